What follows belongs to an exercise in optimizing a design on an open flow for small area, a short achievable clock period and few clock cycles; a production flow would make more cautious choices.
Where RTL was checked, it was by simulation tests only, not by an equivalence proof against the original.
The runs stand in the order in which they began. Some may have run side by side, so a run need not build on the results above it, and the first need not be the original design.
Some runs may be left out. An edit can pass the tests and still lose a function that they never use.
No functional check of the RTL was part of runs 3, 9, 11 to 18, 20, 23 to 27 and 33.
Power is estimated from default activity; no workload was simulated.

$ cat flow/design.v
module fp_mult(A,B,clk,reset,C,done,flow);
    input [31:0] A,B;
    input clk;
    input reset;
    output [31:0] C;
    output done;
    output [1:0] flow;
    parameter step1 = 3'b000;
    parameter step2 = 3'b001;
    parameter step3 = 3'b010;
    parameter step4 = 3'b011;
    parameter step5 = 3'b100;
    parameter step6 = 3'b101;
    parameter step7 = 3'b110;
    parameter step8 = 3'b111;
    parameter normal = 2'b00;
    parameter overflow = 2'b01;
    parameter underflow = 2'b10;
    reg [2:0] state;
    reg [1:0] r_flow;
    reg r_done;
    reg c1_out;
    reg [8:0] c2_out;
    reg [47:0] c3_out_b;
    reg [24:0] c3_out_s;
    reg [23:0] a_mult, b_mult;
    reg start;
    wire [47:0] c_mult;
    wire done_mult;
    wire a1_in = A[31];
    wire b1_in = B[31];
    wire [7:0] a2_in = A[30:23];
    wire [7:0] b2_in = B[30:23];
    wire [22:0] a3_in = A[22:0];
    wire [22:0] b3_in = B[22:0];
    assign flow = r_flow;
    assign done = r_done;
    assign C = {c1_out, c2_out[7:0], c3_out_s[22:0]};
    bit24_mult mult(a_mult, b_mult, clk, reset, start, c_mult, done_mult);
    always @(posedge clk)
    begin
        if (reset)
        begin
            r_flow <= 2'b00;
            r_done <= 1'b0;
            c1_out <= 1'b0;
            c2_out <= 9'b0;
            c3_out_s <= 25'b0;
            c3_out_b <= 48'b0;
            a_mult <= 24'b0;
            b_mult <= 24'b0;
            start <= 1'b0;
			state <= step1;
        end 
        else
        begin
            case (state)
                step1:
                begin
                    if (a2_in + b2_in < 127)
                    begin
                    r_flow <= 2'b10;
                    state <= step8;
                    end
                    else
                    begin
                    state <= step2;
                    end
                end
                step2:
                begin
                    c1_out <= a1_in ^ b1_in;
                    c2_out <= a2_in + b2_in - 127;
                    a_mult <= {1'b1, a3_in};
                    b_mult <= {1'b1, b3_in};
                    start <= 1'b1;
                    state <= step3;
                end
                step3:
                begin
                    if (done_mult)
                    begin
                        c3_out_b <= c_mult;
                        state <= step4;
                    end
                    start <= 1'b0;
                end
                step4:
                begin
                    if (c3_out_b[47])
                    begin
                        c3_out_b <= c3_out_b >> 1;
                        c2_out <= c2_out + 1;
                    end
                    state <= step5;
                end
                step5:
                begin
                    if (c2_out >= 255)
                    begin
		                r_flow <= 2'b01;
                        state <= step8;
                    end
                    else
                    begin
                        if (c3_out_b[22])
                        begin
                            c3_out_s <= c3_out_b[47:23] + 1;
                            state <= step6;
                        end
                        else 
                        begin
                            c3_out_s <= c3_out_b[47:23];
                            state <= step7;
                        end
                    end
                end
                step6: 
                begin
                    c3_out_b <= {c3_out_s, 23'b0};
                    state <= step4;
                end
                step7: r_done <= 1'b1;
                step8:
                begin
                    c1_out <= 1'b0;
                    c2_out <= 9'b0;
                    c3_out_s <= 25'b0;
                    state <= step7;
                end
            endcase
        end
    end
endmodule
module bit24_mult(A,B,clk,reset,start,C,done);
    input [23:0] A,B;
    input clk;
    input start, reset;
    output [47:0] C;
    output done;
    parameter step1 = 2'b00;
    parameter step2 = 2'b01;
    parameter step3 = 2'b10;
    reg [1:0] state;
    reg [5:0] counter;
    reg r_done;
    reg [47:0] r_c;
    reg [23:0] P, PA;
    reg[23:0] a_add, b_add;
    reg cin;
    wire [23:0] c_add;
    wire cout_add;
    assign C = r_c;
    assign done = r_done;
    bit24_select_adder adder(a_add, b_add, cin, c_add, cout_add);
    always@(posedge clk)
    begin
        if (reset)
        begin
            counter <= 0;
            r_done <= 1'b0;
            P <= 24'b0;
            PA <= 24'b0;
            a_add <= 24'b0;
            b_add <= 24'b0;
            cin <= 1'b0;
            state <= step1;
        end
        else
        begin
            case (state)
                step1:
                begin
                    if (start)
                    begin
                    counter <= 0;
                    P <= 24'b0;
                    PA <= A;
                    state <= step2;
                    end
                end
                step2:
                begin
                    if (counter == 24)
                    begin
                        r_c <= {P, PA};
                        r_done <= 1'b1;
                        state <= step1;
                    end
                    else
                    begin
                        counter <= counter + 1;
                        a_add <= {24{PA[0]}} & B;
                        b_add <= P[23:0];
                        state <= step3;
                    end
                end
                step3:
                begin
                    P <= {cout_add, c_add[23:1]};
                    PA <= {c_add[0], PA[23:1]};
                    state <= step2;
                end
            endcase
        end
    end
endmodule
module bit24_select_adder(A,B,CIN,C,COUT);
    input [23:0] A,B;
    input CIN;
    output [23:0] C;
    output COUT;
    wire [5:0] TC;
    bit4_select_adder adder1(A[3:0],B[3:0],C[3:0],CIN,TC[0]);
    bit4_select_adder adder2(A[7:4],B[7:4],C[7:4],TC[0],TC[1]);
    bit4_select_adder adder3(A[11:8],B[11:8],C[11:8],TC[1],TC[2]);
    bit4_select_adder adder4(A[15:12],B[15:12],C[15:12],TC[2],TC[3]);
    bit4_select_adder adder5(A[19:16],B[19:16],C[19:16],TC[3],TC[4]);
    bit4_select_adder adder6(A[23:20],B[23:20],C[23:20],TC[4],TC[5]);
    assign COUT = TC[5];
endmodule
module bit4_select_adder(A,B,C,CIN,COUT);
    input [3:0] A,B;
    input CIN;
    output [3:0] C;
    output COUT;
    wire COUTG,COUTV;
    wire [3:0] CG,CV;
    parameter GROUND = 1'b0;
    parameter VDD = 1'b1;
    bit4_adder adder1(A,B,CG,GROUND,COUTG);
    bit4_adder adder2(A,B,CV,VDD,COUTV);
    adder_mux mux1(CG[0],CV[0],CIN,C[0]);
    adder_mux mux2(CG[1],CV[1],CIN,C[1]);
    adder_mux mux3(CG[2],CV[2],CIN,C[2]);
    adder_mux mux4(CG[3],CV[3],CIN,C[3]);
    adder_mux mux5(COUTG,COUTV,CIN,COUT);
endmodule
module adder_mux(CG,CV,CIN,C);
    input CG,CV,CIN;
    output C;
    assign C = (CIN) ? CV : CG;
endmodule 
module bit4_adder(A,B,C,CIN,COUT);
    input [3:0] A,B;
    input CIN;
    output [3:0] C;
    output COUT;
    wire [2:0] TC;
    full_adder adder1(A[0],B[0],C[0],CIN,TC[0]);
    full_adder adder2(A[1],B[1],C[1],TC[0],TC[1]);
    full_adder adder3(A[2],B[2],C[2],TC[1],TC[2]);
    full_adder adder4(A[3],B[3],C[3],TC[2],COUT);
endmodule
module full_adder(A,B,C,CIN,COUT);
    input A,B,CIN;
    output C,COUT;
    assign C = A ^ B ^ CIN;
    assign COUT = (A & B) | (A & CIN) | (B & CIN);
endmodule
$ cat flow/run.sh
#!/bin/bash
# synth_recipe.tcl (not shown) runs the flow's synth.tcl, then flattens the netlist and writes it again
# the make line also repeats each setting of config.mk as NAME=value (left out here)
make -C /OpenROAD-flow-scripts/flow DESIGN_CONFIG=/design/flow/config.mk WORK_HOME=/design/flow/orfs CLKGATE_MAP_FILE= SYNTH_SCRIPT=/design/flow/synth_recipe.tcl finish
$ cat flow/config.mk
export PLATFORM = sky130hd
export DESIGN_NAME = fp_mult
export DESIGN_NICKNAME = fp_mult
export VERILOG_FILES = /design/flow/design.v
export SDC_FILE = /design/flow/constraint.sdc
export NUM_CORES = 4
export LEC_CHECK = 0
export CAP_MARGIN = 20
export CORE_MARGIN = 2
export CORE_UTILIZATION = 40
export SLEW_MARGIN = 20
$ cat flow/constraint.sdc
create_clock -name core_clock -period 5.0 [get_ports {clk}]
set_input_delay 1.0000 -clock core_clock [delete_from_list [all_inputs] [get_ports {clk}]]
set_output_delay 1.0000 -clock core_clock [all_outputs]
set_load 0.01 [all_outputs]
==> results of run 1 <==
[routing by layer]
metal  wire length (µm)  share of wire (%)
met1              13400                 51
met2              11300                 43
met3               1060                4.0
met4                373                1.4
met5                  0                  0
[placed cells by master (no fill, tap or decap), types with 6 or more instances in the layout]
cell and count:
sky130_fd_sc_hd__or3_1 9, sky130_fd_sc_hd__nor2b_1 6, sky130_fd_sc_hd__xor2_1 20, sky130_fd_sc_hd__xnor2_1 30
sky130_fd_sc_hd__ha_1 41, sky130_fd_sc_hd__nor3b_1 7, sky130_fd_sc_hd__a22oi_1 42, sky130_fd_sc_hd__nor2_1 138
sky130_fd_sc_hd__nand4_1 7, sky130_fd_sc_hd__or2_2 7, sky130_fd_sc_hd__buf_4 14, sky130_fd_sc_hd__mux2i_1 7
sky130_fd_sc_hd__clkdlybuf4s50_1 99, sky130_fd_sc_hd__nor3_1 12, sky130_fd_sc_hd__edfxtp_1 26, sky130_fd_sc_hd__inv_1 48
sky130_fd_sc_hd__o21ai_0 27, sky130_fd_sc_hd__nand2_1 271, sky130_fd_sc_hd__a21oi_1 136, sky130_fd_sc_hd__and3_1 11
sky130_fd_sc_hd__nand3_1 45, sky130_fd_sc_hd__a311oi_1 45, sky130_fd_sc_hd__clkbuf_16 27, sky130_fd_sc_hd__a211oi_1 21
sky130_fd_sc_hd__nand2b_1 8, sky130_fd_sc_hd__dfxtp_1 220
[kinds of logic (layout without fill, tap and decap cells)]
group / Yosys count / count (layout) / synth area share, %
buf+inv: 167 / 213 / 6.50
compound gates: 315 / 315 / 18.2
flops: 246 / 246 / 45.1
fa+ha+maj: 45 / 45 / 5.16
simple gates: 543 / 543 / 20.3
xor+xnor: 50 / 50 / 3.81
mux: 10 / 10 / 0.925
[power by group through the flow]
stage	clock network [mW]	registers, mW	logic [mW]
4_1_cts	2.09	2.38	0.971
6_report	2.05	2.38	0.961
3_5_place_dp	0	2.42	0.967
2_1_floorplan	0	2.33	0.745
3_3_place_gp	0	2.42	0.953
5_1_grt	2.17	2.41	1.09
[flip-flops by register name, indices dropped and copies added, names as in the netlist, 3 cells and up]
name / cells
a_mult: 23
mult.counter: 6
c3_out_b: 26
b_mult: 24
mult.P: 24
mult.b_add: 24
mult.a_add: 24
c2_out: 9
c3_out_s: 25
mult.r_c: 26
mult.PA: 24
state: 3
[cell type report]
type                            instances  area share, %
Multi-Input combinational cell        963           41.5
Sequential cell                       246           38.4
Timing Repair Buffer                  115           8.35
Clock buffer                           34           5.49
Tap cell                              384           3.56
Clock inverter                         15           1.36
Inverter                               49           1.36
[worst max path at each step]
| stage | startpoint | to | slack, ps |
|---|---|---|---|
| 2_1_floorplan | mult.b_add[0]$_SDFFE_PP0P_ | mult.P[21]$_SDFFE_PP0P_ | 870 |
| 3_3_place_gp | A[23] | state[1]$_SDFFE_PP0P_ | 540 |
| 3_5_place_dp | A[23] | state[1]$_SDFFE_PP0P_ | 460 |
| 4_1_cts | mult.a_add[0]$_SDFFE_PP0P_ | mult.P[21]$_SDFFE_PP0P_ | 610 |
| 5_1_grt | mult.b_add[0]$_SDFFE_PP0P_ | mult.P[21]$_SDFFE_PP0P_ | 390 |
| 6_report | mult.a_add[0]$_SDFFE_PP0P_ | mult.P[21]$_SDFFE_PP0P_ | 600 |
[critical path: stages (launching register included)]
cell                       delay (ps)
sky130_fd_sc_hd__dfxtp_1          330
sky130_fd_sc_hd__ha_1             140
sky130_fd_sc_hd__inv_1             50
sky130_fd_sc_hd__fa_1             380
sky130_fd_sc_hd__fa_1             390
sky130_fd_sc_hd__fa_1             420
sky130_fd_sc_hd__nor2b_1          240
sky130_fd_sc_hd__o311ai_4         150
sky130_fd_sc_hd__a2111o_1         500
sky130_fd_sc_hd__a311o_2          440
sky130_fd_sc_hd__o211ai_4         140
sky130_fd_sc_hd__mux2i_2          360
sky130_fd_sc_hd__mux2i_1          190
sky130_fd_sc_hd__or4b_1           520
sky130_fd_sc_hd__nand3_1           90
[per-stage QoR]
step	worst slack [ps]	instance area [µm²]	cells	hold slack, ps	utilization (%)
finish	604	13500	1806	448	47.4
global route	394	13500	1806	477	47.4
CTS	605	13500	1806	451	47.4
detailed placement	456	12600	1757	443	44.2
global placement	540	12600	1756	441	44.1
floorplan	868	11500	1376	422	-
==> results.ini, run 1 <==
[status]
status=timing/DRC/antenna clean

[worst_setup_path]
crit-reg2reg-capture=mult.P[21]$_SDFFE_PP0P_
reg_to_reg_start=mult.a_add[0]$_SDFFE_PP0P_
cp_max_fo=4
timing.critical_path.to_type=flip-flop
worst-r2r-cell-count=14
crit_path_start_kind=flip-flop
r2r_slack_ps=600
crit_required_ps=5470
cp_data_arrival_time_ps=4860
crit_type=flip-flop to flip-flop

[clocking]
cts_tree=done
cts_post_setup_buffers_inserted=0
clock-root-buffer=sky130_fd_sc_hd__clkbuf_16
numCtsBuffers=27
post_cts_resize_count=0
path_clk_slew_ps=60
cts_sinks=246
ctsHoldBuffers=0
worst_skew_pair.late_latency_ps=530
ctsLongestPathBuffers=3
cts_max_level=1

[global_route]
grt_pass1_wl_um=43500
met2_usage_pct=26.5
overflow=0
grt_start_max_net_pins=81
globalRouteMet1Util_pct=25.4
gr-usage-all-layers_pct=17.1
grt.busiest_layer=met2
grt_pass1_vias=8616
grt_use_met3_pct=2.48
grt_antenna_before_repair=0

[synthesis]
synth_sequential_area_ratio_pct=45.1
syn_area_per_cell_um2=8.36
yosys_most_used_dff=sky130_fd_sc_hd__dfxtp_1
synthArstFlopShare_pct=0
synth_enable_flop_cells=26
yosysWarnings=2
yosys_register_bits=246
post_synth_num_cell_types=62
most_frequently_used_cell_type_in_the_post_synthesis_netlist=sky130_fd_sc_hd__nand2_1
most_area_consuming_cells_after_synthesis=sky130_fd_sc_hd__dfxtp_1 (38%), sky130_fd_sc_hd__nand2_1 (8.8%), sky130_fd_sc_hd__edfxtp_1 (6.8%)
synth_largest_area_cell=sky130_fd_sc_hd__dfxtp_1
synth.cells.most_frequent=sky130_fd_sc_hd__nand2_1 (271), sky130_fd_sc_hd__dfxtp_1 (220), sky130_fd_sc_hd__nor2_1 (141), sky130_fd_sc_hd__a21oi_1 (136), sky130_fd_sc_hd__clkbuf_1 (80)
netlist_area_mm2=0.0115
postSynthNetCount=1487
synthesis.instances=1376
share_of_the_synthesized_area_in_the_top_cell_type_pct=38.3

[power_and_ir_drop]
powerDensity_mw_per_mm2=400
total_switching_power_mw=1.56
p_int_mw=3.83
p_total_mw=5.40
pwr-share-comb_pct=17.8
leakagePower_nw=4.76
pwr-share-seq_pct=44.1
sw_frac_of_total_pct=29.0
ir_worst_vdd_mv=0.250
portion_of_total_power_attributed_to_the_clock_network_pct=38.1

[sta]
timing.final.setup_violations=0
timing.clock.skew_ps=11.4
timing_hold_violations_final=0
worst_pin_slew_ps=1020
layout_min_cycle_time_ps=4400
max_freq_ghz=0.227
rsz_0062_raised_after_global_routing=false
timing.slew.headroom_pct=31.5
totalNegativeSetupSlack_ps=0
final_min_period_over_clock_period_pct=87.9
drv_slew=0

[floorplan]
effective_utilization_at_floorplan_pct=40.4
design.portCount=101
dieWidth_um=174
fp.dieArea_mm2=0.0301
rows=62
die_y_um=174
area_of_the_placeable_core_mm2=0.0285

[place]
post-dp-hpwl_um=17500
place.gp.congestion=0.813
placement.io_buffers=100

[min_path]
hold-path-cell-count=2
min_to=mult.a_add[1]$_SDFFE_PP0P_
hold_path_class=flip-flop to flip-flop
min_from=mult.a_add[1]$_SDFFE_PP0P_

[detailed_routing]
drt_first_pass_iters=5
drt_iter0_drc=543
postRouteAntennaNets=0
routed-via-count=9304
routed_wire_length_per_instance_um=14.5
route.final.wire_length_um=26200
vias_per_cell=5.15
route.detailed.drc=0

[finish]
register_area_mm2=0.00518
area.growth.synth_to_final_pct=17.4
antennaDiodeCount=0
multi_input_comb_area_mm2=0.00560
final_layout_size_suffix_gt1_share_pct=6.19
final_net_count=1513
final.fill_count=2794

[flow_run]
drv.max_cap_violation_count=0

Testbench counts, summed over its fixed seeds: cycles 140,472.
==> run 2: changes to the inputs <==
==> flow/design.v (replaced) <==
module fp_mult(A, B, clk, reset, C, done, flow);
    input [31:0] A, B;
    input clk;
    input reset;
    output [31:0] C;
    output done;
    output [1:0] flow;
    wire be0_one = B[0] ^ 1'b0;
    wire be0_two = (B[1] & ~B[0] & ~1'b0) | (~B[1] & B[0] & 1'b0);
    wire be0_neg = B[1];
    wire pp1 = ((be0_one & A[0])) ^ be0_neg;
    wire pp2 = ((be0_one & A[1]) | (be0_two & A[0])) ^ be0_neg;
    wire pp3 = ((be0_one & A[2]) | (be0_two & A[1])) ^ be0_neg;
    wire pp4 = ((be0_one & A[3]) | (be0_two & A[2])) ^ be0_neg;
    wire pp5 = ((be0_one & A[4]) | (be0_two & A[3])) ^ be0_neg;
    wire pp6 = ((be0_one & A[5]) | (be0_two & A[4])) ^ be0_neg;
    wire pp7 = ((be0_one & A[6]) | (be0_two & A[5])) ^ be0_neg;
    wire pp8 = ((be0_one & A[7]) | (be0_two & A[6])) ^ be0_neg;
    wire pp9 = ((be0_one & A[8]) | (be0_two & A[7])) ^ be0_neg;
    wire pp10 = ((be0_one & A[9]) | (be0_two & A[8])) ^ be0_neg;
    wire pp11 = ((be0_one & A[10]) | (be0_two & A[9])) ^ be0_neg;
    wire pp12 = ((be0_one & A[11]) | (be0_two & A[10])) ^ be0_neg;
    wire pp13 = ((be0_one & A[12]) | (be0_two & A[11])) ^ be0_neg;
    wire pp14 = ((be0_one & A[13]) | (be0_two & A[12])) ^ be0_neg;
    wire pp15 = ((be0_one & A[14]) | (be0_two & A[13])) ^ be0_neg;
    wire pp16 = ((be0_one & A[15]) | (be0_two & A[14])) ^ be0_neg;
    wire pp17 = ((be0_one & A[16]) | (be0_two & A[15])) ^ be0_neg;
    wire pp18 = ((be0_one & A[17]) | (be0_two & A[16])) ^ be0_neg;
    wire pp19 = ((be0_one & A[18]) | (be0_two & A[17])) ^ be0_neg;
    wire pp20 = ((be0_one & A[19]) | (be0_two & A[18])) ^ be0_neg;
    wire pp21 = ((be0_one & A[20]) | (be0_two & A[19])) ^ be0_neg;
    wire pp22 = ((be0_one & A[21]) | (be0_two & A[20])) ^ be0_neg;
    wire pp23 = ((be0_one & A[22]) | (be0_two & A[21])) ^ be0_neg;
    wire pp24 = (be0_one | (be0_two & A[22])) ^ be0_neg;
    wire pp25 = (be0_two) ^ be0_neg;
    wire pp26 = ~be0_neg;
    wire pp27 = be0_neg;
    wire be1_one = B[2] ^ B[1];
    wire be1_two = (B[3] & ~B[2] & ~B[1]) | (~B[3] & B[2] & B[1]);
    wire be1_neg = B[3];
    wire pp28 = ((be1_one & A[0])) ^ be1_neg;
    wire pp29 = ((be1_one & A[1]) | (be1_two & A[0])) ^ be1_neg;
    wire pp30 = ((be1_one & A[2]) | (be1_two & A[1])) ^ be1_neg;
    wire pp31 = ((be1_one & A[3]) | (be1_two & A[2])) ^ be1_neg;
    wire pp32 = ((be1_one & A[4]) | (be1_two & A[3])) ^ be1_neg;
    wire pp33 = ((be1_one & A[5]) | (be1_two & A[4])) ^ be1_neg;
    wire pp34 = ((be1_one & A[6]) | (be1_two & A[5])) ^ be1_neg;
    wire pp35 = ((be1_one & A[7]) | (be1_two & A[6])) ^ be1_neg;
    wire pp36 = ((be1_one & A[8]) | (be1_two & A[7])) ^ be1_neg;
    wire pp37 = ((be1_one & A[9]) | (be1_two & A[8])) ^ be1_neg;
    wire pp38 = ((be1_one & A[10]) | (be1_two & A[9])) ^ be1_neg;
    wire pp39 = ((be1_one & A[11]) | (be1_two & A[10])) ^ be1_neg;
    wire pp40 = ((be1_one & A[12]) | (be1_two & A[11])) ^ be1_neg;
    wire pp41 = ((be1_one & A[13]) | (be1_two & A[12])) ^ be1_neg;
    wire pp42 = ((be1_one & A[14]) | (be1_two & A[13])) ^ be1_neg;
    wire pp43 = ((be1_one & A[15]) | (be1_two & A[14])) ^ be1_neg;
    wire pp44 = ((be1_one & A[16]) | (be1_two & A[15])) ^ be1_neg;
    wire pp45 = ((be1_one & A[17]) | (be1_two & A[16])) ^ be1_neg;
    wire pp46 = ((be1_one & A[18]) | (be1_two & A[17])) ^ be1_neg;
    wire pp47 = ((be1_one & A[19]) | (be1_two & A[18])) ^ be1_neg;
    wire pp48 = ((be1_one & A[20]) | (be1_two & A[19])) ^ be1_neg;
    wire pp49 = ((be1_one & A[21]) | (be1_two & A[20])) ^ be1_neg;
    wire pp50 = ((be1_one & A[22]) | (be1_two & A[21])) ^ be1_neg;
    wire pp51 = (be1_one | (be1_two & A[22])) ^ be1_neg;
    wire pp52 = (be1_two) ^ be1_neg;
    wire pp53 = ~be1_neg;
    wire pp54 = be1_neg;
    wire be2_one = B[4] ^ B[3];
    wire be2_two = (B[5] & ~B[4] & ~B[3]) | (~B[5] & B[4] & B[3]);
    wire be2_neg = B[5];
    wire pp55 = ((be2_one & A[0])) ^ be2_neg;
    wire pp56 = ((be2_one & A[1]) | (be2_two & A[0])) ^ be2_neg;
    wire pp57 = ((be2_one & A[2]) | (be2_two & A[1])) ^ be2_neg;
    wire pp58 = ((be2_one & A[3]) | (be2_two & A[2])) ^ be2_neg;
    wire pp59 = ((be2_one & A[4]) | (be2_two & A[3])) ^ be2_neg;
    wire pp60 = ((be2_one & A[5]) | (be2_two & A[4])) ^ be2_neg;
    wire pp61 = ((be2_one & A[6]) | (be2_two & A[5])) ^ be2_neg;
    wire pp62 = ((be2_one & A[7]) | (be2_two & A[6])) ^ be2_neg;
    wire pp63 = ((be2_one & A[8]) | (be2_two & A[7])) ^ be2_neg;
    wire pp64 = ((be2_one & A[9]) | (be2_two & A[8])) ^ be2_neg;
    wire pp65 = ((be2_one & A[10]) | (be2_two & A[9])) ^ be2_neg;
    wire pp66 = ((be2_one & A[11]) | (be2_two & A[10])) ^ be2_neg;
    wire pp67 = ((be2_one & A[12]) | (be2_two & A[11])) ^ be2_neg;
    wire pp68 = ((be2_one & A[13]) | (be2_two & A[12])) ^ be2_neg;
    wire pp69 = ((be2_one & A[14]) | (be2_two & A[13])) ^ be2_neg;
    wire pp70 = ((be2_one & A[15]) | (be2_two & A[14])) ^ be2_neg;
    wire pp71 = ((be2_one & A[16]) | (be2_two & A[15])) ^ be2_neg;
    wire pp72 = ((be2_one & A[17]) | (be2_two & A[16])) ^ be2_neg;
    wire pp73 = ((be2_one & A[18]) | (be2_two & A[17])) ^ be2_neg;
    wire pp74 = ((be2_one & A[19]) | (be2_two & A[18])) ^ be2_neg;
    wire pp75 = ((be2_one & A[20]) | (be2_two & A[19])) ^ be2_neg;
    wire pp76 = ((be2_one & A[21]) | (be2_two & A[20])) ^ be2_neg;
    wire pp77 = ((be2_one & A[22]) | (be2_two & A[21])) ^ be2_neg;
    wire pp78 = (be2_one | (be2_two & A[22])) ^ be2_neg;
    wire pp79 = (be2_two) ^ be2_neg;
    wire pp80 = ~be2_neg;
    wire pp81 = be2_neg;
    wire be3_one = B[6] ^ B[5];
    wire be3_two = (B[7] & ~B[6] & ~B[5]) | (~B[7] & B[6] & B[5]);
    wire be3_neg = B[7];
    wire pp82 = ((be3_one & A[0])) ^ be3_neg;
    wire pp83 = ((be3_one & A[1]) | (be3_two & A[0])) ^ be3_neg;
    wire pp84 = ((be3_one & A[2]) | (be3_two & A[1])) ^ be3_neg;
    wire pp85 = ((be3_one & A[3]) | (be3_two & A[2])) ^ be3_neg;
    wire pp86 = ((be3_one & A[4]) | (be3_two & A[3])) ^ be3_neg;
    wire pp87 = ((be3_one & A[5]) | (be3_two & A[4])) ^ be3_neg;
    wire pp88 = ((be3_one & A[6]) | (be3_two & A[5])) ^ be3_neg;
    wire pp89 = ((be3_one & A[7]) | (be3_two & A[6])) ^ be3_neg;
    wire pp90 = ((be3_one & A[8]) | (be3_two & A[7])) ^ be3_neg;
    wire pp91 = ((be3_one & A[9]) | (be3_two & A[8])) ^ be3_neg;
    wire pp92 = ((be3_one & A[10]) | (be3_two & A[9])) ^ be3_neg;
    wire pp93 = ((be3_one & A[11]) | (be3_two & A[10])) ^ be3_neg;
    wire pp94 = ((be3_one & A[12]) | (be3_two & A[11])) ^ be3_neg;
    wire pp95 = ((be3_one & A[13]) | (be3_two & A[12])) ^ be3_neg;
    wire pp96 = ((be3_one & A[14]) | (be3_two & A[13])) ^ be3_neg;
    wire pp97 = ((be3_one & A[15]) | (be3_two & A[14])) ^ be3_neg;
    wire pp98 = ((be3_one & A[16]) | (be3_two & A[15])) ^ be3_neg;
    wire pp99 = ((be3_one & A[17]) | (be3_two & A[16])) ^ be3_neg;
    wire pp100 = ((be3_one & A[18]) | (be3_two & A[17])) ^ be3_neg;
    wire pp101 = ((be3_one & A[19]) | (be3_two & A[18])) ^ be3_neg;
    wire pp102 = ((be3_one & A[20]) | (be3_two & A[19])) ^ be3_neg;
    wire pp103 = ((be3_one & A[21]) | (be3_two & A[20])) ^ be3_neg;
    wire pp104 = ((be3_one & A[22]) | (be3_two & A[21])) ^ be3_neg;
    wire pp105 = (be3_one | (be3_two & A[22])) ^ be3_neg;
    wire pp106 = (be3_two) ^ be3_neg;
    wire pp107 = ~be3_neg;
    wire pp108 = be3_neg;
    wire be4_one = B[8] ^ B[7];
    wire be4_two = (B[9] & ~B[8] & ~B[7]) | (~B[9] & B[8] & B[7]);
    wire be4_neg = B[9];
    wire pp109 = ((be4_one & A[0])) ^ be4_neg;
    wire pp110 = ((be4_one & A[1]) | (be4_two & A[0])) ^ be4_neg;
    wire pp111 = ((be4_one & A[2]) | (be4_two & A[1])) ^ be4_neg;
    wire pp112 = ((be4_one & A[3]) | (be4_two & A[2])) ^ be4_neg;
    wire pp113 = ((be4_one & A[4]) | (be4_two & A[3])) ^ be4_neg;
    wire pp114 = ((be4_one & A[5]) | (be4_two & A[4])) ^ be4_neg;
    wire pp115 = ((be4_one & A[6]) | (be4_two & A[5])) ^ be4_neg;
    wire pp116 = ((be4_one & A[7]) | (be4_two & A[6])) ^ be4_neg;
    wire pp117 = ((be4_one & A[8]) | (be4_two & A[7])) ^ be4_neg;
    wire pp118 = ((be4_one & A[9]) | (be4_two & A[8])) ^ be4_neg;
    wire pp119 = ((be4_one & A[10]) | (be4_two & A[9])) ^ be4_neg;
    wire pp120 = ((be4_one & A[11]) | (be4_two & A[10])) ^ be4_neg;
    wire pp121 = ((be4_one & A[12]) | (be4_two & A[11])) ^ be4_neg;
    wire pp122 = ((be4_one & A[13]) | (be4_two & A[12])) ^ be4_neg;
    wire pp123 = ((be4_one & A[14]) | (be4_two & A[13])) ^ be4_neg;
    wire pp124 = ((be4_one & A[15]) | (be4_two & A[14])) ^ be4_neg;
    wire pp125 = ((be4_one & A[16]) | (be4_two & A[15])) ^ be4_neg;
    wire pp126 = ((be4_one & A[17]) | (be4_two & A[16])) ^ be4_neg;
    wire pp127 = ((be4_one & A[18]) | (be4_two & A[17])) ^ be4_neg;
    wire pp128 = ((be4_one & A[19]) | (be4_two & A[18])) ^ be4_neg;
    wire pp129 = ((be4_one & A[20]) | (be4_two & A[19])) ^ be4_neg;
    wire pp130 = ((be4_one & A[21]) | (be4_two & A[20])) ^ be4_neg;
    wire pp131 = ((be4_one & A[22]) | (be4_two & A[21])) ^ be4_neg;
    wire pp132 = (be4_one | (be4_two & A[22])) ^ be4_neg;
    wire pp133 = (be4_two) ^ be4_neg;
    wire pp134 = ~be4_neg;
    wire pp135 = be4_neg;
    wire be5_one = B[10] ^ B[9];
    wire be5_two = (B[11] & ~B[10] & ~B[9]) | (~B[11] & B[10] & B[9]);
    wire be5_neg = B[11];
    wire pp136 = ((be5_one & A[0])) ^ be5_neg;
    wire pp137 = ((be5_one & A[1]) | (be5_two & A[0])) ^ be5_neg;
    wire pp138 = ((be5_one & A[2]) | (be5_two & A[1])) ^ be5_neg;
    wire pp139 = ((be5_one & A[3]) | (be5_two & A[2])) ^ be5_neg;
    wire pp140 = ((be5_one & A[4]) | (be5_two & A[3])) ^ be5_neg;
    wire pp141 = ((be5_one & A[5]) | (be5_two & A[4])) ^ be5_neg;
    wire pp142 = ((be5_one & A[6]) | (be5_two & A[5])) ^ be5_neg;
    wire pp143 = ((be5_one & A[7]) | (be5_two & A[6])) ^ be5_neg;
    wire pp144 = ((be5_one & A[8]) | (be5_two & A[7])) ^ be5_neg;
    wire pp145 = ((be5_one & A[9]) | (be5_two & A[8])) ^ be5_neg;
    wire pp146 = ((be5_one & A[10]) | (be5_two & A[9])) ^ be5_neg;
    wire pp147 = ((be5_one & A[11]) | (be5_two & A[10])) ^ be5_neg;
    wire pp148 = ((be5_one & A[12]) | (be5_two & A[11])) ^ be5_neg;
    wire pp149 = ((be5_one & A[13]) | (be5_two & A[12])) ^ be5_neg;
    wire pp150 = ((be5_one & A[14]) | (be5_two & A[13])) ^ be5_neg;
    wire pp151 = ((be5_one & A[15]) | (be5_two & A[14])) ^ be5_neg;
    wire pp152 = ((be5_one & A[16]) | (be5_two & A[15])) ^ be5_neg;
    wire pp153 = ((be5_one & A[17]) | (be5_two & A[16])) ^ be5_neg;
    wire pp154 = ((be5_one & A[18]) | (be5_two & A[17])) ^ be5_neg;
    wire pp155 = ((be5_one & A[19]) | (be5_two & A[18])) ^ be5_neg;
    wire pp156 = ((be5_one & A[20]) | (be5_two & A[19])) ^ be5_neg;
    wire pp157 = ((be5_one & A[21]) | (be5_two & A[20])) ^ be5_neg;
    wire pp158 = ((be5_one & A[22]) | (be5_two & A[21])) ^ be5_neg;
    wire pp159 = (be5_one | (be5_two & A[22])) ^ be5_neg;
    wire pp160 = (be5_two) ^ be5_neg;
    wire pp161 = ~be5_neg;
    wire pp162 = be5_neg;
    wire be6_one = B[12] ^ B[11];
    wire be6_two = (B[13] & ~B[12] & ~B[11]) | (~B[13] & B[12] & B[11]);
    wire be6_neg = B[13];
    wire pp163 = ((be6_one & A[0])) ^ be6_neg;
    wire pp164 = ((be6_one & A[1]) | (be6_two & A[0])) ^ be6_neg;
    wire pp165 = ((be6_one & A[2]) | (be6_two & A[1])) ^ be6_neg;
    wire pp166 = ((be6_one & A[3]) | (be6_two & A[2])) ^ be6_neg;
    wire pp167 = ((be6_one & A[4]) | (be6_two & A[3])) ^ be6_neg;
    wire pp168 = ((be6_one & A[5]) | (be6_two & A[4])) ^ be6_neg;
    wire pp169 = ((be6_one & A[6]) | (be6_two & A[5])) ^ be6_neg;
    wire pp170 = ((be6_one & A[7]) | (be6_two & A[6])) ^ be6_neg;
    wire pp171 = ((be6_one & A[8]) | (be6_two & A[7])) ^ be6_neg;
    wire pp172 = ((be6_one & A[9]) | (be6_two & A[8])) ^ be6_neg;
    wire pp173 = ((be6_one & A[10]) | (be6_two & A[9])) ^ be6_neg;
    wire pp174 = ((be6_one & A[11]) | (be6_two & A[10])) ^ be6_neg;
    wire pp175 = ((be6_one & A[12]) | (be6_two & A[11])) ^ be6_neg;
    wire pp176 = ((be6_one & A[13]) | (be6_two & A[12])) ^ be6_neg;
    wire pp177 = ((be6_one & A[14]) | (be6_two & A[13])) ^ be6_neg;
    wire pp178 = ((be6_one & A[15]) | (be6_two & A[14])) ^ be6_neg;
    wire pp179 = ((be6_one & A[16]) | (be6_two & A[15])) ^ be6_neg;
    wire pp180 = ((be6_one & A[17]) | (be6_two & A[16])) ^ be6_neg;
    wire pp181 = ((be6_one & A[18]) | (be6_two & A[17])) ^ be6_neg;
    wire pp182 = ((be6_one & A[19]) | (be6_two & A[18])) ^ be6_neg;
    wire pp183 = ((be6_one & A[20]) | (be6_two & A[19])) ^ be6_neg;
    wire pp184 = ((be6_one & A[21]) | (be6_two & A[20])) ^ be6_neg;
    wire pp185 = ((be6_one & A[22]) | (be6_two & A[21])) ^ be6_neg;
    wire pp186 = (be6_one | (be6_two & A[22])) ^ be6_neg;
    wire pp187 = (be6_two) ^ be6_neg;
    wire pp188 = ~be6_neg;
    wire pp189 = be6_neg;
    wire be7_one = B[14] ^ B[13];
    wire be7_two = (B[15] & ~B[14] & ~B[13]) | (~B[15] & B[14] & B[13]);
    wire be7_neg = B[15];
    wire pp190 = ((be7_one & A[0])) ^ be7_neg;
    wire pp191 = ((be7_one & A[1]) | (be7_two & A[0])) ^ be7_neg;
    wire pp192 = ((be7_one & A[2]) | (be7_two & A[1])) ^ be7_neg;
    wire pp193 = ((be7_one & A[3]) | (be7_two & A[2])) ^ be7_neg;
    wire pp194 = ((be7_one & A[4]) | (be7_two & A[3])) ^ be7_neg;
    wire pp195 = ((be7_one & A[5]) | (be7_two & A[4])) ^ be7_neg;
    wire pp196 = ((be7_one & A[6]) | (be7_two & A[5])) ^ be7_neg;
    wire pp197 = ((be7_one & A[7]) | (be7_two & A[6])) ^ be7_neg;
    wire pp198 = ((be7_one & A[8]) | (be7_two & A[7])) ^ be7_neg;
    wire pp199 = ((be7_one & A[9]) | (be7_two & A[8])) ^ be7_neg;
    wire pp200 = ((be7_one & A[10]) | (be7_two & A[9])) ^ be7_neg;
    wire pp201 = ((be7_one & A[11]) | (be7_two & A[10])) ^ be7_neg;
    wire pp202 = ((be7_one & A[12]) | (be7_two & A[11])) ^ be7_neg;
    wire pp203 = ((be7_one & A[13]) | (be7_two & A[12])) ^ be7_neg;
    wire pp204 = ((be7_one & A[14]) | (be7_two & A[13])) ^ be7_neg;
    wire pp205 = ((be7_one & A[15]) | (be7_two & A[14])) ^ be7_neg;
    wire pp206 = ((be7_one & A[16]) | (be7_two & A[15])) ^ be7_neg;
    wire pp207 = ((be7_one & A[17]) | (be7_two & A[16])) ^ be7_neg;
    wire pp208 = ((be7_one & A[18]) | (be7_two & A[17])) ^ be7_neg;
    wire pp209 = ((be7_one & A[19]) | (be7_two & A[18])) ^ be7_neg;
    wire pp210 = ((be7_one & A[20]) | (be7_two & A[19])) ^ be7_neg;
    wire pp211 = ((be7_one & A[21]) | (be7_two & A[20])) ^ be7_neg;
    wire pp212 = ((be7_one & A[22]) | (be7_two & A[21])) ^ be7_neg;
    wire pp213 = (be7_one | (be7_two & A[22])) ^ be7_neg;
    wire pp214 = (be7_two) ^ be7_neg;
    wire pp215 = ~be7_neg;
    wire pp216 = be7_neg;
    wire be8_one = B[16] ^ B[15];
    wire be8_two = (B[17] & ~B[16] & ~B[15]) | (~B[17] & B[16] & B[15]);
    wire be8_neg = B[17];
    wire pp217 = ((be8_one & A[0])) ^ be8_neg;
    wire pp218 = ((be8_one & A[1]) | (be8_two & A[0])) ^ be8_neg;
    wire pp219 = ((be8_one & A[2]) | (be8_two & A[1])) ^ be8_neg;
    wire pp220 = ((be8_one & A[3]) | (be8_two & A[2])) ^ be8_neg;
    wire pp221 = ((be8_one & A[4]) | (be8_two & A[3])) ^ be8_neg;
    wire pp222 = ((be8_one & A[5]) | (be8_two & A[4])) ^ be8_neg;
    wire pp223 = ((be8_one & A[6]) | (be8_two & A[5])) ^ be8_neg;
    wire pp224 = ((be8_one & A[7]) | (be8_two & A[6])) ^ be8_neg;
    wire pp225 = ((be8_one & A[8]) | (be8_two & A[7])) ^ be8_neg;
    wire pp226 = ((be8_one & A[9]) | (be8_two & A[8])) ^ be8_neg;
    wire pp227 = ((be8_one & A[10]) | (be8_two & A[9])) ^ be8_neg;
    wire pp228 = ((be8_one & A[11]) | (be8_two & A[10])) ^ be8_neg;
    wire pp229 = ((be8_one & A[12]) | (be8_two & A[11])) ^ be8_neg;
    wire pp230 = ((be8_one & A[13]) | (be8_two & A[12])) ^ be8_neg;
    wire pp231 = ((be8_one & A[14]) | (be8_two & A[13])) ^ be8_neg;
    wire pp232 = ((be8_one & A[15]) | (be8_two & A[14])) ^ be8_neg;
    wire pp233 = ((be8_one & A[16]) | (be8_two & A[15])) ^ be8_neg;
    wire pp234 = ((be8_one & A[17]) | (be8_two & A[16])) ^ be8_neg;
    wire pp235 = ((be8_one & A[18]) | (be8_two & A[17])) ^ be8_neg;
    wire pp236 = ((be8_one & A[19]) | (be8_two & A[18])) ^ be8_neg;
    wire pp237 = ((be8_one & A[20]) | (be8_two & A[19])) ^ be8_neg;
    wire pp238 = ((be8_one & A[21]) | (be8_two & A[20])) ^ be8_neg;
    wire pp239 = ((be8_one & A[22]) | (be8_two & A[21])) ^ be8_neg;
    wire pp240 = (be8_one | (be8_two & A[22])) ^ be8_neg;
    wire pp241 = (be8_two) ^ be8_neg;
    wire pp242 = ~be8_neg;
    wire pp243 = be8_neg;
    wire be9_one = B[18] ^ B[17];
    wire be9_two = (B[19] & ~B[18] & ~B[17]) | (~B[19] & B[18] & B[17]);
    wire be9_neg = B[19];
    wire pp244 = ((be9_one & A[0])) ^ be9_neg;
    wire pp245 = ((be9_one & A[1]) | (be9_two & A[0])) ^ be9_neg;
    wire pp246 = ((be9_one & A[2]) | (be9_two & A[1])) ^ be9_neg;
    wire pp247 = ((be9_one & A[3]) | (be9_two & A[2])) ^ be9_neg;
    wire pp248 = ((be9_one & A[4]) | (be9_two & A[3])) ^ be9_neg;
    wire pp249 = ((be9_one & A[5]) | (be9_two & A[4])) ^ be9_neg;
    wire pp250 = ((be9_one & A[6]) | (be9_two & A[5])) ^ be9_neg;
    wire pp251 = ((be9_one & A[7]) | (be9_two & A[6])) ^ be9_neg;
    wire pp252 = ((be9_one & A[8]) | (be9_two & A[7])) ^ be9_neg;
    wire pp253 = ((be9_one & A[9]) | (be9_two & A[8])) ^ be9_neg;
    wire pp254 = ((be9_one & A[10]) | (be9_two & A[9])) ^ be9_neg;
    wire pp255 = ((be9_one & A[11]) | (be9_two & A[10])) ^ be9_neg;
    wire pp256 = ((be9_one & A[12]) | (be9_two & A[11])) ^ be9_neg;
    wire pp257 = ((be9_one & A[13]) | (be9_two & A[12])) ^ be9_neg;
    wire pp258 = ((be9_one & A[14]) | (be9_two & A[13])) ^ be9_neg;
    wire pp259 = ((be9_one & A[15]) | (be9_two & A[14])) ^ be9_neg;
    wire pp260 = ((be9_one & A[16]) | (be9_two & A[15])) ^ be9_neg;
    wire pp261 = ((be9_one & A[17]) | (be9_two & A[16])) ^ be9_neg;
    wire pp262 = ((be9_one & A[18]) | (be9_two & A[17])) ^ be9_neg;
    wire pp263 = ((be9_one & A[19]) | (be9_two & A[18])) ^ be9_neg;
    wire pp264 = ((be9_one & A[20]) | (be9_two & A[19])) ^ be9_neg;
    wire pp265 = ((be9_one & A[21]) | (be9_two & A[20])) ^ be9_neg;
    wire pp266 = ((be9_one & A[22]) | (be9_two & A[21])) ^ be9_neg;
    wire pp267 = (be9_one | (be9_two & A[22])) ^ be9_neg;
    wire pp268 = (be9_two) ^ be9_neg;
    wire pp269 = ~be9_neg;
    wire pp270 = be9_neg;
    wire be10_one = B[20] ^ B[19];
    wire be10_two = (B[21] & ~B[20] & ~B[19]) | (~B[21] & B[20] & B[19]);
    wire be10_neg = B[21];
    wire pp271 = ((be10_one & A[0])) ^ be10_neg;
    wire pp272 = ((be10_one & A[1]) | (be10_two & A[0])) ^ be10_neg;
    wire pp273 = ((be10_one & A[2]) | (be10_two & A[1])) ^ be10_neg;
    wire pp274 = ((be10_one & A[3]) | (be10_two & A[2])) ^ be10_neg;
    wire pp275 = ((be10_one & A[4]) | (be10_two & A[3])) ^ be10_neg;
    wire pp276 = ((be10_one & A[5]) | (be10_two & A[4])) ^ be10_neg;
    wire pp277 = ((be10_one & A[6]) | (be10_two & A[5])) ^ be10_neg;
    wire pp278 = ((be10_one & A[7]) | (be10_two & A[6])) ^ be10_neg;
    wire pp279 = ((be10_one & A[8]) | (be10_two & A[7])) ^ be10_neg;
    wire pp280 = ((be10_one & A[9]) | (be10_two & A[8])) ^ be10_neg;
    wire pp281 = ((be10_one & A[10]) | (be10_two & A[9])) ^ be10_neg;
    wire pp282 = ((be10_one & A[11]) | (be10_two & A[10])) ^ be10_neg;
    wire pp283 = ((be10_one & A[12]) | (be10_two & A[11])) ^ be10_neg;
    wire pp284 = ((be10_one & A[13]) | (be10_two & A[12])) ^ be10_neg;
    wire pp285 = ((be10_one & A[14]) | (be10_two & A[13])) ^ be10_neg;
    wire pp286 = ((be10_one & A[15]) | (be10_two & A[14])) ^ be10_neg;
    wire pp287 = ((be10_one & A[16]) | (be10_two & A[15])) ^ be10_neg;
    wire pp288 = ((be10_one & A[17]) | (be10_two & A[16])) ^ be10_neg;
    wire pp289 = ((be10_one & A[18]) | (be10_two & A[17])) ^ be10_neg;
    wire pp290 = ((be10_one & A[19]) | (be10_two & A[18])) ^ be10_neg;
    wire pp291 = ((be10_one & A[20]) | (be10_two & A[19])) ^ be10_neg;
    wire pp292 = ((be10_one & A[21]) | (be10_two & A[20])) ^ be10_neg;
    wire pp293 = ((be10_one & A[22]) | (be10_two & A[21])) ^ be10_neg;
    wire pp294 = (be10_one | (be10_two & A[22])) ^ be10_neg;
    wire pp295 = (be10_two) ^ be10_neg;
    wire pp296 = ~be10_neg;
    wire pp297 = be10_neg;
    wire be11_one = B[22] ^ B[21];
    wire be11_two = (1'b1 & ~B[22] & ~B[21]) | (~1'b1 & B[22] & B[21]);
    wire be11_neg = 1'b1;
    wire pp298 = ((be11_one & A[0])) ^ be11_neg;
    wire pp299 = ((be11_one & A[1]) | (be11_two & A[0])) ^ be11_neg;
    wire pp300 = ((be11_one & A[2]) | (be11_two & A[1])) ^ be11_neg;
    wire pp301 = ((be11_one & A[3]) | (be11_two & A[2])) ^ be11_neg;
    wire pp302 = ((be11_one & A[4]) | (be11_two & A[3])) ^ be11_neg;
    wire pp303 = ((be11_one & A[5]) | (be11_two & A[4])) ^ be11_neg;
    wire pp304 = ((be11_one & A[6]) | (be11_two & A[5])) ^ be11_neg;
    wire pp305 = ((be11_one & A[7]) | (be11_two & A[6])) ^ be11_neg;
    wire pp306 = ((be11_one & A[8]) | (be11_two & A[7])) ^ be11_neg;
    wire pp307 = ((be11_one & A[9]) | (be11_two & A[8])) ^ be11_neg;
    wire pp308 = ((be11_one & A[10]) | (be11_two & A[9])) ^ be11_neg;
    wire pp309 = ((be11_one & A[11]) | (be11_two & A[10])) ^ be11_neg;
    wire pp310 = ((be11_one & A[12]) | (be11_two & A[11])) ^ be11_neg;
    wire pp311 = ((be11_one & A[13]) | (be11_two & A[12])) ^ be11_neg;
    wire pp312 = ((be11_one & A[14]) | (be11_two & A[13])) ^ be11_neg;
    wire pp313 = ((be11_one & A[15]) | (be11_two & A[14])) ^ be11_neg;
    wire pp314 = ((be11_one & A[16]) | (be11_two & A[15])) ^ be11_neg;
    wire pp315 = ((be11_one & A[17]) | (be11_two & A[16])) ^ be11_neg;
    wire pp316 = ((be11_one & A[18]) | (be11_two & A[17])) ^ be11_neg;
    wire pp317 = ((be11_one & A[19]) | (be11_two & A[18])) ^ be11_neg;
    wire pp318 = ((be11_one & A[20]) | (be11_two & A[19])) ^ be11_neg;
    wire pp319 = ((be11_one & A[21]) | (be11_two & A[20])) ^ be11_neg;
    wire pp320 = ((be11_one & A[22]) | (be11_two & A[21])) ^ be11_neg;
    wire pp321 = (be11_one | (be11_two & A[22])) ^ be11_neg;
    wire pp322 = (be11_two) ^ be11_neg;
    wire pp323 = A[0];
    wire pp324 = A[1];
    wire pp325 = A[2];
    wire pp326 = A[3];
    wire pp327 = A[4];
    wire pp328 = A[5];
    wire pp329 = A[6];
    wire pp330 = A[7];
    wire pp331 = A[8];
    wire pp332 = A[9];
    wire pp333 = A[10];
    wire pp334 = A[11];
    wire pp335 = A[12];
    wire pp336 = A[13];
    wire pp337 = A[14];
    wire pp338 = A[15];
    wire pp339 = A[16];
    wire pp340 = A[17];
    wire pp341 = A[18];
    wire pp342 = A[19];
    wire pp343 = A[20];
    wire pp344 = A[21];
    wire pp345 = A[22];
    wire k346 = 1'b1;
    wire k347 = 1'b1;
    wire k348 = 1'b1;
    wire k349 = 1'b1;
    wire k350 = 1'b1;
    wire k351 = 1'b1;
    wire k352 = 1'b1;
    wire k353 = 1'b1;
    wire k354 = 1'b1;
    wire k355 = 1'b1;
    wire k356 = 1'b1;
    wire k357 = 1'b1;
    wire k358 = 1'b1;
    wire k359 = 1'b1;
    wire s360 = pp54 ^ pp3;
    wire c361 = pp54 & pp3;
    wire s362 = pp4 ^ pp29;
    wire c363 = pp4 & pp29;
    wire s364 = pp81 ^ pp5 ^ pp30;
    wire c365 = (pp81 & pp5) | (pp81 & pp30) | (pp5 & pp30);
    wire s366 = pp55 ^ c363;
    wire c367 = pp55 & c363;
    wire s368 = pp6 ^ pp31 ^ pp56;
    wire c369 = (pp6 & pp31) | (pp6 & pp56) | (pp31 & pp56);
    wire s370 = c365 ^ s368;
    wire c371 = c365 & s368;
    wire s372 = pp108 ^ pp7 ^ pp32;
    wire c373 = (pp108 & pp7) | (pp108 & pp32) | (pp7 & pp32);
    wire s374 = pp57 ^ pp82 ^ c369;
    wire c375 = (pp57 & pp82) | (pp57 & c369) | (pp82 & c369);
    wire s376 = s372 ^ c371;
    wire c377 = s372 & c371;
    wire s378 = pp8 ^ pp33 ^ pp58;
    wire c379 = (pp8 & pp33) | (pp8 & pp58) | (pp33 & pp58);
    wire s380 = pp83 ^ c373 ^ s378;
    wire c381 = (pp83 & c373) | (pp83 & s378) | (c373 & s378);
    wire s382 = c375 ^ s380;
    wire c383 = c375 & s380;
    wire s384 = pp135 ^ pp9 ^ pp34;
    wire c385 = (pp135 & pp9) | (pp135 & pp34) | (pp9 & pp34);
    wire s386 = pp59 ^ pp84 ^ pp109;
    wire c387 = (pp59 & pp84) | (pp59 & pp109) | (pp84 & pp109);
    wire s388 = c379 ^ s384 ^ s386;
    wire c389 = (c379 & s384) | (c379 & s386) | (s384 & s386);
    wire s390 = c381 ^ s388;
    wire c391 = c381 & s388;
    wire s392 = pp10 ^ pp35 ^ pp60;
    wire c393 = (pp10 & pp35) | (pp10 & pp60) | (pp35 & pp60);
    wire s394 = pp85 ^ pp110 ^ c385;
    wire c395 = (pp85 & pp110) | (pp85 & c385) | (pp110 & c385);
    wire s396 = c387 ^ s392 ^ s394;
    wire c397 = (c387 & s392) | (c387 & s394) | (s392 & s394);
    wire s398 = c389 ^ c391;
    wire c399 = c389 & c391;
    wire s400 = pp162 ^ pp11 ^ pp36;
    wire c401 = (pp162 & pp11) | (pp162 & pp36) | (pp11 & pp36);
    wire s402 = pp61 ^ pp86 ^ pp111;
    wire c403 = (pp61 & pp86) | (pp61 & pp111) | (pp86 & pp111);
    wire s404 = pp136 ^ c393 ^ s400;
    wire c405 = (pp136 & c393) | (pp136 & s400) | (c393 & s400);
    wire s406 = s402 ^ c395 ^ s404;
    wire c407 = (s402 & c395) | (s402 & s404) | (c395 & s404);
    wire s408 = c397 ^ s406;
    wire c409 = c397 & s406;
    wire s410 = pp12 ^ pp37 ^ pp62;
    wire c411 = (pp12 & pp37) | (pp12 & pp62) | (pp37 & pp62);
    wire s412 = pp87 ^ pp112 ^ pp137;
    wire c413 = (pp87 & pp112) | (pp87 & pp137) | (pp112 & pp137);
    wire s414 = c401 ^ c403 ^ s410;
    wire c415 = (c401 & c403) | (c401 & s410) | (c403 & s410);
    wire s416 = s412 ^ c405 ^ s414;
    wire c417 = (s412 & c405) | (s412 & s414) | (c405 & s414);
    wire s418 = c407 ^ s416;
    wire c419 = c407 & s416;
    wire s420 = pp189 ^ pp13 ^ pp38;
    wire c421 = (pp189 & pp13) | (pp189 & pp38) | (pp13 & pp38);
    wire s422 = pp63 ^ pp88 ^ pp113;
    wire c423 = (pp63 & pp88) | (pp63 & pp113) | (pp88 & pp113);
    wire s424 = pp138 ^ pp163 ^ c411;
    wire c425 = (pp138 & pp163) | (pp138 & c411) | (pp163 & c411);
    wire s426 = c413 ^ s420 ^ s422;
    wire c427 = (c413 & s420) | (c413 & s422) | (s420 & s422);
    wire s428 = s424 ^ c415 ^ s426;
    wire c429 = (s424 & c415) | (s424 & s426) | (c415 & s426);
    wire s430 = c417 ^ s428;
    wire c431 = c417 & s428;
    wire s432 = pp14 ^ pp39 ^ pp64;
    wire c433 = (pp14 & pp39) | (pp14 & pp64) | (pp39 & pp64);
    wire s434 = pp89 ^ pp114 ^ pp139;
    wire c435 = (pp89 & pp114) | (pp89 & pp139) | (pp114 & pp139);
    wire s436 = pp164 ^ c421 ^ c423;
    wire c437 = (pp164 & c421) | (pp164 & c423) | (c421 & c423);
    wire s438 = s432 ^ s434 ^ c425;
    wire c439 = (s432 & s434) | (s432 & c425) | (s434 & c425);
    wire s440 = s436 ^ c427 ^ s438;
    wire c441 = (s436 & c427) | (s436 & s438) | (c427 & s438);
    wire s442 = c429 ^ c431;
    wire c443 = c429 & c431;
    wire s444 = pp216 ^ pp15 ^ pp40;
    wire c445 = (pp216 & pp15) | (pp216 & pp40) | (pp15 & pp40);
    wire s446 = pp65 ^ pp90 ^ pp115;
    wire c447 = (pp65 & pp90) | (pp65 & pp115) | (pp90 & pp115);
    wire s448 = pp140 ^ pp165 ^ pp190;
    wire c449 = (pp140 & pp165) | (pp140 & pp190) | (pp165 & pp190);
    wire s450 = c433 ^ c435 ^ s444;
    wire c451 = (c433 & c435) | (c433 & s444) | (c435 & s444);
    wire s452 = s446 ^ s448 ^ c437;
    wire c453 = (s446 & s448) | (s446 & c437) | (s448 & c437);
    wire s454 = s450 ^ c439 ^ s452;
    wire c455 = (s450 & c439) | (s450 & s452) | (c439 & s452);
    wire s456 = c441 ^ s454;
    wire c457 = c441 & s454;
    wire s458 = pp16 ^ pp41 ^ pp66;
    wire c459 = (pp16 & pp41) | (pp16 & pp66) | (pp41 & pp66);
    wire s460 = pp91 ^ pp116 ^ pp141;
    wire c461 = (pp91 & pp116) | (pp91 & pp141) | (pp116 & pp141);
    wire s462 = pp166 ^ pp191 ^ c445;
    wire c463 = (pp166 & pp191) | (pp166 & c445) | (pp191 & c445);
    wire s464 = c447 ^ c449 ^ s458;
    wire c465 = (c447 & c449) | (c447 & s458) | (c449 & s458);
    wire s466 = s460 ^ s462 ^ c451;
    wire c467 = (s460 & s462) | (s460 & c451) | (s462 & c451);
    wire s468 = s464 ^ c453 ^ s466;
    wire c469 = (s464 & c453) | (s464 & s466) | (c453 & s466);
    wire s470 = c455 ^ s468;
    wire c471 = c455 & s468;
    wire s472 = pp243 ^ pp17 ^ pp42;
    wire c473 = (pp243 & pp17) | (pp243 & pp42) | (pp17 & pp42);
    wire s474 = pp67 ^ pp92 ^ pp117;
    wire c475 = (pp67 & pp92) | (pp67 & pp117) | (pp92 & pp117);
    wire s476 = pp142 ^ pp167 ^ pp192;
    wire c477 = (pp142 & pp167) | (pp142 & pp192) | (pp167 & pp192);
    wire s478 = pp217 ^ c459 ^ c461;
    wire c479 = (pp217 & c459) | (pp217 & c461) | (c459 & c461);
    wire s480 = s472 ^ s474 ^ s476;
    wire c481 = (s472 & s474) | (s472 & s476) | (s474 & s476);
    wire s482 = c463 ^ s478 ^ c465;
    wire c483 = (c463 & s478) | (c463 & c465) | (s478 & c465);
    wire s484 = s480 ^ c467 ^ s482;
    wire c485 = (s480 & c467) | (s480 & s482) | (c467 & s482);
    wire s486 = c469 ^ s484;
    wire c487 = c469 & s484;
    wire s488 = pp18 ^ pp43 ^ pp68;
    wire c489 = (pp18 & pp43) | (pp18 & pp68) | (pp43 & pp68);
    wire s490 = pp93 ^ pp118 ^ pp143;
    wire c491 = (pp93 & pp118) | (pp93 & pp143) | (pp118 & pp143);
    wire s492 = pp168 ^ pp193 ^ pp218;
    wire c493 = (pp168 & pp193) | (pp168 & pp218) | (pp193 & pp218);
    wire s494 = c473 ^ c475 ^ c477;
    wire c495 = (c473 & c475) | (c473 & c477) | (c475 & c477);
    wire s496 = s488 ^ s490 ^ s492;
    wire c497 = (s488 & s490) | (s488 & s492) | (s490 & s492);
    wire s498 = c479 ^ s494 ^ c481;
    wire c499 = (c479 & s494) | (c479 & c481) | (s494 & c481);
    wire s500 = s496 ^ c483 ^ s498;
    wire c501 = (s496 & c483) | (s496 & s498) | (c483 & s498);
    wire s502 = c485 ^ s500;
    wire c503 = c485 & s500;
    wire s504 = pp270 ^ pp19 ^ pp44;
    wire c505 = (pp270 & pp19) | (pp270 & pp44) | (pp19 & pp44);
    wire s506 = pp69 ^ pp94 ^ pp119;
    wire c507 = (pp69 & pp94) | (pp69 & pp119) | (pp94 & pp119);
    wire s508 = pp144 ^ pp169 ^ pp194;
    wire c509 = (pp144 & pp169) | (pp144 & pp194) | (pp169 & pp194);
    wire s510 = pp219 ^ pp244 ^ c489;
    wire c511 = (pp219 & pp244) | (pp219 & c489) | (pp244 & c489);
    wire s512 = c491 ^ c493 ^ s504;
    wire c513 = (c491 & c493) | (c491 & s504) | (c493 & s504);
    wire s514 = s506 ^ s508 ^ c495;
    wire c515 = (s506 & s508) | (s506 & c495) | (s508 & c495);
    wire s516 = s510 ^ c497 ^ s512;
    wire c517 = (s510 & c497) | (s510 & s512) | (c497 & s512);
    wire s518 = s514 ^ c499 ^ s516;
    wire c519 = (s514 & c499) | (s514 & s516) | (c499 & s516);
    wire s520 = c501 ^ s518;
    wire c521 = c501 & s518;
    wire s522 = pp20 ^ pp45 ^ pp70;
    wire c523 = (pp20 & pp45) | (pp20 & pp70) | (pp45 & pp70);
    wire s524 = pp95 ^ pp120 ^ pp145;
    wire c525 = (pp95 & pp120) | (pp95 & pp145) | (pp120 & pp145);
    wire s526 = pp170 ^ pp195 ^ pp220;
    wire c527 = (pp170 & pp195) | (pp170 & pp220) | (pp195 & pp220);
    wire s528 = pp245 ^ c505 ^ c507;
    wire c529 = (pp245 & c505) | (pp245 & c507) | (c505 & c507);
    wire s530 = c509 ^ s522 ^ s524;
    wire c531 = (c509 & s522) | (c509 & s524) | (s522 & s524);
    wire s532 = s526 ^ c511 ^ s528;
    wire c533 = (s526 & c511) | (s526 & s528) | (c511 & s528);
    wire s534 = c513 ^ s530 ^ c515;
    wire c535 = (c513 & s530) | (c513 & c515) | (s530 & c515);
    wire s536 = c517 ^ s532 ^ s534;
    wire c537 = (c517 & s532) | (c517 & s534) | (s532 & s534);
    wire s538 = c519 ^ c521;
    wire c539 = c519 & c521;
    wire s540 = pp297 ^ pp21 ^ pp46;
    wire c541 = (pp297 & pp21) | (pp297 & pp46) | (pp21 & pp46);
    wire s542 = pp71 ^ pp96 ^ pp121;
    wire c543 = (pp71 & pp96) | (pp71 & pp121) | (pp96 & pp121);
    wire s544 = pp146 ^ pp171 ^ pp196;
    wire c545 = (pp146 & pp171) | (pp146 & pp196) | (pp171 & pp196);
    wire s546 = pp221 ^ pp246 ^ pp271;
    wire c547 = (pp221 & pp246) | (pp221 & pp271) | (pp246 & pp271);
    wire s548 = c523 ^ c525 ^ c527;
    wire c549 = (c523 & c525) | (c523 & c527) | (c525 & c527);
    wire s550 = s540 ^ s542 ^ s544;
    wire c551 = (s540 & s542) | (s540 & s544) | (s542 & s544);
    wire s552 = s546 ^ c529 ^ s548;
    wire c553 = (s546 & c529) | (s546 & s548) | (c529 & s548);
    wire s554 = c531 ^ s550 ^ c533;
    wire c555 = (c531 & s550) | (c531 & c533) | (s550 & c533);
    wire s556 = s552 ^ c535 ^ s554;
    wire c557 = (s552 & c535) | (s552 & s554) | (c535 & s554);
    wire s558 = c537 ^ s556;
    wire c559 = c537 & s556;
    wire s560 = pp22 ^ pp47 ^ pp72;
    wire c561 = (pp22 & pp47) | (pp22 & pp72) | (pp47 & pp72);
    wire s562 = pp97 ^ pp122 ^ pp147;
    wire c563 = (pp97 & pp122) | (pp97 & pp147) | (pp122 & pp147);
    wire s564 = pp172 ^ pp197 ^ pp222;
    wire c565 = (pp172 & pp197) | (pp172 & pp222) | (pp197 & pp222);
    wire s566 = pp247 ^ pp272 ^ c541;
    wire c567 = (pp247 & pp272) | (pp247 & c541) | (pp272 & c541);
    wire s568 = c543 ^ c545 ^ c547;
    wire c569 = (c543 & c545) | (c543 & c547) | (c545 & c547);
    wire s570 = s560 ^ s562 ^ s564;
    wire c571 = (s560 & s562) | (s560 & s564) | (s562 & s564);
    wire s572 = c549 ^ s566 ^ s568;
    wire c573 = (c549 & s566) | (c549 & s568) | (s566 & s568);
    wire s574 = c551 ^ s570 ^ c553;
    wire c575 = (c551 & s570) | (c551 & c553) | (s570 & c553);
    wire s576 = s572 ^ c555 ^ s574;
    wire c577 = (s572 & c555) | (s572 & s574) | (c555 & s574);
    wire s578 = c557 ^ s576;
    wire c579 = c557 & s576;
    wire s580 = k346 ^ pp23 ^ pp48;
    wire c581 = (k346 & pp23) | (k346 & pp48) | (pp23 & pp48);
    wire s582 = pp73 ^ pp98 ^ pp123;
    wire c583 = (pp73 & pp98) | (pp73 & pp123) | (pp98 & pp123);
    wire s584 = pp148 ^ pp173 ^ pp198;
    wire c585 = (pp148 & pp173) | (pp148 & pp198) | (pp173 & pp198);
    wire s586 = pp223 ^ pp248 ^ pp273;
    wire c587 = (pp223 & pp248) | (pp223 & pp273) | (pp248 & pp273);
    wire s588 = pp298 ^ c561 ^ c563;
    wire c589 = (pp298 & c561) | (pp298 & c563) | (c561 & c563);
    wire s590 = c565 ^ s580 ^ s582;
    wire c591 = (c565 & s580) | (c565 & s582) | (s580 & s582);
    wire s592 = s584 ^ s586 ^ c567;
    wire c593 = (s584 & s586) | (s584 & c567) | (s586 & c567);
    wire s594 = c569 ^ s588 ^ c571;
    wire c595 = (c569 & s588) | (c569 & c571) | (s588 & c571);
    wire s596 = s590 ^ s592 ^ c573;
    wire c597 = (s590 & s592) | (s590 & c573) | (s592 & c573);
    wire s598 = s594 ^ c575 ^ s596;
    wire c599 = (s594 & c575) | (s594 & s596) | (c575 & s596);
    wire s600 = c577 ^ s598;
    wire c601 = c577 & s598;
    wire s602 = pp24 ^ pp49 ^ pp74;
    wire c603 = (pp24 & pp49) | (pp24 & pp74) | (pp49 & pp74);
    wire s604 = pp99 ^ pp124 ^ pp149;
    wire c605 = (pp99 & pp124) | (pp99 & pp149) | (pp124 & pp149);
    wire s606 = pp174 ^ pp199 ^ pp224;
    wire c607 = (pp174 & pp199) | (pp174 & pp224) | (pp199 & pp224);
    wire s608 = pp249 ^ pp274 ^ pp299;
    wire c609 = (pp249 & pp274) | (pp249 & pp299) | (pp274 & pp299);
    wire s610 = c581 ^ c583 ^ c585;
    wire c611 = (c581 & c583) | (c581 & c585) | (c583 & c585);
    wire s612 = c587 ^ s602 ^ s604;
    wire c613 = (c587 & s602) | (c587 & s604) | (s602 & s604);
    wire s614 = s606 ^ s608 ^ c589;
    wire c615 = (s606 & s608) | (s606 & c589) | (s608 & c589);
    wire s616 = s610 ^ c591 ^ s612;
    wire c617 = (s610 & c591) | (s610 & s612) | (c591 & s612);
    wire s618 = c593 ^ s614 ^ c595;
    wire c619 = (c593 & s614) | (c593 & c595) | (s614 & c595);
    wire s620 = s616 ^ c597 ^ s618;
    wire c621 = (s616 & c597) | (s616 & s618) | (c597 & s618);
    wire s622 = c599 ^ s620;
    wire c623 = c599 & s620;
    wire s624 = pp323 ^ pp25 ^ pp50;
    wire c625 = (pp323 & pp25) | (pp323 & pp50) | (pp25 & pp50);
    wire s626 = pp75 ^ pp100 ^ pp125;
    wire c627 = (pp75 & pp100) | (pp75 & pp125) | (pp100 & pp125);
    wire s628 = pp150 ^ pp175 ^ pp200;
    wire c629 = (pp150 & pp175) | (pp150 & pp200) | (pp175 & pp200);
    wire s630 = pp225 ^ pp250 ^ pp275;
    wire c631 = (pp225 & pp250) | (pp225 & pp275) | (pp250 & pp275);
    wire s632 = pp300 ^ c603 ^ c605;
    wire c633 = (pp300 & c603) | (pp300 & c605) | (c603 & c605);
    wire s634 = c607 ^ c609 ^ s624;
    wire c635 = (c607 & c609) | (c607 & s624) | (c609 & s624);
    wire s636 = s626 ^ s628 ^ s630;
    wire c637 = (s626 & s628) | (s626 & s630) | (s628 & s630);
    wire s638 = c611 ^ s632 ^ c613;
    wire c639 = (c611 & s632) | (c611 & c613) | (s632 & c613);
    wire s640 = s634 ^ s636 ^ c615;
    wire c641 = (s634 & s636) | (s634 & c615) | (s636 & c615);
    wire s642 = c617 ^ s638 ^ s640;
    wire c643 = (c617 & s638) | (c617 & s640) | (s638 & s640);
    wire s644 = c619 ^ s642 ^ c621;
    wire c645 = (c619 & s642) | (c619 & c621) | (s642 & c621);
    wire s646 = k347 ^ pp26 ^ pp324;
    wire c647 = (k347 & pp26) | (k347 & pp324) | (pp26 & pp324);
    wire s648 = pp51 ^ pp76 ^ pp101;
    wire c649 = (pp51 & pp76) | (pp51 & pp101) | (pp76 & pp101);
    wire s650 = pp126 ^ pp151 ^ pp176;
    wire c651 = (pp126 & pp151) | (pp126 & pp176) | (pp151 & pp176);
    wire s652 = pp201 ^ pp226 ^ pp251;
    wire c653 = (pp201 & pp226) | (pp201 & pp251) | (pp226 & pp251);
    wire s654 = pp276 ^ pp301 ^ s646;
    wire c655 = (pp276 & pp301) | (pp276 & s646) | (pp301 & s646);
    wire s656 = c625 ^ c627 ^ c629;
    wire c657 = (c625 & c627) | (c625 & c629) | (c627 & c629);
    wire s658 = c631 ^ s648 ^ s650;
    wire c659 = (c631 & s648) | (c631 & s650) | (s648 & s650);
    wire s660 = s652 ^ s654 ^ c633;
    wire c661 = (s652 & s654) | (s652 & c633) | (s654 & c633);
    wire s662 = s656 ^ c635 ^ c637;
    wire c663 = (s656 & c635) | (s656 & c637) | (c635 & c637);
    wire s664 = s658 ^ s660 ^ c639;
    wire c665 = (s658 & s660) | (s658 & c639) | (s660 & c639);
    wire s666 = s662 ^ c641 ^ s664;
    wire c667 = (s662 & c641) | (s662 & s664) | (c641 & s664);
    wire s668 = c643 ^ s666;
    wire c669 = c643 & s666;
    wire s670 = k348 ^ pp325 ^ pp52;
    wire c671 = (k348 & pp325) | (k348 & pp52) | (pp325 & pp52);
    wire s672 = pp77 ^ pp102 ^ pp127;
    wire c673 = (pp77 & pp102) | (pp77 & pp127) | (pp102 & pp127);
    wire s674 = pp152 ^ pp177 ^ pp202;
    wire c675 = (pp152 & pp177) | (pp152 & pp202) | (pp177 & pp202);
    wire s676 = pp227 ^ pp252 ^ pp277;
    wire c677 = (pp227 & pp252) | (pp227 & pp277) | (pp252 & pp277);
    wire s678 = pp302 ^ c647 ^ c649;
    wire c679 = (pp302 & c647) | (pp302 & c649) | (c647 & c649);
    wire s680 = c651 ^ c653 ^ s670;
    wire c681 = (c651 & c653) | (c651 & s670) | (c653 & s670);
    wire s682 = s672 ^ s674 ^ s676;
    wire c683 = (s672 & s674) | (s672 & s676) | (s674 & s676);
    wire s684 = c655 ^ c657 ^ s678;
    wire c685 = (c655 & c657) | (c655 & s678) | (c657 & s678);
    wire s686 = c659 ^ s680 ^ s682;
    wire c687 = (c659 & s680) | (c659 & s682) | (s680 & s682);
    wire s688 = c661 ^ c663 ^ s684;
    wire c689 = (c661 & c663) | (c661 & s684) | (c663 & s684);
    wire s690 = s686 ^ c665 ^ s688;
    wire c691 = (s686 & c665) | (s686 & s688) | (c665 & s688);
    wire s692 = c667 ^ s690;
    wire c693 = c667 & s690;
    wire s694 = pp53 ^ pp326 ^ pp78;
    wire c695 = (pp53 & pp326) | (pp53 & pp78) | (pp326 & pp78);
    wire s696 = pp103 ^ pp128 ^ pp153;
    wire c697 = (pp103 & pp128) | (pp103 & pp153) | (pp128 & pp153);
    wire s698 = pp178 ^ pp203 ^ pp228;
    wire c699 = (pp178 & pp203) | (pp178 & pp228) | (pp203 & pp228);
    wire s700 = pp253 ^ pp278 ^ pp303;
    wire c701 = (pp253 & pp278) | (pp253 & pp303) | (pp278 & pp303);
    wire s702 = c671 ^ c673 ^ c675;
    wire c703 = (c671 & c673) | (c671 & c675) | (c673 & c675);
    wire s704 = c677 ^ s694 ^ s696;
    wire c705 = (c677 & s694) | (c677 & s696) | (s694 & s696);
    wire s706 = s698 ^ s700 ^ c679;
    wire c707 = (s698 & s700) | (s698 & c679) | (s700 & c679);
    wire s708 = s702 ^ c681 ^ c683;
    wire c709 = (s702 & c681) | (s702 & c683) | (c681 & c683);
    wire s710 = s704 ^ s706 ^ c685;
    wire c711 = (s704 & s706) | (s704 & c685) | (s706 & c685);
    wire s712 = c687 ^ s708 ^ c689;
    wire c713 = (c687 & s708) | (c687 & c689) | (s708 & c689);
    wire s714 = s710 ^ c691 ^ s712;
    wire c715 = (s710 & c691) | (s710 & s712) | (c691 & s712);
    wire s716 = k349 ^ pp327 ^ pp79;
    wire c717 = (k349 & pp327) | (k349 & pp79) | (pp327 & pp79);
    wire s718 = pp104 ^ pp129 ^ pp154;
    wire c719 = (pp104 & pp129) | (pp104 & pp154) | (pp129 & pp154);
    wire s720 = pp179 ^ pp204 ^ pp229;
    wire c721 = (pp179 & pp204) | (pp179 & pp229) | (pp204 & pp229);
    wire s722 = pp254 ^ pp279 ^ pp304;
    wire c723 = (pp254 & pp279) | (pp254 & pp304) | (pp279 & pp304);
    wire s724 = c695 ^ c697 ^ c699;
    wire c725 = (c695 & c697) | (c695 & c699) | (c697 & c699);
    wire s726 = c701 ^ s716 ^ s718;
    wire c727 = (c701 & s716) | (c701 & s718) | (s716 & s718);
    wire s728 = s720 ^ s722 ^ c703;
    wire c729 = (s720 & s722) | (s720 & c703) | (s722 & c703);
    wire s730 = s724 ^ c705 ^ s726;
    wire c731 = (s724 & c705) | (s724 & s726) | (c705 & s726);
    wire s732 = c707 ^ s728 ^ c709;
    wire c733 = (c707 & s728) | (c707 & c709) | (s728 & c709);
    wire s734 = s730 ^ c711 ^ s732;
    wire c735 = (s730 & c711) | (s730 & s732) | (c711 & s732);
    wire s736 = c713 ^ s734;
    wire c737 = c713 & s734;
    wire s738 = pp80 ^ pp328 ^ pp105;
    wire c739 = (pp80 & pp328) | (pp80 & pp105) | (pp328 & pp105);
    wire s740 = pp130 ^ pp155 ^ pp180;
    wire c741 = (pp130 & pp155) | (pp130 & pp180) | (pp155 & pp180);
    wire s742 = pp205 ^ pp230 ^ pp255;
    wire c743 = (pp205 & pp230) | (pp205 & pp255) | (pp230 & pp255);
    wire s744 = pp280 ^ pp305 ^ c717;
    wire c745 = (pp280 & pp305) | (pp280 & c717) | (pp305 & c717);
    wire s746 = c719 ^ c721 ^ c723;
    wire c747 = (c719 & c721) | (c719 & c723) | (c721 & c723);
    wire s748 = s738 ^ s740 ^ s742;
    wire c749 = (s738 & s740) | (s738 & s742) | (s740 & s742);
    wire s750 = c725 ^ s744 ^ s746;
    wire c751 = (c725 & s744) | (c725 & s746) | (s744 & s746);
    wire s752 = c727 ^ s748 ^ c729;
    wire c753 = (c727 & s748) | (c727 & c729) | (s748 & c729);
    wire s754 = c731 ^ s750 ^ s752;
    wire c755 = (c731 & s750) | (c731 & s752) | (s750 & s752);
    wire s756 = c733 ^ s754 ^ c735;
    wire c757 = (c733 & s754) | (c733 & c735) | (s754 & c735);
    wire s758 = k350 ^ pp329 ^ pp106;
    wire c759 = (k350 & pp329) | (k350 & pp106) | (pp329 & pp106);
    wire s760 = pp131 ^ pp156 ^ pp181;
    wire c761 = (pp131 & pp156) | (pp131 & pp181) | (pp156 & pp181);
    wire s762 = pp206 ^ pp231 ^ pp256;
    wire c763 = (pp206 & pp231) | (pp206 & pp256) | (pp231 & pp256);
    wire s764 = pp281 ^ pp306 ^ c739;
    wire c765 = (pp281 & pp306) | (pp281 & c739) | (pp306 & c739);
    wire s766 = c741 ^ c743 ^ s758;
    wire c767 = (c741 & c743) | (c741 & s758) | (c743 & s758);
    wire s768 = s760 ^ s762 ^ c745;
    wire c769 = (s760 & s762) | (s760 & c745) | (s762 & c745);
    wire s770 = c747 ^ s764 ^ c749;
    wire c771 = (c747 & s764) | (c747 & c749) | (s764 & c749);
    wire s772 = s766 ^ s768 ^ c751;
    wire c773 = (s766 & s768) | (s766 & c751) | (s768 & c751);
    wire s774 = s770 ^ c753 ^ s772;
    wire c775 = (s770 & c753) | (s770 & s772) | (c753 & s772);
    wire s776 = c755 ^ s774;
    wire c777 = c755 & s774;
    wire s778 = pp107 ^ pp330 ^ pp132;
    wire c779 = (pp107 & pp330) | (pp107 & pp132) | (pp330 & pp132);
    wire s780 = pp157 ^ pp182 ^ pp207;
    wire c781 = (pp157 & pp182) | (pp157 & pp207) | (pp182 & pp207);
    wire s782 = pp232 ^ pp257 ^ pp282;
    wire c783 = (pp232 & pp257) | (pp232 & pp282) | (pp257 & pp282);
    wire s784 = pp307 ^ c759 ^ c761;
    wire c785 = (pp307 & c759) | (pp307 & c761) | (c759 & c761);
    wire s786 = c763 ^ s778 ^ s780;
    wire c787 = (c763 & s778) | (c763 & s780) | (s778 & s780);
    wire s788 = s782 ^ c765 ^ s784;
    wire c789 = (s782 & c765) | (s782 & s784) | (c765 & s784);
    wire s790 = c767 ^ s786 ^ c769;
    wire c791 = (c767 & s786) | (c767 & c769) | (s786 & c769);
    wire s792 = c771 ^ s788 ^ s790;
    wire c793 = (c771 & s788) | (c771 & s790) | (s788 & s790);
    wire s794 = c773 ^ s792 ^ c775;
    wire c795 = (c773 & s792) | (c773 & c775) | (s792 & c775);
    wire s796 = k351 ^ pp331 ^ pp133;
    wire c797 = (k351 & pp331) | (k351 & pp133) | (pp331 & pp133);
    wire s798 = pp158 ^ pp183 ^ pp208;
    wire c799 = (pp158 & pp183) | (pp158 & pp208) | (pp183 & pp208);
    wire s800 = pp233 ^ pp258 ^ pp283;
    wire c801 = (pp233 & pp258) | (pp233 & pp283) | (pp258 & pp283);
    wire s802 = pp308 ^ c779 ^ c781;
    wire c803 = (pp308 & c779) | (pp308 & c781) | (c779 & c781);
    wire s804 = c783 ^ s796 ^ s798;
    wire c805 = (c783 & s796) | (c783 & s798) | (s796 & s798);
    wire s806 = s800 ^ c785 ^ s802;
    wire c807 = (s800 & c785) | (s800 & s802) | (c785 & s802);
    wire s808 = c787 ^ s804 ^ c789;
    wire c809 = (c787 & s804) | (c787 & c789) | (s804 & c789);
    wire s810 = s806 ^ c791 ^ s808;
    wire c811 = (s806 & c791) | (s806 & s808) | (c791 & s808);
    wire s812 = c793 ^ s810;
    wire c813 = c793 & s810;
    wire s814 = pp134 ^ pp332 ^ pp159;
    wire c815 = (pp134 & pp332) | (pp134 & pp159) | (pp332 & pp159);
    wire s816 = pp184 ^ pp209 ^ pp234;
    wire c817 = (pp184 & pp209) | (pp184 & pp234) | (pp209 & pp234);
    wire s818 = pp259 ^ pp284 ^ pp309;
    wire c819 = (pp259 & pp284) | (pp259 & pp309) | (pp284 & pp309);
    wire s820 = c797 ^ c799 ^ c801;
    wire c821 = (c797 & c799) | (c797 & c801) | (c799 & c801);
    wire s822 = s814 ^ s816 ^ s818;
    wire c823 = (s814 & s816) | (s814 & s818) | (s816 & s818);
    wire s824 = c803 ^ s820 ^ c805;
    wire c825 = (c803 & s820) | (c803 & c805) | (s820 & c805);
    wire s826 = s822 ^ c807 ^ s824;
    wire c827 = (s822 & c807) | (s822 & s824) | (c807 & s824);
    wire s828 = c809 ^ s826 ^ c811;
    wire c829 = (c809 & s826) | (c809 & c811) | (s826 & c811);
    wire s830 = k352 ^ pp333 ^ pp160;
    wire c831 = (k352 & pp333) | (k352 & pp160) | (pp333 & pp160);
    wire s832 = pp185 ^ pp210 ^ pp235;
    wire c833 = (pp185 & pp210) | (pp185 & pp235) | (pp210 & pp235);
    wire s834 = pp260 ^ pp285 ^ pp310;
    wire c835 = (pp260 & pp285) | (pp260 & pp310) | (pp285 & pp310);
    wire s836 = c815 ^ c817 ^ c819;
    wire c837 = (c815 & c817) | (c815 & c819) | (c817 & c819);
    wire s838 = s830 ^ s832 ^ s834;
    wire c839 = (s830 & s832) | (s830 & s834) | (s832 & s834);
    wire s840 = c821 ^ s836 ^ c823;
    wire c841 = (c821 & s836) | (c821 & c823) | (s836 & c823);
    wire s842 = s838 ^ c825 ^ s840;
    wire c843 = (s838 & c825) | (s838 & s840) | (c825 & s840);
    wire s844 = c827 ^ s842;
    wire c845 = c827 & s842;
    wire s846 = pp161 ^ pp334 ^ pp186;
    wire c847 = (pp161 & pp334) | (pp161 & pp186) | (pp334 & pp186);
    wire s848 = pp211 ^ pp236 ^ pp261;
    wire c849 = (pp211 & pp236) | (pp211 & pp261) | (pp236 & pp261);
    wire s850 = pp286 ^ pp311 ^ c831;
    wire c851 = (pp286 & pp311) | (pp286 & c831) | (pp311 & c831);
    wire s852 = c833 ^ c835 ^ s846;
    wire c853 = (c833 & c835) | (c833 & s846) | (c835 & s846);
    wire s854 = s848 ^ c837 ^ s850;
    wire c855 = (s848 & c837) | (s848 & s850) | (c837 & s850);
    wire s856 = c839 ^ s852 ^ c841;
    wire c857 = (c839 & s852) | (c839 & c841) | (s852 & c841);
    wire s858 = s854 ^ c843 ^ s856;
    wire c859 = (s854 & c843) | (s854 & s856) | (c843 & s856);
    wire s860 = k353 ^ pp335 ^ pp187;
    wire c861 = (k353 & pp335) | (k353 & pp187) | (pp335 & pp187);
    wire s862 = pp212 ^ pp237 ^ pp262;
    wire c863 = (pp212 & pp237) | (pp212 & pp262) | (pp237 & pp262);
    wire s864 = pp287 ^ pp312 ^ c847;
    wire c865 = (pp287 & pp312) | (pp287 & c847) | (pp312 & c847);
    wire s866 = c849 ^ s860 ^ s862;
    wire c867 = (c849 & s860) | (c849 & s862) | (s860 & s862);
    wire s868 = c851 ^ s864 ^ c853;
    wire c869 = (c851 & s864) | (c851 & c853) | (s864 & c853);
    wire s870 = s866 ^ c855 ^ s868;
    wire c871 = (s866 & c855) | (s866 & s868) | (c855 & s868);
    wire s872 = c857 ^ s870;
    wire c873 = c857 & s870;
    wire s874 = pp188 ^ pp336 ^ pp213;
    wire c875 = (pp188 & pp336) | (pp188 & pp213) | (pp336 & pp213);
    wire s876 = pp238 ^ pp263 ^ pp288;
    wire c877 = (pp238 & pp263) | (pp238 & pp288) | (pp263 & pp288);
    wire s878 = pp313 ^ c861 ^ c863;
    wire c879 = (pp313 & c861) | (pp313 & c863) | (c861 & c863);
    wire s880 = s874 ^ s876 ^ c865;
    wire c881 = (s874 & s876) | (s874 & c865) | (s876 & c865);
    wire s882 = s878 ^ c867 ^ s880;
    wire c883 = (s878 & c867) | (s878 & s880) | (c867 & s880);
    wire s884 = c869 ^ s882 ^ c871;
    wire c885 = (c869 & s882) | (c869 & c871) | (s882 & c871);
    wire s886 = k354 ^ pp337 ^ pp214;
    wire c887 = (k354 & pp337) | (k354 & pp214) | (pp337 & pp214);
    wire s888 = pp239 ^ pp264 ^ pp289;
    wire c889 = (pp239 & pp264) | (pp239 & pp289) | (pp264 & pp289);
    wire s890 = pp314 ^ c875 ^ c877;
    wire c891 = (pp314 & c875) | (pp314 & c877) | (c875 & c877);
    wire s892 = s886 ^ s888 ^ c879;
    wire c893 = (s886 & s888) | (s886 & c879) | (s888 & c879);
    wire s894 = s890 ^ c881 ^ s892;
    wire c895 = (s890 & c881) | (s890 & s892) | (c881 & s892);
    wire s896 = c883 ^ s894;
    wire c897 = c883 & s894;
    wire s898 = pp215 ^ pp338 ^ pp240;
    wire c899 = (pp215 & pp338) | (pp215 & pp240) | (pp338 & pp240);
    wire s900 = pp265 ^ pp290 ^ pp315;
    wire c901 = (pp265 & pp290) | (pp265 & pp315) | (pp290 & pp315);
    wire s902 = c887 ^ c889 ^ s898;
    wire c903 = (c887 & c889) | (c887 & s898) | (c889 & s898);
    wire s904 = s900 ^ c891 ^ s902;
    wire c905 = (s900 & c891) | (s900 & s902) | (c891 & s902);
    wire s906 = c893 ^ s904 ^ c895;
    wire c907 = (c893 & s904) | (c893 & c895) | (s904 & c895);
    wire s908 = k355 ^ pp339 ^ pp241;
    wire c909 = (k355 & pp339) | (k355 & pp241) | (pp339 & pp241);
    wire s910 = pp266 ^ pp291 ^ pp316;
    wire c911 = (pp266 & pp291) | (pp266 & pp316) | (pp291 & pp316);
    wire s912 = c899 ^ c901 ^ s908;
    wire c913 = (c899 & c901) | (c899 & s908) | (c901 & s908);
    wire s914 = s910 ^ c903 ^ s912;
    wire c915 = (s910 & c903) | (s910 & s912) | (c903 & s912);
    wire s916 = c905 ^ s914;
    wire c917 = c905 & s914;
    wire s918 = pp242 ^ pp340 ^ pp267;
    wire c919 = (pp242 & pp340) | (pp242 & pp267) | (pp340 & pp267);
    wire s920 = pp292 ^ pp317 ^ c909;
    wire c921 = (pp292 & pp317) | (pp292 & c909) | (pp317 & c909);
    wire s922 = c911 ^ s918 ^ s920;
    wire c923 = (c911 & s918) | (c911 & s920) | (s918 & s920);
    wire s924 = c913 ^ c915 ^ s922;
    wire c925 = (c913 & c915) | (c913 & s922) | (c915 & s922);
    wire s926 = k356 ^ pp341 ^ pp268;
    wire c927 = (k356 & pp341) | (k356 & pp268) | (pp341 & pp268);
    wire s928 = pp293 ^ pp318 ^ c919;
    wire c929 = (pp293 & pp318) | (pp293 & c919) | (pp318 & c919);
    wire s930 = s926 ^ c921 ^ s928;
    wire c931 = (s926 & c921) | (s926 & s928) | (c921 & s928);
    wire s932 = c923 ^ s930;
    wire c933 = c923 & s930;
    wire s934 = pp269 ^ pp342 ^ pp294;
    wire c935 = (pp269 & pp342) | (pp269 & pp294) | (pp342 & pp294);
    wire s936 = pp319 ^ c927 ^ s934;
    wire c937 = (pp319 & c927) | (pp319 & s934) | (c927 & s934);
    wire s938 = c929 ^ s936 ^ c931;
    wire c939 = (c929 & s936) | (c929 & c931) | (s936 & c931);
    wire s940 = k357 ^ pp343 ^ pp295;
    wire c941 = (k357 & pp343) | (k357 & pp295) | (pp343 & pp295);
    wire s942 = pp320 ^ c935 ^ s940;
    wire c943 = (pp320 & c935) | (pp320 & s940) | (c935 & s940);
    wire s944 = c937 ^ s942;
    wire c945 = c937 & s942;
    wire s946 = pp296 ^ pp344 ^ pp321;
    wire c947 = (pp296 & pp344) | (pp296 & pp321) | (pp344 & pp321);
    wire s948 = c941 ^ s946 ^ c943;
    wire c949 = (c941 & s946) | (c941 & c943) | (s946 & c943);
    wire s950 = k358 ^ pp345 ^ pp322;
    wire c951 = (k358 & pp345) | (k358 & pp322) | (pp345 & pp322);
    wire s952 = c947 ^ s950;
    wire c953 = c947 & s950;
    wire s954 = k359 ^ c951;
    wire c955 = k359 & c951;
    wire [21:0] low_s = {c559, c539, s536, c503, c487, c471, c457, c443, s440, c419, c409, c399, s396, c383, c377, s374, c367, s364, c361, pp28, pp2, pp1};
    wire [21:0] low_c = {s578, s558, s538, s520, s502, s486, s470, s456, s442, s430, s418, s408, s398, s390, s382, s376, s370, s366, s362, s360, 1'b0, pp27};
    wire [22:0] low_sum = {1'b0, low_s} + {1'b0, low_c};
    wire [25:0] hi_s = {c953, c949, c945, c939, c933, c925, c917, c907, c897, c885, c873, c859, c845, c829, c813, c795, c777, c757, c737, c715, c693, c669, c645, c623, c601, c579};
    wire [25:0] hi_c = {s954, s952, s948, s944, s938, s932, s924, s916, s906, s896, s884, s872, s858, s844, s828, s812, s794, s776, s756, s736, s714, s692, s668, s644, s622, s600};
    reg [25:0] r_s, r_c;
    reg r_cin;
    reg [8:0] r_esum;
    reg r_sign;
    reg r_done;
    always @(posedge clk) begin
        if (reset) begin
            r_s <= hi_s;
            r_c <= hi_c;
            r_cin <= low_sum[22];
            r_esum <= {1'b0, A[30:23]} + {1'b0, B[30:23]};
            r_sign <= A[31] ^ B[31];
            r_done <= 1'b1;
        end
    end
    wire [25:0] q = r_s + r_c + r_cin;        
    wire [24:0] t = q[25] ? q[25:1] : q[24:0];   
    wire [23:0] s = {1'b0, t[23:1]} + t[0];   
    wire [9:0] e = {1'b0, r_esum} - 10'd127 + q[25] + s[23];
    wire uf = r_esum < 9'd127;
    wire ov = !uf && e >= 10'd255;
    assign done = r_done;
    assign flow = uf ? 2'b10 : ov ? 2'b01 : 2'b00;
    assign C = (uf || ov) ? 32'd0 : {r_sign, e[7:0], s[22:0]};
endmodule
==> run 2 against run 1 <==
Against the previous run: now fails the layout checks on negative setup slack; total power rose to 3.3 times the previous value; utilization up 8.6 points; die area up 92%; fmax down 41%; setup slack worse by 3000 ps; critical path type is now flip-flop to primary output; largest power group is now combinational logic.
==> results.ini, run 2 <==
[global_route]
grt_start_max_net_pins=79
overflow=0
gr-usage-all-layers_pct=32.8
grt_antenna_before_repair=2
grt_pass1_vias=24292
grt_pass1_wl_um=146000

[synthesis]
post_synth_fa_ha_maj_area_fraction_pct=29.9
yosys_register_bits=63
synth_enable_flop_cells=63
syn_area_per_cell_um2=7.39
synthArstFlopShare_pct=0
most_area_consuming_cells_after_synthesis=sky130_fd_sc_hd__fa_1 (23%), sky130_fd_sc_hd__a21oi_1 (8.5%), sky130_fd_sc_hd__edfxtp_1 (8.4%)
post_synth_mux_area_share_pct=0.413
fraction_of_the_mapped_netlist_area_in_compound_gates_pct=33.8
dominant_combinational_cell_family_by_area_after_synthesis=compound AO/OA/AOI/OAI gates
post_synth_num_cell_types=78
synthesis.instances=3035
yosys_most_used_dff=sky130_fd_sc_hd__edfxtp_1
yosysWarnings=1
share_of_the_synthesized_area_in_the_top_cell_type_pct=22.7
synth.cells.most_frequent=sky130_fd_sc_hd__a21oi_1 (380), sky130_fd_sc_hd__inv_1 (302), sky130_fd_sc_hd__clkbuf_1 (284), sky130_fd_sc_hd__fa_1 (254), sky130_fd_sc_hd__nor2_1 (240)
postSynthNetCount=3464
most_frequently_used_cell_type_in_the_post_synthesis_netlist=sky130_fd_sc_hd__a21oi_1
yosys.area_share.xor_xnor_pct=3.56
netlist_area_mm2=0.0224
synth_largest_area_cell=sky130_fd_sc_hd__fa_1
synth_sequential_area_ratio_pct=8.44
yosys.area_share.simple_pct=12.8

[worst_setup_path]
critical-path-slowest-cell=sky130_fd_sc_hd__or4b_4
crit_required_ps=4000
timing.critical_path.to_type=primary output
critPathBufInv=7
path_depth=33
cp_max_fo=5
crit_path_start_kind=flip-flop
crit_type=flip-flop to primary output
worst_path_largest_cell_delay_ps=500
cp_data_arrival_time_ps=6440
cpLargestDelayFamily=simple AND/OR/NAND/NOR gates

[flow_run]
drv.max_cap_violation_count=0

[status]
status=failed layout checks
check.faults=negative setup slack

[power_and_ir_drop]
pwr-share-comb_pct=89.2
p_int_mw=9.20
ir_worst_vdd_mv=0.466
sw_frac_of_total_pct=48.5
powerDensity_mw_per_mm2=578
leakagePower_nw=13.2
pwr-share-seq_pct=7.4
total_switching_power_mw=8.66
portion_of_total_power_attributed_to_the_clock_network_pct=3.5

[sta]
timing_hold_violations_final=0
max_freq_ghz=0.134
finalWorstSetupSlack_ps=-2440
final_min_period_over_clock_period_pct=149
drv_slew=0
timing.slew.headroom_pct=55.6
layout_min_cycle_time_ps=7440
rsz_0062_raised_after_global_routing=true
finalHoldWorstSlack_ps=1130
worst_pin_slew_ps=658
timing.final.setup_violations=34

[clocking]
path_clk_slew_ps=60
ctsLongestPathBuffers=2
cts_sinks=63
clock-root-buffer=sky130_fd_sc_hd__clkbuf_16
cts_tree=done
cts_max_level=3
numCtsBuffers=9

[finish]
layout.cells.most_common=sky130_fd_sc_hd__buf_4
final_net_count=3970
layout.cells.most_common_list=sky130_fd_sc_hd__buf_4 (658), sky130_fd_sc_hd__a21oi_1 (366), sky130_fd_sc_hd__inv_1 (276)
final_layout_size_suffix_gt1_share_pct=32.4
register_area_mm2=0.00189
area.growth.synth_to_final_pct=38.0
final_core_util_pct=56.0
multi_input_comb_area_mm2=0.0195
final.fill_count=5194
layout_top_registers=r_c x26, r_s x26, r_esum x9

[detailed_routing]
route.detailed.drc=0
drt_iter0_drc=2908
route.final.wire_length_um=97900
routed_wire_length_per_instance_um=22.8
routed-via-count=25906
drt_first_pass_iters=6
postRouteAntennaNets=0
vias_per_cell=6.03

[min_path]
hold-path-cell-count=1
hold_path_class=input port to flip-flop

[place]
post-dp-hpwl_um=77100
place.gp.congestion=0.970
placement.io_buffers=99

[floorplan]
rows=86
dieWidth_um=241
design.portCount=101
die_y_um=241
area_of_the_placeable_core_mm2=0.0552
effective_utilization_at_floorplan_pct=40.6
fp.dieArea_mm2=0.0580

-- run 2: changes by cell type after synthesis, moves of 58 or more --
cell / change
sky130_fd_sc_hd__inv_1: +254
sky130_fd_sc_hd__fa_1: +250
sky130_fd_sc_hd__a21oi_1: +244
sky130_fd_sc_hd__dfxtp_1: -220
sky130_fd_sc_hd__clkbuf_1: +204
sky130_fd_sc_hd__o21ai_0: +183
sky130_fd_sc_hd__o22ai_1: +131
sky130_fd_sc_hd__nor2_1: +99
sky130_fd_sc_hd__a211oi_1: +77
sky130_fd_sc_hd__a22oi_1: +69
sky130_fd_sc_hd__ha_1: +68
sky130_fd_sc_hd__nand2_1: -58
-- run 2: cell families after synthesis --
family	after synthesis
buffers and inverters	657
AOI/OAI and AO/OA	1186
muxes	9
other	1
adders and majority gates	388
and+or+nand+nor	640
DFF	63
xor gates and xnor gates	91
-- run 2: through the flow --
step           setup slack (ps)  cells  total power, mW  area, µm²  setup TNS (ps)
2_1_floorplan             -2100   3035             9.55      23000          -66810
3_3_place_gp              -2470   4205             15.5      28500          -98440
3_5_place_dp              -2590   4205             15.8      28500         -102100
4_1_cts                   -2450   4263             17.2      29900          -75660
5_1_grt                   -2710   4295             19.7      30900          -81630
6_report                  -2440   4295             17.9      30900          -73590
-- run 2: power groups by stage --
stage	Clock [mW]	Sequential, mW	Combinational (mW)
after CTS	0.628	1.29	15.3
after floorplan	0	1.27	8.28
after global placement	0	1.28	14.3
after global routing	0.656	1.33	17.7
after detailed placement	0	1.29	14.5
final	0.619	1.32	15.9
-- run 2: path summary, 6_finish.rpt --
path / from / slack (ps) / endpoint
max: r_s[22]$_DFFE_PP_ / -2440 / C[14]
min: reset / 1130 / r_sign$_DFFE_PP_
-- run 2: timing repair --
item / in CTS / in global routing
gates resized for setup: 437 / 188
cloned: 4 / 5
pin swaps: 88 / 89
hold buffers: 0 / 0
buffers inserted: 43 / 32
endpoints found under the setup margin: 61 / 52
-- run 2: area by class of cell --
type | count | share of cell area, %
sequential | 63 | 6.12
tap | 748 | 3.03
timing repair buffer | 838 | 22.8
timing repair inverter | 1 | 0.0202
inverter | 311 | 3.87
clock inverter | 7 | 0.239
clock buffer | 9 | 0.728
multi-input combinational | 2317 | 63.2
antenna | 1 | 0.00809
-- run 2: routing by layer --
metal	global-route usage (%)	part of all wire, %	vias up
met5	0	0	-
met2	49.3	43	1373
met1	48.3	44	12556
li1	-	-	11787
met4	9.03	3.3	0
met3	5.60	9.7	190
Testbench counts for the RTL of run 2, summed over its fixed seeds: cycles 2,400.
--- run 3: outline of the changes from run 2 ---
flow/design.v: 1028 -> 1258 lines; modules unchanged: 0
  fp_mult: edited, 1028 -> 1246 lines, shown in part
  fa_cell: new, 6 lines
  ha_cell: new, 6 lines
==> module fp_mult as of run 3, first 31 of 1246 lines <==
module fp_mult(A, B, clk, reset, C, done, flow);
    input [31:0] A, B;
    input clk;
    input reset;
    output [31:0] C;
    output done;
    output [1:0] flow;
    wire be0_one = B[0] ^ 1'b0;
    wire be0_two = (B[1] & ~B[0] & ~1'b0) | (~B[1] & B[0] & 1'b0);
    wire be0_neg = B[1];
    wire pp1 = ((be0_one & A[0])) ^ be0_neg;
    wire pp2 = ((be0_one & A[1]) | (be0_two & A[0])) ^ be0_neg;
    wire pp3 = ((be0_one & A[2]) | (be0_two & A[1])) ^ be0_neg;
    wire pp4 = ((be0_one & A[3]) | (be0_two & A[2])) ^ be0_neg;
    wire pp5 = ((be0_one & A[4]) | (be0_two & A[3])) ^ be0_neg;
    wire pp6 = ((be0_one & A[5]) | (be0_two & A[4])) ^ be0_neg;
    wire pp7 = ((be0_one & A[6]) | (be0_two & A[5])) ^ be0_neg;
    wire pp8 = ((be0_one & A[7]) | (be0_two & A[6])) ^ be0_neg;
    wire pp9 = ((be0_one & A[8]) | (be0_two & A[7])) ^ be0_neg;
    wire pp10 = ((be0_one & A[9]) | (be0_two & A[8])) ^ be0_neg;
    wire pp11 = ((be0_one & A[10]) | (be0_two & A[9])) ^ be0_neg;
    wire pp12 = ((be0_one & A[11]) | (be0_two & A[10])) ^ be0_neg;
    wire pp13 = ((be0_one & A[12]) | (be0_two & A[11])) ^ be0_neg;
    wire pp14 = ((be0_one & A[13]) | (be0_two & A[12])) ^ be0_neg;
    wire pp15 = ((be0_one & A[14]) | (be0_two & A[13])) ^ be0_neg;
    wire pp16 = ((be0_one & A[15]) | (be0_two & A[14])) ^ be0_neg;
    wire pp17 = ((be0_one & A[16]) | (be0_two & A[15])) ^ be0_neg;
    wire pp18 = ((be0_one & A[17]) | (be0_two & A[16])) ^ be0_neg;
    wire pp19 = ((be0_one & A[18]) | (be0_two & A[17])) ^ be0_neg;
    wire pp20 = ((be0_one & A[19]) | (be0_two & A[18])) ^ be0_neg;
    wire pp21 = ((be0_one & A[20]) | (be0_two & A[19])) ^ be0_neg;
==> module fa_cell as of run 3 <==
module fa_cell(a, b, c, s, co);
    input a, b, c;
    output s, co;
    assign s = a ^ b ^ c;
    assign co = (a & b) | (a & c) | (b & c);
endmodule
==> module ha_cell as of run 3 <==
module ha_cell(a, b, s, co);
    input a, b;
    output s, co;
    assign s = a ^ b;
    assign co = a & b;
endmodule
--- a/flow/config.mk
+++ b/flow/config.mk
@@ -5,7 +5,9 @@
 export SDC_FILE = /design/flow/constraint.sdc
 export NUM_CORES = 4
 export LEC_CHECK = 0
+export ABC_AREA = 1
 export CAP_MARGIN = 20
 export CORE_MARGIN = 2
 export CORE_UTILIZATION = 40
 export SLEW_MARGIN = 20
+export SYNTH_HIERARCHICAL = 1
==> run 3 against run 2 <==
Against the previous run: the layout still fails its checks (negative setup slack); clock-buffer cell count increased by 2; first-iteration DRC count down 62%; clock power increased by 5.2%; synthesized cell count decreased by 38%; routed wire length is 42% lower; area after synthesis decreased by 22%; critical path depth decreased by 6.
==> results.ini, run 3 <==
[detailed_routing]
postRouteAntennaNets=0
drt_iter0_drc=1113
drt_first_pass_iters=8
route.final.wire_length_um=57200
routed-via-count=14629
vias_per_cell=5.44
routed_wire_length_per_instance_um=21.3
route.detailed.drc=0

[synthesis]
yosysWarnings=7
synth_enable_flop_cells=90
syn_area_per_cell_um2=9.27
most_frequently_used_cell_type_in_the_post_synthesis_netlist=sky130_fd_sc_hd__xor2_1
most_area_consuming_cells_after_synthesis=sky130_fd_sc_hd__fa_1 (29%), sky130_fd_sc_hd__edfxtp_1 (16%), sky130_fd_sc_hd__xor2_1 (14%)
synth.cells.most_frequent=sky130_fd_sc_hd__xor2_1 (288), sky130_fd_sc_hd__o22ai_1 (263), sky130_fd_sc_hd__fa_1 (256), sky130_fd_sc_hd__nand2_1 (212), sky130_fd_sc_hd__inv_1 (185)
synth_largest_area_cell=sky130_fd_sc_hd__fa_1
synthesis.instances=1880
postSynthNetCount=2326
netlist_area_mm2=0.0174
synth_sequential_area_ratio_pct=15.5
share_of_the_synthesized_area_in_the_top_cell_type_pct=29.4
post_synth_num_cell_types=47
yosys_most_used_dff=sky130_fd_sc_hd__edfxtp_1
synthArstFlopShare_pct=0
yosys_register_bits=90

[worst_setup_path]
crit_path_start_kind=flip-flop
crit_required_ps=4000
cp_data_arrival_time_ps=4080
critical-path-slowest-cell=sky130_fd_sc_hd__edfxtp_1
worst_path_largest_cell_delay_ps=420
timing.critical_path.to_type=primary output
crit_type=flip-flop to primary output
critPathMostFrequentCell=sky130_fd_sc_hd__nand2_2
cp_max_fo=6

[finish]
largest_reg_flops=80
postLayoutCellArea_mm2=0.0212
antennaDiodeCount=0
final_net_count=2545
layout.cells.most_common=sky130_fd_sc_hd__xor2_1
area.growth.synth_to_final_pct=21.9
layout_top_registers=r_m x80, r_esum x9, r_sign x1
final_layout_size_suffix_gt1_share_pct=18.7
top_register=r_m
layout.cells.most_common_list=sky130_fd_sc_hd__xor2_1 (288), sky130_fd_sc_hd__o22ai_1 (263), sky130_fd_sc_hd__fa_1 (254)

[sta]
timing_hold_violations_final=0
max_freq_ghz=0.197
timing.slew.headroom_pct=40.1
worst_pin_slew_ps=898
finalWorstSetupSlack_ps=-84.2
totalNegativeSetupSlack_ps=-1650
drv_slew=0
rsz_0062_raised_after_global_routing=true
final_min_period_over_clock_period_pct=102
timing.final.setup_violations=30
layout_min_cycle_time_ps=5080

[place]
post-dp-hpwl_um=46100
place_area_mm2=0.0205
detailedPlace.worstSlack_ps=-268
placement.io_buffers=99
place.gp.congestion=0.974

[power_and_ir_drop]
pwr-share-seq_pct=11.7
leakagePower_nw=9.39
powerDensity_mw_per_mm2=747
pwr-share-comb_pct=84.2
portion_of_total_power_attributed_to_the_clock_network_pct=4.1
total_switching_power_mw=7.85
ir_worst_vdd_mv=0.453
p_int_mw=8.01
sw_frac_of_total_pct=49.5

[min_path]
min_to=r_esum[1]$_DFFE_PP_
min_from=reset
hold-path-cell-count=1
hold_path_class=input port to flip-flop

[global_route]
gr-usage-all-layers_pct=25.6
grt_pass1_wl_um=86400
grt_antenna_before_repair=1
overflow=0
grt_pass1_vias=14654
grt_start_max_net_pins=64

[clocking]
ctsHoldBuffers=0
numCtsBuffers=9
cts_max_level=3
ctsLongestPathBuffers=2
cts_tree=done
path_clk_slew_ps=70
cts_sinks=90
clock-root-buffer=sky130_fd_sc_hd__clkbuf_16

[flow_run]
drv.max_cap_violation_count=0

[status]
check.faults=negative setup slack
status=failed layout checks

[floorplan]
design.portCount=101
rows=76
dieWidth_um=213
fp.dieArea_mm2=0.0453
effective_utilization_at_floorplan_pct=40.5
area_of_the_placeable_core_mm2=0.0431
die_y_um=213

[run 3: cell types whose count changed after synthesis, moves of 117 or more]
cell,change
sky130_fd_sc_hd__nor2_1,-155
sky130_fd_sc_hd__a21oi_1,-353
sky130_fd_sc_hd__o22ai_1,+129
sky130_fd_sc_hd__clkbuf_1,-195
sky130_fd_sc_hd__xor2_1,+243
sky130_fd_sc_hd__o21ai_0,-169
sky130_fd_sc_hd__inv_1,-117
[run 3: layer usage]
layer / track usage, % / vias to the layer above / routed length [µm]
li1: - / 6723 / -
met1: 34.4 / 7154 / 24300
met2: 41.3 / 654 / 26300
met3: 4.46 / 98 / 4470
met4: 9.96 / 0 / 2180
met5: 0 / - / 0
[run 3: worst max-delay path by stage]
stage,from,end,slack [ps],cells past startpoint
final,r_m[3]$_DFFE_PP_,C[4],-80,27
after CTS,r_m[3]$_DFFE_PP_,C[16],-260,27
after floorplan,B[7],r_m[80]$_DFFE_PP_,40,14
after global placement,B[13],r_m[22]$_DFFE_PP_,-240,12
after detailed placement,B[3],r_m[80]$_DFFE_PP_,-270,12
after global routing,r_m[1]$_DFFE_PP_,C[11],-320,27
[run 3: power groups by stage]
| stage | registers, mW | logic, mW | clock network [mW] |
|---|---|---|---|
| after global placement | 1.86 | 12.1 | 0 |
| after detailed placement | 1.87 | 12.4 | 0 |
| final | 1.86 | 13.4 | 0.651 |
| after global routing | 1.90 | 15.0 | 0.695 |
| after floorplan | 1.80 | 8.18 | 0 |
| after CTS | 1.86 | 12.4 | 0.671 |
[run 3: area by class of cell]
type	count	area [µm²]
fill	4053	21800
multi-input combinational	1455	13600
timing repair buffer	348	3200
sequential	90	2700
inverter	195	732
tap	585	732
clock buffer	11	233
clock inverter	5	31.3
[run 3: modules after synthesis (local to each module, per instance)]
| module | flip-flops and latches | cell area (µm²) | cells |
|---|---|---|---|
| fa_cell | 0 | 20.0 | 1 |
| fp_mult | 90 | 11800 | 1581 |
| ha_cell | 0 | 12.5 | 1 |
[run 3: cells by family (layout without fill, tap and decap cells)]
logic type,after synthesis,count (layout),share of synthesized area (%)
and+or+nand+nor,409,409,10.6
adders and majority gates,380,380,38.3
AOI/OAI and AO/OA,368,368,12.9
buffers and inverters,335,559,7.74
xor gates and xnor gates,297,297,14.9
DFF,90,90,15.5
other,1,1,0.0215
[run 3: per-stage QoR]
step / hold WS (ps) / std cells / power [mW] / util, %
floorplan: 1110 / 1880 / 9.98 / -
global placement: 1680 / 2658 / 13.9 / 47.6
detailed placement: 1680 / 2658 / 14.3 / 47.6
CTS: 1290 / 2684 / 14.9 / 48.3
global route: 1320 / 2689 / 17.6 / 49.3
finish: 1280 / 2689 / 15.9 / 49.3
[run 3: worst max-delay path, delay by kind of cell, from the launching register on]
kind	cells	cell delay, ps
and+or+nand+nor	18	1650
AOI/OAI and AO/OA	1	130
DFF	1	420
buffers and inverters	4	450
adders and majority gates	4	1040
[run 3: what timing repair did]
action,4_1_cts,5_1_grt
pin swaps,5,20
resized for setup,134,104
endpoints found under the setup margin,33,39
setup buffers,10,8
--- run 4: outline of the changes from run 3 ---
flow/design.v: 1258 -> 1251 lines; modules unchanged: 2
  fp_mult: edited, 1246 -> 1239 lines, shown in part
==> module fp_mult, changes in run 4, first 32 of 946 lines <==
@@ -565,556 +565,544 @@
     wire s522, c523;
     fa_cell u_s522 (.a(s518), .b(c503), .c(s520), .s(s522), .co(c523));
     wire s524, c525;
-    fa_cell u_s524 (.a(pp297), .b(pp21), .c(pp46), .s(s524), .co(c525));
+    ha_cell u_s524 (.a(c505), .b(c507), .s(s524), .co(c525));
     wire s526, c527;
-    fa_cell u_s526 (.a(pp71), .b(pp96), .c(pp121), .s(s526), .co(c527));
+    fa_cell u_s526 (.a(pp297), .b(pp21), .c(pp46), .s(s526), .co(c527));
     wire s528, c529;
-    fa_cell u_s528 (.a(pp146), .b(pp171), .c(pp196), .s(s528), .co(c529));
+    fa_cell u_s528 (.a(pp71), .b(pp96), .c(pp121), .s(s528), .co(c529));
     wire s530, c531;
-    fa_cell u_s530 (.a(pp221), .b(pp246), .c(pp271), .s(s530), .co(c531));
+    fa_cell u_s530 (.a(pp146), .b(pp171), .c(pp196), .s(s530), .co(c531));
     wire s532, c533;
-    fa_cell u_s532 (.a(c509), .b(c511), .c(c513), .s(s532), .co(c533));
+    fa_cell u_s532 (.a(pp221), .b(pp246), .c(pp271), .s(s532), .co(c533));
     wire s534, c535;
-    fa_cell u_s534 (.a(s524), .b(s526), .c(s528), .s(s534), .co(c535));
+    fa_cell u_s534 (.a(c509), .b(c511), .c(c513), .s(s534), .co(c535));
     wire s536, c537;
-    fa_cell u_s536 (.a(s530), .b(c515), .c(c517), .s(s536), .co(c537));
+    fa_cell u_s536 (.a(s526), .b(s528), .c(s530), .s(s536), .co(c537));
     wire s538, c539;
-    fa_cell u_s538 (.a(s532), .b(s534), .c(c519), .s(s538), .co(c539));
+    fa_cell u_s538 (.a(s532), .b(c515), .c(c517), .s(s538), .co(c539));
     wire s540, c541;
-    fa_cell u_s540 (.a(s536), .b(c521), .c(s538), .s(s540), .co(c541));
+    fa_cell u_s540 (.a(s534), .b(s536), .c(c519), .s(s540), .co(c541));
     wire s542, c543;
-    fa_cell u_s542 (.a(pp22), .b(pp47), .c(pp72), .s(s542), .co(c543));
==> run 4 against run 3 <==
Against the previous run: now clean on timing, DRC and antenna; synthesized cell count rose by 14%; clock-buffer cell count fell by 1; via count rose by 13%; clock power barely moved; global-route usage rose by 1.1 points; hold slack got worse by 50 ps; total power rose by 11%; design area rose by 6.5%; first-iteration DRC count rose by 19%.
==> results.ini, run 4 <==
[synthesis]
share_of_the_synthesized_area_in_the_top_cell_type_pct=27.6
most_frequently_used_cell_type_in_the_post_synthesis_netlist=sky130_fd_sc_hd__nand2_1
synthesis.instances=2140
yosys_register_bits=91
yosys.area_share.simple_pct=13.9
post_synth_fa_ha_maj_area_fraction_pct=35.5
synth_enable_flop_cells=91
synth_largest_area_cell=sky130_fd_sc_hd__fa_1
syn_area_per_cell_um2=8.69
synthArstFlopShare_pct=0
fraction_of_the_mapped_netlist_area_in_compound_gates_pct=13.7
most_area_consuming_cells_after_synthesis=sky130_fd_sc_hd__fa_1 (28%), sky130_fd_sc_hd__edfxtp_1 (15%), sky130_fd_sc_hd__xor2_1 (14%)
dominant_combinational_cell_family_by_area_after_synthesis=adder cells
post_synth_num_cell_types=50
postSynthNetCount=2580
synth_sequential_area_ratio_pct=14.7
yosys_most_used_dff=sky130_fd_sc_hd__edfxtp_1
netlist_area_mm2=0.0186
yosys.area_share.xor_xnor_pct=14.1
synth.cells.most_frequent=sky130_fd_sc_hd__nand2_1 (337), sky130_fd_sc_hd__xor2_1 (295), sky130_fd_sc_hd__o22ai_1 (263), sky130_fd_sc_hd__fa_1 (256), sky130_fd_sc_hd__inv_1 (202)
post_synth_mux_area_share_pct=0.215
yosysWarnings=7

[finish]
antennaDiodeCount=0
postLayoutCellArea_mm2=0.0226
layout_top_registers=r_m x81, r_esum x9, r_sign x1
layout.cells.most_common_list=sky130_fd_sc_hd__nand2_1 (323), sky130_fd_sc_hd__xor2_1 (289), sky130_fd_sc_hd__buf_4 (258)
stdcell_count=2995
final_net_count=2823
final_layout_size_suffix_gt1_share_pct=20.6
area.growth.synth_to_final_pct=21.7
layout.cells.most_common=sky130_fd_sc_hd__nand2_1
largest_reg_flops=81
top_register=r_m

[place]
place_area_mm2=0.0218
place.detailed.instances=2949
place.gp.congestion=0.981
placement.io_buffers=99
post-dp-hpwl_um=51200

[detailed_routing]
route.detailed.drc=0
vias_per_cell=5.52
postRouteAntennaNets=0
drt_iter0_drc=1324
route.final.wire_length_um=63100
routed_wire_length_per_instance_um=21.1
drt_first_pass_iters=7
routed-via-count=16547

[global_route]
gr-usage-all-layers_pct=26.7
grt_antenna_before_repair=2
grt_pass1_wl_um=97600
overflow=0
grt_pass1_vias=16596
grt_start_max_net_pins=55

[clocking]
ctsHoldBuffers=0
ctsLongestPathBuffers=2
cts_sinks=91
cts_max_level=3
cts_tree=done
clock-root-buffer=sky130_fd_sc_hd__clkbuf_16
path_clk_slew_ps=70
numCtsBuffers=9

[worst_setup_path]
crit_required_ps=5130
cp_max_fo=9
crit_path_start_kind=input port
cp_data_arrival_time_ps=5010
crit_type=input port to flip-flop
timing.critical_path.to_type=flip-flop

[floorplan]
dieWidth_um=220
die_y_um=220
fp.dieArea_mm2=0.0482
area_of_the_placeable_core_mm2=0.0463
design.portCount=101
rows=79
effective_utilization_at_floorplan_pct=40.2

[sta]
max_freq_ghz=0.205
drv_slew=0
worst_pin_slew_ps=792
layout_min_cycle_time_ps=4880
rsz_0062_raised_after_global_routing=true
timing_hold_violations_final=0
timing.final.setup_violations=0
timing.slew.headroom_pct=47.2
final_min_period_over_clock_period_pct=97.6

[min_path]
hold_path_class=input port to flip-flop

[flow_run]
drv.max_cap_violation_count=0

[power_and_ir_drop]
pwr-share-comb_pct=85.3
powerDensity_mw_per_mm2=776
ir_worst_vdd_mv=0.844
portion_of_total_power_attributed_to_the_clock_network_pct=3.7
sw_frac_of_total_pct=52.3
total_switching_power_mw=9.19
pwr-share-seq_pct=11.0
leakagePower_nw=10.3
p_int_mw=8.37

[status]
status=timing/DRC/antenna clean

run 4: metal layers:
layer	vias up	part of all wire, %	global-route usage [%]
met1	8081	43	36.0
li1	7617	-	-
met5	-	0.021	0
met3	141	7.2	4.07
met2	706	45	42.1
met4	2	4.9	12.6
run 4: worst max-delay path: stages:
cell and delay (ps):
sky130_fd_sc_hd__clkdlybuf4s50_1 560, sky130_fd_sc_hd__inv_1 190, sky130_fd_sc_hd__buf_4 230, sky130_fd_sc_hd__o22ai_1 200
sky130_fd_sc_hd__xor2_1 210, sky130_fd_sc_hd__fa_1 470, sky130_fd_sc_hd__fa_2 640, sky130_fd_sc_hd__fa_1 460
sky130_fd_sc_hd__fa_1 470, sky130_fd_sc_hd__ha_1 300, sky130_fd_sc_hd__ha_1 270
run 4: area by class of cell:
class	instances	area, µm²
well taps	607	759
fillers	4476	23600
repair buffers	383	3240
inverters	221	841
clock buffers	10	229
clock inverters	6	41.3
multi-input cells	1677	14800
flip-flops and latches	91	2730
run 4: what timing repair did:
action	CTS	global route
pin swaps	20	55
setup buffers	19	11
resized for setup	91	150
setup endpoints to repair	51	64
run 4: cells by family (layout without fill, tap and decap cells):
| family | after synthesis | count (layout) |
|---|---|---|
| AOI/OAI and AO/OA | 422 | 422 |
| other | 1 | 1 |
| adders and majority gates | 374 | 374 |
| xor gates and xnor gates | 299 | 299 |
| DFF | 91 | 91 |
| and+or+nand+nor | 577 | 577 |
| buffers and inverters | 372 | 620 |
| muxes | 4 | 4 |
run 4: metrics by stage:
stage	util, %	power [mW]	setup WS (ps)	setup TNS [ps]	hold slack (ps)
floorplan	-	11.8	3.94	0	1110
global placement	47.1	16.1	-590	-15640	1630
detailed placement	47.1	16.5	-563	-16070	1640
CTS	48.3	17.4	-28.4	-153	1240
global route	48.9	19.6	-81.7	-304	1240
finish	48.9	17.6	119	0	1230
run 4: path summary, 6_finish.rpt:
| check | depth (start not counted) | from | endpoint |
|---|---|---|---|
| hold / removal | 1 | reset | r_m[75]$_DFFE_PP_ |
| setup / recovery | 11 | A[17] | r_m[81]$_DFFE_PP_ |
run 4: power groups by stage:
stage	Clock [mW]	Sequential, mW	Combinational, mW
after detailed placement	0	1.95	14.5
after global routing	0.699	1.97	17.0
after CTS	0.678	1.93	14.8
final	0.650	1.92	15.0
after floorplan	0	1.89	9.89
after global placement	0	1.94	14.2
run 4: modules after synthesis, one instance, submodules excluded:
module | flip-flops and latches | cell area [µm²] | cells inside
fp_mult | 91 | 13100 | 1847
ha_cell | 0 | 12.5 | 1
fa_cell | 0 | 20.0 | 1
Testbench counts for the RTL of run 4, summed over its fixed seeds: cycles 2,400.
==> run 5: changes to the inputs <==
--- a/flow/config.mk
+++ b/flow/config.mk
@@ -9,5 +9,6 @@
 export CAP_MARGIN = 20
 export CORE_MARGIN = 2
 export CORE_UTILIZATION = 40
+export SETUP_SLACK_MARGIN = 0.3
 export SLEW_MARGIN = 20
 export SYNTH_HIERARCHICAL = 1
==> run 5 against run 4 <==
Against the previous run: routed wire length shrank 3.4%; design area grew 2.5%; flip-flop and latch count is the same; non-clock buffer count shrank 8; global-route usage shrank 0.87 points; critical path depth grew 13; die area is the same; clock-buffer cell count is the same; synthesized cell count is the same; sequential share of layout area shrank 0.29 points; critical endpoint is now C[29]; largest cell class unchanged; highest routed layer is now met4.
==> results.ini, run 5 <==
[synthesis]
post_synth_num_cell_types=50
most_area_consuming_cells_after_synthesis=sky130_fd_sc_hd__fa_1 (28%), sky130_fd_sc_hd__edfxtp_1 (15%), sky130_fd_sc_hd__xor2_1 (14%)
yosysWarnings=7
most_frequently_used_cell_type_in_the_post_synthesis_netlist=sky130_fd_sc_hd__nand2_1
synth_largest_area_cell=sky130_fd_sc_hd__fa_1
yosys_register_bits=91
synthArstFlopShare_pct=0
synthesis.instances=2140
synth.cells.most_frequent=sky130_fd_sc_hd__nand2_1 (337), sky130_fd_sc_hd__xor2_1 (295), sky130_fd_sc_hd__o22ai_1 (263), sky130_fd_sc_hd__fa_1 (256), sky130_fd_sc_hd__inv_1 (202)
yosys_most_used_dff=sky130_fd_sc_hd__edfxtp_1
postSynthNetCount=2580
syn_area_per_cell_um2=8.69
share_of_the_synthesized_area_in_the_top_cell_type_pct=27.6
netlist_area_mm2=0.0186
synth_sequential_area_ratio_pct=14.7
synth_enable_flop_cells=91

[detailed_routing]
route.final.wire_length_um=60900
vias_per_cell=5.51
drt_first_pass_iters=5
routed-via-count=16444
drt_iter0_drc=1220
routed_wire_length_per_instance_um=20.4
route.detailed.drc=0
postRouteAntennaNets=0

[sta]
rsz_0062_raised_after_global_routing=true
worst_pin_slew_ps=868
finalWorstSetupSlack_ps=174
layout_min_cycle_time_ps=4830
totalNegativeSetupSlack_ps=0
drv_slew=0
timing.final.setup_violations=0
finalHoldWorstSlack_ps=1250
final_min_period_over_clock_period_pct=96.5
max_freq_ghz=0.207
timing_hold_violations_final=0
timing.slew.headroom_pct=42.2

[min_path]
hold_path_class=input port to flip-flop

[finish]
largest_reg_flops=81
final_layout_size_suffix_gt1_share_pct=25.9
top_register=r_m
antennaDiodeCount=0
postLayoutCellArea_mm2=0.0232
area.growth.synth_to_final_pct=24.6
final_core_util_pct=50.1
layout.cells.most_common=sky130_fd_sc_hd__nand2_1
final.fill_count=4385
layout.cells.most_common_list=sky130_fd_sc_hd__nand2_1 (300), sky130_fd_sc_hd__xor2_1 (276), sky130_fd_sc_hd__buf_4 (244)
register_area_mm2=0.00273
multi_input_comb_area_mm2=0.0154
layout_top_registers=r_m x81, r_esum x9, r_sign x1
final_net_count=2815
stdcell_count=2987

[global_route]
grt_antenna_before_repair=1
grt_pass1_wl_um=95200
overflow=0
grt_start_max_net_pins=65
grt_pass1_vias=16578
gr-usage-all-layers_pct=25.8

[clocking]
cts_tree=done
ctsHoldBuffers=0
clock-root-buffer=sky130_fd_sc_hd__clkbuf_16
cts_sinks=91
ctsLongestPathBuffers=2
cts_max_level=3
path_clk_slew_ps=70
numCtsBuffers=9

[power_and_ir_drop]
ir_worst_vdd_mv=0.735
powerDensity_mw_per_mm2=770
leakagePower_nw=10.3
p_total_mw=17.8

[floorplan]
area_of_the_placeable_core_mm2=0.0463
die_y_um=220
design.portCount=101
effective_utilization_at_floorplan_pct=40.2
rows=79
fp.dieArea_mm2=0.0482
dieWidth_um=220

[worst_setup_path]
cp_max_fo=8
crit_type=flip-flop to primary output
cp_data_arrival_time_ps=3830
crit_path_start_kind=flip-flop
crit_required_ps=4000
timing.critical_path.to_type=primary output

[place]
post-dp-hpwl_um=48800
place.gp.congestion=0.967
place.detailed.instances=2922
place_area_mm2=0.0216
detailedPlace.worstSlack_ps=-460
placement.io_buffers=99

[status]
status=timing/DRC/antenna clean

[flow_run]
drv.max_cap_violation_count=0

==> run 5: kinds of logic (layout without fill, tap and decap cells) <==
| logic type | after synthesis | count (layout) | synth area share, % |
|---|---|---|---|
| buffers and inverters | 372 | 612 | 7.82 |
| other | 1 | 1 | 0.0202 |
| adder cells (fa/ha/maj) | 374 | 374 | 35.5 |
| AO/OA/AOI/OAI | 422 | 422 | 13.7 |
| flip-flops | 91 | 91 | 14.7 |
| XOR/XNOR | 299 | 299 | 14.1 |
| AND/OR/NAND/NOR | 577 | 577 | 13.9 |
| multiplexers | 4 | 4 | 0.215 |
==> run 5: layer usage <==
layer	vias to the layer above	GRT usage (%)	routed length, µm
met4	0	9.02	2050
met1	8076	35.2	26700
li1	7583	-	-
met2	655	42.6	28800
met5	-	0	0
met3	130	2.87	3400
==> run 5: area by class of cell <==
class                           count  area share [%]
Clock buffer                       10           0.988
Multi-Input combinational cell   1677            66.2
Timing Repair Buffer              375            13.7
Inverter                          221            3.75
Clock inverter                      6           0.275
Tap cell                          607            3.28
Sequential cell                    91            11.8
==> run 5: worst max-delay path, stage by stage, from the launching register on <==
cell	delay [ps]
sky130_fd_sc_hd__edfxtp_1	460
sky130_fd_sc_hd__fa_2	640
sky130_fd_sc_hd__ha_2	180
sky130_fd_sc_hd__inv_2	40
sky130_fd_sc_hd__fa_2	350
sky130_fd_sc_hd__inv_2	70
sky130_fd_sc_hd__nand3_2	60
sky130_fd_sc_hd__nand2_2	80
sky130_fd_sc_hd__nand2_2	70
sky130_fd_sc_hd__nand2_4	90
sky130_fd_sc_hd__nand2_4	70
sky130_fd_sc_hd__nand2_8	90
sky130_fd_sc_hd__nand2_8	80
sky130_fd_sc_hd__nand2_8	80
sky130_fd_sc_hd__nand2_4	50
sky130_fd_sc_hd__nand2_4	100
sky130_fd_sc_hd__buf_6	110
sky130_fd_sc_hd__nand2_4	60
sky130_fd_sc_hd__nand4_4	110
sky130_fd_sc_hd__nand2_2	70
sky130_fd_sc_hd__nor2_4	120
sky130_fd_sc_hd__buf_6	160
sky130_fd_sc_hd__nand3_1	100
sky130_fd_sc_hd__nand2_2	100
sky130_fd_sc_hd__buf_6	100
==> run 5: per-module statistics from Yosys (local to each module, per instance) <==
| module | area (µm²) | copies in the design | flops+latches | cells |
|---|---|---|---|---|
| fp_mult | 13100 | 1 | 91 | 1847 |
| fa_cell | 20.0 | 250 | 0 | 1 |
| ha_cell | 12.5 | 43 | 0 | 1 |
==> run 5: worst paths after layout <==
kind                  cells after the start           endpoint  slack (ps)        startpoint
worst min-delay path                      1  r_m[60]$_DFFE_PP_        1250             reset
worst max-delay path                     24              C[29]         170  r_m[4]$_DFFE_PP_
==> run 5: repair_timing <==
item | in CTS | in global routing
gates resized for setup | 277 | 135
pin swaps | 47 | 72
setup buffers | 31 | 15
setup endpoints to repair | 71 | 54
cloned | 1 | 2
==> run 5: report_power, final <==
group | leakage (nW) | switching (mW) | internal [mW]
combinational | 9.32 | 8.84 | 6.38
clock | 0.141 | 0.312 | 0.388
sequential | 0.888 | 0.155 | 1.77
total | 10.3 | 9.30 | 8.53
==> run 6: changes to the inputs <==
--- a/flow/config.mk
+++ b/flow/config.mk
@@ -8,7 +8,6 @@
 export ABC_AREA = 1
 export CAP_MARGIN = 20
 export CORE_MARGIN = 2
-export CORE_UTILIZATION = 40
-export SETUP_SLACK_MARGIN = 0.3
+export CORE_UTILIZATION = 60
 export SLEW_MARGIN = 20
 export SYNTH_HIERARCHICAL = 1
==> run 6 against run 5 <==
Against the previous run: now fails the layout checks on negative setup slack; flip-flop and latch count unchanged; hold slack got worse by 18 ps; utilization increased by 23 points; total power increased by 1.3%; critical path depth decreased by 9; cell count decreased by 7.1%; largest power group unchanged.
==> results.ini, run 6 <==
[place]
place_area_mm2=0.0212
place.detailed.instances=2709
place.gp.congestion=1.00
placement.io_buffers=99
post-dp-hpwl_um=46900
detailedPlace.worstSlack_ps=-500

[synthesis]
yosys_most_used_dff=sky130_fd_sc_hd__edfxtp_1
synthesis.instances=2140
syn_area_per_cell_um2=8.69
postSynthNetCount=2580
yosys_register_bits=91
yosysWarnings=7
most_area_consuming_cells_after_synthesis=sky130_fd_sc_hd__fa_1 (28%), sky130_fd_sc_hd__edfxtp_1 (15%), sky130_fd_sc_hd__xor2_1 (14%)
post_synth_num_cell_types=50
synthArstFlopShare_pct=0
share_of_the_synthesized_area_in_the_top_cell_type_pct=27.6
synth_enable_flop_cells=91
synth_sequential_area_ratio_pct=14.7
synth.cells.most_frequent=sky130_fd_sc_hd__nand2_1 (337), sky130_fd_sc_hd__xor2_1 (295), sky130_fd_sc_hd__o22ai_1 (263), sky130_fd_sc_hd__fa_1 (256), sky130_fd_sc_hd__inv_1 (202)
synth_largest_area_cell=sky130_fd_sc_hd__fa_1
netlist_area_mm2=0.0186
most_frequently_used_cell_type_in_the_post_synthesis_netlist=sky130_fd_sc_hd__nand2_1

[finish]
antennaDiodeCount=0
top_register=r_m
layout_top_registers=r_m x81, r_esum x9, r_sign x1
stdcell_count=2774
final_core_util_pct=73.0
final_net_count=2813
postLayoutCellArea_mm2=0.0223
final_layout_size_suffix_gt1_share_pct=19.8
layout.cells.most_common_list=sky130_fd_sc_hd__nand2_1 (328), sky130_fd_sc_hd__xor2_1 (289), sky130_fd_sc_hd__o22ai_1 (245), sky130_fd_sc_hd__buf_4 (245), sky130_fd_sc_hd__fa_1 (239)
final.fill_count=2328
largest_reg_flops=81
layout.cells.most_common=sky130_fd_sc_hd__nand2_1
area.growth.synth_to_final_pct=20.1

[sta]
rsz_0062_raised_after_global_routing=true
timing.slew.headroom_pct=42.9
max_freq_ghz=0.199
drv_slew=0
finalWorstSetupSlack_ps=-19.4
layout_min_cycle_time_ps=5020
final_min_period_over_clock_period_pct=100
timing.final.setup_violations=7
worst_pin_slew_ps=856
timing_hold_violations_final=0

[detailed_routing]
route.detailed.drc=0
drt_first_pass_iters=6
route.final.wire_length_um=59900
vias_per_cell=6.07
routed_wire_length_per_instance_um=21.6
drt_iter0_drc=1816
postRouteAntennaNets=0
routed-via-count=16847

[global_route]
overflow=0
gr-usage-all-layers_pct=35.7
grt_start_max_net_pins=68
grt_pass1_wl_um=90500
grt_pass1_vias=16496
grt_antenna_before_repair=0

[clocking]
cts_tree=done
ctsHoldBuffers=0
cts_max_level=3
path_clk_slew_ps=70
numCtsBuffers=9
cts_sinks=91
clock-root-buffer=sky130_fd_sc_hd__clkbuf_16
ctsLongestPathBuffers=2

[flow_run]
drv.max_cap_violation_count=0

[floorplan]
effective_utilization_at_floorplan_pct=60.8
fp.dieArea_mm2=0.0324
dieWidth_um=180
design.portCount=101
die_y_um=180
rows=64
area_of_the_placeable_core_mm2=0.0306

[worst_setup_path]
crit_path_start_kind=input port
crit_type=input port to flip-flop
cp_data_arrival_time_ps=5130
crit_required_ps=5110
timing.critical_path.to_type=flip-flop
cp_max_fo=5

[power_and_ir_drop]
pwr-share-comb_pct=85.3
powerDensity_mw_per_mm2=809
portion_of_total_power_attributed_to_the_clock_network_pct=4.0
total_switching_power_mw=9.43
pwr-share-seq_pct=10.7
leakagePower_nw=10.2
sw_frac_of_total_pct=52.2
p_int_mw=8.64
p_total_mw=18.1
ir_worst_vdd_mv=0.549

[min_path]
hold_path_class=input port to flip-flop

[status]
status=failed layout checks
check.faults=negative setup slack

run 6: kinds of logic after synthesis:
family,Yosys count,share of synthesized area (%)
compound gates,422,13.7
xor+xnor,299,14.1
fa+ha+maj,374,35.5
buf+inv,372,7.82
flops,91,14.7
mux,4,0.215
other cells,1,0.0202
simple gates,577,13.9
run 6: per-stage QoR:
| step | setup TNS, ps | hold slack [ps] |
|---|---|---|
| floorplan | 0 | 1110 |
| global placement | -9560 | 1630 |
| detailed placement | -12900 | 1640 |
| CTS | -1140 | 1260 |
| global route | -3700 | 1290 |
| finish | -92.1 | 1230 |
run 6: metal layers:
metal | vias up | part of all wire, % | global-route usage (%)
met5 | - | 0 | 0
met4 | 0 | 4.9 | 16.3
met3 | 189 | 8.8 | 5.58
met2 | 965 | 47 | 57.5
met1 | 8109 | 40 | 48.0
li1 | 7584 | - | -
run 6: worst max-delay path, cell delays in order:
cell                              delay (ps)
sky130_fd_sc_hd__clkdlybuf4s50_1         470
sky130_fd_sc_hd__buf_6                   130
sky130_fd_sc_hd__inv_2                    70
sky130_fd_sc_hd__o21ai_1                 120
sky130_fd_sc_hd__nand2_1                 130
sky130_fd_sc_hd__buf_4                   170
sky130_fd_sc_hd__o22ai_2                 160
sky130_fd_sc_hd__xor2_2                  130
sky130_fd_sc_hd__fa_2                    400
sky130_fd_sc_hd__fa_2                    390
sky130_fd_sc_hd__fa_1                    410
sky130_fd_sc_hd__fa_2                    550
sky130_fd_sc_hd__fa_1                    430
sky130_fd_sc_hd__ha_1                    290
sky130_fd_sc_hd__ha_1                    290
run 6: repair_timing:
| item | CTS | global route |
|---|---|---|
| gates cloned | 0 | 6 |
| buffers inserted | 12 | 31 |
| endpoints found under the setup margin | 38 | 53 |
| gates resized for setup | 70 | 164 |
| pin swaps | 11 | 48 |
run 6: final timing paths:
path  start  slack [ps]  depth (start not counted)           endpoint
max   B[15]         -20                         15  r_m[79]$_DFFE_PP_
min   reset        1230                          1  r_m[27]$_DFFE_PP_
run 6: power groups by stage:
stage / logic, mW / registers (mW) / clock network (mW)
after floorplan: 9.89 / 1.89 / 0
after global placement: 13.7 / 1.93 / 0
after detailed placement: 14.3 / 1.95 / 0
after CTS: 14.4 / 1.94 / 0.728
after global routing: 17.0 / 1.97 / 0.757
final: 15.4 / 1.94 / 0.718
run 6: final cells by class:
type	instances	area, µm²	area share [%]
inverters	221	840	3.76
clock buffers	9	225	1.01
well taps	396	495	2.22
repair buffers	371	3140	14.0
clock inverters	7	82.6	0.370
flip-flops and latches	91	2730	12.2
multi-input cells	1679	14800	66.4
run 6: per-module statistics from Yosys (local to each module, per instance):
module / flip-flops and latches / times used / cells inside / area, µm²
fp_mult: 91 / 1 / 1847 / 13100
fa_cell: 0 / 250 / 1 / 20.0
ha_cell: 0 / 43 / 1 / 12.5
==> run 7: changes to the inputs <==
--- a/flow/config.mk
+++ b/flow/config.mk
@@ -8,6 +8,7 @@
 export ABC_AREA = 1
 export CAP_MARGIN = 20
 export CORE_MARGIN = 2
-export CORE_UTILIZATION = 60
+export CORE_UTILIZATION = 40
+export GPL_TIMING_DRIVEN = 0
 export SLEW_MARGIN = 20
 export SYNTH_HIERARCHICAL = 1
==> run 7 against run 6 <==
Against the previous run: the layout still fails its checks (negative setup slack); setup slack lost 23 ps; synthesized cell count is the same; first-iteration DRC count fell by 6.1%; via count increased by 0.46%; critical path type unchanged; largest cell class unchanged.
==> results.ini, run 7 <==
[status]
status=failed layout checks
check.faults=negative setup slack

[global_route]
grt_start_max_net_pins=62
grt_antenna_before_repair=1
gr-usage-all-layers_pct=29.3
overflow=0
grt_pass1_vias=17086
grt_pass1_wl_um=105000

[detailed_routing]
vias_per_cell=5.68
route.final.wire_length_um=70500
route.detailed.drc=0
postRouteAntennaNets=0
drt_first_pass_iters=6
routed_wire_length_per_instance_um=23.7
routed-via-count=16924
drt_iter0_drc=1706

[sta]
max_freq_ghz=0.198
totalNegativeSetupSlack_ps=-49.2
finalHoldWorstSlack_ps=1030
timing.slew.headroom_pct=35.0
worst_pin_slew_ps=975
layout_min_cycle_time_ps=5040
rsz_0062_raised_after_global_routing=true
timing_hold_violations_final=0
finalWorstSetupSlack_ps=-42.5
final_min_period_over_clock_period_pct=101
drv_slew=0
timing.final.setup_violations=2

[clocking]
cts_max_level=3
cts_sinks=91
ctsHoldBuffers=0
clock-root-buffer=sky130_fd_sc_hd__clkbuf_16
cts_tree=done
path_clk_slew_ps=80
numCtsBuffers=9
ctsLongestPathBuffers=2

[finish]
top_register=r_m
layout_top_registers=r_m x81, r_esum x9, r_sign x1
final_layout_size_suffix_gt1_share_pct=21.3
final_net_count=2808
antennaDiodeCount=0
layout.cells.most_common=sky130_fd_sc_hd__nand2_1
area.growth.synth_to_final_pct=22.0
largest_reg_flops=81
stdcell_count=2980
final_core_util_pct=49.0
postLayoutCellArea_mm2=0.0227
layout.cells.most_common_list=sky130_fd_sc_hd__nand2_1 (320), sky130_fd_sc_hd__xor2_1 (282), sky130_fd_sc_hd__o22ai_1 (231)

[place]
place.gp.congestion=1.06
place_area_mm2=0.0204
placement.io_buffers=99
post-dp-hpwl_um=56000
place.detailed.instances=2847

[worst_setup_path]
crit_path_start_kind=input port
crit_type=input port to flip-flop
crit_required_ps=5110
worstSetupStartpoint=B[21]
critical_path.endpoint=r_m[11]$_DFFE_PP_
timing.critical_path.to_type=flip-flop
cp_max_fo=10
cp_data_arrival_time_ps=5150

[synthesis]
syn_area_per_cell_um2=8.69
synth.cells.most_frequent=sky130_fd_sc_hd__nand2_1 (337), sky130_fd_sc_hd__xor2_1 (295), sky130_fd_sc_hd__o22ai_1 (263), sky130_fd_sc_hd__fa_1 (256), sky130_fd_sc_hd__inv_1 (202)
post_synth_num_cell_types=50
synthArstFlopShare_pct=0
most_area_consuming_cells_after_synthesis=sky130_fd_sc_hd__fa_1 (28%), sky130_fd_sc_hd__edfxtp_1 (15%), sky130_fd_sc_hd__xor2_1 (14%)
synth_sequential_area_ratio_pct=14.7
yosysWarnings=7
yosys_most_used_dff=sky130_fd_sc_hd__edfxtp_1
synth_largest_area_cell=sky130_fd_sc_hd__fa_1
postSynthNetCount=2580
share_of_the_synthesized_area_in_the_top_cell_type_pct=27.6
yosys_register_bits=91
netlist_area_mm2=0.0186
synthesis.instances=2140
synth_enable_flop_cells=91
most_frequently_used_cell_type_in_the_post_synthesis_netlist=sky130_fd_sc_hd__nand2_1

[floorplan]
effective_utilization_at_floorplan_pct=40.2
dieWidth_um=220
die_y_um=220
area_of_the_placeable_core_mm2=0.0463
design.portCount=101
rows=79
fp.dieArea_mm2=0.0482

[min_path]
min_from=reset
hold_path_class=input port to flip-flop
hold-path-cell-count=1

[flow_run]
drv.max_cap_violation_count=0

[power_and_ir_drop]
leakagePower_nw=10.1
powerDensity_mw_per_mm2=806
ir_worst_vdd_mv=0.621

## run 7: cell count changes in the layout (fill, tap and decap cells not counted), moves of 12 or more
cell / delta
sky130_fd_sc_hd__buf_4: -108
sky130_fd_sc_hd__clkbuf_2: +33
sky130_fd_sc_hd__clkbuf_1: +28
sky130_fd_sc_hd__inv_1: -19
sky130_fd_sc_hd__clkbuf_4: +18
sky130_fd_sc_hd__clkbuf_8: +16
sky130_fd_sc_hd__clkdlybuf4s50_1: -16
sky130_fd_sc_hd__o22ai_1: -14
sky130_fd_sc_hd__o22ai_2: +12
## run 7: area by class of cell
| cell class | count | area (µm²) |
|---|---|---|
| Timing Repair Buffer | 224 | 1850 |
| Clock inverter | 6 | 71.3 |
| Multi-Input combinational cell | 1677 | 15100 |
| Inverter | 221 | 877 |
| Clock buffer | 10 | 229 |
| Tap cell | 607 | 759 |
| Fill cell | 4381 | 23600 |
| Sequential cell | 91 | 2730 |
| Buffer | 144 | 1100 |
## run 7: Yosys stat by module, one instance, submodules excluded
module	cells	cell area (µm²)
ha_cell	1	12.5
fa_cell	1	20.0
fp_mult	1847	13100
## run 7: cell families after synthesis
group	share of synthesized area [%]
other	0.0202
XOR/XNOR	14.1
AO/OA/AOI/OAI	13.7
buffers and inverters	7.82
adder cells (fa/ha/maj)	35.5
AND/OR/NAND/NOR	13.9
multiplexers	0.215
flip-flops	14.7
## run 7: where the power goes
part	internal (mW)	switching [mW]	leakage, nW
Combinational	6.43	9.24	9.10
Sequential	1.77	0.142	0.888
Clock	0.392	0.324	0.140
## run 7: worst min-delay path by stage
stage                               end  slack [ps]
floorplan           r_esum[0]$_DFFE_PP_        1110
global placement    r_esum[0]$_DFFE_PP_        1680
detailed placement     r_m[6]$_DFFE_PP_        1420
CTS                    r_m[2]$_DFFE_PP_         990
global route           r_m[2]$_DFFE_PP_        1020
finish                 r_m[2]$_DFFE_PP_        1030
## run 7: through the flow
stage               power (mW)  worst slack [ps]
floorplan                 11.8              3.94
global placement          16.6             -1590
detailed placement        16.7             -1540
CTS                       18.0              -119
global route              20.4              -116
finish                    18.3             -42.5
## run 7: metal layers
layer  wire length, µm  track usage, %  vias up
met3              4770            3.99      224
met5                 0               0        -
li1                  -               -     7595
met1             29100            38.0     8278
met2             32400            48.0      827
met4              4290            15.1        0
## run 7: critical path, stage by stage
cell and delay, ps:
sky130_fd_sc_hd__clkdlybuf4s50_1 530, sky130_fd_sc_hd__clkbuf_8 190, sky130_fd_sc_hd__clkinvlp_4 150, sky130_fd_sc_hd__o21ai_0 180, sky130_fd_sc_hd__nand2_1 120, sky130_fd_sc_hd__buf_4 220
sky130_fd_sc_hd__o22ai_1 180, sky130_fd_sc_hd__xor2_1 240, sky130_fd_sc_hd__fa_1 530, sky130_fd_sc_hd__fa_1 430, sky130_fd_sc_hd__fa_2 380, sky130_fd_sc_hd__fa_1 530
sky130_fd_sc_hd__fa_1 460
## run 7: repair_timing
item	in CTS	in global routing
pin swaps	44	55
setup endpoints to repair	85	62
cloned	3	1
gates resized for setup	354	192
buffers inserted	86	34
==> run 8: changes to the inputs <==
==> flow/flow/run.sh (new file) <==
#!/bin/bash
set -o pipefail
export BUFFER_PORTS_ARGS="-buffer_cell sky130_fd_sc_hd__buf_4"
bash standard.sh > standard.log 2>&1
==> flow/standard.sh (new file) <==
#!/bin/bash
# synth_recipe.tcl (not shown) runs the flow's synth.tcl, then flattens the netlist and writes it again
# the make line also repeats each setting of config.mk as NAME=value (left out here)
make -C /OpenROAD-flow-scripts/flow DESIGN_CONFIG=/design/flow/config.mk WORK_HOME=/design/flow/orfs CLKGATE_MAP_FILE= SYNTH_SCRIPT=/design/flow/synth_recipe.tcl "${@:-finish}"
--- a/flow/config.mk
+++ b/flow/config.mk
@@ -9,6 +9,5 @@
 export CAP_MARGIN = 20
 export CORE_MARGIN = 2
 export CORE_UTILIZATION = 40
-export GPL_TIMING_DRIVEN = 0
 export SLEW_MARGIN = 20
 export SYNTH_HIERARCHICAL = 1
removed: flow/run.sh
==> run 8 against run 7 <==
Against the previous run: now clean on timing, DRC and antenna; hold slack lost 120 ps; critical path depth grew 10; first-iteration DRC count is 13% lower; critical path type is now flip-flop to primary output.
==> results.ini, run 8 <==
[status]
status=timing/DRC/antenna clean

[sta]
layout_min_cycle_time_ps=4900
timing.final.setup_violations=0
worst_pin_slew_ps=1140
timing.slew.headroom_pct=23.7
max_freq_ghz=0.204
finalWorstSetupSlack_ps=97.4
totalNegativeSetupSlack_ps=0
final_min_period_over_clock_period_pct=98.1
timing_hold_violations_final=0
finalHoldWorstSlack_ps=909
rsz_0062_raised_after_global_routing=true
drv_slew=0

[finish]
largest_reg_flops=81
final_net_count=2715
layout_top_registers=r_m x81, r_esum x9, r_sign x1
layout.cells.most_common=sky130_fd_sc_hd__nand2_1
stdcell_count=2887
area.growth.synth_to_final_pct=16.1
layout.cells.most_common_list=sky130_fd_sc_hd__nand2_1 (324), sky130_fd_sc_hd__xor2_1 (294), sky130_fd_sc_hd__o22ai_1 (263)
top_register=r_m
final_core_util_pct=46.7
final_layout_size_suffix_gt1_share_pct=17.5
postLayoutCellArea_mm2=0.0216
antennaDiodeCount=0

[power_and_ir_drop]
p_total_mw=18.0
total_switching_power_mw=9.43
pwr-share-seq_pct=10.8
leakagePower_nw=9.75
pwr-share-comb_pct=85.4
p_int_mw=8.54
sw_frac_of_total_pct=52.5
ir_worst_vdd_mv=0.848
powerDensity_mw_per_mm2=832
portion_of_total_power_attributed_to_the_clock_network_pct=3.9

[min_path]
hold_path_class=input port to flip-flop
min_to=r_esum[0]$_DFFE_PP_
hold-path-cell-count=2
min_from=B[23]

[flow_run]
drv.max_cap_violation_count=0

[clocking]
cts_tree=done
numCtsBuffers=9
cts_max_level=3
cts_sinks=91
ctsLongestPathBuffers=2
path_clk_slew_ps=70
clock-root-buffer=sky130_fd_sc_hd__clkbuf_16
ctsHoldBuffers=0

[place]
place.detailed.instances=2849
place.gp.congestion=0.985
post-dp-hpwl_um=50800
place_area_mm2=0.0208
placement.io_buffers=99
detailedPlace.worstSlack_ps=-180

[synthesis]
synthArstFlopShare_pct=0
syn_area_per_cell_um2=8.69
synth_sequential_area_ratio_pct=14.7
netlist_area_mm2=0.0186
post_synth_num_cell_types=50
share_of_the_synthesized_area_in_the_top_cell_type_pct=27.6
postSynthNetCount=2580
most_frequently_used_cell_type_in_the_post_synthesis_netlist=sky130_fd_sc_hd__nand2_1
yosys_register_bits=91
synth_largest_area_cell=sky130_fd_sc_hd__fa_1
synthesis.instances=2140
most_area_consuming_cells_after_synthesis=sky130_fd_sc_hd__fa_1 (28%), sky130_fd_sc_hd__edfxtp_1 (15%), sky130_fd_sc_hd__xor2_1 (14%)
synth_enable_flop_cells=91
yosys_most_used_dff=sky130_fd_sc_hd__edfxtp_1
synth.cells.most_frequent=sky130_fd_sc_hd__nand2_1 (337), sky130_fd_sc_hd__xor2_1 (295), sky130_fd_sc_hd__o22ai_1 (263), sky130_fd_sc_hd__fa_1 (256), sky130_fd_sc_hd__inv_1 (202)
yosysWarnings=7

[global_route]
overflow=0
grt_antenna_before_repair=0
grt_pass1_vias=16120
grt_pass1_wl_um=95900
gr-usage-all-layers_pct=26.1
grt_start_max_net_pins=60

[detailed_routing]
drt_first_pass_iters=5
drt_iter0_drc=1476
route.detailed.drc=0
route.final.wire_length_um=62600
vias_per_cell=5.58
routed-via-count=16122
postRouteAntennaNets=0
routed_wire_length_per_instance_um=21.7

[floorplan]
dieWidth_um=220
rows=79
effective_utilization_at_floorplan_pct=40.2
fp.dieArea_mm2=0.0482
area_of_the_placeable_core_mm2=0.0463
design.portCount=101
die_y_um=220

[worst_setup_path]
cp_data_arrival_time_ps=3900
crit_type=flip-flop to primary output
crit_path_start_kind=flip-flop
cp_max_fo=8
crit_required_ps=4000
timing.critical_path.to_type=primary output

==> run 8: cell types whose count changed in the layout (fill, tap and decap cells not counted), sizes merged, moves of 2 or more <==
| cell | change |
|---|---|
| buf | +70 |
| clkbuf | -101 |
| clkdlybuf4s15 | -3 |
| clkdlybuf4s50 | -38 |
| clkinv | +2 |
| clkinvlp | -12 |
| dlygate4sd2 | -12 |
| dlymetal6s2s | -9 |
| inv | +10 |
==> run 8: cells by family (layout without fill, tap and decap cells) <==
group           Yosys count  count (layout)  share of synthesized area [%]
compound gates          422             422                           13.7
xor+xnor                299             299                           14.1
fa+ha+maj               374             374                           35.5
buf+inv                 372             511                           7.82
flops                    91              91                           14.7
mux                       4               4                          0.215
other cells               1               1                         0.0202
simple gates            577             578                           13.9
==> run 8: final cells by class <==
cell class              instances  area, µm²
repair buffers                274       2330
well taps                     607        759
clock inverters                 6       63.8
multi-input cells            1678      14600
clock buffers                  10        229
flip-flops and latches         91       2730
inverters                     221        840
fillers                      4485      24700
==> run 8: worst max-delay path, cell delays in order, from the launching register on <==
cell and delay (ps):
sky130_fd_sc_hd__edfxtp_1 510, sky130_fd_sc_hd__fa_1 560, sky130_fd_sc_hd__ha_2 180, sky130_fd_sc_hd__inv_2 40, sky130_fd_sc_hd__fa_2 380, sky130_fd_sc_hd__inv_2 60
sky130_fd_sc_hd__nand3_2 60, sky130_fd_sc_hd__nand2_2 110, sky130_fd_sc_hd__nand2_2 70, sky130_fd_sc_hd__nand2_4 130, sky130_fd_sc_hd__nand2_4 80, sky130_fd_sc_hd__nand2_8 100
sky130_fd_sc_hd__nand2_8 70, sky130_fd_sc_hd__nand2_4 90, sky130_fd_sc_hd__nand2_4 70, sky130_fd_sc_hd__nand2_8 100, sky130_fd_sc_hd__nand2_8 70, sky130_fd_sc_hd__nand3_4 90
sky130_fd_sc_hd__nand2_4 60, sky130_fd_sc_hd__inv_2 70, sky130_fd_sc_hd__nand4_4 140, sky130_fd_sc_hd__clkbuf_16 240, sky130_fd_sc_hd__a21oi_2 120, sky130_fd_sc_hd__buf_4 130
==> run 8: worst max path at each step <==
stage | from | endpoint | slack, ps | cells past startpoint
global route | r_m[4]$_DFFE_PP_ | C[2] | -70 | 23
CTS | r_m[4]$_DFFE_PP_ | C[17] | 10 | 22
finish | r_m[4]$_DFFE_PP_ | C[31] | 100 | 23
floorplan | B[5] | r_m[81]$_DFFE_PP_ | 4 | 14
detailed placement | B[13] | r_m[81]$_DFFE_PP_ | -180 | 13
global placement | B[1] | r_m[81]$_DFFE_PP_ | -200 | 14
==> run 8: modules after synthesis (local to each module, per instance) <==
module,cells,cell area [µm²],copies in the design,flip-flops and latches
fp_mult,1847,13100,1,91
ha_cell,1,12.5,43,0
fa_cell,1,20.0,250,0
==> run 8: power groups by stage <==
stage | Clock [mW] | Sequential, mW | Combinational [mW]
2_1_floorplan | 0 | 1.89 | 9.89
3_3_place_gp | 0 | 1.94 | 13.8
3_5_place_dp | 0 | 1.95 | 14.1
4_1_cts | 0.715 | 1.94 | 14.4
5_1_grt | 0.747 | 1.97 | 17.3
6_report | 0.697 | 1.93 | 15.3
==> run 8: layer usage <==
layer	vias to the layer above	GRT usage [%]	wire length [µm]	share of wire, %
met5	-	0	0	0
met4	0	7.56	1970	3.2
met3	103	3.73	4100	6.5
met2	657	42.1	28600	46
met1	7978	36.7	27800	45
li1	7384	-	-	-
==> run 8: timing repair <==
| item | in CTS | in global routing |
|---|---|---|
| cloned | 0 | 5 |
| pin swaps | 4 | 17 |
| resized for setup | 12 | 57 |
| buffers inserted | 6 | 12 |
| setup endpoints to repair | 33 | 33 |
==> run 9: too many edits to list; what changed since run 8 <==
flow/design.v: 1251 -> 1281 lines; modules unchanged: 2
  fp_mult: edited, 1239 -> 1269 lines, shown in part
==> module fp_mult, changes in run 9, first 35 of 752 lines <==
@@ -666,439 +666,469 @@
     fa_cell u_s622 (.a(s614), .b(s616), .c(s618), .s(s622), .co(c623));
     wire s624, c625;
     fa_cell u_s624 (.a(c601), .b(s620), .c(s622), .s(s624), .co(c625));
-    wire s626 = ~(pp324 ^ pp26);
-    wire c627 = pp324 | pp26;
-    wire s628, c629;
-    fa_cell u_s628 (.a(pp51), .b(pp76), .c(pp101), .s(s628), .co(c629));
+    wire s626, c627;
+    ha_cell u_s626 (.a(c603), .b(s624), .s(s626), .co(c627));
+    wire s628 = ~(pp324 ^ pp26);
+    wire c629 = pp324 | pp26;
     wire s630, c631;
-    fa_cell u_s630 (.a(pp126), .b(pp151), .c(pp176), .s(s630), .co(c631));
+    fa_cell u_s630 (.a(pp51), .b(pp76), .c(pp101), .s(s630), .co(c631));
     wire s632, c633;
-    fa_cell u_s632 (.a(pp201), .b(pp226), .c(pp251), .s(s632), .co(c633));
+    fa_cell u_s632 (.a(pp126), .b(pp151), .c(pp176), .s(s632), .co(c633));
     wire s634, c635;
-    fa_cell u_s634 (.a(pp276), .b(pp301), .c(s626), .s(s634), .co(c635));
+    fa_cell u_s634 (.a(pp201), .b(pp226), .c(pp251), .s(s634), .co(c635));
     wire s636, c637;
-    fa_cell u_s636 (.a(c607), .b(c609), .c(c611), .s(s636), .co(c637));
+    fa_cell u_s636 (.a(pp276), .b(pp301), .c(s628), .s(s636), .co(c637));
     wire s638, c639;
-    fa_cell u_s638 (.a(c613), .b(s628), .c(s630), .s(s638), .co(c639));
+    fa_cell u_s638 (.a(c607), .b(c609), .c(c611), .s(s638), .co(c639));
     wire s640, c641;
-    fa_cell u_s640 (.a(s632), .b(s634), .c(c615), .s(s640), .co(c641));
+    fa_cell u_s640 (.a(c613), .b(s630), .c(s632), .s(s640), .co(c641));
     wire s642, c643;
-    fa_cell u_s642 (.a(c617), .b(c619), .c(s636), .s(s642), .co(c643));
+    fa_cell u_s642 (.a(s634), .b(s636), .c(c615), .s(s642), .co(c643));
     wire s644, c645;
-    fa_cell u_s644 (.a(s638), .b(c621), .c(s640), .s(s644), .co(c645));
==> run 9 against run 8 <==
Against the previous run: fmax is 0.81% higher; global-route usage rose by 0.33 points; utilization barely moved; hold slack better by 12 ps; critical path depth stayed put; first-iteration DRC count is 2.2% lower; still clean on timing, DRC and antenna.
==> results.ini, run 9 <==
[synthesis]
synth_sequential_area_ratio_pct=13.9
syn_area_per_cell_um2=8.62
yosys_most_used_dff=sky130_fd_sc_hd__edfxtp_1
synthArstFlopShare_pct=0
most_frequently_used_cell_type_in_the_post_synthesis_netlist=sky130_fd_sc_hd__nand2_1
synthesis.instances=2106
yosysWarnings=7
netlist_area_mm2=0.0182
yosys_register_bits=84
post_synth_num_cell_types=44
synth_enable_flop_cells=84
postSynthNetCount=2553
share_of_the_synthesized_area_in_the_top_cell_type_pct=28.2
synth_largest_area_cell=sky130_fd_sc_hd__fa_1
most_area_consuming_cells_after_synthesis=sky130_fd_sc_hd__fa_1 (28%), sky130_fd_sc_hd__xor2_1 (15%), sky130_fd_sc_hd__edfxtp_1 (14%)
synth.cells.most_frequent=sky130_fd_sc_hd__nand2_1 (337), sky130_fd_sc_hd__xor2_1 (302), sky130_fd_sc_hd__o22ai_1 (268), sky130_fd_sc_hd__fa_1 (256), sky130_fd_sc_hd__inv_1 (197)

[worst_setup_path]
timing.critical_path.to_type=primary output
critPathMostFrequentCell=sky130_fd_sc_hd__nand2_4
cp_data_arrival_time_ps=3860
crit_path_start_kind=flip-flop
path_depth=23
crit_required_ps=4000
cpLargestDelayFamily=simple AND/OR/NAND/NOR gates
cp_max_fo=6
worst_path_largest_cell_delay_ps=490
crit_type=flip-flop to primary output
critPathBufInv=4
timing.critical_path.cells=fa_1 -> ha_2 -> fa_2 -> nand3_1 -> nand2_2 -> nand4_1 -> nand2_2 -> nand2_2 -> nand2_4 -> nand2_4 -> nand2_1 -> nand2_2 -> nand2_4 -> inv_6 -> nand2_4 -> nand2_8 -> nor2_8 -> nand2_4 -> nand4_4 -> buf_6 -> o21ai_2 -> buf_4 -> buf_4
critical-path-slowest-cell=sky130_fd_sc_hd__fa_1

[finish]
layout.cells.most_common=sky130_fd_sc_hd__nand2_1
area.growth.synth_to_final_pct=15.9
stdcell_count=2829
final_layout_size_suffix_gt1_share_pct=16.8
postLayoutCellArea_mm2=0.0210
layout_top_registers=r_m x74, r_esum x9, r_sign x1
antennaDiodeCount=0
final_net_count=2672
top_register=r_m
largest_reg_flops=74
layout.cells.most_common_list=sky130_fd_sc_hd__nand2_1 (319), sky130_fd_sc_hd__xor2_1 (300), sky130_fd_sc_hd__o22ai_1 (268)

[detailed_routing]
vias_per_cell=5.56
route.final.wire_length_um=61900
route.detailed.drc=0
routed_wire_length_per_instance_um=21.9
routed-via-count=15738
drt_iter0_drc=1444
drt_first_pass_iters=5
postRouteAntennaNets=0

[clocking]
clock-root-buffer=sky130_fd_sc_hd__clkbuf_16
cts_sinks=84
ctsHoldBuffers=0
cts_max_level=3
cts_tree=done
ctsLongestPathBuffers=2
numCtsBuffers=9
path_clk_slew_ps=70

[global_route]
overflow=0
grt_start_max_net_pins=50
grt_pass1_wl_um=95300
gr-usage-all-layers_pct=26.5
grt_pass1_vias=15679
grt_antenna_before_repair=0

[power_and_ir_drop]
pwr-share-seq_pct=10.3
pwr-share-comb_pct=85.4
total_switching_power_mw=9.09
p_int_mw=8.26
sw_frac_of_total_pct=52.4
powerDensity_mw_per_mm2=825
p_total_mw=17.3
portion_of_total_power_attributed_to_the_clock_network_pct=4.3
ir_worst_vdd_mv=0.568
leakagePower_nw=9.47

[sta]
layout_min_cycle_time_ps=4860
worst_pin_slew_ps=751
timing_hold_violations_final=0
finalWorstSetupSlack_ps=137
rsz_0062_raised_after_global_routing=true
timing.slew.headroom_pct=49.9
drv_slew=0
final_min_period_over_clock_period_pct=97.3
max_freq_ghz=0.206
timing.final.setup_violations=0

[floorplan]
dieWidth_um=217
design.portCount=101
fp.dieArea_mm2=0.0471
effective_utilization_at_floorplan_pct=40.3
rows=78
area_of_the_placeable_core_mm2=0.0451
die_y_um=217

[status]
status=timing/DRC/antenna clean

[min_path]
hold-path-cell-count=2
min_from=B[23]
hold_path_class=input port to flip-flop
min_to=r_esum[0]$_DFFE_PP_

[place]
post-dp-hpwl_um=49900
place.detailed.instances=2798
detailedPlace.worstSlack_ps=-40.9
placement.io_buffers=99
place_area_mm2=0.0202
place.gp.congestion=0.954

[flow_run]
drv.max_cap_violation_count=0

## run 9: cell types whose count changed after synthesis, sizes merged, moves of 5 or more
cell    before  now
nand3b       7    0
o21ai      104  109
xor2       295  302
o22ai      263  268
nand4       13    6
nand2      359  354
nand3       76   37
a21oi       34   54
o21bai       3    8
ha         118  125
edfxtp      91   84
inv        219  214
## run 9: power groups by stage
stage | clock network (mW) | logic, mW | registers [mW]
5_1_grt | 0.776 | 16.7 | 1.83
2_1_floorplan | 0 | 9.37 | 1.74
3_3_place_gp | 0 | 13.5 | 1.80
3_5_place_dp | 0 | 13.8 | 1.81
6_report | 0.737 | 14.8 | 1.79
4_1_cts | 0.758 | 14.2 | 1.80
## run 9: how the worst max path moves through the flow
| stage | startpoint | endpoint | slack (ps) |
|---|---|---|---|
| floorplan | B[9] | r_m[1]$_DFFE_PP_ | 7 |
| global placement | B[13] | r_m[1]$_DFFE_PP_ | -5 |
| detailed placement | B[13] | r_m[1]$_DFFE_PP_ | -40 |
| CTS | r_m[2]$_DFFE_PP_ | C[15] | 4 |
| global route | r_m[3]$_DFFE_PP_ | C[30] | -40 |
| finish | r_m[4]$_DFFE_PP_ | C[16] | 140 |
## run 9: logic make-up (layout without fill, tap and decap cells)
family	after synthesis	in the layout	share of synthesized area, %
AOI/OAI and AO/OA	454	454	14.7
xor gates and xnor gates	303	303	14.6
and+or+nand+nor	514	514	11.9
other	1	1	0.0207
adders and majority gates	381	381	36.9
muxes	1	1	0.0551
buffers and inverters	368	491	7.91
DFF	84	84	13.9
## run 9: timing repair
item,in CTS,in global routing
hold endpoints to repair,0,0
setup endpoints to repair,32,32
gates resized for setup,23,65
buffers inserted,5,10
pin swaps,5,30
gates cloned,0,1
## run 9: per-layer routing
| layer | share of wire (%) | track usage [%] | wire, µm |
|---|---|---|---|
| met1 | 44 | 37.6 | 27500 |
| met2 | 45 | 41.0 | 27600 |
| met3 | 7.7 | 4.64 | 4790 |
| met4 | 3.3 | 8.52 | 2030 |
| met5 | 0 | 0 | 0 |
## run 9: metrics by stage
stage	util [%]	hold WS, ps	setup TNS (ps)
finish	46.6	920	0
global route	46.6	919	-287
CTS	45.9	904	0
detailed placement	44.9	1310	-42.9
global placement	44.9	1310	-4.62
floorplan	-	1110	0
## run 9: final cells by class
type                       instances  area [µm²]
sequential                        84        2520
tap                              600         751
clock buffer                       9         225
multi-input combinational       1654       14500
fill                            4367       24100
clock inverter                     6        88.8
timing repair buffer             261        2140
inverter                         215         830
## run 9: Yosys stat by module (local to each module, per instance)
module,area [µm²],flops+latches,cells
fp_mult,12500,84,1806
fa_cell,20.0,0,1
ha_cell,12.5,0,1
## Run 10: large edit since run 9, in outline
flow/design.v: 1281 -> 1269 lines; modules unchanged: 2
  fp_mult: edited, 1269 -> 1257 lines, shown in part
==> module fp_mult, changes in run 10, first 35 of 769 lines <==
@@ -666,469 +666,457 @@
     fa_cell u_s622 (.a(s614), .b(s616), .c(s618), .s(s622), .co(c623));
     wire s624, c625;
     fa_cell u_s624 (.a(c601), .b(s620), .c(s622), .s(s624), .co(c625));
-    wire s626, c627;
-    ha_cell u_s626 (.a(c603), .b(s624), .s(s626), .co(c627));
-    wire s628 = ~(pp324 ^ pp26);
-    wire c629 = pp324 | pp26;
+    wire s626 = ~(pp324 ^ pp26);
+    wire c627 = pp324 | pp26;
+    wire s628, c629;
+    fa_cell u_s628 (.a(pp51), .b(pp76), .c(pp101), .s(s628), .co(c629));
     wire s630, c631;
-    fa_cell u_s630 (.a(pp51), .b(pp76), .c(pp101), .s(s630), .co(c631));
+    fa_cell u_s630 (.a(pp126), .b(pp151), .c(pp176), .s(s630), .co(c631));
     wire s632, c633;
-    fa_cell u_s632 (.a(pp126), .b(pp151), .c(pp176), .s(s632), .co(c633));
+    fa_cell u_s632 (.a(pp201), .b(pp226), .c(pp251), .s(s632), .co(c633));
     wire s634, c635;
-    fa_cell u_s634 (.a(pp201), .b(pp226), .c(pp251), .s(s634), .co(c635));
+    fa_cell u_s634 (.a(pp276), .b(pp301), .c(s626), .s(s634), .co(c635));
     wire s636, c637;
-    fa_cell u_s636 (.a(pp276), .b(pp301), .c(s628), .s(s636), .co(c637));
+    fa_cell u_s636 (.a(c607), .b(c609), .c(c611), .s(s636), .co(c637));
     wire s638, c639;
-    fa_cell u_s638 (.a(c607), .b(c609), .c(c611), .s(s638), .co(c639));
+    fa_cell u_s638 (.a(c613), .b(s628), .c(s630), .s(s638), .co(c639));
     wire s640, c641;
-    fa_cell u_s640 (.a(c613), .b(s630), .c(s632), .s(s640), .co(c641));
+    fa_cell u_s640 (.a(s632), .b(s634), .c(c615), .s(s640), .co(c641));
     wire s642, c643;
-    fa_cell u_s642 (.a(s634), .b(s636), .c(c615), .s(s642), .co(c643));
+    fa_cell u_s642 (.a(c617), .b(c619), .c(s636), .s(s642), .co(c643));
     wire s644, c645;
-    fa_cell u_s644 (.a(c617), .b(c619), .c(s638), .s(s644), .co(c645));
==> run 10 against run 9 <==
Against the previous run: critical path depth unchanged; die area up 1.9%; fmax about the same; cell count down 0.42%; synthesized cell count up 0.47%; sequential share of layout area up 1.0 points; critical endpoint is now C[23]; largest power group unchanged; highest routed layer unchanged.
==> results.ini, run 10 <==
[status]
status=timing/DRC/antenna clean

[finish]
area.growth.synth_to_final_pct=13.6
final.fill_count=4445
layout_top_registers=r_m x81, r_esum x9, r_sign x1
final_layout_size_suffix_gt1_share_pct=16.6
top_register=r_m
layout.cells.most_common_list=sky130_fd_sc_hd__nand2_1 (302), sky130_fd_sc_hd__xor2_1 (295), sky130_fd_sc_hd__o22ai_1 (263)
register_area_mm2=0.00273
largest_reg_flops=81
final_core_util_pct=46.2
antennaDiodeCount=0
final_net_count=2652
layout.cells.most_common=sky130_fd_sc_hd__nand2_1
multi_input_comb_area_mm2=0.0145

[global_route]
grt_pass1_vias=15847
grt_start_max_net_pins=59
overflow=0
gr-usage-all-layers_pct=25.5
grt_pass1_wl_um=93800
grt_antenna_before_repair=0

[sta]
timing.final.setup_violations=0
layout_min_cycle_time_ps=4860
final_min_period_over_clock_period_pct=97.3
max_freq_ghz=0.206
drv_slew=0
timing.slew.headroom_pct=41.1
rsz_0062_raised_after_global_routing=true
timing_hold_violations_final=0
finalWorstSetupSlack_ps=136
worst_pin_slew_ps=883

[detailed_routing]
routed-via-count=15606
drt_iter0_drc=1574
routed_wire_length_per_instance_um=21.2
postRouteAntennaNets=0
vias_per_cell=5.54
drt_first_pass_iters=6
route.detailed.drc=0
route.final.wire_length_um=59700

[clocking]
cts_tree=done
ctsLongestPathBuffers=2
cts_sinks=91
numCtsBuffers=9
ctsHoldBuffers=0
cts_max_level=3
clock-root-buffer=sky130_fd_sc_hd__clkbuf_16
path_clk_slew_ps=80

[synthesis]
postSynthNetCount=2556
post_synth_num_cell_types=43
most_frequently_used_cell_type_in_the_post_synthesis_netlist=sky130_fd_sc_hd__nand2_1
share_of_the_synthesized_area_in_the_top_cell_type_pct=27.7
synth_sequential_area_ratio_pct=14.8
synthesis.instances=2116
netlist_area_mm2=0.0185
yosys_most_used_dff=sky130_fd_sc_hd__edfxtp_1
synthArstFlopShare_pct=0
most_area_consuming_cells_after_synthesis=sky130_fd_sc_hd__fa_1 (28%), sky130_fd_sc_hd__edfxtp_1 (15%), sky130_fd_sc_hd__xor2_1 (14%)
syn_area_per_cell_um2=8.74
synth.cells.most_frequent=sky130_fd_sc_hd__nand2_1 (311), sky130_fd_sc_hd__xor2_1 (295), sky130_fd_sc_hd__o22ai_1 (263), sky130_fd_sc_hd__fa_1 (256), sky130_fd_sc_hd__inv_1 (200)
yosysWarnings=7
synth_largest_area_cell=sky130_fd_sc_hd__fa_1
yosys_register_bits=91
synth_enable_flop_cells=91

[worst_setup_path]
crit_type=flip-flop to primary output
crit_path_start_kind=flip-flop
cp_max_fo=7
cp_data_arrival_time_ps=3860
timing.critical_path.to_type=primary output
crit_required_ps=4000

[floorplan]
dieWidth_um=219
effective_utilization_at_floorplan_pct=40.7
rows=78
fp.dieArea_mm2=0.0480
die_y_um=219
area_of_the_placeable_core_mm2=0.0455
design.portCount=101

[power_and_ir_drop]
leakagePower_nw=9.40
ir_worst_vdd_mv=0.531
p_total_mw=17.3
powerDensity_mw_per_mm2=821

[min_path]
hold_path_class=input port to flip-flop

[place]
post-dp-hpwl_um=48400
placement.io_buffers=99
place.gp.congestion=0.956
detailedPlace.worstSlack_ps=20.0

[flow_run]
drv.max_cap_violation_count=0

==> run 10: metal layers <==
layer	GRT usage [%]	vias to the layer above	share of wire, %	routed length, µm
met5	0	-	0	0
met2	41.0	620	46	27500
li1	-	7272	-	-
met1	35.9	7632	45	26700
met3	3.30	82	6.6	3950
met4	7.82	0	2.8	1660
==> run 10: worst paths after layout <==
check / end / depth (start not counted) / start / slack (ps)
worst max-delay path: C[23] / 23 / r_m[4]$_DFFE_PP_ / 140
worst min-delay path: r_esum[0]$_DFFE_PP_ / 2 / B[23] / 920
==> run 10: cells by family after synthesis <==
logic type,after synthesis,synth area share [%]
simple gates,549,13.2
compound gates,422,13.8
fa+ha+maj,374,35.7
buf+inv,373,7.99
xor+xnor,302,14.3
flops,91,14.8
mux,4,0.216
other cells,1,0.0203
==> run 10: critical path: stages (launching register included) <==
cell	delay [ps]
sky130_fd_sc_hd__edfxtp_1	400
sky130_fd_sc_hd__fa_1	570
sky130_fd_sc_hd__ha_2	170
sky130_fd_sc_hd__inv_1	50
sky130_fd_sc_hd__fa_2	370
sky130_fd_sc_hd__inv_2	70
sky130_fd_sc_hd__nand3_2	60
sky130_fd_sc_hd__nand2_2	100
sky130_fd_sc_hd__nand2_2	70
sky130_fd_sc_hd__nand2_4	90
sky130_fd_sc_hd__nand2_4	50
sky130_fd_sc_hd__nand2_4	100
sky130_fd_sc_hd__nand2_4	80
sky130_fd_sc_hd__nand2_4	70
sky130_fd_sc_hd__nand2_4	70
sky130_fd_sc_hd__nand2_8	110
sky130_fd_sc_hd__nand2_8	70
sky130_fd_sc_hd__nand3_4	90
sky130_fd_sc_hd__nand2_4	60
sky130_fd_sc_hd__inv_2	80
sky130_fd_sc_hd__nand4_4	160
sky130_fd_sc_hd__buf_12	240
sky130_fd_sc_hd__o21ai_4	220
sky130_fd_sc_hd__buf_6	130
==> run 10: layout make-up <==
cell class | instances | share of cell area (%)
clock inverter | 7 | 0.423
multi-input combinational | 1652 | 69.0
clock buffer | 9 | 1.07
tap | 600 | 3.57
sequential | 91 | 13.0
inverter | 219 | 3.92
timing repair buffer | 239 | 9.04
==> run 10: what timing repair did <==
action,4_1_cts,5_1_grt
setup buffers,5,7
endpoints found under the setup margin,31,33
pin swaps,3,13
gates cloned,1,0
resized for setup,11,48
==> run 10: where the power goes <==
group          switching [mW]  total (mW)  internal, mW
Combinational            8.63        14.7          6.04
Sequential              0.151        1.86          1.71
Clock                   0.363       0.723         0.360
Total                    9.15        17.3          8.11
==> run 10: stage by stage <==
| step | hold slack [ps] | TNS, ps | instance area (µm²) | instances |
|---|---|---|---|---|
| 3_3_place_gp | 1320 | 0 | 20300 | 2788 |
| 3_5_place_dp | 1310 | 0 | 20300 | 2788 |
| 5_1_grt | 923 | -79.0 | 21000 | 2817 |
| 4_1_cts | 909 | 0 | 20800 | 2810 |
| 2_1_floorplan | 1110 | 0 | 18500 | 2116 |
| 6_report | 921 | 0 | 21000 | 2817 |
==> run 10: modules after synthesis (local to each module, per instance) <==
module / area, µm² / flip-flops and latches / times used / cells
fp_mult: 13000 / 91 / 1 / 1823
ha_cell: 12.5 / 0 / 43 / 1
fa_cell: 20.0 / 0 / 250 / 1
Testbench counts for the RTL of run 10, summed over its fixed seeds: cycles 2,400.
==> run 11: too many edits to list; what changed since run 10 <==
flow/design.v: 1269 -> 1287 lines; modules unchanged: 2
  fp_mult: edited, 1257 -> 1275 lines, shown in part
==> module fp_mult, changes in run 11, first 33 of 807 lines <==
@@ -647,476 +647,494 @@
     wire s604, c605;
     fa_cell u_s604 (.a(c581), .b(s600), .c(s602), .s(s604), .co(c605));
     wire s606, c607;
-    fa_cell u_s606 (.a(pp323), .b(pp25), .c(pp50), .s(s606), .co(c607));
+    ha_cell u_s606 (.a(c583), .b(s604), .s(s606), .co(c607));
     wire s608, c609;
-    fa_cell u_s608 (.a(pp75), .b(pp100), .c(pp125), .s(s608), .co(c609));
+    fa_cell u_s608 (.a(pp323), .b(pp25), .c(pp50), .s(s608), .co(c609));
     wire s610, c611;
-    fa_cell u_s610 (.a(pp150), .b(pp175), .c(pp200), .s(s610), .co(c611));
+    fa_cell u_s610 (.a(pp75), .b(pp100), .c(pp125), .s(s610), .co(c611));
     wire s612, c613;
-    fa_cell u_s612 (.a(pp225), .b(pp250), .c(pp275), .s(s612), .co(c613));
+    fa_cell u_s612 (.a(pp150), .b(pp175), .c(pp200), .s(s612), .co(c613));
     wire s614, c615;
-    fa_cell u_s614 (.a(pp300), .b(c587), .c(c589), .s(s614), .co(c615));
+    fa_cell u_s614 (.a(pp225), .b(pp250), .c(pp275), .s(s614), .co(c615));
     wire s616, c617;
-    fa_cell u_s616 (.a(c591), .b(c593), .c(s606), .s(s616), .co(c617));
+    fa_cell u_s616 (.a(pp300), .b(c587), .c(c589), .s(s616), .co(c617));
     wire s618, c619;
-    fa_cell u_s618 (.a(s608), .b(s610), .c(s612), .s(s618), .co(c619));
+    fa_cell u_s618 (.a(c591), .b(c593), .c(s608), .s(s618), .co(c619));
     wire s620, c621;
-    fa_cell u_s620 (.a(c595), .b(c597), .c(c599), .s(s620), .co(c621));
+    fa_cell u_s620 (.a(s610), .b(s612), .c(s614), .s(s620), .co(c621));
     wire s622, c623;
-    fa_cell u_s622 (.a(s614), .b(s616), .c(s618), .s(s622), .co(c623));
+    fa_cell u_s622 (.a(c595), .b(c597), .c(c599), .s(s622), .co(c623));
     wire s624, c625;
-    fa_cell u_s624 (.a(c601), .b(s620), .c(s622), .s(s624), .co(c625));
-    wire s626 = ~(pp324 ^ pp26);
==> run 11 against run 10 <==
Against the previous run: still clean on timing, DRC and antenna; die area barely moved; total power barely moved; combinational power barely moved; via count rose by 2.2%; cell count rose by 1.7%; sequential share of layout area fell by 0.77 points; design area rose by 1.6%; fmax rose by 0.73%; synthesized cell count rose by 0.24%; first-iteration DRC count fell by 13%; clock-buffer cell count rose by 1; utilization rose by 0.73 points; critical path type unchanged.
==> results.ini, run 11 <==
[synthesis]
fraction_of_the_mapped_netlist_area_in_compound_gates_pct=13.8
share_of_the_synthesized_area_in_the_top_cell_type_pct=27.7
yosys.area_share.simple_pct=13.2
most_area_consuming_cells_after_synthesis=sky130_fd_sc_hd__fa_1 (28%), sky130_fd_sc_hd__edfxtp_1 (14%), sky130_fd_sc_hd__xor2_1 (14%)
yosysWarnings=7
synth_enable_flop_cells=87
yosys_most_used_dff=sky130_fd_sc_hd__edfxtp_1
yosys_register_bits=87
synth_largest_area_cell=sky130_fd_sc_hd__fa_1
yosys.area_share.xor_xnor_pct=14.3
synth_sequential_area_ratio_pct=14.1
post_synth_mux_area_share_pct=0.217
most_frequently_used_cell_type_in_the_post_synthesis_netlist=sky130_fd_sc_hd__nand2_1
syn_area_per_cell_um2=8.72
synthesis.instances=2121
synth.cells.most_frequent=sky130_fd_sc_hd__nand2_1 (311), sky130_fd_sc_hd__xor2_1 (295), sky130_fd_sc_hd__o22ai_1 (263), sky130_fd_sc_hd__fa_1 (256), sky130_fd_sc_hd__inv_1 (200)
postSynthNetCount=2570
post_synth_fa_ha_maj_area_fraction_pct=36.3
dominant_combinational_cell_family_by_area_after_synthesis=adder cells
post_synth_num_cell_types=43
netlist_area_mm2=0.0185
synthArstFlopShare_pct=0

[sta]
timing_hold_violations_final=0
drv_slew=0
timing.final.setup_violations=0
worst_pin_slew_ps=701
max_freq_ghz=0.207
final_min_period_over_clock_period_pct=96.6
totalNegativeSetupSlack_ps=0
timing.slew.headroom_pct=53.3
layout_min_cycle_time_ps=4830

[floorplan]
dieWidth_um=219
area_of_the_placeable_core_mm2=0.0455
effective_utilization_at_floorplan_pct=40.7
design.portCount=101
die_y_um=219
rows=78
fp.dieArea_mm2=0.0480

[status]
status=timing/DRC/antenna clean

[min_path]
hold-path-cell-count=2
min_from=A[31]
min_to=r_sign$_DFFE_PP_
hold_path_class=input port to flip-flop

[clocking]
cts_tree=done
ctsHoldBuffers=0
cts_sinks=87
path_clk_slew_ps=80
ctsLongestPathBuffers=2
cts_max_level=3
numCtsBuffers=9
clock-root-buffer=sky130_fd_sc_hd__clkbuf_16

[finish]
layout.cells.most_common_list=sky130_fd_sc_hd__nand2_1 (309), sky130_fd_sc_hd__xor2_1 (295), sky130_fd_sc_hd__buf_4 (266)
layout_top_registers=r_m x77, r_esum x9, r_sign x1
final.fill_count=4445
final_net_count=2710
area.growth.synth_to_final_pct=15.5
antennaDiodeCount=0
layout.cells.most_common=sky130_fd_sc_hd__nand2_1
final_layout_size_suffix_gt1_share_pct=17.5
postLayoutCellArea_mm2=0.0214
top_register=r_m
largest_reg_flops=77

[worst_setup_path]
timing.critical_path.to_type=primary output
crit_required_ps=4000
cp_max_fo=8
crit_type=flip-flop to primary output
cp_data_arrival_time_ps=3830
crit_path_start_kind=flip-flop

[detailed_routing]
routed_wire_length_per_instance_um=20.6
drt_first_pass_iters=7
vias_per_cell=5.56
drt_iter0_drc=1362
route.final.wire_length_um=59100
route.detailed.drc=0
postRouteAntennaNets=0
routed-via-count=15947

[global_route]
grt_start_max_net_pins=50
grt_antenna_before_repair=0
overflow=0
gr-usage-all-layers_pct=25.0
grt_pass1_vias=15909
grt_pass1_wl_um=92000

[power_and_ir_drop]
pwr-share-comb_pct=84.7
pwr-share-seq_pct=11.0
p_int_mw=8.16
ir_worst_vdd_mv=0.761
powerDensity_mw_per_mm2=808
leakagePower_nw=9.63
total_switching_power_mw=9.10
portion_of_total_power_attributed_to_the_clock_network_pct=4.3
sw_frac_of_total_pct=52.7

[place]
place.gp.congestion=0.962
place_area_mm2=0.0208
post-dp-hpwl_um=48200
placement.io_buffers=99

[flow_run]
drv.max_cap_violation_count=0

-- run 11: changes by cell type after synthesis, sizes merged --
cell	delta
edfxtp	-4
ha	+9
-- run 11: cell families (layout without fill, tap and decap cells) --
| logic type | Yosys count | count (layout) |
|---|---|---|
| xor gates and xnor gates | 302 | 302 |
| buffers and inverters | 373 | 517 |
| muxes | 4 | 4 |
| and+or+nand+nor | 549 | 550 |
| DFF | 87 | 87 |
| other | 1 | 1 |
| adders and majority gates | 383 | 383 |
| AOI/OAI and AO/OA | 422 | 422 |
-- run 11: worst max-delay path by stage --
stage / start / to / slack, ps / cells after the start
finish: r_m[16]$_DFFE_PP_ / C[29] / 170 / 19
CTS: r_m[3]$_DFFE_PP_ / C[16] / 5 / 17
global route: r_m[9]$_DFFE_PP_ / C[17] / -30 / 16
floorplan: B[5] / r_m[11]$_DFFE_PP_ / 20 / 13
global placement: B[13] / r_m[13]$_DFFE_PP_ / -110 / 14
detailed placement: B[9] / r_m[1]$_DFFE_PP_ / -200 / 13
-- run 11: per-module statistics from Yosys (local to each module, per instance) --
| module | times used | flip-flops and latches | area [µm²] |
|---|---|---|---|
| fa_cell | 250 | 0 | 20.0 |
| fp_mult | 1 | 87 | 12800 |
| ha_cell | 52 | 0 | 12.5 |
-- run 11: what timing repair did --
| action | CTS | global route |
|---|---|---|
| cloned | 0 | 1 |
| pin swaps | 0 | 10 |
| resized for setup | 1 | 27 |
| buffers inserted | 0 | 7 |
| hold endpoints to repair | 0 | 0 |
| endpoints found under the setup margin | 1 | 34 |
-- run 11: power by group through the flow --
stage	Sequential, mW	Combinational (mW)	Clock [mW]
after floorplan	1.85	9.75	0
after global placement	1.91	13.6	0
after detailed placement	1.91	14.0	0
after CTS	1.90	14.1	0.767
after global routing	1.93	16.4	0.783
final	1.90	14.6	0.743
-- run 11: area by class of cell --
type	count	area, µm²	share of cell area [%]
Clock buffer	10	229	1.07
Clock inverter	6	85.1	0.398
Inverter	219	826	3.87
Multi-Input combinational cell	1662	14600	68.2
Sequential cell	87	2610	12.2
Tap cell	600	751	3.52
Timing Repair Buffer	282	2290	10.7
-- run 11: per-stage QoR --
stage          hold WS (ps)  total power, mW  cells  worst slack (ps)  utilization, %
5_1_grt                 923             19.2   2866             -31.3            47.0
6_report                923             17.3   2866               172            47.0
3_3_place_gp           1300             15.5   2842              -112            45.8
4_1_cts                 901             16.8   2858              4.95            46.5
2_1_floorplan          1110             11.6   2121              16.2               -
3_5_place_dp           1310             15.9   2842              -196            45.8
-- run 11: critical path, cell delays in order, from the launching register on --
cell	delay, ps
sky130_fd_sc_hd__edfxtp_1	450
sky130_fd_sc_hd__ha_1	380
sky130_fd_sc_hd__ha_1	400
sky130_fd_sc_hd__nand2_2	130
sky130_fd_sc_hd__inv_2	30
sky130_fd_sc_hd__a21oi_1	220
sky130_fd_sc_hd__nand2_4	130
sky130_fd_sc_hd__nand2_2	100
sky130_fd_sc_hd__nand2_4	100
sky130_fd_sc_hd__nand2_4	100
sky130_fd_sc_hd__nand3_1	100
sky130_fd_sc_hd__nand2_1	160
sky130_fd_sc_hd__nand2_2	150
sky130_fd_sc_hd__nand4_1	170
sky130_fd_sc_hd__nand2_1	110
sky130_fd_sc_hd__nor2_4	140
sky130_fd_sc_hd__buf_4	200
sky130_fd_sc_hd__nand3_1	90
sky130_fd_sc_hd__nand2_1	140
sky130_fd_sc_hd__buf_4	150
-- run 11: layer usage --
layer	up-vias	share of wire, %	global-route usage (%)
met5	-	0	0
met4	0	3.3	8.65
met3	89	6.3	2.81
met2	691	46	40.0
met1	7798	45	35.1
li1	7369	-	-
## Run 12: large edit since run 11, in outline
flow/design.v: 1287 -> 1279 lines; modules unchanged: 2
  fp_mult: edited, 1275 -> 1267 lines, shown in part
==> module fp_mult, changes in run 12, first 33 of 619 lines <==
@@ -761,254 +761,254 @@
     wire s718, c719;
     fa_cell u_s718 (.a(s714), .b(c695), .c(s716), .s(s718), .co(c719));
     wire s720, c721;
-    ha_cell u_s720 (.a(c697), .b(s718), .s(s720), .co(c721));
+    fa_cell u_s720 (.a(pp328), .b(pp80), .c(pp105), .s(s720), .co(c721));
     wire s722, c723;
-    fa_cell u_s722 (.a(pp328), .b(pp80), .c(pp105), .s(s722), .co(c723));
+    fa_cell u_s722 (.a(pp130), .b(pp155), .c(pp180), .s(s722), .co(c723));
     wire s724, c725;
-    fa_cell u_s724 (.a(pp130), .b(pp155), .c(pp180), .s(s724), .co(c725));
+    fa_cell u_s724 (.a(pp205), .b(pp230), .c(pp255), .s(s724), .co(c725));
     wire s726, c727;
-    fa_cell u_s726 (.a(pp205), .b(pp230), .c(pp255), .s(s726), .co(c727));
+    fa_cell u_s726 (.a(pp280), .b(pp305), .c(c701), .s(s726), .co(c727));
     wire s728, c729;
-    fa_cell u_s728 (.a(pp280), .b(pp305), .c(c701), .s(s728), .co(c729));
+    fa_cell u_s728 (.a(c703), .b(c705), .c(c707), .s(s728), .co(c729));
     wire s730, c731;
-    fa_cell u_s730 (.a(c703), .b(c705), .c(c707), .s(s730), .co(c731));
+    fa_cell u_s730 (.a(s720), .b(s722), .c(s724), .s(s730), .co(c731));
     wire s732, c733;
-    fa_cell u_s732 (.a(s722), .b(s724), .c(s726), .s(s732), .co(c733));
+    fa_cell u_s732 (.a(c709), .b(c711), .c(s726), .s(s732), .co(c733));
     wire s734, c735;
-    fa_cell u_s734 (.a(c709), .b(c711), .c(s728), .s(s734), .co(c735));
+    fa_cell u_s734 (.a(s728), .b(s730), .c(c713), .s(s734), .co(c735));
     wire s736, c737;
-    fa_cell u_s736 (.a(s730), .b(s732), .c(c713), .s(s736), .co(c737));
-    wire s738, c739;
-    fa_cell u_s738 (.a(c715), .b(s734), .c(s736), .s(s738), .co(c739));
+    fa_cell u_s736 (.a(c715), .b(s732), .c(s734), .s(s736), .co(c737));
+    wire s738 = ~(pp329 ^ pp106);
==> run 12 against run 11 <==
Against the previous run: first-iteration DRC count is 1.6% higher; utilization shrank 0.73 points; total power down 0.90%; area after synthesis about the same; hold slack worse by 16 ps; design area fell by 1.6%; still clean.
==> results.ini, run 12 <==
[status]
status=timing/DRC/antenna clean

[finish]
final_layout_size_suffix_gt1_share_pct=16.6
area.growth.synth_to_final_pct=13.6
final_net_count=2681
top_register=r_m
layout.cells.most_common=sky130_fd_sc_hd__nand2_1
final_core_util_pct=46.2
layout.cells.most_common_list=sky130_fd_sc_hd__nand2_1 (309), sky130_fd_sc_hd__xor2_1 (295), sky130_fd_sc_hd__o22ai_1 (263)
layout_top_registers=r_m x79, r_esum x9, r_sign x1
antennaDiodeCount=0
largest_reg_flops=79

[floorplan]
dieWidth_um=219
die_y_um=219
area_of_the_placeable_core_mm2=0.0455
rows=78
effective_utilization_at_floorplan_pct=40.7
fp.dieArea_mm2=0.0480
design.portCount=101

[clocking]
cts_max_level=3
ctsLongestPathBuffers=2
cts_sinks=89
cts_tree=done
clock-root-buffer=sky130_fd_sc_hd__clkbuf_16
path_clk_slew_ps=80
numCtsBuffers=9

[detailed_routing]
met3WireLength_um=4190
route.detailed.drc=0
routed_wire_length_per_instance_um=20.8
dr.max_layer_used=met5
drt_iter0_drc=1384
met2_wirelength_um=27300
route.final.wire_length_um=59100
drt_first_pass_iters=6
wl_met1_um=25700
vias_per_cell=5.56
postRouteAntennaNets=0
routed-via-count=15786

[sta]
finalHoldWorstSlack_ps=907
final_min_period_over_clock_period_pct=96.0
max_freq_ghz=0.208
worst_pin_slew_ps=911
timing.slew.headroom_pct=39.3
layout_min_cycle_time_ps=4800
timing_hold_violations_final=0
drv_slew=0
timing.final.setup_violations=0

[worst_setup_path]
worst_path_largest_cell_delay_ps=550
timing.critical_path.to_type=primary output
crit_required_ps=4000
crit_type=flip-flop to primary output
critPathMostFrequentCell=sky130_fd_sc_hd__nand2_1
cp_max_fo=12
crit_path_start_kind=flip-flop
critPathBufInv=4
cpLargestDelayFamily=simple AND/OR/NAND/NOR gates
critical-path-slowest-cell=sky130_fd_sc_hd__fa_1
cp_data_arrival_time_ps=3800
timing.critical_path.cells=fa_1 -> ha_1 -> nand2_2 -> inv_1 -> nand2_1 -> nand2_1 -> a21oi_2 -> nand2_4 -> nand2_4 -> nand2_1 -> nand2_4 -> nand2_8 -> inv_2 -> nand3_1 -> nand2_1 -> nand2_2 -> nor2_8 -> buf_4 -> nand3_1 -> o21ai_2 -> buf_4

[synthesis]
most_area_consuming_cells_after_synthesis=sky130_fd_sc_hd__fa_1 (28%), sky130_fd_sc_hd__edfxtp_1 (14%), sky130_fd_sc_hd__xor2_1 (14%)
syn_area_per_cell_um2=8.73
share_of_the_synthesized_area_in_the_top_cell_type_pct=27.7
post_synth_num_cell_types=43
synth_largest_area_cell=sky130_fd_sc_hd__fa_1
synthArstFlopShare_pct=0
synthesis.instances=2119
yosys_register_bits=89
synth_sequential_area_ratio_pct=14.4
synth.cells.most_frequent=sky130_fd_sc_hd__nand2_1 (311), sky130_fd_sc_hd__xor2_1 (295), sky130_fd_sc_hd__o22ai_1 (263), sky130_fd_sc_hd__fa_1 (256), sky130_fd_sc_hd__inv_1 (200)
yosysWarnings=7
netlist_area_mm2=0.0185
yosys_most_used_dff=sky130_fd_sc_hd__edfxtp_1
most_frequently_used_cell_type_in_the_post_synthesis_netlist=sky130_fd_sc_hd__nand2_1
postSynthNetCount=2564
synth_enable_flop_cells=89

[power_and_ir_drop]
powerDensity_mw_per_mm2=813
ir_worst_vdd_mv=0.599
leakagePower_nw=9.46

[global_route]
gr-usage-all-layers_pct=24.9
overflow=0
grt_pass1_vias=15672
grt_pass1_wl_um=91400
grt_antenna_before_repair=1
grt_start_max_net_pins=63

[min_path]
min_to=r_esum[0]$_DFFE_PP_
hold-path-cell-count=2
hold_path_class=input port to flip-flop
min_from=B[23]

[place]
placement.io_buffers=99
post-dp-hpwl_um=48000
place.gp.congestion=0.931

[flow_run]
drv.max_cap_violation_count=0

==> run 12: cell types whose count changed in the layout (fill, tap and decap cells not counted), sizes merged <==
cell and delta:
clkinvlp -2, ha -4, edfxtp +2, nand2 +1, buf -23, bufinv -1
clkbuf -2, inv +4
==> run 12: Yosys stat by module (local to each module, per instance) <==
module   flops+latches  cell area [µm²]  times used  cells inside
fa_cell              0             20.0         250             1
ha_cell              0             12.5          48             1
fp_mult             89            12900           1          1821
==> run 12: cell families after synthesis <==
| logic type | count (synthesis) | synth area share, % |
|---|---|---|
| other | 1 | 0.0203 |
| muxes | 4 | 0.216 |
| adders and majority gates | 379 | 36.0 |
| DFF | 89 | 14.4 |
| buffers and inverters | 373 | 7.99 |
| AOI/OAI and AO/OA | 422 | 13.8 |
| xor gates and xnor gates | 302 | 14.3 |
| and+or+nand+nor | 549 | 13.2 |
==> run 12: area by class of cell <==
type                            count  area, µm²
Inverter                          219        823
Multi-Input combinational cell   1659      14500
Timing Repair Buffer              258       1970
Clock inverter                      7       92.6
Tap cell                          600        751
Sequential cell                    89       2670
Clock buffer                        9        225
Fill cell                        4464      24500
==> run 12: layer usage <==
layer / track usage (%) / vias to the layer above
met3: 3.53 / 95
met5: 0 / -
met4: 8.33 / 2
met1: 34.1 / 7729
li1: - / 7314
met2: 40.3 / 646
==> run 12: timing repair <==
| action | 4_1_cts | 5_1_grt |
|---|---|---|
| gates resized for setup | 1 | 20 |
| hold buffers | 0 | 0 |
| setup endpoints to repair | 3 | 32 |
| pin swaps | 1 | 6 |
| setup buffers | 0 | 8 |
| gates cloned | 0 | 2 |
==> run 12: worst max-delay path by stage <==
stage	from	cells past startpoint	to	slack (ps)
final	r_m[35]$_DFFE_PP_	21	C[4]	200
after CTS	r_m[25]$_DFFE_PP_	21	C[5]	60
after floorplan	B[5]	13	r_m[11]$_DFFE_PP_	20
after global placement	B[9]	13	r_m[1]$_DFFE_PP_	-20
after detailed placement	B[9]	13	r_m[1]$_DFFE_PP_	-100
after global routing	r_m[27]$_DFFE_PP_	21	C[20]	-7
==> run 12: power breakdown <==
part           internal (mW)  switching (mW)  leakage, nW
Clock                  0.402           0.344        0.156
Combinational           5.90            8.56         8.44
Sequential              1.74           0.149        0.868
Total                   8.04            9.06         9.46
==> run 12: per-stage QoR <==
| step | power (mW) | area, µm² | std cells | setup WS, ps | setup TNS (ps) |
|---|---|---|---|---|---|
| after global placement | 15.6 | 20500 | 2815 | -22.1 | -22.1 |
| final | 17.1 | 21000 | 2841 | 198 | 0 |
| after floorplan | 11.6 | 18500 | 2119 | 16.2 | 0 |
| after detailed placement | 15.9 | 20500 | 2815 | -100 | -191 |
| after CTS | 16.7 | 20800 | 2831 | 56.5 | 0 |
| after global routing | 19.1 | 21000 | 2841 | -6.60 | -8.38 |
==> run 13: too many edits to list; what changed since run 12 <==
flow/design.v: 1279 -> 1317 lines; modules unchanged: 2
  fp_mult: edited, 1267 -> 1300 lines, shown in part
  xor_cell: new, 5 lines
==> module fp_mult, changes in run 13, first 33 of 847 lines <==
@@ -647,360 +647,360 @@
     wire s604, c605;
     fa_cell u_s604 (.a(c581), .b(s600), .c(s602), .s(s604), .co(c605));
     wire s606, c607;
-    ha_cell u_s606 (.a(c583), .b(s604), .s(s606), .co(c607));
+    fa_cell u_s606 (.a(pp323), .b(pp25), .c(pp50), .s(s606), .co(c607));
     wire s608, c609;
-    fa_cell u_s608 (.a(pp323), .b(pp25), .c(pp50), .s(s608), .co(c609));
+    fa_cell u_s608 (.a(pp75), .b(pp100), .c(pp125), .s(s608), .co(c609));
     wire s610, c611;
-    fa_cell u_s610 (.a(pp75), .b(pp100), .c(pp125), .s(s610), .co(c611));
+    fa_cell u_s610 (.a(pp150), .b(pp175), .c(pp200), .s(s610), .co(c611));
     wire s612, c613;
-    fa_cell u_s612 (.a(pp150), .b(pp175), .c(pp200), .s(s612), .co(c613));
+    fa_cell u_s612 (.a(pp225), .b(pp250), .c(pp275), .s(s612), .co(c613));
     wire s614, c615;
-    fa_cell u_s614 (.a(pp225), .b(pp250), .c(pp275), .s(s614), .co(c615));
+    fa_cell u_s614 (.a(pp300), .b(c587), .c(c589), .s(s614), .co(c615));
     wire s616, c617;
-    fa_cell u_s616 (.a(pp300), .b(c587), .c(c589), .s(s616), .co(c617));
+    fa_cell u_s616 (.a(c591), .b(c593), .c(s606), .s(s616), .co(c617));
     wire s618, c619;
-    fa_cell u_s618 (.a(c591), .b(c593), .c(s608), .s(s618), .co(c619));
+    fa_cell u_s618 (.a(s608), .b(s610), .c(s612), .s(s618), .co(c619));
     wire s620, c621;
-    fa_cell u_s620 (.a(s610), .b(s612), .c(s614), .s(s620), .co(c621));
+    fa_cell u_s620 (.a(c595), .b(c597), .c(c599), .s(s620), .co(c621));
     wire s622, c623;
-    fa_cell u_s622 (.a(c595), .b(c597), .c(c599), .s(s622), .co(c623));
+    fa_cell u_s622 (.a(s614), .b(s616), .c(s618), .s(s622), .co(c623));
     wire s624, c625;
-    fa_cell u_s624 (.a(s616), .b(s618), .c(s620), .s(s624), .co(c625));
-    wire s626, c627;
==> module xor_cell as of run 13 <==
module xor_cell(a, b, y);
    input a, b;
    output y;
    assign y = a ^ b;
endmodule
==> run 13 against run 12 <==
Against the previous run: combinational power is 14% lower; hold slack worse by 10 ps; die area is 1.8% higher; via count grew 6.0%; clock-buffer cell count unchanged; clock power is essentially flat; first-iteration DRC count increased by 5.3%; fmax down 0.14%; total power down 11%; setup slack worse by 6.7 ps; area after synthesis is 1.8% higher; routed wire length is 4.9% higher.
==> results.ini, run 13 <==
[place]
post-dp-hpwl_um=49100
place.gp.congestion=0.970
detailedPlace.worstSlack_ps=70.4
placement.io_buffers=99
place.detailed.instances=3022

[global_route]
grt_antenna_before_repair=1
grt_start_max_net_pins=61
gr-usage-all-layers_pct=25.6
grt_pass1_vias=16874
overflow=0
grt_pass1_wl_um=97100

[finish]
final_layout_size_suffix_gt1_share_pct=14.5
top_register=r_m
largest_reg_flops=81
area.growth.synth_to_final_pct=14.5
layout.cells.most_common=sky130_fd_sc_hd__nand2_1
stdcell_count=3053
final_net_count=2838
layout.cells.most_common_list=sky130_fd_sc_hd__nand2_1 (467), sky130_fd_sc_hd__xor2_1 (290), sky130_fd_sc_hd__inv_1 (286)
layout_top_registers=r_m x81, r_esum x9, r_sign x1
antennaDiodeCount=0

[sta]
layout_min_cycle_time_ps=4810
timing.final.setup_violations=0
drv_slew=0
timing.slew.headroom_pct=40.3
final_min_period_over_clock_period_pct=96.2
timing_hold_violations_final=0
rsz_0062_raised_after_global_routing=true
max_freq_ghz=0.208
worst_pin_slew_ps=895
finalWorstSetupSlack_ps=191

[worst_setup_path]
worst_path_largest_cell_delay_ps=590
cpLargestDelayFamily=simple AND/OR/NAND/NOR gates
critical-path-slowest-cell=sky130_fd_sc_hd__fa_1
crit_path_start_kind=flip-flop
cp_data_arrival_time_ps=3810
critPathBufInv=6
critPathMostFrequentCell=sky130_fd_sc_hd__nand2_2
crit_required_ps=4000
crit_type=flip-flop to primary output
cp_max_fo=7
timing.critical_path.to_type=primary output

[synthesis]
synthesis.instances=2341
synth_enable_flop_cells=91
synth_largest_area_cell=sky130_fd_sc_hd__fa_1
yosysWarnings=7
yosys_register_bits=91
most_frequently_used_cell_type_in_the_post_synthesis_netlist=sky130_fd_sc_hd__nand2_1
yosys_most_used_dff=sky130_fd_sc_hd__edfxtp_1
synthArstFlopShare_pct=0
syn_area_per_cell_um2=8.05
postSynthNetCount=2737
synth.cells.most_frequent=sky130_fd_sc_hd__nand2_1 (486), sky130_fd_sc_hd__xor2_1 (291), sky130_fd_sc_hd__inv_1 (287), sky130_fd_sc_hd__o22ai_1 (263), sky130_fd_sc_hd__fa_1 (251)
share_of_the_synthesized_area_in_the_top_cell_type_pct=26.7
most_area_consuming_cells_after_synthesis=sky130_fd_sc_hd__fa_1 (27%), sky130_fd_sc_hd__edfxtp_1 (15%), sky130_fd_sc_hd__xor2_1 (14%)
synth_sequential_area_ratio_pct=14.5
netlist_area_mm2=0.0188
post_synth_num_cell_types=50

[floorplan]
effective_utilization_at_floorplan_pct=40.5
dieWidth_um=221
design.portCount=101
fp.dieArea_mm2=0.0488
rows=79
die_y_um=221
area_of_the_placeable_core_mm2=0.0466

[detailed_routing]
drt_iter0_drc=1457
route.final.wire_length_um=62000
vias_per_cell=5.48
drt_first_pass_iters=5
routed_wire_length_per_instance_um=20.3
routed-via-count=16740
postRouteAntennaNets=0
route.detailed.drc=0

[power_and_ir_drop]
leakagePower_nw=10.1
ir_worst_vdd_mv=0.724
total_switching_power_mw=7.97
portion_of_total_power_attributed_to_the_clock_network_pct=4.9
sw_frac_of_total_pct=52.3
pwr-share-comb_pct=82.3
pwr-share-seq_pct=12.8
powerDensity_mw_per_mm2=707
p_int_mw=7.27

[clocking]
path_clk_slew_ps=70
cts_sinks=91
clock-root-buffer=sky130_fd_sc_hd__clkbuf_16
cts_max_level=3
cts_tree=done
ctsLongestPathBuffers=2
numCtsBuffers=9

[flow_run]
drv.max_cap_violation_count=0

[status]
status=timing/DRC/antenna clean

[min_path]
hold_path_class=input port to flip-flop

run 13: cell count changes after synthesis, moves of 10 or more:
cell,previous run,this run
sky130_fd_sc_hd__o21ai_1,14,1
sky130_fd_sc_hd__o21ai_0,75,91
sky130_fd_sc_hd__nand2_1,311,486
sky130_fd_sc_hd__ha_1,123,79
sky130_fd_sc_hd__o21ai_2,11,1
sky130_fd_sc_hd__inv_1,200,287
sky130_fd_sc_hd__nand3_1,75,90
run 13: per-module statistics from Yosys (local to each module, per instance):
module    cell area, µm²  times used  cells inside  flops+latches
fp_mult            12700           1          1851             91
fa_cell             20.0         250             1              0
xor_cell            18.8          43             5              0
ha_cell             12.5          25             1              0
run 13: power groups by stage:
stage | logic, mW | clock network, mW | registers (mW)
final | 12.5 | 0.748 | 1.95
after global routing | 14.3 | 0.790 | 2.01
after CTS | 12.1 | 0.764 | 1.96
after detailed placement | 11.8 | 0 | 1.97
after global placement | 11.6 | 0 | 1.96
after floorplan | 8.21 | 0 | 1.89
run 13: cell families after synthesis:
group                    synth area share (%)
flip-flops                               14.5
XOR/XNOR                                 13.8
adder cells (fa/ha/maj)                  31.9
buffers and inverters                    9.44
AND/OR/NAND/NOR                          16.7
other                                  0.0199
AO/OA/AOI/OAI                            13.6
run 13: path summary, 6_finish.rpt:
check                                 end  slack, ps  depth (start not counted)             start
worst max-delay path                C[16]        190                         26  r_m[5]$_DFFE_PP_
worst min-delay path  r_esum[0]$_DFFE_PP_        900                          2             B[23]
run 13: area by class of cell:
cell class | count | area (µm²)
clock buffers | 9 | 225
flip-flops and latches | 91 | 2730
fillers | 4573 | 25000
well taps | 607 | 759
inverters | 306 | 1160
clock inverters | 6 | 81.3
repair buffers | 244 | 2080
multi-input cells | 1790 | 14500
run 13: stage by stage:
step                      setup TNS [ps]  hold slack, ps  utilization (%)  instance area, µm²  power (mW)
after floorplan                        0            1110                -               18800        10.1
after global placement                 0            1290             44.7               20800        13.5
after detailed placement               0            1300             44.7               20800        13.7
after CTS                              0             880             45.6               21200        14.8
after global routing                -425             894             46.3               21600        17.1
final                                  0             896             46.3               21600        15.2
run 13: timing repair:
item / 4_1_cts / 5_1_grt
hold buffers: 0 / 0
gates resized for setup: 11 / 63
endpoints found under the setup margin: 32 / 32
pin swaps: 5 / 25
gates cloned: 1 / 2
setup buffers: 5 / 9
run 13: layer usage:
layer	wire length (µm)	global-route usage [%]	vias up
met3	4860	4.90	89
met5	0	0	-
met2	27700	39.9	642
met1	27800	36.0	8162
met4	1710	8.05	0
li1	-	-	7847
--- run 14: outline of the changes from run 13 ---
flow/design.v: 1317 -> 1592 lines; modules unchanged: 3
  fp_mult: edited, 1300 -> 1575 lines, shown in part
==> module fp_mult, changes in run 14, first 30 of 906 lines <==
@@ -8,333 +8,608 @@
     wire be0_one = B[0] ^ 1'b0;
     wire be0_two = (B[1] & ~B[0] & ~1'b0) | (~B[1] & B[0] & 1'b0);
     wire be0_neg = B[1];
-    wire pp1 = ((be0_one & A[0])) ^ be0_neg;
-    wire pp2 = ((be0_one & A[1]) | (be0_two & A[0])) ^ be0_neg;
-    wire pp3 = ((be0_one & A[2]) | (be0_two & A[1])) ^ be0_neg;
-    wire pp4 = ((be0_one & A[3]) | (be0_two & A[2])) ^ be0_neg;
-    wire pp5 = ((be0_one & A[4]) | (be0_two & A[3])) ^ be0_neg;
-    wire pp6 = ((be0_one & A[5]) | (be0_two & A[4])) ^ be0_neg;
-    wire pp7 = ((be0_one & A[6]) | (be0_two & A[5])) ^ be0_neg;
-    wire pp8 = ((be0_one & A[7]) | (be0_two & A[6])) ^ be0_neg;
-    wire pp9 = ((be0_one & A[8]) | (be0_two & A[7])) ^ be0_neg;
-    wire pp10 = ((be0_one & A[9]) | (be0_two & A[8])) ^ be0_neg;
-    wire pp11 = ((be0_one & A[10]) | (be0_two & A[9])) ^ be0_neg;
-    wire pp12 = ((be0_one & A[11]) | (be0_two & A[10])) ^ be0_neg;
-    wire pp13 = ((be0_one & A[12]) | (be0_two & A[11])) ^ be0_neg;
-    wire pp14 = ((be0_one & A[13]) | (be0_two & A[12])) ^ be0_neg;
-    wire pp15 = ((be0_one & A[14]) | (be0_two & A[13])) ^ be0_neg;
-    wire pp16 = ((be0_one & A[15]) | (be0_two & A[14])) ^ be0_neg;
-    wire pp17 = ((be0_one & A[16]) | (be0_two & A[15])) ^ be0_neg;
-    wire pp18 = ((be0_one & A[17]) | (be0_two & A[16])) ^ be0_neg;
-    wire pp19 = ((be0_one & A[18]) | (be0_two & A[17])) ^ be0_neg;
-    wire pp20 = ((be0_one & A[19]) | (be0_two & A[18])) ^ be0_neg;
-    wire pp21 = ((be0_one & A[20]) | (be0_two & A[19])) ^ be0_neg;
-    wire pp22 = ((be0_one & A[21]) | (be0_two & A[20])) ^ be0_neg;
-    wire pp23 = ((be0_one & A[22]) | (be0_two & A[21])) ^ be0_neg;
-    wire pp24 = (be0_one | (be0_two & A[22])) ^ be0_neg;
-    wire pp25 = (be0_two) ^ be0_neg;
-    wire pp26 = ~be0_neg;
==> run 14 against run 13 <==
Against the previous run: largest cell class unchanged; highest routed layer unchanged; combinational power down 4%; largest power group unchanged; critical path depth fell by 1; sequential share of layout area grew 0.17 points; critical endpoint is now C[18]; synthesized cell count is 0.56% higher.
==> results.ini, run 14 <==
[floorplan]
design.portCount=101
dieWidth_um=222
die_y_um=222
area_of_the_placeable_core_mm2=0.0468
fp.dieArea_mm2=0.0493
rows=79
effective_utilization_at_floorplan_pct=40.6

[detailed_routing]
route.detailed.drc=0
route.final.wire_length_um=58900
postRouteAntennaNets=0
drt_first_pass_iters=5
vias_per_cell=5.47
routed_wire_length_per_instance_um=19.4
routed-via-count=16599
drt_iter0_drc=1540

[clocking]
clock-root-buffer=sky130_fd_sc_hd__clkbuf_16
path_clk_slew_ps=70
numCtsBuffers=9
ctsLongestPathBuffers=2
cts_sinks=91
cts_tree=done
ctsHoldBuffers=0
cts_max_level=3

[sta]
layout_min_cycle_time_ps=4770
timing.slew.headroom_pct=33.2
timing.final.setup_violations=0
totalNegativeSetupSlack_ps=0
finalHoldWorstSlack_ps=908
drv_slew=0
final_min_period_over_clock_period_pct=95.5
max_freq_ghz=0.209
timing_hold_violations_final=0
worst_pin_slew_ps=1000

[synthesis]
netlist_area_mm2=0.0190
synth_largest_area_cell=sky130_fd_sc_hd__fa_1
synth_enable_flop_cells=91
yosys_most_used_dff=sky130_fd_sc_hd__edfxtp_1
synth.cells.most_frequent=sky130_fd_sc_hd__nand2_1 (481), sky130_fd_sc_hd__inv_1 (326), sky130_fd_sc_hd__o22ai_1 (273), sky130_fd_sc_hd__xnor2_1 (253), sky130_fd_sc_hd__fa_1 (251)
post_synth_num_cell_types=49
synthesis.instances=2354
syn_area_per_cell_um2=8.07
yosysWarnings=7
share_of_the_synthesized_area_in_the_top_cell_type_pct=26.4
most_area_consuming_cells_after_synthesis=sky130_fd_sc_hd__fa_1 (26%), sky130_fd_sc_hd__edfxtp_1 (14%), sky130_fd_sc_hd__xnor2_1 (12%)
most_frequently_used_cell_type_in_the_post_synthesis_netlist=sky130_fd_sc_hd__nand2_1
synthArstFlopShare_pct=0
postSynthNetCount=2760
yosys_register_bits=91
synth_sequential_area_ratio_pct=14.4

[worst_setup_path]
cp_max_fo=8
timing.critical_path.to_type=primary output
worst_path_largest_cell_delay_ps=590
critPathBufInv=5
crit_path_start_kind=flip-flop
cp_data_arrival_time_ps=3770
critical-path-slowest-cell=sky130_fd_sc_hd__fa_1
critPathMostFrequentCell=sky130_fd_sc_hd__nand2_2
crit_type=flip-flop to primary output
crit_required_ps=4000
cpLargestDelayFamily=simple AND/OR/NAND/NOR gates

[flow_run]
drv.max_cap_violation_count=0

[power_and_ir_drop]
powerDensity_mw_per_mm2=684
leakagePower_nw=9.61
ir_worst_vdd_mv=0.309

[global_route]
gr-usage-all-layers_pct=24.4
grt_antenna_before_repair=2
grt_pass1_wl_um=92900
grt_pass1_vias=16559
grt_start_max_net_pins=67
overflow=0

[finish]
layout_top_registers=r_m x81, r_esum x9, r_sign x1
layout.cells.most_common_list=sky130_fd_sc_hd__nand2_1 (467), sky130_fd_sc_hd__inv_1 (325), sky130_fd_sc_hd__o22ai_1 (273)
final.fill_count=4526
final_layout_size_suffix_gt1_share_pct=13.1
largest_reg_flops=81
area.growth.synth_to_final_pct=12.1
layout.cells.most_common=sky130_fd_sc_hd__nand2_1
final_net_count=2827
top_register=r_m

[place]
place.gp.congestion=0.940
placement.io_buffers=99
post-dp-hpwl_um=48000

[min_path]
hold_path_class=input port to flip-flop

[status]
status=timing/DRC/antenna clean

-- run 14: cell families (layout without fill, tap and decap cells) --
| group | after synthesis | count (layout) | synth area share, % |
|---|---|---|---|
| flip-flops | 91 | 91 | 14.4 |
| other | 1 | 3 | 0.0197 |
| XOR/XNOR | 283 | 283 | 13.0 |
| AND/OR/NAND/NOR | 714 | 715 | 16.4 |
| AO/OA/AOI/OAI | 433 | 433 | 13.7 |
| adder cells (fa/ha/maj) | 340 | 340 | 32.3 |
| buffers and inverters | 492 | 563 | 10.1 |
-- run 14: final cells by class --
cell class / instances / area (µm²) / area share [%]
Clock buffer: 9 / 225 / 1.06
Clock inverter: 7 / 67.6 / 0.317
Tap cell: 607 / 759 / 3.57
Antenna cell: 2 / 5.00 / 0.0235
Inverter: 339 / 1280 / 6.01
Sequential cell: 91 / 2730 / 12.8
Timing Repair Buffer: 208 / 1740 / 8.17
Multi-Input combinational cell: 1772 / 14500 / 68.0
-- run 14: per-module statistics from Yosys (local to each module, per instance) --
module / times used / flops+latches / cell area, µm²
ha_cell: 25 / 0 / 12.5
xor_cell: 43 / 0 / 18.8
fa_cell: 250 / 0 / 20.0
fp_mult: 1 / 91 / 12900
-- run 14: what timing repair did --
action                     in CTS  in global routing
pin swaps                       2                 17
setup endpoints to repair      31                 32
resized for setup               9                 43
cloned                          1                  4
setup buffers                   2                 16
-- run 14: path summary, 6_finish.rpt --
| check | startpoint | to | slack, ps | cells past startpoint |
|---|---|---|---|---|
| worst max-delay path | r_m[7]$_DFFE_PP_ | C[18] | 230 | 25 |
| worst min-delay path | B[23] | r_esum[0]$_DFFE_PP_ | 910 | 2 |
-- run 14: metrics by stage --
stage	worst slack [ps]	instance area, µm²	cells	total power, mW	util [%]
2_1_floorplan	71.2	19000	2354	9.89	-
3_3_place_gp	214	20600	2994	13.1	44.0
3_5_place_dp	143	20600	2994	13.3	44.0
4_1_cts	-9.04	20900	3013	14.2	44.8
5_1_grt	-23.8	21300	3033	16.3	45.5
6_report	226	21300	3035	14.6	45.5
-- run 14: power breakdown --
| part | internal (mW) | total, mW | switching, mW |
|---|---|---|---|
| clock | 0.385 | 0.699 | 0.314 |
| sequential | 1.64 | 1.86 | 0.223 |
| combinational | 4.89 | 12.0 | 7.12 |
-- run 14: metal layers --
metal / global-route usage (%) / vias up / wire [µm]
li1: - / 7836 / -
met1: 33.3 / 8009 / 26000
met2: 37.1 / 669 / 25600
met3: 6.23 / 85 / 5320
met4: 9.18 / 0 / 2040
met5: 0 / - / 0
==> run 15: changes to the inputs <==
--- a/flow/design.v
+++ b/flow/design.v
@@ -1299,76 +1299,58 @@
             r_done <= 1'b1;
         end
     end
-    wire s972;
-    xor_cell u_s972 (.a(r_m[0]), .b(r_m[1]), .y(s972));
-    wire c973 = r_m[0] & r_m[1];
+    wire s972, c973;
+    ha_cell u_s972 (.a(r_m[0]), .b(r_m[1]), .s(s972), .co(c973));
     wire s974, c975;
     fa_cell u_s974 (.a(r_m[2]), .b(r_m[3]), .c(r_m[4]), .s(s974), .co(c975));
     wire s976, c977;
     fa_cell u_s976 (.a(r_m[5]), .b(r_m[6]), .c(r_m[7]), .s(s976), .co(c977));
-    wire s978;
-    xor_cell u_s978 (.a(r_m[8]), .b(r_m[9]), .y(s978));
-    wire c979 = r_m[8] & r_m[9];
-    wire s980;
-    xor_cell u_s980 (.a(r_m[10]), .b(r_m[11]), .y(s980));
-    wire c981 = r_m[10] & r_m[11];
+    wire s978, c979;
+    ha_cell u_s978 (.a(r_m[8]), .b(r_m[9]), .s(s978), .co(c979));
+    wire s980, c981;
+    ha_cell u_s980 (.a(r_m[10]), .b(r_m[11]), .s(s980), .co(c981));
     wire s982, c983;
     fa_cell u_s982 (.a(r_m[12]), .b(r_m[13]), .c(r_m[14]), .s(s982), .co(c983));
-    wire s984;
-    xor_cell u_s984 (.a(r_m[15]), .b(r_m[16]), .y(s984));
-    wire c985 = r_m[15] & r_m[16];
+    wire s984, c985;
+    ha_cell u_s984 (.a(r_m[15]), .b(r_m[16]), .s(s984), .co(c985));
     wire s986, c987;
     fa_cell u_s986 (.a(r_m[17]), .b(r_m[18]), .c(r_m[19]), .s(s986), .co(c987));
-    wire s988;
-    xor_cell u_s988 (.a(r_m[20]), .b(r_m[21]), .y(s988));
-    wire c989 = r_m[20] & r_m[21];
+    wire s988, c989;
+    ha_cell u_s988 (.a(r_m[20]), .b(r_m[21]), .s(s988), .co(c989));
     wire s990, c991;
     fa_cell u_s990 (.a(r_m[22]), .b(r_m[23]), .c(r_m[24]), .s(s990), .co(c991));
-    wire s992;
-    xor_cell u_s992 (.a(r_m[25]), .b(r_m[26]), .y(s992));
-    wire c993 = r_m[25] & r_m[26];
+    wire s992, c993;
+    ha_cell u_s992 (.a(r_m[25]), .b(r_m[26]), .s(s992), .co(c993));
     wire s994, c995;
     fa_cell u_s994 (.a(r_m[27]), .b(r_m[28]), .c(r_m[29]), .s(s994), .co(c995));
-    wire s996;
-    xor_cell u_s996 (.a(r_m[30]), .b(r_m[31]), .y(s996));
-    wire c997 = r_m[30] & r_m[31];
+    wire s996, c997;
+    ha_cell u_s996 (.a(r_m[30]), .b(r_m[31]), .s(s996), .co(c997));
     wire s998, c999;
     fa_cell u_s998 (.a(r_m[32]), .b(r_m[33]), .c(r_m[34]), .s(s998), .co(c999));
-    wire s1000;
-    xor_cell u_s1000 (.a(r_m[35]), .b(r_m[36]), .y(s1000));
-    wire c1001 = r_m[35] & r_m[36];
+    wire s1000, c1001;
+    ha_cell u_s1000 (.a(r_m[35]), .b(r_m[36]), .s(s1000), .co(c1001));
     wire s1002, c1003;
     fa_cell u_s1002 (.a(r_m[37]), .b(r_m[38]), .c(r_m[39]), .s(s1002), .co(c1003));
-    wire s1004;
-    xor_cell u_s1004 (.a(r_m[40]), .b(r_m[41]), .y(s1004));
-    wire c1005 = r_m[40] & r_m[41];
-    wire s1006;
-    xor_cell u_s1006 (.a(r_m[42]), .b(r_m[43]), .y(s1006));
-    wire c1007 = r_m[42] & r_m[43];
-    wire s1008;
-    xor_cell u_s1008 (.a(r_m[44]), .b(r_m[45]), .y(s1008));
-    wire c1009 = r_m[44] & r_m[45];
-    wire s1010;
-    xor_cell u_s1010 (.a(r_m[46]), .b(r_m[47]), .y(s1010));
-    wire c1011 = r_m[46] & r_m[47];
-    wire s1012;
-    xor_cell u_s1012 (.a(r_m[48]), .b(r_m[49]), .y(s1012));
-    wire c1013 = r_m[48] & r_m[49];
-    wire s1014;
-    xor_cell u_s1014 (.a(r_m[50]), .b(r_m[51]), .y(s1014));
-    wire c1015 = r_m[50] & r_m[51];
-    wire s1016;
-    xor_cell u_s1016 (.a(r_m[52]), .b(r_m[53]), .y(s1016));
-    wire c1017 = r_m[52] & r_m[53];
-    wire s1018;
-    xor_cell u_s1018 (.a(r_m[54]), .b(r_m[55]), .y(s1018));
-    wire c1019 = r_m[54] & r_m[55];
-    wire s1020;
-    xor_cell u_s1020 (.a(r_m[56]), .b(r_m[57]), .y(s1020));
-    wire c1021 = r_m[56] & r_m[57];
-    wire s1022;
-    xor_cell u_s1022 (.a(r_m[58]), .b(r_m[59]), .y(s1022));
-    wire c1023 = r_m[58] & r_m[59];
+    wire s1004, c1005;
+    ha_cell u_s1004 (.a(r_m[40]), .b(r_m[41]), .s(s1004), .co(c1005));
+    wire s1006, c1007;
+    ha_cell u_s1006 (.a(r_m[42]), .b(r_m[43]), .s(s1006), .co(c1007));
+    wire s1008, c1009;
+    ha_cell u_s1008 (.a(r_m[44]), .b(r_m[45]), .s(s1008), .co(c1009));
+    wire s1010, c1011;
+    ha_cell u_s1010 (.a(r_m[46]), .b(r_m[47]), .s(s1010), .co(c1011));
+    wire s1012, c1013;
+    ha_cell u_s1012 (.a(r_m[48]), .b(r_m[49]), .s(s1012), .co(c1013));
+    wire s1014, c1015;
+    ha_cell u_s1014 (.a(r_m[50]), .b(r_m[51]), .s(s1014), .co(c1015));
+    wire s1016, c1017;
+    ha_cell u_s1016 (.a(r_m[52]), .b(r_m[53]), .s(s1016), .co(c1017));
+    wire s1018, c1019;
+    ha_cell u_s1018 (.a(r_m[54]), .b(r_m[55]), .s(s1018), .co(c1019));
+    wire s1020, c1021;
+    ha_cell u_s1020 (.a(r_m[56]), .b(r_m[57]), .s(s1020), .co(c1021));
+    wire s1022, c1023;
+    ha_cell u_s1022 (.a(r_m[58]), .b(r_m[59]), .s(s1022), .co(c1023));
     wire g1024 = r_m[64] & r_m[65];
     wire p1025 = r_m[64] ^ r_m[65];
     wire g1026 = r_m[66] & r_m[67];
@@ -1413,32 +1395,7 @@
     wire [24:0] xa = r_a[25:1];
     wire [24:0] xb = r_b;
     wire [24:0] gg = xa & xb;
-    wire [24:0] pp;
-    xor_cell u_pp0 (.a(xa[0]), .b(xb[0]), .y(pp[0]));
-    xor_cell u_pp1 (.a(xa[1]), .b(xb[1]), .y(pp[1]));
-    xor_cell u_pp2 (.a(xa[2]), .b(xb[2]), .y(pp[2]));
-    xor_cell u_pp3 (.a(xa[3]), .b(xb[3]), .y(pp[3]));
-    xor_cell u_pp4 (.a(xa[4]), .b(xb[4]), .y(pp[4]));
-    xor_cell u_pp5 (.a(xa[5]), .b(xb[5]), .y(pp[5]));
-    xor_cell u_pp6 (.a(xa[6]), .b(xb[6]), .y(pp[6]));
-    xor_cell u_pp7 (.a(xa[7]), .b(xb[7]), .y(pp[7]));
-    xor_cell u_pp8 (.a(xa[8]), .b(xb[8]), .y(pp[8]));
-    xor_cell u_pp9 (.a(xa[9]), .b(xb[9]), .y(pp[9]));
-    xor_cell u_pp10 (.a(xa[10]), .b(xb[10]), .y(pp[10]));
-    xor_cell u_pp11 (.a(xa[11]), .b(xb[11]), .y(pp[11]));
-    xor_cell u_pp12 (.a(xa[12]), .b(xb[12]), .y(pp[12]));
-    xor_cell u_pp13 (.a(xa[13]), .b(xb[13]), .y(pp[13]));
-    xor_cell u_pp14 (.a(xa[14]), .b(xb[14]), .y(pp[14]));
-    xor_cell u_pp15 (.a(xa[15]), .b(xb[15]), .y(pp[15]));
-    xor_cell u_pp16 (.a(xa[16]), .b(xb[16]), .y(pp[16]));
-    xor_cell u_pp17 (.a(xa[17]), .b(xb[17]), .y(pp[17]));
-    xor_cell u_pp18 (.a(xa[18]), .b(xb[18]), .y(pp[18]));
-    xor_cell u_pp19 (.a(xa[19]), .b(xb[19]), .y(pp[19]));
-    xor_cell u_pp20 (.a(xa[20]), .b(xb[20]), .y(pp[20]));
-    xor_cell u_pp21 (.a(xa[21]), .b(xb[21]), .y(pp[21]));
-    xor_cell u_pp22 (.a(xa[22]), .b(xb[22]), .y(pp[22]));
-    xor_cell u_pp23 (.a(xa[23]), .b(xb[23]), .y(pp[23]));
-    xor_cell u_pp24 (.a(xa[24]), .b(xb[24]), .y(pp[24]));
+    wire [24:0] pp = xa ^ xb;
     wire G0_1 = gg[1] | (pp[1] & gg[0]);
     wire P0_1 = pp[1] & pp[0];
     wire G0_3 = gg[3] | (pp[3] & gg[2]);
@@ -1585,8 +1542,3 @@
     assign s = a ^ b;
     assign co = a & b;
 endmodule
-module xor_cell(a, b, y);
-    input a, b;
-    output y;
-    assign y = a ^ b;
-endmodule
==> run 15 against run 14 <==
Against the previous run: sequential power is 4% lower; die area is 2.8% lower; highest routed layer is now met5; hold slack better by 8.3 ps; routed wire length is 1.6% higher; critical path depth fell by 3; non-clock buffer count decreased by 12; sequential share of layout area is 0.38 points higher; setup slack got worse by 150 ps; clock power is 2% lower; via count decreased by 5.4%; critical endpoint is now C[6]; first-iteration DRC count fell by 1.9%.
==> results.ini, run 15 <==
[floorplan]
effective_utilization_at_floorplan_pct=40.6
dieWidth_um=219
design.portCount=101
area_of_the_placeable_core_mm2=0.0455
fp.dieArea_mm2=0.0479
rows=78
die_y_um=219

[detailed_routing]
route.final.wire_length_um=59900
vias_per_cell=5.64
routed_wire_length_per_instance_um=21.5
drt_first_pass_iters=5
route.detailed.drc=0
postRouteAntennaNets=0
routed-via-count=15703
drt_iter0_drc=1511

[sta]
timing.slew.headroom_pct=34.2
rsz_0062_raised_after_global_routing=true
timing.final.setup_violations=0
worst_pin_slew_ps=987
totalNegativeSetupSlack_ps=0
layout_min_cycle_time_ps=4920
timing_hold_violations_final=0
final_min_period_over_clock_period_pct=98.4
max_freq_ghz=0.203
drv_slew=0

[status]
status=timing/DRC/antenna clean

[worst_setup_path]
crit_type=flip-flop to primary output
crit_path_start_kind=flip-flop
cp_max_fo=6
crit_required_ps=4000
cp_data_arrival_time_ps=3920
timing.critical_path.to_type=primary output

[global_route]
grt_antenna_before_repair=1
gr-usage-all-layers_pct=25.5
grt_pass1_wl_um=92100
overflow=0
grt_start_max_net_pins=68
grt_pass1_vias=15813

[synthesis]
yosys_register_bits=91
most_area_consuming_cells_after_synthesis=sky130_fd_sc_hd__fa_1 (28%), sky130_fd_sc_hd__edfxtp_1 (15%), sky130_fd_sc_hd__xnor2_1 (12%)
netlist_area_mm2=0.0185
synth_enable_flop_cells=91
yosysWarnings=7
most_frequently_used_cell_type_in_the_post_synthesis_netlist=sky130_fd_sc_hd__nand2_1
synthArstFlopShare_pct=0
post_synth_num_cell_types=46
synth_largest_area_cell=sky130_fd_sc_hd__fa_1
share_of_the_synthesized_area_in_the_top_cell_type_pct=27.8
yosys_most_used_dff=sky130_fd_sc_hd__edfxtp_1
postSynthNetCount=2570
synth_sequential_area_ratio_pct=14.8
synthesis.instances=2120
syn_area_per_cell_um2=8.71
synth.cells.most_frequent=sky130_fd_sc_hd__nand2_1 (284), sky130_fd_sc_hd__o22ai_1 (274), sky130_fd_sc_hd__xnor2_1 (258), sky130_fd_sc_hd__fa_1 (256), sky130_fd_sc_hd__inv_1 (246)

[place]
place.gp.congestion=0.985
place_area_mm2=0.0200
post-dp-hpwl_um=49200
placement.io_buffers=99

[clocking]
cts_max_level=3
numCtsBuffers=9
clock-root-buffer=sky130_fd_sc_hd__clkbuf_16
cts_tree=done
cts_sinks=91
ctsLongestPathBuffers=2
path_clk_slew_ps=60
ctsHoldBuffers=0

[min_path]
hold_path_class=input port to flip-flop
min_from=B[23]
hold-path-cell-count=2
min_to=r_esum[0]$_DFFE_PP_

[finish]
layout.cells.most_common_list=sky130_fd_sc_hd__nand2_1 (279), sky130_fd_sc_hd__o22ai_1 (274), sky130_fd_sc_hd__xnor2_1 (257)
antennaDiodeCount=0
area.growth.synth_to_final_pct=12.0
layout.cells.most_common=sky130_fd_sc_hd__nand2_1
layout_top_registers=r_m x81, r_esum x9, r_sign x1
multi_input_comb_area_mm2=0.0144
register_area_mm2=0.00273
final.fill_count=4496
largest_reg_flops=81
final_net_count=2628
final_layout_size_suffix_gt1_share_pct=13.1
postLayoutCellArea_mm2=0.0207
top_register=r_m

[power_and_ir_drop]
ir_worst_vdd_mv=0.666
leakagePower_nw=8.82
powerDensity_mw_per_mm2=809
p_total_mw=16.7

[flow_run]
drv.max_cap_violation_count=0

[run 15: per-layer routing]
| layer | track usage, % | routed length, µm |
|---|---|---|
| met3 | 4.92 | 4400 |
| met5 | 0 | 10 |
| met4 | 11.4 | 2670 |
| met1 | 34.1 | 25600 |
| met2 | 40.2 | 27200 |
[run 15: cells by family after synthesis]
logic type | after synthesis | synth area share (%)
muxes | 8 | 0.434
xor gates and xnor gates | 286 | 13.6
buffers and inverters | 401 | 8.39
AOI/OAI and AO/OA | 440 | 14.1
DFF | 91 | 14.8
adders and majority gates | 384 | 36.4
and+or+nand+nor | 509 | 12.2
other | 1 | 0.0203
[run 15: cell type report]
cell class / instances / area share (%)
flip-flops and latches: 91 / 13.2
clock inverters: 3 / 0.188
inverters: 252 / 4.61
well taps: 600 / 3.63
clock buffers: 13 / 1.16
repair buffers: 196 / 7.35
multi-input cells: 1628 / 69.8
[run 15: where the power goes]
part | total [mW] | leakage, nW | internal [mW] | switching (mW)
sequential | 1.78 | 0.887 | 1.63 | 0.148
clock | 0.682 | 0.135 | 0.386 | 0.296
combinational | 14.3 | 7.80 | 5.85 | 8.40
total | 16.7 | 8.82 | 7.88 | 8.84
[run 15: worst max path at each step]
stage	cells after the start	to	from	slack (ps)
4_1_cts	23	C[1]	r_m[2]$_DFFE_PP_	20
3_5_place_dp	10	r_m[1]$_DFFE_PP_	B[5]	70
6_report	22	C[6]	r_m[3]$_DFFE_PP_	80
2_1_floorplan	14	r_m[1]$_DFFE_PP_	B[7]	70
5_1_grt	23	C[1]	r_m[3]$_DFFE_PP_	-70
3_3_place_gp	10	r_m[1]$_DFFE_PP_	B[5]	120
[run 15: timing repair]
| action | in CTS | in global routing |
|---|---|---|
| pin swaps | 3 | 13 |
| setup buffers | 2 | 13 |
| cloned | 1 | 3 |
| resized for setup | 14 | 55 |
| endpoints found under the setup margin | 32 | 33 |
[run 15: modules after synthesis (local to each module, per instance)]
module,area (µm²),cells
fp_mult,12900,1827
fa_cell,20.0,1
ha_cell,12.5,1
[run 15: stage by stage]
step / worst slack [ps] / utilization (%) / instances / hold slack (ps)
2_1_floorplan: 71.2 / - / 2120 / 1110
3_3_place_gp: 120 / 43.9 / 2749 / 1320
3_5_place_dp: 68.8 / 43.9 / 2749 / 1290
4_1_cts: 24.1 / 44.7 / 2768 / 889
5_1_grt: -66.1 / 45.5 / 2783 / 915
6_report: 80.3 / 45.5 / 2783 / 917
[run 15: critical path, cell delays in order, from the launching register on]
cell and delay, ps:
sky130_fd_sc_hd__edfxtp_1 410, sky130_fd_sc_hd__fa_1 580, sky130_fd_sc_hd__ha_2 180, sky130_fd_sc_hd__inv_2 40, sky130_fd_sc_hd__fa_2 370, sky130_fd_sc_hd__inv_1 70
sky130_fd_sc_hd__nand2_1 60, sky130_fd_sc_hd__nand2_2 90, sky130_fd_sc_hd__nand3_2 90, sky130_fd_sc_hd__nand2_4 130, sky130_fd_sc_hd__nand2_4 80, sky130_fd_sc_hd__nand2_8 100
sky130_fd_sc_hd__buf_4 110, sky130_fd_sc_hd__nand2_1 50, sky130_fd_sc_hd__o211ai_1 100, sky130_fd_sc_hd__nor2_2 130, sky130_fd_sc_hd__nand4_1 140, sky130_fd_sc_hd__nand2_1 100
sky130_fd_sc_hd__nor2_4 240, sky130_fd_sc_hd__buf_4 210, sky130_fd_sc_hd__nand3_1 70, sky130_fd_sc_hd__o21ai_1 80, sky130_fd_sc_hd__buf_4 130
## Run 16: large edit since run 15, in outline
flow/design.v: 1544 -> 1576 lines; modules unchanged: 2
  fp_mult: edited, 1532 -> 1564 lines, shown in part
==> module fp_mult, changes in run 16, first 33 of 830 lines <==
@@ -922,476 +922,508 @@
     wire s604, c605;
     fa_cell u_s604 (.a(c581), .b(s600), .c(s602), .s(s604), .co(c605));
     wire s606, c607;
-    fa_cell u_s606 (.a(pp323), .b(pp25), .c(pp50), .s(s606), .co(c607));
+    ha_cell u_s606 (.a(c583), .b(s604), .s(s606), .co(c607));
     wire s608, c609;
-    fa_cell u_s608 (.a(pp75), .b(pp100), .c(pp125), .s(s608), .co(c609));
+    fa_cell u_s608 (.a(pp323), .b(pp25), .c(pp50), .s(s608), .co(c609));
     wire s610, c611;
-    fa_cell u_s610 (.a(pp150), .b(pp175), .c(pp200), .s(s610), .co(c611));
+    fa_cell u_s610 (.a(pp75), .b(pp100), .c(pp125), .s(s610), .co(c611));
     wire s612, c613;
-    fa_cell u_s612 (.a(pp225), .b(pp250), .c(pp275), .s(s612), .co(c613));
+    fa_cell u_s612 (.a(pp150), .b(pp175), .c(pp200), .s(s612), .co(c613));
     wire s614, c615;
-    fa_cell u_s614 (.a(pp300), .b(c587), .c(c589), .s(s614), .co(c615));
+    fa_cell u_s614 (.a(pp225), .b(pp250), .c(pp275), .s(s614), .co(c615));
     wire s616, c617;
-    fa_cell u_s616 (.a(c591), .b(c593), .c(s606), .s(s616), .co(c617));
+    fa_cell u_s616 (.a(pp300), .b(c587), .c(c589), .s(s616), .co(c617));
     wire s618, c619;
-    fa_cell u_s618 (.a(s608), .b(s610), .c(s612), .s(s618), .co(c619));
+    fa_cell u_s618 (.a(c591), .b(c593), .c(s608), .s(s618), .co(c619));
     wire s620, c621;
-    fa_cell u_s620 (.a(c595), .b(c597), .c(c599), .s(s620), .co(c621));
+    fa_cell u_s620 (.a(s610), .b(s612), .c(s614), .s(s620), .co(c621));
     wire s622, c623;
-    fa_cell u_s622 (.a(s614), .b(s616), .c(s618), .s(s622), .co(c623));
+    fa_cell u_s622 (.a(c595), .b(c597), .c(c599), .s(s622), .co(c623));
     wire s624, c625;
-    fa_cell u_s624 (.a(c601), .b(s620), .c(s622), .s(s624), .co(c625));
-    wire s626 = ~(pp324 ^ pp26);
==> run 16 against run 15 <==
Against the previous run: still clean on timing, DRC and antenna; utilization rose by 0.76 points; fmax rose by 2.1%; combinational power fell by 4%; via count rose by 0.31%; hold slack got worse by 1.8 ps; first-iteration DRC count fell by 12%; highest routed layer is now met4.
==> results.ini, run 16 <==
[status]
status=timing/DRC/antenna clean

[finish]
layout_top_registers=r_m x73, r_esum x9, r_sign x1
final_layout_size_suffix_gt1_share_pct=13.2
final_net_count=2680
layout.cells.most_common_list=sky130_fd_sc_hd__nand2_1 (282), sky130_fd_sc_hd__o22ai_1 (274), sky130_fd_sc_hd__xnor2_1 (258)
layout.cells.most_common=sky130_fd_sc_hd__nand2_1
area.growth.synth_to_final_pct=13.9
final.fill_count=4445
largest_reg_flops=73
top_register=r_m

[worst_setup_path]
cpLargestDelayFamily=simple AND/OR/NAND/NOR gates
crit_required_ps=4000
cp_max_fo=7
cp_data_arrival_time_ps=3820
timing.critical_path.to_type=primary output
crit_type=flip-flop to primary output
crit_path_start_kind=flip-flop
critical-path-slowest-cell=sky130_fd_sc_hd__edfxtp_1
timing.critical_path.cells=ha_4 -> ha_1 -> inv_1 -> fa_2 -> inv_1 -> nand2_1 -> nand2_1 -> nand3_2 -> nand2_4 -> nand2_2 -> nand2_4 -> nand2_4 -> nand3_4 -> nand3_2 -> nand4_1 -> nand2_1 -> nor2_4 -> buf_12 -> buf_12 -> nand3_1 -> o21ai_1 -> buf_4
critPathBufInv=5
worst_path_largest_cell_delay_ps=500

[sta]
timing.slew.headroom_pct=39.1
drv_slew=0
final_min_period_over_clock_period_pct=96.4
max_freq_ghz=0.207
timing.final.setup_violations=0
totalNegativeSetupSlack_ps=0
layout_min_cycle_time_ps=4820
worst_pin_slew_ps=913
timing_hold_violations_final=0

[floorplan]
dieWidth_um=219
rows=78
die_y_um=219
area_of_the_placeable_core_mm2=0.0454
fp.dieArea_mm2=0.0478
design.portCount=101
effective_utilization_at_floorplan_pct=40.6

[detailed_routing]
vias_per_cell=5.59
routed_wire_length_per_instance_um=21.4
route.final.wire_length_um=60400
drt_iter0_drc=1325
route.detailed.drc=0
postRouteAntennaNets=0
drt_first_pass_iters=5
routed-via-count=15752

[synthesis]
share_of_the_synthesized_area_in_the_top_cell_type_pct=27.8
yosys_most_used_dff=sky130_fd_sc_hd__edfxtp_1
postSynthNetCount=2594
yosysWarnings=7
synth.cells.most_frequent=sky130_fd_sc_hd__nand2_1 (284), sky130_fd_sc_hd__o22ai_1 (274), sky130_fd_sc_hd__xnor2_1 (258), sky130_fd_sc_hd__fa_1 (256), sky130_fd_sc_hd__inv_1 (246)
most_area_consuming_cells_after_synthesis=sky130_fd_sc_hd__fa_1 (28%), sky130_fd_sc_hd__edfxtp_1 (14%), sky130_fd_sc_hd__xnor2_1 (12%)
most_frequently_used_cell_type_in_the_post_synthesis_netlist=sky130_fd_sc_hd__nand2_1
synth_largest_area_cell=sky130_fd_sc_hd__fa_1
synth_enable_flop_cells=83
yosys_register_bits=83
synthArstFlopShare_pct=0
netlist_area_mm2=0.0184
synth_sequential_area_ratio_pct=13.5
syn_area_per_cell_um2=8.66
post_synth_num_cell_types=46
synthesis.instances=2128

[clocking]
path_clk_slew_ps=70
cts_sinks=83
clock-root-buffer=sky130_fd_sc_hd__clkbuf_16
numCtsBuffers=9
ctsLongestPathBuffers=2
cts_tree=done
cts_max_level=3

[power_and_ir_drop]
ir_worst_vdd_mv=0.725
leakagePower_nw=9.09
p_total_mw=16.3
powerDensity_mw_per_mm2=776

[global_route]
grt_pass1_wl_um=92200
grt_antenna_before_repair=1
gr-usage-all-layers_pct=25.8
grt_pass1_vias=15400
overflow=0
grt_start_max_net_pins=62

[flow_run]
drv.max_cap_violation_count=0

[place]
place.gp.congestion=0.956
placement.io_buffers=99
post-dp-hpwl_um=49500

[min_path]
min_to=r_sign$_DFFE_PP_
hold_path_class=input port to flip-flop
hold-path-cell-count=2
min_from=A[31]

-- run 16: report_power, final --
group	internal, mW	switching (mW)
registers	1.64	0.135
clock network	0.485	0.314
logic	5.66	8.03
-- run 16: layer usage --
metal / GRT usage, % / share of wire [%]
met1: 37.0 / 45
met2: 37.8 / 43
met3: 5.34 / 7.9
met4: 9.93 / 3.5
met5: 0 / 0
-- run 16: worst max path at each step --
stage               slack [ps]  depth (start not counted)              from                 to
floorplan                   20                         14             B[21]  r_m[19]$_DFFE_PP_
global placement            20                         14             B[11]  r_m[15]$_DFFE_PP_
detailed placement          -4                         11             B[13]   r_m[1]$_DFFE_PP_
CTS                          3                         22  r_m[3]$_DFFE_PP_              C[18]
global route               -70                         18  r_m[3]$_DFFE_PP_              C[27]
finish                     180                         22  r_m[3]$_DFFE_PP_               C[1]
-- run 16: cell type report --
cell class	instances	area, µm²	share of cell area (%)
Multi-Input combinational cell	1644	14500	69.1
Clock buffer	10	229	1.09
Antenna cell	1	2.50	0.0119
Clock inverter	6	104	0.495
Timing Repair Buffer	224	1950	9.28
Tap cell	600	751	3.58
Inverter	252	953	4.55
Sequential cell	83	2490	11.9
-- run 16: logic make-up after synthesis --
family                     share of synthesized area (%)
other                                             0.0204
buffers and inverters                               8.41
and+or+nand+nor                                     12.3
AOI/OAI and AO/OA                                   14.1
DFF                                                 13.5
muxes                                              0.435
adders and majority gates                           37.6
xor gates and xnor gates                            13.6
-- run 16: metrics by stage --
step | worst slack [ps] | cell area, µm² | instances | hold slack (ps) | utilization [%]
after floorplan | 19.7 | 18400 | 2128 | 1110 | -
after global placement | 20.5 | 20400 | 2794 | 1310 | 45.0
after detailed placement | -3.54 | 20400 | 2794 | 1310 | 45.0
after CTS | 2.68 | 20800 | 2810 | 896 | 45.8
after global routing | -69.2 | 21000 | 2820 | 905 | 46.2
final | 179 | 21000 | 2820 | 915 | 46.2
-- run 16: modules after synthesis (local to each module, per instance) --
module,copies in the design,flops+latches,cell area (µm²)
fp_mult,1,83,12700
fa_cell,250,0,20.0
ha_cell,59,0,12.5
-- run 16: repair_timing --
action,4_1_cts,5_1_grt
cloned,0,3
hold buffers,0,0
pin swaps,0,3
endpoints found under the setup margin,29,33
gates resized for setup,7,19
setup buffers,0,6
==> run 17: changes to the inputs <==
--- a/flow/design.v
+++ b/flow/design.v
@@ -1319,111 +1319,97 @@
     wire P1001 = 1'b0;
     wire G1002 = g962 | (p963 & g960);
     wire P1003 = p963 & p961;
-    reg [73:0] r_m;           
+    wire G1004 = G1002 | (P1003 & G1000);
+    wire P1005 = 1'b0;
+    wire G1006 = g964 | (p965 & G1004);
+    wire P1007 = 1'b0;
+    wire G1008 = g966 | (p967 & G1006);
+    wire P1009 = 1'b0;
+    wire G1010 = g970 | (p971 & g968);
+    wire P1011 = p971 & p969;
+    wire G1012 = g974 | (p975 & g972);
+    wire P1013 = p975 & p973;
+    wire G1014 = G1010 | (P1011 & G1008);
+    wire P1015 = 1'b0;
+    wire G1016 = g976 | (p977 & G1012);
+    wire P1017 = p977 & P1013;
+    wire G1018 = G1016 | (P1017 & G1014);
+    wire P1019 = 1'b0;
+    reg [57:0] r_m;           
     reg [8:0] r_esum;
     reg r_sign;
     reg r_done;
     always @(posedge clk) begin
         if (reset) begin
-            r_m <= {s564, c545, s544, c525, s524, s522, s506, c489, s488, c473, s472, c457, s456, c443, s442, c429, s428, s426, P1003, G1002, P1001, G1000, s938, c937, c933, s936, s932, c929, c923, s928, s922, c917, c909, s916, s908, c901, c891, s900, s890, c881, c869, s880, s868, c857, c843, s856, s842, c829, c813, s828, s812, c797, c779, s796, s778, c761, c741, s760, s740, c721, c699, s720, s698, c677, s676, c653, c629, s652, s628, c607, c585, s606, s584, c565};
+            r_m <= {s564, c545, s544, c525, P1019, G1018, s938, c937, c933, s936, s932, c929, c923, s928, s922, c917, c909, s916, s908, c901, c891, s900, s890, c881, c869, s880, s868, c857, c843, s856, s842, c829, c813, s828, s812, c797, c779, s796, s778, c761, c741, s760, s740, c721, c699, s720, s698, c677, s676, c653, c629, s652, s628, c607, c585, s606, s584, c565};
             r_esum <= {1'b0, A[30:23]} + {1'b0, B[30:23]};
             r_sign <= A[31] ^ B[31];
             r_done <= 1'b1;
         end
     end
-    wire s1004, c1005;
-    ha_cell u_s1004 (.a(r_m[0]), .b(r_m[1]), .s(s1004), .co(c1005));
-    wire s1006, c1007;
-    ha_cell u_s1006 (.a(r_m[2]), .b(r_m[3]), .s(s1006), .co(c1007));
-    wire s1008, c1009;
-    ha_cell u_s1008 (.a(r_m[4]), .b(r_m[5]), .s(s1008), .co(c1009));
-    wire s1010, c1011;
-    ha_cell u_s1010 (.a(r_m[6]), .b(r_m[7]), .s(s1010), .co(c1011));
-    wire s1012, c1013;
-    ha_cell u_s1012 (.a(r_m[8]), .b(r_m[9]), .s(s1012), .co(c1013));
-    wire s1014, c1015;
-    ha_cell u_s1014 (.a(r_m[10]), .b(r_m[11]), .s(s1014), .co(c1015));
-    wire s1016, c1017;
-    ha_cell u_s1016 (.a(r_m[12]), .b(r_m[13]), .s(s1016), .co(c1017));
-    wire s1018, c1019;
-    ha_cell u_s1018 (.a(r_m[14]), .b(r_m[15]), .s(s1018), .co(c1019));
     wire s1020, c1021;
-    ha_cell u_s1020 (.a(r_m[16]), .b(r_m[17]), .s(s1020), .co(c1021));
+    ha_cell u_s1020 (.a(r_m[0]), .b(r_m[1]), .s(s1020), .co(c1021));
     wire s1022, c1023;
-    ha_cell u_s1022 (.a(r_m[18]), .b(r_m[19]), .s(s1022), .co(c1023));
+    ha_cell u_s1022 (.a(r_m[2]), .b(r_m[3]), .s(s1022), .co(c1023));
     wire s1024, c1025;
-    ha_cell u_s1024 (.a(r_m[20]), .b(r_m[21]), .s(s1024), .co(c1025));
+    ha_cell u_s1024 (.a(r_m[4]), .b(r_m[5]), .s(s1024), .co(c1025));
     wire s1026, c1027;
-    ha_cell u_s1026 (.a(r_m[22]), .b(r_m[23]), .s(s1026), .co(c1027));
+    ha_cell u_s1026 (.a(r_m[6]), .b(r_m[7]), .s(s1026), .co(c1027));
     wire s1028, c1029;
-    ha_cell u_s1028 (.a(r_m[24]), .b(r_m[25]), .s(s1028), .co(c1029));
+    ha_cell u_s1028 (.a(r_m[8]), .b(r_m[9]), .s(s1028), .co(c1029));
     wire s1030, c1031;
-    ha_cell u_s1030 (.a(r_m[26]), .b(r_m[27]), .s(s1030), .co(c1031));
+    ha_cell u_s1030 (.a(r_m[10]), .b(r_m[11]), .s(s1030), .co(c1031));
     wire s1032, c1033;
-    ha_cell u_s1032 (.a(r_m[28]), .b(r_m[29]), .s(s1032), .co(c1033));
+    ha_cell u_s1032 (.a(r_m[12]), .b(r_m[13]), .s(s1032), .co(c1033));
     wire s1034, c1035;
-    ha_cell u_s1034 (.a(r_m[30]), .b(r_m[31]), .s(s1034), .co(c1035));
+    ha_cell u_s1034 (.a(r_m[14]), .b(r_m[15]), .s(s1034), .co(c1035));
     wire s1036, c1037;
-    ha_cell u_s1036 (.a(r_m[32]), .b(r_m[33]), .s(s1036), .co(c1037));
+    ha_cell u_s1036 (.a(r_m[16]), .b(r_m[17]), .s(s1036), .co(c1037));
     wire s1038, c1039;
-    ha_cell u_s1038 (.a(r_m[34]), .b(r_m[35]), .s(s1038), .co(c1039));
+    ha_cell u_s1038 (.a(r_m[18]), .b(r_m[19]), .s(s1038), .co(c1039));
     wire s1040, c1041;
-    ha_cell u_s1040 (.a(r_m[36]), .b(r_m[37]), .s(s1040), .co(c1041));
+    ha_cell u_s1040 (.a(r_m[20]), .b(r_m[21]), .s(s1040), .co(c1041));
     wire s1042, c1043;
-    ha_cell u_s1042 (.a(r_m[38]), .b(r_m[39]), .s(s1042), .co(c1043));
+    ha_cell u_s1042 (.a(r_m[22]), .b(r_m[23]), .s(s1042), .co(c1043));
     wire s1044, c1045;
-    ha_cell u_s1044 (.a(r_m[40]), .b(r_m[41]), .s(s1044), .co(c1045));
+    ha_cell u_s1044 (.a(r_m[24]), .b(r_m[25]), .s(s1044), .co(c1045));
     wire s1046, c1047;
-    ha_cell u_s1046 (.a(r_m[42]), .b(r_m[43]), .s(s1046), .co(c1047));
+    ha_cell u_s1046 (.a(r_m[26]), .b(r_m[27]), .s(s1046), .co(c1047));
     wire s1048, c1049;
-    ha_cell u_s1048 (.a(r_m[44]), .b(r_m[45]), .s(s1048), .co(c1049));
+    ha_cell u_s1048 (.a(r_m[28]), .b(r_m[29]), .s(s1048), .co(c1049));
     wire s1050, c1051;
-    ha_cell u_s1050 (.a(r_m[46]), .b(r_m[47]), .s(s1050), .co(c1051));
+    ha_cell u_s1050 (.a(r_m[30]), .b(r_m[31]), .s(s1050), .co(c1051));
     wire s1052, c1053;
-    ha_cell u_s1052 (.a(r_m[48]), .b(r_m[49]), .s(s1052), .co(c1053));
+    ha_cell u_s1052 (.a(r_m[32]), .b(r_m[33]), .s(s1052), .co(c1053));
     wire s1054, c1055;
-    ha_cell u_s1054 (.a(r_m[50]), .b(r_m[51]), .s(s1054), .co(c1055));
-    wire g1056 = r_m[56] & r_m[57];
-    wire p1057 = r_m[56] ^ r_m[57];
-    wire g1058 = r_m[58] & r_m[59];
-    wire p1059 = r_m[58] ^ r_m[59];
-    wire g1060 = r_m[60] & r_m[61];
-    wire p1061 = r_m[60] ^ r_m[61];
-    wire g1062 = r_m[62] & r_m[63];
-    wire p1063 = r_m[62] ^ r_m[63];
-    wire g1064 = r_m[64] & r_m[65];
-    wire p1065 = r_m[64] ^ r_m[65];
-    wire g1066 = r_m[66] & r_m[67];
-    wire p1067 = r_m[66] ^ r_m[67];
-    wire g1068 = r_m[68] & r_m[69];
-    wire p1069 = r_m[68] ^ r_m[69];
-    wire g1070 = r_m[70] & r_m[71];
-    wire p1071 = r_m[70] ^ r_m[71];
-    wire g1072 = r_m[72] & r_m[73];
-    wire p1073 = r_m[72] ^ r_m[73];
-    wire G1074 = r_m[54] | (r_m[55] & r_m[52]);
-    wire P1075 = 1'b0;
-    wire G1076 = g1056 | (p1057 & G1074);
+    ha_cell u_s1054 (.a(r_m[34]), .b(r_m[35]), .s(s1054), .co(c1055));
+    wire s1056, c1057;
+    ha_cell u_s1056 (.a(r_m[36]), .b(r_m[37]), .s(s1056), .co(c1057));
+    wire s1058, c1059;
+    ha_cell u_s1058 (.a(r_m[38]), .b(r_m[39]), .s(s1058), .co(c1059));
+    wire s1060, c1061;
+    ha_cell u_s1060 (.a(r_m[40]), .b(r_m[41]), .s(s1060), .co(c1061));
+    wire s1062, c1063;
+    ha_cell u_s1062 (.a(r_m[42]), .b(r_m[43]), .s(s1062), .co(c1063));
+    wire s1064, c1065;
+    ha_cell u_s1064 (.a(r_m[44]), .b(r_m[45]), .s(s1064), .co(c1065));
+    wire s1066, c1067;
+    ha_cell u_s1066 (.a(r_m[46]), .b(r_m[47]), .s(s1066), .co(c1067));
+    wire s1068, c1069;
+    ha_cell u_s1068 (.a(r_m[48]), .b(r_m[49]), .s(s1068), .co(c1069));
+    wire s1070, c1071;
+    ha_cell u_s1070 (.a(r_m[50]), .b(r_m[51]), .s(s1070), .co(c1071));
+    wire g1072 = r_m[54] & r_m[55];
+    wire p1073 = r_m[54] ^ r_m[55];
+    wire g1074 = r_m[56] & r_m[57];
+    wire p1075 = r_m[56] ^ r_m[57];
+    wire G1076 = g1072 | (p1073 & r_m[52]);
     wire P1077 = 1'b0;
-    wire G1078 = g1060 | (p1061 & g1058);
-    wire P1079 = p1061 & p1059;
-    wire G1080 = g1064 | (p1065 & g1062);
-    wire P1081 = p1065 & p1063;
-    wire G1082 = g1068 | (p1069 & g1066);
-    wire P1083 = p1069 & p1067;
-    wire G1084 = g1072 | (p1073 & g1070);
-    wire P1085 = p1073 & p1071;
-    wire G1086 = G1078 | (P1079 & G1076);
-    wire P1087 = 1'b0;
-    wire G1088 = G1082 | (P1083 & G1080);
-    wire P1089 = P1083 & P1081;
-    wire G1090 = G1088 | (P1089 & G1086);
-    wire P1091 = 1'b0;
-    wire G1092 = G1084 | (P1085 & G1090);
-    wire P1093 = 1'b0;
-    wire cin = G1092;
-    wire [25:0] r_a = {c1053, c1051, c1049, c1047, c1045, c1043, c1041, c1039, c1037, c1035, c1033, c1031, c1029, c1027, c1025, c1023, c1021, c1019, c1017, c1015, c1013, c1011, c1009, c1007, c1005, s1004};
-    wire [24:0] r_b = {s1054, s1052, s1050, s1048, s1046, s1044, s1042, s1040, s1038, s1036, s1034, s1032, s1030, s1028, s1026, s1024, s1022, s1020, s1018, s1016, s1014, s1012, s1010, s1008, s1006};
+    wire G1078 = g1074 | (p1075 & G1076);
+    wire P1079 = 1'b0;
+    wire cin = G1078;
+    wire [25:0] r_a = {c1069, c1067, c1065, c1063, c1061, c1059, c1057, c1055, c1053, c1051, c1049, c1047, c1045, c1043, c1041, c1039, c1037, c1035, c1033, c1031, c1029, c1027, c1025, c1023, c1021, s1020};
+    wire [24:0] r_b = {s1070, s1068, s1066, s1064, s1062, s1060, s1058, s1056, s1054, s1052, s1050, s1048, s1046, s1044, s1042, s1040, s1038, s1036, s1034, s1032, s1030, s1028, s1026, s1024, s1022};
     wire [24:0] xa = r_a[25:1];
     wire [24:0] xb = r_b;
     wire [24:0] gg = xa & xb;
==> run 17 against run 16 <==
Against the previous run: synthesized cell count is 1.7% lower; utilization up 2.6 points; largest power group unchanged; global-route usage rose by 0.80 points.
==> results.ini, run 17 <==
[detailed_routing]
drt_first_pass_iters=6
routed-via-count=15900
drt_iter0_drc=1296
vias_per_cell=5.52
routed_wire_length_per_instance_um=21.4
postRouteAntennaNets=0
route.detailed.drc=0
route.final.wire_length_um=61800

[sta]
timing.final.setup_violations=0
max_freq_ghz=0.204
drv_slew=0
final_min_period_over_clock_period_pct=98.2
layout_min_cycle_time_ps=4910
timing.slew.headroom_pct=40.0
worst_pin_slew_ps=900
rsz_0062_raised_after_global_routing=true
finalWorstSetupSlack_ps=89.9
timing_hold_violations_final=0

[synthesis]
synthArstFlopShare_pct=0
most_frequently_used_cell_type_in_the_post_synthesis_netlist=sky130_fd_sc_hd__nand2_1
netlist_area_mm2=0.0178
yosys.area_share.simple_pct=12.0
post_synth_fa_ha_maj_area_fraction_pct=39.0
yosys.area_share.xor_xnor_pct=14.1
yosysWarnings=7
synth.cells.most_frequent=sky130_fd_sc_hd__nand2_1 (298), sky130_fd_sc_hd__o22ai_1 (278), sky130_fd_sc_hd__fa_1 (256), sky130_fd_sc_hd__xnor2_1 (255), sky130_fd_sc_hd__inv_1 (244)
most_area_consuming_cells_after_synthesis=sky130_fd_sc_hd__fa_1 (29%), sky130_fd_sc_hd__xnor2_1 (13%), sky130_fd_sc_hd__edfxtp_1 (11%)
postSynthNetCount=2557
syn_area_per_cell_um2=8.49
fraction_of_the_mapped_netlist_area_in_compound_gates_pct=14.7
post_synth_num_cell_types=47
synthesis.instances=2091
yosys_most_used_dff=sky130_fd_sc_hd__edfxtp_1
synth_sequential_area_ratio_pct=11.3
post_synth_mux_area_share_pct=0.113
yosys_register_bits=67
share_of_the_synthesized_area_in_the_top_cell_type_pct=28.9
synth_enable_flop_cells=67
dominant_combinational_cell_family_by_area_after_synthesis=adder cells
synth_largest_area_cell=sky130_fd_sc_hd__fa_1

[worst_setup_path]
cp_data_arrival_time_ps=3910
crit_type=flip-flop to primary output
critical-path-slowest-cell=sky130_fd_sc_hd__edfxtp_1
timing.critical_path.to_type=primary output
critPathMostFrequentCell=sky130_fd_sc_hd__nand2_4
worst_path_largest_cell_delay_ps=370
crit_required_ps=4000
cp_max_fo=8
crit_path_start_kind=flip-flop

[global_route]
gr-usage-all-layers_pct=26.6
grt_pass1_wl_um=93500
grt_antenna_before_repair=1
grt_start_max_net_pins=68
grt_pass1_vias=16013
overflow=0

[place]
detailedPlace.worstSlack_ps=-210
post-dp-hpwl_um=51700
place.gp.congestion=0.986
placement.io_buffers=99
place_area_mm2=0.0204

[clocking]
clock-root-buffer=sky130_fd_sc_hd__clkbuf_16
cts_sinks=67
cts_max_level=3
ctsLongestPathBuffers=2
path_clk_slew_ps=50
numCtsBuffers=9
ctsHoldBuffers=0
cts_tree=done

[finish]
postLayoutCellArea_mm2=0.0215
register_area_mm2=0.00201
layout_top_registers=r_m x57, r_esum x9, r_sign x1
largest_reg_flops=57
final_layout_size_suffix_gt1_share_pct=21.3
multi_input_comb_area_mm2=0.0148
final_net_count=2750
top_register=r_m
final_core_util_pct=48.9
area.growth.synth_to_final_pct=21.2
layout.cells.most_common=sky130_fd_sc_hd__buf_4
layout.cells.most_common_list=sky130_fd_sc_hd__buf_4 (297), sky130_fd_sc_hd__o22ai_1 (268), sky130_fd_sc_hd__nand2_1 (260)
final.fill_count=4257

[min_path]
min_from=A[31]
hold-path-cell-count=2
hold_path_class=input port to flip-flop
min_to=r_sign$_DFFE_PP_

[floorplan]
design.portCount=101
effective_utilization_at_floorplan_pct=40.3
rows=77
die_y_um=215
fp.dieArea_mm2=0.0461
dieWidth_um=215
area_of_the_placeable_core_mm2=0.0440

[power_and_ir_drop]
sw_frac_of_total_pct=52.3
p_int_mw=8.50
ir_worst_vdd_mv=0.682
powerDensity_mw_per_mm2=829
portion_of_total_power_attributed_to_the_clock_network_pct=3.8
leakagePower_nw=9.47
pwr-share-seq_pct=8.2
total_switching_power_mw=9.34
pwr-share-comb_pct=88.0

[status]
status=timing/DRC/antenna clean

[flow_run]
drv.max_cap_violation_count=0

## run 17: cell count changes after synthesis, moves of 5 or more
cell	previous run	this run
sky130_fd_sc_hd__nand4_1	18	6
sky130_fd_sc_hd__nor2_1	64	88
sky130_fd_sc_hd__a211oi_1	0	9
sky130_fd_sc_hd__nand2_1	284	298
sky130_fd_sc_hd__o21ai_0	82	70
sky130_fd_sc_hd__a21oi_1	42	49
sky130_fd_sc_hd__buf_4	8	3
sky130_fd_sc_hd__o21ai_1	19	3
sky130_fd_sc_hd__nand3_1	91	68
sky130_fd_sc_hd__mux2i_1	8	2
sky130_fd_sc_hd__edfxtp_1	83	67
sky130_fd_sc_hd__a31oi_1	2	7
## run 17: area by class of cell
| type | instances | area share [%] |
|---|---|---|
| clock buffer | 11 | 1.08 |
| tap | 592 | 3.44 |
| inverter | 250 | 4.37 |
| sequential | 67 | 9.35 |
| clock inverter | 5 | 0.361 |
| multi-input combinational | 1623 | 68.7 |
| timing repair buffer | 333 | 12.7 |
| antenna | 1 | 0.0116 |
## run 17: power groups by stage
stage	Combinational, mW	Sequential (mW)	Clock [mW]
2_1_floorplan	9.31	1.40	0
3_3_place_gp	13.8	1.44	0
3_5_place_dp	14.0	1.45	0
4_1_cts	14.3	1.44	0.696
5_1_grt	17.5	1.48	0.714
6_report	15.7	1.46	0.679
## run 17: worst max-delay path by stage
stage | startpoint | endpoint | cells after the start
global route | r_m[2]$_DFFE_PP_ | C[12] | 28
finish | r_m[2]$_DFFE_PP_ | C[12] | 27
CTS | r_m[3]$_DFFE_PP_ | C[9] | 26
global placement | B[9] | r_m[52]$_DFFE_PP_ | 15
detailed placement | B[9] | r_m[52]$_DFFE_PP_ | 15
floorplan | B[9] | r_m[52]$_DFFE_PP_ | 19
## run 17: layer usage
metal	track usage [%]	up-vias	share of wire (%)
met5	0	-	0
met4	11.8	0	4.6
met3	4.70	120	6.8
met2	42.8	582	46
met1	34.9	7830	42
li1	-	7368	-
## run 17: through the flow
step	TNS [ps]	instances	hold slack [ps]	power (mW)
3_3_place_gp	-731	2840	1290	15.2
2_1_floorplan	-44.6	2091	1110	10.7
5_1_grt	-2490	2881	966	19.7
3_5_place_dp	-1240	2840	1310	15.4
4_1_cts	0	2863	933	16.5
6_report	0	2882	953	17.8
## run 17: cell families (layout without fill, tap and decap cells)
| group | count (synthesis) | after routing |
|---|---|---|
| flops | 67 | 67 |
| fa+ha+maj | 400 | 400 |
| mux | 2 | 2 |
| other cells | 1 | 2 |
| compound gates | 434 | 434 |
| buf+inv | 401 | 599 |
| xor+xnor | 286 | 286 |
| simple gates | 500 | 500 |
## run 17: worst max-delay path: cells and delay by family (launching register included)
kind	cells	cell delay, ps
AOI/OAI and AO/OA	2	150
DFF	1	370
buffers and inverters	4	510
adders and majority gates	3	890
and+or+nand+nor	18	1630
## run 17: modules after synthesis, one instance, submodules excluded
module,flops+latches,cells inside
fa_cell,0,1
fp_mult,67,1782
ha_cell,0,1
## run 17: what timing repair did
item / in CTS / in global routing
gates resized for setup: 27 / 129
pin swaps: 7 / 43
setup endpoints to repair: 33 / 34
cloned: 1 / 2
setup buffers: 6 / 17
--- run 18: outline of the changes from run 17 ---
flow/design.v: 1562 -> 1554 lines; modules unchanged: 2
  fp_mult: edited, 1550 -> 1535 lines, shown in part
  hold_mux: new, 7 lines
==> module fp_mult, changes in run 18, first 33 of 827 lines <==
@@ -922,494 +922,479 @@
     wire s604, c605;
     fa_cell u_s604 (.a(c581), .b(s600), .c(s602), .s(s604), .co(c605));
     wire s606, c607;
-    ha_cell u_s606 (.a(c583), .b(s604), .s(s606), .co(c607));
+    fa_cell u_s606 (.a(pp323), .b(pp25), .c(pp50), .s(s606), .co(c607));
     wire s608, c609;
-    fa_cell u_s608 (.a(pp323), .b(pp25), .c(pp50), .s(s608), .co(c609));
+    fa_cell u_s608 (.a(pp75), .b(pp100), .c(pp125), .s(s608), .co(c609));
     wire s610, c611;
-    fa_cell u_s610 (.a(pp75), .b(pp100), .c(pp125), .s(s610), .co(c611));
+    fa_cell u_s610 (.a(pp150), .b(pp175), .c(pp200), .s(s610), .co(c611));
     wire s612, c613;
-    fa_cell u_s612 (.a(pp150), .b(pp175), .c(pp200), .s(s612), .co(c613));
+    fa_cell u_s612 (.a(pp225), .b(pp250), .c(pp275), .s(s612), .co(c613));
     wire s614, c615;
-    fa_cell u_s614 (.a(pp225), .b(pp250), .c(pp275), .s(s614), .co(c615));
+    fa_cell u_s614 (.a(pp300), .b(c587), .c(c589), .s(s614), .co(c615));
     wire s616, c617;
-    fa_cell u_s616 (.a(pp300), .b(c587), .c(c589), .s(s616), .co(c617));
+    fa_cell u_s616 (.a(c591), .b(c593), .c(s606), .s(s616), .co(c617));
     wire s618, c619;
-    fa_cell u_s618 (.a(c591), .b(c593), .c(s608), .s(s618), .co(c619));
+    fa_cell u_s618 (.a(s608), .b(s610), .c(s612), .s(s618), .co(c619));
     wire s620, c621;
-    fa_cell u_s620 (.a(s610), .b(s612), .c(s614), .s(s620), .co(c621));
+    fa_cell u_s620 (.a(c595), .b(c597), .c(c599), .s(s620), .co(c621));
     wire s622, c623;
-    fa_cell u_s622 (.a(c595), .b(c597), .c(c599), .s(s622), .co(c623));
+    fa_cell u_s622 (.a(s614), .b(s616), .c(s618), .s(s622), .co(c623));
     wire s624, c625;
-    fa_cell u_s624 (.a(s616), .b(s618), .c(s620), .s(s624), .co(c625));
-    wire s626, c627;
==> module hold_mux as of run 18 <==
module hold_mux(load, q, d, y);
    parameter W = 1;
    input load;
    input [W-1:0] q, d;
    output [W-1:0] y;
    assign y = load ? d : q;
endmodule
==> run 18 against run 17 <==
Against the previous run: via count is 3.7% higher; routed wire length decreased by 2.7%; clock power increased by 14%; combinational power is 24% lower; largest cell class unchanged; clock-buffer cell count is the same.
==> results.ini, run 18 <==
[global_route]
grt.busiest_layer=met2
gr-usage-all-layers_pct=25.2
met2_usage_pct=39.0
grt_pass1_wl_um=92600
overflow=0
grt_antenna_before_repair=1
grt_pass1_vias=16113
globalRouteMet1Util_pct=33.2
grt_start_max_net_pins=61
grt_use_met3_pct=6.25

[finish]
largest_reg_flops=81
antennaDiodeCount=0
layout.cells.most_common_list=sky130_fd_sc_hd__nand2_1 (544), sky130_fd_sc_hd__o22ai_1 (274), sky130_fd_sc_hd__fa_1 (254)
layout.cells.most_common=sky130_fd_sc_hd__nand2_1
layout_top_registers=r_m x81, r_esum x9, r_sign x1
top_register=r_m
area.growth.synth_to_final_pct=10.3
final_net_count=2857
final.fill_count=4635
postLayoutCellArea_mm2=0.0206
final_layout_size_suffix_gt1_share_pct=11.3

[detailed_routing]
vias_per_cell=5.46
routed_wire_length_per_instance_um=19.9
postRouteAntennaNets=0
routed-via-count=16484
route.final.wire_length_um=60100
drt_first_pass_iters=5
drt_iter0_drc=1267
route.detailed.drc=0

[worst_setup_path]
reg_to_reg_start=r_m[21]$_DFF_P_
cp_data_arrival_time_ps=3810
cp_max_fo=16
worstSetupStartpoint=r_m[3]$_DFF_P_
crit_path_start_kind=flip-flop
crit_required_ps=4000
timing.critical_path.to_type=primary output
crit_type=flip-flop to primary output

[sta]
timing.final.setup_violations=0
timing.slew.headroom_pct=53.3
finalWorstSetupSlack_ps=194
timing_hold_violations_final=0
final_min_period_over_clock_period_pct=96.1
worst_pin_slew_ps=692
max_freq_ghz=0.208
finalHoldWorstSlack_ps=452
timing.clock.skew_ps=0
totalNegativeSetupSlack_ps=0
rsz_0062_raised_after_global_routing=true
drv_slew=0
layout_min_cycle_time_ps=4810

[min_path]
hold_path_class=flip-flop to flip-flop
min_from=r_m[56]$_DFF_P_

[power_and_ir_drop]
p_total_mw=14.1
powerDensity_mw_per_mm2=686
leakagePower_nw=9.42
ir_worst_vdd_mv=0.626

[floorplan]
fp.dieArea_mm2=0.0484
dieWidth_um=220
area_of_the_placeable_core_mm2=0.0463
rows=79
effective_utilization_at_floorplan_pct=40.3
die_y_um=220
design.portCount=101

[clocking]
ctsHoldBuffers=0
clock-root-buffer=sky130_fd_sc_hd__clkbuf_16
numCtsBuffers=9
path_clk_slew_ps=60
cts_tree=done
worst_skew_pair.late_latency_ps=360
cts_max_level=3
ctsLongestPathBuffers=2
cts_sinks=91

[status]
status=timing/DRC/antenna clean

[synthesis]
syn_area_per_cell_um2=7.88
postSynthNetCount=2817
synthesis.instances=2367
netlist_area_mm2=0.0187
yosysWarnings=7

[place]
place_area_mm2=0.0201
post-dp-hpwl_um=50300
detailedPlace.worstSlack_ps=157
place.gp.congestion=1.03
placement.io_buffers=99

[flow_run]
drv.max_cap_violation_count=0

-- run 18: worst paths after layout --
path,end,slack (ps),cells after the start
worst max-delay path,C[0],190,23
worst min-delay path,r_m[56]$_DFF_P_,450,2
worst max register to register,r_m[21]$_DFF_P_,4340,2
worst min register to register,r_m[56]$_DFF_P_,450,2
-- run 18: power by group --
group | internal [mW] | switching (mW) | total (mW) | leakage [nW]
Clock | 0.467 | 0.309 | 0.776 | 0.163
Combinational | 4.94 | 7.08 | 12.0 | 8.48
Sequential | 1.10 | 0.220 | 1.32 | 0.777
-- run 18: final cells by class --
cell class	count	area, µm²	share of cell area (%)
clock buffers	11	253	1.23
clock inverters	5	82.6	0.401
inverters	248	931	4.52
multi-input cells	1864	15100	73.4
flip-flops and latches	91	1920	9.35
well taps	607	759	3.69
repair buffers	193	1520	7.41
-- run 18: metal layers --
metal | share of wire, % | vias to the layer above
met5 | 0.022 | -
met2 | 44 | 656
li1 | - | 7842
met4 | 4.8 | 2
met3 | 8.1 | 128
met1 | 43 | 7856
-- run 18: per-stage QoR --
step | instances | util [%]
finish | 3019 | 44.5
global placement | 2991 | 43.4
floorplan | 2367 | -
detailed placement | 2991 | 43.4
CTS | 3011 | 44.2
global route | 3019 | 44.5
-- run 18: timing repair --
action	CTS	global route
pin swaps	2	9
endpoints found under the setup margin	28	32
gates resized for setup	5	17
setup buffers	4	8
-- run 18: critical path: stages (launching register included) --
cell                      delay, ps
sky130_fd_sc_hd__dfxtp_2        330
sky130_fd_sc_hd__fa_1           560
sky130_fd_sc_hd__ha_1           150
sky130_fd_sc_hd__inv_1           50
sky130_fd_sc_hd__fa_2           360
sky130_fd_sc_hd__inv_1           70
sky130_fd_sc_hd__nand2_1         60
sky130_fd_sc_hd__nand2_2         70
sky130_fd_sc_hd__nand3_2         80
sky130_fd_sc_hd__nand2_4        100
sky130_fd_sc_hd__nand2_4         60
sky130_fd_sc_hd__nand2_8         80
sky130_fd_sc_hd__nand2_4         70
sky130_fd_sc_hd__nand2_1         70
sky130_fd_sc_hd__nand2_2         90
sky130_fd_sc_hd__nand2_8        140
sky130_fd_sc_hd__nand2_1         80
sky130_fd_sc_hd__nand3_1        130
sky130_fd_sc_hd__nand2_2        100
sky130_fd_sc_hd__inv_2           90
sky130_fd_sc_hd__nand4_4         90
sky130_fd_sc_hd__buf_12         180
sky130_fd_sc_hd__o21ai_0        230
sky130_fd_sc_hd__buf_4          180
==> run 19: too many edits to list; what changed since run 18 <==
flow/design.v: 1554 -> 1586 lines; modules unchanged: 3
  fp_mult: edited, 1535 -> 1567 lines, shown in part
==> module fp_mult, changes in run 19, first 33 of 832 lines <==
@@ -922,377 +922,409 @@
     wire s604, c605;
     fa_cell u_s604 (.a(c581), .b(s600), .c(s602), .s(s604), .co(c605));
     wire s606, c607;
-    fa_cell u_s606 (.a(pp323), .b(pp25), .c(pp50), .s(s606), .co(c607));
+    ha_cell u_s606 (.a(c583), .b(s604), .s(s606), .co(c607));
     wire s608, c609;
-    fa_cell u_s608 (.a(pp75), .b(pp100), .c(pp125), .s(s608), .co(c609));
+    fa_cell u_s608 (.a(pp323), .b(pp25), .c(pp50), .s(s608), .co(c609));
     wire s610, c611;
-    fa_cell u_s610 (.a(pp150), .b(pp175), .c(pp200), .s(s610), .co(c611));
+    fa_cell u_s610 (.a(pp75), .b(pp100), .c(pp125), .s(s610), .co(c611));
     wire s612, c613;
-    fa_cell u_s612 (.a(pp225), .b(pp250), .c(pp275), .s(s612), .co(c613));
+    fa_cell u_s612 (.a(pp150), .b(pp175), .c(pp200), .s(s612), .co(c613));
     wire s614, c615;
-    fa_cell u_s614 (.a(pp300), .b(c587), .c(c589), .s(s614), .co(c615));
+    fa_cell u_s614 (.a(pp225), .b(pp250), .c(pp275), .s(s614), .co(c615));
     wire s616, c617;
-    fa_cell u_s616 (.a(c591), .b(c593), .c(s606), .s(s616), .co(c617));
+    fa_cell u_s616 (.a(pp300), .b(c587), .c(c589), .s(s616), .co(c617));
     wire s618, c619;
-    fa_cell u_s618 (.a(s608), .b(s610), .c(s612), .s(s618), .co(c619));
+    fa_cell u_s618 (.a(c591), .b(c593), .c(s608), .s(s618), .co(c619));
     wire s620, c621;
-    fa_cell u_s620 (.a(c595), .b(c597), .c(c599), .s(s620), .co(c621));
+    fa_cell u_s620 (.a(s610), .b(s612), .c(s614), .s(s620), .co(c621));
     wire s622, c623;
-    fa_cell u_s622 (.a(s614), .b(s616), .c(s618), .s(s622), .co(c623));
+    fa_cell u_s622 (.a(c595), .b(c597), .c(c599), .s(s622), .co(c623));
     wire s624, c625;
-    fa_cell u_s624 (.a(c601), .b(s620), .c(s622), .s(s624), .co(c625));
-    wire s626 = ~(pp324 ^ pp26);
==> run 19 against run 18 <==
Against the previous run: still clean; fmax increased by 2.3%; hold slack got worse by 3.6 ps; setup slack improved by 110 ps; flip-flop and latch count decreased by 8; routed wire length about the same.
==> results.ini, run 19 <==
[floorplan]
die_y_um=219
design.portCount=101
dieWidth_um=219
fp.dieArea_mm2=0.0481
effective_utilization_at_floorplan_pct=40.7
rows=78
area_of_the_placeable_core_mm2=0.0456

[detailed_routing]
route.final.wire_length_um=60100
drt_first_pass_iters=7
routed-via-count=16623
drt_iter0_drc=1084
route.detailed.drc=0
postRouteAntennaNets=0
routed_wire_length_per_instance_um=20.0
vias_per_cell=5.52

[sta]
timing.slew.headroom_pct=43.5
worst_pin_slew_ps=848
drv_slew=0
final_min_period_over_clock_period_pct=93.9
timing_hold_violations_final=0
timing.clock.skew_ps=0
timing.final.setup_violations=0
max_freq_ghz=0.213
rsz_0062_raised_after_global_routing=false
layout_min_cycle_time_ps=4700

[global_route]
gr-usage-all-layers_pct=25.3
grt_pass1_wl_um=92700
grt_pass1_vias=16470
overflow=0
grt_antenna_before_repair=0
grt_start_max_net_pins=84

[finish]
top_register=r_m
stdcell_count=3011
layout_top_registers=r_m x73, r_esum x9, r_sign x1
layout.cells.most_common=sky130_fd_sc_hd__nand2_1
register_area_mm2=0.00176
layout.cells.most_common_list=sky130_fd_sc_hd__nand2_1 (521), sky130_fd_sc_hd__o22ai_1 (274), sky130_fd_sc_hd__fa_1 (254)
final_net_count=2872
antennaDiodeCount=0
final.fill_count=4545
largest_reg_flops=73
multi_input_comb_area_mm2=0.0152
final_layout_size_suffix_gt1_share_pct=11.7
area.growth.synth_to_final_pct=11.2

[clocking]
cts_max_level=3
path_clk_slew_ps=60
clock-root-buffer=sky130_fd_sc_hd__clkbuf_16
worst_skew_pair.late_latency_ps=350
cts_sinks=83
cts_tree=done
numCtsBuffers=9
ctsHoldBuffers=0
ctsLongestPathBuffers=2

[status]
status=timing/DRC/antenna clean

[worst_setup_path]
crit-reg2reg-capture=r_m[31]$_DFF_P_
critical-path-slowest-cell=sky130_fd_sc_hd__fa_2
cp_max_fo=15
timing.critical_path.cells=ha_4 -> ha_1 -> inv_1 -> fa_2 -> inv_1 -> nand2_1 -> nand2_1 -> nand3_2 -> nand2_4 -> nand2_4 -> nand2_8 -> nand2_4 -> nand2_1 -> nand2_2 -> nand2_4 -> nand3_1 -> nand2_1 -> nand2_2 -> nor2_4 -> buf_4 -> nand3_1 -> o21ai_0 -> buf_4
worstSetupStartpoint=r_m[3]$_DFF_P_
crit_required_ps=4000
r2r_slack_ps=4420
worst-r2r-cell-count=2
timing.critical_path.to_type=primary output
crit_path_start_kind=flip-flop
cp_data_arrival_time_ps=3700
crit_type=flip-flop to primary output
worst_path_largest_cell_delay_ps=360
reg_to_reg_start=r_m[31]$_DFF_P_
critical_path.endpoint=C[5]

[min_path]
hold_path_class=flip-flop to flip-flop

[place]
place.detailed.instances=2993
place.gp.congestion=0.984
placement.io_buffers=99
post-dp-hpwl_um=51200

[synthesis]
synthesis.instances=2350
yosysWarnings=7
postSynthNetCount=2816
syn_area_per_cell_um2=7.90
netlist_area_mm2=0.0186

[power_and_ir_drop]
ir_worst_vdd_mv=0.534
p_total_mw=13.4
leakagePower_nw=9.48
powerDensity_mw_per_mm2=649

[flow_run]
drv.max_cap_violation_count=0

==> run 19: worst min path at each step <==
stage | startpoint | cells past startpoint | slack [ps] | end
3_3_place_gp | r_m[54]$_DFF_P_ | 2 | 430 | r_m[54]$_DFF_P_
3_5_place_dp | r_m[52]$_DFF_P_ | 2 | 440 | r_m[52]$_DFF_P_
5_1_grt | r_m[42]$_DFF_P_ | 2 | 470 | r_m[42]$_DFF_P_
6_report | r_m[52]$_DFF_P_ | 2 | 450 | r_m[52]$_DFF_P_
4_1_cts | r_m[52]$_DFF_P_ | 2 | 450 | r_m[52]$_DFF_P_
2_1_floorplan | r_m[55]$_DFF_P_ | 2 | 420 | r_m[55]$_DFF_P_
==> run 19: timing repair <==
item / in CTS / in global routing
gates resized for setup: 1 / 11
endpoints found under the setup margin: 1 / 31
pin swaps: 1 / 3
buffers inserted: 0 / 2
==> run 19: cell type report <==
| cell class | instances | share of cell area [%] |
|---|---|---|
| Multi-Input combinational cell | 1856 | 73.6 |
| Inverter | 248 | 4.52 |
| Sequential cell | 83 | 8.54 |
| Clock inverter | 7 | 0.412 |
| Tap cell | 600 | 3.64 |
| Clock buffer | 9 | 1.09 |
| Timing Repair Buffer | 208 | 8.19 |
==> run 19: where the power goes <==
group	switching (mW)	total [mW]	internal, mW	leakage [nW]
Combinational	6.74	11.5	4.78	8.63
Sequential	0.169	1.18	1.02	0.709
Clock	0.301	0.696	0.395	0.146
==> run 19: critical path: cells and delay by family, from the launching register on <==
family | cells | cell delay (ps)
fa+ha+maj | 3 | 760
buf+inv | 4 | 550
flops | 1 | 350
compound gates | 1 | 180
simple gates | 15 | 1460
==> run 19: metrics by stage <==
step | hold WS (ps) | worst slack [ps] | setup TNS, ps | utilization [%] | area, µm²
2_1_floorplan | 419 | 2.38 | 0 | - | 18600
6_report | 449 | 304 | 0 | 45.3 | 20600
5_1_grt | 473 | 16.4 | 0 | 45.3 | 20600
3_5_place_dp | 439 | -6.61 | -6.61 | 44.5 | 20300
4_1_cts | 454 | 6.64 | 0 | 45.2 | 20600
3_3_place_gp | 430 | 40.3 | 0 | 44.5 | 20300
==> run 19: routing by layer <==
layer / global-route usage [%] / vias to the layer above / part of all wire (%)
li1: - / 7841 / -
met1: 32.0 / 8127 / 42
met2: 42.6 / 526 / 48
met3: 3.80 / 129 / 5.5
met4: 11.5 / 0 / 4.8
met5: 0 / - / 0
Testbench counts for the RTL of run 19, summed over its fixed seeds: cycles 2,400.
## Run 20: large edit since run 19, in outline
flow/design.v: 1586 -> 1536 lines; modules unchanged: 3
  fp_mult: edited, 1567 -> 1517 lines, shown in part
==> module fp_mult, changes in run 20, first 35 of 818 lines <==
@@ -901,405 +901,405 @@
     fa_cell u_s582 (.a(s578), .b(c559), .c(s580), .s(s582), .co(c583));
     wire s584, c585;
     fa_cell u_s584 (.a(c561), .b(s582), .c(c563), .s(s584), .co(c585));
-    wire s586 = ~(pp24 ^ pp49);
-    wire c587 = pp24 | pp49;
-    wire s588, c589;
-    fa_cell u_s588 (.a(pp74), .b(pp99), .c(pp124), .s(s588), .co(c589));
+    wire s586, c587;
+    ha_cell u_s586 (.a(c565), .b(s584), .s(s586), .co(c587));
+    wire s588 = ~(pp24 ^ pp49);
+    wire c589 = pp24 | pp49;
     wire s590, c591;
-    fa_cell u_s590 (.a(pp149), .b(pp174), .c(pp199), .s(s590), .co(c591));
+    fa_cell u_s590 (.a(pp74), .b(pp99), .c(pp124), .s(s590), .co(c591));
     wire s592, c593;
-    fa_cell u_s592 (.a(pp224), .b(pp249), .c(pp274), .s(s592), .co(c593));
+    fa_cell u_s592 (.a(pp149), .b(pp174), .c(pp199), .s(s592), .co(c593));
     wire s594, c595;
-    fa_cell u_s594 (.a(pp299), .b(c567), .c(c569), .s(s594), .co(c595));
+    fa_cell u_s594 (.a(pp224), .b(pp249), .c(pp274), .s(s594), .co(c595));
     wire s596, c597;
-    fa_cell u_s596 (.a(c571), .b(c573), .c(s586), .s(s596), .co(c597));
+    fa_cell u_s596 (.a(pp299), .b(c567), .c(c569), .s(s596), .co(c597));
     wire s598, c599;
-    fa_cell u_s598 (.a(s588), .b(s590), .c(s592), .s(s598), .co(c599));
+    fa_cell u_s598 (.a(c571), .b(c573), .c(s588), .s(s598), .co(c599));
     wire s600, c601;
-    fa_cell u_s600 (.a(c575), .b(c577), .c(s594), .s(s600), .co(c601));
+    fa_cell u_s600 (.a(s590), .b(s592), .c(s594), .s(s600), .co(c601));
     wire s602, c603;
-    fa_cell u_s602 (.a(s596), .b(s598), .c(c579), .s(s602), .co(c603));
+    fa_cell u_s602 (.a(c575), .b(c577), .c(s596), .s(s602), .co(c603));
     wire s604, c605;
-    fa_cell u_s604 (.a(c581), .b(s600), .c(s602), .s(s604), .co(c605));
==> run 20 against run 19 <==
Against the previous run: total power fell by 5.1%; hold slack gained 2.0 ps; clock power increased by 18%; setup slack got worse by 190 ps; still clean; combinational power shrank 7%; area after synthesis down 1.7%; clock-buffer cell count grew 2; non-clock buffer count increased by 74; utilization is 0.98 points higher; first-iteration DRC count increased by 48%.
==> results.ini, run 20 <==
[global_route]
overflow=0
grt_use_met3_pct=4.94
grt.busiest_layer=met2
grt_antenna_before_repair=0
grt_pass1_wl_um=94000
globalRouteMet1Util_pct=34.9
grt_pass1_vias=16368
grt_start_max_net_pins=83
gr-usage-all-layers_pct=25.8
met2_usage_pct=40.3

[worst_setup_path]
reg_to_reg_start=r_m[0]$_DFF_P_
crit_type=input port to flip-flop
crit_path_start_kind=input port
worstSetupStartpoint=B[13]
cp_data_arrival_time_ps=5200
timing.critical_path.to_type=flip-flop
cp_max_fo=25
crit_required_ps=5310

[clocking]
clock-root-buffer=sky130_fd_sc_hd__clkbuf_16
cts_sinks=82
numCtsBuffers=9
ctsHoldBuffers=0
worst_skew_pair.late_latency_ps=360
cts_tree=done
ctsLongestPathBuffers=2
cts_max_level=3
path_clk_slew_ps=70

[detailed_routing]
postRouteAntennaNets=0
route.detailed.drc=0
vias_per_cell=5.37
drt_first_pass_iters=6
drt_iter0_drc=1606
routed_wire_length_per_instance_um=19.7
routed-via-count=16397
route.final.wire_length_um=60200

[min_path]
min_from=r_m[65]$_DFF_P_
hold_path_class=flip-flop to flip-flop

[sta]
finalWorstSetupSlack_ps=110
rsz_0062_raised_after_global_routing=false
drv_slew=0
timing.slew.headroom_pct=38.1
worst_pin_slew_ps=928
finalHoldWorstSlack_ps=451
final_min_period_over_clock_period_pct=97.8
timing.clock.skew_ps=0
totalNegativeSetupSlack_ps=0
timing_hold_violations_final=0
timing.final.setup_violations=0
layout_min_cycle_time_ps=4890
max_freq_ghz=0.204

[place]
detailedPlace.worstSlack_ps=-221
post-dp-hpwl_um=51100
place.gp.congestion=0.963
placement.io_buffers=99
place.detailed.instances=3037
place_area_mm2=0.0205

[finish]
antennaDiodeCount=0
register_area_mm2=0.00174
largest_reg_flops=72
layout_top_registers=r_m x72, r_esum x9, r_sign x1
layout.cells.most_common=sky130_fd_sc_hd__nand2_1
final_layout_size_suffix_gt1_share_pct=14.5
layout.cells.most_common_list=sky130_fd_sc_hd__nand2_1 (517), sky130_fd_sc_hd__buf_4 (273), sky130_fd_sc_hd__o22ai_1 (270)
multi_input_comb_area_mm2=0.0149
area.growth.synth_to_final_pct=14.6
final.fill_count=4507
top_register=r_m
final_core_util_pct=46.3
stdcell_count=3056
final_net_count=2892
postLayoutCellArea_mm2=0.0209

[synthesis]
synthesis.instances=2320
postSynthNetCount=2761
yosysWarnings=7
syn_area_per_cell_um2=7.87
netlist_area_mm2=0.0183

[floorplan]
design.portCount=101
dieWidth_um=218
area_of_the_placeable_core_mm2=0.0452
fp.dieArea_mm2=0.0473
rows=78
effective_utilization_at_floorplan_pct=40.4
die_y_um=218

[power_and_ir_drop]
ir_worst_vdd_mv=0.402
leakagePower_nw=9.62
p_total_mw=12.7
powerDensity_mw_per_mm2=609

[status]
status=timing/DRC/antenna clean

[flow_run]
drv.max_cap_violation_count=0

[run 20: cell types whose count changed in the layout (fill, tap and decap cells not counted), moves of 3 or more]
cell                      change
sky130_fd_sc_hd__o22ai_2      +4
sky130_fd_sc_hd__o22ai_1      -4
sky130_fd_sc_hd__buf_4       +76
sky130_fd_sc_hd__nand2_1      -4
sky130_fd_sc_hd__o21ai_0      +3
sky130_fd_sc_hd__ha_1        -25
sky130_fd_sc_hd__fa_1         +3
[run 20: worst paths after layout]
path / endpoint / slack, ps / cells after the start
worst max-delay path: r_m[2]$_DFF_P_ / 110 / 14
worst min-delay path: r_m[65]$_DFF_P_ / 450 / 2
worst max register to register: r_m[0]$_DFF_P_ / 4320 / 2
worst min register to register: r_m[65]$_DFF_P_ / 450 / 2
[run 20: timing repair]
item | in CTS | in global routing
endpoints found under the setup margin | 0 | 26
gates resized for setup | 0 | 5
setup buffers | 0 | 3
[run 20: final cells by class]
cell class | count | area share (%)
multi-input cells | 1828 | 71.2
repair buffers | 282 | 10.7
flip-flops and latches | 82 | 8.33
inverters | 248 | 4.48
well taps | 600 | 3.59
clock buffers | 11 | 1.21
clock inverters | 5 | 0.515
[run 20: power breakdown]
group	switching [mW]	internal, mW	leakage (nW)	total [mW]
Combinational	6.18	4.53	8.75	10.7
Sequential	0.197	1.01	0.700	1.20
Clock	0.299	0.522	0.175	0.821
[run 20: routing by layer]
| metal | share of wire, % | wire length (µm) | vias to the layer above |
|---|---|---|---|
| met5 | 0 | 0 | - |
| met4 | 4.2 | 2510 | 0 |
| met3 | 7.5 | 4520 | 108 |
| met2 | 44 | 26600 | 643 |
| met1 | 44 | 26600 | 7791 |
| li1 | - | - | 7855 |
[run 20: critical path, cell delays in order]
cell,delay (ps)
sky130_fd_sc_hd__buf_4,140
sky130_fd_sc_hd__buf_4,160
sky130_fd_sc_hd__buf_12,170
sky130_fd_sc_hd__xnor2_1,240
sky130_fd_sc_hd__o22ai_1,170
sky130_fd_sc_hd__fa_1,470
sky130_fd_sc_hd__fa_1,480
sky130_fd_sc_hd__fa_1,430
sky130_fd_sc_hd__fa_1,470
sky130_fd_sc_hd__fa_1,400
sky130_fd_sc_hd__fa_1,430
sky130_fd_sc_hd__fa_1,500
sky130_fd_sc_hd__nand2_1,50
sky130_fd_sc_hd__nand2_1,100
==> run 21: changes to the inputs <==
==> flow/design.v: back to that of run 19 <==
--- a/flow/config.mk
+++ b/flow/config.mk
@@ -9,5 +9,7 @@
 export CAP_MARGIN = 20
 export CORE_MARGIN = 2
 export CORE_UTILIZATION = 40
+export CTS_BUF_LIST = sky130_fd_sc_hd__clkbuf_8
+export CTS_CLUSTER_SIZE = 40
 export SLEW_MARGIN = 20
 export SYNTH_HIERARCHICAL = 1
==> run 21 against run 20 <==
Against the previous run: critical endpoint is now C[17]; register-to-register slack better by 90 ps; still clean on timing, DRC and antenna; total power up 4.0%; routed wire length decreased by 0.16%; flip-flop and latch count rose by 1; largest power group unchanged; fmax rose by 2.6%; hold slack better by 1.5 ps; cell count down 1.4%.
==> results.ini, run 21 <==
[floorplan]
design.portCount=101
dieWidth_um=219
fp.dieArea_mm2=0.0481
die_y_um=219
area_of_the_placeable_core_mm2=0.0456
effective_utilization_at_floorplan_pct=40.7
rows=78

[detailed_routing]
route.detailed.drc=0
postRouteAntennaNets=0
drt_iter0_drc=1155
route.final.wire_length_um=60100
vias_per_cell=5.52
drt_first_pass_iters=5
routed_wire_length_per_instance_um=20.0
routed-via-count=16615

[finish]
layout.cells.most_common=sky130_fd_sc_hd__nand2_1
largest_reg_flops=73
antennaDiodeCount=0
final_layout_size_suffix_gt1_share_pct=11.7
top_register=r_m
area.growth.synth_to_final_pct=10.7
final_net_count=2873
layout.cells.most_common_list=sky130_fd_sc_hd__nand2_1 (521), sky130_fd_sc_hd__o22ai_1 (274), sky130_fd_sc_hd__fa_1 (254)
postLayoutCellArea_mm2=0.0206
final_core_util_pct=45.1
layout_top_registers=r_m x73, r_esum x9, r_sign x1

[clocking]
worst_skew_pair.late_latency_ps=390
cts_max_level=3
cts_tree=done
numCtsBuffers=9
ctsHoldBuffers=0
clock-root-buffer=sky130_fd_sc_hd__clkbuf_8
cts_sinks=83
ctsLongestPathBuffers=2
path_clk_slew_ps=90

[global_route]
grt_antenna_before_repair=0
grt_pass1_wl_um=92600
grt_pass1_vias=16480
overflow=0
grt_start_max_net_pins=84
gr-usage-all-layers_pct=25.3

[place]
placement.io_buffers=99
detailedPlace.worstSlack_ps=-6.61
place_area_mm2=0.0203
post-dp-hpwl_um=51200
place.gp.congestion=0.984

[flow_run]
drv.max_cap_violation_count=0

[synthesis]
postSynthNetCount=2816
synthesis.instances=2350
syn_area_per_cell_um2=7.90
yosysWarnings=7
netlist_area_mm2=0.0186

[sta]
drv_slew=0
timing.final.setup_violations=0
finalWorstSetupSlack_ps=232
timing_hold_violations_final=0
finalHoldWorstSlack_ps=452
worst_pin_slew_ps=857
timing.slew.headroom_pct=42.8
final_min_period_over_clock_period_pct=95.4
timing.clock.skew_ps=0
layout_min_cycle_time_ps=4770
rsz_0062_raised_after_global_routing=true
max_freq_ghz=0.210

[power_and_ir_drop]
powerDensity_mw_per_mm2=644
leakagePower_nw=9.44
ir_worst_vdd_mv=0.527

[worst_setup_path]
timing.critical_path.to_type=primary output
worst-r2r-cell-count=2
cp_max_fo=10
cp_data_arrival_time_ps=3770
r2r_slack_ps=4410
crit-reg2reg-capture=r_m[31]$_DFF_P_
crit_path_start_kind=flip-flop
reg_to_reg_start=r_m[31]$_DFF_P_
crit_type=flip-flop to primary output
crit_required_ps=4000

[status]
status=timing/DRC/antenna clean

[min_path]
hold_path_class=flip-flop to flip-flop
min_from=r_m[52]$_DFF_P_
min_to=r_m[52]$_DFF_P_
hold-path-cell-count=2

-- run 21: metal layers --
metal | GRT usage (%) | vias up | part of all wire (%)
met5 | 0 | - | 0
met4 | 12.0 | 0 | 5.0
met3 | 3.53 | 142 | 5.1
met2 | 42.5 | 519 | 48
met1 | 31.9 | 8119 | 42
li1 | - | 7835 | -
-- run 21: how the worst max path moves through the flow --
stage                      endpoint      startpoint  depth (start not counted)  slack, ps
finish                        C[17]  r_m[3]$_DFF_P_                         25        230
global route                  C[17]  r_m[3]$_DFF_P_                         25       -120
floorplan           r_m[11]$_DFF_P_           B[17]                         16          2
global placement    r_m[15]$_DFF_P_            B[9]                         13         40
CTS                           C[17]  r_m[3]$_DFF_P_                         25        0.5
detailed placement  r_m[15]$_DFF_P_            B[9]                         13         -7
-- run 21: layout make-up --
type	instances	area, µm²
fill	4563	25000
multi-input combinational	1856	15200
sequential	83	1760
timing repair buffer	209	1700
inverter	248	933
tap	600	751
clock buffer	9	124
clock inverter	7	85.1
-- run 21: where the power goes --
| part | total (mW) | switching, mW | internal (mW) |
|---|---|---|---|
| combinational | 11.5 | 6.75 | 4.79 |
| sequential | 1.18 | 0.170 | 1.01 |
| clock | 0.517 | 0.279 | 0.239 |
-- run 21: metrics by stage --
stage	total power, mW	setup TNS [ps]	cells
floorplan	9.16	0	2350
global placement	12.5	0	2993
detailed placement	12.7	-6.61	2993
CTS	13.3	0	3009
global route	14.9	-119	3012
finish	13.2	0	3012
-- run 21: repair_timing --
action	4_1_cts	5_1_grt
setup endpoints to repair	1	33
pin swaps	2	4
setup buffers	0	3
gates resized for setup	2	9
-- run 21: worst max-delay path: stages (launching register included) --
cell and delay [ps]:
sky130_fd_sc_hd__dfxtp_2 360, sky130_fd_sc_hd__ha_4 270, sky130_fd_sc_hd__ha_1 130, sky130_fd_sc_hd__inv_1 50, sky130_fd_sc_hd__fa_2 360, sky130_fd_sc_hd__inv_1 80
sky130_fd_sc_hd__nand2_1 50, sky130_fd_sc_hd__nand2_1 80, sky130_fd_sc_hd__nand3_1 110, sky130_fd_sc_hd__nand2_2 130, sky130_fd_sc_hd__nand2_4 70, sky130_fd_sc_hd__nand2_8 100
sky130_fd_sc_hd__inv_1 60, sky130_fd_sc_hd__fa_2 340, sky130_fd_sc_hd__nand2_1 70, sky130_fd_sc_hd__inv_1 40, sky130_fd_sc_hd__nor2_2 110, sky130_fd_sc_hd__inv_1 70
sky130_fd_sc_hd__o21ai_0 70, sky130_fd_sc_hd__nand2_1 110, sky130_fd_sc_hd__nand2_1 60, sky130_fd_sc_hd__o21ai_0 110, sky130_fd_sc_hd__o21ai_1 210, sky130_fd_sc_hd__nand3_1 90
sky130_fd_sc_hd__o21ai_1 80, sky130_fd_sc_hd__buf_4 130
Testbench counts for the RTL of run 21, summed over its fixed seeds: cycles 2,400.
==> run 22: changes to the inputs <==
==> flow/flow/run.sh (replaced) <==
#!/bin/bash
set -o pipefail
export BUFFER_PORTS_ARGS="-buffer_cell sky130_fd_sc_hd__buf_2"
bash standard.sh > standard.log 2>&1
--- a/flow/config.mk
+++ b/flow/config.mk
@@ -9,7 +9,5 @@
 export CAP_MARGIN = 20
 export CORE_MARGIN = 2
 export CORE_UTILIZATION = 40
-export CTS_BUF_LIST = sky130_fd_sc_hd__clkbuf_8
-export CTS_CLUSTER_SIZE = 40
 export SLEW_MARGIN = 20
 export SYNTH_HIERARCHICAL = 1
==> run 22 against run 21 <==
Against the previous run: die area stayed put; clock-buffer cell count grew 2; total power increased by 0.71%; global-route usage up 0.70 points; critical path depth decreased by 9; routed wire length increased by 3.1%; sequential share of layout area down 0.075 points; register-to-register slack barely moved; design area increased by 0.88%; setup slack improved by 7.3 ps; sequential power is essentially flat; critical path type unchanged; highest routed layer unchanged.
==> results.ini, run 22 <==
[status]
status=timing/DRC/antenna clean

[worst_setup_path]
crit-reg2reg-capture=r_m[2]$_DFF_P_
critPathBufInv=4
timing.critical_path.cells=ha_4 -> inv_1 -> ha_1 -> nand3_1 -> nor2_2 -> nand2_2 -> nor2_4 -> nand2_1 -> nand4_1 -> nand3_1 -> buf_4 -> nand4_1 -> nand4_4 -> buf_4 -> o21ai_1 -> buf_2
cpLargestDelayFamily=simple AND/OR/NAND/NOR gates
path_depth=16
critical-path-slowest-cell=sky130_fd_sc_hd__ha_1
worst_path_largest_cell_delay_ps=350
crit_required_ps=4000
reg_to_reg_start=r_m[2]$_DFF_P_
worst-r2r-cell-count=2
worstSetupStartpoint=r_m[3]$_DFF_P_
timing.critical_path.to_type=primary output
critical_path.endpoint=C[10]
r2r_slack_ps=4410
crit_type=flip-flop to primary output
crit_path_start_kind=flip-flop
cp_data_arrival_time_ps=3760
cp_max_fo=10

[floorplan]
die_y_um=219
effective_utilization_at_floorplan_pct=40.7
design.portCount=101
fp.dieArea_mm2=0.0481
rows=78
area_of_the_placeable_core_mm2=0.0456
dieWidth_um=219

[detailed_routing]
route.detailed.drc=0
postRouteAntennaNets=0
vias_per_cell=5.49
drt_first_pass_iters=5
route.final.wire_length_um=62000
routed-via-count=16791
routed_wire_length_per_instance_um=20.3
drt_iter0_drc=1214

[place]
place.detailed.instances=3038
post-dp-hpwl_um=52400
place_area_mm2=0.0203
placement.io_buffers=99
place.gp.congestion=1.00

[clocking]
numCtsBuffers=9
cts_max_level=3
worst_skew_pair.late_latency_ps=370
clock-root-buffer=sky130_fd_sc_hd__clkbuf_16
ctsHoldBuffers=0
cts_tree=done
ctsLongestPathBuffers=2
cts_sinks=83
path_clk_slew_ps=60

[finish]
layout.cells.most_common_list=sky130_fd_sc_hd__nand2_1 (520), sky130_fd_sc_hd__o22ai_1 (274), sky130_fd_sc_hd__fa_1 (254)
layout.cells.most_common=sky130_fd_sc_hd__nand2_1
multi_input_comb_area_mm2=0.0152
final_layout_size_suffix_gt1_share_pct=13.5
final_net_count=2918
final.fill_count=4585
area.growth.synth_to_final_pct=11.7
antennaDiodeCount=0
largest_reg_flops=73
stdcell_count=3057
layout_top_registers=r_m x73, r_esum x9, r_sign x1
top_register=r_m
postLayoutCellArea_mm2=0.0207
register_area_mm2=0.00176

[flow_run]
drv.max_cap_violation_count=0

[synthesis]
postSynthNetCount=2816
syn_area_per_cell_um2=7.90
netlist_area_mm2=0.0186
synthesis.instances=2350
yosysWarnings=7

[global_route]
grt_start_max_net_pins=85
grt_pass1_wl_um=94800
grt_antenna_before_repair=0
grt_pass1_vias=16626
gr-usage-all-layers_pct=26.0
overflow=0

[power_and_ir_drop]
p_total_mw=13.3
ir_worst_vdd_mv=0.717
powerDensity_mw_per_mm2=643
leakagePower_nw=9.63

[sta]
timing.final.setup_violations=0
timing.slew.headroom_pct=41.5
totalNegativeSetupSlack_ps=0
layout_min_cycle_time_ps=4760
drv_slew=0
worst_pin_slew_ps=878
timing_hold_violations_final=0
final_min_period_over_clock_period_pct=95.2
max_freq_ghz=0.210
timing.clock.skew_ps=0

[min_path]
hold-path-cell-count=2
hold_path_class=flip-flop to flip-flop

run 22: how the worst min path moves through the flow:
stage	start	to	slack, ps
detailed placement	r_m[54]$_DFF_P_	r_m[54]$_DFF_P_	430
global placement	r_m[54]$_DFF_P_	r_m[54]$_DFF_P_	430
global route	r_m[8]$_DFF_P_	r_m[8]$_DFF_P_	470
finish	r_m[51]$_DFF_P_	r_m[51]$_DFF_P_	450
CTS	r_m[54]$_DFF_P_	r_m[54]$_DFF_P_	450
floorplan	r_m[55]$_DFF_P_	r_m[55]$_DFF_P_	420
run 22: layer usage:
metal / vias up / GRT usage, % / routed length, µm
li1: 7925 / - / -
met4: 0 / 13.6 / 3400
met3: 140 / 3.12 / 3160
met2: 556 / 43.1 / 29300
met1: 8170 / 33.2 / 26100
met5: - / 0 / 0
run 22: metrics by stage:
stage                     hold WS (ps)  setup slack, ps  util, %
after floorplan                    419             2.38        -
after global placement             431            -49.9     44.6
after detailed placement           433            -31.2     44.6
after CTS                          449             2.27     45.3
after global routing               466            -50.6     45.5
final                              449              239     45.5
run 22: where the power goes:
part           switching (mW)  internal (mW)  leakage, nW
Combinational            6.80           4.68         8.78
Clock                   0.301          0.370        0.145
Sequential              0.167           1.02        0.709
Total                    7.27           6.06         9.63
run 22: area by class of cell:
cell class	count	area share, %
Multi-Input combinational cell	1856	73.3
Tap cell	600	3.62
Inverter	248	4.49
Sequential cell	83	8.50
Clock buffer	11	1.22
Timing Repair Buffer	254	8.62
Clock inverter	5	0.205
run 22: worst register-to-register path, cell delays in order, from the launching register on:
cell                      delay (ps)
sky130_fd_sc_hd__dfxtp_1         380
sky130_fd_sc_hd__nand2_1          70
sky130_fd_sc_hd__nand2_1          90
run 22: what timing repair did:
action / 4_1_cts / 5_1_grt
resized for setup: 1 / 13
setup buffers: 0 / 3
endpoints found under the setup margin: 1 / 26
pin swaps: 0 / 5
==> run 23: changes to the inputs <==
--- a/flow/design.v
+++ b/flow/design.v
@@ -1255,48 +1255,48 @@
     ha_cell u_s936 (.a(c931), .b(s934), .s(s936), .co(c937));
     wire s938 = ~c935;
     wire c939 = c935;
-    wire g940 = pp27 & pp1;
-    wire p941 = pp27 ^ pp1;
-    wire g942 = pp28 & s346;
-    wire p943 = pp28 ^ s346;
-    wire g944 = c347 & s348;
-    wire p945 = c347 ^ s348;
-    wire g946 = s352 & s350;
-    wire p947 = s352 ^ s350;
-    wire g948 = s354 & s356;
-    wire p949 = s354 ^ s356;
-    wire g950 = s362 & s360;
-    wire p951 = s362 ^ s360;
-    wire g952 = s366 & s368;
-    wire p953 = s366 ^ s368;
-    wire g954 = c369 & s376;
-    wire p955 = c369 ^ s376;
-    wire g956 = s382 & s384;
-    wire p957 = s382 ^ s384;
-    wire g958 = s392 & s394;
-    wire p959 = s392 ^ s394;
-    wire g960 = c395 & s404;
-    wire p961 = c395 ^ s404;
-    wire g962 = c405 & s416;
-    wire p963 = c405 ^ s416;
-    wire g964 = s426 & s428;
-    wire p965 = s426 ^ s428;
-    wire g966 = c429 & s442;
-    wire p967 = c429 ^ s442;
-    wire g968 = c443 & s456;
-    wire p969 = c443 ^ s456;
-    wire g970 = c457 & s472;
-    wire p971 = c457 ^ s472;
-    wire g972 = c473 & s488;
-    wire p973 = c473 ^ s488;
-    wire g974 = c489 & s506;
-    wire p975 = c489 ^ s506;
-    wire g976 = s522 & s524;
-    wire p977 = s522 ^ s524;
-    wire g978 = c525 & s544;
-    wire p979 = c525 ^ s544;
-    wire g980 = c545 & s564;
-    wire p981 = c545 ^ s564;
+    wire g940, p941;
+    ha_cell u_g940 (.a(pp27), .b(pp1), .s(p941), .co(g940));
+    wire g942, p943;
+    ha_cell u_g942 (.a(pp28), .b(s346), .s(p943), .co(g942));
+    wire g944, p945;
+    ha_cell u_g944 (.a(c347), .b(s348), .s(p945), .co(g944));
+    wire g946, p947;
+    ha_cell u_g946 (.a(s352), .b(s350), .s(p947), .co(g946));
+    wire g948, p949;
+    ha_cell u_g948 (.a(s354), .b(s356), .s(p949), .co(g948));
+    wire g950, p951;
+    ha_cell u_g950 (.a(s362), .b(s360), .s(p951), .co(g950));
+    wire g952, p953;
+    ha_cell u_g952 (.a(s366), .b(s368), .s(p953), .co(g952));
+    wire g954, p955;
+    ha_cell u_g954 (.a(c369), .b(s376), .s(p955), .co(g954));
+    wire g956, p957;
+    ha_cell u_g956 (.a(s382), .b(s384), .s(p957), .co(g956));
+    wire g958, p959;
+    ha_cell u_g958 (.a(s392), .b(s394), .s(p959), .co(g958));
+    wire g960, p961;
+    ha_cell u_g960 (.a(c395), .b(s404), .s(p961), .co(g960));
+    wire g962, p963;
+    ha_cell u_g962 (.a(c405), .b(s416), .s(p963), .co(g962));
+    wire g964, p965;
+    ha_cell u_g964 (.a(s426), .b(s428), .s(p965), .co(g964));
+    wire g966, p967;
+    ha_cell u_g966 (.a(c429), .b(s442), .s(p967), .co(g966));
+    wire g968, p969;
+    ha_cell u_g968 (.a(c443), .b(s456), .s(p969), .co(g968));
+    wire g970, p971;
+    ha_cell u_g970 (.a(c457), .b(s472), .s(p971), .co(g970));
+    wire g972, p973;
+    ha_cell u_g972 (.a(c473), .b(s488), .s(p973), .co(g972));
+    wire g974, p975;
+    ha_cell u_g974 (.a(c489), .b(s506), .s(p975), .co(g974));
+    wire g976, p977;
+    ha_cell u_g976 (.a(s522), .b(s524), .s(p977), .co(g976));
+    wire g978, p979;
+    ha_cell u_g978 (.a(c525), .b(s544), .s(p979), .co(g978));
+    wire g980, p981;
+    ha_cell u_g980 (.a(c545), .b(s564), .s(p981), .co(g980));
     wire G982 = 1'b0 | (pp2 & g940);
     wire P983 = 1'b0;
     wire G984 = g942 | (p943 & G982);
@@ -1386,24 +1386,24 @@
     ha_cell u_s1052 (.a(r_m[48]), .b(r_m[49]), .s(s1052), .co(c1053));
     wire s1054, c1055;
     ha_cell u_s1054 (.a(r_m[50]), .b(r_m[51]), .s(s1054), .co(c1055));
-    wire g1056 = r_m[56] & r_m[57];
-    wire p1057 = r_m[56] ^ r_m[57];
-    wire g1058 = r_m[58] & r_m[59];
-    wire p1059 = r_m[58] ^ r_m[59];
-    wire g1060 = r_m[60] & r_m[61];
-    wire p1061 = r_m[60] ^ r_m[61];
-    wire g1062 = r_m[62] & r_m[63];
-    wire p1063 = r_m[62] ^ r_m[63];
-    wire g1064 = r_m[64] & r_m[65];
-    wire p1065 = r_m[64] ^ r_m[65];
-    wire g1066 = r_m[66] & r_m[67];
-    wire p1067 = r_m[66] ^ r_m[67];
-    wire g1068 = r_m[68] & r_m[69];
-    wire p1069 = r_m[68] ^ r_m[69];
-    wire g1070 = r_m[70] & r_m[71];
-    wire p1071 = r_m[70] ^ r_m[71];
-    wire g1072 = r_m[72] & r_m[73];
-    wire p1073 = r_m[72] ^ r_m[73];
+    wire g1056, p1057;
+    ha_cell u_g1056 (.a(r_m[56]), .b(r_m[57]), .s(p1057), .co(g1056));
+    wire g1058, p1059;
+    ha_cell u_g1058 (.a(r_m[58]), .b(r_m[59]), .s(p1059), .co(g1058));
+    wire g1060, p1061;
+    ha_cell u_g1060 (.a(r_m[60]), .b(r_m[61]), .s(p1061), .co(g1060));
+    wire g1062, p1063;
+    ha_cell u_g1062 (.a(r_m[62]), .b(r_m[63]), .s(p1063), .co(g1062));
+    wire g1064, p1065;
+    ha_cell u_g1064 (.a(r_m[64]), .b(r_m[65]), .s(p1065), .co(g1064));
+    wire g1066, p1067;
+    ha_cell u_g1066 (.a(r_m[66]), .b(r_m[67]), .s(p1067), .co(g1066));
+    wire g1068, p1069;
+    ha_cell u_g1068 (.a(r_m[68]), .b(r_m[69]), .s(p1069), .co(g1068));
+    wire g1070, p1071;
+    ha_cell u_g1070 (.a(r_m[70]), .b(r_m[71]), .s(p1071), .co(g1070));
+    wire g1072, p1073;
+    ha_cell u_g1072 (.a(r_m[72]), .b(r_m[73]), .s(p1073), .co(g1072));
     wire G1074 = r_m[54] | (r_m[55] & r_m[52]);
     wire P1075 = 1'b0;
     wire G1076 = g1056 | (p1057 & G1074);
@@ -1429,8 +1429,32 @@
     wire [24:0] r_b = {s1054, s1052, s1050, s1048, s1046, s1044, s1042, s1040, s1038, s1036, s1034, s1032, s1030, s1028, s1026, s1024, s1022, s1020, s1018, s1016, s1014, s1012, s1010, s1008, s1006};
     wire [24:0] xa = r_a[25:1];
     wire [24:0] xb = r_b;
-    wire [24:0] gg = xa & xb;
-    wire [24:0] pp = xa ^ xb;
+    wire [24:0] gg, pp;
+    ha_cell u_gp0 (.a(xa[0]), .b(xb[0]), .s(pp[0]), .co(gg[0]));
+    ha_cell u_gp1 (.a(xa[1]), .b(xb[1]), .s(pp[1]), .co(gg[1]));
+    ha_cell u_gp2 (.a(xa[2]), .b(xb[2]), .s(pp[2]), .co(gg[2]));
+    ha_cell u_gp3 (.a(xa[3]), .b(xb[3]), .s(pp[3]), .co(gg[3]));
+    ha_cell u_gp4 (.a(xa[4]), .b(xb[4]), .s(pp[4]), .co(gg[4]));
+    ha_cell u_gp5 (.a(xa[5]), .b(xb[5]), .s(pp[5]), .co(gg[5]));
+    ha_cell u_gp6 (.a(xa[6]), .b(xb[6]), .s(pp[6]), .co(gg[6]));
+    ha_cell u_gp7 (.a(xa[7]), .b(xb[7]), .s(pp[7]), .co(gg[7]));
+    ha_cell u_gp8 (.a(xa[8]), .b(xb[8]), .s(pp[8]), .co(gg[8]));
+    ha_cell u_gp9 (.a(xa[9]), .b(xb[9]), .s(pp[9]), .co(gg[9]));
+    ha_cell u_gp10 (.a(xa[10]), .b(xb[10]), .s(pp[10]), .co(gg[10]));
+    ha_cell u_gp11 (.a(xa[11]), .b(xb[11]), .s(pp[11]), .co(gg[11]));
+    ha_cell u_gp12 (.a(xa[12]), .b(xb[12]), .s(pp[12]), .co(gg[12]));
+    ha_cell u_gp13 (.a(xa[13]), .b(xb[13]), .s(pp[13]), .co(gg[13]));
+    ha_cell u_gp14 (.a(xa[14]), .b(xb[14]), .s(pp[14]), .co(gg[14]));
+    ha_cell u_gp15 (.a(xa[15]), .b(xb[15]), .s(pp[15]), .co(gg[15]));
+    ha_cell u_gp16 (.a(xa[16]), .b(xb[16]), .s(pp[16]), .co(gg[16]));
+    ha_cell u_gp17 (.a(xa[17]), .b(xb[17]), .s(pp[17]), .co(gg[17]));
+    ha_cell u_gp18 (.a(xa[18]), .b(xb[18]), .s(pp[18]), .co(gg[18]));
+    ha_cell u_gp19 (.a(xa[19]), .b(xb[19]), .s(pp[19]), .co(gg[19]));
+    ha_cell u_gp20 (.a(xa[20]), .b(xb[20]), .s(pp[20]), .co(gg[20]));
+    ha_cell u_gp21 (.a(xa[21]), .b(xb[21]), .s(pp[21]), .co(gg[21]));
+    ha_cell u_gp22 (.a(xa[22]), .b(xb[22]), .s(pp[22]), .co(gg[22]));
+    ha_cell u_gp23 (.a(xa[23]), .b(xb[23]), .s(pp[23]), .co(gg[23]));
+    ha_cell u_gp24 (.a(xa[24]), .b(xb[24]), .s(pp[24]), .co(gg[24]));
     wire G0_1 = gg[1] | (pp[1] & gg[0]);
     wire P0_1 = pp[1] & pp[0];
     wire G0_3 = gg[3] | (pp[3] & gg[2]);
==> flow/flow/run.sh (replaced) <==
#!/bin/bash
set -o pipefail
export BUFFER_PORTS_ARGS="-buffer_cell sky130_fd_sc_hd__buf_4"
bash standard.sh > standard.log 2>&1
==> run 23 against run 22 <==
Against the previous run: largest cell class unchanged; fmax about the same; clock power is 18% higher; combinational power about the same.
==> results.ini, run 23 <==
[status]
status=timing/DRC/antenna clean

[worst_setup_path]
worstSetupStartpoint=r_m[25]$_DFF_P_
cp_data_arrival_time_ps=3760
critical_path.endpoint=C[20]
worst-r2r-cell-count=2
crit_required_ps=4000
crit_type=flip-flop to primary output
r2r_slack_ps=4280
reg_to_reg_start=r_m[25]$_DFF_P_
crit_path_start_kind=flip-flop
critPathMostFrequentCell=sky130_fd_sc_hd__nand2_1
crit-reg2reg-capture=r_m[25]$_DFF_P_
timing.critical_path.cells=ha_1 -> ha_1 -> nand2_1 -> inv_2 -> nand2_1 -> nand2_1 -> a21oi_2 -> nand2_4 -> nand2_4 -> nand3_2 -> nand2_8 -> nand3_1 -> nand2_1 -> nand2_4 -> nor2_8 -> buf_12 -> nand3_1 -> o21ai_1 -> buf_4
cp_max_fo=15
worst_path_largest_cell_delay_ps=490
timing.critical_path.to_type=primary output
critical-path-slowest-cell=sky130_fd_sc_hd__dfxtp_1

[clocking]
cts_sinks=83
path_clk_slew_ps=80
ctsLongestPathBuffers=2
worst_skew_pair.late_latency_ps=370
clock-root-buffer=sky130_fd_sc_hd__clkbuf_16
numCtsBuffers=9
ctsHoldBuffers=0
cts_tree=done
cts_max_level=3

[floorplan]
design.portCount=101
fp.dieArea_mm2=0.0482
area_of_the_placeable_core_mm2=0.0456
die_y_um=220
rows=78
effective_utilization_at_floorplan_pct=40.8
dieWidth_um=220

[sta]
totalNegativeSetupSlack_ps=0
drv_slew=0
timing.clock.skew_ps=0
timing.slew.headroom_pct=47.4
layout_min_cycle_time_ps=4760
timing_hold_violations_final=0
timing.final.setup_violations=0
final_min_period_over_clock_period_pct=95.3
max_freq_ghz=0.210
worst_pin_slew_ps=788

[finish]
layout.cells.most_common=sky130_fd_sc_hd__nand2_1
layout_top_registers=r_m x73, r_esum x9, r_sign x1
final_net_count=2879
final_core_util_pct=45.3
antennaDiodeCount=0
final_layout_size_suffix_gt1_share_pct=12.1
layout.cells.most_common_list=sky130_fd_sc_hd__nand2_1 (514), sky130_fd_sc_hd__o22ai_1 (271), sky130_fd_sc_hd__xnor2_1 (256)
largest_reg_flops=73
top_register=r_m
area.growth.synth_to_final_pct=11.2

[global_route]
grt_start_max_net_pins=74
grt_antenna_before_repair=0
grt_pass1_vias=16217
grt_pass1_wl_um=91900
overflow=0
gr-usage-all-layers_pct=24.7

[synthesis]
syn_area_per_cell_um2=7.88
yosysWarnings=7
netlist_area_mm2=0.0186
postSynthNetCount=2824
synthesis.instances=2358

[detailed_routing]
postRouteAntennaNets=0
routed-via-count=16501
route.final.wire_length_um=59100
route.detailed.drc=0
drt_first_pass_iters=5
vias_per_cell=5.47
routed_wire_length_per_instance_um=19.6
drt_iter0_drc=1658

[place]
place.gp.congestion=0.932
post-dp-hpwl_um=48300
placement.io_buffers=99

[power_and_ir_drop]
total_switching_power_mw=7.06
powerDensity_mw_per_mm2=648
leakagePower_nw=9.49
sw_frac_of_total_pct=52.7
pwr-share-comb_pct=85.0
pwr-share-seq_pct=9.1
portion_of_total_power_attributed_to_the_clock_network_pct=5.9
p_int_mw=6.33
ir_worst_vdd_mv=0.402

[flow_run]
drv.max_cap_violation_count=0

[min_path]
hold_path_class=flip-flop to flip-flop

-- run 23: worst max-delay path, delay by kind of cell, from the launching register on --
kind | cells | cell delay (ps)
AND/OR/NAND/NOR | 12 | 1570
adder cells (fa/ha/maj) | 2 | 660
flip-flops | 1 | 490
buffers and inverters | 3 | 370
AO/OA/AOI/OAI | 2 | 280
-- run 23: area by class of cell --
cell class,count,area (µm²)
clock inverter,6,91.3
tap,600,751
clock buffer,10,250
fill,4549,24900
sequential,83,1760
multi-input combinational,1873,15200
inverter,237,893
timing repair buffer,209,1670
-- run 23: power by group through the flow --
| stage | sequential (mW) | combinational (mW) | clock [mW] |
|---|---|---|---|
| 6_report | 1.22 | 11.4 | 0.791 |
| 5_1_grt | 1.25 | 13.0 | 0.833 |
| 4_1_cts | 1.21 | 11.3 | 0.810 |
| 3_5_place_dp | 1.22 | 11.2 | 0 |
| 3_3_place_gp | 1.22 | 11.0 | 0 |
| 2_1_floorplan | 1.14 | 8.12 | 0 |
-- run 23: per-layer routing --
layer  part of all wire [%]  track usage (%)
met3                    7.3             3.86
met4                    2.4             6.76
met5                      0                0
met2                     44             38.9
met1                     46             35.2
-- run 23: timing repair --
| action | 4_1_cts | 5_1_grt |
|---|---|---|
| endpoints found under the hold margin | 0 | 0 |
| endpoints found under the setup margin | 1 | 33 |
| cloned | 0 | 1 |
| gates resized for setup | 0 | 10 |
| pin swaps | 1 | 1 |
| buffers inserted | 1 | 4 |
-- run 23: worst min path at each step --
stage	start	end	slack (ps)	cells past startpoint
2_1_floorplan	r_m[55]$_DFF_P_	r_m[55]$_DFF_P_	420	2
3_3_place_gp	r_m[55]$_DFF_P_	r_m[55]$_DFF_P_	430	2
3_5_place_dp	r_m[55]$_DFF_P_	r_m[55]$_DFF_P_	440	2
4_1_cts	r_m[55]$_DFF_P_	r_m[55]$_DFF_P_	450	2
5_1_grt	r_m[72]$_DFF_P_	r_m[72]$_DFF_P_	470	2
6_report	r_m[65]$_DFF_P_	r_m[65]$_DFF_P_	450	2
-- run 23: stage by stage --
step	worst slack (ps)	hold WS, ps	total power [mW]	instance area [µm²]	std cells
6_report	235	449	13.4	20700	3018
3_3_place_gp	34.3	428	12.2	20200	2996
5_1_grt	-0.206	465	15.0	20700	3018
2_1_floorplan	2.34	419	9.26	18600	2358
3_5_place_dp	13.6	436	12.4	20200	2996
4_1_cts	42.6	452	13.3	20600	3013
==> run 24: changes to the inputs <==
--- a/flow/design.v
+++ b/flow/design.v
@@ -60,7 +60,8 @@
     wire be0_sgn = B[1] & ~(B[0] & 1'b0);
     wire pp26 = ~be0_sgn;
     wire pp27 = be0_sgn;
-    wire be1_one = B[2] ^ B[1];
+    wire be1_one;
+    xor_cell u_be1_one (.a(B[2]), .b(B[1]), .y(be1_one));
     wire be1_two = (B[3] & ~B[2] & ~B[1]) | (~B[3] & B[2] & B[1]);
     wire be1_neg = B[3];
     wire be1_x0 = (A[0] ^ B[3]);
@@ -115,7 +116,8 @@
     wire be1_sgn = B[3] & ~(B[2] & B[1]);
     wire pp53 = ~be1_sgn;
     wire pp54 = be1_sgn;
-    wire be2_one = B[4] ^ B[3];
+    wire be2_one;
+    xor_cell u_be2_one (.a(B[4]), .b(B[3]), .y(be2_one));
     wire be2_two = (B[5] & ~B[4] & ~B[3]) | (~B[5] & B[4] & B[3]);
     wire be2_neg = B[5];
     wire be2_x0 = (A[0] ^ B[5]);
@@ -170,7 +172,8 @@
     wire be2_sgn = B[5] & ~(B[4] & B[3]);
     wire pp80 = ~be2_sgn;
     wire pp81 = be2_sgn;
-    wire be3_one = B[6] ^ B[5];
+    wire be3_one;
+    xor_cell u_be3_one (.a(B[6]), .b(B[5]), .y(be3_one));
     wire be3_two = (B[7] & ~B[6] & ~B[5]) | (~B[7] & B[6] & B[5]);
     wire be3_neg = B[7];
     wire be3_x0 = (A[0] ^ B[7]);
@@ -225,7 +228,8 @@
     wire be3_sgn = B[7] & ~(B[6] & B[5]);
     wire pp107 = ~be3_sgn;
     wire pp108 = be3_sgn;
-    wire be4_one = B[8] ^ B[7];
+    wire be4_one;
+    xor_cell u_be4_one (.a(B[8]), .b(B[7]), .y(be4_one));
     wire be4_two = (B[9] & ~B[8] & ~B[7]) | (~B[9] & B[8] & B[7]);
     wire be4_neg = B[9];
     wire be4_x0 = (A[0] ^ B[9]);
@@ -280,7 +284,8 @@
     wire be4_sgn = B[9] & ~(B[8] & B[7]);
     wire pp134 = ~be4_sgn;
     wire pp135 = be4_sgn;
-    wire be5_one = B[10] ^ B[9];
+    wire be5_one;
+    xor_cell u_be5_one (.a(B[10]), .b(B[9]), .y(be5_one));
     wire be5_two = (B[11] & ~B[10] & ~B[9]) | (~B[11] & B[10] & B[9]);
     wire be5_neg = B[11];
     wire be5_x0 = (A[0] ^ B[11]);
@@ -335,7 +340,8 @@
     wire be5_sgn = B[11] & ~(B[10] & B[9]);
     wire pp161 = ~be5_sgn;
     wire pp162 = be5_sgn;
-    wire be6_one = B[12] ^ B[11];
+    wire be6_one;
+    xor_cell u_be6_one (.a(B[12]), .b(B[11]), .y(be6_one));
     wire be6_two = (B[13] & ~B[12] & ~B[11]) | (~B[13] & B[12] & B[11]);
     wire be6_neg = B[13];
     wire be6_x0 = (A[0] ^ B[13]);
@@ -390,7 +396,8 @@
     wire be6_sgn = B[13] & ~(B[12] & B[11]);
     wire pp188 = ~be6_sgn;
     wire pp189 = be6_sgn;
-    wire be7_one = B[14] ^ B[13];
+    wire be7_one;
+    xor_cell u_be7_one (.a(B[14]), .b(B[13]), .y(be7_one));
     wire be7_two = (B[15] & ~B[14] & ~B[13]) | (~B[15] & B[14] & B[13]);
     wire be7_neg = B[15];
     wire be7_x0 = (A[0] ^ B[15]);
@@ -445,7 +452,8 @@
     wire be7_sgn = B[15] & ~(B[14] & B[13]);
     wire pp215 = ~be7_sgn;
     wire pp216 = be7_sgn;
-    wire be8_one = B[16] ^ B[15];
+    wire be8_one;
+    xor_cell u_be8_one (.a(B[16]), .b(B[15]), .y(be8_one));
     wire be8_two = (B[17] & ~B[16] & ~B[15]) | (~B[17] & B[16] & B[15]);
     wire be8_neg = B[17];
     wire be8_x0 = (A[0] ^ B[17]);
@@ -500,7 +508,8 @@
     wire be8_sgn = B[17] & ~(B[16] & B[15]);
     wire pp242 = ~be8_sgn;
     wire pp243 = be8_sgn;
-    wire be9_one = B[18] ^ B[17];
+    wire be9_one;
+    xor_cell u_be9_one (.a(B[18]), .b(B[17]), .y(be9_one));
     wire be9_two = (B[19] & ~B[18] & ~B[17]) | (~B[19] & B[18] & B[17]);
     wire be9_neg = B[19];
     wire be9_x0 = (A[0] ^ B[19]);
@@ -555,7 +564,8 @@
     wire be9_sgn = B[19] & ~(B[18] & B[17]);
     wire pp269 = ~be9_sgn;
     wire pp270 = be9_sgn;
-    wire be10_one = B[20] ^ B[19];
+    wire be10_one;
+    xor_cell u_be10_one (.a(B[20]), .b(B[19]), .y(be10_one));
     wire be10_two = (B[21] & ~B[20] & ~B[19]) | (~B[21] & B[20] & B[19]);
     wire be10_neg = B[21];
     wire be10_x0 = (A[0] ^ B[21]);
@@ -610,7 +620,8 @@
     wire be10_sgn = B[21] & ~(B[20] & B[19]);
     wire pp296 = ~be10_sgn;
     wire pp297 = be10_sgn;
-    wire be11_one = B[22] ^ B[21];
+    wire be11_one;
+    xor_cell u_be11_one (.a(B[22]), .b(B[21]), .y(be11_one));
     wire be11_two = (1'b1 & ~B[22] & ~B[21]) | (~1'b1 & B[22] & B[21]);
     wire be11_neg = 1'b1;
     wire pp298 = ((be11_one & A[0])) ^ be11_neg;
@@ -1608,3 +1619,8 @@
     output [W-1:0] y;
     assign y = load ? d : q;
 endmodule
+module xor_cell(a, b, y);
+    input a, b;
+    output y;
+    assign y = a ^ b;
+endmodule
==> run 24 against run 23 <==
Against the previous run: still clean; area after synthesis up 0.28%; design area shrank 0.24%; synthesized cell count increased by 0.64%; flip-flop and latch count unchanged; register-to-register slack gained 30 ps; clock power decreased by 9.7%; critical path type unchanged; critical endpoint is now C[0]; largest power group unchanged.
==> results.ini, run 24 <==
[power_and_ir_drop]
ir_worst_vdd_mv=0.357
leakagePower_nw=9.52
powerDensity_mw_per_mm2=602
p_total_mw=12.4

[synthesis]
synthesis.instances=2373
netlist_area_mm2=0.0186
postSynthNetCount=2828
syn_area_per_cell_um2=7.85
yosysWarnings=7

[place]
post-dp-hpwl_um=48500
place.gp.congestion=0.918
detailedPlace.worstSlack_ps=110
place_area_mm2=0.0202
placement.io_buffers=99

[floorplan]
area_of_the_placeable_core_mm2=0.0463
design.portCount=101
fp.dieArea_mm2=0.0483
effective_utilization_at_floorplan_pct=40.3
die_y_um=220
rows=79
dieWidth_um=220

[sta]
finalHoldWorstSlack_ps=446
worst_pin_slew_ps=814
rsz_0062_raised_after_global_routing=false
timing.final.setup_violations=0
max_freq_ghz=0.210
timing.clock.skew_ps=0
finalWorstSetupSlack_ps=241
drv_slew=0
layout_min_cycle_time_ps=4760
timing.slew.headroom_pct=45.7
totalNegativeSetupSlack_ps=0
timing_hold_violations_final=0
final_min_period_over_clock_period_pct=95.2

[worst_setup_path]
crit-reg2reg-capture=r_m[23]$_DFF_P_
timing.critical_path.cells=ha_1 -> ha_1 -> nand2_1 -> nor2_2 -> inv_2 -> nor2_4 -> nand2_2 -> inv_2 -> nand4_1 -> nand2_4 -> inv_2 -> nand2_1 -> nand3_2 -> nand2_1 -> nand2_2 -> nor2_8 -> nand3_1 -> o21ai_0 -> buf_4
cp_max_fo=14
critical_path.endpoint=C[0]
timing.critical_path.to_type=primary output
crit_required_ps=4000
crit_type=flip-flop to primary output
r2r_slack_ps=4310
cp_data_arrival_time_ps=3760
worst_path_largest_cell_delay_ps=450
worstSetupStartpoint=r_m[17]$_DFF_P_
worst-r2r-cell-count=2
reg_to_reg_start=r_m[23]$_DFF_P_
crit_path_start_kind=flip-flop
critical-path-slowest-cell=sky130_fd_sc_hd__dfxtp_1

[flow_run]
drv.max_cap_violation_count=0

[clocking]
cts_sinks=83
clock-root-buffer=sky130_fd_sc_hd__clkbuf_16
cts_max_level=3
path_clk_slew_ps=70
cts_tree=done
ctsLongestPathBuffers=2
ctsHoldBuffers=0
numCtsBuffers=9
worst_skew_pair.late_latency_ps=360

[global_route]
grt_pass1_wl_um=93100
overflow=0
grt_antenna_before_repair=3
grt_start_max_net_pins=74
gr-usage-all-layers_pct=24.9
grt_pass1_vias=16615

[detailed_routing]
routed_wire_length_per_instance_um=19.6
drt_iter0_drc=1471
drt_first_pass_iters=6
route.detailed.drc=0
postRouteAntennaNets=0
routed-via-count=16729
vias_per_cell=5.51
route.final.wire_length_um=59400

[finish]
layout_top_registers=r_m x73, r_esum x9, r_sign x1
largest_reg_flops=73
layout.cells.most_common=sky130_fd_sc_hd__nand2_1
final_layout_size_suffix_gt1_share_pct=12.6
final.fill_count=4649
multi_input_comb_area_mm2=0.0153
top_register=r_m
register_area_mm2=0.00176
final_net_count=2878
layout.cells.most_common_list=sky130_fd_sc_hd__nand2_1 (567), sky130_fd_sc_hd__fa_1 (251), sky130_fd_sc_hd__xnor2_1 (238)
area.growth.synth_to_final_pct=10.6
postLayoutCellArea_mm2=0.0206

[status]
status=timing/DRC/antenna clean

[min_path]
hold_path_class=flip-flop to flip-flop

==> run 24: worst max-delay path, delay by kind of cell (launching register included) <==
| kind | cells | cell delay (ps) |
|---|---|---|
| AND/OR/NAND/NOR | 12 | 1680 |
| adder cells (fa/ha/maj) | 2 | 650 |
| buffers and inverters | 4 | 470 |
| flip-flops | 1 | 450 |
| AO/OA/AOI/OAI | 1 | 150 |
==> run 24: stage by stage <==
step | cells | utilization (%)
after floorplan | 2373 | -
after global placement | 3012 | 43.6
after detailed placement | 3012 | 43.6
after CTS | 3028 | 44.3
after global routing | 3035 | 44.5
final | 3036 | 44.5
==> run 24: final cells by class <==
type	instances	share of cell area [%]
multi-input cells	1898	74.4
inverters	226	4.15
well taps	607	3.69
diodes	1	0.0121
clock buffers	12	1.29
flip-flops and latches	83	8.55
clock inverters	4	0.231
repair buffers	205	7.71
==> run 24: worst min path at each step <==
stage,to,slack [ps],cells past startpoint,start
after detailed placement,r_m[54]$_DFF_P_,440,2,r_m[54]$_DFF_P_
after floorplan,r_m[55]$_DFF_P_,420,2,r_m[55]$_DFF_P_
after global placement,r_m[55]$_DFF_P_,430,2,r_m[55]$_DFF_P_
final,r_m[54]$_DFF_P_,450,2,r_m[54]$_DFF_P_
after global routing,r_m[43]$_DFF_P_,470,2,r_m[43]$_DFF_P_
after CTS,r_m[54]$_DFF_P_,450,2,r_m[54]$_DFF_P_
==> run 24: where the power goes <==
| group | switching (mW) | internal [mW] |
|---|---|---|
| clock | 0.288 | 0.426 |
| sequential | 0.207 | 1.00 |
| combinational | 6.14 | 4.35 |
==> run 24: what timing repair did <==
action,in CTS,in global routing
endpoints found under the setup margin,0,32
setup buffers,0,6
resized for setup,0,6
==> run 24: metal layers <==
layer  part of all wire, %  up-vias  wire (µm)  GRT usage [%]
met5                 0.039        -         23              0
met4                   3.8        4       2260           9.60
met3                   7.8      133       4610           4.00
met2                    44      693      26000           38.9
met1                    45     7951      26500           34.4
li1                      -     7948          -              -
==> run 25: changes to the inputs <==
--- a/flow/design.v
+++ b/flow/design.v
@@ -60,8 +60,7 @@
     wire be0_sgn = B[1] & ~(B[0] & 1'b0);
     wire pp26 = ~be0_sgn;
     wire pp27 = be0_sgn;
-    wire be1_one;
-    xor_cell u_be1_one (.a(B[2]), .b(B[1]), .y(be1_one));
+    wire be1_one = B[2] ^ B[1];
     wire be1_two = (B[3] & ~B[2] & ~B[1]) | (~B[3] & B[2] & B[1]);
     wire be1_neg = B[3];
     wire be1_x0 = (A[0] ^ B[3]);
@@ -116,8 +115,7 @@
     wire be1_sgn = B[3] & ~(B[2] & B[1]);
     wire pp53 = ~be1_sgn;
     wire pp54 = be1_sgn;
-    wire be2_one;
-    xor_cell u_be2_one (.a(B[4]), .b(B[3]), .y(be2_one));
+    wire be2_one = B[4] ^ B[3];
     wire be2_two = (B[5] & ~B[4] & ~B[3]) | (~B[5] & B[4] & B[3]);
     wire be2_neg = B[5];
     wire be2_x0 = (A[0] ^ B[5]);
@@ -172,8 +170,7 @@
     wire be2_sgn = B[5] & ~(B[4] & B[3]);
     wire pp80 = ~be2_sgn;
     wire pp81 = be2_sgn;
-    wire be3_one;
-    xor_cell u_be3_one (.a(B[6]), .b(B[5]), .y(be3_one));
+    wire be3_one = B[6] ^ B[5];
     wire be3_two = (B[7] & ~B[6] & ~B[5]) | (~B[7] & B[6] & B[5]);
     wire be3_neg = B[7];
     wire be3_x0 = (A[0] ^ B[7]);
@@ -228,8 +225,7 @@
     wire be3_sgn = B[7] & ~(B[6] & B[5]);
     wire pp107 = ~be3_sgn;
     wire pp108 = be3_sgn;
-    wire be4_one;
-    xor_cell u_be4_one (.a(B[8]), .b(B[7]), .y(be4_one));
+    wire be4_one = B[8] ^ B[7];
     wire be4_two = (B[9] & ~B[8] & ~B[7]) | (~B[9] & B[8] & B[7]);
     wire be4_neg = B[9];
     wire be4_x0 = (A[0] ^ B[9]);
@@ -284,8 +280,7 @@
     wire be4_sgn = B[9] & ~(B[8] & B[7]);
     wire pp134 = ~be4_sgn;
     wire pp135 = be4_sgn;
-    wire be5_one;
-    xor_cell u_be5_one (.a(B[10]), .b(B[9]), .y(be5_one));
+    wire be5_one = B[10] ^ B[9];
     wire be5_two = (B[11] & ~B[10] & ~B[9]) | (~B[11] & B[10] & B[9]);
     wire be5_neg = B[11];
     wire be5_x0 = (A[0] ^ B[11]);
@@ -340,8 +335,7 @@
     wire be5_sgn = B[11] & ~(B[10] & B[9]);
     wire pp161 = ~be5_sgn;
     wire pp162 = be5_sgn;
-    wire be6_one;
-    xor_cell u_be6_one (.a(B[12]), .b(B[11]), .y(be6_one));
+    wire be6_one = B[12] ^ B[11];
     wire be6_two = (B[13] & ~B[12] & ~B[11]) | (~B[13] & B[12] & B[11]);
     wire be6_neg = B[13];
     wire be6_x0 = (A[0] ^ B[13]);
@@ -396,8 +390,7 @@
     wire be6_sgn = B[13] & ~(B[12] & B[11]);
     wire pp188 = ~be6_sgn;
     wire pp189 = be6_sgn;
-    wire be7_one;
-    xor_cell u_be7_one (.a(B[14]), .b(B[13]), .y(be7_one));
+    wire be7_one = B[14] ^ B[13];
     wire be7_two = (B[15] & ~B[14] & ~B[13]) | (~B[15] & B[14] & B[13]);
     wire be7_neg = B[15];
     wire be7_x0 = (A[0] ^ B[15]);
@@ -452,8 +445,7 @@
     wire be7_sgn = B[15] & ~(B[14] & B[13]);
     wire pp215 = ~be7_sgn;
     wire pp216 = be7_sgn;
-    wire be8_one;
-    xor_cell u_be8_one (.a(B[16]), .b(B[15]), .y(be8_one));
+    wire be8_one = B[16] ^ B[15];
     wire be8_two = (B[17] & ~B[16] & ~B[15]) | (~B[17] & B[16] & B[15]);
     wire be8_neg = B[17];
     wire be8_x0 = (A[0] ^ B[17]);
@@ -508,8 +500,7 @@
     wire be8_sgn = B[17] & ~(B[16] & B[15]);
     wire pp242 = ~be8_sgn;
     wire pp243 = be8_sgn;
-    wire be9_one;
-    xor_cell u_be9_one (.a(B[18]), .b(B[17]), .y(be9_one));
+    wire be9_one = B[18] ^ B[17];
     wire be9_two = (B[19] & ~B[18] & ~B[17]) | (~B[19] & B[18] & B[17]);
     wire be9_neg = B[19];
     wire be9_x0 = (A[0] ^ B[19]);
@@ -564,8 +555,7 @@
     wire be9_sgn = B[19] & ~(B[18] & B[17]);
     wire pp269 = ~be9_sgn;
     wire pp270 = be9_sgn;
-    wire be10_one;
-    xor_cell u_be10_one (.a(B[20]), .b(B[19]), .y(be10_one));
+    wire be10_one = B[20] ^ B[19];
     wire be10_two = (B[21] & ~B[20] & ~B[19]) | (~B[21] & B[20] & B[19]);
     wire be10_neg = B[21];
     wire be10_x0 = (A[0] ^ B[21]);
@@ -620,8 +610,7 @@
     wire be10_sgn = B[21] & ~(B[20] & B[19]);
     wire pp296 = ~be10_sgn;
     wire pp297 = be10_sgn;
-    wire be11_one;
-    xor_cell u_be11_one (.a(B[22]), .b(B[21]), .y(be11_one));
+    wire be11_one = B[22] ^ B[21];
     wire be11_two = (1'b1 & ~B[22] & ~B[21]) | (~1'b1 & B[22] & B[21]);
     wire be11_neg = 1'b1;
     wire pp298 = ((be11_one & A[0])) ^ be11_neg;
@@ -1266,48 +1255,48 @@
     ha_cell u_s936 (.a(c931), .b(s934), .s(s936), .co(c937));
     wire s938 = ~c935;
     wire c939 = c935;
-    wire g940, p941;
-    ha_cell u_g940 (.a(pp27), .b(pp1), .s(p941), .co(g940));
-    wire g942, p943;
-    ha_cell u_g942 (.a(pp28), .b(s346), .s(p943), .co(g942));
-    wire g944, p945;
-    ha_cell u_g944 (.a(c347), .b(s348), .s(p945), .co(g944));
-    wire g946, p947;
-    ha_cell u_g946 (.a(s352), .b(s350), .s(p947), .co(g946));
-    wire g948, p949;
-    ha_cell u_g948 (.a(s354), .b(s356), .s(p949), .co(g948));
-    wire g950, p951;
-    ha_cell u_g950 (.a(s362), .b(s360), .s(p951), .co(g950));
-    wire g952, p953;
-    ha_cell u_g952 (.a(s366), .b(s368), .s(p953), .co(g952));
-    wire g954, p955;
-    ha_cell u_g954 (.a(c369), .b(s376), .s(p955), .co(g954));
-    wire g956, p957;
-    ha_cell u_g956 (.a(s382), .b(s384), .s(p957), .co(g956));
-    wire g958, p959;
-    ha_cell u_g958 (.a(s392), .b(s394), .s(p959), .co(g958));
-    wire g960, p961;
-    ha_cell u_g960 (.a(c395), .b(s404), .s(p961), .co(g960));
-    wire g962, p963;
-    ha_cell u_g962 (.a(c405), .b(s416), .s(p963), .co(g962));
-    wire g964, p965;
-    ha_cell u_g964 (.a(s426), .b(s428), .s(p965), .co(g964));
-    wire g966, p967;
-    ha_cell u_g966 (.a(c429), .b(s442), .s(p967), .co(g966));
-    wire g968, p969;
-    ha_cell u_g968 (.a(c443), .b(s456), .s(p969), .co(g968));
-    wire g970, p971;
-    ha_cell u_g970 (.a(c457), .b(s472), .s(p971), .co(g970));
-    wire g972, p973;
-    ha_cell u_g972 (.a(c473), .b(s488), .s(p973), .co(g972));
-    wire g974, p975;
-    ha_cell u_g974 (.a(c489), .b(s506), .s(p975), .co(g974));
-    wire g976, p977;
-    ha_cell u_g976 (.a(s522), .b(s524), .s(p977), .co(g976));
-    wire g978, p979;
-    ha_cell u_g978 (.a(c525), .b(s544), .s(p979), .co(g978));
-    wire g980, p981;
-    ha_cell u_g980 (.a(c545), .b(s564), .s(p981), .co(g980));
+    wire g940 = pp27 & pp1;
+    wire p941 = pp27 ^ pp1;
+    wire g942 = pp28 & s346;
+    wire p943 = pp28 ^ s346;
+    wire g944 = c347 & s348;
+    wire p945 = c347 ^ s348;
+    wire g946 = s352 & s350;
+    wire p947 = s352 ^ s350;
+    wire g948 = s354 & s356;
+    wire p949 = s354 ^ s356;
+    wire g950 = s362 & s360;
+    wire p951 = s362 ^ s360;
+    wire g952 = s366 & s368;
+    wire p953 = s366 ^ s368;
+    wire g954 = c369 & s376;
+    wire p955 = c369 ^ s376;
+    wire g956 = s382 & s384;
+    wire p957 = s382 ^ s384;
+    wire g958 = s392 & s394;
+    wire p959 = s392 ^ s394;
+    wire g960 = c395 & s404;
+    wire p961 = c395 ^ s404;
+    wire g962 = c405 & s416;
+    wire p963 = c405 ^ s416;
+    wire g964 = s426 & s428;
+    wire p965 = s426 ^ s428;
+    wire g966 = c429 & s442;
+    wire p967 = c429 ^ s442;
+    wire g968 = c443 & s456;
+    wire p969 = c443 ^ s456;
+    wire g970 = c457 & s472;
+    wire p971 = c457 ^ s472;
+    wire g972 = c473 & s488;
+    wire p973 = c473 ^ s488;
+    wire g974 = c489 & s506;
+    wire p975 = c489 ^ s506;
+    wire g976 = s522 & s524;
+    wire p977 = s522 ^ s524;
+    wire g978 = c525 & s544;
+    wire p979 = c525 ^ s544;
+    wire g980 = c545 & s564;
+    wire p981 = c545 ^ s564;
     wire G982 = 1'b0 | (pp2 & g940);
     wire P983 = 1'b0;
     wire G984 = g942 | (p943 & G982);
@@ -1330,12 +1319,28 @@
     wire P1001 = 1'b0;
     wire G1002 = g962 | (p963 & g960);
     wire P1003 = p963 & p961;
-    reg [73:0] r_m;           
+    wire G1004 = G1002 | (P1003 & G1000);
+    wire P1005 = 1'b0;
+    wire G1006 = g964 | (p965 & G1004);
+    wire P1007 = 1'b0;
+    wire G1008 = g966 | (p967 & G1006);
+    wire P1009 = 1'b0;
+    wire G1010 = g970 | (p971 & g968);
+    wire P1011 = p971 & p969;
+    wire G1012 = g974 | (p975 & g972);
+    wire P1013 = p975 & p973;
+    wire G1014 = G1010 | (P1011 & G1008);
+    wire P1015 = 1'b0;
+    wire G1016 = g976 | (p977 & G1012);
+    wire P1017 = p977 & P1013;
+    wire G1018 = G1016 | (P1017 & G1014);
+    wire P1019 = 1'b0;
+    reg [57:0] r_m;           
     reg [8:0] r_esum;
     reg r_sign;
     reg r_done;
-    wire [73:0] m_next;
-    hold_mux #(.W(74)) u_hold (.load(reset), .q(r_m), .d({s564, c545, s544, c525, s524, s522, s506, c489, s488, c473, s472, c457, s456, c443, s442, c429, s428, s426, P1003, G1002, P1001, G1000, s938, c937, c933, s936, s932, c929, c923, s928, s922, c917, c909, s916, s908, c901, c891, s900, s890, c881, c869, s880, s868, c857, c843, s856, s842, c829, c813, s828, s812, c797, c779, s796, s778, c761, c741, s760, s740, c721, c699, s720, s698, c677, s676, c653, c629, s652, s628, c607, c585, s606, s584, c565}), .y(m_next));
+    wire [57:0] m_next;
+    hold_mux #(.W(58)) u_hold (.load(reset), .q(r_m), .d({s564, c545, s544, c525, P1019, G1018, s938, c937, c933, s936, s932, c929, c923, s928, s922, c917, c909, s916, s908, c901, c891, s900, s890, c881, c869, s880, s868, c857, c843, s856, s842, c829, c813, s828, s812, c797, c779, s796, s778, c761, c741, s760, s740, c721, c699, s720, s698, c677, s676, c653, c629, s652, s628, c607, c585, s606, s584, c565}), .y(m_next));
     always @(posedge clk)
         r_m <= m_next;
     always @(posedge clk) begin
@@ -1345,127 +1350,73 @@
             r_done <= 1'b1;
         end
     end
-    wire s1004, c1005;
-    ha_cell u_s1004 (.a(r_m[0]), .b(r_m[1]), .s(s1004), .co(c1005));
-    wire s1006, c1007;
-    ha_cell u_s1006 (.a(r_m[2]), .b(r_m[3]), .s(s1006), .co(c1007));
-    wire s1008, c1009;
-    ha_cell u_s1008 (.a(r_m[4]), .b(r_m[5]), .s(s1008), .co(c1009));
-    wire s1010, c1011;
-    ha_cell u_s1010 (.a(r_m[6]), .b(r_m[7]), .s(s1010), .co(c1011));
-    wire s1012, c1013;
-    ha_cell u_s1012 (.a(r_m[8]), .b(r_m[9]), .s(s1012), .co(c1013));
-    wire s1014, c1015;
-    ha_cell u_s1014 (.a(r_m[10]), .b(r_m[11]), .s(s1014), .co(c1015));
-    wire s1016, c1017;
-    ha_cell u_s1016 (.a(r_m[12]), .b(r_m[13]), .s(s1016), .co(c1017));
-    wire s1018, c1019;
-    ha_cell u_s1018 (.a(r_m[14]), .b(r_m[15]), .s(s1018), .co(c1019));
     wire s1020, c1021;
-    ha_cell u_s1020 (.a(r_m[16]), .b(r_m[17]), .s(s1020), .co(c1021));
+    ha_cell u_s1020 (.a(r_m[0]), .b(r_m[1]), .s(s1020), .co(c1021));
     wire s1022, c1023;
-    ha_cell u_s1022 (.a(r_m[18]), .b(r_m[19]), .s(s1022), .co(c1023));
+    ha_cell u_s1022 (.a(r_m[2]), .b(r_m[3]), .s(s1022), .co(c1023));
     wire s1024, c1025;
-    ha_cell u_s1024 (.a(r_m[20]), .b(r_m[21]), .s(s1024), .co(c1025));
+    ha_cell u_s1024 (.a(r_m[4]), .b(r_m[5]), .s(s1024), .co(c1025));
     wire s1026, c1027;
-    ha_cell u_s1026 (.a(r_m[22]), .b(r_m[23]), .s(s1026), .co(c1027));
+    ha_cell u_s1026 (.a(r_m[6]), .b(r_m[7]), .s(s1026), .co(c1027));
     wire s1028, c1029;
-    ha_cell u_s1028 (.a(r_m[24]), .b(r_m[25]), .s(s1028), .co(c1029));
+    ha_cell u_s1028 (.a(r_m[8]), .b(r_m[9]), .s(s1028), .co(c1029));
     wire s1030, c1031;
-    ha_cell u_s1030 (.a(r_m[26]), .b(r_m[27]), .s(s1030), .co(c1031));
+    ha_cell u_s1030 (.a(r_m[10]), .b(r_m[11]), .s(s1030), .co(c1031));
     wire s1032, c1033;
-    ha_cell u_s1032 (.a(r_m[28]), .b(r_m[29]), .s(s1032), .co(c1033));
+    ha_cell u_s1032 (.a(r_m[12]), .b(r_m[13]), .s(s1032), .co(c1033));
     wire s1034, c1035;
-    ha_cell u_s1034 (.a(r_m[30]), .b(r_m[31]), .s(s1034), .co(c1035));
+    ha_cell u_s1034 (.a(r_m[14]), .b(r_m[15]), .s(s1034), .co(c1035));
     wire s1036, c1037;
-    ha_cell u_s1036 (.a(r_m[32]), .b(r_m[33]), .s(s1036), .co(c1037));
+    ha_cell u_s1036 (.a(r_m[16]), .b(r_m[17]), .s(s1036), .co(c1037));
     wire s1038, c1039;
-    ha_cell u_s1038 (.a(r_m[34]), .b(r_m[35]), .s(s1038), .co(c1039));
+    ha_cell u_s1038 (.a(r_m[18]), .b(r_m[19]), .s(s1038), .co(c1039));
     wire s1040, c1041;
-    ha_cell u_s1040 (.a(r_m[36]), .b(r_m[37]), .s(s1040), .co(c1041));
+    ha_cell u_s1040 (.a(r_m[20]), .b(r_m[21]), .s(s1040), .co(c1041));
     wire s1042, c1043;
-    ha_cell u_s1042 (.a(r_m[38]), .b(r_m[39]), .s(s1042), .co(c1043));
+    ha_cell u_s1042 (.a(r_m[22]), .b(r_m[23]), .s(s1042), .co(c1043));
     wire s1044, c1045;
-    ha_cell u_s1044 (.a(r_m[40]), .b(r_m[41]), .s(s1044), .co(c1045));
+    ha_cell u_s1044 (.a(r_m[24]), .b(r_m[25]), .s(s1044), .co(c1045));
     wire s1046, c1047;
-    ha_cell u_s1046 (.a(r_m[42]), .b(r_m[43]), .s(s1046), .co(c1047));
+    ha_cell u_s1046 (.a(r_m[26]), .b(r_m[27]), .s(s1046), .co(c1047));
     wire s1048, c1049;
-    ha_cell u_s1048 (.a(r_m[44]), .b(r_m[45]), .s(s1048), .co(c1049));
+    ha_cell u_s1048 (.a(r_m[28]), .b(r_m[29]), .s(s1048), .co(c1049));
     wire s1050, c1051;
-    ha_cell u_s1050 (.a(r_m[46]), .b(r_m[47]), .s(s1050), .co(c1051));
+    ha_cell u_s1050 (.a(r_m[30]), .b(r_m[31]), .s(s1050), .co(c1051));
     wire s1052, c1053;
-    ha_cell u_s1052 (.a(r_m[48]), .b(r_m[49]), .s(s1052), .co(c1053));
+    ha_cell u_s1052 (.a(r_m[32]), .b(r_m[33]), .s(s1052), .co(c1053));
     wire s1054, c1055;
-    ha_cell u_s1054 (.a(r_m[50]), .b(r_m[51]), .s(s1054), .co(c1055));
-    wire g1056, p1057;
-    ha_cell u_g1056 (.a(r_m[56]), .b(r_m[57]), .s(p1057), .co(g1056));
-    wire g1058, p1059;
-    ha_cell u_g1058 (.a(r_m[58]), .b(r_m[59]), .s(p1059), .co(g1058));
-    wire g1060, p1061;
-    ha_cell u_g1060 (.a(r_m[60]), .b(r_m[61]), .s(p1061), .co(g1060));
-    wire g1062, p1063;
-    ha_cell u_g1062 (.a(r_m[62]), .b(r_m[63]), .s(p1063), .co(g1062));
-    wire g1064, p1065;
-    ha_cell u_g1064 (.a(r_m[64]), .b(r_m[65]), .s(p1065), .co(g1064));
-    wire g1066, p1067;
-    ha_cell u_g1066 (.a(r_m[66]), .b(r_m[67]), .s(p1067), .co(g1066));
-    wire g1068, p1069;
-    ha_cell u_g1068 (.a(r_m[68]), .b(r_m[69]), .s(p1069), .co(g1068));
-    wire g1070, p1071;
-    ha_cell u_g1070 (.a(r_m[70]), .b(r_m[71]), .s(p1071), .co(g1070));
-    wire g1072, p1073;
-    ha_cell u_g1072 (.a(r_m[72]), .b(r_m[73]), .s(p1073), .co(g1072));
-    wire G1074 = r_m[54] | (r_m[55] & r_m[52]);
-    wire P1075 = 1'b0;
-    wire G1076 = g1056 | (p1057 & G1074);
+    ha_cell u_s1054 (.a(r_m[34]), .b(r_m[35]), .s(s1054), .co(c1055));
+    wire s1056, c1057;
+    ha_cell u_s1056 (.a(r_m[36]), .b(r_m[37]), .s(s1056), .co(c1057));
+    wire s1058, c1059;
+    ha_cell u_s1058 (.a(r_m[38]), .b(r_m[39]), .s(s1058), .co(c1059));
+    wire s1060, c1061;
+    ha_cell u_s1060 (.a(r_m[40]), .b(r_m[41]), .s(s1060), .co(c1061));
+    wire s1062, c1063;
+    ha_cell u_s1062 (.a(r_m[42]), .b(r_m[43]), .s(s1062), .co(c1063));
+    wire s1064, c1065;
+    ha_cell u_s1064 (.a(r_m[44]), .b(r_m[45]), .s(s1064), .co(c1065));
+    wire s1066, c1067;
+    ha_cell u_s1066 (.a(r_m[46]), .b(r_m[47]), .s(s1066), .co(c1067));
+    wire s1068, c1069;
+    ha_cell u_s1068 (.a(r_m[48]), .b(r_m[49]), .s(s1068), .co(c1069));
+    wire s1070, c1071;
+    ha_cell u_s1070 (.a(r_m[50]), .b(r_m[51]), .s(s1070), .co(c1071));
+    wire g1072 = r_m[54] & r_m[55];
+    wire p1073 = r_m[54] ^ r_m[55];
+    wire g1074 = r_m[56] & r_m[57];
+    wire p1075 = r_m[56] ^ r_m[57];
+    wire G1076 = g1072 | (p1073 & r_m[52]);
     wire P1077 = 1'b0;
-    wire G1078 = g1060 | (p1061 & g1058);
-    wire P1079 = p1061 & p1059;
-    wire G1080 = g1064 | (p1065 & g1062);
-    wire P1081 = p1065 & p1063;
-    wire G1082 = g1068 | (p1069 & g1066);
-    wire P1083 = p1069 & p1067;
-    wire G1084 = g1072 | (p1073 & g1070);
-    wire P1085 = p1073 & p1071;
-    wire G1086 = G1078 | (P1079 & G1076);
-    wire P1087 = 1'b0;
-    wire G1088 = G1082 | (P1083 & G1080);
-    wire P1089 = P1083 & P1081;
-    wire G1090 = G1088 | (P1089 & G1086);
-    wire P1091 = 1'b0;
-    wire G1092 = G1084 | (P1085 & G1090);
-    wire P1093 = 1'b0;
-    wire cin = G1092;
-    wire [25:0] r_a = {c1053, c1051, c1049, c1047, c1045, c1043, c1041, c1039, c1037, c1035, c1033, c1031, c1029, c1027, c1025, c1023, c1021, c1019, c1017, c1015, c1013, c1011, c1009, c1007, c1005, s1004};
-    wire [24:0] r_b = {s1054, s1052, s1050, s1048, s1046, s1044, s1042, s1040, s1038, s1036, s1034, s1032, s1030, s1028, s1026, s1024, s1022, s1020, s1018, s1016, s1014, s1012, s1010, s1008, s1006};
+    wire G1078 = g1074 | (p1075 & G1076);
+    wire P1079 = 1'b0;
+    wire cin = G1078;
+    wire [25:0] r_a = {c1069, c1067, c1065, c1063, c1061, c1059, c1057, c1055, c1053, c1051, c1049, c1047, c1045, c1043, c1041, c1039, c1037, c1035, c1033, c1031, c1029, c1027, c1025, c1023, c1021, s1020};
+    wire [24:0] r_b = {s1070, s1068, s1066, s1064, s1062, s1060, s1058, s1056, s1054, s1052, s1050, s1048, s1046, s1044, s1042, s1040, s1038, s1036, s1034, s1032, s1030, s1028, s1026, s1024, s1022};
     wire [24:0] xa = r_a[25:1];
     wire [24:0] xb = r_b;
-    wire [24:0] gg, pp;
-    ha_cell u_gp0 (.a(xa[0]), .b(xb[0]), .s(pp[0]), .co(gg[0]));
-    ha_cell u_gp1 (.a(xa[1]), .b(xb[1]), .s(pp[1]), .co(gg[1]));
-    ha_cell u_gp2 (.a(xa[2]), .b(xb[2]), .s(pp[2]), .co(gg[2]));
-    ha_cell u_gp3 (.a(xa[3]), .b(xb[3]), .s(pp[3]), .co(gg[3]));
-    ha_cell u_gp4 (.a(xa[4]), .b(xb[4]), .s(pp[4]), .co(gg[4]));
-    ha_cell u_gp5 (.a(xa[5]), .b(xb[5]), .s(pp[5]), .co(gg[5]));
-    ha_cell u_gp6 (.a(xa[6]), .b(xb[6]), .s(pp[6]), .co(gg[6]));
-    ha_cell u_gp7 (.a(xa[7]), .b(xb[7]), .s(pp[7]), .co(gg[7]));
-    ha_cell u_gp8 (.a(xa[8]), .b(xb[8]), .s(pp[8]), .co(gg[8]));
-    ha_cell u_gp9 (.a(xa[9]), .b(xb[9]), .s(pp[9]), .co(gg[9]));
-    ha_cell u_gp10 (.a(xa[10]), .b(xb[10]), .s(pp[10]), .co(gg[10]));
-    ha_cell u_gp11 (.a(xa[11]), .b(xb[11]), .s(pp[11]), .co(gg[11]));
-    ha_cell u_gp12 (.a(xa[12]), .b(xb[12]), .s(pp[12]), .co(gg[12]));
-    ha_cell u_gp13 (.a(xa[13]), .b(xb[13]), .s(pp[13]), .co(gg[13]));
-    ha_cell u_gp14 (.a(xa[14]), .b(xb[14]), .s(pp[14]), .co(gg[14]));
-    ha_cell u_gp15 (.a(xa[15]), .b(xb[15]), .s(pp[15]), .co(gg[15]));
-    ha_cell u_gp16 (.a(xa[16]), .b(xb[16]), .s(pp[16]), .co(gg[16]));
-    ha_cell u_gp17 (.a(xa[17]), .b(xb[17]), .s(pp[17]), .co(gg[17]));
-    ha_cell u_gp18 (.a(xa[18]), .b(xb[18]), .s(pp[18]), .co(gg[18]));
-    ha_cell u_gp19 (.a(xa[19]), .b(xb[19]), .s(pp[19]), .co(gg[19]));
-    ha_cell u_gp20 (.a(xa[20]), .b(xb[20]), .s(pp[20]), .co(gg[20]));
-    ha_cell u_gp21 (.a(xa[21]), .b(xb[21]), .s(pp[21]), .co(gg[21]));
-    ha_cell u_gp22 (.a(xa[22]), .b(xb[22]), .s(pp[22]), .co(gg[22]));
-    ha_cell u_gp23 (.a(xa[23]), .b(xb[23]), .s(pp[23]), .co(gg[23]));
-    ha_cell u_gp24 (.a(xa[24]), .b(xb[24]), .s(pp[24]), .co(gg[24]));
+    wire [24:0] gg = xa & xb;
+    wire [24:0] pp = xa ^ xb;
     wire G0_1 = gg[1] | (pp[1] & gg[0]);
     wire P0_1 = pp[1] & pp[0];
     wire G0_3 = gg[3] | (pp[3] & gg[2]);
@@ -1619,8 +1570,3 @@
     output [W-1:0] y;
     assign y = load ? d : q;
 endmodule
-module xor_cell(a, b, y);
-    input a, b;
-    output y;
-    assign y = a ^ b;
-endmodule
==> run 25 against run 24 <==
Against the previous run: the layout now fails its checks (negative setup slack); sequential power down 18%; first-iteration DRC count down 18%; clock power up 2.9%; die area down 3.5%; register-to-register slack about the same; clock-buffer cell count down 1; critical path depth up 7; clock skew unchanged; via count down 1.2%; highest routed layer unchanged; design area up 5.3%.
==> results.ini, run 25 <==
[status]
status=failed layout checks
check.faults=negative setup slack

[sta]
worst_pin_slew_ps=952
layout_min_cycle_time_ps=5000
timing.final.setup_violations=2
max_freq_ghz=0.200
timing_hold_violations_final=0
rsz_0062_raised_after_global_routing=true
drv_slew=0
finalHoldWorstSlack_ps=450
totalNegativeSetupSlack_ps=-5.10
final_min_period_over_clock_period_pct=100
timing.slew.headroom_pct=36.5
finalWorstSetupSlack_ps=-2.85
timing.clock.skew_ps=0

[finish]
layout_top_registers=r_m x57, r_esum x9, r_sign x1
final_layout_size_suffix_gt1_share_pct=20.2
layout.cells.most_common=sky130_fd_sc_hd__nand2_1
final_net_count=2903
top_register=r_m
stdcell_count=3034
largest_reg_flops=57
layout.cells.most_common_list=sky130_fd_sc_hd__nand2_1 (438), sky130_fd_sc_hd__buf_4 (268), sky130_fd_sc_hd__o22ai_1 (264)
area.growth.synth_to_final_pct=20.8
antennaDiodeCount=0

[detailed_routing]
postRouteAntennaNets=0
vias_per_cell=5.45
routed-via-count=16522
drt_iter0_drc=1212
route.detailed.drc=0
drt_first_pass_iters=6
routed_wire_length_per_instance_um=20.7
route.final.wire_length_um=62700

[worst_setup_path]
cp_data_arrival_time_ps=4000
crit_type=flip-flop to primary output
crit_path_start_kind=flip-flop
worst-r2r-cell-count=2
timing.critical_path.to_type=primary output
reg_to_reg_start=r_m[52]$_DFF_P_
cp_max_fo=5
r2r_slack_ps=4320
crit-reg2reg-capture=r_m[52]$_DFF_P_
crit_required_ps=4000

[min_path]
hold-path-cell-count=2
hold_path_class=flip-flop to flip-flop
min_from=r_m[29]$_DFF_P_
min_to=r_m[29]$_DFF_P_

[floorplan]
area_of_the_placeable_core_mm2=0.0443
rows=77
die_y_um=216
fp.dieArea_mm2=0.0466
effective_utilization_at_floorplan_pct=40.5
design.portCount=101
dieWidth_um=216

[power_and_ir_drop]
p_total_mw=15.2
powerDensity_mw_per_mm2=701
leakagePower_nw=9.83
ir_worst_vdd_mv=0.684

[global_route]
overflow=0
grt_antenna_before_repair=1
grt_pass1_wl_um=95100
grt_pass1_vias=16962
grt_start_max_net_pins=69
gr-usage-all-layers_pct=26.3

[synthesis]
yosysWarnings=7
synthesis.instances=2281
syn_area_per_cell_um2=7.88
netlist_area_mm2=0.0180
postSynthNetCount=2747

[clocking]
cts_sinks=67
numCtsBuffers=9
cts_tree=done
cts_max_level=3
ctsLongestPathBuffers=2
clock-root-buffer=sky130_fd_sc_hd__clkbuf_16
path_clk_slew_ps=60
worst_skew_pair.late_latency_ps=350
ctsHoldBuffers=0

[place]
detailedPlace.worstSlack_ps=-218
place.detailed.instances=2991
placement.io_buffers=99
place.gp.congestion=0.951
post-dp-hpwl_um=51700

[flow_run]
drv.max_cap_violation_count=0

==> run 25: per-layer routing <==
| metal | GRT usage, % | routed length, µm | vias up |
|---|---|---|---|
| met3 | 3.04 | 3430 | 162 |
| met1 | 33.0 | 26100 | 7927 |
| met2 | 45.9 | 30500 | 621 |
| met4 | 10.8 | 2730 | 2 |
| li1 | - | - | 7810 |
| met5 | 0 | 10 | - |
==> run 25: what timing repair did <==
item	CTS	global route
setup endpoints to repair	31	34
buffers inserted	7	15
pin swaps	4	46
gates resized for setup	16	172
cloned	1	4
==> run 25: layout make-up <==
cell class	count	area, µm²
multi-input cells	1798	15700
inverters	255	962
well taps	592	741
clock buffers	11	264
fillers	4351	22600
flip-flops and latches	67	1450
clock inverters	5	82.6
repair buffers	306	2550
==> run 25: power by group <==
group          internal (mW)  switching (mW)
logic                   5.84            7.65
clock network          0.481           0.254
registers              0.827           0.170
total                   7.15            8.07
==> run 25: worst max-delay path: stages (launching register included) <==
cell and delay, ps:
sky130_fd_sc_hd__dfxtp_4 360, sky130_fd_sc_hd__ha_4 250, sky130_fd_sc_hd__ha_4 170, sky130_fd_sc_hd__fa_2 380, sky130_fd_sc_hd__nand3_2 90, sky130_fd_sc_hd__nand2_2 80
sky130_fd_sc_hd__nand2_2 100, sky130_fd_sc_hd__nand2_2 60, sky130_fd_sc_hd__nand2_2 110, sky130_fd_sc_hd__nand2_4 80, sky130_fd_sc_hd__nand3_4 70, sky130_fd_sc_hd__nand3_4 80
sky130_fd_sc_hd__nand2_4 80, sky130_fd_sc_hd__nand2_4 60, sky130_fd_sc_hd__nand2_4 70, sky130_fd_sc_hd__nand2_4 70, sky130_fd_sc_hd__inv_4 90, sky130_fd_sc_hd__nand2_8 70
sky130_fd_sc_hd__a21oi_4 170, sky130_fd_sc_hd__o21ai_4 100, sky130_fd_sc_hd__nand4_1 190, sky130_fd_sc_hd__nand2_4 80, sky130_fd_sc_hd__nor3_4 360, sky130_fd_sc_hd__clkbuf_16 240
sky130_fd_sc_hd__nand2_1 60, sky130_fd_sc_hd__nand2_2 80, sky130_fd_sc_hd__buf_6 100
==> run 25: through the flow <==
step / cell area, µm² / util [%]
6_report: 21700 / 49.0
5_1_grt: 21700 / 49.0
4_1_cts: 20700 / 46.8
3_5_place_dp: 20200 / 45.7
3_3_place_gp: 20200 / 45.7
2_1_floorplan: 18100 / -
==> run 25: worst max-delay path by stage <==
stage                    startpoint              end  slack [ps]  depth (start not counted)
floorplan                     B[11]  r_m[52]$_DFF_P_          -6                         21
global placement               B[5]  r_m[52]$_DFF_P_        -200                         17
detailed placement             B[5]  r_m[52]$_DFF_P_        -220                         17
CTS                 r_m[13]$_DFF_P_            C[17]         0.7                         25
global route         r_m[3]$_DFF_P_             C[6]        -170                         26
finish               r_m[3]$_DFF_P_             C[6]          -3                         26
==> run 26: changes to the inputs <==
--- a/flow/design.v
+++ b/flow/design.v
@@ -1331,16 +1331,12 @@
     wire P1013 = p975 & p973;
     wire G1014 = G1010 | (P1011 & G1008);
     wire P1015 = 1'b0;
-    wire G1016 = g976 | (p977 & G1012);
-    wire P1017 = p977 & P1013;
-    wire G1018 = G1016 | (P1017 & G1014);
-    wire P1019 = 1'b0;
-    reg [57:0] r_m;           
+    reg [61:0] r_m;           
     reg [8:0] r_esum;
     reg r_sign;
     reg r_done;
-    wire [57:0] m_next;
-    hold_mux #(.W(58)) u_hold (.load(reset), .q(r_m), .d({s564, c545, s544, c525, P1019, G1018, s938, c937, c933, s936, s932, c929, c923, s928, s922, c917, c909, s916, s908, c901, c891, s900, s890, c881, c869, s880, s868, c857, c843, s856, s842, c829, c813, s828, s812, c797, c779, s796, s778, c761, c741, s760, s740, c721, c699, s720, s698, c677, s676, c653, c629, s652, s628, c607, c585, s606, s584, c565}), .y(m_next));
+    wire [61:0] m_next;
+    hold_mux #(.W(62)) u_hold (.load(reset), .q(r_m), .d({s564, c545, s544, c525, s524, s522, P1013, G1012, P1015, G1014, s938, c937, c933, s936, s932, c929, c923, s928, s922, c917, c909, s916, s908, c901, c891, s900, s890, c881, c869, s880, s868, c857, c843, s856, s842, c829, c813, s828, s812, c797, c779, s796, s778, c761, c741, s760, s740, c721, c699, s720, s698, c677, s676, c653, c629, s652, s628, c607, c585, s606, s584, c565}), .y(m_next));
     always @(posedge clk)
         r_m <= m_next;
     always @(posedge clk) begin
@@ -1350,69 +1346,75 @@
             r_done <= 1'b1;
         end
     end
+    wire s1016, c1017;
+    ha_cell u_s1016 (.a(r_m[0]), .b(r_m[1]), .s(s1016), .co(c1017));
+    wire s1018, c1019;
+    ha_cell u_s1018 (.a(r_m[2]), .b(r_m[3]), .s(s1018), .co(c1019));
     wire s1020, c1021;
-    ha_cell u_s1020 (.a(r_m[0]), .b(r_m[1]), .s(s1020), .co(c1021));
+    ha_cell u_s1020 (.a(r_m[4]), .b(r_m[5]), .s(s1020), .co(c1021));
     wire s1022, c1023;
-    ha_cell u_s1022 (.a(r_m[2]), .b(r_m[3]), .s(s1022), .co(c1023));
+    ha_cell u_s1022 (.a(r_m[6]), .b(r_m[7]), .s(s1022), .co(c1023));
     wire s1024, c1025;
-    ha_cell u_s1024 (.a(r_m[4]), .b(r_m[5]), .s(s1024), .co(c1025));
+    ha_cell u_s1024 (.a(r_m[8]), .b(r_m[9]), .s(s1024), .co(c1025));
     wire s1026, c1027;
-    ha_cell u_s1026 (.a(r_m[6]), .b(r_m[7]), .s(s1026), .co(c1027));
+    ha_cell u_s1026 (.a(r_m[10]), .b(r_m[11]), .s(s1026), .co(c1027));
     wire s1028, c1029;
-    ha_cell u_s1028 (.a(r_m[8]), .b(r_m[9]), .s(s1028), .co(c1029));
+    ha_cell u_s1028 (.a(r_m[12]), .b(r_m[13]), .s(s1028), .co(c1029));
     wire s1030, c1031;
-    ha_cell u_s1030 (.a(r_m[10]), .b(r_m[11]), .s(s1030), .co(c1031));
+    ha_cell u_s1030 (.a(r_m[14]), .b(r_m[15]), .s(s1030), .co(c1031));
     wire s1032, c1033;
-    ha_cell u_s1032 (.a(r_m[12]), .b(r_m[13]), .s(s1032), .co(c1033));
+    ha_cell u_s1032 (.a(r_m[16]), .b(r_m[17]), .s(s1032), .co(c1033));
     wire s1034, c1035;
-    ha_cell u_s1034 (.a(r_m[14]), .b(r_m[15]), .s(s1034), .co(c1035));
+    ha_cell u_s1034 (.a(r_m[18]), .b(r_m[19]), .s(s1034), .co(c1035));
     wire s1036, c1037;
-    ha_cell u_s1036 (.a(r_m[16]), .b(r_m[17]), .s(s1036), .co(c1037));
+    ha_cell u_s1036 (.a(r_m[20]), .b(r_m[21]), .s(s1036), .co(c1037));
     wire s1038, c1039;
-    ha_cell u_s1038 (.a(r_m[18]), .b(r_m[19]), .s(s1038), .co(c1039));
+    ha_cell u_s1038 (.a(r_m[22]), .b(r_m[23]), .s(s1038), .co(c1039));
     wire s1040, c1041;
-    ha_cell u_s1040 (.a(r_m[20]), .b(r_m[21]), .s(s1040), .co(c1041));
+    ha_cell u_s1040 (.a(r_m[24]), .b(r_m[25]), .s(s1040), .co(c1041));
     wire s1042, c1043;
-    ha_cell u_s1042 (.a(r_m[22]), .b(r_m[23]), .s(s1042), .co(c1043));
+    ha_cell u_s1042 (.a(r_m[26]), .b(r_m[27]), .s(s1042), .co(c1043));
     wire s1044, c1045;
-    ha_cell u_s1044 (.a(r_m[24]), .b(r_m[25]), .s(s1044), .co(c1045));
+    ha_cell u_s1044 (.a(r_m[28]), .b(r_m[29]), .s(s1044), .co(c1045));
     wire s1046, c1047;
-    ha_cell u_s1046 (.a(r_m[26]), .b(r_m[27]), .s(s1046), .co(c1047));
+    ha_cell u_s1046 (.a(r_m[30]), .b(r_m[31]), .s(s1046), .co(c1047));
     wire s1048, c1049;
-    ha_cell u_s1048 (.a(r_m[28]), .b(r_m[29]), .s(s1048), .co(c1049));
+    ha_cell u_s1048 (.a(r_m[32]), .b(r_m[33]), .s(s1048), .co(c1049));
     wire s1050, c1051;
-    ha_cell u_s1050 (.a(r_m[30]), .b(r_m[31]), .s(s1050), .co(c1051));
+    ha_cell u_s1050 (.a(r_m[34]), .b(r_m[35]), .s(s1050), .co(c1051));
     wire s1052, c1053;
-    ha_cell u_s1052 (.a(r_m[32]), .b(r_m[33]), .s(s1052), .co(c1053));
+    ha_cell u_s1052 (.a(r_m[36]), .b(r_m[37]), .s(s1052), .co(c1053));
     wire s1054, c1055;
-    ha_cell u_s1054 (.a(r_m[34]), .b(r_m[35]), .s(s1054), .co(c1055));
+    ha_cell u_s1054 (.a(r_m[38]), .b(r_m[39]), .s(s1054), .co(c1055));
     wire s1056, c1057;
-    ha_cell u_s1056 (.a(r_m[36]), .b(r_m[37]), .s(s1056), .co(c1057));
+    ha_cell u_s1056 (.a(r_m[40]), .b(r_m[41]), .s(s1056), .co(c1057));
     wire s1058, c1059;
-    ha_cell u_s1058 (.a(r_m[38]), .b(r_m[39]), .s(s1058), .co(c1059));
+    ha_cell u_s1058 (.a(r_m[42]), .b(r_m[43]), .s(s1058), .co(c1059));
     wire s1060, c1061;
-    ha_cell u_s1060 (.a(r_m[40]), .b(r_m[41]), .s(s1060), .co(c1061));
+    ha_cell u_s1060 (.a(r_m[44]), .b(r_m[45]), .s(s1060), .co(c1061));
     wire s1062, c1063;
-    ha_cell u_s1062 (.a(r_m[42]), .b(r_m[43]), .s(s1062), .co(c1063));
+    ha_cell u_s1062 (.a(r_m[46]), .b(r_m[47]), .s(s1062), .co(c1063));
     wire s1064, c1065;
-    ha_cell u_s1064 (.a(r_m[44]), .b(r_m[45]), .s(s1064), .co(c1065));
+    ha_cell u_s1064 (.a(r_m[48]), .b(r_m[49]), .s(s1064), .co(c1065));
     wire s1066, c1067;
-    ha_cell u_s1066 (.a(r_m[46]), .b(r_m[47]), .s(s1066), .co(c1067));
-    wire s1068, c1069;
-    ha_cell u_s1068 (.a(r_m[48]), .b(r_m[49]), .s(s1068), .co(c1069));
-    wire s1070, c1071;
-    ha_cell u_s1070 (.a(r_m[50]), .b(r_m[51]), .s(s1070), .co(c1071));
-    wire g1072 = r_m[54] & r_m[55];
-    wire p1073 = r_m[54] ^ r_m[55];
-    wire g1074 = r_m[56] & r_m[57];
-    wire p1075 = r_m[56] ^ r_m[57];
-    wire G1076 = g1072 | (p1073 & r_m[52]);
+    ha_cell u_s1066 (.a(r_m[50]), .b(r_m[51]), .s(s1066), .co(c1067));
+    wire g1068 = r_m[56] & r_m[57];
+    wire p1069 = r_m[56] ^ r_m[57];
+    wire g1070 = r_m[58] & r_m[59];
+    wire p1071 = r_m[58] ^ r_m[59];
+    wire g1072 = r_m[60] & r_m[61];
+    wire p1073 = r_m[60] ^ r_m[61];
+    wire G1074 = r_m[54] | (r_m[55] & r_m[52]);
+    wire P1075 = 1'b0;
+    wire G1076 = g1068 | (p1069 & G1074);
     wire P1077 = 1'b0;
-    wire G1078 = g1074 | (p1075 & G1076);
-    wire P1079 = 1'b0;
-    wire cin = G1078;
-    wire [25:0] r_a = {c1069, c1067, c1065, c1063, c1061, c1059, c1057, c1055, c1053, c1051, c1049, c1047, c1045, c1043, c1041, c1039, c1037, c1035, c1033, c1031, c1029, c1027, c1025, c1023, c1021, s1020};
-    wire [24:0] r_b = {s1070, s1068, s1066, s1064, s1062, s1060, s1058, s1056, s1054, s1052, s1050, s1048, s1046, s1044, s1042, s1040, s1038, s1036, s1034, s1032, s1030, s1028, s1026, s1024, s1022};
+    wire G1078 = g1072 | (p1073 & g1070);
+    wire P1079 = p1073 & p1071;
+    wire G1080 = G1078 | (P1079 & G1076);
+    wire P1081 = 1'b0;
+    wire cin = G1080;
+    wire [25:0] r_a = {c1065, c1063, c1061, c1059, c1057, c1055, c1053, c1051, c1049, c1047, c1045, c1043, c1041, c1039, c1037, c1035, c1033, c1031, c1029, c1027, c1025, c1023, c1021, c1019, c1017, s1016};
+    wire [24:0] r_b = {s1066, s1064, s1062, s1060, s1058, s1056, s1054, s1052, s1050, s1048, s1046, s1044, s1042, s1040, s1038, s1036, s1034, s1032, s1030, s1028, s1026, s1024, s1022, s1020, s1018};
     wire [24:0] xa = r_a[25:1];
     wire [24:0] xb = r_b;
     wire [24:0] gg = xa & xb;
==> run 26 against run 25 <==
Against the previous run: the run now finishes clean; clock skew unchanged; critical path depth shrank 1; synthesized cell count grew 1.4%; fmax is 3.1% higher; combinational power fell by 8%; cell count shrank 0.86%; sequential power up 4%; setup slack better by 150 ps; critical path type unchanged; largest power group unchanged.
==> results.ini, run 26 <==
[global_route]
grt_pass1_vias=16704
grt_pass1_wl_um=94100
grt_start_max_net_pins=73
overflow=0
gr-usage-all-layers_pct=25.7
grt_antenna_before_repair=0

[clocking]
numCtsBuffers=9
clock-root-buffer=sky130_fd_sc_hd__clkbuf_16
worst_skew_pair.late_latency_ps=350
ctsLongestPathBuffers=2
ctsHoldBuffers=0
cts_max_level=3
path_clk_slew_ps=60
cts_tree=done
cts_sinks=71

[finish]
final_layout_size_suffix_gt1_share_pct=13.5
top_register=r_m
layout_top_registers=r_m x61, r_esum x9, r_sign x1
multi_input_comb_area_mm2=0.0153
register_area_mm2=0.00153
final_net_count=2868
postLayoutCellArea_mm2=0.0209
largest_reg_flops=61
area.growth.synth_to_final_pct=14.4
layout.cells.most_common_list=sky130_fd_sc_hd__nand2_1 (469), sky130_fd_sc_hd__o22ai_1 (273), sky130_fd_sc_hd__xnor2_1 (256)
final.fill_count=4533
layout.cells.most_common=sky130_fd_sc_hd__nand2_1

[place]
place.gp.congestion=0.939
placement.io_buffers=99
post-dp-hpwl_um=49200
place_area_mm2=0.0201

[synthesis]
yosysWarnings=7
syn_area_per_cell_um2=7.91
netlist_area_mm2=0.0183
synthesis.instances=2313
postSynthNetCount=2779

[detailed_routing]
drt_iter0_drc=1320
routed-via-count=16462
routed_wire_length_per_instance_um=20.3
route.detailed.drc=0
route.final.wire_length_um=60900
postRouteAntennaNets=0
drt_first_pass_iters=6
vias_per_cell=5.47

[power_and_ir_drop]
p_total_mw=14.2
pwr-share-comb_pct=87.6
total_switching_power_mw=7.52
p_int_mw=6.70
sw_frac_of_total_pct=52.9
portion_of_total_power_attributed_to_the_clock_network_pct=5.2
ir_worst_vdd_mv=0.508
leakagePower_nw=9.48
powerDensity_mw_per_mm2=679
pwr-share-seq_pct=7.3

[min_path]
hold_path_class=flip-flop to flip-flop

[worst_setup_path]
cp_data_arrival_time_ps=3850
crit_required_ps=4000
crit_path_start_kind=flip-flop
timing.critical_path.to_type=primary output
cp_max_fo=9
crit_type=flip-flop to primary output

[floorplan]
effective_utilization_at_floorplan_pct=40.4
design.portCount=101
die_y_um=218
rows=78
fp.dieArea_mm2=0.0475
dieWidth_um=218
area_of_the_placeable_core_mm2=0.0453

[sta]
drv_slew=0
timing.slew.headroom_pct=39.7
totalNegativeSetupSlack_ps=0
max_freq_ghz=0.206
layout_min_cycle_time_ps=4850
timing_hold_violations_final=0
worst_pin_slew_ps=904
timing.final.setup_violations=0
final_min_period_over_clock_period_pct=97.1
timing.clock.skew_ps=0

[flow_run]
drv.max_cap_violation_count=0

[status]
status=timing/DRC/antenna clean

-- run 26: power groups by stage --
stage	Sequential [mW]	Combinational (mW)	Clock [mW]
after floorplan	0.976	8.45	0
after global placement	1.03	11.6	0
after detailed placement	1.03	11.8	0
after CTS	1.03	12.1	0.748
after global routing	1.06	14.2	0.772
final	1.04	12.4	0.732
-- run 26: final cells by class --
type                       count  share of cell area (%)
inverter                     252                    4.69
tap                          600                    3.59
sequential                    71                    7.29
clock inverter                 5                   0.389
clock buffer                  11                    1.16
timing repair inverter         2                  0.0837
timing repair buffer         244                    9.86
multi-input combinational   1822                    72.9
antenna                        1                  0.0120
-- run 26: worst max-delay path: stages (launching register included) --
cell	delay (ps)
sky130_fd_sc_hd__dfxtp_4	360
sky130_fd_sc_hd__ha_4	270
sky130_fd_sc_hd__inv_2	40
sky130_fd_sc_hd__ha_4	250
sky130_fd_sc_hd__nand2_1	80
sky130_fd_sc_hd__nor2_2	140
sky130_fd_sc_hd__nand2_2	70
sky130_fd_sc_hd__inv_2	80
sky130_fd_sc_hd__nand2_2	70
sky130_fd_sc_hd__nor2_4	120
sky130_fd_sc_hd__inv_2	60
sky130_fd_sc_hd__nor3_4	140
sky130_fd_sc_hd__nand3_2	130
sky130_fd_sc_hd__nor2_4	170
sky130_fd_sc_hd__nand3_2	120
sky130_fd_sc_hd__nand3_2	90
sky130_fd_sc_hd__nand2_1	60
sky130_fd_sc_hd__nand3_2	140
sky130_fd_sc_hd__nand2_8	100
sky130_fd_sc_hd__nand2_1	70
sky130_fd_sc_hd__nand2_1	100
sky130_fd_sc_hd__nor2_4	280
sky130_fd_sc_hd__buf_6	190
sky130_fd_sc_hd__nand4_1	100
sky130_fd_sc_hd__nand2_2	140
sky130_fd_sc_hd__buf_4	130
-- run 26: layer usage --
layer	up-vias	part of all wire, %	GRT usage [%]
met5	-	0	0
met4	0	4.1	10.7
met3	118	5.8	2.47
met2	650	47	43.1
met1	7910	43	33.9
li1	7784	-	-
-- run 26: what timing repair did --
item | CTS | global route
buffers inserted | 10 | 18
gates resized for setup | 14 | 38
endpoints found under the setup margin | 32 | 35
pin swaps | 6 | 21
gates cloned | 3 | 2
-- run 26: per-stage QoR --
| stage | util [%] | hold WS, ps | setup slack (ps) | cells |
|---|---|---|---|---|
| after floorplan | - | 419 | 2.33 | 2313 |
| after global placement | 44.3 | 429 | -25.9 | 2959 |
| after detailed placement | 44.3 | 441 | -123 | 2959 |
| after CTS | 45.5 | 452 | 10.0 | 2988 |
| after global routing | 46.2 | 465 | -84.8 | 3007 |
| final | 46.2 | 450 | 146 | 3008 |
-- run 26: final timing paths --
path | start | endpoint | slack, ps | cells after the start
hold / removal | r_m[55]$_DFF_P_ | r_m[55]$_DFF_P_ | 450 | 2
setup / recovery | r_m[3]$_DFF_P_ | C[2] | 150 | 25
hold reg to reg | r_m[55]$_DFF_P_ | r_m[55]$_DFF_P_ | 450 | 2
setup reg to reg | r_m[52]$_DFF_P_ | r_m[52]$_DFF_P_ | 4270 | 2
==> run 27: changes to the inputs <==
--- a/flow/design.v
+++ b/flow/design.v
@@ -1319,24 +1319,12 @@
     wire P1001 = 1'b0;
     wire G1002 = g962 | (p963 & g960);
     wire P1003 = p963 & p961;
-    wire G1004 = G1002 | (P1003 & G1000);
-    wire P1005 = 1'b0;
-    wire G1006 = g964 | (p965 & G1004);
-    wire P1007 = 1'b0;
-    wire G1008 = g966 | (p967 & G1006);
-    wire P1009 = 1'b0;
-    wire G1010 = g970 | (p971 & g968);
-    wire P1011 = p971 & p969;
-    wire G1012 = g974 | (p975 & g972);
-    wire P1013 = p975 & p973;
-    wire G1014 = G1010 | (P1011 & G1008);
-    wire P1015 = 1'b0;
-    reg [61:0] r_m;           
+    reg [73:0] r_m;           
     reg [8:0] r_esum;
     reg r_sign;
     reg r_done;
-    wire [61:0] m_next;
-    hold_mux #(.W(62)) u_hold (.load(reset), .q(r_m), .d({s564, c545, s544, c525, s524, s522, P1013, G1012, P1015, G1014, s938, c937, c933, s936, s932, c929, c923, s928, s922, c917, c909, s916, s908, c901, c891, s900, s890, c881, c869, s880, s868, c857, c843, s856, s842, c829, c813, s828, s812, c797, c779, s796, s778, c761, c741, s760, s740, c721, c699, s720, s698, c677, s676, c653, c629, s652, s628, c607, c585, s606, s584, c565}), .y(m_next));
+    wire [73:0] m_next;
+    hold_mux #(.W(74)) u_hold (.load(reset), .q(r_m), .d({s564, c545, s544, c525, s524, s522, s506, c489, s488, c473, s472, c457, s456, c443, s442, c429, s428, s426, P1003, G1002, P1001, G1000, s938, c937, c933, s936, s932, c929, c923, s928, s922, c917, c909, s916, s908, c901, c891, s900, s890, c881, c869, s880, s868, c857, c843, s856, s842, c829, c813, s828, s812, c797, c779, s796, s778, c761, c741, s760, s740, c721, c699, s720, s698, c677, s676, c653, c629, s652, s628, c607, c585, s606, s584, c565}), .y(m_next));
     always @(posedge clk)
         r_m <= m_next;
     always @(posedge clk) begin
@@ -1346,187 +1334,291 @@
             r_done <= 1'b1;
         end
     end
+    wire s1004, c1005;
+    ha_cell u_s1004 (.a(r_m[0]), .b(r_m[1]), .s(s1004), .co(c1005));
+    wire s1006, c1007;
+    ha_cell u_s1006 (.a(r_m[2]), .b(r_m[3]), .s(s1006), .co(c1007));
+    wire s1008, c1009;
+    ha_cell u_s1008 (.a(r_m[4]), .b(r_m[5]), .s(s1008), .co(c1009));
+    wire s1010, c1011;
+    ha_cell u_s1010 (.a(r_m[6]), .b(r_m[7]), .s(s1010), .co(c1011));
+    wire s1012, c1013;
+    ha_cell u_s1012 (.a(r_m[8]), .b(r_m[9]), .s(s1012), .co(c1013));
+    wire s1014, c1015;
+    ha_cell u_s1014 (.a(r_m[10]), .b(r_m[11]), .s(s1014), .co(c1015));
     wire s1016, c1017;
-    ha_cell u_s1016 (.a(r_m[0]), .b(r_m[1]), .s(s1016), .co(c1017));
+    ha_cell u_s1016 (.a(r_m[12]), .b(r_m[13]), .s(s1016), .co(c1017));
     wire s1018, c1019;
-    ha_cell u_s1018 (.a(r_m[2]), .b(r_m[3]), .s(s1018), .co(c1019));
+    ha_cell u_s1018 (.a(r_m[14]), .b(r_m[15]), .s(s1018), .co(c1019));
     wire s1020, c1021;
-    ha_cell u_s1020 (.a(r_m[4]), .b(r_m[5]), .s(s1020), .co(c1021));
+    ha_cell u_s1020 (.a(r_m[16]), .b(r_m[17]), .s(s1020), .co(c1021));
     wire s1022, c1023;
-    ha_cell u_s1022 (.a(r_m[6]), .b(r_m[7]), .s(s1022), .co(c1023));
+    ha_cell u_s1022 (.a(r_m[18]), .b(r_m[19]), .s(s1022), .co(c1023));
     wire s1024, c1025;
-    ha_cell u_s1024 (.a(r_m[8]), .b(r_m[9]), .s(s1024), .co(c1025));
+    ha_cell u_s1024 (.a(r_m[20]), .b(r_m[21]), .s(s1024), .co(c1025));
     wire s1026, c1027;
-    ha_cell u_s1026 (.a(r_m[10]), .b(r_m[11]), .s(s1026), .co(c1027));
+    ha_cell u_s1026 (.a(r_m[22]), .b(r_m[23]), .s(s1026), .co(c1027));
     wire s1028, c1029;
-    ha_cell u_s1028 (.a(r_m[12]), .b(r_m[13]), .s(s1028), .co(c1029));
+    ha_cell u_s1028 (.a(r_m[24]), .b(r_m[25]), .s(s1028), .co(c1029));
     wire s1030, c1031;
-    ha_cell u_s1030 (.a(r_m[14]), .b(r_m[15]), .s(s1030), .co(c1031));
+    ha_cell u_s1030 (.a(r_m[26]), .b(r_m[27]), .s(s1030), .co(c1031));
     wire s1032, c1033;
-    ha_cell u_s1032 (.a(r_m[16]), .b(r_m[17]), .s(s1032), .co(c1033));
+    ha_cell u_s1032 (.a(r_m[28]), .b(r_m[29]), .s(s1032), .co(c1033));
     wire s1034, c1035;
-    ha_cell u_s1034 (.a(r_m[18]), .b(r_m[19]), .s(s1034), .co(c1035));
+    ha_cell u_s1034 (.a(r_m[30]), .b(r_m[31]), .s(s1034), .co(c1035));
     wire s1036, c1037;
-    ha_cell u_s1036 (.a(r_m[20]), .b(r_m[21]), .s(s1036), .co(c1037));
+    ha_cell u_s1036 (.a(r_m[32]), .b(r_m[33]), .s(s1036), .co(c1037));
     wire s1038, c1039;
-    ha_cell u_s1038 (.a(r_m[22]), .b(r_m[23]), .s(s1038), .co(c1039));
+    ha_cell u_s1038 (.a(r_m[34]), .b(r_m[35]), .s(s1038), .co(c1039));
     wire s1040, c1041;
-    ha_cell u_s1040 (.a(r_m[24]), .b(r_m[25]), .s(s1040), .co(c1041));
+    ha_cell u_s1040 (.a(r_m[36]), .b(r_m[37]), .s(s1040), .co(c1041));
     wire s1042, c1043;
-    ha_cell u_s1042 (.a(r_m[26]), .b(r_m[27]), .s(s1042), .co(c1043));
+    ha_cell u_s1042 (.a(r_m[38]), .b(r_m[39]), .s(s1042), .co(c1043));
     wire s1044, c1045;
-    ha_cell u_s1044 (.a(r_m[28]), .b(r_m[29]), .s(s1044), .co(c1045));
+    ha_cell u_s1044 (.a(r_m[40]), .b(r_m[41]), .s(s1044), .co(c1045));
     wire s1046, c1047;
-    ha_cell u_s1046 (.a(r_m[30]), .b(r_m[31]), .s(s1046), .co(c1047));
+    ha_cell u_s1046 (.a(r_m[42]), .b(r_m[43]), .s(s1046), .co(c1047));
     wire s1048, c1049;
-    ha_cell u_s1048 (.a(r_m[32]), .b(r_m[33]), .s(s1048), .co(c1049));
+    ha_cell u_s1048 (.a(r_m[44]), .b(r_m[45]), .s(s1048), .co(c1049));
     wire s1050, c1051;
-    ha_cell u_s1050 (.a(r_m[34]), .b(r_m[35]), .s(s1050), .co(c1051));
+    ha_cell u_s1050 (.a(r_m[46]), .b(r_m[47]), .s(s1050), .co(c1051));
     wire s1052, c1053;
-    ha_cell u_s1052 (.a(r_m[36]), .b(r_m[37]), .s(s1052), .co(c1053));
+    ha_cell u_s1052 (.a(r_m[48]), .b(r_m[49]), .s(s1052), .co(c1053));
     wire s1054, c1055;
-    ha_cell u_s1054 (.a(r_m[38]), .b(r_m[39]), .s(s1054), .co(c1055));
-    wire s1056, c1057;
-    ha_cell u_s1056 (.a(r_m[40]), .b(r_m[41]), .s(s1056), .co(c1057));
-    wire s1058, c1059;
-    ha_cell u_s1058 (.a(r_m[42]), .b(r_m[43]), .s(s1058), .co(c1059));
-    wire s1060, c1061;
-    ha_cell u_s1060 (.a(r_m[44]), .b(r_m[45]), .s(s1060), .co(c1061));
-    wire s1062, c1063;
-    ha_cell u_s1062 (.a(r_m[46]), .b(r_m[47]), .s(s1062), .co(c1063));
-    wire s1064, c1065;
-    ha_cell u_s1064 (.a(r_m[48]), .b(r_m[49]), .s(s1064), .co(c1065));
-    wire s1066, c1067;
-    ha_cell u_s1066 (.a(r_m[50]), .b(r_m[51]), .s(s1066), .co(c1067));
-    wire g1068 = r_m[56] & r_m[57];
-    wire p1069 = r_m[56] ^ r_m[57];
-    wire g1070 = r_m[58] & r_m[59];
-    wire p1071 = r_m[58] ^ r_m[59];
-    wire g1072 = r_m[60] & r_m[61];
-    wire p1073 = r_m[60] ^ r_m[61];
+    ha_cell u_s1054 (.a(r_m[50]), .b(r_m[51]), .s(s1054), .co(c1055));
+    wire g1056 = r_m[56] & r_m[57];
+    wire p1057 = r_m[56] ^ r_m[57];
+    wire g1058 = r_m[58] & r_m[59];
+    wire p1059 = r_m[58] ^ r_m[59];
+    wire g1060 = r_m[60] & r_m[61];
+    wire p1061 = r_m[60] ^ r_m[61];
+    wire g1062 = r_m[62] & r_m[63];
+    wire p1063 = r_m[62] ^ r_m[63];
+    wire g1064 = r_m[64] & r_m[65];
+    wire p1065 = r_m[64] ^ r_m[65];
+    wire g1066 = r_m[66] & r_m[67];
+    wire p1067 = r_m[66] ^ r_m[67];
+    wire g1068 = r_m[68] & r_m[69];
+    wire p1069 = r_m[68] ^ r_m[69];
+    wire g1070 = r_m[70] & r_m[71];
+    wire p1071 = r_m[70] ^ r_m[71];
+    wire g1072 = r_m[72] & r_m[73];
+    wire p1073 = r_m[72] ^ r_m[73];
     wire G1074 = r_m[54] | (r_m[55] & r_m[52]);
     wire P1075 = 1'b0;
-    wire G1076 = g1068 | (p1069 & G1074);
+    wire G1076 = g1056 | (p1057 & G1074);
     wire P1077 = 1'b0;
-    wire G1078 = g1072 | (p1073 & g1070);
-    wire P1079 = p1073 & p1071;
-    wire G1080 = G1078 | (P1079 & G1076);
-    wire P1081 = 1'b0;
-    wire cin = G1080;
-    wire [25:0] r_a = {c1065, c1063, c1061, c1059, c1057, c1055, c1053, c1051, c1049, c1047, c1045, c1043, c1041, c1039, c1037, c1035, c1033, c1031, c1029, c1027, c1025, c1023, c1021, c1019, c1017, s1016};
-    wire [24:0] r_b = {s1066, s1064, s1062, s1060, s1058, s1056, s1054, s1052, s1050, s1048, s1046, s1044, s1042, s1040, s1038, s1036, s1034, s1032, s1030, s1028, s1026, s1024, s1022, s1020, s1018};
+    wire G1078 = g1060 | (p1061 & g1058);
+    wire P1079 = p1061 & p1059;
+    wire G1080 = g1064 | (p1065 & g1062);
+    wire P1081 = p1065 & p1063;
+    wire G1082 = g1068 | (p1069 & g1066);
+    wire P1083 = p1069 & p1067;
+    wire G1084 = g1072 | (p1073 & g1070);
+    wire P1085 = p1073 & p1071;
+    wire G1086 = G1078 | (P1079 & G1076);
+    wire P1087 = 1'b0;
+    wire G1088 = G1082 | (P1083 & G1080);
+    wire P1089 = P1083 & P1081;
+    wire G1090 = G1088 | (P1089 & G1086);
+    wire P1091 = 1'b0;
+    wire G1092 = G1084 | (P1085 & G1090);
+    wire P1093 = 1'b0;
+    wire cin = G1092;
+    wire [25:0] r_a = {c1053, c1051, c1049, c1047, c1045, c1043, c1041, c1039, c1037, c1035, c1033, c1031, c1029, c1027, c1025, c1023, c1021, c1019, c1017, c1015, c1013, c1011, c1009, c1007, c1005, s1004};
+    wire [24:0] r_b = {s1054, s1052, s1050, s1048, s1046, s1044, s1042, s1040, s1038, s1036, s1034, s1032, s1030, s1028, s1026, s1024, s1022, s1020, s1018, s1016, s1014, s1012, s1010, s1008, s1006};
     wire [24:0] xa = r_a[25:1];
     wire [24:0] xb = r_b;
     wire [24:0] gg = xa & xb;
     wire [24:0] pp = xa ^ xb;
     wire G0_1 = gg[1] | (pp[1] & gg[0]);
     wire P0_1 = pp[1] & pp[0];
+    wire G0_2 = gg[2] | (pp[2] & gg[1]);
+    wire P0_2 = pp[2] & pp[1];
     wire G0_3 = gg[3] | (pp[3] & gg[2]);
     wire P0_3 = pp[3] & pp[2];
+    wire G0_4 = gg[4] | (pp[4] & gg[3]);
+    wire P0_4 = pp[4] & pp[3];
     wire G0_5 = gg[5] | (pp[5] & gg[4]);
     wire P0_5 = pp[5] & pp[4];
+    wire G0_6 = gg[6] | (pp[6] & gg[5]);
+    wire P0_6 = pp[6] & pp[5];
     wire G0_7 = gg[7] | (pp[7] & gg[6]);
     wire P0_7 = pp[7] & pp[6];
+    wire G0_8 = gg[8] | (pp[8] & gg[7]);
+    wire P0_8 = pp[8] & pp[7];
     wire G0_9 = gg[9] | (pp[9] & gg[8]);
     wire P0_9 = pp[9] & pp[8];
+    wire G0_10 = gg[10] | (pp[10] & gg[9]);
+    wire P0_10 = pp[10] & pp[9];
     wire G0_11 = gg[11] | (pp[11] & gg[10]);
     wire P0_11 = pp[11] & pp[10];
+    wire G0_12 = gg[12] | (pp[12] & gg[11]);
+    wire P0_12 = pp[12] & pp[11];
     wire G0_13 = gg[13] | (pp[13] & gg[12]);
     wire P0_13 = pp[13] & pp[12];
+    wire G0_14 = gg[14] | (pp[14] & gg[13]);
+    wire P0_14 = pp[14] & pp[13];
     wire G0_15 = gg[15] | (pp[15] & gg[14]);
     wire P0_15 = pp[15] & pp[14];
+    wire G0_16 = gg[16] | (pp[16] & gg[15]);
+    wire P0_16 = pp[16] & pp[15];
     wire G0_17 = gg[17] | (pp[17] & gg[16]);
     wire P0_17 = pp[17] & pp[16];
+    wire G0_18 = gg[18] | (pp[18] & gg[17]);
+    wire P0_18 = pp[18] & pp[17];
     wire G0_19 = gg[19] | (pp[19] & gg[18]);
     wire P0_19 = pp[19] & pp[18];
+    wire G0_20 = gg[20] | (pp[20] & gg[19]);
+    wire P0_20 = pp[20] & pp[19];
     wire G0_21 = gg[21] | (pp[21] & gg[20]);
     wire P0_21 = pp[21] & pp[20];
+    wire G0_22 = gg[22] | (pp[22] & gg[21]);
+    wire P0_22 = pp[22] & pp[21];
     wire G0_23 = gg[23] | (pp[23] & gg[22]);
     wire P0_23 = pp[23] & pp[22];
-    wire G1_2 = gg[2] | (pp[2] & G0_1);
-    wire P1_2 = pp[2] & P0_1;
+    wire G0_24 = gg[24] | (pp[24] & gg[23]);
+    wire P0_24 = pp[24] & pp[23];
+    wire G1_2 = G0_2 | (P0_2 & gg[0]);
+    wire P1_2 = P0_2 & pp[0];
     wire G1_3 = G0_3 | (P0_3 & G0_1);
     wire P1_3 = P0_3 & P0_1;
-    wire G1_6 = gg[6] | (pp[6] & G0_5);
-    wire P1_6 = pp[6] & P0_5;
+    wire G1_4 = G0_4 | (P0_4 & G0_2);
+    wire P1_4 = P0_4 & P0_2;
+    wire G1_5 = G0_5 | (P0_5 & G0_3);
+    wire P1_5 = P0_5 & P0_3;
+    wire G1_6 = G0_6 | (P0_6 & G0_4);
+    wire P1_6 = P0_6 & P0_4;
     wire G1_7 = G0_7 | (P0_7 & G0_5);
     wire P1_7 = P0_7 & P0_5;
-    wire G1_10 = gg[10] | (pp[10] & G0_9);
-    wire P1_10 = pp[10] & P0_9;
+    wire G1_8 = G0_8 | (P0_8 & G0_6);
+    wire P1_8 = P0_8 & P0_6;
+    wire G1_9 = G0_9 | (P0_9 & G0_7);
+    wire P1_9 = P0_9 & P0_7;
+    wire G1_10 = G0_10 | (P0_10 & G0_8);
+    wire P1_10 = P0_10 & P0_8;
     wire G1_11 = G0_11 | (P0_11 & G0_9);
     wire P1_11 = P0_11 & P0_9;
-    wire G1_14 = gg[14] | (pp[14] & G0_13);
-    wire P1_14 = pp[14] & P0_13;
+    wire G1_12 = G0_12 | (P0_12 & G0_10);
+    wire P1_12 = P0_12 & P0_10;
+    wire G1_13 = G0_13 | (P0_13 & G0_11);
+    wire P1_13 = P0_13 & P0_11;
+    wire G1_14 = G0_14 | (P0_14 & G0_12);
+    wire P1_14 = P0_14 & P0_12;
     wire G1_15 = G0_15 | (P0_15 & G0_13);
     wire P1_15 = P0_15 & P0_13;
-    wire G1_18 = gg[18] | (pp[18] & G0_17);
-    wire P1_18 = pp[18] & P0_17;
+    wire G1_16 = G0_16 | (P0_16 & G0_14);
+    wire P1_16 = P0_16 & P0_14;
+    wire G1_17 = G0_17 | (P0_17 & G0_15);
+    wire P1_17 = P0_17 & P0_15;
+    wire G1_18 = G0_18 | (P0_18 & G0_16);
+    wire P1_18 = P0_18 & P0_16;
     wire G1_19 = G0_19 | (P0_19 & G0_17);
     wire P1_19 = P0_19 & P0_17;
-    wire G1_22 = gg[22] | (pp[22] & G0_21);
-    wire P1_22 = pp[22] & P0_21;
+    wire G1_20 = G0_20 | (P0_20 & G0_18);
+    wire P1_20 = P0_20 & P0_18;
+    wire G1_21 = G0_21 | (P0_21 & G0_19);
+    wire P1_21 = P0_21 & P0_19;
+    wire G1_22 = G0_22 | (P0_22 & G0_20);
+    wire P1_22 = P0_22 & P0_20;
     wire G1_23 = G0_23 | (P0_23 & G0_21);
     wire P1_23 = P0_23 & P0_21;
-    wire G2_4 = gg[4] | (pp[4] & G1_3);
-    wire P2_4 = pp[4] & P1_3;
-    wire G2_5 = G0_5 | (P0_5 & G1_3);
-    wire P2_5 = P0_5 & P1_3;
-    wire G2_6 = G1_6 | (P1_6 & G1_3);
-    wire P2_6 = P1_6 & P1_3;
+    wire G1_24 = G0_24 | (P0_24 & G0_22);
+    wire P1_24 = P0_24 & P0_22;
+    wire G2_4 = G1_4 | (P1_4 & gg[0]);
+    wire P2_4 = P1_4 & pp[0];
+    wire G2_5 = G1_5 | (P1_5 & G0_1);
+    wire P2_5 = P1_5 & P0_1;
+    wire G2_6 = G1_6 | (P1_6 & G1_2);
+    wire P2_6 = P1_6 & P1_2;
     wire G2_7 = G1_7 | (P1_7 & G1_3);
     wire P2_7 = P1_7 & P1_3;
-    wire G2_12 = gg[12] | (pp[12] & G1_11);
-    wire P2_12 = pp[12] & P1_11;
-    wire G2_13 = G0_13 | (P0_13 & G1_11);
-    wire P2_13 = P0_13 & P1_11;
-    wire G2_14 = G1_14 | (P1_14 & G1_11);
-    wire P2_14 = P1_14 & P1_11;
+    wire G2_8 = G1_8 | (P1_8 & G1_4);
+    wire P2_8 = P1_8 & P1_4;
+    wire G2_9 = G1_9 | (P1_9 & G1_5);
+    wire P2_9 = P1_9 & P1_5;
+    wire G2_10 = G1_10 | (P1_10 & G1_6);
+    wire P2_10 = P1_10 & P1_6;
+    wire G2_11 = G1_11 | (P1_11 & G1_7);
+    wire P2_11 = P1_11 & P1_7;
+    wire G2_12 = G1_12 | (P1_12 & G1_8);
+    wire P2_12 = P1_12 & P1_8;
+    wire G2_13 = G1_13 | (P1_13 & G1_9);
+    wire P2_13 = P1_13 & P1_9;
+    wire G2_14 = G1_14 | (P1_14 & G1_10);
+    wire P2_14 = P1_14 & P1_10;
     wire G2_15 = G1_15 | (P1_15 & G1_11);
     wire P2_15 = P1_15 & P1_11;
-    wire G2_20 = gg[20] | (pp[20] & G1_19);
-    wire P2_20 = pp[20] & P1_19;
-    wire G2_21 = G0_21 | (P0_21 & G1_19);
-    wire P2_21 = P0_21 & P1_19;
-    wire G2_22 = G1_22 | (P1_22 & G1_19);
-    wire P2_22 = P1_22 & P1_19;
+    wire G2_16 = G1_16 | (P1_16 & G1_12);
+    wire P2_16 = P1_16 & P1_12;
+    wire G2_17 = G1_17 | (P1_17 & G1_13);
+    wire P2_17 = P1_17 & P1_13;
+    wire G2_18 = G1_18 | (P1_18 & G1_14);
+    wire P2_18 = P1_18 & P1_14;
+    wire G2_19 = G1_19 | (P1_19 & G1_15);
+    wire P2_19 = P1_19 & P1_15;
+    wire G2_20 = G1_20 | (P1_20 & G1_16);
+    wire P2_20 = P1_20 & P1_16;
+    wire G2_21 = G1_21 | (P1_21 & G1_17);
+    wire P2_21 = P1_21 & P1_17;
+    wire G2_22 = G1_22 | (P1_22 & G1_18);
+    wire P2_22 = P1_22 & P1_18;
     wire G2_23 = G1_23 | (P1_23 & G1_19);
     wire P2_23 = P1_23 & P1_19;
-    wire G3_8 = gg[8] | (pp[8] & G2_7);
-    wire P3_8 = pp[8] & P2_7;
-    wire G3_9 = G0_9 | (P0_9 & G2_7);
-    wire P3_9 = P0_9 & P2_7;
-    wire G3_10 = G1_10 | (P1_10 & G2_7);
-    wire P3_10 = P1_10 & P2_7;
-    wire G3_11 = G1_11 | (P1_11 & G2_7);
-    wire P3_11 = P1_11 & P2_7;
-    wire G3_12 = G2_12 | (P2_12 & G2_7);
-    wire P3_12 = P2_12 & P2_7;
-    wire G3_13 = G2_13 | (P2_13 & G2_7);
-    wire P3_13 = P2_13 & P2_7;
-    wire G3_14 = G2_14 | (P2_14 & G2_7);
-    wire P3_14 = P2_14 & P2_7;
+    wire G2_24 = G1_24 | (P1_24 & G1_20);
+    wire P2_24 = P1_24 & P1_20;
+    wire G3_8 = G2_8 | (P2_8 & gg[0]);
+    wire P3_8 = P2_8 & pp[0];
+    wire G3_9 = G2_9 | (P2_9 & G0_1);
+    wire P3_9 = P2_9 & P0_1;
+    wire G3_10 = G2_10 | (P2_10 & G1_2);
+    wire P3_10 = P2_10 & P1_2;
+    wire G3_11 = G2_11 | (P2_11 & G1_3);
+    wire P3_11 = P2_11 & P1_3;
+    wire G3_12 = G2_12 | (P2_12 & G2_4);
+    wire P3_12 = P2_12 & P2_4;
+    wire G3_13 = G2_13 | (P2_13 & G2_5);
+    wire P3_13 = P2_13 & P2_5;
+    wire G3_14 = G2_14 | (P2_14 & G2_6);
+    wire P3_14 = P2_14 & P2_6;
     wire G3_15 = G2_15 | (P2_15 & G2_7);
     wire P3_15 = P2_15 & P2_7;
-    wire G3_24 = gg[24] | (pp[24] & G2_23);
-    wire P3_24 = pp[24] & P2_23;
-    wire G4_16 = gg[16] | (pp[16] & G3_15);
-    wire P4_16 = pp[16] & P3_15;
-    wire G4_17 = G0_17 | (P0_17 & G3_15);
-    wire P4_17 = P0_17 & P3_15;
-    wire G4_18 = G1_18 | (P1_18 & G3_15);
-    wire P4_18 = P1_18 & P3_15;
-    wire G4_19 = G1_19 | (P1_19 & G3_15);
-    wire P4_19 = P1_19 & P3_15;
-    wire G4_20 = G2_20 | (P2_20 & G3_15);
-    wire P4_20 = P2_20 & P3_15;
-    wire G4_21 = G2_21 | (P2_21 & G3_15);
-    wire P4_21 = P2_21 & P3_15;
-    wire G4_22 = G2_22 | (P2_22 & G3_15);
-    wire P4_22 = P2_22 & P3_15;
-    wire G4_23 = G2_23 | (P2_23 & G3_15);
-    wire P4_23 = P2_23 & P3_15;
-    wire G4_24 = G3_24 | (P3_24 & G3_15);
-    wire P4_24 = P3_24 & P3_15;
+    wire G3_16 = G2_16 | (P2_16 & G2_8);
+    wire P3_16 = P2_16 & P2_8;
+    wire G3_17 = G2_17 | (P2_17 & G2_9);
+    wire P3_17 = P2_17 & P2_9;
+    wire G3_18 = G2_18 | (P2_18 & G2_10);
+    wire P3_18 = P2_18 & P2_10;
+    wire G3_19 = G2_19 | (P2_19 & G2_11);
+    wire P3_19 = P2_19 & P2_11;
+    wire G3_20 = G2_20 | (P2_20 & G2_12);
+    wire P3_20 = P2_20 & P2_12;
+    wire G3_21 = G2_21 | (P2_21 & G2_13);
+    wire P3_21 = P2_21 & P2_13;
+    wire G3_22 = G2_22 | (P2_22 & G2_14);
+    wire P3_22 = P2_22 & P2_14;
+    wire G3_23 = G2_23 | (P2_23 & G2_15);
+    wire P3_23 = P2_23 & P2_15;
+    wire G3_24 = G2_24 | (P2_24 & G2_16);
+    wire P3_24 = P2_24 & P2_16;
+    wire G4_16 = G3_16 | (P3_16 & gg[0]);
+    wire P4_16 = P3_16 & pp[0];
+    wire G4_17 = G3_17 | (P3_17 & G0_1);
+    wire P4_17 = P3_17 & P0_1;
+    wire G4_18 = G3_18 | (P3_18 & G1_2);
+    wire P4_18 = P3_18 & P1_2;
+    wire G4_19 = G3_19 | (P3_19 & G1_3);
+    wire P4_19 = P3_19 & P1_3;
+    wire G4_20 = G3_20 | (P3_20 & G2_4);
+    wire P4_20 = P3_20 & P2_4;
+    wire G4_21 = G3_21 | (P3_21 & G2_5);
+    wire P4_21 = P3_21 & P2_5;
+    wire G4_22 = G3_22 | (P3_22 & G2_6);
+    wire P4_22 = P3_22 & P2_6;
+    wire G4_23 = G3_23 | (P3_23 & G2_7);
+    wire P4_23 = P3_23 & P2_7;
+    wire G4_24 = G3_24 | (P3_24 & G3_8);
+    wire P4_24 = P3_24 & P3_8;
     wire [25:0] uu = {1'b0, pp} ^ {G4_24, G4_23, G4_22, G4_21, G4_20, G4_19, G4_18, G4_17, G4_16, G3_15, G3_14, G3_13, G3_12, G3_11, G3_10, G3_9, G3_8, G2_7, G2_6, G2_5, G2_4, G1_3, G1_2, G0_1, gg[0], 1'b0};
     wire [25:0] vv = {1'b0, pp} ^ {(G4_24 | P4_24), (G4_23 | P4_23), (G4_22 | P4_22), (G4_21 | P4_21), (G4_20 | P4_20), (G4_19 | P4_19), (G4_18 | P4_18), (G4_17 | P4_17), (G4_16 | P4_16), (G3_15 | P3_15), (G3_14 | P3_14), (G3_13 | P3_13), (G3_12 | P3_12), (G3_11 | P3_11), (G3_10 | P3_10), (G3_9 | P3_9), (G3_8 | P3_8), (G2_7 | P2_7), (G2_6 | P2_6), (G2_5 | P2_5), (G2_4 | P2_4), (G1_3 | P1_3), (G1_2 | P1_2), (G0_1 | P0_1), (gg[0] | pp[0]), 1'b1};
     wire a0 = r_a[0];
==> run 27 against run 26 <==
Against the previous run: still clean on timing, DRC and antenna; global-route usage down 0.31 points; sequential share of layout area up 1.1 points; clock skew unchanged; combinational power down 3%; routed wire length up 2.7%; fmax up 0.22%; utilization down 1.1 points; clock power down 7.4%; critical path type unchanged; highest routed layer is now met5.
==> results.ini, run 27 <==
[place]
detailedPlace.worstSlack_ps=-37.0
place.detailed.instances=3137
placement.io_buffers=99
place_area_mm2=0.0207
post-dp-hpwl_um=51800
place.gp.congestion=0.966

[global_route]
overflow=0
gr-usage-all-layers_pct=25.4
grt_start_max_net_pins=74
grt_pass1_wl_um=98200
grt_antenna_before_repair=1
grt_pass1_vias=17510

[floorplan]
area_of_the_placeable_core_mm2=0.0468
design.portCount=101
fp.dieArea_mm2=0.0494
die_y_um=222
rows=79
dieWidth_um=222
effective_utilization_at_floorplan_pct=40.8

[sta]
max_freq_ghz=0.206
timing.clock.skew_ps=0
final_min_period_over_clock_period_pct=96.9
timing_hold_violations_final=0
timing.slew.headroom_pct=30.3
drv_slew=0
totalNegativeSetupSlack_ps=0
timing.final.setup_violations=0
layout_min_cycle_time_ps=4840
rsz_0062_raised_after_global_routing=false
finalWorstSetupSlack_ps=156
worst_pin_slew_ps=1040

[worst_setup_path]
crit-reg2reg-capture=r_m[25]$_DFF_P_
critPathBufInv=1
timing.critical_path.cells=ha_1 -> ha_1 -> a21oi_1 -> nand3_2 -> nand2_1 -> nand2_2 -> nand2_1 -> nand2_1 -> nand2_1 -> nand3b_1 -> nand3_1 -> nand3_2 -> nor2_4 -> nand3_1 -> nand2_1 -> buf_4
reg_to_reg_start=r_m[25]$_DFF_P_
worst_path_largest_cell_delay_ps=460
cp_data_arrival_time_ps=3840
crit_required_ps=4000
critPathMostFrequentCell=sky130_fd_sc_hd__nand2_1
r2r_slack_ps=4300
cp_max_fo=16
crit_type=flip-flop to primary output
timing.critical_path.to_type=primary output
crit_path_start_kind=flip-flop
worstSetupStartpoint=r_m[11]$_DFF_P_
critical-path-slowest-cell=sky130_fd_sc_hd__nor2_4
cpLargestDelayFamily=simple AND/OR/NAND/NOR gates
worst-r2r-cell-count=2

[finish]
final_layout_size_suffix_gt1_share_pct=10.5
layout.cells.most_common=sky130_fd_sc_hd__nand2_1
area.growth.synth_to_final_pct=10.8
stdcell_count=3157
largest_reg_flops=73
layout_top_registers=r_m x73, r_esum x9, r_sign x1
top_register=r_m
postLayoutCellArea_mm2=0.0211
final_net_count=3007
layout.cells.most_common_list=sky130_fd_sc_hd__nand2_1 (557), sky130_fd_sc_hd__o22ai_1 (274), sky130_fd_sc_hd__xnor2_1 (256)
antennaDiodeCount=0

[status]
status=timing/DRC/antenna clean

[clocking]
ctsHoldBuffers=0
worst_skew_pair.late_latency_ps=360
ctsLongestPathBuffers=2
cts_tree=done
numCtsBuffers=9
path_clk_slew_ps=70
cts_max_level=3
clock-root-buffer=sky130_fd_sc_hd__clkbuf_16
cts_sinks=83

[synthesis]
syn_area_per_cell_um2=7.65
postSynthNetCount=2954
yosysWarnings=7
netlist_area_mm2=0.0191
synthesis.instances=2492

[power_and_ir_drop]
leakagePower_nw=9.77
powerDensity_mw_per_mm2=658
p_int_mw=6.32
total_switching_power_mw=7.56
ir_worst_vdd_mv=0.341
pwr-share-comb_pct=86.4
sw_frac_of_total_pct=54.5
p_total_mw=13.9
portion_of_total_power_attributed_to_the_clock_network_pct=4.9
pwr-share-seq_pct=8.7

[detailed_routing]
route.detailed.drc=0
routed-via-count=17402
vias_per_cell=5.51
drt_iter0_drc=1273
route.final.wire_length_um=62600
routed_wire_length_per_instance_um=19.8
postRouteAntennaNets=0
drt_first_pass_iters=5

[min_path]
min_from=r_m[67]$_DFF_P_
hold-path-cell-count=2
hold_path_class=flip-flop to flip-flop
min_to=r_m[67]$_DFF_P_

[flow_run]
drv.max_cap_violation_count=0

## run 27: timing repair
action	in CTS	in global routing
hold endpoints to repair	0	0
setup buffers	0	2
setup endpoints to repair	0	32
resized for setup	0	2
## run 27: per-layer routing
| metal | share of wire [%] | global-route usage (%) |
|---|---|---|
| met1 | 44 | 33.9 |
| met2 | 45 | 41.1 |
| met3 | 6.8 | 4.81 |
| met4 | 3.6 | 8.76 |
| met5 | 0.024 | 0 |
## run 27: worst register-to-register path, delay by kind of cell (launching register included)
family           cells  cell delay [ps]
DFF                  1              450
and+or+nand+nor      2              200
## run 27: worst max-delay path by stage
stage / to / depth (start not counted)
6_report: C[26] / 16
5_1_grt: C[4] / 18
4_1_cts: C[26] / 16
3_5_place_dp: r_m[15]$_DFF_P_ / 16
3_3_place_gp: r_m[11]$_DFF_P_ / 13
2_1_floorplan: r_m[11]$_DFF_P_ / 16
## run 27: stage by stage
step	utilization (%)	hold WS, ps
final	45.1	449
after global routing	45.1	473
after CTS	45.0	450
after detailed placement	44.4	435
after global placement	44.4	432
after floorplan	-	419
## run 27: final cells by class
type,count,area [µm²]
fill,4779,25600
multi-input combinational,1987,15600
sequential,83,1760
timing repair buffer,213,1740
inverter,251,942
tap,607,759
clock buffer,12,268
clock inverter,4,32.5
## run 27: power by group through the flow
stage	Clock [mW]	Sequential [mW]	Combinational, mW
after floorplan	0	1.14	8.35
after global placement	0	1.21	11.7
after CTS	0.706	1.20	11.8
after detailed placement	0	1.21	11.8
final	0.678	1.21	12.0
after global routing	0.727	1.24	13.6
==> run 28: changes to the inputs <==
==> flow/design.v: back to that of run 19 <==
--- a/flow/config.mk
+++ b/flow/config.mk
@@ -8,6 +8,6 @@
 export ABC_AREA = 1
 export CAP_MARGIN = 20
 export CORE_MARGIN = 2
-export CORE_UTILIZATION = 40
+export CORE_UTILIZATION = 50
 export SLEW_MARGIN = 20
 export SYNTH_HIERARCHICAL = 1
==> run 28 against run 27 <==
Against the previous run: still clean on timing, DRC and antenna; via count shrank 5.8%; routed wire length fell by 7.6%; clock-buffer cell count decreased by 2; first-iteration DRC count fell by 3.4%; hold slack got worse by 1.5 ps; register-to-register slack worse by 20 ps; total power is 4.2% lower; utilization grew 11 points; setup slack improved by 160 ps; critical path depth decreased by 3; sequential power barely moved; synthesized cell count decreased by 5.7%; highest routed layer is now met4.
==> results.ini, run 28 <==
[worst_setup_path]
crit_type=input port to flip-flop
crit_path_start_kind=input port
timing.critical_path.to_type=flip-flop
worst_path_largest_cell_delay_ps=500
worstSetupStartpoint=B[9]
critPathMostFrequentCell=sky130_fd_sc_hd__fa_1
cp_max_fo=13
critPathBufInv=3
timing.critical_path.cells=buf_4 -> ha_1 -> inv_1 -> buf_4 -> o22ai_1 -> fa_1 -> fa_1 -> fa_1 -> fa_1 -> fa_1 -> fa_1 -> nand2_1 -> nand2_1
cpLargestDelayFamily=adder cells
reg_to_reg_start=r_m[25]$_DFF_P_
critical-path-slowest-cell=sky130_fd_sc_hd__fa_1
cp_data_arrival_time_ps=4990
crit_required_ps=5300

[global_route]
grt_pass1_vias=16006
grt_start_max_net_pins=74
grt_pass1_wl_um=90800
overflow=0
gr-usage-all-layers_pct=30.5
grt_antenna_before_repair=0

[sta]
timing_hold_violations_final=0
timing.slew.headroom_pct=48.4
timing.final.setup_violations=0
drv_slew=0
worst_pin_slew_ps=775
timing.clock.skew_ps=0
finalHoldWorstSlack_ps=448
final_min_period_over_clock_period_pct=93.7
layout_min_cycle_time_ps=4690
rsz_0062_raised_after_global_routing=false
max_freq_ghz=0.213
totalNegativeSetupSlack_ps=0

[synthesis]
netlist_area_mm2=0.0186
synthesis.instances=2350
syn_area_per_cell_um2=7.90
yosysWarnings=7
postSynthNetCount=2816

[finish]
layout.cells.most_common=sky130_fd_sc_hd__nand2_1
top_register=r_m
antennaDiodeCount=0
layout_top_registers=r_m x73, r_esum x9, r_sign x1
largest_reg_flops=73
final_core_util_pct=55.8
layout.cells.most_common_list=sky130_fd_sc_hd__nand2_1 (520), sky130_fd_sc_hd__o22ai_1 (274), sky130_fd_sc_hd__fa_1 (254)
final_layout_size_suffix_gt1_share_pct=11.5
stdcell_count=2876
area.growth.synth_to_final_pct=10.1
final_net_count=2869
postLayoutCellArea_mm2=0.0204

[clocking]
cts_tree=done
ctsLongestPathBuffers=2
cts_max_level=3
clock-root-buffer=sky130_fd_sc_hd__clkbuf_16
path_clk_slew_ps=70
cts_sinks=83
worst_skew_pair.late_latency_ps=350
numCtsBuffers=9

[place]
place.gp.congestion=0.949
post-dp-hpwl_um=47500
place.detailed.instances=2856
place_area_mm2=0.0200
placement.io_buffers=99

[floorplan]
rows=70
dieWidth_um=197
design.portCount=101
effective_utilization_at_floorplan_pct=50.7
die_y_um=197
area_of_the_placeable_core_mm2=0.0366
fp.dieArea_mm2=0.0387

[detailed_routing]
postRouteAntennaNets=0
routed_wire_length_per_instance_um=20.1
drt_iter0_drc=1230
route.detailed.drc=0
drt_first_pass_iters=5
vias_per_cell=5.70
route.final.wire_length_um=57800
routed-via-count=16391

[power_and_ir_drop]
powerDensity_mw_per_mm2=651
leakagePower_nw=9.47
ir_worst_vdd_mv=0.358

[status]
status=timing/DRC/antenna clean

[flow_run]
drv.max_cap_violation_count=0

[min_path]
hold_path_class=flip-flop to flip-flop
min_from=r_m[54]$_DFF_P_

==> run 28: per-stage QoR <==
stage | worst slack, ps | power, mW
2_1_floorplan | 2.38 | 9.16
3_3_place_gp | 70.6 | 12.2
3_5_place_dp | -22.1 | 12.3
4_1_cts | 17.9 | 13.2
5_1_grt | 22.6 | 14.9
6_report | 313 | 13.3
==> run 28: what timing repair did <==
action / in CTS / in global routing
hold endpoints to repair: 0 / 0
pin swaps: 0 / 3
hold buffers: 0 / 0
resized for setup: 1 / 11
endpoints found under the setup margin: 1 / 30
setup buffers: 0 / 4
==> run 28: layout make-up <==
type | instances | area [µm²]
sequential | 83 | 1760
timing repair buffer | 205 | 1640
tap | 468 | 586
inverter | 248 | 931
clock buffer | 10 | 229
multi-input combinational | 1856 | 15200
fill | 3563 | 16200
clock inverter | 6 | 96.3
==> run 28: per-layer routing <==
| metal | up-vias | wire, µm | share of wire [%] | track usage (%) |
|---|---|---|---|---|
| li1 | 7840 | - | - | - |
| met1 | 7769 | 25400 | 44 | 42.2 |
| met2 | 686 | 25900 | 45 | 48.3 |
| met3 | 96 | 4570 | 7.9 | 5.46 |
| met4 | 0 | 1990 | 3.4 | 10.4 |
| met5 | - | 0 | 0 | 0 |
==> run 28: final timing paths <==
check                                        to  slack, ps  depth (start not counted)
worst max-delay path             r_m[1]$_DFF_P_        310                         13
worst max register to register  r_m[25]$_DFF_P_       4280                          2
worst min-delay path            r_m[54]$_DFF_P_        450                          2
worst min register to register  r_m[54]$_DFF_P_        450                          2
==> run 28: worst min-delay path: stages (launching register included) <==
cell and delay (ps):
sky130_fd_sc_hd__dfxtp_1 310, sky130_fd_sc_hd__nand2_1 60, sky130_fd_sc_hd__nand2_1 40
==> run 28: power breakdown <==
| part | internal [mW] | switching [mW] |
|---|---|---|
| Combinational | 4.78 | 6.55 |
| Clock | 0.445 | 0.305 |
| Sequential | 1.01 | 0.204 |
Testbench counts for the RTL of run 28, summed over its fixed seeds: cycles 2,400.
==> run 29: changes to the inputs <==
--- a/flow/config.mk
+++ b/flow/config.mk
@@ -8,6 +8,6 @@
 export ABC_AREA = 1
 export CAP_MARGIN = 20
 export CORE_MARGIN = 2
-export CORE_UTILIZATION = 50
+export CORE_UTILIZATION = 60
 export SLEW_MARGIN = 20
 export SYNTH_HIERARCHICAL = 1
==> run 29 against run 28 <==
Against the previous run: still clean on timing, DRC and antenna; clock-buffer cell count rose by 1; critical path depth up 4; hold slack improved by 1.4 ps; via count rose by 2.2%; routed wire length increased by 0.93%; clock power is 6.4% lower; setup slack lost 31 ps; die area shrank 16%; total power shrank 0.45%.
==> results.ini, run 29 <==
[clocking]
cts_tree=done
ctsHoldBuffers=0
numCtsBuffers=9
cts_max_level=3
ctsLongestPathBuffers=2
clock-root-buffer=sky130_fd_sc_hd__clkbuf_16
path_clk_slew_ps=60
cts_sinks=83
worst_skew_pair.late_latency_ps=350

[detailed_routing]
routed-via-count=16746
route.final.wire_length_um=58400
route.detailed.drc=0
drt_first_pass_iters=6
wl_met1_um=24400
routed_wire_length_per_instance_um=20.8
dr.max_layer_used=met4
postRouteAntennaNets=0
vias_per_cell=5.96
met2_wirelength_um=25600
met3WireLength_um=5570
drt_iter0_drc=1707

[worst_setup_path]
critical_path.endpoint=C[13]
cp_data_arrival_time_ps=3720
crit-reg2reg-capture=r_m[23]$_DFF_P_
timing.critical_path.to_type=primary output
reg_to_reg_start=r_m[23]$_DFF_P_
crit_type=flip-flop to primary output
crit_path_start_kind=flip-flop
worstSetupStartpoint=r_m[3]$_DFF_P_
crit_required_ps=4000
worst-r2r-cell-count=2
cp_max_fo=13
r2r_slack_ps=4340

[synthesis]
syn_area_per_cell_um2=7.90
synthesis.instances=2350
netlist_area_mm2=0.0186
yosysWarnings=7
postSynthNetCount=2816

[global_route]
grt_start_max_net_pins=85
grt_pass1_vias=16299
gr-usage-all-layers_pct=36.2
grt_pass1_wl_um=91500
grt_antenna_before_repair=0
overflow=0

[finish]
top_register=r_m
largest_reg_flops=73
area.growth.synth_to_final_pct=9.58
stdcell_count=2808
layout_top_registers=r_m x73, r_esum x9, r_sign x1
layout.cells.most_common=sky130_fd_sc_hd__nand2_1
antennaDiodeCount=0
final_net_count=2873
layout.cells.most_common_list=sky130_fd_sc_hd__nand2_1 (521), sky130_fd_sc_hd__o22ai_1 (274), sky130_fd_sc_hd__fa_1 (254)
final.fill_count=2725
final_layout_size_suffix_gt1_share_pct=11.6

[sta]
finalHoldWorstSlack_ps=449
worst_pin_slew_ps=917
timing.clock.skew_ps=0
timing_hold_violations_final=0
drv_slew=0
timing.final.setup_violations=0
layout_min_cycle_time_ps=4720
rsz_0062_raised_after_global_routing=false
timing.slew.headroom_pct=38.9
final_min_period_over_clock_period_pct=94.4
max_freq_ghz=0.212

[power_and_ir_drop]
powerDensity_mw_per_mm2=651
ir_worst_vdd_mv=0.407
leakagePower_nw=9.47

[floorplan]
fp.dieArea_mm2=0.0324
rows=64
design.portCount=101
die_y_um=180
dieWidth_um=180
area_of_the_placeable_core_mm2=0.0305
effective_utilization_at_floorplan_pct=60.8

[place]
place.gp.congestion=0.999
place.detailed.instances=2788
placement.io_buffers=99
post-dp-hpwl_um=48300

[status]
status=timing/DRC/antenna clean

[flow_run]
drv.max_cap_violation_count=0

[min_path]
hold_path_class=flip-flop to flip-flop

==> run 29: cell count changes in the layout (fill, tap and decap cells not counted), sizes merged <==
cell / change
clkinv: +2
bufinv: -1
buf: +4
clkbuf: +1
inv: -2
==> run 29: how the worst min path moves through the flow <==
| stage | from | end | slack, ps | depth (start not counted) |
|---|---|---|---|---|
| 2_1_floorplan | r_m[55]$_DFF_P_ | r_m[55]$_DFF_P_ | 420 | 2 |
| 3_5_place_dp | r_m[55]$_DFF_P_ | r_m[55]$_DFF_P_ | 430 | 2 |
| 6_report | r_m[63]$_DFF_P_ | r_m[63]$_DFF_P_ | 450 | 2 |
| 4_1_cts | r_m[54]$_DFF_P_ | r_m[54]$_DFF_P_ | 450 | 2 |
| 3_3_place_gp | r_m[54]$_DFF_P_ | r_m[54]$_DFF_P_ | 430 | 2 |
| 5_1_grt | r_m[64]$_DFF_P_ | r_m[64]$_DFF_P_ | 460 | 2 |
==> run 29: layout make-up <==
class | count | area (µm²) | area share, %
Multi-Input combinational cell | 1856 | 15200 | 74.6
Sequential cell | 83 | 1760 | 8.66
Timing Repair Buffer | 209 | 1660 | 8.14
Inverter | 248 | 933 | 4.59
Tap cell | 396 | 495 | 2.44
Clock buffer | 11 | 253 | 1.24
Clock inverter | 5 | 60.1 | 0.295
==> run 29: per-layer routing <==
| layer | up-vias | global-route usage, % |
|---|---|---|
| li1 | 7843 | - |
| met2 | 854 | 56.3 |
| met4 | 0 | 15.9 |
| met1 | 7919 | 50.0 |
| met3 | 130 | 6.04 |
| met5 | - | 0 |
==> run 29: metrics by stage <==
stage	area (µm²)	total power, mW	TNS (ps)	setup WS, ps	util [%]
after floorplan	18600	9.16	0	2.38	-
after global placement	20000	12.1	0	16.9	65.5
after detailed placement	20000	12.4	-46.0	-30.4	65.5
after CTS	20300	13.1	0	56.4	66.5
after global routing	20300	14.8	0	3.35	66.7
final	20300	13.2	0	282	66.7
==> run 29: critical path: stages (launching register included) <==
cell                      delay (ps)
sky130_fd_sc_hd__dfxtp_1         340
sky130_fd_sc_hd__ha_4            280
sky130_fd_sc_hd__inv_1            40
sky130_fd_sc_hd__ha_1            320
sky130_fd_sc_hd__nand3_1         120
sky130_fd_sc_hd__nor2_2          170
sky130_fd_sc_hd__nand2_2         160
sky130_fd_sc_hd__nor2_4          270
sky130_fd_sc_hd__nand2_1         140
sky130_fd_sc_hd__nand3_1         140
sky130_fd_sc_hd__nand2_1          60
sky130_fd_sc_hd__nand3_1         150
sky130_fd_sc_hd__nand2_1         360
sky130_fd_sc_hd__buf_4           320
sky130_fd_sc_hd__o21ai_0         170
sky130_fd_sc_hd__nand3_1          90
sky130_fd_sc_hd__o21ai_1         100
sky130_fd_sc_hd__buf_4           130
==> run 29: what timing repair did <==
item / in CTS / in global routing
buffers inserted: 0 / 4
endpoints found under the setup margin: 0 / 24
gates resized for setup: 0 / 6
endpoints found under the hold margin: 0 / 0
==> run 29: where the power goes <==
part | internal, mW | switching (mW) | total, mW
clock | 0.416 | 0.287 | 0.702
combinational | 4.79 | 6.54 | 11.3
sequential | 1.01 | 0.185 | 1.20
total | 6.22 | 7.01 | 13.2
==> run 30: changes to the inputs <==
--- a/flow/config.mk
+++ b/flow/config.mk
@@ -8,6 +8,6 @@
 export ABC_AREA = 1
 export CAP_MARGIN = 20
 export CORE_MARGIN = 2
-export CORE_UTILIZATION = 60
+export CORE_UTILIZATION = 45
 export SLEW_MARGIN = 20
 export SYNTH_HIERARCHICAL = 1
==> run 30 against run 29 <==
Against the previous run: still clean; utilization fell by 16 points; flip-flop and latch count did not move; clock skew did not move; global-route usage fell by 9.2 points; synthesized cell count did not move; register-to-register slack improved by 30 ps; hold slack improved by 2.7 ps; clock-buffer cell count fell by 1; total power rose by 2.9%; area after synthesis did not move; combinational power barely moved; critical path type is now input port to flip-flop; critical endpoint is now r_m[11]$_DFF_P_; largest power group unchanged; highest routed layer is now met5.
==> results.ini, run 30 <==
[status]
status=timing/DRC/antenna clean

[power_and_ir_drop]
powerDensity_mw_per_mm2=659
leakagePower_nw=9.55
ir_worst_vdd_mv=0.478
p_total_mw=13.6

[worst_setup_path]
r2r_slack_ps=4370
critical-path-slowest-cell=sky130_fd_sc_hd__fa_1
cp_data_arrival_time_ps=5070
reg_to_reg_start=r_m[21]$_DFF_P_
critPathMostFrequentCell=sky130_fd_sc_hd__fa_1
timing.critical_path.cells=buf_4 -> inv_1 -> nor3_1 -> inv_1 -> nand2_1 -> inv_1 -> o22ai_1 -> fa_1 -> fa_1 -> fa_1 -> fa_1 -> fa_1 -> fa_1 -> nand2_1 -> nand2_1
crit_path_start_kind=input port
crit_type=input port to flip-flop
timing.critical_path.to_type=flip-flop
worstSetupStartpoint=B[9]
worst_path_largest_cell_delay_ps=510
crit_required_ps=5290
cp_max_fo=6

[floorplan]
fp.dieArea_mm2=0.0429
area_of_the_placeable_core_mm2=0.0407
die_y_um=207
dieWidth_um=207
design.portCount=101
rows=74
effective_utilization_at_floorplan_pct=45.6

[sta]
rsz_0062_raised_after_global_routing=false
layout_min_cycle_time_ps=4780
timing.slew.headroom_pct=39.2
worst_pin_slew_ps=912
timing.final.setup_violations=0
drv_slew=0
timing_hold_violations_final=0
max_freq_ghz=0.209
final_min_period_over_clock_period_pct=95.5
timing.clock.skew_ps=0
finalHoldWorstSlack_ps=452

[flow_run]
drv.max_cap_violation_count=0

[clocking]
ctsHoldBuffers=0
cts_max_level=3
ctsLongestPathBuffers=2
cts_sinks=83
cts_tree=done
clock-root-buffer=sky130_fd_sc_hd__clkbuf_16
worst_skew_pair.late_latency_ps=340
path_clk_slew_ps=60
numCtsBuffers=9

[finish]
layout.cells.most_common_list=sky130_fd_sc_hd__nand2_1 (520), sky130_fd_sc_hd__o22ai_1 (274), sky130_fd_sc_hd__fa_1 (255)
register_area_mm2=0.00177
multi_input_comb_area_mm2=0.0152
largest_reg_flops=73
final_layout_size_suffix_gt1_share_pct=12.0
top_register=r_m
antennaDiodeCount=0
final.fill_count=3946
area.growth.synth_to_final_pct=11.4
postLayoutCellArea_mm2=0.0207
final_net_count=2879
layout_top_registers=r_m x73, r_esum x9, r_sign x1
layout.cells.most_common=sky130_fd_sc_hd__nand2_1

[place]
place_area_mm2=0.0202
place.gp.congestion=0.981
post-dp-hpwl_um=48200
placement.io_buffers=99

[min_path]
min_from=r_m[6]$_DFF_P_
hold_path_class=flip-flop to flip-flop

[synthesis]
syn_area_per_cell_um2=7.90
postSynthNetCount=2816
synthesis.instances=2350
yosysWarnings=7
netlist_area_mm2=0.0186

[detailed_routing]
routed-via-count=16508
postRouteAntennaNets=0
routed_wire_length_per_instance_um=19.8
route.detailed.drc=0
drt_iter0_drc=1518
drt_first_pass_iters=5
vias_per_cell=5.60
route.final.wire_length_um=58300

[global_route]
grt_antenna_before_repair=1
grt_start_max_net_pins=84
grt_pass1_wl_um=91600
overflow=0
grt_pass1_vias=16244
gr-usage-all-layers_pct=27.0

-- run 30: path summary, 6_finish.rpt --
| path | end | depth (start not counted) |
|---|---|---|
| worst min register to register | r_m[6]$_DFF_P_ | 2 |
| worst max-delay path | r_m[11]$_DFF_P_ | 15 |
| worst min-delay path | r_m[6]$_DFF_P_ | 2 |
| worst max register to register | r_m[21]$_DFF_P_ | 2 |
-- run 30: what timing repair did --
item                                    in CTS  in global routing
setup buffers                                0                  8
gates resized for setup                      2                 15
endpoints found under the setup margin       1                 31
pin swaps                                    1                  3
-- run 30: layout make-up --
class	count	area share, %
clock buffers	10	1.21
clock inverters	6	0.569
multi-input cells	1856	73.5
flip-flops and latches	83	8.54
repair buffers	215	8.47
well taps	532	3.22
inverters	248	4.50
-- run 30: report_power, final --
group	internal, mW	switching (mW)
combinational	4.84	6.75
clock	0.524	0.298
sequential	1.02	0.187
total	6.39	7.23
-- run 30: stage by stage --
step	cells	util, %	setup slack (ps)	setup TNS (ps)
finish	2950	50.8	224	0
global route	2950	50.8	4.17	0
CTS	2942	50.5	29.3	0
detailed placement	2926	49.6	-88.6	-376
global placement	2926	49.6	-83.1	-233
floorplan	2350	-	2.38	0
-- run 30: critical path: cells and delay by family --
kind            cells  cell delay (ps)
fa+ha+maj           6             2720
buf+inv             4              400
simple gates        4              670
compound gates      1              280
-- run 30: metal layers --
layer,wire length [µm],GRT usage [%],up-vias,part of all wire [%]
li1,-,-,7868,-
met1,25800,37.3,7924,44
met2,26400,43.0,621,45
met3,4150,4.46,93,7.1
met4,1920,9.04,2,3.3
met5,9,0,-,0.015
==> run 31: changes to the inputs <==
--- a/flow/config.mk
+++ b/flow/config.mk
@@ -6,8 +6,9 @@
 export NUM_CORES = 4
 export LEC_CHECK = 0
 export ABC_AREA = 1
+export ABC_CLOCK_PERIOD_IN_PS = 8000
 export CAP_MARGIN = 20
 export CORE_MARGIN = 2
-export CORE_UTILIZATION = 45
+export CORE_UTILIZATION = 40
 export SLEW_MARGIN = 20
 export SYNTH_HIERARCHICAL = 1
==> run 31 against run 30 <==
Against the previous run: still clean on timing, DRC and antenna; synthesized cell count unchanged; cell count up 2.1%; utilization down 5.5 points; design area down 0.16%; non-clock buffer count down 7; sequential power about the same; combinational power about the same; critical path type is now flip-flop to primary output; largest power group unchanged.
==> results.ini, run 31 <==
[sta]
layout_min_cycle_time_ps=4700
max_freq_ghz=0.213
rsz_0062_raised_after_global_routing=false
drv_slew=0
timing.clock.skew_ps=0
finalHoldWorstSlack_ps=449
worst_pin_slew_ps=848
timing.final.setup_violations=0
timing.slew.headroom_pct=43.5
timing_hold_violations_final=0
final_min_period_over_clock_period_pct=93.9

[clocking]
worst_skew_pair.late_latency_ps=350
path_clk_slew_ps=60
ctsLongestPathBuffers=2
cts_max_level=3
clock-root-buffer=sky130_fd_sc_hd__clkbuf_16
cts_sinks=83
numCtsBuffers=9
cts_tree=done

[finish]
final_core_util_pct=45.3
layout.cells.most_common=sky130_fd_sc_hd__nand2_1
layout_top_registers=r_m x73, r_esum x9, r_sign x1
top_register=r_m
final_layout_size_suffix_gt1_share_pct=11.7
stdcell_count=3011
layout.cells.most_common_list=sky130_fd_sc_hd__nand2_1 (521), sky130_fd_sc_hd__o22ai_1 (274), sky130_fd_sc_hd__fa_1 (254)
largest_reg_flops=73
postLayoutCellArea_mm2=0.0206
antennaDiodeCount=0
final_net_count=2872
area.growth.synth_to_final_pct=11.2

[floorplan]
die_y_um=219
dieWidth_um=219
rows=78
area_of_the_placeable_core_mm2=0.0456
fp.dieArea_mm2=0.0481
effective_utilization_at_floorplan_pct=40.7
design.portCount=101

[place]
placement.io_buffers=99
place_area_mm2=0.0203
place.detailed.instances=2993
place.gp.congestion=0.984
post-dp-hpwl_um=51200

[worst_setup_path]
timing.critical_path.to_type=primary output
worst_path_largest_cell_delay_ps=360
cp_data_arrival_time_ps=3700
crit_required_ps=4000
critPathBufInv=4
critical-path-slowest-cell=sky130_fd_sc_hd__fa_2
crit_type=flip-flop to primary output
worst-r2r-cell-count=2
cpLargestDelayFamily=simple AND/OR/NAND/NOR gates
crit_path_start_kind=flip-flop
timing.critical_path.cells=ha_4 -> ha_1 -> inv_1 -> fa_2 -> inv_1 -> nand2_1 -> nand2_1 -> nand3_2 -> nand2_4 -> nand2_4 -> nand2_8 -> nand2_4 -> nand2_1 -> nand2_2 -> nand2_4 -> nand3_1 -> nand2_1 -> nand2_2 -> nor2_4 -> buf_4 -> nand3_1 -> o21ai_0 -> buf_4
cp_max_fo=15
path_depth=23

[power_and_ir_drop]
p_total_mw=13.4
leakagePower_nw=9.48
powerDensity_mw_per_mm2=649
ir_worst_vdd_mv=0.534

[detailed_routing]
route.final.wire_length_um=60100
drt_iter0_drc=1084
routed_wire_length_per_instance_um=20.0
vias_per_cell=5.52
postRouteAntennaNets=0
route.detailed.drc=0
routed-via-count=16623
drt_first_pass_iters=7

[min_path]
hold-path-cell-count=2
hold_path_class=flip-flop to flip-flop

[global_route]
grt_antenna_before_repair=0
grt_start_max_net_pins=84
gr-usage-all-layers_pct=25.3
overflow=0
grt_pass1_wl_um=92700
grt_pass1_vias=16470

[synthesis]
synthesis.instances=2350
yosysWarnings=7
postSynthNetCount=2816
netlist_area_mm2=0.0186
syn_area_per_cell_um2=7.90

[status]
status=timing/DRC/antenna clean

[flow_run]
drv.max_cap_violation_count=0

-- run 31: layout make-up --
class,instances,area [µm²]
Inverter,248,933
Tap cell,600,751
Fill cell,4545,24900
Multi-Input combinational cell,1856,15200
Clock buffer,9,225
Clock inverter,7,85.1
Timing Repair Buffer,208,1690
Sequential cell,83,1760
-- run 31: worst paths after layout --
path	start	end	slack, ps
max	r_m[3]$_DFF_P_	C[5]	300
min	r_m[52]$_DFF_P_	r_m[52]$_DFF_P_	450
max reg2reg	r_m[31]$_DFF_P_	r_m[31]$_DFF_P_	4420
min reg2reg	r_m[52]$_DFF_P_	r_m[52]$_DFF_P_	450
-- run 31: repair_timing --
action | CTS | global route
setup buffers | 0 | 2
pin swaps | 1 | 3
endpoints found under the setup margin | 1 | 31
resized for setup | 1 | 11
hold buffers | 0 | 0
endpoints found under the hold margin | 0 | 0
-- run 31: where the power goes --
group	leakage (nW)	switching [mW]	internal [mW]
combinational	8.63	6.74	4.78
sequential	0.709	0.169	1.02
clock	0.146	0.301	0.395
-- run 31: worst min-delay path: stages, from the launching register on --
cell and delay [ps]:
sky130_fd_sc_hd__dfxtp_1 320, sky130_fd_sc_hd__nand2_1 50, sky130_fd_sc_hd__nand2_1 50
-- run 31: metrics by stage --
step | worst slack [ps] | setup TNS (ps)
after CTS | 6.64 | 0
after global routing | 16.4 | 0
after detailed placement | -6.61 | -6.61
after global placement | 40.3 | 0
after floorplan | 2.38 | 0
final | 304 | 0
-- run 31: layer usage --
metal  global-route usage [%]  wire [µm]  part of all wire (%)
met5                        0          0                     0
met4                     11.5       2910                   4.8
met1                     32.0      25000                    42
met2                     42.6      28900                    48
met3                     3.80       3300                   5.5
==> run 32: changes to the inputs <==
--- a/flow/config.mk
+++ b/flow/config.mk
@@ -6,7 +6,7 @@
 export NUM_CORES = 4
 export LEC_CHECK = 0
 export ABC_AREA = 1
-export ABC_CLOCK_PERIOD_IN_PS = 8000
+export ABC_CLOCK_PERIOD_IN_PS = 3000
 export CAP_MARGIN = 20
 export CORE_MARGIN = 2
 export CORE_UTILIZATION = 40
==> run 32 against run 31 <==
Against the previous run: critical path type unchanged; register-to-register slack barely moved; setup slack did not move; area after synthesis did not move; utilization did not move; cell count did not move.
==> results.ini, run 32 <==
[worst_setup_path]
cp_data_arrival_time_ps=3700
worst-r2r-cell-count=2
cp_max_fo=15
crit_required_ps=4000
crit_path_start_kind=flip-flop
timing.critical_path.to_type=primary output
crit_type=flip-flop to primary output
r2r_slack_ps=4420

[clocking]
worst_skew_pair.late_latency_ps=350
cts_tree=done
cts_sinks=83
clock-root-buffer=sky130_fd_sc_hd__clkbuf_16
ctsHoldBuffers=0
numCtsBuffers=9
path_clk_slew_ps=60
cts_max_level=3
ctsLongestPathBuffers=2

[finish]
layout.cells.most_common_list=sky130_fd_sc_hd__nand2_1 (521), sky130_fd_sc_hd__o22ai_1 (274), sky130_fd_sc_hd__fa_1 (254)
layout.cells.most_common=sky130_fd_sc_hd__nand2_1
final_layout_size_suffix_gt1_share_pct=11.7
postLayoutCellArea_mm2=0.0206
final_net_count=2872
layout_top_registers=r_m x73, r_esum x9, r_sign x1
multi_input_comb_area_mm2=0.0152
top_register=r_m
register_area_mm2=0.00176
stdcell_count=3011
antennaDiodeCount=0
final.fill_count=4545
area.growth.synth_to_final_pct=11.2
largest_reg_flops=73

[synthesis]
yosysWarnings=7
syn_area_per_cell_um2=7.90
postSynthNetCount=2816
synthesis.instances=2350
netlist_area_mm2=0.0186

[detailed_routing]
route.detailed.drc=0
met3WireLength_um=3300
postRouteAntennaNets=0
drt_first_pass_iters=7
vias_per_cell=5.52
routed_wire_length_per_instance_um=20.0
drt_iter0_drc=1084
dr.max_layer_used=met4
routed-via-count=16623
wl_met1_um=25000
route.final.wire_length_um=60100
met2_wirelength_um=28900

[global_route]
grt_antenna_before_repair=0
grt_start_max_net_pins=84
grt_pass1_vias=16470
grt_pass1_wl_um=92700
gr-usage-all-layers_pct=25.3
overflow=0

[sta]
max_freq_ghz=0.213
timing.final.setup_violations=0
drv_slew=0
totalNegativeSetupSlack_ps=0
worst_pin_slew_ps=848
timing.slew.headroom_pct=43.5
layout_min_cycle_time_ps=4700
timing_hold_violations_final=0
final_min_period_over_clock_period_pct=93.9
finalHoldWorstSlack_ps=449
timing.clock.skew_ps=0
rsz_0062_raised_after_global_routing=false

[place]
post-dp-hpwl_um=51200
place.detailed.instances=2993
placement.io_buffers=99
place_area_mm2=0.0203
place.gp.congestion=0.984

[floorplan]
rows=78
effective_utilization_at_floorplan_pct=40.7
fp.dieArea_mm2=0.0481
design.portCount=101
dieWidth_um=219
area_of_the_placeable_core_mm2=0.0456
die_y_um=219

[power_and_ir_drop]
leakagePower_nw=9.48
p_total_mw=13.4
powerDensity_mw_per_mm2=649
ir_worst_vdd_mv=0.534

[min_path]
hold_path_class=flip-flop to flip-flop
hold-path-cell-count=2

[status]
status=timing/DRC/antenna clean

[flow_run]
drv.max_cap_violation_count=0

[run 32: what timing repair did]
action | in CTS | in global routing
gates resized for setup | 1 | 11
cloned | 0 | 0
setup buffers | 0 | 2
setup endpoints to repair | 1 | 31
pin swaps | 1 | 3
[run 32: worst max-delay path, cell delays in order (launching register included)]
cell and delay (ps):
sky130_fd_sc_hd__dfxtp_2 350, sky130_fd_sc_hd__ha_4 270, sky130_fd_sc_hd__ha_1 130, sky130_fd_sc_hd__inv_1 50, sky130_fd_sc_hd__fa_2 360, sky130_fd_sc_hd__inv_1 80, sky130_fd_sc_hd__nand2_1 50, sky130_fd_sc_hd__nand2_1 90
sky130_fd_sc_hd__nand3_2 100, sky130_fd_sc_hd__nand2_4 100, sky130_fd_sc_hd__nand2_4 60, sky130_fd_sc_hd__nand2_8 100, sky130_fd_sc_hd__nand2_4 70, sky130_fd_sc_hd__nand2_1 70, sky130_fd_sc_hd__nand2_2 70, sky130_fd_sc_hd__nand2_4 180
sky130_fd_sc_hd__nand3_1 130, sky130_fd_sc_hd__nand2_1 100, sky130_fd_sc_hd__nand2_2 60, sky130_fd_sc_hd__nor2_4 220, sky130_fd_sc_hd__buf_4 210, sky130_fd_sc_hd__nand3_1 60, sky130_fd_sc_hd__o21ai_0 180, sky130_fd_sc_hd__buf_4 210
[run 32: where the power goes]
part	total (mW)	switching (mW)	internal [mW]
combinational	11.5	6.74	4.78
sequential	1.18	0.169	1.02
clock	0.696	0.301	0.395
total	13.4	7.21	6.19
[run 32: per-stage QoR]
step	setup slack (ps)	util (%)
2_1_floorplan	2.38	-
3_3_place_gp	40.3	44.5
3_5_place_dp	-6.61	44.5
4_1_cts	6.64	45.2
5_1_grt	16.4	45.3
6_report	304	45.3
[run 32: final cells by class]
class                           instances  share of cell area, %
Tap cell                              600                   3.64
Clock buffer                            9                   1.09
Multi-Input combinational cell       1856                   73.6
Clock inverter                          7                  0.412
Sequential cell                        83                   8.54
Inverter                              248                   4.52
Timing Repair Buffer                  208                   8.19
[run 32: path summary, 6_finish.rpt]
check | from | end
min | r_m[52]$_DFF_P_ | r_m[52]$_DFF_P_
max reg2reg | r_m[31]$_DFF_P_ | r_m[31]$_DFF_P_
max | r_m[3]$_DFF_P_ | C[5]
min reg2reg | r_m[52]$_DFF_P_ | r_m[52]$_DFF_P_
[run 32: metal layers]
| layer | global-route usage [%] | vias up |
|---|---|---|
| li1 | - | 7841 |
| met1 | 32.0 | 8127 |
| met2 | 42.6 | 526 |
| met3 | 3.80 | 129 |
| met4 | 11.5 | 0 |
| met5 | 0 | - |
==> run 33: changes to the inputs <==
--- a/flow/design.v
+++ b/flow/design.v
@@ -60,7 +60,8 @@
     wire be0_sgn = B[1] & ~(B[0] & 1'b0);
     wire pp26 = ~be0_sgn;
     wire pp27 = be0_sgn;
-    wire be1_one = B[2] ^ B[1];
+    wire be1_one;
+    xor_cell u_be1_one (.a(B[2]), .b(B[1]), .y(be1_one));
     wire be1_two = (B[3] & ~B[2] & ~B[1]) | (~B[3] & B[2] & B[1]);
     wire be1_neg = B[3];
     wire be1_x0 = (A[0] ^ B[3]);
@@ -115,7 +116,8 @@
     wire be1_sgn = B[3] & ~(B[2] & B[1]);
     wire pp53 = ~be1_sgn;
     wire pp54 = be1_sgn;
-    wire be2_one = B[4] ^ B[3];
+    wire be2_one;
+    xor_cell u_be2_one (.a(B[4]), .b(B[3]), .y(be2_one));
     wire be2_two = (B[5] & ~B[4] & ~B[3]) | (~B[5] & B[4] & B[3]);
     wire be2_neg = B[5];
     wire be2_x0 = (A[0] ^ B[5]);
@@ -170,7 +172,8 @@
     wire be2_sgn = B[5] & ~(B[4] & B[3]);
     wire pp80 = ~be2_sgn;
     wire pp81 = be2_sgn;
-    wire be3_one = B[6] ^ B[5];
+    wire be3_one;
+    xor_cell u_be3_one (.a(B[6]), .b(B[5]), .y(be3_one));
     wire be3_two = (B[7] & ~B[6] & ~B[5]) | (~B[7] & B[6] & B[5]);
     wire be3_neg = B[7];
     wire be3_x0 = (A[0] ^ B[7]);
@@ -225,7 +228,8 @@
     wire be3_sgn = B[7] & ~(B[6] & B[5]);
     wire pp107 = ~be3_sgn;
     wire pp108 = be3_sgn;
-    wire be4_one = B[8] ^ B[7];
+    wire be4_one;
+    xor_cell u_be4_one (.a(B[8]), .b(B[7]), .y(be4_one));
     wire be4_two = (B[9] & ~B[8] & ~B[7]) | (~B[9] & B[8] & B[7]);
     wire be4_neg = B[9];
     wire be4_x0 = (A[0] ^ B[9]);
@@ -280,7 +284,8 @@
     wire be4_sgn = B[9] & ~(B[8] & B[7]);
     wire pp134 = ~be4_sgn;
     wire pp135 = be4_sgn;
-    wire be5_one = B[10] ^ B[9];
+    wire be5_one;
+    xor_cell u_be5_one (.a(B[10]), .b(B[9]), .y(be5_one));
     wire be5_two = (B[11] & ~B[10] & ~B[9]) | (~B[11] & B[10] & B[9]);
     wire be5_neg = B[11];
     wire be5_x0 = (A[0] ^ B[11]);
@@ -335,7 +340,8 @@
     wire be5_sgn = B[11] & ~(B[10] & B[9]);
     wire pp161 = ~be5_sgn;
     wire pp162 = be5_sgn;
-    wire be6_one = B[12] ^ B[11];
+    wire be6_one;
+    xor_cell u_be6_one (.a(B[12]), .b(B[11]), .y(be6_one));
     wire be6_two = (B[13] & ~B[12] & ~B[11]) | (~B[13] & B[12] & B[11]);
     wire be6_neg = B[13];
     wire be6_x0 = (A[0] ^ B[13]);
@@ -390,7 +396,8 @@
     wire be6_sgn = B[13] & ~(B[12] & B[11]);
     wire pp188 = ~be6_sgn;
     wire pp189 = be6_sgn;
-    wire be7_one = B[14] ^ B[13];
+    wire be7_one;
+    xor_cell u_be7_one (.a(B[14]), .b(B[13]), .y(be7_one));
     wire be7_two = (B[15] & ~B[14] & ~B[13]) | (~B[15] & B[14] & B[13]);
     wire be7_neg = B[15];
     wire be7_x0 = (A[0] ^ B[15]);
@@ -445,7 +452,8 @@
     wire be7_sgn = B[15] & ~(B[14] & B[13]);
     wire pp215 = ~be7_sgn;
     wire pp216 = be7_sgn;
-    wire be8_one = B[16] ^ B[15];
+    wire be8_one;
+    xor_cell u_be8_one (.a(B[16]), .b(B[15]), .y(be8_one));
     wire be8_two = (B[17] & ~B[16] & ~B[15]) | (~B[17] & B[16] & B[15]);
     wire be8_neg = B[17];
     wire be8_x0 = (A[0] ^ B[17]);
@@ -500,7 +508,8 @@
     wire be8_sgn = B[17] & ~(B[16] & B[15]);
     wire pp242 = ~be8_sgn;
     wire pp243 = be8_sgn;
-    wire be9_one = B[18] ^ B[17];
+    wire be9_one;
+    xor_cell u_be9_one (.a(B[18]), .b(B[17]), .y(be9_one));
     wire be9_two = (B[19] & ~B[18] & ~B[17]) | (~B[19] & B[18] & B[17]);
     wire be9_neg = B[19];
     wire be9_x0 = (A[0] ^ B[19]);
@@ -555,7 +564,8 @@
     wire be9_sgn = B[19] & ~(B[18] & B[17]);
     wire pp269 = ~be9_sgn;
     wire pp270 = be9_sgn;
-    wire be10_one = B[20] ^ B[19];
+    wire be10_one;
+    xor_cell u_be10_one (.a(B[20]), .b(B[19]), .y(be10_one));
     wire be10_two = (B[21] & ~B[20] & ~B[19]) | (~B[21] & B[20] & B[19]);
     wire be10_neg = B[21];
     wire be10_x0 = (A[0] ^ B[21]);
@@ -610,7 +620,8 @@
     wire be10_sgn = B[21] & ~(B[20] & B[19]);
     wire pp296 = ~be10_sgn;
     wire pp297 = be10_sgn;
-    wire be11_one = B[22] ^ B[21];
+    wire be11_one;
+    xor_cell u_be11_one (.a(B[22]), .b(B[21]), .y(be11_one));
     wire be11_two = (1'b1 & ~B[22] & ~B[21]) | (~1'b1 & B[22] & B[21]);
     wire be11_neg = 1'b1;
     wire pp298 = ((be11_one & A[0])) ^ be11_neg;
@@ -1584,3 +1595,8 @@
     output [W-1:0] y;
     assign y = load ? d : q;
 endmodule
+module xor_cell(a, b, y);
+    input a, b;
+    output y;
+    assign y = a ^ b;
+endmodule
--- a/flow/config.mk
+++ b/flow/config.mk
@@ -6,7 +6,6 @@
 export NUM_CORES = 4
 export LEC_CHECK = 0
 export ABC_AREA = 1
-export ABC_CLOCK_PERIOD_IN_PS = 3000
 export CAP_MARGIN = 20
 export CORE_MARGIN = 2
 export CORE_UTILIZATION = 40
==> run 33 against run 32 <==
Against the previous run: hold slack better by 3.3 ps; highest routed layer unchanged; clock power up 5.5%; area after synthesis up 0.96%; sequential power about the same; die area up 0.94%; combinational power down 7%; global-route usage about the same; synthesized cell count up 3.6%; critical path type unchanged; setup slack worse by 74 ps; flip-flop and latch count unchanged.
==> results.ini, run 33 <==
[clocking]
worst_skew_pair.late_latency_ps=370
ctsLongestPathBuffers=2
path_clk_slew_ps=70
cts_tree=done
ctsHoldBuffers=0
numCtsBuffers=9
cts_sinks=83
cts_max_level=3
clock-root-buffer=sky130_fd_sc_hd__clkbuf_16

[detailed_routing]
drt_first_pass_iters=7
routed_wire_length_per_instance_um=19.4
routed-via-count=17119
route.detailed.drc=0
vias_per_cell=5.50
route.final.wire_length_um=60400
postRouteAntennaNets=0
drt_iter0_drc=1429

[global_route]
overflow=0
grt_pass1_wl_um=95300
gr-usage-all-layers_pct=25.3
grt_antenna_before_repair=0
grt_pass1_vias=16962
grt_start_max_net_pins=74

[finish]
layout_top_registers=r_m x73, r_esum x9, r_sign x1
multi_input_comb_area_mm2=0.0154
postLayoutCellArea_mm2=0.0209
layout.cells.most_common=sky130_fd_sc_hd__nand2_1
top_register=r_m
antennaDiodeCount=0
register_area_mm2=0.00176
final_net_count=2954
layout.cells.most_common_list=sky130_fd_sc_hd__nand2_1 (575), sky130_fd_sc_hd__fa_1 (256), sky130_fd_sc_hd__xnor2_1 (254)
largest_reg_flops=73
final.fill_count=4678
final_layout_size_suffix_gt1_share_pct=11.2
area.growth.synth_to_final_pct=11.6

[worst_setup_path]
reg_to_reg_start=r_m[19]$_DFF_P_
timing.critical_path.to_type=primary output
crit_required_ps=4000
r2r_slack_ps=4300
critical_path.endpoint=C[9]
worst-r2r-cell-count=2
cp_data_arrival_time_ps=3770
cp_max_fo=23
crit-reg2reg-capture=r_m[19]$_DFF_P_
crit_type=flip-flop to primary output
worstSetupStartpoint=r_m[2]$_DFF_P_
crit_path_start_kind=flip-flop

[sta]
timing.slew.headroom_pct=26.2
timing.clock.skew_ps=0
timing.final.setup_violations=0
layout_min_cycle_time_ps=4770
worst_pin_slew_ps=1110
finalWorstSetupSlack_ps=230
timing_hold_violations_final=0
max_freq_ghz=0.210
drv_slew=0
final_min_period_over_clock_period_pct=95.4
totalNegativeSetupSlack_ps=0

[power_and_ir_drop]
portion_of_total_power_attributed_to_the_clock_network_pct=5.8
pwr-share-seq_pct=9.5
pwr-share-comb_pct=84.7
sw_frac_of_total_pct=53.2
leakagePower_nw=9.68
ir_worst_vdd_mv=0.313
p_int_mw=5.93
total_switching_power_mw=6.75
powerDensity_mw_per_mm2=606

[synthesis]
syn_area_per_cell_um2=7.70
netlist_area_mm2=0.0187
synthesis.instances=2435
yosysWarnings=7
postSynthNetCount=2890

[status]
status=timing/DRC/antenna clean

[floorplan]
rows=79
dieWidth_um=220
die_y_um=220
fp.dieArea_mm2=0.0486
design.portCount=101
area_of_the_placeable_core_mm2=0.0464
effective_utilization_at_floorplan_pct=40.4

[place]
post-dp-hpwl_um=48700
detailedPlace.worstSlack_ps=33.2
place_area_mm2=0.0204
placement.io_buffers=99
place.gp.congestion=0.938

[flow_run]
drv.max_cap_violation_count=0

[min_path]
hold_path_class=flip-flop to flip-flop

==> run 33: repair_timing <==
item,in CTS,in global routing
pin swaps,0,4
gates cloned,0,3
endpoints found under the setup margin,3,33
endpoints found under the hold margin,0,0
buffers inserted,0,10
gates resized for setup,1,8
==> run 33: area by class of cell <==
type | instances | share of cell area (%)
multi-input cells | 1947 | 73.7
repair buffers | 223 | 8.53
flip-flops and latches | 83 | 8.44
inverters | 235 | 4.22
well taps | 607 | 3.63
clock buffers | 13 | 1.30
clock inverters | 3 | 0.215
==> run 33: worst min-delay path by stage <==
stage	startpoint	endpoint	depth (start not counted)
6_report	r_m[48]$_DFF_P_	r_m[48]$_DFF_P_	2
5_1_grt	r_m[65]$_DFF_P_	r_m[65]$_DFF_P_	2
4_1_cts	r_m[55]$_DFF_P_	r_m[55]$_DFF_P_	2
3_5_place_dp	r_m[41]$_DFF_P_	r_m[41]$_DFF_P_	2
3_3_place_gp	r_m[55]$_DFF_P_	r_m[55]$_DFF_P_	2
2_1_floorplan	r_m[55]$_DFF_P_	r_m[55]$_DFF_P_	2
==> run 33: layer usage <==
layer	vias to the layer above	wire length, µm	part of all wire (%)	GRT usage (%)
li1	8139	-	-	-
met5	-	0	0	0
met2	719	27000	45	39.7
met4	0	1880	3.1	8.50
met1	8164	26700	44	35.4
met3	97	4790	7.9	4.25
==> run 33: worst max-delay path, stage by stage, from the launching register on <==
cell and delay (ps):
sky130_fd_sc_hd__dfxtp_1 320, sky130_fd_sc_hd__ha_1 300, sky130_fd_sc_hd__ha_1 140, sky130_fd_sc_hd__inv_1 50, sky130_fd_sc_hd__fa_1 430, sky130_fd_sc_hd__o21ai_2 170, sky130_fd_sc_hd__nand3_1 140, sky130_fd_sc_hd__nand2_4 140
sky130_fd_sc_hd__nand2_2 80, sky130_fd_sc_hd__nand2_4 160, sky130_fd_sc_hd__nand2_4 70, sky130_fd_sc_hd__nand2_1 70, sky130_fd_sc_hd__nand2_1 90, sky130_fd_sc_hd__nand2_4 180, sky130_fd_sc_hd__inv_2 50, sky130_fd_sc_hd__nand2_1 80
sky130_fd_sc_hd__nand3_2 140, sky130_fd_sc_hd__nor2_4 220, sky130_fd_sc_hd__buf_12 190, sky130_fd_sc_hd__nand3_1 80, sky130_fd_sc_hd__nand2_1 150, sky130_fd_sc_hd__buf_4 130
==> run 33: power groups by stage <==
| stage | registers (mW) | logic, mW | clock network, mW |
|---|---|---|---|
| finish | 1.20 | 10.7 | 0.734 |
| global route | 1.23 | 12.3 | 0.784 |
| CTS | 1.20 | 10.6 | 0.760 |
| detailed placement | 1.21 | 10.5 | 0 |
| global placement | 1.20 | 10.3 | 0 |
| floorplan | 1.13 | 7.64 | 0 |
==> run 33: metrics by stage <==
step / power (mW) / instances / util, % / hold WS (ps)
floorplan: 8.77 / 2435 / - / 419
global placement: 11.5 / 3082 / 44.1 / 430
detailed placement: 11.7 / 3082 / 44.1 / 437
CTS: 12.6 / 3098 / 44.8 / 455
global route: 14.4 / 3111 / 45.1 / 470
finish: 12.7 / 3111 / 45.1 / 452

[what the ideal ports hide]
The flow's constraints put no driver on any port. The routed layouts listed below were extracted and timed again, unchanged, in two steps.
Step 1 (the two cells are an assumption about what drives the block):
set clk [get_ports {clk}]
set_driving_cell -lib_cell sky130_fd_sc_hd__clkbuf_16 $clk
set_driving_cell -lib_cell sky130_fd_sc_hd__buf_2 [delete_from_list [all_inputs] $clk]
Step 2 times the ports against the registers' clock, not the clock port: input delays grow and output delays shrink by t, the midpoint of the rising clock arrivals with the driver on.
a / b / c = ideal ports / drivers / drivers and shift; a / b = the first two.
run | shift t [ns] | slack for setup (ns) | worst hold slack (ns) | latest minus earliest clock arrival (ns)
run 1 | 0.569 | 0.604 / 0.604 / 0.416 | 0.448 / 0.448 / 0.448 | 0.012 / 0.012
run 2 | 0.369 | -2.441 / -2.483 / -2.113 | 1.131 / 1.110 / 1.480 | 0.015 / 0.015
run 3 | 0.419 | -0.084 / -0.137 / -0.274 | 1.278 / 1.246 / 1.575 | 0.015 / 0.015
run 4 | 0.422 | 0.119 / 0.076 / -0.288 | 1.228 / 1.192 / 1.585 | 0.015 / 0.016
run 5 | 0.430 | 0.174 / 0.119 / -0.066 | 1.248 / 1.214 / 1.595 | 0.015 / 0.015
run 6 | 0.413 | -0.019 / -0.069 / -0.404 | 1.230 / 1.207 / 1.620 | 0.009 / 0.010
run 7 | 0.433 | -0.042 / -0.015 / -0.448 | 1.026 / 1.002 / 1.435 | 0.021 / 0.022
run 8 | 0.421 | 0.097 / 0.041 / -0.240 | 0.909 / 0.886 / 1.308 | 0.014 / 0.015
run 9 | 0.415 | 0.137 / 0.088 / -0.116 | 0.920 / 0.903 / 1.318 | 0.019 / 0.018
run 10 | 0.412 | 0.136 / 0.091 / -0.036 | 0.921 / 0.903 / 1.315 | 0.022 / 0.022
run 11 | 0.417 | 0.172 / 0.121 / -0.202 | 0.923 / 0.901 / 1.318 | 0.018 / 0.019
run 12 | 0.416 | 0.198 / 0.151 / -0.133 | 0.907 / 0.893 / 1.309 | 0.018 / 0.019
run 13 | 0.435 | 0.191 / 0.138 / 0.040 | 0.896 / 0.873 / 1.308 | 0.019 / 0.020
run 14 | 0.434 | 0.226 / 0.174 / 0.075 | 0.908 / 0.885 / 1.319 | 0.016 / 0.016
run 15 | 0.420 | 0.080 / 0.027 / 0.006 | 0.917 / 0.900 / 1.320 | 0.014 / 0.014
run 16 | 0.430 | 0.179 / 0.126 / -0.074 | 0.915 / 0.887 / 1.318 | 0.010 / 0.011
run 17 | 0.395 | 0.090 / 0.042 / -0.238 | 0.953 / 0.934 / 1.329 | 0.015 / 0.014
run 18 | 0.420 | 0.194 / 0.140 / 0.118 | 0.452 / 0.452 / 0.452 | 0.015 / 0.016
run 19 | 0.413 | 0.304 / 0.247 / -0.037 | 0.449 / 0.449 / 0.449 | 0.008 / 0.008
run 20 | 0.404 | 0.110 / 0.130 / -0.274 | 0.451 / 0.451 / 0.451 | 0.020 / 0.019
run 21 | 0.443 | 0.232 / 0.179 / -0.053 | 0.452 / 0.452 / 0.452 | 0.009 / 0.010
run 22 | 0.418 | 0.239 / 0.184 / -0.085 | 0.449 / 0.449 / 0.449 | 0.010 / 0.011
run 23 | 0.419 | 0.235 / 0.184 / -0.027 | 0.449 / 0.449 / 0.449 | 0.020 / 0.020
run 24 | 0.415 | 0.241 / 0.189 / 0.055 | 0.446 / 0.446 / 0.446 | 0.020 / 0.020
run 25 | 0.394 | -0.003 / -0.050 / -0.215 | 0.450 / 0.450 / 0.450 | 0.010 / 0.010
run 26 | 0.399 | 0.146 / 0.097 / -0.124 | 0.450 / 0.450 / 0.450 | 0.016 / 0.016
run 27 | 0.413 | 0.156 / 0.109 / -0.067 | 0.449 / 0.449 / 0.449 | 0.017 / 0.017
run 28 | 0.409 | 0.313 / 0.280 / -0.062 | 0.448 / 0.448 / 0.448 | 0.015 / 0.015
run 29 | 0.409 | 0.282 / 0.230 / -0.127 | 0.449 / 0.449 / 0.449 | 0.013 / 0.013
run 30 | 0.404 | 0.224 / 0.195 / -0.149 | 0.452 / 0.452 / 0.452 | 0.018 / 0.018
run 31 | 0.413 | 0.304 / 0.247 / -0.037 | 0.449 / 0.449 / 0.449 | 0.008 / 0.008
run 32 | 0.413 | 0.304 / 0.247 / -0.037 | 0.449 / 0.449 / 0.449 | 0.008 / 0.008
run 33 | 0.416 | 0.230 / 0.182 / -0.036 | 0.452 / 0.452 / 0.452 | 0.016 / 0.015
Met with ideal ports but missed after step 2: setup timing in 22 of these runs. For run 29, which loses most, drivers alone change the setup slack by -0.052 ns; drivers and shift together by -0.409 ns.
